Context: an optimization exercise on an open-source flow, tuned for small area and a short achievable clock period. The choices shown serve that exercise and are no tape-out recipe. Where RTL was checked, it was by simulation tests only, not by an equivalence proof against the original. Runs are listed by start time; runs that overlapped did not see each other's results, and the first one shown may already differ from the original design. The series may have gaps, and a smaller design here may also do less where the tests do not look. Function not checked in run 1: the RTL went through the layout flow alone.

$ cat flow/run.sh
#!/bin/bash
# synth_recipe.tcl (not shown) runs the flow's synth.tcl, then flattens the netlist and writes it again
# the make line also repeats each setting of config.mk as NAME=value (left out here)
make -C /OpenROAD-flow-scripts/flow DESIGN_CONFIG=/design/flow/config.mk WORK_HOME=/design/flow/orfs CLKGATE_MAP_FILE= SYNTH_SCRIPT=/design/flow/synth_recipe.tcl finish
$ cat flow/config.mk
export PLATFORM = sky130hd
export DESIGN_NAME = cu_top
export DESIGN_NICKNAME = cu_top
export VERILOG_FILES = /design/flow/design.v
export SDC_FILE = /design/flow/constraint.sdc
export NUM_CORES = 4
export LEC_CHECK = 0
export CAP_MARGIN = 20
export CORE_MARGIN = 2
export CORE_UTILIZATION = 35
export PLACE_DENSITY = 0.55
export SLEW_MARGIN = 20
$ cat flow/constraint.sdc
create_clock -name core_clock -period 28.0 [get_ports {clk}]
set_input_delay 5.6000 -clock core_clock [delete_from_list [all_inputs] [get_ports {clk}]]
set_output_delay 5.6000 -clock core_clock [all_outputs]
set_load 0.01 [all_outputs]
$ cat flow/design.v
module cu_top 	#(parameter RF_DATASIZE=16, ADDRESS_WIDTH=4, SIGNAL_WIDTH=3)
		(
			input wire clk, reset, stall,
			input wire  ps_cu_trunc, ps_cu_float, 
			input wire ps_mul_en,ps_mul_otreg,
			input wire[3:0] ps_mul_dtsts,
			input wire[1:0] ps_mul_cls, ps_mul_sc,
			output wire mul_ps_mv, mul_ps_mn, mul_ps_mu, mul_ps_mi,
			input wire[(SIGNAL_WIDTH-1):0]ps_xb_w_cuEn,
			input wire ps_xb_w_bcEn,
			input wire[(ADDRESS_WIDTH-1):0] ps_xb_raddx, ps_xb_raddy, ps_xb_wadd,
			input wire [RF_DATASIZE-1:0] bc_dt,
			output wire [RF_DATASIZE-1:0] xb_dtx,	
			input wire ps_shf_en,
			input wire [1:0] ps_shf_cls,
			output wire shf_ps_sv, shf_ps_sz,
			input wire ps_alu_en,
			input wire [1:0]ps_alu_hc, ps_alu_sc2,
			input wire [2:0]ps_alu_sc1,
			input wire ps_alu_sat, ps_alu_ci, 
			output wire alu_ps_az, alu_ps_an, alu_ps_ac, alu_ps_av, alu_ps_au, alu_ps_as, alu_ps_ai,
			output wire alu_ps_compd
		);
	wire [RF_DATASIZE-1:0] xb_dty;
	wire xb_rf_w_En;
	wire [RF_DATASIZE-1:0] xb_rf_dt, alu_xb_dt, shf_xb_dt, mul_xb_dt, rf_xb_dtx, rf_xb_dty;
	crossbar #(.DATA_WIDTH(RF_DATASIZE), .ADDRESS_WIDTH(ADDRESS_WIDTH), .SIGNAL_WIDTH(SIGNAL_WIDTH)) xb_obj
		(	clk, stall,
			ps_xb_w_cuEn, ps_xb_w_bcEn,
			ps_xb_wadd, ps_xb_raddx, ps_xb_raddy,
			bc_dt, alu_xb_dt, shf_xb_dt, mul_xb_dt, rf_xb_dtx, rf_xb_dty,
			xb_dtx, xb_dty, 
			xb_rf_w_En, 
			xb_rf_dt
		);
	regfile #(.DATA_WIDTH(RF_DATASIZE), .ADDRESS_WIDTH(ADDRESS_WIDTH), .SIGNAL_WIDTH(SIGNAL_WIDTH)) rf_obj
			( 
				clk, xb_rf_w_En, 
				ps_xb_wadd,  ps_xb_raddx,  ps_xb_raddy,
				xb_rf_dt,
				rf_xb_dtx, rf_xb_dty
			);		
	multiplier #(.RF_DATASIZE(RF_DATASIZE)) mul_obj 
			(
				xb_dtx, xb_dty, mul_xb_dt,
				ps_mul_en, ps_cu_float, ps_mul_otreg, ps_cu_trunc,
				ps_mul_dtsts,
				ps_mul_cls, ps_mul_sc,
				clk, reset,
				mul_ps_mv, mul_ps_mn, mul_ps_mu, mul_ps_mi
			);	
	shifter #(.DATASIZE(RF_DATASIZE)) shf_obj
			(
				clk, reset,
				ps_shf_en, ps_shf_cls, 
				xb_dtx, xb_dty, 
				shf_xb_dt, shf_ps_sv, shf_ps_sz
			);
	alu #(.RF_DATASIZE(RF_DATASIZE)) alu_obj
			(
				clk, reset,
				xb_dtx, xb_dty, 
				alu_xb_dt,
				ps_alu_en, ps_cu_float, ps_alu_sat, ps_alu_ci, ps_cu_trunc,
				ps_alu_hc, ps_alu_sc2,
				ps_alu_sc1,
				alu_ps_az, alu_ps_an, alu_ps_ac, alu_ps_av, alu_ps_au, alu_ps_as, alu_ps_ai,
				alu_ps_compd
			);
endmodule
module regfile #(parameter DATA_WIDTH=16, ADDRESS_WIDTH=4, SIGNAL_WIDTH=3)
			( 
			input wire clk_rf,  xb_rf_w_En, 
			input wire [(ADDRESS_WIDTH-1):0]ps_xb_wadd,  ps_xb_raddx,  ps_xb_raddy,
			input wire[(DATA_WIDTH-1):0] xb_rf_dt,  
			output reg[(DATA_WIDTH-1):0] rf_xb_dtx,  rf_xb_dty
			);
reg[(DATA_WIDTH-1):0]regfile[(2**ADDRESS_WIDTH-1):0];
always@(posedge clk_rf)
begin
	if(xb_rf_w_En)
	begin
		case(ps_xb_wadd)
	4'h0:regfile[0]<=xb_rf_dt;
	4'h1:regfile[1]<=xb_rf_dt;
	4'h2:regfile[2]<=xb_rf_dt;
	4'h3:regfile[3]<=xb_rf_dt;
	4'h4:regfile[4]<=xb_rf_dt;
	4'h5:regfile[5]<=xb_rf_dt;
	4'h6:regfile[6]<=xb_rf_dt;
	4'h7:regfile[7]<=xb_rf_dt;
	4'h8:regfile[8]<=xb_rf_dt;
	4'h9:regfile[9]<=xb_rf_dt;
	4'ha:regfile[10]<=xb_rf_dt;
	4'hb:regfile[11]<=xb_rf_dt;
	4'hc:regfile[12]<=xb_rf_dt;
	4'hd:regfile[13]<=xb_rf_dt;
	4'he:regfile[14]<=xb_rf_dt;
	4'hf:regfile[15]<=xb_rf_dt;
		endcase
	end
end
always@(*)
begin
	rf_xb_dtx<=regfile[ps_xb_raddx];
	rf_xb_dty<=regfile[ps_xb_raddy];
end
endmodule 
module crossbar #(parameter DATA_WIDTH=16, ADDRESS_WIDTH=4, SIGNAL_WIDTH=3)
		(input  wire clk_dcd, ps_xb_stall,
		input wire[(SIGNAL_WIDTH-1):0] ps_xb_w_cuEn,
		input wire ps_xb_w_bcEn,
		input wire[(ADDRESS_WIDTH-1):0] ps_xb_wadd,  ps_xb_raddx,  ps_xb_raddy,
		input wire [(DATA_WIDTH-1):0] bc_dt, alu_xb_dt, shf_xb_dt, mul_xb_dt, rf_xb_dtx, rf_xb_dty,
		output reg [(DATA_WIDTH-1):0] xb_dtx, xb_dty, 
		output reg xb_rf_w_En, 
		output reg [(DATA_WIDTH-1):0]xb_rf_dt
		);
	wire x,y;
	reg[(ADDRESS_WIDTH-1):0] ps_xb_wadd_p;
	reg ps_xb_stall_p;
always @(posedge clk_dcd) begin
	ps_xb_stall_p<=ps_xb_stall;
	ps_xb_wadd_p<=ps_xb_wadd;
end
	wire cuEn=ps_xb_w_cuEn[0]|ps_xb_w_cuEn[1]|ps_xb_w_cuEn[2];
	assign x=((ps_xb_raddx==ps_xb_wadd)&ps_xb_stall_p&ps_xb_stall)|((ps_xb_raddx==ps_xb_wadd_p)&(~ps_xb_stall_p)&ps_xb_stall);
	assign y=((ps_xb_raddy==ps_xb_wadd)&ps_xb_stall_p&ps_xb_stall)|((ps_xb_raddy==ps_xb_wadd_p)&(~ps_xb_stall_p)&ps_xb_stall);
always@(*)
begin
	if(cuEn|ps_xb_w_bcEn)
	 xb_rf_w_En<=1;
		else
			xb_rf_w_En<=0;
end
always@(*)
begin
  case ({ps_xb_w_cuEn[2],ps_xb_w_cuEn[1],ps_xb_w_cuEn[0],ps_xb_w_bcEn})
  {1'b0,1'b0,1'b0,1'b1}:xb_rf_dt=bc_dt;
  {1'b0,1'b0,1'b1,1'b0}:xb_rf_dt=alu_xb_dt;
  {1'b0,1'b1,1'b0,1'b0}:xb_rf_dt=mul_xb_dt;
  {1'b1,1'b0,1'b0,1'b0}:xb_rf_dt=shf_xb_dt;
  default: xb_rf_dt=alu_xb_dt;
  endcase
end
always@(*)
begin
	begin
		case(x)
			0:xb_dtx<=rf_xb_dtx;
			1:begin
				case(xb_rf_w_En)
					0:xb_dtx<=rf_xb_dtx;
					1:xb_dtx<=xb_rf_dt;
					default:xb_dtx<=0;
				endcase
			end
			default:xb_dtx<=0;
		endcase
	end
	begin
		case(y)
			0:xb_dty<=rf_xb_dty;
			1:begin
				case(xb_rf_w_En)
					0:xb_dty<=rf_xb_dty;
					1:xb_dty<=xb_rf_dt;
					default:xb_dty<=0;
				endcase
			end
			default:xb_dty<=0;
		endcase
	end
end
endmodule 
module alu   
            #(parameter RF_DATASIZE = 16)  
            (
                input wire clk, reset,
                input wire [RF_DATASIZE-1:0] xb_dtx, xb_dty,
                output reg  [RF_DATASIZE-1:0] alu_xb_dt,
                input wire ps_alu_en, ps_alu_float, ps_alu_sat, ps_alu_ci, ps_alu_trunc,
                input wire [1:0] ps_alu_hc, ps_alu_sc2,
                input wire [2:0] ps_alu_sc1,
                output reg alu_ps_az, alu_ps_an, alu_ps_ac, alu_ps_av, alu_ps_au, alu_ps_as, alu_ps_ai,
                output wire alu_ps_compd
            );
    reg alu_en, alu_float, alu_sat, alu_trunc;
    reg [1:0]alu_hc, alu_sc2;
    reg [2:0]alu_sc1;
    wire satEn;
    always@(posedge clk or negedge reset)
    begin
        if(~reset)
        begin
                alu_en  <= 1'b0;
                alu_sat <= 1'b0;
        end
        else
        begin
            alu_en  <= ps_alu_en;
            alu_sat <= satEn; 
        end
    end
    assign satEn = alu_en ? ps_alu_sat : alu_sat;
    always@(posedge clk or negedge reset)
    begin
        if(~reset)
        begin
            alu_float <= 1'b0;
            alu_trunc <= 1'b0;
            alu_hc    <= 2'b00;
            alu_sc1   <= 3'b000;
            alu_sc2   <= 2'b00;
        end
        else 
            if(ps_alu_en)
                    begin
                        alu_float <= ps_alu_float;
                        alu_trunc <= ps_alu_trunc;
                        alu_hc    <= ps_alu_hc;
                        alu_sc1   <= ps_alu_sc1;
                        alu_sc2   <= ps_alu_sc2;
                    end 
    end
    reg [RF_DATASIZE-1:0] x, y;
    always@(posedge clk or negedge reset)
    begin
        if(~reset)
        begin
            x  <= 16'h0001;
            y  <= 16'h0000;
        end
        else
        begin
            x <= ps_alu_en ? xb_dtx : x;
            y <= ps_alu_en ? (~ps_alu_sc2[1] ? xb_dty : 16'h0000) : y; 
        end
    end
    wire invld_x, invld_y;       
    wire infs;                   
    assign invld_x = (&x[RF_DATASIZE-2:RF_DATASIZE-6]) & (|x[RF_DATASIZE-7:0]) & alu_float;
    assign invld_y = (&y[RF_DATASIZE-2:RF_DATASIZE-6]) & (|y[RF_DATASIZE-7:0]) & alu_float;
    assign infs = (&x[RF_DATASIZE-2:RF_DATASIZE-6]) & ~(|x[RF_DATASIZE-7:0]) & (&y[RF_DATASIZE-2:RF_DATASIZE-6]) & ~(|y[RF_DATASIZE-7:0]) & alu_float;
    reg sx, sy, s;
    reg [4:0] ex, ey;
    reg [15:0] e;
    reg [10:0] mx, my;
    reg [9:0] m;
    reg [4:0] diff;
    reg [4:0] tru_diff;
    reg [RF_DATASIZE-1:0] Fz;
    reg  [RF_DATASIZE-1:0] a, b;
    reg  c;
    wire signed [RF_DATASIZE-1:0] sum, cout;
    reg  [RF_DATASIZE-1:0] norm_ip;
    reg  [RF_DATASIZE-1:0] temp_x, temp_y;
    reg signed [25:0] temp_dt_2, temp_dt_3;
    reg signed [15:0] temp_dt_1, temp_dt; 
    always@(*)
    begin
        sx = 0; sy = 0; mx = 0; my = 0; tru_diff = 0;
        temp_x = 0; temp_y = 0; temp_dt_1 = 0; temp_dt_2 = 0; temp_dt_3 = 0;
        if(alu_hc == 2'b00)      
        begin
            if(alu_float & ~alu_sc1[0])      
            begin
                temp_dt = 0;
                sx = x[RF_DATASIZE-1];
                sy = y[RF_DATASIZE-1];
                ex = x[RF_DATASIZE-2:RF_DATASIZE-6];
                ey = y[RF_DATASIZE-2:RF_DATASIZE-6];
                diff = ex + ~ey + 1;
                tru_diff = (diff^{5{diff[4]}}) + diff[4];
                mx = {1'b1,x[RF_DATASIZE - 7:0]} >> (tru_diff & {5{diff[4]}});
                my = {1'b1,y[RF_DATASIZE - 7:0]} >> (tru_diff & {5{~diff[4]}});
                temp_x = (ex == 5'b0_0000) ? {x[15],15'b000_0000_0000_0000} : (({{5{1'b0}},mx} ^ {16{sx}}) + sx);
                temp_y = (ey == 5'b0_0000) ? {y[15],15'b000_0000_0000_0000} : (({{5{1'b0}},my} ^ {16{sy}}) + sy);
                norm_ip = sum;
            end
            else if(alu_float)
            begin
                ey = 0;
                case(alu_sc1[2:1])
                    2'b00:           
                    begin
                        sx = 0;
                        diff = 0;
                        norm_ip = 0;
                        tru_diff = 0;
                        temp_dt = 0;
                        ex = x[RF_DATASIZE-2:RF_DATASIZE-6];
                        temp_x = {{11{1'b0}},ex};
                        temp_y = alu_sc2[1] ? 16'b1111_1111_1111_0001 : y;
                    end
                    2'b01:           
                    begin
                        diff = 0;
                        norm_ip = 0;
                        sx = x[RF_DATASIZE-1];
                        ex = x[RF_DATASIZE-2:RF_DATASIZE-6];
                        temp_x = {{11{1'b0}},ex};
                        temp_y = y;
                        temp_dt_3 = {15'b000_0000_0000_0000,((|ex) ? 1'b1 : 1'b0),x[RF_DATASIZE - 7:0]};
                        if(sum < 15)
                        begin
                            temp_dt_2 = temp_dt_3 & 0;
                        end
                        else
                        begin
                            temp_dt_2 = temp_dt_3 << sum;
                        end
                        temp_dt_1 = temp_dt_2[25:10];
                        temp_dt = alu_ps_au ? 16'h0000 : (temp_dt_1 ^ {16{sx}}) + sx;
                    end
                    2'b10:           
                    begin
                        diff = 0;
                        norm_ip = 0;
                        sx = x[RF_DATASIZE-1];
                        ex = x[RF_DATASIZE-2:RF_DATASIZE-6];
                        temp_x = {{11{1'b0}},ex};
                        temp_y = y;
                        temp_dt_3 = {15'b000_0000_0000_0000,((|ex) ? 1'b1 : 1'b0),x[RF_DATASIZE - 7:0]};
                        if(sum < 15)
                        begin
                            temp_dt_2 = temp_dt_3 & 0;
                        end
                        else
                        begin
                            temp_dt_2 = temp_dt_3 << sum;
                        end
                        if(~alu_trunc)
                        begin
                            if(~temp_dt_2[9] & (~alu_trunc))	
                                temp_dt_1 = temp_dt_2[25:10];
                            else
                            begin
                                if(temp_dt_2[8:0] == 9'b0_0000_0000)
                                    temp_dt_1 = (temp_dt_2[25:10] + temp_dt_2[10]);
                                else
                                    temp_dt_1 = (temp_dt_2[25:10] + 1);
                            end
                        end
                        else
                            temp_dt_1 = temp_dt_2[25:10];
                        temp_dt = alu_ps_au ? (sx ? (alu_trunc ? 16'hffff : 16'h0000) : 16'h0000) : ((temp_dt_1 ^ {16{sx}}) + sx);
                    end
                    2'b11:           
                    begin
                        sx = 0;
                        ex = 0;
                        diff = 0;
                        temp_x = 1;
                        temp_y = 0;
                        tru_diff = 0;
                        temp_dt = 0;
                        norm_ip = x;
                    end
                    default:
                    begin
                        sx = 0;
                        ex = 0;
                        temp_x = 1;
                        temp_y = 0;
                    end
                endcase
            end
            else             
            begin
                ex = 0;
                ey = 0;
                diff = 0;
                norm_ip = 0;
                tru_diff = 0;
                temp_dt = 0;
                temp_x = x;
                temp_y = y;
            end
            c = (~alu_float) & alu_sc1[0] & ps_alu_ci;
            a = (alu_sc2[1] & alu_sc1[1] & ~alu_sc1[0]) ? (~temp_x): temp_x;
            b = alu_sc2[1] ? (((^alu_sc1[2:1]) & (~alu_float)) ? (16'hffff + (ps_alu_ci & alu_sc1[0])) : ((temp_y & {16{alu_sc2[0]}}) + ({15'b000_0000_0000_0000, (~alu_sc1[0])}) + c)) : (alu_sc2[0] ? (~temp_y + 1 - alu_sc1[0] + c) : (temp_y + c));
        end
        else
        begin
            ex = 0;
            ey = 0;
            diff = 0;
            norm_ip = 0;
            a = 1;
            b = 0;
            c = 0;
            tru_diff = 0;
            temp_dt = 0;
        end
    end
    reg [RF_DATASIZE-1:0] num_x, num_y;
    reg temp_max;    
    reg max;         
    reg [RF_DATASIZE-1:0] norm_x, norm_y;
    always@(*)
    begin
        num_x = 0; norm_x = 0; norm_y = 0;
        if(alu_hc == 2'b10)          
        begin
            norm_x = ((x[14:10] == 5'b0_0000) & alu_float) ? {x[15],15'b000_0000_0000_0000} : x;
            norm_y = ((y[14:10] == 5'b0_0000) & alu_float) ? {y[15],15'b000_0000_0000_0000} : y;
            num_x = alu_float ? norm_x[14:0] : ((x ^ {16{x[15]}}) + x[15]);
            num_y = alu_float ? norm_y[14:0] : ((y ^ {16{y[15]}}) + y[15]);
            if(num_x[15] ^ num_y[15])
                temp_max = num_y[15];
            else if(num_x[14] ^ num_y[14])
                temp_max = num_y[14];
            else if(num_x[13] ^ num_y[13])
                temp_max = num_y[13];
            else if(num_x[12] ^ num_y[12])
                temp_max = num_y[12];
            else if(num_x[11] ^ num_y[11])
                temp_max = num_y[11];
            else if(num_x[10] ^ num_y[10])
                temp_max = num_y[10];
            else if(num_x[9] ^ num_y[9])
                temp_max = num_y[9];
            else if(num_x[8] ^ num_y[8])
                temp_max = num_y[8];
            else if(num_x[7] ^ num_y[7])
                temp_max = num_y[7];
            else if(num_x[6] ^ num_y[6])
                temp_max = num_y[6];
            else if(num_x[5] ^ num_y[5])
                temp_max = num_y[5];
            else if(num_x[4] ^ num_y[4])
                temp_max = num_y[4];
            else if(num_x[3] ^ num_y[3])
                temp_max = num_y[3];
            else if(num_x[2] ^ num_y[2])
                temp_max = num_y[2];
            else if(num_x[1] ^ num_y[1])
                temp_max = num_y[1];
            else if(num_x[0] ^ num_y[0])
                temp_max = num_y[0];
            else
                temp_max = 1'b0;
            if(x[15] ^ y[15])
                max = x[15];
            else
                max = temp_max ^ x[15];
        end
        else
        begin
            num_y = 0;
            temp_max = 0;
            max = 0;
        end
    end
    always@(*)
    begin
        case(alu_hc)
            2'b00:       
            begin
                if(alu_float & ~alu_sc1[0])
                begin
                    if(~alu_sc2[0])          
                        alu_ps_ai = (invld_x | invld_y) | (infs & (x[15] ^ y[15]));
                    else if(alu_sc2[0] & alu_sc1[1])
                        alu_ps_ai = (invld_x | invld_y);
                    else
                        alu_ps_ai = (invld_x | invld_y) | (infs & ~(x[15] ^ y[15]));
                    alu_ps_av = (alu_sc1[1] & alu_sc2[0]) ? 1'b0 : (e[5] ^ (&e[4:0])) & (~alu_ps_ai);       
                    alu_ps_au = (alu_sc1[1] & alu_sc2[0]) ? 1'b0 : e[15] | ~(|e[14:0]) & (~alu_ps_ai);      
                    alu_xb_dt = (invld_x | invld_y) ? 16'hffff : ((~alu_sc2[1] & alu_sc1[2]) ? {1'b0,Fz[14:0]} : Fz);
                end
                else if(alu_float)
                begin
                    case(alu_sc1[2:1])
                        2'b00:       
                        begin
                            alu_ps_ai = invld_x;
                            alu_ps_av = (alu_sc2[1] ? ((&ex | ~(|ex)) & ~invld_x) : (~y[15] & ((|sum[15:5]) | (&sum[4:0])))) & (~alu_ps_ai);       
                            alu_ps_au = (sum[15] | ~(|sum[14:0])) & ~(alu_sc2[1]) & (~alu_ps_ai);              
                            if(alu_sc2[1])
                            begin
                                if(invld_x)
                                    alu_xb_dt = 16'hffff;
                                else if(alu_ps_av)
                                    alu_xb_dt = satEn ? ({16{&ex}} & 16'h7fff | {16{~(|ex)}} & 16'h8000) : ({16{&ex}} & 16'h7c00 | {16{~(|ex)}} & 16'hfc00);
                                else
                                    alu_xb_dt = sum;
                            end
                            else
                            begin
                                alu_xb_dt = alu_ps_av ? (alu_trunc ? {x[15],15'b11110_11_1111_1111} : {x[15],15'b11111_00_0000_0000}) : (alu_ps_au ? {x[15],15'b000_0000_0000_0000} : {x[RF_DATASIZE-1], sum[4:0],x[9:0]});
                            end
                        end
                        2'b01:       
                        begin
                            alu_ps_av = (((sum > 29) | &ex) ? 1'b1 : 1'b0) & (~invld_x);
                            alu_ps_au = (|temp_dt_3[10:0]) & (sum < 15) & (~invld_x);
                            alu_ps_ai = invld_x | (~satEn & alu_ps_av);
                            if(invld_x)
                                alu_xb_dt = 16'hffff;
                            else if(satEn)
                                alu_xb_dt = alu_ps_av ? (sx ? 16'h8000 : 16'h7fff) : temp_dt;
                            else
                                alu_xb_dt = alu_ps_av ? 16'hffff : temp_dt;
                        end
                        2'b10:       
                        begin
                            alu_ps_av = (((sum > 29) | &ex) ? 1'b1 : 1'b0) & (~invld_x);
                            alu_ps_au = (|temp_dt_3[10:0]) & (sum < 15) & (~invld_x);
                            alu_ps_ai = invld_x | (~satEn & alu_ps_av);
                            if(invld_x)
                                alu_xb_dt = 16'hffff;
                            else if(satEn)
                                alu_xb_dt = alu_ps_av ? (sx ? 16'h8000 : 16'h7fff) : temp_dt;
                            else
                                alu_xb_dt = alu_ps_av ? 16'hffff : temp_dt;
                        end
                        2'b11:       
                        begin
                            alu_ps_ai = 1'b0;        
                            alu_ps_av = (~y[15] & ((|e[15:5]) | (&e[4:0]))) & (~alu_ps_ai);       
                            alu_ps_au = (e[15] | ~(|e[14:0])) & (~alu_ps_ai);                     
                            alu_xb_dt = ~(|x) ? 16'h0000 : Fz;
                        end  
                    endcase
                end
                else
                begin
                    alu_ps_au = 1'b0;        
                    alu_ps_av = ((alu_sc1 == 3'b010) ? 1'b0 : (cout[RF_DATASIZE-1] ^ cout[RF_DATASIZE-2]));        
                    alu_ps_ai = 1'b0;        
                    alu_xb_dt = (satEn & alu_ps_av) ? (sum[15] ? 16'h7fff : 16'h8000) : ((~alu_sc2[1] & alu_sc1[1] & ~alu_sc2[0]) ? (sum >>> 1) : sum);
                end
            end       
            2'b10:       
            begin
                alu_ps_av = 1'b0;        
                alu_ps_au = 1'b0;        
                alu_ps_ai = invld_x | invld_y;     
                case(alu_sc1[1:0])
                    2'b00:       
                        alu_xb_dt = alu_ps_ai ? 16'b1111_1111_1111_1111 : (max ? norm_x : norm_y);
                    2'b10:       
                        alu_xb_dt = alu_ps_ai ? 16'b1111_1111_1111_1111 : (max ? norm_y : norm_x);
                    2'b01:       
                        alu_xb_dt = alu_ps_ai ? 16'b1111_1111_1111_1111 : (temp_max ? x : (alu_float ? ((x[15]) ? {1'b1,num_y} : {1'b0,num_y}) : ((x[15]) ? ({1'b0,num_y} ^ {16{1'b1}} + 1'b1): {1'b0,num_y})));
                    2'b11:       
                        alu_xb_dt = alu_ps_ai ? 16'b1111_1111_1111_1111 : ((x == y) ? 0 : (max ? 16'hffff : 16'h0001));
                    default:
                        alu_xb_dt = 16'h1;
                endcase
            end
            2'b01:       
            begin
                alu_ps_av = 1'b0;        
                alu_ps_au = 1'b0;        
                alu_ps_ai = 1'b0;        
                case(alu_sc1)
                    3'b000:      
                        alu_xb_dt = x & y;
                    3'b001:      
                        alu_xb_dt = x | y;
                    3'b010:      
                        alu_xb_dt = x ^ y;
                    3'b100:      
                        alu_xb_dt = &x;
                    3'b101:      
                        alu_xb_dt = |x;
                    3'b111:      
                        alu_xb_dt = ~x;
                    default: 
                        alu_xb_dt = 16'h1;
                endcase
            end
            2'b11:       
            begin
                case(alu_sc1)
                    3'b000:      
                    begin
                        alu_ps_av = 1'b0;        
                        alu_ps_au = 1'b0;        
                        if((x[RF_DATASIZE-2:RF_DATASIZE-6] == 5'b0_0000))
                        begin
                            alu_xb_dt = {~x[RF_DATASIZE-1],15'b000_0000_0000_0000};
                            alu_ps_ai = 1'b0;        
                        end
                        else if(invld_x)
                        begin
                            alu_xb_dt = 16'b1111_1111_1111_1111;
                            alu_ps_ai = 1'b1;        
                        end
                        else
                        begin
                            alu_xb_dt = {~x[RF_DATASIZE-1], x[RF_DATASIZE-2:0]};
                            alu_ps_ai = 1'b0;        
                        end
                    end
                    3'b001:      
                    begin
                        alu_ps_av = 1'b0;        
                        alu_ps_au = 1'b0;        
                        if((x[RF_DATASIZE-2:RF_DATASIZE-6] == 5'b0_0000) & alu_float)
                        begin
                            alu_xb_dt = {x[RF_DATASIZE-1],15'b000_0000_0000_0000};
                            alu_ps_ai = 1'b0;        
                        end
                        else if(invld_x)
                        begin
                            alu_xb_dt = 16'b1111_1111_1111_1111;
                            alu_ps_ai = 1'b1;        
                        end
                        else
                        begin
                            alu_xb_dt = x;
                            alu_ps_ai = 1'b0;        
                        end
                    end
                    3'b010:      
                    begin
                        alu_ps_av = 1'b0;        
                        alu_ps_au = 1'b0;        
                        if(x[RF_DATASIZE-2:RF_DATASIZE-6] == 5'b00000)
                        begin
                            alu_xb_dt = {x[RF_DATASIZE-1],15'b000_0000_0000_0000};
                            alu_ps_ai = 1'b0;        
                        end
                        else
                            if(x[RF_DATASIZE-2:RF_DATASIZE-6] == 5'b11111)
                            begin
                                alu_xb_dt = 16'b1111_1111_1111_1111;
                                alu_ps_ai = 1'b1;        
                            end
                            else
                            begin
                                alu_xb_dt = {1'b1, x[RF_DATASIZE-7:0], 5'b0_0000};
                                alu_ps_ai = 1'b1;        
                            end
                    end
                    3'b011:      
                    begin
                        alu_ps_au = 1'b0;        
                        alu_ps_ai = invld_x;     
                        alu_ps_av = (alu_float ? 1'b0 : ((x == 16'b1000_0000_0000_0000) ? 1'b1 : 1'b0)) & (~alu_ps_ai);        
                        alu_xb_dt = alu_float ? {1'b0, x[RF_DATASIZE-2:0]} : ((satEn & alu_ps_av) ? 16'h7fff : (({16{x[RF_DATASIZE-1]}} ^ x) + x[RF_DATASIZE-1]));
                    end
                    3'b100:      
                    begin
                        alu_ps_av = 1'b0;        
                        alu_ps_au = 1'b0;        
                        alu_ps_ai = invld_x | invld_y;
                        if(x[RF_DATASIZE-2:RF_DATASIZE-6] == 5'b0_0000)
                            alu_xb_dt = {y[RF_DATASIZE-1],15'b000_0000_0000_0000};
                        else
                            if(invld_x | invld_y)
                                alu_xb_dt = 16'b1111_1111_1111_1111;
                            else
                                alu_xb_dt = {y[RF_DATASIZE-1], x[RF_DATASIZE-2:0]};
                    end
                    default:
                    begin
                        alu_ps_av = 0;
                        alu_ps_au = 0;
                        alu_ps_ai = 0;
                        alu_xb_dt = 16'h1;
                    end
                endcase
            end
            default:
            begin
                alu_xb_dt = 16'h1;
            end
        endcase
    end
    reg [RF_DATASIZE-1:0] tru_norm_ip;
    reg [4:0] zeroes;
    reg [7:0] zval8;
    reg [3:0] zval4;
    reg signed [4:0] shft_amnt;
    reg signed [15:0] exp_diff;
    reg [15:0] norm_out;
    always@(*)
    begin
        zval8 = 0; zval4 = 0;
        tru_norm_ip = (norm_ip ^ {16{norm_ip[RF_DATASIZE-1]}}) + norm_ip[RF_DATASIZE-1];
        if(tru_norm_ip == 16'h0000) 	
            zeroes = 5'b10000;		 
        else
        begin
            zeroes[4] = 1'b0;
            zeroes[3] = (tru_norm_ip[15:8] == 8'h00);	
            zval8     = (zeroes[3] ? tru_norm_ip[7:0] : tru_norm_ip[15:8]);
            zeroes[2] = (zval8[7:4] == 4'h0);
            zval4     = (zeroes[2] ? zval8[3:0] : zval8[7:4]);
            zeroes[1] = (zval4[3:2] == 2'b00);
            zeroes[0] = zeroes[1] ? ~zval4[1] : ~zval4[3];
        end
        shft_amnt = 5'b0_0101 - zeroes;      
        exp_diff  = shft_amnt - {16{({alu_en,alu_float,alu_hc,alu_sc2,alu_sc1[1:0]} == 8'b11_00_00_10)}};      
        norm_out = tru_norm_ip << zeroes;
    end
    reg [9:0] rnd_out;
    always@(*)
    begin
		if(~alu_trunc)
		begin
			if(~norm_out[4])	
				rnd_out = norm_out[14:5];
			else
			begin
				if(norm_out[3:0] == 4'b0000)
					rnd_out = (norm_out[14:5] + norm_out[5]);
				else
					rnd_out = (norm_out[14:5] + 1);
			end
		end
		else
			rnd_out = norm_out[14:5];
	end
    always@(*)
    begin
        s = norm_ip[RF_DATASIZE-1];
        e = alu_sc1[0] ? (30 - zeroes + ({16{alu_sc2[1]}} & y)) : (((ex & {5{~diff[4]}}) | (ey & {5{diff[4]}})) + exp_diff);
        m = rnd_out;
        Fz = alu_ps_av ? (alu_trunc ? {s,15'b11110_11_1111_1111} : {s,15'b11111_00_0000_0000}) : (alu_ps_au ? {s,15'b000_0000_0000_0000} : {s, e[4:0], m});
    end
    always@(*)
    begin 
        alu_ps_az = ((alu_float & ~(alu_sc1[0] & ~alu_sc2[0] & (^alu_sc1[2:1]))) ? (alu_xb_dt[14:0] == 15'h0): (alu_xb_dt == 16'h0000)) & (~alu_ps_ai);          
        alu_ps_an = (({alu_hc,alu_sc1} == 5'b11_010) ? 1'b0 : alu_xb_dt[RF_DATASIZE-1]) & (~alu_ps_ai);
        alu_ps_ac = (cout[RF_DATASIZE-1] & ~(|alu_hc) & (~alu_float) & ~({alu_hc,alu_sc2,alu_sc1} == 7'b00_01_011)) & (~alu_ps_ai);
        alu_ps_as = (({alu_hc,alu_sc1[1]} == 3'b11_1) ? x[15] : 1'b0) & (~alu_ps_ai);
    end
        assign alu_ps_compd = alu_en & ({alu_hc,alu_sc1,alu_sc2} == 7'b10_011_01);
    genvar i;
    generate
        full_adder f (a[0], b[0], 1'b0, sum[0], cout[0]);
        for(i=1; i<RF_DATASIZE; i=i+1)
        begin
            full_adder f (a[i], b[i], cout[i-1], sum[i], cout[i]);
        end
    endgenerate
endmodule
module full_adder
    (
        input wire a,b,c,
        output wire sum,cout
    );
    assign sum  = a^b^c;
    assign cout = (a&b) | (b&c) | (a&c);
endmodule
module multiplier
			#(parameter RF_DATASIZE=16)
			(	
				input wire[RF_DATASIZE-1:0] xb_dtx, xb_dty, 
				output wire[RF_DATASIZE-1:0] mul_xb_dt,
				input wire ps_mul_en, ps_mul_float, ps_mul_otreg, ps_mul_trunc,
				input wire[3:0] ps_mul_dtsts,
				input wire[1:0] ps_mul_cls, ps_mul_sc,
				input wire clk, reset,
				output wire mul_ps_mv, mul_ps_mn, mul_ps_mu, mul_ps_mi
			);
		reg mul_en, mul_float, mul_otreg, mul_trunc;
		reg mul_rndPrdt, mul_IbF, mul_rxUbS, mul_ryUbS;		 
		reg[1:0] mul_cls, mul_sc;
		always@(posedge clk or negedge reset)
		begin 
			if(~reset)
			begin
				mul_en <= 1'b0;
			end
			else
				mul_en <= ps_mul_en;
		end	
		always@(posedge clk or negedge reset)
		begin
		    if(~reset)
		    begin
				mul_float <= 1'b0;
		        mul_otreg <= 1'b0;
				mul_trunc <= 1'b0;
				mul_ryUbS <= 1'b0;
				mul_rxUbS <= 1'b0;
				mul_IbF <= 1'b0;
				mul_rndPrdt <= 1'b0;
				mul_cls <= 2'b00;
				mul_sc <= 2'b00;
			end
			else if(ps_mul_en)
			begin
				mul_float <= ps_mul_float;
				mul_otreg <= ps_mul_otreg;
				mul_trunc <= ps_mul_trunc;
				mul_ryUbS <= ps_mul_dtsts[3];
				mul_rxUbS <= ps_mul_dtsts[2];
				mul_IbF <= ps_mul_dtsts[1];
				mul_rndPrdt <= ps_mul_dtsts[0];
				mul_cls <= ps_mul_cls;
				mul_sc <= ps_mul_sc;
			end
		end
		wire mul_mrUbS;
		assign mul_mrUbS=mul_rxUbS;	 
		reg[RF_DATASIZE-1:0] Rx16_latched, Ry16_latched;
		reg sx, sy;
		reg [4:0] ex, ey;
		reg [10:0] mx, my;
		wire mul_mi;
		wire den_zero;
		assign mul_mi = &xb_dtx[14:10] | &xb_dty[14:10];
		assign den_zero = ~(|xb_dtx[14:10] & |xb_dty[14:10]);
		always@(posedge clk or negedge reset)
		begin
			if(~reset)
			begin
				Ry16_latched <= 16'h0;
				sy <= 1'b0;
				ey <= 5'b0;
				my <= 11'b0;
			end
			else
				if( ps_mul_en & ps_mul_cls!=2'b00 &(~ps_mul_float))
					Ry16_latched <= xb_dty;
			else if (ps_mul_float & ~mul_mi & ~den_zero)
			begin
				sy <= xb_dty[15];
				ey <= xb_dty[14:10];
				my <= {1'b1, xb_dty[9:0]};
			end
		end
		always@(posedge clk or negedge reset)
		begin
		    if(~reset)
		    begin
		        Rx16_latched <= 16'h0;
				sx <= 1'b0;
				ex <= 5'b0;
				mx <= 11'b0;
			end
			else if( ps_mul_en & ~(ps_mul_cls==2'b00 & (~ps_mul_otreg|(&ps_mul_sc))) & (~ps_mul_float))
				Rx16_latched <= xb_dtx;
			else if (ps_mul_float & ~mul_mi & ~den_zero)
			begin
				sx <= xb_dtx[15];
				ex <= xb_dtx[14:10];
				mx <= {1'b1, xb_dtx[9:0]};
			end
		end
		wire[RF_DATASIZE:0] U_Rx, S_Rx, U_Ry, S_Ry;	 
		assign U_Rx={1'b0,Rx16_latched};
		assign S_Rx={Rx16_latched,1'b0};		 
		assign U_Ry={1'b0,Ry16_latched};
		assign S_Ry={Ry16_latched,1'b0};
		wire signed[RF_DATASIZE:0] S_x,S_y;		 
		assign S_x = mul_float ? {6'b0,mx} : mul_rxUbS ? S_Rx : U_Rx;
		assign S_y = mul_float ? {6'b0,my} : mul_ryUbS ? S_Ry : U_Ry;
		wire signed[2*RF_DATASIZE+1:0] S_p;		 
		assign S_p = S_x * S_y;
		wire s;
		wire [5:0]e;
		assign s = sx^sy;
		assign e = ex + ey - 15 + (1 & S_p[21]);
		wire s1,s0;	 
		assign s1 = ~mul_rxUbS | ~mul_ryUbS;
		assign s0 = (mul_rxUbS & (~mul_ryUbS |  mul_IbF)) | (~mul_rxUbS & mul_ryUbS);
		reg[2*RF_DATASIZE-1:0] mul32_product_data;	 
		reg[(RF_DATASIZE*5/2)-1:0] mul40_out_data;	 
		always@(*)
		begin
			case( {s1,s0} )
				2'b00:	mul32_product_data=S_p[2*RF_DATASIZE+1:2];		 
				2'b01:	mul32_product_data=S_p[2*RF_DATASIZE+1:2]<<1;		 
				2'b10:	mul32_product_data= mul_float ? ( S_p[21] ? S_p[2*RF_DATASIZE-1:0] : (S_p[2*RF_DATASIZE-1:0] << 1)) : S_p[2*RF_DATASIZE-1:0];		 
				2'b11:	mul32_product_data=S_p[2*RF_DATASIZE:1];		 
			endcase
		end
		reg [(RF_DATASIZE*5/2)-1:0] mr40_data;
		wire [(RF_DATASIZE*5/2)-1:0] mr_in_data;
		reg [RF_DATASIZE-1:0] mr_slice;	 
		wire[(RF_DATASIZE*5/2)-1:0] sat_out;
		wire satEn;
		assign satEn = (mul_cls==2'b00) & (mul_sc==2'b11);
		mul_sat sat1(satEn, mr40_data, mul_mrUbS, mul_IbF, sat_out);	
		defparam sat1.SIZE=RF_DATASIZE;
		wire[RF_DATASIZE*5/2-1:0] rnd40_out;
		mul_rnd rnd1(mul40_out_data, mul_rndPrdt, mul_trunc , mul_float, rnd40_out);
		defparam rnd1.SIZE=RF_DATASIZE;
		always@(*)
		begin
			casex(mul_cls)
				2'b00:	 
					case(mul_sc)			 
						2'b00:			 
							begin	
								mul40_out_data = { mr40_data[RF_DATASIZE*5/2-1:RF_DATASIZE], Rx16_latched };
								mr_slice = mr40_data[RF_DATASIZE-1:0];	
							end
						2'b01:			 
							begin
								mul40_out_data = { {RF_DATASIZE/2{Rx16_latched[RF_DATASIZE-1]}}, Rx16_latched, mr40_data[RF_DATASIZE-1:0] };
								mr_slice = mr40_data[RF_DATASIZE*2-1:RF_DATASIZE];
							end
						2'b10:					
							begin		 
								mul40_out_data = { Rx16_latched[RF_DATASIZE/2-1:0], mr40_data[RF_DATASIZE*2-1:0] };
								mr_slice = {{RF_DATASIZE/2{mr40_data[RF_DATASIZE*5/2-1]}}, mr40_data[RF_DATASIZE*5/2-1 : RF_DATASIZE*2]};
							end				
						2'b11:	
						    begin
						          mul40_out_data = sat_out;	 
					              mr_slice = {RF_DATASIZE{1'h0}};
					        end
					endcase
				2'b01:	 
				    begin
                        mul40_out_data = mul_float ? {3'b0, mul32_product_data, 5'b0} : { { RF_DATASIZE/2 { S_x[RF_DATASIZE]^S_y[RF_DATASIZE] } }, mul32_product_data };
						mr_slice = {RF_DATASIZE{1'h0}};
                    end
				2'b1X:	 
					begin
                        mul40_out_data = mr40_data + mul_cls[0] + ( { { RF_DATASIZE/2 { S_x[RF_DATASIZE]^S_y[RF_DATASIZE] } }, mul32_product_data } ^ { RF_DATASIZE*5/2 {mul_cls[0]} } ) ;	 
                        mr_slice = {RF_DATASIZE{1'h0}};
                    end
			endcase
		end
		assign mr_in_data = (mul_otreg & mul_en) ? rnd40_out : mr40_data;
		always@(posedge clk or negedge reset)
		begin
			if(~reset)
				mr40_data<=40'h0;		 
			else
				mr40_data<=mr_in_data;
		end
		wire [RF_DATASIZE-1:0] mul_out;
		reg mul_mi_l, den_zero_l;	 
		always@(posedge clk or negedge reset)
		begin
			if(~reset)
			begin
				mul_mi_l <= 1'b0;
				den_zero_l <= 1'b0;
			end
			else if(ps_mul_en)
			begin
				mul_mi_l <= mul_mi;
				den_zero_l <= den_zero;
			end
		end
		assign mul_out = mul_float ? (mul_mi_l ? 16'hffff : den_zero_l ? 16'h0000 : {s,e[4:0],rnd40_out[25:16]}) : mul_IbF ? rnd40_out[(2*RF_DATASIZE-1):RF_DATASIZE] : rnd40_out[RF_DATASIZE-1:0];
		assign mul_xb_dt = (mul_cls==2'b00 & mul_sc!=2'b11) ? mr_slice : mul_out;
		wire mul_mn;
		reg mul_mv;
		wire mul_mu;
		always@(*)
		begin
			case( {mul_rxUbS|mul_ryUbS , mul_IbF} )		
					2'b00:	 
						mul_mv = mul_float ? (&e[4:0]) | (e[5] & ~e[4]) : ~(rnd40_out[(RF_DATASIZE*5/2)-1:RF_DATASIZE]=={24{1'h0}}); 
					2'b01:	 
						mul_mv = ~(rnd40_out[(RF_DATASIZE*5/2)-1:RF_DATASIZE*2]==8'h00);
					2'b10:	 
						mul_mv = ~(rnd40_out[(RF_DATASIZE*5/2)-1:RF_DATASIZE-1]=={25{1'h1}} | mul40_out_data[(RF_DATASIZE*5/2)-1:RF_DATASIZE-1]=={25{1'h0}});	
					2'b11:	 
						mul_mv = ~(rnd40_out[(RF_DATASIZE*5/2)-1:RF_DATASIZE*2-1]=={9{1'h1}} | mul40_out_data[(RF_DATASIZE*5/2)-1:RF_DATASIZE*2-1]=={9{1'h0}});
			endcase
		end
		assign mul_mn = mul_float ? s : (mul_rxUbS|mul_ryUbS) & rnd40_out[(RF_DATASIZE*5/2)-1];
		assign mul_mu = mul_float ? (~|e) | (e[5] & e[4]) : 1'b0;
		assign mul_ps_mv = mul_mi ? 1'b0 : mul_mv & ~(mul_cls==2'b00 & mul_sc!=2'b11);
		assign mul_ps_mn = mul_mi ? 1'b0 : mul_mn & ~(mul_cls==2'b00 & mul_sc!=2'b11);
		assign mul_ps_mu = mul_mi ? 1'b0 : mul_mu;
		assign mul_ps_mi = mul_mi & ps_mul_en;
endmodule
module mul_rnd	
		#(parameter SIZE=16)
		(
			input wire[SIZE*5/2-1:0] data_in,		 
			input wire ps_mul_rndPrdt, mul_trunc,mul_float,
			output reg[SIZE*5/2-1:0] out		 
		);
	always@(*)
	begin
		if(ps_mul_rndPrdt | (~mul_trunc&mul_float))		 
		begin
			if(~data_in[SIZE-1])	
				out = { data_in[SIZE*5/2-1:SIZE], {SIZE{1'b0}} };
			else
			begin
				if(data_in[SIZE-2:0]=={(SIZE-1){1'b0}})
					out = { (data_in[SIZE*5/2-1:SIZE]+data_in[SIZE]), {SIZE{1'b0}} };
				else
					out = { (data_in[SIZE*5/2-1:SIZE]+1), {SIZE{1'b0}} };
			end
		end
		else if (mul_trunc)
		begin
			out = { data_in[SIZE*5/2-1:SIZE], {SIZE{1'b0}} };
		end
		else
			out=data_in;
	end
endmodule
module mul_sat	
		#(parameter SIZE=16)
		(
		input wire mul_satEn,	
		input wire[(SIZE*5/2)-1:0] data_in, 	 
		input wire UbS, IbF, 		
		output reg[(SIZE*5/2)-1:0] out		 
		);
	always@(*)
	begin
		if(mul_satEn)	 
		begin
			case( {UbS,IbF} )		 
				2'b00:	 
					out = (data_in[(SIZE*5/2)-1:SIZE]=={ (SIZE*5/2 - SIZE){1'h0} }) ? data_in : 40'h00_0000_FFFF;		 
				2'b01:	 
					out = (data_in[(SIZE*5/2)-1:SIZE*2]=={(SIZE/2){1'h0}}) ? data_in : 40'h00_FFFF_FFFF;		 
				2'b10:	 
					if(data_in[(SIZE*5/2)-1:SIZE-1]=={ (SIZE*5/2 - SIZE + 1){1'h1}} | data_in[(SIZE*5/2)-1:SIZE-1]=={ (SIZE*5/2 - SIZE + 1){1'h0}})				 
						out=data_in;
					else
						out = data_in[(SIZE*5/2)-1] ? 40'hFF_FFFF_8000 : 40'h00_0000_7FFF;
				2'b11:	 
					if(data_in[(SIZE*5/2)-1:SIZE*2-1]=={ (SIZE*5/2 - 2*SIZE +1){1'h1}} | data_in[(SIZE*5/2)-1:SIZE*2-1]=={ (SIZE*5/2 - 2*SIZE + 1){1'h0}})			 
						out=data_in;
					else
						out = data_in[(SIZE*5/2)-1] ? 40'hFF_8000_0000 : 40'h00_7FFF_FFFF;			 
			endcase
		end
		else
			out=data_in;
	end
endmodule 
module shifter #(parameter DATASIZE = 16)(clk_exe, reset, ps_shf_en, ps_shf_cls, xb_dtx, xb_dty, shf_xb_dt, shf_ps_sv, shf_ps_sz);
input wire reset, clk_exe;
input wire ps_shf_en;
input wire [1:0]ps_shf_cls;
input wire [DATASIZE-1:0]xb_dtx;
input wire [DATASIZE-1:0]xb_dty;
output reg [DATASIZE-1:0]shf_xb_dt;
output reg shf_ps_sv, shf_ps_sz;
reg [DATASIZE-1:0]ip1, ip2; 
reg [1:0]shf_cls;
reg shf_en;
wire [DATASIZE-1:0]ip2_2c;
wire [DATASIZE-1:0]rot;
wire [DATASIZE-1:0]rot_inv;
assign ip2_2c = (ip2^{DATASIZE{ip2[DATASIZE-1]}})+ip2[DATASIZE-1];
assign rot = ip2_2c%16'd16;
assign rot_inv = 16'd16-rot;
reg [7:0]zval8, oval8;
reg [4:0]zval4, oval4;
reg [4:0]leftz, lefto;
reg [DATASIZE-1:0]rot1, rot2;
always@*
begin
	zval8=0; zval4=0; oval8=0; oval4=0; leftz=0; lefto=0; rot1=0; rot2=0;
	case(shf_cls)
		2'b00:	begin
			if(ip2[DATASIZE-1])				 
			begin
				shf_xb_dt=$signed(ip1)>>>ip2_2c;
				shf_ps_sv=1'b0;	 
			end
			else	
			begin		
				shf_xb_dt=ip1<<<ip2;
			if(ip1[DATASIZE-1]!=shf_xb_dt[DATASIZE-1])
				shf_ps_sv=1'b1;
			else 
				shf_ps_sv=1'b0;
			end
			if(shf_xb_dt==16'h0000)
				shf_ps_sz=1'b1;
			else 
				shf_ps_sz=1'b0;
			end
		2'b01:	begin
			if(ip2[DATASIZE-1])			 
			begin
				rot1=rot;
				rot2=rot_inv;
			end
			else
			begin
				rot1=rot_inv;
				rot2=rot;
			end
			shf_xb_dt = (ip1>>rot1) | (ip1<<rot2);
			if(shf_xb_dt==16'h0000)
				shf_ps_sz=1'b1;
			else 
				shf_ps_sz=1'b0;
			shf_ps_sv=1'b0;
			end	
	2'b10:	begin
				if(ip1 == 16'h0000) 	leftz=5'b10000;		 
				else
				begin
					leftz[4]=1'b0;
					leftz[3] = (ip1[15:8] == 8'h00);	
					zval8      = (leftz[3] ? ip1[7:0] : ip1[15:8]);
					leftz[2] = (zval8[7:4] == 4'h0);
					zval4      = (leftz[2] ? zval8[3:0] : zval8[7:4]);
					leftz[1] = (zval4[3:2] ==2'b00);
					leftz[0] = leftz[1] ? ~zval4[1] : ~zval4[3];
				end
				shf_xb_dt=leftz;	
				if(ip1[DATASIZE-1])
					shf_ps_sz=1'b1;
				else 
					shf_ps_sz=1'b0;
				if(shf_xb_dt==16'h0010)
					shf_ps_sv=1'b1;
				else 
					shf_ps_sv=1'b0;
		end
	2'b11:	begin
				if(ip1 == 16'hffff) 	lefto=5'b10000;		 
				else
				begin
					lefto[4]=1'b0;
					lefto[3] = (ip1[15:8] == 8'hff);
					oval8    = (lefto[3] ? ip1[7:0] : ip1[15:8]);
					lefto[2] = (oval8[7:4] == 4'hf);
					oval4   = (lefto[2] ? oval8[3:0] : oval8[7:4]);
					lefto[1] = (oval4[3:2] == 2'b11);
					lefto[0] = lefto[1] ? oval4[1] : oval4[3];
				end
				shf_xb_dt=lefto;
				if(!ip1[DATASIZE-1])
					shf_ps_sz=1'b1;
				else 
					shf_ps_sz=1'b0;
				if(shf_xb_dt==16'h0010)
					shf_ps_sv=1'b1;
				else 
					shf_ps_sv=1'b0;
		end
	endcase
end
always@(posedge clk_exe or negedge reset)
begin
	if(~reset)
	begin
		shf_en<=1'b0;
		shf_cls<=2'b0;
		ip1<=16'h1;
		ip2<=16'h1;
	end
	else
	begin
		shf_en<=ps_shf_en;
		if(ps_shf_en) 
		begin
			shf_cls<=ps_shf_cls;
			ip1<=xb_dtx;
			if(!ps_shf_cls[1])	ip2<=xb_dty;
		end
	end
end
endmodule
==> results of run 1 <==
path summary, 6_finish.rpt:
kind                       cells past startpoint                  startpoint                                 to  slack [ps]
max reg2reg                                   88   alu_obj.x[12]$_DFFE_PN0P_          mul_obj.ex[1]$_DFFE_PN0P_        6390
max                                           67                   ps_alu_ci                          mul_ps_mv         650
min reg2reg                                    1  mul_obj.my[10]$_DFFE_PN0P_         mul_obj.my[10]$_DFFE_PN0P_         470
min                                            1  mul_obj.my[10]$_DFFE_PN0P_         mul_obj.my[10]$_DFFE_PN0P_         470
min in group asynchronous                      1                       reset  mul_obj.mr40_data[16]$_DFFE_PN0P_        5010
max in group asynchronous                      3                       reset      mul_obj.mul_float$_DFFE_PN0P_       20720
critical path, delay by kind of cell:
family | cells | cell delay, ps
adder cells (fa/ha/maj) | 20 | 7080
XOR/XNOR | 1 | 150
AO/OA/AOI/OAI | 21 | 4520
AND/OR/NAND/NOR | 12 | 2480
buffers and inverters | 13 | 1900
per-stage QoR:
| step | hold WS [ps] | cell area, µm² | TNS (ps) | utilization [%] |
|---|---|---|---|---|
| 6_report | 474 | 68800 | 0 | 40.1 |
| 5_1_grt | 503 | 68800 | 0 | 40.0 |
| 4_1_cts | 478 | 68400 | -582 | 39.8 |
| 3_5_place_dp | 459 | 66300 | -15900 | 38.6 |
| 3_3_place_gp | 454 | 66300 | -13580 | 38.6 |
| 2_1_floorplan | 440 | 60600 | 0 | - |
final cells by class:
cell class / instances / area share, %
well taps: 2310 / 4.20
repair buffers: 591 / 6.86
flip-flops and latches: 458 / 18.5
diodes: 5 / 0.0182
clock inverters: 37 / 0.640
inverters: 529 / 2.89
multi-input cells: 6109 / 64.9
clock buffers: 60 / 2.01
cells in the final DEF (no fill, tap or decap), drive strengths merged, types with 61 or more instances in the layout:
master         netlist  final
nor2               736    736
nand2b              65     65
a22oi              216    216
inv                518    521
nor3               168    168
a211oi             104    104
o211ai              71     71
buf                 83    504
mux2i              237    237
o21ai              509    509
o21a                61     61
xor2                97     97
edfxtp             256    256
nand3              187    187
fa                 323    323
o22ai              120    120
nand2              759    759
a31oi               86     86
dfrtp              194    194
a221oi              80     80
a21o                91     91
xnor2              241    241
ha                 255    255
a21oi              542    542
nor4                73     73
clkdlybuf4s50        0     78
mux2                68     68
nand4              105    105
cells by family (layout without fill, tap and decap cells):
family	Yosys count	in the layout	synth area share (%)
and+or+nand+nor	2449	2449	18.9
DFF	458	458	21.0
xor gates and xnor gates	338	338	4.90
AOI/OAI and AO/OA	2403	2403	26.6
buffers and inverters	1047	1217	6.57
muxes	325	325	5.93
adders and majority gates	582	582	16.0
other	2	17	0.0124
flip-flops by register name, summed over array words and instances, names as in the netlist, 11 cells and up:
signal,cells
rf_obj.regfile,256
mul_obj.mr40_data,40
alu_obj.x,16
alu_obj.y,16
mul_obj.Rx16_latched,16
mul_obj.Ry16_latched,16
shf_obj.ip1,16
shf_obj.ip2,16
mul_obj.mx,11
mul_obj.my,11
repair_timing:
action,4_1_cts,5_1_grt
endpoints found under the setup margin,21,22
pin swaps,19,40
cloned,0,1
resized for setup,57,67
setup buffers,5,10
metal layers:
metal	vias up	track usage [%]	part of all wire, %
met4	6	18.5	7.1
li1	28100	-	-
met2	3673	50.1	44
met3	871	5.92	9.0
met5	-	0	0.011
met1	31600	42.1	40
==> results by group, run 1 <==
Clocking
  • Cts bufs inserted: between 50 and 60
  • Worst-case clock buffer depth: 3
  • Clk sinks: 458
  • Root Driver: clkbuf_16
  • CTS tree: built
  • Cts hold-fix bufs: 0
  • # H-tree levels: 2
  • Clk slew on worst S/H paths: 80 ps
  • Worst skew pair latency: 700 ps

Yosys
  • Number of synthesized register bits: 458
  • Share of Yosys cell area claimed by the top area cell type: about 13%
  • Top cells by count, synth: nand2_1 (759), nor2_1 (735), a21oi_1 (537), inv_1 (512), o21ai_0 (468)
  • Synthesized cell area: 0.0605 mm²
  • Top post-synthesis cells by area: edfxtp_1 (13%), fa_1 (11%), dfrtp_1 (8.0%), ha_1 (5.3%), nand2_1 (4.7%)
  • Post-synthesis sequential area ratio: 21.0%
  • Synth area leader: edfxtp_1
  • Mean area per synthesized cell: 7.96 µm²
  • Post-Syn Instances: between 7k and 8k
  • Synthesis Warnings: 8
  • Top-count cell post-synth: nand2_1
  • Most used DFF post-synth: edfxtp_1
  • Fraction of registers with async set/reset: 43.0%
  • Post-synth EDFFs: 256
  • Synth cell types: 114

Layout
  • Fin nets: 8379
  • Multi-input logic area: 0.0446 mm²
  • FF+latch area: 0.0127 mm²
  • Finished Layout Cells: between 10k and 15k
  • Filler cells: 17.6k
  • Layout cells sized above 1: 12.1%
  • Area growth, synth to finish: 13.6%

GRT
  • Total Routing Usage GR: 32.3%
  • Overflow left after global routing: 0
  • First-pass GRT wire length: roughly 430000 µm
  • Number of global-route vias before repair: 61.4k
  • Initial antenna violation count: 9
  • Largest net degree at the start of global routing: 90

Routing
  • Post-route ant nets: 0
  • First DRT Iteration DRCs: 8080
  • Router iterations before antenna repair: 7
  • Final wirelength: 294000 µm
  • Wirelength per Cell: 29.1 µm
  • Avg Vias per Cell: 6.36
  • Vias post-DR: around 64k
  • # DRC: 0

Floorplanning
  • Site row count: 152
  • Die area: between 0.15 and 0.2 mm²
  • Initial Util: a little over a third
  • Ports: 90
  • Die Height: about 420 µm
  • Core Area: 0.172 mm²
  • Die width: 420 µm

Timing
  • Min Tclk post-route: 27350 ps
  • RSZ-0062 raised after global routing: no
  • Setup Viol. Count Final: 0
  • Clock skew: 96.9 ps
  • Max Fclk: 36.6 MHz
  • Setup ws final: 648 ps
  • Worst slew pin tran: 1220 ps
  • Slew headroom: between 10% and 20%
  • Final period util: 97.7%
  • Hold Fails Final Rpt: 0
  • Fin. max-slew vios: 0

Critical path
  • Top cell by count, worst path: fa_2
  • Crit Path Max Fanout: 7
  • Crit-path max cell delay: ~550 ps
  • CP Class: input port to primary output
  • Slowest-stage cell, CP: fa_1
  • CP startpoint kind: input port
  • Crit path DAT: 21750 ps
  • CP required: 22400 ps
  • Setup crit end kind: primary output

Run
  • Number of max-cap violations: 0

Place
  • Global placement routability congestion: 1.02
  • PortBufs: 89
  • Hpwl dp: 221000 µm
  • Pre-CTS setup slack: -1260 ps
  • Dpl cells: 9980

Hold path
  • Hold crit path type: register to register

Status
  • Status: no timing/DRC/antenna violations
Power of run 1 is left out: the tool's default activity adds up to more than one toggle a clock period on the data nets, which glitch-free logic cannot reach.
==> run 2: changes to the inputs <==
--- a/flow/design.v
+++ b/flow/design.v
@@ -751,9 +751,9 @@
 endmodule
 module multiplier
 			#(parameter RF_DATASIZE=16)
-			(	
-				input wire[RF_DATASIZE-1:0] xb_dtx, xb_dty, 
-				output wire[RF_DATASIZE-1:0] mul_xb_dt,
+			(
+				input wire[15:0] xb_dtx, xb_dty,
+				output wire[15:0] mul_xb_dt,
 				input wire ps_mul_en, ps_mul_float, ps_mul_otreg, ps_mul_trunc,
 				input wire[3:0] ps_mul_dtsts,
 				input wire[1:0] ps_mul_cls, ps_mul_sc,
@@ -761,17 +761,15 @@
 				output wire mul_ps_mv, mul_ps_mn, mul_ps_mu, mul_ps_mi
 			);
 		reg mul_en, mul_float, mul_otreg, mul_trunc;
-		reg mul_rndPrdt, mul_IbF, mul_rxUbS, mul_ryUbS;		 
+		reg mul_rndPrdt, mul_IbF, mul_rxUbS, mul_ryUbS;
 		reg[1:0] mul_cls, mul_sc;
 		always@(posedge clk or negedge reset)
-		begin 
+		begin
 			if(~reset)
-			begin
 				mul_en <= 1'b0;
-			end
 			else
 				mul_en <= ps_mul_en;
-		end	
+		end
 		always@(posedge clk or negedge reset)
 		begin
 		    if(~reset)
@@ -799,16 +797,13 @@
 				mul_sc <= ps_mul_sc;
 			end
 		end
-		wire mul_mrUbS;
-		assign mul_mrUbS=mul_rxUbS;	 
-		reg[RF_DATASIZE-1:0] Rx16_latched, Ry16_latched;
+		reg[15:0] Rx16_latched, Ry16_latched;
 		reg sx, sy;
 		reg [4:0] ex, ey;
 		reg [10:0] mx, my;
-		wire mul_mi;
-		wire den_zero;
-		assign mul_mi = &xb_dtx[14:10] | &xb_dty[14:10];
-		assign den_zero = ~(|xb_dtx[14:10] & |xb_dty[14:10]);
+		wire mul_mi = &xb_dtx[14:10] | &xb_dty[14:10];
+		wire den_zero = ~(|xb_dtx[14:10] & |xb_dty[14:10]);
+		wire fl_ld = ps_mul_float & ~mul_mi & ~den_zero;
 		always@(posedge clk or negedge reset)
 		begin
 			if(~reset)
@@ -818,10 +813,9 @@
 				ey <= 5'b0;
 				my <= 11'b0;
 			end
-			else
-				if( ps_mul_en & ps_mul_cls!=2'b00 &(~ps_mul_float))
-					Ry16_latched <= xb_dty;
-			else if (ps_mul_float & ~mul_mi & ~den_zero)
+			else if( ps_mul_en & ps_mul_cls!=2'b00 &(~ps_mul_float))
+				Ry16_latched <= xb_dty;
+			else if (fl_ld)
 			begin
 				sy <= xb_dty[15];
 				ey <= xb_dty[14:10];
@@ -839,100 +833,88 @@
 			end
 			else if( ps_mul_en & ~(ps_mul_cls==2'b00 & (~ps_mul_otreg|(&ps_mul_sc))) & (~ps_mul_float))
 				Rx16_latched <= xb_dtx;
-			else if (ps_mul_float & ~mul_mi & ~den_zero)
+			else if (fl_ld)
 			begin
 				sx <= xb_dtx[15];
 				ex <= xb_dtx[14:10];
 				mx <= {1'b1, xb_dtx[9:0]};
 			end
 		end
-		wire[RF_DATASIZE:0] U_Rx, S_Rx, U_Ry, S_Ry;	 
-		assign U_Rx={1'b0,Rx16_latched};
-		assign S_Rx={Rx16_latched,1'b0};		 
-		assign U_Ry={1'b0,Ry16_latched};
-		assign S_Ry={Ry16_latched,1'b0};
-		wire signed[RF_DATASIZE:0] S_x,S_y;		 
-		assign S_x = mul_float ? {6'b0,mx} : mul_rxUbS ? S_Rx : U_Rx;
-		assign S_y = mul_float ? {6'b0,my} : mul_ryUbS ? S_Ry : U_Ry;
-		wire signed[2*RF_DATASIZE+1:0] S_p;		 
-		assign S_p = S_x * S_y;
-		wire s;
-		wire [5:0]e;
-		assign s = sx^sy;
-		assign e = ex + ey - 15 + (1 & S_p[21]);
-		wire s1,s0;	 
-		assign s1 = ~mul_rxUbS | ~mul_ryUbS;
-		assign s0 = (mul_rxUbS & (~mul_ryUbS |  mul_IbF)) | (~mul_rxUbS & mul_ryUbS);
-		reg[2*RF_DATASIZE-1:0] mul32_product_data;	 
-		reg[(RF_DATASIZE*5/2)-1:0] mul40_out_data;	 
-		always@(*)
-		begin
-			case( {s1,s0} )
-				2'b00:	mul32_product_data=S_p[2*RF_DATASIZE+1:2];		 
-				2'b01:	mul32_product_data=S_p[2*RF_DATASIZE+1:2]<<1;		 
-				2'b10:	mul32_product_data= mul_float ? ( S_p[21] ? S_p[2*RF_DATASIZE-1:0] : (S_p[2*RF_DATASIZE-1:0] << 1)) : S_p[2*RF_DATASIZE-1:0];		 
-				2'b11:	mul32_product_data=S_p[2*RF_DATASIZE:1];		 
+		wire xs = mul_rxUbS & Rx16_latched[15];
+		wire ys = mul_ryUbS & Ry16_latched[15];
+		wire signed [16:0] X17 = mul_float ? {6'b0, mx} : {xs, Rx16_latched};
+		wire signed [16:0] Y17 = mul_float ? {6'b0, my} : {ys, Ry16_latched};
+		wire signed [31:0] P = X17 * Y17;
+		wire SS = mul_rxUbS & mul_ryUbS;
+		wire UU = ~mul_rxUbS & ~mul_ryUbS;
+		reg [31:0] prod32;
+		always @* begin
+			if (mul_float) begin
+				if (SS)
+					prod32 = mul_IbF ? {11'b0, P[21:2], 1'b0} : {12'b0, P[21:2]};
+				else if (UU)
+					prod32 = P[21] ? {10'b0, P[21:0]} : {9'b0, P[21:0], 1'b0};
+				else
+					prod32 = {11'b0, P[21:1]};
+			end
+			else
+				prod32 = (SS & mul_IbF) ? {P[30:0], 1'b0} : P;
+		end
+		wire sg = ~mul_float & (xs ^ ys);
+		wire [39:0] pext = {{8{sg}}, prod32};
+		reg [39:0] mr40_data;
+		reg [39:0] sat_out;
+		always @* begin
+			case ({mul_rxUbS, mul_IbF})
+				2'b00: sat_out = (mr40_data[39:16] == 24'h0) ? mr40_data : 40'h00_0000_FFFF;
+				2'b01: sat_out = (mr40_data[39:32] == 8'h0) ? mr40_data : 40'h00_FFFF_FFFF;
+				2'b10: sat_out = (&mr40_data[39:15] | ~|mr40_data[39:15]) ? mr40_data :
+				                 (mr40_data[39] ? 40'hFF_FFFF_8000 : 40'h00_0000_7FFF);
+				2'b11: sat_out = (&mr40_data[39:31] | ~|mr40_data[39:31]) ? mr40_data :
+				                 (mr40_data[39] ? 40'hFF_8000_0000 : 40'h00_7FFF_FFFF);
 			endcase
 		end
-		reg [(RF_DATASIZE*5/2)-1:0] mr40_data;
-		wire [(RF_DATASIZE*5/2)-1:0] mr_in_data;
-		reg [RF_DATASIZE-1:0] mr_slice;	 
-		wire[(RF_DATASIZE*5/2)-1:0] sat_out;
-		wire satEn;
-		assign satEn = (mul_cls==2'b00) & (mul_sc==2'b11);
-		mul_sat sat1(satEn, mr40_data, mul_mrUbS, mul_IbF, sat_out);	
-		defparam sat1.SIZE=RF_DATASIZE;
-		wire[RF_DATASIZE*5/2-1:0] rnd40_out;
-		mul_rnd rnd1(mul40_out_data, mul_rndPrdt, mul_trunc , mul_float, rnd40_out);
-		defparam rnd1.SIZE=RF_DATASIZE;
-		always@(*)
-		begin
-			casex(mul_cls)
-				2'b00:	 
-					case(mul_sc)			 
-						2'b00:			 
-							begin	
-								mul40_out_data = { mr40_data[RF_DATASIZE*5/2-1:RF_DATASIZE], Rx16_latched };
-								mr_slice = mr40_data[RF_DATASIZE-1:0];	
-							end
-						2'b01:			 
-							begin
-								mul40_out_data = { {RF_DATASIZE/2{Rx16_latched[RF_DATASIZE-1]}}, Rx16_latched, mr40_data[RF_DATASIZE-1:0] };
-								mr_slice = mr40_data[RF_DATASIZE*2-1:RF_DATASIZE];
-							end
-						2'b10:					
-							begin		 
-								mul40_out_data = { Rx16_latched[RF_DATASIZE/2-1:0], mr40_data[RF_DATASIZE*2-1:0] };
-								mr_slice = {{RF_DATASIZE/2{mr40_data[RF_DATASIZE*5/2-1]}}, mr40_data[RF_DATASIZE*5/2-1 : RF_DATASIZE*2]};
-							end				
-						2'b11:	
-						    begin
-						          mul40_out_data = sat_out;	 
-					              mr_slice = {RF_DATASIZE{1'h0}};
-					        end
+		wire [39:0] acc = mr40_data + (pext ^ {40{mul_cls[0]}}) + mul_cls[0];
+		reg [39:0] mul40_out_data;
+		reg [15:0] mr_slice;
+		always @* begin
+			mr_slice = 16'h0;
+			case (mul_cls)
+				2'b00:
+					case (mul_sc)
+						2'b00: begin
+							mul40_out_data = {mr40_data[39:16], Rx16_latched};
+							mr_slice = mr40_data[15:0];
+						end
+						2'b01: begin
+							mul40_out_data = {{8{Rx16_latched[15]}}, Rx16_latched, mr40_data[15:0]};
+							mr_slice = mr40_data[31:16];
+						end
+						2'b10: begin
+							mul40_out_data = {Rx16_latched[7:0], mr40_data[31:0]};
+							mr_slice = {{8{mr40_data[39]}}, mr40_data[39:32]};
+						end
+						default:
+							mul40_out_data = sat_out;
 					endcase
-				2'b01:	 
-				    begin
-                        mul40_out_data = mul_float ? {3'b0, mul32_product_data, 5'b0} : { { RF_DATASIZE/2 { S_x[RF_DATASIZE]^S_y[RF_DATASIZE] } }, mul32_product_data };
-						mr_slice = {RF_DATASIZE{1'h0}};
-                    end
-				2'b1X:	 
-					begin
-                        mul40_out_data = mr40_data + mul_cls[0] + ( { { RF_DATASIZE/2 { S_x[RF_DATASIZE]^S_y[RF_DATASIZE] } }, mul32_product_data } ^ { RF_DATASIZE*5/2 {mul_cls[0]} } ) ;	 
-                        mr_slice = {RF_DATASIZE{1'h0}};
-                    end
+				2'b01:
+					mul40_out_data = mul_float ? {3'b0, prod32, 5'b0} : pext;
+				default:
+					mul40_out_data = acc;
 			endcase
 		end
-		assign mr_in_data = (mul_otreg & mul_en) ? rnd40_out : mr40_data;
+		wire rnd = mul_rndPrdt | (~mul_trunc & mul_float);
+		wire inc = mul40_out_data[15] & (mul40_out_data[16] | (|mul40_out_data[14:0]));
+		wire [23:0] hi = mul40_out_data[39:16];
+		wire [39:0] rnd40_out = rnd ? {hi + {23'b0, inc}, 16'b0} : mul_trunc ? {hi, 16'b0} : mul40_out_data;
 		always@(posedge clk or negedge reset)
 		begin
 			if(~reset)
-				mr40_data<=40'h0;		 
-			else
-				mr40_data<=mr_in_data;
+				mr40_data<=40'h0;
+			else if (mul_otreg & mul_en)
+				mr40_data<=rnd40_out;
 		end
-		wire [RF_DATASIZE-1:0] mul_out;
-		reg mul_mi_l, den_zero_l;	 
+		reg mul_mi_l, den_zero_l;
 		always@(posedge clk or negedge reset)
 		begin
 			if(~reset)
@@ -946,198 +928,80 @@
 				den_zero_l <= den_zero;
 			end
 		end
-		assign mul_out = mul_float ? (mul_mi_l ? 16'hffff : den_zero_l ? 16'h0000 : {s,e[4:0],rnd40_out[25:16]}) : mul_IbF ? rnd40_out[(2*RF_DATASIZE-1):RF_DATASIZE] : rnd40_out[RF_DATASIZE-1:0];
-		assign mul_xb_dt = (mul_cls==2'b00 & mul_sc!=2'b11) ? mr_slice : mul_out;
-		wire mul_mn;
+		wire s = sx ^ sy;
+		wire [5:0] e = {1'b0, ex} + {1'b0, ey} + 6'd49 + {5'b0, P[21]};
+		wire [15:0] mul_out = mul_float ? (mul_mi_l ? 16'hffff : den_zero_l ? 16'h0000 : {s, e[4:0], rnd40_out[25:16]}) :
+		                      mul_IbF ? rnd40_out[31:16] : rnd40_out[15:0];
+		wire mr_xfer = (mul_cls==2'b00) & (mul_sc!=2'b11);
+		assign mul_xb_dt = mr_xfer ? mr_slice : mul_out;
 		reg mul_mv;
-		wire mul_mu;
-		always@(*)
-		begin
-			case( {mul_rxUbS|mul_ryUbS , mul_IbF} )		
-					2'b00:	 
-						mul_mv = mul_float ? (&e[4:0]) | (e[5] & ~e[4]) : ~(rnd40_out[(RF_DATASIZE*5/2)-1:RF_DATASIZE]=={24{1'h0}}); 
-					2'b01:	 
-						mul_mv = ~(rnd40_out[(RF_DATASIZE*5/2)-1:RF_DATASIZE*2]==8'h00);
-					2'b10:	 
-						mul_mv = ~(rnd40_out[(RF_DATASIZE*5/2)-1:RF_DATASIZE-1]=={25{1'h1}} | mul40_out_data[(RF_DATASIZE*5/2)-1:RF_DATASIZE-1]=={25{1'h0}});	
-					2'b11:	 
-						mul_mv = ~(rnd40_out[(RF_DATASIZE*5/2)-1:RF_DATASIZE*2-1]=={9{1'h1}} | mul40_out_data[(RF_DATASIZE*5/2)-1:RF_DATASIZE*2-1]=={9{1'h0}});
+		always @* begin
+			case ({mul_rxUbS|mul_ryUbS, mul_IbF})
+				2'b00: mul_mv = mul_float ? ((&e[4:0]) | (e[5] & ~e[4])) : (|rnd40_out[39:16]);
+				2'b01: mul_mv = |rnd40_out[39:32];
+				2'b10: mul_mv = ~(&rnd40_out[39:15] | ~|mul40_out_data[39:15]);
+				2'b11: mul_mv = ~(&rnd40_out[39:31] | ~|mul40_out_data[39:31]);
 			endcase
 		end
-		assign mul_mn = mul_float ? s : (mul_rxUbS|mul_ryUbS) & rnd40_out[(RF_DATASIZE*5/2)-1];
-		assign mul_mu = mul_float ? (~|e) | (e[5] & e[4]) : 1'b0;
-		assign mul_ps_mv = mul_mi ? 1'b0 : mul_mv & ~(mul_cls==2'b00 & mul_sc!=2'b11);
-		assign mul_ps_mn = mul_mi ? 1'b0 : mul_mn & ~(mul_cls==2'b00 & mul_sc!=2'b11);
-		assign mul_ps_mu = mul_mi ? 1'b0 : mul_mu;
+		wire mul_mn = mul_float ? s : (mul_rxUbS|mul_ryUbS) & rnd40_out[39];
+		wire mul_mu = mul_float & ((~|e) | (e[5] & e[4]));
+		assign mul_ps_mv = ~mul_mi & mul_mv & ~mr_xfer;
+		assign mul_ps_mn = ~mul_mi & mul_mn & ~mr_xfer;
+		assign mul_ps_mu = ~mul_mi & mul_mu;
 		assign mul_ps_mi = mul_mi & ps_mul_en;
 endmodule
-module mul_rnd	
-		#(parameter SIZE=16)
-		(
-			input wire[SIZE*5/2-1:0] data_in,		 
-			input wire ps_mul_rndPrdt, mul_trunc,mul_float,
-			output reg[SIZE*5/2-1:0] out		 
-		);
-	always@(*)
-	begin
-		if(ps_mul_rndPrdt | (~mul_trunc&mul_float))		 
-		begin
-			if(~data_in[SIZE-1])	
-				out = { data_in[SIZE*5/2-1:SIZE], {SIZE{1'b0}} };
-			else
-			begin
-				if(data_in[SIZE-2:0]=={(SIZE-1){1'b0}})
-					out = { (data_in[SIZE*5/2-1:SIZE]+data_in[SIZE]), {SIZE{1'b0}} };
-				else
-					out = { (data_in[SIZE*5/2-1:SIZE]+1), {SIZE{1'b0}} };
-			end
-		end
-		else if (mul_trunc)
-		begin
-			out = { data_in[SIZE*5/2-1:SIZE], {SIZE{1'b0}} };
-		end
-		else
-			out=data_in;
-	end
-endmodule
-module mul_sat	
-		#(parameter SIZE=16)
-		(
-		input wire mul_satEn,	
-		input wire[(SIZE*5/2)-1:0] data_in, 	 
-		input wire UbS, IbF, 		
-		output reg[(SIZE*5/2)-1:0] out		 
-		);
-	always@(*)
-	begin
-		if(mul_satEn)	 
-		begin
-			case( {UbS,IbF} )		 
-				2'b00:	 
-					out = (data_in[(SIZE*5/2)-1:SIZE]=={ (SIZE*5/2 - SIZE){1'h0} }) ? data_in : 40'h00_0000_FFFF;		 
-				2'b01:	 
-					out = (data_in[(SIZE*5/2)-1:SIZE*2]=={(SIZE/2){1'h0}}) ? data_in : 40'h00_FFFF_FFFF;		 
-				2'b10:	 
-					if(data_in[(SIZE*5/2)-1:SIZE-1]=={ (SIZE*5/2 - SIZE + 1){1'h1}} | data_in[(SIZE*5/2)-1:SIZE-1]=={ (SIZE*5/2 - SIZE + 1){1'h0}})				 
-						out=data_in;
-					else
-						out = data_in[(SIZE*5/2)-1] ? 40'hFF_FFFF_8000 : 40'h00_0000_7FFF;
-				2'b11:	 
-					if(data_in[(SIZE*5/2)-1:SIZE*2-1]=={ (SIZE*5/2 - 2*SIZE +1){1'h1}} | data_in[(SIZE*5/2)-1:SIZE*2-1]=={ (SIZE*5/2 - 2*SIZE + 1){1'h0}})			 
-						out=data_in;
-					else
-						out = data_in[(SIZE*5/2)-1] ? 40'hFF_8000_0000 : 40'h00_7FFF_FFFF;			 
-			endcase
-		end
-		else
-			out=data_in;
-	end
-endmodule 
 module shifter #(parameter DATASIZE = 16)(clk_exe, reset, ps_shf_en, ps_shf_cls, xb_dtx, xb_dty, shf_xb_dt, shf_ps_sv, shf_ps_sz);
 input wire reset, clk_exe;
 input wire ps_shf_en;
 input wire [1:0]ps_shf_cls;
-input wire [DATASIZE-1:0]xb_dtx;
-input wire [DATASIZE-1:0]xb_dty;
-output reg [DATASIZE-1:0]shf_xb_dt;
+input wire [15:0]xb_dtx;
+input wire [15:0]xb_dty;
+output reg [15:0]shf_xb_dt;
 output reg shf_ps_sv, shf_ps_sz;
-reg [DATASIZE-1:0]ip1, ip2; 
+reg [15:0]ip1, ip2;
 reg [1:0]shf_cls;
-reg shf_en;
-wire [DATASIZE-1:0]ip2_2c;
-wire [DATASIZE-1:0]rot;
-wire [DATASIZE-1:0]rot_inv;
-assign ip2_2c = (ip2^{DATASIZE{ip2[DATASIZE-1]}})+ip2[DATASIZE-1];
-assign rot = ip2_2c%16'd16;
-assign rot_inv = 16'd16-rot;
-reg [7:0]zval8, oval8;
-reg [4:0]zval4, oval4;
-reg [4:0]leftz, lefto;
-reg [DATASIZE-1:0]rot1, rot2;
-always@*
-begin
-	zval8=0; zval4=0; oval8=0; oval4=0; leftz=0; lefto=0; rot1=0; rot2=0;
-	case(shf_cls)
-		2'b00:	begin
-			if(ip2[DATASIZE-1])				 
-			begin
-				shf_xb_dt=$signed(ip1)>>>ip2_2c;
-				shf_ps_sv=1'b0;	 
-			end
-			else	
-			begin		
-				shf_xb_dt=ip1<<<ip2;
-			if(ip1[DATASIZE-1]!=shf_xb_dt[DATASIZE-1])
-				shf_ps_sv=1'b1;
-			else 
-				shf_ps_sv=1'b0;
-			end
-			if(shf_xb_dt==16'h0000)
-				shf_ps_sz=1'b1;
-			else 
-				shf_ps_sz=1'b0;
-			end
-		2'b01:	begin
-			if(ip2[DATASIZE-1])			 
-			begin
-				rot1=rot;
-				rot2=rot_inv;
-			end
-			else
-			begin
-				rot1=rot_inv;
-				rot2=rot;
-			end
-			shf_xb_dt = (ip1>>rot1) | (ip1<<rot2);
-			if(shf_xb_dt==16'h0000)
-				shf_ps_sz=1'b1;
-			else 
-				shf_ps_sz=1'b0;
-			shf_ps_sv=1'b0;
-			end	
-	2'b10:	begin
-				if(ip1 == 16'h0000) 	leftz=5'b10000;		 
-				else
-				begin
-					leftz[4]=1'b0;
-					leftz[3] = (ip1[15:8] == 8'h00);	
-					zval8      = (leftz[3] ? ip1[7:0] : ip1[15:8]);
-					leftz[2] = (zval8[7:4] == 4'h0);
-					zval4      = (leftz[2] ? zval8[3:0] : zval8[7:4]);
-					leftz[1] = (zval4[3:2] ==2'b00);
-					leftz[0] = leftz[1] ? ~zval4[1] : ~zval4[3];
-				end
-				shf_xb_dt=leftz;	
-				if(ip1[DATASIZE-1])
-					shf_ps_sz=1'b1;
-				else 
-					shf_ps_sz=1'b0;
-				if(shf_xb_dt==16'h0010)
-					shf_ps_sv=1'b1;
-				else 
-					shf_ps_sv=1'b0;
-		end
-	2'b11:	begin
-				if(ip1 == 16'hffff) 	lefto=5'b10000;		 
-				else
-				begin
-					lefto[4]=1'b0;
-					lefto[3] = (ip1[15:8] == 8'hff);
-					oval8    = (lefto[3] ? ip1[7:0] : ip1[15:8]);
-					lefto[2] = (oval8[7:4] == 4'hf);
-					oval4   = (lefto[2] ? oval8[3:0] : oval8[7:4]);
-					lefto[1] = (oval4[3:2] == 2'b11);
-					lefto[0] = lefto[1] ? oval4[1] : oval4[3];
-				end
-				shf_xb_dt=lefto;
-				if(!ip1[DATASIZE-1])
-					shf_ps_sz=1'b1;
-				else 
-					shf_ps_sz=1'b0;
-				if(shf_xb_dt==16'h0010)
-					shf_ps_sv=1'b1;
-				else 
-					shf_ps_sv=1'b0;
+wire [3:0] k = ip2[3:0];
+wire [15:0] r1 = k[0] ? {ip1[14:0], ip1[15]}    : ip1;
+wire [15:0] r2 = k[1] ? {r1[13:0], r1[15:14]}   : r1;
+wire [15:0] r3 = k[2] ? {r2[11:0], r2[15:12]}   : r2;
+wire [15:0] rot = k[3] ? {r3[7:0], r3[15:8]}    : r3;
+reg [15:0] ge;	 
+integer j;
+always @* begin
+	for (j = 0; j < 16; j = j + 1)
+		ge[j] = (j >= k);
+end
+wire neg = ip2[15];
+wire big_l = |ip2[14:4];
+wire big_r = ~(&ip2[14:4]) | (k == 4'd0);
+wire sgn = ip1[15];
+wire [15:0] shl = big_l ? 16'h0000 : (rot & ge);
+wire [15:0] sar = big_r ? {16{sgn}} : ((rot & ~ge) | ({16{sgn}} & ge));
+wire [15:0] ashf = neg ? sar : shl;
+wire [15:0] lz_in = ip1 ^ {16{shf_cls[0]}};
+reg [4:0] lzc;
+integer t;
+always @* begin
+	lzc = 5'd16;
+	for (t = 0; t < 16; t = t + 1)
+		if (lz_in[t]) lzc = 5'd15 - t;
+end
+always @* begin
+	case (shf_cls)
+		2'b00: begin
+			shf_xb_dt = ashf;
+			shf_ps_sv = ~neg & (sgn ^ ashf[15]);
+			shf_ps_sz = ~|ashf;
+		end
+		2'b01: begin
+			shf_xb_dt = rot;
+			shf_ps_sv = 1'b0;
+			shf_ps_sz = ~|ip1;
+		end
+		default: begin
+			shf_xb_dt = {11'd0, lzc};
+			shf_ps_sv = lzc[4];
+			shf_ps_sz = lz_in[15];
 		end
 	endcase
 end
@@ -1145,15 +1009,13 @@
 begin
 	if(~reset)
 	begin
-		shf_en<=1'b0;
 		shf_cls<=2'b0;
 		ip1<=16'h1;
 		ip2<=16'h1;
 	end
 	else
 	begin
-		shf_en<=ps_shf_en;
-		if(ps_shf_en) 
+		if(ps_shf_en)
 		begin
 			shf_cls<=ps_shf_cls;
 			ip1<=xb_dtx;
==> results by group, run 2 <==
Status
  • Status: no timing/DRC/antenna violations (unchanged)

GRT
  • Total Routing Usage GR: 32.3% (about the same)
  • Initial antenna violation count: 12 (was 9)
  • Number of global-route vias before repair: 58.6k (was 61.4k)
  • Largest net degree at the start of global routing: 82 (was 90)
  • First-pass GRT wire length: 410000 µm (was 425000 µm)
  • Overflow left after global routing: 0 (unchanged)

Floorplanning
  • Core Area: 0.167 mm² (was 0.172 mm²)
  • Site row count: 150 (was 152)
  • Die area: 0.171 mm² (was 0.176 mm²)
  • Die Height: 414 µm (was 420 µm)
  • Initial Util: 35.2% (was 35.3%)
  • Ports: 90 (unchanged)
  • Die width: 414 µm (was 420 µm)

Timing
  • Clock skew: 65.7 ps (was 96.9 ps)
  • Final period util: 97.9% (was 97.7%)
  • Hold Fails Final Rpt: 0 (unchanged)
  • Setup Viol. Count Final: 0 (unchanged)
  • Max Fclk: 36.5 MHz (was 36.6 MHz)
  • Setup TNS Final: 0 ps (unchanged)
  • Worst slew pin tran: 1270 ps (was 1220 ps)
  • Slew headroom: 14.3% (was 18.1%)
  • Min Tclk post-route: 27420 ps (was 27350 ps)
  • Fin. max-slew vios: 0 (unchanged)
  • RSZ-0062 raised after global routing: no (unchanged)

Clocking
  • # H-tree levels: 2 (unchanged)
  • Cts bufs inserted: 51 (was 52)
  • CTS tree: built (unchanged)
  • Clk slew on worst S/H paths: 70 ps (was 80 ps)
  • Root Driver: clkbuf_16 (unchanged)
  • Worst skew pair latency: 690 ps (was 700 ps)
  • Worst-case clock buffer depth: 3 (unchanged)
  • Clk sinks: 458 (unchanged)

Routing
  • Router iterations before antenna repair: 6 (was 7)
  • First DRT Iteration DRCs: 8181 (was 8080)
  • Post-route ant nets: 0 (unchanged)
  • Wirelength per Cell: 29.6 µm (was 29.1 µm)
  • Final wirelength: 285000 µm (was 294000 µm)
  • Vias post-DR: 62.0k (was 64.2k)
  • # DRC: 0 (unchanged)
  • Avg Vias per Cell: 6.43 (was 6.36)

Critical path
  • Crit-path max cell delay: 570 ps (was 550 ps)
  • CP startpoint kind: input port (unchanged)
  • CP required: 22400 ps (about the same)
  • Crit Path Max Fanout: 6 (was 7)
  • Crit path DAT: 21820 ps (was 21750 ps)
  • CP top delay family: adder cells (unchanged)
  • Setup crit end kind: primary output (unchanged)
  • Slowest-stage cell, CP: or4_4 (was fa_1)
  • Worst Path Buf+Inv: 18 (was 13)
  • Top cell by count, worst path: fa_2 (unchanged)
  • CP Class: input port to primary output (unchanged)

Layout
  • Top reg by flops: rf_obj.regfile (unchanged)
  • Area growth, synth to finish: 13.4% (was 13.6%)
  • Finished Layout Cells: 9641 (was 10.1k)
  • Top Registers: rf_obj.regfile x256, mul_obj.mr40_data x40 (unchanged)
  • Max FFs per register: 256 (unchanged)
  • Util after Layout: 39.9% (was 40.1%)
  • Commonest non-fill, non-tap cell in the layout: nand2_1 (unchanged)
  • Layout cells sized above 1: 13.0% (was 12.1%)
  • Fin nets: 8004 (was 8379)
  • Most frequent cells in the layout: nand2_1 (711), nor2_1 (553), buf_4 (484) (was nand2_1 (758), nor2_1 (716), a21oi_1 (522))

Yosys
  • Mean area per synthesized cell: 8.12 µm² (was 7.96 µm²)
  • Number of synthesized register bits: 458 (unchanged)
  • Synth area leader: edfxtp_1 (unchanged)
  • Top cells by count, synth: nand2_1 (713), nor2_1 (567), a21oi_1 (481), inv_1 (471), o21ai_0 (432) (was nand2_1 (759), nor2_1 (735), a21oi_1 (537), inv_1 (512), o21ai_0 (468))
  • Synth cell types: 125 (was 114)
  • Post-synth EDFFs: 256 (unchanged)
  • Most used DFF post-synth: edfxtp_1 (unchanged)
  • Fraction of registers with async set/reset: 43.0% (unchanged)
  • Share of Yosys cell area claimed by the top area cell type: 13.1% (was 12.7%)
  • Post-Syn Instances: 7231 (was 7604)
  • Top post-synthesis cells by area: edfxtp_1 (13%), fa_1 (10%), dfrtp_1 (8.3%), ha_1 (5.3%), nand2_1 (4.6%) (was edfxtp_1 (13%), fa_1 (11%), dfrtp_1 (8.0%), ha_1 (5.3%), nand2_1 (4.7%))
  • Synthesis Warnings: 6 (was 8)
  • Post-synthesis sequential area ratio: 21.7% (was 21.0%)
  • Synthesized cell area: 0.0587 mm² (was 0.0605 mm²)
  • Top-count cell post-synth: nand2_1 (unchanged)

Place
  • Hpwl dp: 211000 µm (was 221000 µm)
  • PortBufs: 89 (unchanged)
  • Dpl cells: 9521 (was 9980)
  • Global placement routability congestion: 1.05 (was 1.02)

Hold path
  • Hold crit path type: register to register (unchanged)

Run
  • Number of max-cap violations: 0 (unchanged)
## run 2: cell types whose count changed after synthesis, moves of 38 or more
| cell | before | now |
|---|---|---|
| o211ai_1 | 71 | 109 |
| a21oi_1 | 537 | 481 |
| nand2_1 | 759 | 713 |
| and2_1 | 52 | 139 |
| mux2i_1 | 237 | 148 |
| nor2_1 | 735 | 567 |
| inv_1 | 512 | 471 |
## run 2: cell families after synthesis
group | synth area share (%)
flip-flops | 21.7
adder cells (fa/ha/maj) | 15.9
AND/OR/NAND/NOR | 20.4
XOR/XNOR | 4.57
multiplexers | 5.38
AO/OA/AOI/OAI | 25.8
other | 0.0128
buffers and inverters | 6.36
## run 2: path summary, 6_finish.rpt
| kind | slack, ps | from | depth (start not counted) | endpoint |
|---|---|---|---|---|
| setup / recovery | 580 | ps_alu_ci | 69 | xb_dtx[7] |
| hold / removal | 480 | mul_obj.my[10]$_DFFE_PN0P_ | 1 | mul_obj.my[10]$_DFFE_PN0P_ |
| setup reg to reg | 6230 | alu_obj.y[11]$_DFFE_PN0P_ | 86 | mul_obj.my[0]$_DFFE_PN0P_ |
| hold reg to reg | 480 | mul_obj.my[10]$_DFFE_PN0P_ | 1 | mul_obj.my[10]$_DFFE_PN0P_ |
| max in group asynchronous | 21570 | reset | 2 | alu_obj.alu_float$_DFFE_PN0P_ |
| min in group asynchronous | 4890 | reset | 1 | mul_obj.mr40_data[39]$_DFFE_PN0P_ |
## run 2: per-stage QoR
| stage | worst slack, ps | cell area [µm²] | hold WS (ps) |
|---|---|---|---|
| global route | 27.6 | 66600 | 515 |
| floorplan | 39.0 | 58800 | 428 |
| global placement | -872 | 64300 | 451 |
| finish | 580 | 66600 | 482 |
| CTS | 20.6 | 66400 | 483 |
| detailed placement | -1050 | 64300 | 461 |
## run 2: area by class of cell
cell class / instances / area (µm²)
Inverter: 487 / 1830
Tap cell: 2204 / 2760
Fill cell: 17000 / 100000
Antenna cell: 7 / 17.5
Sequential cell: 458 / 12700
Clock inverter: 37 / 477
Clock buffer: 59 / 1340
Timing Repair Buffer: 578 / 4580
Multi-Input combinational cell: 5811 / 42900
## run 2: worst reg2reg max path, delay by kind of cell (launching register included)
family	cells	cell delay, ps
AO/OA/AOI/OAI	20	4620
XOR/XNOR	5	670
adder cells (fa/ha/maj)	23	8430
buffers and inverters	19	3060
flip-flops	1	380
multiplexers	3	1040
AND/OR/NAND/NOR	16	3390
## run 2: repair_timing
item | CTS | global route
setup endpoints to repair | 21 | 22
buffers inserted | 7 | 10
hold endpoints to repair | 0 | 0
resized for setup | 67 | 38
hold buffers | 0 | 0
pin swaps | 14 | 26
## run 2: metal layers
metal,GRT usage (%),wire length [µm],vias to the layer above
met5,0,31,-
met1,42.5,114000,30500
met4,17.8,18500,6
li1,-,-,26900
met2,49.4,124000,3687
met3,6.61,29000,840
Power of run 2 is left out for the same reason.
==> run 3: changes to the inputs <==
==> flow/design.v (replaced) <==
module cu_top 	#(parameter RF_DATASIZE=16, ADDRESS_WIDTH=4, SIGNAL_WIDTH=3)
		(
			input wire clk, reset, stall,
			input wire  ps_cu_trunc, ps_cu_float, 
			input wire ps_mul_en,ps_mul_otreg,
			input wire[3:0] ps_mul_dtsts,
			input wire[1:0] ps_mul_cls, ps_mul_sc,
			output wire mul_ps_mv, mul_ps_mn, mul_ps_mu, mul_ps_mi,
			input wire[(SIGNAL_WIDTH-1):0]ps_xb_w_cuEn,
			input wire ps_xb_w_bcEn,
			input wire[(ADDRESS_WIDTH-1):0] ps_xb_raddx, ps_xb_raddy, ps_xb_wadd,
			input wire [RF_DATASIZE-1:0] bc_dt,
			output wire [RF_DATASIZE-1:0] xb_dtx,	
			input wire ps_shf_en,
			input wire [1:0] ps_shf_cls,
			output wire shf_ps_sv, shf_ps_sz,
			input wire ps_alu_en,
			input wire [1:0]ps_alu_hc, ps_alu_sc2,
			input wire [2:0]ps_alu_sc1,
			input wire ps_alu_sat, ps_alu_ci, 
			output wire alu_ps_az, alu_ps_an, alu_ps_ac, alu_ps_av, alu_ps_au, alu_ps_as, alu_ps_ai,
			output wire alu_ps_compd
		);
	wire [RF_DATASIZE-1:0] xb_dty;
	wire xb_rf_w_En;
	wire [RF_DATASIZE-1:0] xb_rf_dt, alu_xb_dt, shf_xb_dt, mul_xb_dt, rf_xb_dtx, rf_xb_dty;
	crossbar #(.DATA_WIDTH(RF_DATASIZE), .ADDRESS_WIDTH(ADDRESS_WIDTH), .SIGNAL_WIDTH(SIGNAL_WIDTH)) xb_obj
		(	clk, stall,
			ps_xb_w_cuEn, ps_xb_w_bcEn,
			ps_xb_wadd, ps_xb_raddx, ps_xb_raddy,
			bc_dt, alu_xb_dt, shf_xb_dt, mul_xb_dt, rf_xb_dtx, rf_xb_dty,
			xb_dtx, xb_dty, 
			xb_rf_w_En, 
			xb_rf_dt
		);
	regfile #(.DATA_WIDTH(RF_DATASIZE), .ADDRESS_WIDTH(ADDRESS_WIDTH), .SIGNAL_WIDTH(SIGNAL_WIDTH)) rf_obj
			( 
				clk, xb_rf_w_En, 
				ps_xb_wadd,  ps_xb_raddx,  ps_xb_raddy,
				xb_rf_dt,
				rf_xb_dtx, rf_xb_dty
			);		
	multiplier #(.RF_DATASIZE(RF_DATASIZE)) mul_obj 
			(
				xb_dtx, xb_dty, mul_xb_dt,
				ps_mul_en, ps_cu_float, ps_mul_otreg, ps_cu_trunc,
				ps_mul_dtsts,
				ps_mul_cls, ps_mul_sc,
				clk, reset,
				mul_ps_mv, mul_ps_mn, mul_ps_mu, mul_ps_mi
			);	
	shifter #(.DATASIZE(RF_DATASIZE)) shf_obj
			(
				clk, reset,
				ps_shf_en, ps_shf_cls, 
				xb_dtx, xb_dty, 
				shf_xb_dt, shf_ps_sv, shf_ps_sz
			);
	alu #(.RF_DATASIZE(RF_DATASIZE)) alu_obj
			(
				clk, reset,
				xb_dtx, xb_dty, 
				alu_xb_dt,
				ps_alu_en, ps_cu_float, ps_alu_sat, ps_alu_ci, ps_cu_trunc,
				ps_alu_hc, ps_alu_sc2,
				ps_alu_sc1,
				alu_ps_az, alu_ps_an, alu_ps_ac, alu_ps_av, alu_ps_au, alu_ps_as, alu_ps_ai,
				alu_ps_compd
			);
endmodule
module regfile #(parameter DATA_WIDTH=16, ADDRESS_WIDTH=4, SIGNAL_WIDTH=3)
			( 
			input wire clk_rf,  xb_rf_w_En, 
			input wire [(ADDRESS_WIDTH-1):0]ps_xb_wadd,  ps_xb_raddx,  ps_xb_raddy,
			input wire[(DATA_WIDTH-1):0] xb_rf_dt,  
			output reg[(DATA_WIDTH-1):0] rf_xb_dtx,  rf_xb_dty
			);
reg[(DATA_WIDTH-1):0]regfile[(2**ADDRESS_WIDTH-1):0];
always@(posedge clk_rf)
begin
	if(xb_rf_w_En)
	begin
		case(ps_xb_wadd)
	4'h0:regfile[0]<=xb_rf_dt;
	4'h1:regfile[1]<=xb_rf_dt;
	4'h2:regfile[2]<=xb_rf_dt;
	4'h3:regfile[3]<=xb_rf_dt;
	4'h4:regfile[4]<=xb_rf_dt;
	4'h5:regfile[5]<=xb_rf_dt;
	4'h6:regfile[6]<=xb_rf_dt;
	4'h7:regfile[7]<=xb_rf_dt;
	4'h8:regfile[8]<=xb_rf_dt;
	4'h9:regfile[9]<=xb_rf_dt;
	4'ha:regfile[10]<=xb_rf_dt;
	4'hb:regfile[11]<=xb_rf_dt;
	4'hc:regfile[12]<=xb_rf_dt;
	4'hd:regfile[13]<=xb_rf_dt;
	4'he:regfile[14]<=xb_rf_dt;
	4'hf:regfile[15]<=xb_rf_dt;
		endcase
	end
end
always@(*)
begin
	rf_xb_dtx<=regfile[ps_xb_raddx];
	rf_xb_dty<=regfile[ps_xb_raddy];
end
endmodule 
module crossbar #(parameter DATA_WIDTH=16, ADDRESS_WIDTH=4, SIGNAL_WIDTH=3)
		(input  wire clk_dcd, ps_xb_stall,
		input wire[(SIGNAL_WIDTH-1):0] ps_xb_w_cuEn,
		input wire ps_xb_w_bcEn,
		input wire[(ADDRESS_WIDTH-1):0] ps_xb_wadd,  ps_xb_raddx,  ps_xb_raddy,
		input wire [(DATA_WIDTH-1):0] bc_dt, alu_xb_dt, shf_xb_dt, mul_xb_dt, rf_xb_dtx, rf_xb_dty,
		output reg [(DATA_WIDTH-1):0] xb_dtx, xb_dty, 
		output reg xb_rf_w_En, 
		output reg [(DATA_WIDTH-1):0]xb_rf_dt
		);
	wire x,y;
	reg[(ADDRESS_WIDTH-1):0] ps_xb_wadd_p;
	reg ps_xb_stall_p;
always @(posedge clk_dcd) begin
	ps_xb_stall_p<=ps_xb_stall;
	ps_xb_wadd_p<=ps_xb_wadd;
end
	wire cuEn=ps_xb_w_cuEn[0]|ps_xb_w_cuEn[1]|ps_xb_w_cuEn[2];
	assign x=((ps_xb_raddx==ps_xb_wadd)&ps_xb_stall_p&ps_xb_stall)|((ps_xb_raddx==ps_xb_wadd_p)&(~ps_xb_stall_p)&ps_xb_stall);
	assign y=((ps_xb_raddy==ps_xb_wadd)&ps_xb_stall_p&ps_xb_stall)|((ps_xb_raddy==ps_xb_wadd_p)&(~ps_xb_stall_p)&ps_xb_stall);
always@(*)
begin
	if(cuEn|ps_xb_w_bcEn)
	 xb_rf_w_En<=1;
		else
			xb_rf_w_En<=0;
end
always@(*)
begin
  case ({ps_xb_w_cuEn[2],ps_xb_w_cuEn[1],ps_xb_w_cuEn[0],ps_xb_w_bcEn})
  {1'b0,1'b0,1'b0,1'b1}:xb_rf_dt=bc_dt;
  {1'b0,1'b0,1'b1,1'b0}:xb_rf_dt=alu_xb_dt;
  {1'b0,1'b1,1'b0,1'b0}:xb_rf_dt=mul_xb_dt;
  {1'b1,1'b0,1'b0,1'b0}:xb_rf_dt=shf_xb_dt;
  default: xb_rf_dt=alu_xb_dt;
  endcase
end
always@(*)
begin
	begin
		case(x)
			0:xb_dtx<=rf_xb_dtx;
			1:begin
				case(xb_rf_w_En)
					0:xb_dtx<=rf_xb_dtx;
					1:xb_dtx<=xb_rf_dt;
					default:xb_dtx<=0;
				endcase
			end
			default:xb_dtx<=0;
		endcase
	end
	begin
		case(y)
			0:xb_dty<=rf_xb_dty;
			1:begin
				case(xb_rf_w_En)
					0:xb_dty<=rf_xb_dty;
					1:xb_dty<=xb_rf_dt;
					default:xb_dty<=0;
				endcase
			end
			default:xb_dty<=0;
		endcase
	end
end
endmodule 
module alu
            #(parameter RF_DATASIZE = 16)
            (
                input wire clk, reset,
                input wire [15:0] xb_dtx, xb_dty,
                output reg  [15:0] alu_xb_dt,
                input wire ps_alu_en, ps_alu_float, ps_alu_sat, ps_alu_ci, ps_alu_trunc,
                input wire [1:0] ps_alu_hc, ps_alu_sc2,
                input wire [2:0] ps_alu_sc1,
                output reg alu_ps_az, alu_ps_an, alu_ps_ac, alu_ps_av, alu_ps_au, alu_ps_as, alu_ps_ai,
                output wire alu_ps_compd
            );
    reg alu_en, alu_float, alu_sat, alu_trunc;
    reg [1:0] alu_hc, alu_sc2;
    reg [2:0] alu_sc1;
    wire satEn;
    always@(posedge clk or negedge reset)
    begin
        if(~reset)
        begin
            alu_en  <= 1'b0;
            alu_sat <= 1'b0;
        end
        else
        begin
            alu_en  <= ps_alu_en;
            alu_sat <= satEn;
        end
    end
    assign satEn = alu_en ? ps_alu_sat : alu_sat;
    always@(posedge clk or negedge reset)
    begin
        if(~reset)
        begin
            alu_float <= 1'b0;
            alu_trunc <= 1'b0;
            alu_hc    <= 2'b00;
            alu_sc1   <= 3'b000;
            alu_sc2   <= 2'b00;
        end
        else if(ps_alu_en)
        begin
            alu_float <= ps_alu_float;
            alu_trunc <= ps_alu_trunc;
            alu_hc    <= ps_alu_hc;
            alu_sc1   <= ps_alu_sc1;
            alu_sc2   <= ps_alu_sc2;
        end
    end
    reg [15:0] x, y;
    wire [15:0] x_n = ps_alu_en ? xb_dtx : x;
    wire [15:0] y_n = ps_alu_en ? (~ps_alu_sc2[1] ? xb_dty : 16'h0000) : y;
    wire [2:0] sc1_n = ps_alu_en ? ps_alu_sc1 : alu_sc1;
    wire [1:0] sc2_n = ps_alu_en ? ps_alu_sc2 : alu_sc2;
    always@(posedge clk or negedge reset)
    begin
        if(~reset)
        begin
            x  <= 16'h0001;
            y  <= 16'h0000;
        end
        else
        begin
            x <= x_n;
            y <= y_n;
        end
    end
    wire ns_n;
    wire [15:0] tn_n;
    alu_fadd fa (.x(x_n), .y(y_n), .sc1(sc1_n), .sc2(sc2_n), .ns(ns_n), .tn(tn_n));
    reg ns;
    reg [15:0] tn;
    always@(posedge clk or negedge reset)
    begin
        if(~reset)
        begin
            ns <= 1'b0;
            tn <= 16'h0000;
        end
        else
        begin
            ns <= ns_n;
            tn <= tn_n;
        end
    end
    wire F = alu_float;
    wire T = alu_trunc;
    wire [1:0] hc = alu_hc;
    wire [1:0] sc2 = alu_sc2;
    wire [2:0] sc1 = alu_sc1;
    wire sx = x[15];
    wire sy = y[15];
    wire [4:0] ex = x[14:10];
    wire [4:0] ey = y[14:10];
    wire xz = (ex == 5'd0);
    wire yz = (ey == 5'd0);
    wire x_all1 = &ex;
    wire invld_x = x_all1 & (|x[9:0]) & F;
    wire invld_y = (&ey) & (|y[9:0]) & F;
    wire inv = invld_x | invld_y;
    wire infs = x_all1 & ~(|x[9:0]) & (&ey) & ~(|y[9:0]) & F;
    wire [4:0] diff = ex - ey;
    wire d4 = diff[4];
    wire [15:0] absx = (x ^ {16{sx}}) + sx;
    reg [4:0] zeroes;
    integer k;
    always @* begin
        zeroes = 5'd16;
        for (k = 0; k < 16; k = k + 1)
            if (tn[k]) zeroes = 5'd15 - k;
    end
    wire [15:0] nout = tn << zeroes;
    wire [9:0] m = T ? nout[14:5] : (nout[14:5] + (nout[4] & (nout[5] | (|nout[3:0]))));
    wire [4:0] shft_amnt = 5'b0_0101 - zeroes;
    wire by2 = alu_en & F & (hc == 2'b00) & (sc2 == 2'b00) & (sc1[1:0] == 2'b10);
    wire [15:0] exp_diff = {11'b0, shft_amnt} + {15'b0, by2};
    wire [4:0] emax = d4 ? ey : ex;
    wire [15:0] e = sc1[0] ? (16'd30 - {11'b0, zeroes} + ({16{sc2[1]}} & y)) : ({11'b0, emax} + exp_diff);
    wire ai_A = ~sc2[0] ? (inv | (infs & (sx ^ sy))) : sc1[1] ? inv : (inv | (infs & ~(sx ^ sy)));
    wire avau_off = sc1[1] & sc2[0];
    wire av_A = ~avau_off & (e[5] ^ (&e[4:0])) & ~ai_A;
    wire au_A = ~avau_off & (e[15] | (~(|e[14:0]) & ~ai_A));
    wire av_FL = ~sy & ((|e[15:5]) | (&e[4:0]));
    wire au_FL = e[15] | ~(|e[14:0]);
    wire av_f = sc1[0] ? av_FL : av_A;
    wire au_f = sc1[0] ? au_FL : au_A;
    wire [15:0] Fz = av_f ? (T ? {ns, 15'h7bff} : {ns, 15'h7c00}) : (au_f ? {ns, 15'b0} : {ns, e[4:0], m});
    wire [15:0] dt_A = inv ? 16'hffff : ((~sc2[1] & sc1[2]) ? {1'b0, Fz[14:0]} : Fz);
    wire [15:0] dt_FL = ~(|x) ? 16'h0000 : Fz;
    wire [15:0] yb = (sc2 == 2'b01) ? ~y : (sc2 == 2'b10) ? 16'h0000 :
                     ((sc2 == 2'b11) & (sc1[2:1] == 2'b00)) ? 16'hfff1 : y;
    wire [15:0] sum_e = {11'b0, ex} + yb;
    wire av_SL = (sc2[1] ? ((x_all1 | xz) & ~invld_x) : (~sy & ((|sum_e[15:5]) | (&sum_e[4:0])))) & ~invld_x;
    wire au_SL = (sum_e[15] | ~(|sum_e[14:0])) & ~sc2[1] & ~invld_x;
    wire [15:0] sl_sat = ({16{x_all1}} & 16'h7fff) | ({16{xz}} & 16'h8000);
    wire [15:0] sl_nsat = ({16{x_all1}} & 16'h7c00) | ({16{xz}} & 16'hfc00);
    wire [15:0] dt_SCB = av_SL ? (T ? {sx, 15'h7bff} : {sx, 15'h7c00}) : (au_SL ? {sx, 15'b0} : {sx, sum_e[4:0], x[9:0]});
    wire [10:0] tv = {~xz, x[9:0]};
    wire slt15 = $signed(sum_e) < 16'sd15;
    wire sgt29 = $signed(sum_e) > 16'sd29;
    wire [25:0] td2 = slt15 ? 26'd0 : ({15'b0, tv} << sum_e);
    wire [15:0] td1 = td2[25:10];
    wire av_TF = (sgt29 | x_all1) & ~invld_x;
    wire au_TF = (|tv) & slt15 & ~invld_x;
    wire [15:0] td_neg = (td1 ^ {16{sx}}) + sx;
    wire [15:0] temp_dt = au_TF ? ((sc1[2] & sx & T) ? 16'hffff : 16'h0000) : td_neg;
    wire [15:0] a_c = (sc2[1] & sc1[1] & ~sc1[0]) ? ~x : x;
    wire [15:0] B0 = sc2[1] ? ((^sc1[2:1]) ? 16'hffff : ((y & {16{sc2[0]}}) + {15'b0, ~sc1[0]})) :
                              (sc2[0] ? (~y + 16'd1 - {15'b0, sc1[0]}) : y);
    wire [16:0] s0 = {1'b0, a_c} + {1'b0, B0};
    wire [16:0] s1 = {1'b0, a_c} + {1'b0, B0} + 17'd1;
    wire b0_all1 = &B0;
    wire c15_0 = s0[16];
    wire c14_0 = s0[15] ^ a_c[15] ^ B0[15];
    wire c15_1 = s1[16] & ~b0_all1;
    wire c14_1 = s1[15] ^ a_c[15] ^ (B0[15] ^ (&B0[14:0]));
    wire shr = ~sc2[1] & sc1[1] & ~sc2[0];
    wire av_off_C = (sc1 == 3'b010);
    wire [15:0] norm_x = (xz & F) ? {sx, 15'b0} : x;
    wire [15:0] norm_y = (yz & F) ? {sy, 15'b0} : y;
    wire [15:0] num_x = F ? {1'b0, norm_x[14:0]} : absx;
    wire [15:0] num_y = F ? {1'b0, norm_y[14:0]} : ((y ^ {16{sy}}) + sy);
    wire temp_max = num_y > num_x;
    wire max = (sx ^ sy) ? sx : (temp_max ^ sx);
    reg [15:0] dt_CMP;
    always @* begin
        case (sc1[1:0])
            2'b00: dt_CMP = max ? norm_x : norm_y;
            2'b10: dt_CMP = max ? norm_y : norm_x;
            2'b01: dt_CMP = temp_max ? x : num_y;
            default: dt_CMP = (x == y) ? 16'h0000 : (max ? 16'hffff : 16'h0001);
        endcase
        if (inv) dt_CMP = 16'hffff;
    end
    reg [15:0] dt_LOG;
    always @* begin
        case (sc1)
            3'b000: dt_LOG = x & y;
            3'b001: dt_LOG = x | y;
            3'b010: dt_LOG = x ^ y;
            3'b100: dt_LOG = {15'b0, &x};
            3'b101: dt_LOG = {15'b0, |x};
            3'b111: dt_LOG = ~x;
            default: dt_LOG = 16'h0001;
        endcase
    end
    reg [15:0] dt_R;
    reg ai_R;
    always @* begin
        ai_R = 1'b0;
        case (sc1)
            3'b000: begin
                if (xz) dt_R = {~sx, 15'b0};
                else if (invld_x) begin dt_R = 16'hffff; ai_R = 1'b1; end
                else dt_R = {~sx, x[14:0]};
            end
            3'b001: begin
                if (xz & F) dt_R = {sx, 15'b0};
                else if (invld_x) begin dt_R = 16'hffff; ai_R = 1'b1; end
                else dt_R = x;
            end
            3'b010: begin
                if (xz) dt_R = {sx, 15'b0};
                else begin
                    ai_R = 1'b1;
                    dt_R = x_all1 ? 16'hffff : {1'b1, x[9:0], 5'b0};
                end
            end
            3'b100: begin
                ai_R = inv;
                if (xz) dt_R = {sy, 15'b0};
                else if (inv) dt_R = 16'hffff;
                else dt_R = {sy, x[14:0]};
            end
            default: dt_R = 16'h0001;
        endcase
    end
    wire abs_ov = ~F & (x == 16'h8000);
    wire [15:0] abs_x = F ? {1'b0, x[14:0]} : absx;
    wire [22:0] rv [0:3];
    genvar g;
    generate
        for (g = 0; g < 4; g = g + 1) begin : ov
            wire sat = (g >= 2);
            wire ci = (g % 2 == 1);
            wire [22:0] r;
        wire c = ~F & sc1[0] & ci;
        wire [15:0] sum = c ? s1[15:0] : s0[15:0];
        wire c15 = c ? c15_1 : c15_0;
        wire c14 = c ? c14_1 : c14_0;
        reg [15:0] dt;
        reg av, au, ai, ac;
        always @* begin
            ac = 1'b0;
            case (hc)
                2'b00: begin
                    if (F & ~sc1[0]) begin
                        ai = ai_A; av = av_A; au = au_A; dt = dt_A;
                    end
                    else if (F) begin
                        case (sc1[2:1])
                            2'b00: begin
                                ai = invld_x; av = av_SL; au = au_SL;
                                if (sc2[1])
                                    dt = invld_x ? 16'hffff : av_SL ? (sat ? sl_sat : sl_nsat) : sum_e;
                                else
                                    dt = dt_SCB;
                            end
                            2'b11: begin
                                ai = 1'b0; av = av_FL; au = au_FL; dt = dt_FL;
                            end
                            default: begin
                                av = av_TF; au = au_TF;
                                ai = invld_x | (~sat & av_TF);
                                if (invld_x) dt = 16'hffff;
                                else if (sat) dt = av_TF ? (sx ? 16'h8000 : 16'h7fff) : temp_dt;
                                else dt = av_TF ? 16'hffff : temp_dt;
                            end
                        endcase
                    end
                    else begin
                        ai = 1'b0; au = 1'b0;
                        av = ~av_off_C & (c15 ^ c14);
                        ac = c15 & ~((sc2 == 2'b01) & (sc1 == 3'b011));
                        dt = (sat & av) ? (sum[15] ? 16'h7fff : 16'h8000) : (shr ? {1'b0, sum[15:1]} : sum);
                    end
                end
                2'b10: begin
                    av = 1'b0; au = 1'b0; ai = inv; dt = dt_CMP;
                end
                2'b01: begin
                    av = 1'b0; au = 1'b0; ai = 1'b0; dt = dt_LOG;
                end
                default: begin
                    if (sc1 == 3'b011) begin
                        au = 1'b0; ai = invld_x;
                        av = abs_ov;
                        dt = (sat & abs_ov) ? 16'h7fff : abs_x;
                    end
                    else begin
                        av = 1'b0; au = 1'b0; ai = ai_R; dt = dt_R;
                    end
                end
            endcase
        end
        wire az = ((F & ~(sc1[0] & ~sc2[0] & (^sc1[2:1]))) ? (dt[14:0] == 15'h0) : (dt == 16'h0)) & ~ai;
        wire an = (({hc, sc1} == 5'b11_010) ? 1'b0 : dt[15]) & ~ai;
        wire as = (((hc == 2'b11) & sc1[1]) ? x[15] : 1'b0) & ~ai;
        assign r = {dt, az, an, ac & ~ai, av, au, as, ai};
            assign rv[g] = r;
        end
    endgenerate
    wire [22:0] rsel = rv[{satEn, ps_alu_ci}];
    always @* begin
        {alu_xb_dt, alu_ps_az, alu_ps_an, alu_ps_ac, alu_ps_av, alu_ps_au, alu_ps_as, alu_ps_ai} = rsel;
    end
    assign alu_ps_compd = alu_en & ({hc, sc1, sc2} == 7'b10_011_01);
endmodule
module alu_fadd (
    input wire [15:0] x, y,
    input wire [2:0] sc1,
    input wire [1:0] sc2,
    output wire ns,
    output wire [15:0] tn
);
    wire sx = x[15];
    wire sy = y[15];
    wire [4:0] ex = x[14:10];
    wire [4:0] ey = y[14:10];
    wire xz = (ex == 5'd0);
    wire yz = (ey == 5'd0);
    wire [4:0] diff = ex - ey;
    wire [4:0] dyx = ey - ex;
    wire d4 = diff[4];
    wire [10:0] mantx = {1'b1, x[9:0]};
    wire [10:0] manty = {1'b1, y[9:0]};
    wire [10:0] mxs = d4 ? (mantx >> dyx) : mantx;
    wire [10:0] mys = d4 ? manty : (manty >> diff);
    wire [15:0] TXr = xz ? {sx, 15'b0} : ({5'b0, mxs} ^ {16{sx}});
    wire [15:0] TYr = yz ? {sy, 15'b0} : ({5'b0, mys} ^ {16{sy}});
    wire ix = ~xz & sx;
    wire iy = ~yz & sy;
    wire neg_x = sc2[1] & sc1[1];
    wire [15:0] XA = neg_x ? ~TXr : TXr;
    wire cx = neg_x ? ~ix : ix;
    wire [15:0] YB = (sc2 == 2'b01) ? ~TYr : (sc2 == 2'b10) ? 16'h0000 : TYr;
    wire cy = (sc2 == 2'b01) ? ~iy : (sc2 == 2'b10) ? 1'b0 : iy;
    wire ce = sc2[1] & ~neg_x;
    wire [1:0] K = {1'b0, cx} + {1'b0, cy} + {1'b0, ce};
    wire [15:0] K2 = 16'd2 - {14'b0, K};
    wire [15:0] fsum = XA + YB + {14'b0, K};
    wire [15:0] nfsum = ~XA + ~YB + K2;
    wire [15:0] absx = (x ^ {16{sx}}) + sx;
    assign ns = sc1[0] ? sx : fsum[15];
    assign tn = sc1[0] ? absx : (fsum[15] ? nfsum : fsum);
endmodule
module multiplier
			#(parameter RF_DATASIZE=16)
			(
				input wire[15:0] xb_dtx, xb_dty,
				output wire[15:0] mul_xb_dt,
				input wire ps_mul_en, ps_mul_float, ps_mul_otreg, ps_mul_trunc,
				input wire[3:0] ps_mul_dtsts,
				input wire[1:0] ps_mul_cls, ps_mul_sc,
				input wire clk, reset,
				output wire mul_ps_mv, mul_ps_mn, mul_ps_mu, mul_ps_mi
			);
		reg mul_en, mul_float, mul_otreg, mul_trunc;
		reg mul_rndPrdt, mul_IbF, mul_rxUbS, mul_ryUbS;
		reg[1:0] mul_cls, mul_sc;
		always@(posedge clk or negedge reset)
		begin
			if(~reset)
				mul_en <= 1'b0;
			else
				mul_en <= ps_mul_en;
		end
		always@(posedge clk or negedge reset)
		begin
		    if(~reset)
		    begin
				mul_float <= 1'b0;
		        mul_otreg <= 1'b0;
				mul_trunc <= 1'b0;
				mul_ryUbS <= 1'b0;
				mul_rxUbS <= 1'b0;
				mul_IbF <= 1'b0;
				mul_rndPrdt <= 1'b0;
				mul_cls <= 2'b00;
				mul_sc <= 2'b00;
			end
			else if(ps_mul_en)
			begin
				mul_float <= ps_mul_float;
				mul_otreg <= ps_mul_otreg;
				mul_trunc <= ps_mul_trunc;
				mul_ryUbS <= ps_mul_dtsts[3];
				mul_rxUbS <= ps_mul_dtsts[2];
				mul_IbF <= ps_mul_dtsts[1];
				mul_rndPrdt <= ps_mul_dtsts[0];
				mul_cls <= ps_mul_cls;
				mul_sc <= ps_mul_sc;
			end
		end
		reg[15:0] Rx16_latched, Ry16_latched;
		reg sx, sy;
		reg [4:0] ex, ey;
		reg [10:0] mx, my;
		wire mul_mi = &xb_dtx[14:10] | &xb_dty[14:10];
		wire den_zero = ~(|xb_dtx[14:10] & |xb_dty[14:10]);
		wire fl_ld = ps_mul_float & ~mul_mi & ~den_zero;
		wire ry_ld = ps_mul_en & (ps_mul_cls!=2'b00) & ~ps_mul_float;
		wire rx_ld = ps_mul_en & ~(ps_mul_cls==2'b00 & (~ps_mul_otreg|(&ps_mul_sc))) & ~ps_mul_float;
		wire [15:0] Rx_n = rx_ld ? xb_dtx : Rx16_latched;
		wire [15:0] Ry_n = ry_ld ? xb_dty : Ry16_latched;
		wire [10:0] mx_n = fl_ld ? {1'b1, xb_dtx[9:0]} : mx;
		wire [10:0] my_n = fl_ld ? {1'b1, xb_dty[9:0]} : my;
		always@(posedge clk or negedge reset)
		begin
			if(~reset)
			begin
				Ry16_latched <= 16'h0;
				sy <= 1'b0;
				ey <= 5'b0;
				my <= 11'b0;
			end
			else if (ry_ld)
				Ry16_latched <= xb_dty;
			else if (fl_ld)
			begin
				sy <= xb_dty[15];
				ey <= xb_dty[14:10];
				my <= {1'b1, xb_dty[9:0]};
			end
		end
		always@(posedge clk or negedge reset)
		begin
		    if(~reset)
		    begin
		        Rx16_latched <= 16'h0;
				sx <= 1'b0;
				ex <= 5'b0;
				mx <= 11'b0;
			end
			else if (rx_ld)
				Rx16_latched <= xb_dtx;
			else if (fl_ld)
			begin
				sx <= xb_dtx[15];
				ex <= xb_dtx[14:10];
				mx <= {1'b1, xb_dtx[9:0]};
			end
		end
		wire float_n = ps_mul_en ? ps_mul_float : mul_float;
		wire rxS_n = ps_mul_en ? ps_mul_dtsts[2] : mul_rxUbS;
		wire ryS_n = ps_mul_en ? ps_mul_dtsts[3] : mul_ryUbS;
		wire signed [16:0] X17_n = float_n ? {6'b0, mx_n} : {rxS_n & Rx_n[15], Rx_n};
		wire signed [16:0] Y17_n = float_n ? {6'b0, my_n} : {ryS_n & Ry_n[15], Ry_n};
		wire signed [31:0] P_n = X17_n * Y17_n;
		reg [31:0] P;
		always@(posedge clk or negedge reset)
		begin
			if(~reset)
				P <= 32'h0;
			else
				P <= P_n;
		end
		wire xs = mul_rxUbS & Rx16_latched[15];
		wire ys = mul_ryUbS & Ry16_latched[15];
		wire SS = mul_rxUbS & mul_ryUbS;
		wire UU = ~mul_rxUbS & ~mul_ryUbS;
		reg [31:0] prod32;
		always @* begin
			if (mul_float) begin
				if (SS)
					prod32 = mul_IbF ? {11'b0, P[21:2], 1'b0} : {12'b0, P[21:2]};
				else if (UU)
					prod32 = P[21] ? {10'b0, P[21:0]} : {9'b0, P[21:0], 1'b0};
				else
					prod32 = {11'b0, P[21:1]};
			end
			else
				prod32 = (SS & mul_IbF) ? {P[30:0], 1'b0} : P;
		end
		wire sg = ~mul_float & (xs ^ ys);
		wire [39:0] pext = {{8{sg}}, prod32};
		reg [39:0] mr40_data;
		reg [39:0] sat_out;
		always @* begin
			case ({mul_rxUbS, mul_IbF})
				2'b00: sat_out = (mr40_data[39:16] == 24'h0) ? mr40_data : 40'h00_0000_FFFF;
				2'b01: sat_out = (mr40_data[39:32] == 8'h0) ? mr40_data : 40'h00_FFFF_FFFF;
				2'b10: sat_out = (&mr40_data[39:15] | ~|mr40_data[39:15]) ? mr40_data :
				                 (mr40_data[39] ? 40'hFF_FFFF_8000 : 40'h00_0000_7FFF);
				2'b11: sat_out = (&mr40_data[39:31] | ~|mr40_data[39:31]) ? mr40_data :
				                 (mr40_data[39] ? 40'hFF_8000_0000 : 40'h00_7FFF_FFFF);
			endcase
		end
		wire [39:0] acc = mr40_data + (pext ^ {40{mul_cls[0]}}) + mul_cls[0];
		reg [39:0] mul40_out_data;
		reg [15:0] mr_slice;
		always @* begin
			mr_slice = 16'h0;
			case (mul_cls)
				2'b00:
					case (mul_sc)
						2'b00: begin
							mul40_out_data = {mr40_data[39:16], Rx16_latched};
							mr_slice = mr40_data[15:0];
						end
						2'b01: begin
							mul40_out_data = {{8{Rx16_latched[15]}}, Rx16_latched, mr40_data[15:0]};
							mr_slice = mr40_data[31:16];
						end
						2'b10: begin
							mul40_out_data = {Rx16_latched[7:0], mr40_data[31:0]};
							mr_slice = {{8{mr40_data[39]}}, mr40_data[39:32]};
						end
						default:
							mul40_out_data = sat_out;
					endcase
				2'b01:
					mul40_out_data = mul_float ? {3'b0, prod32, 5'b0} : pext;
				default:
					mul40_out_data = acc;
			endcase
		end
		wire rnd = mul_rndPrdt | (~mul_trunc & mul_float);
		wire inc = mul40_out_data[15] & (mul40_out_data[16] | (|mul40_out_data[14:0]));
		wire [23:0] hi = mul40_out_data[39:16];
		wire [39:0] rnd40_out = rnd ? {hi + {23'b0, inc}, 16'b0} : mul_trunc ? {hi, 16'b0} : mul40_out_data;
		always@(posedge clk or negedge reset)
		begin
			if(~reset)
				mr40_data<=40'h0;
			else if (mul_otreg & mul_en)
				mr40_data<=rnd40_out;
		end
		reg mul_mi_l, den_zero_l;
		always@(posedge clk or negedge reset)
		begin
			if(~reset)
			begin
				mul_mi_l <= 1'b0;
				den_zero_l <= 1'b0;
			end
			else if(ps_mul_en)
			begin
				mul_mi_l <= mul_mi;
				den_zero_l <= den_zero;
			end
		end
		wire s = sx ^ sy;
		wire [5:0] e = {1'b0, ex} + {1'b0, ey} + 6'd49 + {5'b0, P[21]};
		wire [15:0] mul_out = mul_float ? (mul_mi_l ? 16'hffff : den_zero_l ? 16'h0000 : {s, e[4:0], rnd40_out[25:16]}) :
		                      mul_IbF ? rnd40_out[31:16] : rnd40_out[15:0];
		wire mr_xfer = (mul_cls==2'b00) & (mul_sc!=2'b11);
		assign mul_xb_dt = mr_xfer ? mr_slice : mul_out;
		reg mul_mv;
		always @* begin
			case ({mul_rxUbS|mul_ryUbS, mul_IbF})
				2'b00: mul_mv = mul_float ? ((&e[4:0]) | (e[5] & ~e[4])) : (|rnd40_out[39:16]);
				2'b01: mul_mv = |rnd40_out[39:32];
				2'b10: mul_mv = ~(&rnd40_out[39:15] | ~|mul40_out_data[39:15]);
				2'b11: mul_mv = ~(&rnd40_out[39:31] | ~|mul40_out_data[39:31]);
			endcase
		end
		wire mul_mn = mul_float ? s : (mul_rxUbS|mul_ryUbS) & rnd40_out[39];
		wire mul_mu = mul_float & ((~|e) | (e[5] & e[4]));
		assign mul_ps_mv = ~mul_mi & mul_mv & ~mr_xfer;
		assign mul_ps_mn = ~mul_mi & mul_mn & ~mr_xfer;
		assign mul_ps_mu = ~mul_mi & mul_mu;
		assign mul_ps_mi = mul_mi & ps_mul_en;
endmodule
module shifter #(parameter DATASIZE = 16)(clk_exe, reset, ps_shf_en, ps_shf_cls, xb_dtx, xb_dty, shf_xb_dt, shf_ps_sv, shf_ps_sz);
input wire reset, clk_exe;
input wire ps_shf_en;
input wire [1:0]ps_shf_cls;
input wire [15:0]xb_dtx;
input wire [15:0]xb_dty;
output reg [15:0]shf_xb_dt;
output reg shf_ps_sv, shf_ps_sz;
reg [15:0]ip1, ip2;
reg [1:0]shf_cls;
wire [3:0] k = ip2[3:0];
wire [15:0] r1 = k[0] ? {ip1[14:0], ip1[15]}    : ip1;
wire [15:0] r2 = k[1] ? {r1[13:0], r1[15:14]}   : r1;
wire [15:0] r3 = k[2] ? {r2[11:0], r2[15:12]}   : r2;
wire [15:0] rot = k[3] ? {r3[7:0], r3[15:8]}    : r3;
reg [15:0] ge;	 
integer j;
always @* begin
	for (j = 0; j < 16; j = j + 1)
		ge[j] = (j >= k);
end
wire neg = ip2[15];
wire big_l = |ip2[14:4];
wire big_r = ~(&ip2[14:4]) | (k == 4'd0);
wire sgn = ip1[15];
wire [15:0] shl = big_l ? 16'h0000 : (rot & ge);
wire [15:0] sar = big_r ? {16{sgn}} : ((rot & ~ge) | ({16{sgn}} & ge));
wire [15:0] ashf = neg ? sar : shl;
wire [15:0] lz_in = ip1 ^ {16{shf_cls[0]}};
reg [4:0] lzc;
integer t;
always @* begin
	lzc = 5'd16;
	for (t = 0; t < 16; t = t + 1)
		if (lz_in[t]) lzc = 5'd15 - t;
end
always @* begin
	case (shf_cls)
		2'b00: begin
			shf_xb_dt = ashf;
			shf_ps_sv = ~neg & (sgn ^ ashf[15]);
			shf_ps_sz = ~|ashf;
		end
		2'b01: begin
			shf_xb_dt = rot;
			shf_ps_sv = 1'b0;
			shf_ps_sz = ~|ip1;
		end
		default: begin
			shf_xb_dt = {11'd0, lzc};
			shf_ps_sv = lzc[4];
			shf_ps_sz = lz_in[15];
		end
	endcase
end
always@(posedge clk_exe or negedge reset)
begin
	if(~reset)
	begin
		shf_cls<=2'b0;
		ip1<=16'h1;
		ip2<=16'h1;
	end
	else
	begin
		if(ps_shf_en)
		begin
			shf_cls<=ps_shf_cls;
			ip1<=xb_dtx;
			if(!ps_shf_cls[1])	ip2<=xb_dty;
		end
	end
end
endmodule
==> results by group, run 3 <==
Status
  • Status: no timing/DRC/antenna violations (unchanged)

Clocking
  • Clk slew on worst S/H paths: 60 ps (was 70 ps)
  • Worst-case clock buffer depth: 3 (unchanged)
  • # H-tree levels: 2 (unchanged)
  • # resized after CTS: 0 (was 67)
  • CTS tree: built (unchanged)
  • Cts hold-fix bufs: 0 (unchanged)
  • Root Driver: clkbuf_16 (unchanged)
  • Total setup buffers inserted after CTS: 0 (was 7)
  • Clk sinks: 507 (was 458)
  • Cts bufs inserted: 60 (was 51)
  • Worst skew pair latency: 740 ps (was 690 ps)

Floorplanning
  • Core Area: 0.183 mm² (was 0.167 mm²)
  • Site row count: 157 (was 150)
  • Initial Util: 35.3% (was 35.2%)
  • Die area: 0.188 mm² (was 0.171 mm²)
  • Ports: 90 (unchanged)
  • Die Height: 434 µm (was 414 µm)
  • Die width: 434 µm (was 414 µm)

Critical path
  • Worst Path Buf+Inv: 6 (was 18)
  • Worst reg-to-reg path cell count: 61 (was 86)
  • Slowest-stage cell, CP: clkinv_1 (was or4_4)
  • CP top delay family: compound AO/OA/AOI/OAI gates (was adder cells)
  • Critical path launch point: alu_obj.y[11]$_DFF_PN0_ (was ps_alu_ci)
  • Crit Path Max Fanout: 36 (was 6)
  • Reg-to-reg endpoint: mul_obj.P[30]$_DFF_PN0_ (was mul_obj.my[0]$_DFFE_PN0P_)
  • FF-to-FF setup slack: 9720 ps (was 6230 ps)
  • Crit-path max cell delay: 790 ps (was 570 ps)
  • CP endpoint: mul_obj.P[30]$_DFF_PN0_ (was xb_dtx[7])
  • Reg2reg start: alu_obj.y[11]$_DFF_PN0_ (was alu_obj.y[11]$_DFFE_PN0P_)
  • Cell count along the critical path: 61 (was 69)
  • CP startpoint kind: register (was input port)
  • CP Class: register to register (was input port to primary output)
  • CP required: 28650 ps (was 22400 ps)
  • Top cell by count, worst path: o21ai_0 (was fa_2)
  • Crit path DAT: 18930 ps (was 21820 ps)
  • Setup crit end kind: register (was primary output)

Hold path
  • Worst Hold Launch: mul_obj.my[10]$_DFFE_PN0N_ (was mul_obj.my[10]$_DFFE_PN0P_)
  • Worst Hold Path Cells: 1 (unchanged)
  • Hold crit path type: register to register (unchanged)

Timing
  • RSZ-0062 raised after global routing: no (unchanged)
  • Clock skew: 53.5 ps (was 65.7 ps)
  • Max Fclk: 54.7 MHz (was 36.5 MHz)
  • Min Tclk post-route: 18280 ps (was 27420 ps)
  • Final Hold Slack: 473 ps (was 482 ps)
  • Worst slew pin tran: 1330 ps (was 1270 ps)
  • Fin. max-slew vios: 0 (unchanged)
  • Setup Viol. Count Final: 0 (unchanged)
  • Setup TNS Final: 0 ps (unchanged)
  • Final period util: 65.3% (was 97.9%)
  • Slew headroom: 10.7% (was 14.3%)
  • Hold Fails Final Rpt: 0 (unchanged)

Yosys
  • Top cells by count, synth: nand2_1 (861), nor2_1 (729), inv_1 (587), a21oi_1 (505), o21ai_0 (491) (was nand2_1 (713), nor2_1 (567), a21oi_1 (481), inv_1 (471), o21ai_0 (432))
  • Synthesized cell area: 0.0647 mm² (was 0.0587 mm²)
  • Mean area per synthesized cell: 7.95 µm² (was 8.12 µm²)
  • Synthesis Warnings: 6 (unchanged)
  • Post-synthesis sequential area ratio: 21.6% (was 21.7%)
  • Number of synthesized register bits: 507 (was 458)
  • Top-count cell post-synth: nand2_1 (unchanged)
  • Top post-synthesis cells by area: edfxtp_1 (12%), fa_1 (9.5%), dfrtp_1 (9.4%), ha_1 (6.1%), nand2_1 (5.0%) (was edfxtp_1 (13%), fa_1 (10%), dfrtp_1 (8.3%), ha_1 (5.3%), nand2_1 (4.6%))
  • Synth area leader: edfxtp_1 (unchanged)
  • Synth cell types: 130 (was 125)
  • Post-Syn Instances: 8133 (was 7231)
  • Share of Yosys cell area claimed by the top area cell type: 11.9% (was 13.1%)
  • Post-synth EDFFs: 256 (unchanged)
  • Most used DFF post-synth: edfxtp_1 (unchanged)
  • Fraction of registers with async set/reset: 48.5% (was 43.0%)

Layout
  • Most frequent cells in the layout: nand2_1 (860), nor2_1 (716), inv_1 (587) (was nand2_1 (711), nor2_1 (553), buf_4 (484))
  • Max FFs per register: 256 (unchanged)
  • Area growth, synth to finish: 9.79% (was 13.4%)
  • Top reg by flops: rf_obj.regfile (unchanged)
  • Commonest non-fill, non-tap cell in the layout: nand2_1 (unchanged)
  • Fin nets: 8731 (was 8004)
  • Layout cells sized above 1: 8.14% (was 13.0%)
  • Top Registers: rf_obj.regfile x256, mul_obj.mr40_data x40, mul_obj.P x32 (was rf_obj.regfile x256, mul_obj.mr40_data x40)

Routing
  • # DRC: 0 (unchanged)
  • Final wirelength: 332000 µm (was 285000 µm)
  • Router iterations before antenna repair: 7 (was 6)
  • Wirelength per Cell: 31.4 µm (was 29.6 µm)
  • First DRT Iteration DRCs: 8969 (was 8181)
  • Vias post-DR: 68.5k (was 62.0k)
  • Post-route ant nets: 0 (unchanged)
  • Avg Vias per Cell: 6.48 (was 6.43)

Place
  • PortBufs: 89 (unchanged)
  • Global placement routability congestion: 1.08 (was 1.05)
  • Hpwl dp: 253000 µm (was 211000 µm)

GRT
  • First-pass GRT wire length: 476000 µm (was 410000 µm)
  • Initial antenna violation count: 21 (was 12)
  • Overflow left after global routing: 0 (unchanged)
  • Total Routing Usage GR: 34.5% (was 32.3%)
  • Number of global-route vias before repair: 65.9k (was 58.6k)
  • Largest net degree at the start of global routing: 162 (was 82)

Run
  • Number of max-cap violations: 0 (unchanged)
-- run 3: changes by cell type after synthesis, sizes merged, moves of 35 or more --
cell,change
o31ai,+36
o21ai,+77
ha,+67
nor2,+163
nand3,+57
nor3,+35
xnor2,+44
a21o,+40
and2,-37
inv,+127
nand2,+148
dfrtp,+49
-- run 3: area by class of cell --
cell class,instances,area [µm²]
fill,19000,112000
multi-input combinational,6525,46700
sequential,507,14000
tap,2464,3080
timing repair buffer,337,2780
inverter,618,2320
clock buffer,73,1620
clock inverter,39,455
antenna,16,40.0
-- run 3: through the flow --
stage	instance area [µm²]	cells	setup slack, ps	utilization [%]
final	71000	10600	9720	38.7
after global routing	71000	10600	8570	38.7
after CTS	70900	10600	9930	38.7
after detailed placement	68800	10400	9940	37.5
after global placement	68800	10400	10190	37.5
after floorplan	64700	8137	12580	-
-- run 3: per-layer routing --
layer  GRT usage [%]  wire (µm)
met1            42.3     125000
met2            52.6     142000
met3            7.43      32900
met4            26.6      31900
met5               0         74
-- run 3: worst min-delay path by stage --
stage                                  to  slack [ps]
5_1_grt        mul_obj.my[10]$_DFFE_PN0N_         520
4_1_cts        mul_obj.my[10]$_DFFE_PN0N_         470
3_5_place_dp   mul_obj.my[10]$_DFFE_PN0N_         460
3_3_place_gp   mul_obj.my[10]$_DFFE_PN0N_         450
2_1_floorplan  mul_obj.mx[10]$_DFFE_PN0N_         440
6_report       mul_obj.my[10]$_DFFE_PN0N_         470
-- run 3: logic make-up (layout without fill, tap and decap cells) --
family	Yosys count	in the layout	share of synthesized area, %
flip-flops	507	507	21.6
adder cells (fa/ha/maj)	622	622	15.6
AND/OR/NAND/NOR	2785	2785	20.4
multiplexers	262	262	4.62
AO/OA/AOI/OAI	2484	2484	26.2
buffers and inverters	1105	1067	6.59
other	2	22	0.0116
XOR/XNOR	366	366	5.04
Power of run 3 is not shown: the default activity estimate is doubtful for this run.
==> run 4: changes to the inputs <==
--- a/flow/design.v
+++ b/flow/design.v
@@ -240,22 +240,22 @@
             y <= y_n;
         end
     end
-    wire ns_n;
-    wire [15:0] tn_n;
-    alu_fadd fa (.x(x_n), .y(y_n), .sc1(sc1_n), .sc2(sc2_n), .ns(ns_n), .tn(tn_n));
-    reg ns;
-    reg [15:0] tn;
+    wire nsf_n;
+    wire [15:0] tnf_n;
+    alu_fadd fa (.x(x_n), .y(y_n), .sc1(sc1_n), .sc2(sc2_n), .ns(nsf_n), .tn(tnf_n));
+    reg nsf;
+    reg [15:0] tnf;
     always@(posedge clk or negedge reset)
     begin
         if(~reset)
         begin
-            ns <= 1'b0;
-            tn <= 16'h0000;
+            nsf <= 1'b0;
+            tnf <= 16'h0000;
         end
         else
         begin
-            ns <= ns_n;
-            tn <= tn_n;
+            nsf <= nsf_n;
+            tnf <= tnf_n;
         end
     end
     wire F = alu_float;
@@ -277,6 +277,8 @@
     wire [4:0] diff = ex - ey;
     wire d4 = diff[4];
     wire [15:0] absx = (x ^ {16{sx}}) + sx;
+    wire ns = sc1[0] ? sx : nsf;
+    wire [15:0] tn = sc1[0] ? absx : tnf;
     reg [4:0] zeroes;
     integer k;
     always @* begin
@@ -392,12 +394,12 @@
     end
     wire abs_ov = ~F & (x == 16'h8000);
     wire [15:0] abs_x = F ? {1'b0, x[14:0]} : absx;
-    wire [22:0] rv [0:3];
+    wire [22:0] rv [0:0];
     genvar g;
     generate
-        for (g = 0; g < 4; g = g + 1) begin : ov
-            wire sat = (g >= 2);
-            wire ci = (g % 2 == 1);
+        for (g = 0; g < 1; g = g + 1) begin : ov
+            wire sat = 1'b0;
+            wire ci = 1'b0;
             wire [22:0] r;
         wire c = ~F & sc1[0] & ci;
         wire [15:0] sum = c ? s1[15:0] : s0[15:0];
@@ -465,7 +467,41 @@
             assign rv[g] = r;
         end
     endgenerate
-    wire [22:0] rsel = rv[{satEn, ps_alu_ci}];
+    reg [15:0] dt_s;
+    reg av_s, au_s, ai_s;
+    always @* begin
+        if (hc == 2'b11) begin
+            dt_s = abs_ov ? 16'h7fff : abs_x; av_s = abs_ov; au_s = 1'b0; ai_s = invld_x;
+        end
+        else if (sc1[2:1] == 2'b00) begin
+            dt_s = sc2[1] ? (invld_x ? 16'hffff : av_SL ? sl_sat : sum_e) : dt_SCB;
+            av_s = av_SL; au_s = au_SL; ai_s = invld_x;
+        end
+        else begin
+            dt_s = invld_x ? 16'hffff : (av_TF ? (sx ? 16'h8000 : 16'h7fff) : temp_dt);
+            av_s = av_TF; au_s = au_TF; ai_s = invld_x;
+        end
+    end
+    wire az_s = ((F & ~(sc1[0] & ~sc2[0] & (^sc1[2:1]))) ? (dt_s[14:0] == 15'h0) : (dt_s == 16'h0)) & ~ai_s;
+    wire an_s = dt_s[15] & ~ai_s;
+    wire as_s = ((hc == 2'b11) & sc1[1]) & sx & ~ai_s;
+    wire [22:0] r_s = {dt_s, az_s, an_s, 1'b0, av_s, au_s, as_s, ai_s};
+    wire sat_op = ((hc == 2'b00) & F & sc1[0] & ((sc1[2:1] == 2'b00) ? sc2[1] : (sc1[2:1] != 2'b11))) |
+                  ((hc == 2'b11) & (sc1 == 3'b011) & ~F);
+    wire av_c0 = ~av_off_C & (c15_0 ^ c14_0);
+    wire av_c1 = ~av_off_C & (c15_1 ^ c14_1);
+    wire ac_mask = ~((sc2 == 2'b01) & (sc1 == 3'b011));
+    wire [15:0] n_c0 = shr ? {1'b0, s0[15:1]} : s0[15:0];
+    wire [15:0] n_c1 = shr ? {1'b0, s1[15:1]} : s1[15:0];
+    wire [22:0] r_fx0 = {n_c0, n_c0 == 16'h0, n_c0[15], c15_0 & ac_mask, av_c0, 3'b000};
+    wire [22:0] r_fx1 = {n_c1, n_c1 == 16'h0, n_c1[15], c15_1 & ac_mask, av_c1, 3'b000};
+    wire [22:0] r_fs0 = {(s0[15] ? 16'h7fff : 16'h8000), 1'b0, ~s0[15], c15_0 & ac_mask, av_c0, 3'b000};
+    wire [22:0] r_fs1 = {(s1[15] ? 16'h7fff : 16'h8000), 1'b0, ~s1[15], c15_1 & ac_mask, av_c1, 3'b000};
+    wire [22:0] r_f0 = (satEn & av_c0) ? r_fs0 : r_fx0;
+    wire [22:0] r_f1 = (satEn & av_c1) ? r_fs1 : r_fx1;
+    wire is_fix = (hc == 2'b00) & ~F;
+    wire [22:0] rsel = is_fix ? ((ps_alu_ci & sc1[0]) ? r_f1 : r_f0) :
+                       ((satEn & sat_op) ? r_s : rv[0]);
     always @* begin
         {alu_xb_dt, alu_ps_az, alu_ps_an, alu_ps_ac, alu_ps_av, alu_ps_au, alu_ps_as, alu_ps_ai} = rsel;
     end
@@ -505,9 +541,8 @@
     wire [15:0] K2 = 16'd2 - {14'b0, K};
     wire [15:0] fsum = XA + YB + {14'b0, K};
     wire [15:0] nfsum = ~XA + ~YB + K2;
-    wire [15:0] absx = (x ^ {16{sx}}) + sx;
-    assign ns = sc1[0] ? sx : fsum[15];
-    assign tn = sc1[0] ? absx : (fsum[15] ? nfsum : fsum);
+    assign ns = fsum[15];
+    assign tn = fsum[15] ? nfsum : fsum;
 endmodule
 module multiplier
 			#(parameter RF_DATASIZE=16)
--- a/flow/config.mk
+++ b/flow/config.mk
@@ -7,6 +7,6 @@
 export LEC_CHECK = 0
 export CAP_MARGIN = 20
 export CORE_MARGIN = 2
-export CORE_UTILIZATION = 35
-export PLACE_DENSITY = 0.55
+export CORE_UTILIZATION = 55
+export PLACE_DENSITY = 0.7
 export SLEW_MARGIN = 20
==> results by group, run 4 <==
GRT
  • Total Routing Usage GR: 52.2% (was 34.5%)
  • Overflow left after global routing: 0 (unchanged)
  • Number of global-route vias before repair: 65.2k (was 65.9k)
  • Largest net degree at the start of global routing: 74 (was 162)
  • First-pass GRT wire length: 451000 µm (was 476000 µm)
  • Initial antenna violation count: 23 (was 21)

Routing
  • Met3 Wirelength: 45100 µm (was 32900 µm)
  • Post-route ant nets: 0 (unchanged)
  • Avg Vias per Cell: 7.35 (was 6.48)
  • First DRT Iteration DRCs: 10.9k (was 8969)
  • Met2 Routed Length: 128000 µm (was 142000 µm)
  • Final wirelength: 313000 µm (was 332000 µm)
  • Router iterations before antenna repair: 8 (was 7)
  • Wirelength per Cell: 33.5 µm (was 31.4 µm)
  • Highest Signal Layer: met5 (unchanged)
  • Met1 wire length: 105000 µm (was 125000 µm)
  • # DRC: 0 (unchanged)
  • Vias post-DR: 68.5k (about the same)

Yosys
  • Share of Yosys cell area claimed by the top area cell type: 12.2% (was 11.9%)
  • Top cells by count, synth: nor2_1 (758), nand2_1 (749), inv_1 (607), o21ai_0 (511), a21oi_1 (492) (was nand2_1 (861), nor2_1 (729), inv_1 (587), a21oi_1 (505), o21ai_0 (491))
  • Post-synthesis sequential area ratio: 22.1% (was 21.6%)
  • Synth area leader: edfxtp_1 (unchanged)
  • Post-synth EDFFs: 256 (unchanged)
  • Post-Syn Instances: 7810 (was 8133)
  • Most used DFF post-synth: edfxtp_1 (unchanged)
  • Number of synthesized register bits: 507 (unchanged)
  • Synthesis Warnings: 6 (unchanged)
  • Mean area per synthesized cell: 8.09 µm² (was 7.95 µm²)
  • Synth cell types: 148 (was 130)
  • Synthesized cell area: 0.0632 mm² (was 0.0647 mm²)
  • Top-count cell post-synth: nor2_1 (was nand2_1)
  • Fraction of registers with async set/reset: 48.5% (unchanged)
  • Top post-synthesis cells by area: edfxtp_1 (12%), fa_1 (9.7%), dfrtp_1 (9.6%), ha_1 (6.1%), nor2_1 (4.5%) (was edfxtp_1 (12%), fa_1 (9.5%), dfrtp_1 (9.4%), ha_1 (6.1%), nand2_1 (5.0%))

Clocking
  • # H-tree levels: 2 (unchanged)
  • Worst skew pair latency: 730 ps (was 740 ps)
  • Worst-case clock buffer depth: 3 (unchanged)
  • Clk sinks: 507 (unchanged)
  • Total setup buffers inserted after CTS: 0 (unchanged)
  • Cts hold-fix bufs: 0 (unchanged)
  • Cts bufs inserted: 59 (was 60)
  • Clk slew on worst S/H paths: 70 ps (was 60 ps)
  • CTS tree: built (unchanged)
  • # resized after CTS: 0 (unchanged)
  • Root Driver: clkbuf_16 (unchanged)

Place
  • Global placement routability congestion: 1.16 (was 1.08)
  • Hpwl dp: 236000 µm (was 253000 µm)
  • PortBufs: 89 (unchanged)
  • Pre-CTS setup slack: 9160 ps (was 9940 ps)

Run
  • Number of max-cap violations: 0 (unchanged)

Critical path
  • Top cell by count, worst path: ha_1 (was o21ai_0)
  • CP required: 28600 ps (was 28650 ps)
  • Slowest-stage cell, CP: a21oi_1 (was clkinv_1)
  • Crit-path max cell delay: 840 ps (was 790 ps)
  • CP Class: register to register (unchanged)
  • Crit path DAT: 20120 ps (was 18930 ps)
  • Setup crit end kind: register (unchanged)
  • Crit Path Max Fanout: 43 (was 36)
  • CP startpoint kind: register (unchanged)

Timing
  • Hold Fails Final Rpt: 0 (unchanged)
  • Max Fclk: 51.2 MHz (was 54.7 MHz)
  • Final Hold Slack: 476 ps (was 473 ps)
  • Final period util: 69.7% (was 65.3%)
  • RSZ-0062 raised after global routing: no (unchanged)
  • Fin. max-slew vios: 0 (unchanged)
  • Setup TNS Final: 0 ps (unchanged)
  • Setup ws final: 8480 ps (was 9720 ps)
  • Min Tclk post-route: 19520 ps (was 18280 ps)
  • Slew headroom: 8.86% (was 10.7%)
  • Worst slew pin tran: 1350 ps (was 1330 ps)
  • Clock skew: 44.8 ps (was 53.5 ps)
  • Setup Viol. Count Final: 0 (unchanged)

Floorplanning
  • Core Area: 0.114 mm² (was 0.183 mm²)
  • Initial Util: 55.3% (was 35.3%)
  • Die width: 343 µm (was 434 µm)
  • Site row count: 124 (was 157)
  • Ports: 90 (unchanged)
  • Die Height: 343 µm (was 434 µm)
  • Die area: 0.118 mm² (was 0.188 mm²)

Layout
  • Top Registers: rf_obj.regfile x256, mul_obj.mr40_data x40, mul_obj.P x32 (unchanged)
  • Layout cells sized above 1: 8.59% (was 8.14%)
  • Filler cells: 10.1k (was 19.0k)
  • Top reg by flops: rf_obj.regfile (unchanged)
  • Fin nets: 8421 (was 8731)
  • Most frequent cells in the layout: nand2_1 (748), nor2_1 (745), inv_1 (607) (was nand2_1 (860), nor2_1 (716), inv_1 (587))
  • Commonest non-fill, non-tap cell in the layout: nand2_1 (unchanged)
  • Area growth, synth to finish: 8.15% (was 9.79%)
  • Max FFs per register: 256 (unchanged)

Status
  • Status: no timing/DRC/antenna violations (unchanged)

Hold path
  • Hold crit path type: register to register (unchanged)
==> run 4: cell count changes after synthesis, sizes merged, moves of 26 or more <==
| cell | previous run | this run |
|---|---|---|
| nor2 | 731 | 760 |
| nand2 | 862 | 751 |
| and2 | 103 | 59 |
| a21o | 101 | 73 |
| nor4 | 91 | 65 |
| nand3 | 253 | 193 |
==> run 4: path summary, 6_finish.rpt <==
kind / from / to / slack, ps / depth (start not counted)
setup reg to reg: alu_obj.x[0]$_DFF_PN1_ / mul_obj.P[30]$_DFF_PN0_ / 8480 / 65
min in group asynchronous: reset / alu_obj.tnf[12]$_DFF_PN0_ / 4840 / 1
max in group asynchronous: reset / mul_obj.P[21]$_DFF_PN0_ / 20660 / 3
hold / removal: mul_obj.my[10]$_DFFE_PN0N_ / mul_obj.my[10]$_DFFE_PN0N_ / 480 / 1
setup / recovery: alu_obj.x[0]$_DFF_PN1_ / mul_obj.P[30]$_DFF_PN0_ / 8480 / 65
hold reg to reg: mul_obj.my[10]$_DFFE_PN0N_ / mul_obj.my[10]$_DFFE_PN0N_ / 480 / 1
==> run 4: kinds of logic (layout without fill, tap and decap cells) <==
family,after synthesis,after routing,synth area share [%]
simple gates,2578,2578,19.5
compound gates,2404,2404,26.0
buf+inv,1080,1065,6.63
fa+ha+maj,613,613,15.8
flops,507,507,22.1
xor+xnor,356,356,5.06
mux,270,270,4.96
other cells,2,25,0.0119
==> run 4: critical path: cells and delay by family (launching register included) <==
kind | cells | cell delay [ps]
adders and majority gates | 12 | 4390
DFF | 1 | 810
AOI/OAI and AO/OA | 26 | 6680
buffers and inverters | 6 | 1290
muxes | 3 | 1470
and+or+nand+nor | 15 | 4040
xor gates and xnor gates | 3 | 670
==> run 4: area by class of cell <==
class,instances,area (µm²),area share [%]
multi-input cells,6227,45300,66.3
well taps,1512,1890,2.77
flip-flops and latches,507,14000,20.4
repair buffers,321,2660,3.89
inverters,632,2370,3.47
clock buffers,69,1620,2.37
diodes,19,47.5,0.0696
clock inverters,43,495,0.725
==> run 4: per-layer routing <==
layer | vias up | track usage (%)
met5 | - | 1.68
met3 | 1788 | 19.8
li1 | 28400 | -
met4 | 26 | 43.5
met2 | 5872 | 75.9
met1 | 32500 | 60.8
==> run 4: metrics by stage <==
| step | area [µm²] | std cells | util [%] |
|---|---|---|---|
| 4_1_cts | 68200 | 9309 | 59.8 |
| 6_report | 68300 | 9330 | 59.9 |
| 5_1_grt | 68300 | 9311 | 59.8 |
| 3_5_place_dp | 66100 | 9197 | 57.9 |
| 2_1_floorplan | 63200 | 7814 | - |
| 3_3_place_gp | 66100 | 9197 | 57.9 |
Power of run 4 is not shown: the default activity estimate is doubtful for this run.
==> run 5: changes to the inputs <==
--- a/flow/design.v
+++ b/flow/design.v
@@ -243,6 +243,18 @@
     wire nsf_n;
     wire [15:0] tnf_n;
     alu_fadd fa (.x(x_n), .y(y_n), .sc1(sc1_n), .sc2(sc2_n), .ns(nsf_n), .tn(tnf_n));
+    wire F_n = ps_alu_en ? ps_alu_float : alu_float;
+    wire [15:0] absx_n = (x_n ^ {16{x_n[15]}}) + x_n[15];
+    wire [15:0] cnx_n = F_n ? {1'b0, ((x_n[14:10] == 5'd0) ? 15'b0 : x_n[14:0])} : absx_n;
+    wire [15:0] cny_n = F_n ? {1'b0, ((y_n[14:10] == 5'd0) ? 15'b0 : y_n[14:0])} : ((y_n ^ {16{y_n[15]}}) + y_n[15]);
+    reg temp_max;
+    always@(posedge clk or negedge reset)
+    begin
+        if(~reset)
+            temp_max <= 1'b0;
+        else
+            temp_max <= cny_n > cnx_n;
+    end
     reg nsf;
     reg [15:0] tnf;
     always@(posedge clk or negedge reset)
@@ -254,8 +266,8 @@
         end
         else
         begin
-            nsf <= nsf_n;
-            tnf <= tnf_n;
+            nsf <= sc1_n[0] ? x_n[15] : nsf_n;
+            tnf <= sc1_n[0] ? absx_n : tnf_n;
         end
     end
     wire F = alu_float;
@@ -277,8 +289,8 @@
     wire [4:0] diff = ex - ey;
     wire d4 = diff[4];
     wire [15:0] absx = (x ^ {16{sx}}) + sx;
-    wire ns = sc1[0] ? sx : nsf;
-    wire [15:0] tn = sc1[0] ? absx : tnf;
+    wire ns = nsf;
+    wire [15:0] tn = tnf;
     reg [4:0] zeroes;
     integer k;
     always @* begin
@@ -322,22 +334,21 @@
     wire [15:0] td_neg = (td1 ^ {16{sx}}) + sx;
     wire [15:0] temp_dt = au_TF ? ((sc1[2] & sx & T) ? 16'hffff : 16'h0000) : td_neg;
     wire [15:0] a_c = (sc2[1] & sc1[1] & ~sc1[0]) ? ~x : x;
-    wire [15:0] B0 = sc2[1] ? ((^sc1[2:1]) ? 16'hffff : ((y & {16{sc2[0]}}) + {15'b0, ~sc1[0]})) :
-                              (sc2[0] ? (~y + 16'd1 - {15'b0, sc1[0]}) : y);
-    wire [16:0] s0 = {1'b0, a_c} + {1'b0, B0};
-    wire [16:0] s1 = {1'b0, a_c} + {1'b0, B0} + 17'd1;
-    wire b0_all1 = &B0;
-    wire c15_0 = s0[16];
-    wire c14_0 = s0[15] ^ a_c[15] ^ B0[15];
-    wire c15_1 = s1[16] & ~b0_all1;
-    wire c14_1 = s1[15] ^ a_c[15] ^ (B0[15] ^ (&B0[14:0]));
+    wire [15:0] Braw = sc2[1] ? ((^sc1[2:1]) ? 16'hffff : (y & {16{sc2[0]}})) : (sc2[0] ? ~y : y);
+    wire k1 = sc2[1] ? (~(^sc1[2:1]) & ~sc1[0]) : (sc2[0] & ~sc1[0]);
+    wire [16:0] s0 = {1'b0, a_c} + {1'b0, Braw} + {16'b0, k1};
+    wire [16:0] s1 = {1'b0, a_c} + {1'b0, Braw} + 17'd1;
+    wire braw_all1 = &Braw;
+    wire b0_15 = Braw[15] ^ (k1 & (&Braw[14:0]));
+    wire c15_0 = s0[16] & ~(k1 & braw_all1);
+    wire c14_0 = s0[15] ^ a_c[15] ^ b0_15;
+    wire c15_1 = s1[16] & ~braw_all1;
+    wire c14_1 = s1[15] ^ a_c[15] ^ (Braw[15] ^ (&Braw[14:0]));
     wire shr = ~sc2[1] & sc1[1] & ~sc2[0];
     wire av_off_C = (sc1 == 3'b010);
     wire [15:0] norm_x = (xz & F) ? {sx, 15'b0} : x;
     wire [15:0] norm_y = (yz & F) ? {sy, 15'b0} : y;
-    wire [15:0] num_x = F ? {1'b0, norm_x[14:0]} : absx;
     wire [15:0] num_y = F ? {1'b0, norm_y[14:0]} : ((y ^ {16{sy}}) + sy);
-    wire temp_max = num_y > num_x;
     wire max = (sx ^ sy) ? sx : (temp_max ^ sx);
     reg [15:0] dt_CMP;
     always @* begin
@@ -539,8 +550,13 @@
     wire ce = sc2[1] & ~neg_x;
     wire [1:0] K = {1'b0, cx} + {1'b0, cy} + {1'b0, ce};
     wire [15:0] K2 = 16'd2 - {14'b0, K};
-    wire [15:0] fsum = XA + YB + {14'b0, K};
-    wire [15:0] nfsum = ~XA + ~YB + K2;
+    wire [15:0] Kv = {14'b0, K};
+    wire [15:0] fs_s = XA ^ YB ^ Kv;
+    wire [15:0] fs_c = (XA & YB) | (XA & Kv) | (YB & Kv);
+    wire [15:0] fsum = fs_s + {fs_c[14:0], 1'b0};
+    wire [15:0] nf_s = ~XA ^ ~YB ^ K2;
+    wire [15:0] nf_c = (~XA & ~YB) | (~XA & K2) | (~YB & K2);
+    wire [15:0] nfsum = nf_s + {nf_c[14:0], 1'b0};
     assign ns = fsum[15];
     assign tn = fsum[15] ? nfsum : fsum;
 endmodule
@@ -646,7 +662,8 @@
 		wire ryS_n = ps_mul_en ? ps_mul_dtsts[3] : mul_ryUbS;
 		wire signed [16:0] X17_n = float_n ? {6'b0, mx_n} : {rxS_n & Rx_n[15], Rx_n};
 		wire signed [16:0] Y17_n = float_n ? {6'b0, my_n} : {ryS_n & Ry_n[15], Ry_n};
-		wire signed [31:0] P_n = X17_n * Y17_n;
+		wire [31:0] P_n;
+		mul17 mp (.a(X17_n), .b(Y17_n), .p(P_n));
 		reg [31:0] P;
 		always@(posedge clk or negedge reset)
 		begin
@@ -762,6 +779,1547 @@
 		assign mul_ps_mu = ~mul_mi & mul_mu;
 		assign mul_ps_mi = mul_mi & ps_mul_en;
 endmodule
+module mul17 (input wire [16:0] a, input wire [16:0] b, output wire [31:0] p);
+    wire pp1;
+    assign pp1 = (a[0] & b[0]);
+    wire pp2;
+    assign pp2 = (a[0] & b[1]);
+    wire pp3;
+    assign pp3 = (a[1] & b[0]);
+    wire pp4;
+    assign pp4 = (a[0] & b[2]);
+    wire pp5;
+    assign pp5 = (a[1] & b[1]);
+    wire pp6;
+    assign pp6 = (a[2] & b[0]);
+    wire pp7;
+    assign pp7 = (a[0] & b[3]);
+    wire pp8;
+    assign pp8 = (a[1] & b[2]);
+    wire pp9;
+    assign pp9 = (a[2] & b[1]);
+    wire pp10;
+    assign pp10 = (a[3] & b[0]);
+    wire pp11;
+    assign pp11 = (a[0] & b[4]);
+    wire pp12;
+    assign pp12 = (a[1] & b[3]);
+    wire pp13;
+    assign pp13 = (a[2] & b[2]);
+    wire pp14;
+    assign pp14 = (a[3] & b[1]);
+    wire pp15;
+    assign pp15 = (a[4] & b[0]);
+    wire pp16;
+    assign pp16 = (a[0] & b[5]);
+    wire pp17;
+    assign pp17 = (a[1] & b[4]);
+    wire pp18;
+    assign pp18 = (a[2] & b[3]);
+    wire pp19;
+    assign pp19 = (a[3] & b[2]);
+    wire pp20;
+    assign pp20 = (a[4] & b[1]);
+    wire pp21;
+    assign pp21 = (a[5] & b[0]);
+    wire pp22;
+    assign pp22 = (a[0] & b[6]);
+    wire pp23;
+    assign pp23 = (a[1] & b[5]);
+    wire pp24;
+    assign pp24 = (a[2] & b[4]);
+    wire pp25;
+    assign pp25 = (a[3] & b[3]);
+    wire pp26;
+    assign pp26 = (a[4] & b[2]);
+    wire pp27;
+    assign pp27 = (a[5] & b[1]);
+    wire pp28;
+    assign pp28 = (a[6] & b[0]);
+    wire pp29;
+    assign pp29 = (a[0] & b[7]);
+    wire pp30;
+    assign pp30 = (a[1] & b[6]);
+    wire pp31;
+    assign pp31 = (a[2] & b[5]);
+    wire pp32;
+    assign pp32 = (a[3] & b[4]);
+    wire pp33;
+    assign pp33 = (a[4] & b[3]);
+    wire pp34;
+    assign pp34 = (a[5] & b[2]);
+    wire pp35;
+    assign pp35 = (a[6] & b[1]);
+    wire pp36;
+    assign pp36 = (a[7] & b[0]);
+    wire pp37;
+    assign pp37 = (a[0] & b[8]);
+    wire pp38;
+    assign pp38 = (a[1] & b[7]);
+    wire pp39;
+    assign pp39 = (a[2] & b[6]);
+    wire pp40;
+    assign pp40 = (a[3] & b[5]);
+    wire pp41;
+    assign pp41 = (a[4] & b[4]);
+    wire pp42;
+    assign pp42 = (a[5] & b[3]);
+    wire pp43;
+    assign pp43 = (a[6] & b[2]);
+    wire pp44;
+    assign pp44 = (a[7] & b[1]);
+    wire pp45;
+    assign pp45 = (a[8] & b[0]);
+    wire pp46;
+    assign pp46 = (a[0] & b[9]);
+    wire pp47;
+    assign pp47 = (a[1] & b[8]);
+    wire pp48;
+    assign pp48 = (a[2] & b[7]);
+    wire pp49;
+    assign pp49 = (a[3] & b[6]);
+    wire pp50;
+    assign pp50 = (a[4] & b[5]);
+    wire pp51;
+    assign pp51 = (a[5] & b[4]);
+    wire pp52;
+    assign pp52 = (a[6] & b[3]);
+    wire pp53;
+    assign pp53 = (a[7] & b[2]);
+    wire pp54;
+    assign pp54 = (a[8] & b[1]);
+    wire pp55;
+    assign pp55 = (a[9] & b[0]);
+    wire pp56;
+    assign pp56 = (a[0] & b[10]);
+    wire pp57;
+    assign pp57 = (a[1] & b[9]);
+    wire pp58;
+    assign pp58 = (a[2] & b[8]);
+    wire pp59;
+    assign pp59 = (a[3] & b[7]);
+    wire pp60;
+    assign pp60 = (a[4] & b[6]);
+    wire pp61;
+    assign pp61 = (a[5] & b[5]);
+    wire pp62;
+    assign pp62 = (a[6] & b[4]);
+    wire pp63;
+    assign pp63 = (a[7] & b[3]);
+    wire pp64;
+    assign pp64 = (a[8] & b[2]);
+    wire pp65;
+    assign pp65 = (a[9] & b[1]);
+    wire pp66;
+    assign pp66 = (a[10] & b[0]);
+    wire pp67;
+    assign pp67 = (a[0] & b[11]);
+    wire pp68;
+    assign pp68 = (a[1] & b[10]);
+    wire pp69;
+    assign pp69 = (a[2] & b[9]);
+    wire pp70;
+    assign pp70 = (a[3] & b[8]);
+    wire pp71;
+    assign pp71 = (a[4] & b[7]);
+    wire pp72;
+    assign pp72 = (a[5] & b[6]);
+    wire pp73;
+    assign pp73 = (a[6] & b[5]);
+    wire pp74;
+    assign pp74 = (a[7] & b[4]);
+    wire pp75;
+    assign pp75 = (a[8] & b[3]);
+    wire pp76;
+    assign pp76 = (a[9] & b[2]);
+    wire pp77;
+    assign pp77 = (a[10] & b[1]);
+    wire pp78;
+    assign pp78 = (a[11] & b[0]);
+    wire pp79;
+    assign pp79 = (a[0] & b[12]);
+    wire pp80;
+    assign pp80 = (a[1] & b[11]);
+    wire pp81;
+    assign pp81 = (a[2] & b[10]);
+    wire pp82;
+    assign pp82 = (a[3] & b[9]);
+    wire pp83;
+    assign pp83 = (a[4] & b[8]);
+    wire pp84;
+    assign pp84 = (a[5] & b[7]);
+    wire pp85;
+    assign pp85 = (a[6] & b[6]);
+    wire pp86;
+    assign pp86 = (a[7] & b[5]);
+    wire pp87;
+    assign pp87 = (a[8] & b[4]);
+    wire pp88;
+    assign pp88 = (a[9] & b[3]);
+    wire pp89;
+    assign pp89 = (a[10] & b[2]);
+    wire pp90;
+    assign pp90 = (a[11] & b[1]);
+    wire pp91;
+    assign pp91 = (a[12] & b[0]);
+    wire pp92;
+    assign pp92 = (a[0] & b[13]);
+    wire pp93;
+    assign pp93 = (a[1] & b[12]);
+    wire pp94;
+    assign pp94 = (a[2] & b[11]);
+    wire pp95;
+    assign pp95 = (a[3] & b[10]);
+    wire pp96;
+    assign pp96 = (a[4] & b[9]);
+    wire pp97;
+    assign pp97 = (a[5] & b[8]);
+    wire pp98;
+    assign pp98 = (a[6] & b[7]);
+    wire pp99;
+    assign pp99 = (a[7] & b[6]);
+    wire pp100;
+    assign pp100 = (a[8] & b[5]);
+    wire pp101;
+    assign pp101 = (a[9] & b[4]);
+    wire pp102;
+    assign pp102 = (a[10] & b[3]);
+    wire pp103;
+    assign pp103 = (a[11] & b[2]);
+    wire pp104;
+    assign pp104 = (a[12] & b[1]);
+    wire pp105;
+    assign pp105 = (a[13] & b[0]);
+    wire pp106;
+    assign pp106 = (a[0] & b[14]);
+    wire pp107;
+    assign pp107 = (a[1] & b[13]);
+    wire pp108;
+    assign pp108 = (a[2] & b[12]);
+    wire pp109;
+    assign pp109 = (a[3] & b[11]);
+    wire pp110;
+    assign pp110 = (a[4] & b[10]);
+    wire pp111;
+    assign pp111 = (a[5] & b[9]);
+    wire pp112;
+    assign pp112 = (a[6] & b[8]);
+    wire pp113;
+    assign pp113 = (a[7] & b[7]);
+    wire pp114;
+    assign pp114 = (a[8] & b[6]);
+    wire pp115;
+    assign pp115 = (a[9] & b[5]);
+    wire pp116;
+    assign pp116 = (a[10] & b[4]);
+    wire pp117;
+    assign pp117 = (a[11] & b[3]);
+    wire pp118;
+    assign pp118 = (a[12] & b[2]);
+    wire pp119;
+    assign pp119 = (a[13] & b[1]);
+    wire pp120;
+    assign pp120 = (a[14] & b[0]);
+    wire pp121;
+    assign pp121 = (a[0] & b[15]);
+    wire pp122;
+    assign pp122 = (a[1] & b[14]);
+    wire pp123;
+    assign pp123 = (a[2] & b[13]);
+    wire pp124;
+    assign pp124 = (a[3] & b[12]);
+    wire pp125;
+    assign pp125 = (a[4] & b[11]);
+    wire pp126;
+    assign pp126 = (a[5] & b[10]);
+    wire pp127;
+    assign pp127 = (a[6] & b[9]);
+    wire pp128;
+    assign pp128 = (a[7] & b[8]);
+    wire pp129;
+    assign pp129 = (a[8] & b[7]);
+    wire pp130;
+    assign pp130 = (a[9] & b[6]);
+    wire pp131;
+    assign pp131 = (a[10] & b[5]);
+    wire pp132;
+    assign pp132 = (a[11] & b[4]);
+    wire pp133;
+    assign pp133 = (a[12] & b[3]);
+    wire pp134;
+    assign pp134 = (a[13] & b[2]);
+    wire pp135;
+    assign pp135 = (a[14] & b[1]);
+    wire pp136;
+    assign pp136 = (a[15] & b[0]);
+    wire pp137;
+    assign pp137 = ~(a[0] & b[16]);
+    wire pp138;
+    assign pp138 = (a[1] & b[15]);
+    wire pp139;
+    assign pp139 = (a[2] & b[14]);
+    wire pp140;
+    assign pp140 = (a[3] & b[13]);
+    wire pp141;
+    assign pp141 = (a[4] & b[12]);
+    wire pp142;
+    assign pp142 = (a[5] & b[11]);
+    wire pp143;
+    assign pp143 = (a[6] & b[10]);
+    wire pp144;
+    assign pp144 = (a[7] & b[9]);
+    wire pp145;
+    assign pp145 = (a[8] & b[8]);
+    wire pp146;
+    assign pp146 = (a[9] & b[7]);
+    wire pp147;
+    assign pp147 = (a[10] & b[6]);
+    wire pp148;
+    assign pp148 = (a[11] & b[5]);
+    wire pp149;
+    assign pp149 = (a[12] & b[4]);
+    wire pp150;
+    assign pp150 = (a[13] & b[3]);
+    wire pp151;
+    assign pp151 = (a[14] & b[2]);
+    wire pp152;
+    assign pp152 = (a[15] & b[1]);
+    wire pp153;
+    assign pp153 = ~(a[16] & b[0]);
+    wire pp154;
+    assign pp154 = ~(a[1] & b[16]);
+    wire pp155;
+    assign pp155 = (a[2] & b[15]);
+    wire pp156;
+    assign pp156 = (a[3] & b[14]);
+    wire pp157;
+    assign pp157 = (a[4] & b[13]);
+    wire pp158;
+    assign pp158 = (a[5] & b[12]);
+    wire pp159;
+    assign pp159 = (a[6] & b[11]);
+    wire pp160;
+    assign pp160 = (a[7] & b[10]);
+    wire pp161;
+    assign pp161 = (a[8] & b[9]);
+    wire pp162;
+    assign pp162 = (a[9] & b[8]);
+    wire pp163;
+    assign pp163 = (a[10] & b[7]);
+    wire pp164;
+    assign pp164 = (a[11] & b[6]);
+    wire pp165;
+    assign pp165 = (a[12] & b[5]);
+    wire pp166;
+    assign pp166 = (a[13] & b[4]);
+    wire pp167;
+    assign pp167 = (a[14] & b[3]);
+    wire pp168;
+    assign pp168 = (a[15] & b[2]);
+    wire pp169;
+    assign pp169 = ~(a[16] & b[1]);
+    wire pp170;
+    assign pp170 = ~(a[2] & b[16]);
+    wire pp171;
+    assign pp171 = (a[3] & b[15]);
+    wire pp172;
+    assign pp172 = (a[4] & b[14]);
+    wire pp173;
+    assign pp173 = (a[5] & b[13]);
+    wire pp174;
+    assign pp174 = (a[6] & b[12]);
+    wire pp175;
+    assign pp175 = (a[7] & b[11]);
+    wire pp176;
+    assign pp176 = (a[8] & b[10]);
+    wire pp177;
+    assign pp177 = (a[9] & b[9]);
+    wire pp178;
+    assign pp178 = (a[10] & b[8]);
+    wire pp179;
+    assign pp179 = (a[11] & b[7]);
+    wire pp180;
+    assign pp180 = (a[12] & b[6]);
+    wire pp181;
+    assign pp181 = (a[13] & b[5]);
+    wire pp182;
+    assign pp182 = (a[14] & b[4]);
+    wire pp183;
+    assign pp183 = (a[15] & b[3]);
+    wire pp184;
+    assign pp184 = ~(a[16] & b[2]);
+    wire pp185;
+    assign pp185 = ~(a[3] & b[16]);
+    wire pp186;
+    assign pp186 = (a[4] & b[15]);
+    wire pp187;
+    assign pp187 = (a[5] & b[14]);
+    wire pp188;
+    assign pp188 = (a[6] & b[13]);
+    wire pp189;
+    assign pp189 = (a[7] & b[12]);
+    wire pp190;
+    assign pp190 = (a[8] & b[11]);
+    wire pp191;
+    assign pp191 = (a[9] & b[10]);
+    wire pp192;
+    assign pp192 = (a[10] & b[9]);
+    wire pp193;
+    assign pp193 = (a[11] & b[8]);
+    wire pp194;
+    assign pp194 = (a[12] & b[7]);
+    wire pp195;
+    assign pp195 = (a[13] & b[6]);
+    wire pp196;
+    assign pp196 = (a[14] & b[5]);
+    wire pp197;
+    assign pp197 = (a[15] & b[4]);
+    wire pp198;
+    assign pp198 = ~(a[16] & b[3]);
+    wire pp199;
+    assign pp199 = ~(a[4] & b[16]);
+    wire pp200;
+    assign pp200 = (a[5] & b[15]);
+    wire pp201;
+    assign pp201 = (a[6] & b[14]);
+    wire pp202;
+    assign pp202 = (a[7] & b[13]);
+    wire pp203;
+    assign pp203 = (a[8] & b[12]);
+    wire pp204;
+    assign pp204 = (a[9] & b[11]);
+    wire pp205;
+    assign pp205 = (a[10] & b[10]);
+    wire pp206;
+    assign pp206 = (a[11] & b[9]);
+    wire pp207;
+    assign pp207 = (a[12] & b[8]);
+    wire pp208;
+    assign pp208 = (a[13] & b[7]);
+    wire pp209;
+    assign pp209 = (a[14] & b[6]);
+    wire pp210;
+    assign pp210 = (a[15] & b[5]);
+    wire pp211;
+    assign pp211 = ~(a[16] & b[4]);
+    wire pp212;
+    assign pp212 = ~(a[5] & b[16]);
+    wire pp213;
+    assign pp213 = (a[6] & b[15]);
+    wire pp214;
+    assign pp214 = (a[7] & b[14]);
+    wire pp215;
+    assign pp215 = (a[8] & b[13]);
+    wire pp216;
+    assign pp216 = (a[9] & b[12]);
+    wire pp217;
+    assign pp217 = (a[10] & b[11]);
+    wire pp218;
+    assign pp218 = (a[11] & b[10]);
+    wire pp219;
+    assign pp219 = (a[12] & b[9]);
+    wire pp220;
+    assign pp220 = (a[13] & b[8]);
+    wire pp221;
+    assign pp221 = (a[14] & b[7]);
+    wire pp222;
+    assign pp222 = (a[15] & b[6]);
+    wire pp223;
+    assign pp223 = ~(a[16] & b[5]);
+    wire pp224;
+    assign pp224 = ~(a[6] & b[16]);
+    wire pp225;
+    assign pp225 = (a[7] & b[15]);
+    wire pp226;
+    assign pp226 = (a[8] & b[14]);
+    wire pp227;
+    assign pp227 = (a[9] & b[13]);
+    wire pp228;
+    assign pp228 = (a[10] & b[12]);
+    wire pp229;
+    assign pp229 = (a[11] & b[11]);
+    wire pp230;
+    assign pp230 = (a[12] & b[10]);
+    wire pp231;
+    assign pp231 = (a[13] & b[9]);
+    wire pp232;
+    assign pp232 = (a[14] & b[8]);
+    wire pp233;
+    assign pp233 = (a[15] & b[7]);
+    wire pp234;
+    assign pp234 = ~(a[16] & b[6]);
+    wire pp235;
+    assign pp235 = ~(a[7] & b[16]);
+    wire pp236;
+    assign pp236 = (a[8] & b[15]);
+    wire pp237;
+    assign pp237 = (a[9] & b[14]);
+    wire pp238;
+    assign pp238 = (a[10] & b[13]);
+    wire pp239;
+    assign pp239 = (a[11] & b[12]);
+    wire pp240;
+    assign pp240 = (a[12] & b[11]);
+    wire pp241;
+    assign pp241 = (a[13] & b[10]);
+    wire pp242;
+    assign pp242 = (a[14] & b[9]);
+    wire pp243;
+    assign pp243 = (a[15] & b[8]);
+    wire pp244;
+    assign pp244 = ~(a[16] & b[7]);
+    wire pp245;
+    assign pp245 = ~(a[8] & b[16]);
+    wire pp246;
+    assign pp246 = (a[9] & b[15]);
+    wire pp247;
+    assign pp247 = (a[10] & b[14]);
+    wire pp248;
+    assign pp248 = (a[11] & b[13]);
+    wire pp249;
+    assign pp249 = (a[12] & b[12]);
+    wire pp250;
+    assign pp250 = (a[13] & b[11]);
+    wire pp251;
+    assign pp251 = (a[14] & b[10]);
+    wire pp252;
+    assign pp252 = (a[15] & b[9]);
+    wire pp253;
+    assign pp253 = ~(a[16] & b[8]);
+    wire pp254;
+    assign pp254 = ~(a[9] & b[16]);
+    wire pp255;
+    assign pp255 = (a[10] & b[15]);
+    wire pp256;
+    assign pp256 = (a[11] & b[14]);
+    wire pp257;
+    assign pp257 = (a[12] & b[13]);
+    wire pp258;
+    assign pp258 = (a[13] & b[12]);
+    wire pp259;
+    assign pp259 = (a[14] & b[11]);
+    wire pp260;
+    assign pp260 = (a[15] & b[10]);
+    wire pp261;
+    assign pp261 = ~(a[16] & b[9]);
+    wire pp262;
+    assign pp262 = ~(a[10] & b[16]);
+    wire pp263;
+    assign pp263 = (a[11] & b[15]);
+    wire pp264;
+    assign pp264 = (a[12] & b[14]);
+    wire pp265;
+    assign pp265 = (a[13] & b[13]);
+    wire pp266;
+    assign pp266 = (a[14] & b[12]);
+    wire pp267;
+    assign pp267 = (a[15] & b[11]);
+    wire pp268;
+    assign pp268 = ~(a[16] & b[10]);
+    wire pp269;
+    assign pp269 = ~(a[11] & b[16]);
+    wire pp270;
+    assign pp270 = (a[12] & b[15]);
+    wire pp271;
+    assign pp271 = (a[13] & b[14]);
+    wire pp272;
+    assign pp272 = (a[14] & b[13]);
+    wire pp273;
+    assign pp273 = (a[15] & b[12]);
+    wire pp274;
+    assign pp274 = ~(a[16] & b[11]);
+    wire pp275;
+    assign pp275 = ~(a[12] & b[16]);
+    wire pp276;
+    assign pp276 = (a[13] & b[15]);
+    wire pp277;
+    assign pp277 = (a[14] & b[14]);
+    wire pp278;
+    assign pp278 = (a[15] & b[13]);
+    wire pp279;
+    assign pp279 = ~(a[16] & b[12]);
+    wire pp280;
+    assign pp280 = ~(a[13] & b[16]);
+    wire pp281;
+    assign pp281 = (a[14] & b[15]);
+    wire pp282;
+    assign pp282 = (a[15] & b[14]);
+    wire pp283;
+    assign pp283 = ~(a[16] & b[13]);
+    wire pp284;
+    assign pp284 = ~(a[14] & b[16]);
+    wire pp285;
+    assign pp285 = (a[15] & b[15]);
+    wire pp286;
+    assign pp286 = ~(a[16] & b[14]);
+    wire pp287;
+    assign pp287 = ~(a[15] & b[16]);
+    wire pp288;
+    assign pp288 = ~(a[16] & b[15]);
+    wire s289;
+    wire c290;
+    assign s289 = pp92 ^ pp93;
+    assign c290 = pp92 & pp93;
+    wire s291;
+    wire c292;
+    assign s291 = pp106 ^ pp107 ^ pp108;
+    assign c292 = (pp106 & pp107) | (pp108 & (pp106 ^ pp107));
+    wire s293;
+    wire c294;
+    assign s293 = pp109 ^ pp110;
+    assign c294 = pp109 & pp110;
+    wire s295;
+    wire c296;
+    assign s295 = pp121 ^ pp122 ^ pp123;
+    assign c296 = (pp121 & pp122) | (pp123 & (pp121 ^ pp122));
+    wire s297;
+    wire c298;
+    assign s297 = pp124 ^ pp125 ^ pp126;
+    assign c298 = (pp124 & pp125) | (pp126 & (pp124 ^ pp125));
+    wire s299;
+    wire c300;
+    assign s299 = pp127 ^ pp128;
+    assign c300 = pp127 & pp128;
+    wire s301;
+    wire c302;
+    assign s301 = pp137 ^ pp138 ^ pp139;
+    assign c302 = (pp137 & pp138) | (pp139 & (pp137 ^ pp138));
+    wire s303;
+    wire c304;
+    assign s303 = pp140 ^ pp141 ^ pp142;
+    assign c304 = (pp140 & pp141) | (pp142 & (pp140 ^ pp141));
+    wire s305;
+    wire c306;
+    assign s305 = pp143 ^ pp144 ^ pp145;
+    assign c306 = (pp143 & pp144) | (pp145 & (pp143 ^ pp144));
+    wire s307;
+    wire c308;
+    assign s307 = pp146 ^ pp147;
+    assign c308 = pp146 & pp147;
+    wire s309;
+    wire c310;
+    assign s309 = pp154 ^ pp155 ^ pp156;
+    assign c310 = (pp154 & pp155) | (pp156 & (pp154 ^ pp155));
+    wire s311;
+    wire c312;
+    assign s311 = pp157 ^ pp158 ^ pp159;
+    assign c312 = (pp157 & pp158) | (pp159 & (pp157 ^ pp158));
+    wire s313;
+    wire c314;
+    assign s313 = pp160 ^ pp161 ^ pp162;
+    assign c314 = (pp160 & pp161) | (pp162 & (pp160 ^ pp161));
+    wire s315;
+    wire c316;
+    assign s315 = pp163 ^ pp164 ^ pp165;
+    assign c316 = (pp163 & pp164) | (pp165 & (pp163 ^ pp164));
+    wire s317;
+    wire c318;
+    assign s317 = pp170 ^ pp171 ^ pp172;
+    assign c318 = (pp170 & pp171) | (pp172 & (pp170 ^ pp171));
+    wire s319;
+    wire c320;
+    assign s319 = pp173 ^ pp174 ^ pp175;
+    assign c320 = (pp173 & pp174) | (pp175 & (pp173 ^ pp174));
+    wire s321;
+    wire c322;
+    assign s321 = pp176 ^ pp177 ^ pp178;
+    assign c322 = (pp176 & pp177) | (pp178 & (pp176 ^ pp177));
+    wire s323;
+    wire c324;
+    assign s323 = pp185 ^ pp186 ^ pp187;
+    assign c324 = (pp185 & pp186) | (pp187 & (pp185 ^ pp186));
+    wire s325;
+    wire c326;
+    assign s325 = pp188 ^ pp189 ^ pp190;
+    assign c326 = (pp188 & pp189) | (pp190 & (pp188 ^ pp189));
+    wire s327;
+    wire c328;
+    assign s327 = pp199 ^ pp200 ^ pp201;
+    assign c328 = (pp199 & pp200) | (pp201 & (pp199 ^ pp200));
+    wire s329;
+    wire c330;
+    assign s329 = pp46 ^ pp47;
+    assign c330 = pp46 & pp47;
+    wire s331;
+    wire c332;
+    assign s331 = pp56 ^ pp57 ^ pp58;
+    assign c332 = (pp56 & pp57) | (pp58 & (pp56 ^ pp57));
+    wire s333;
+    wire c334;
+    assign s333 = pp59 ^ pp60;
+    assign c334 = pp59 & pp60;
+    wire s335;
+    wire c336;
+    assign s335 = pp67 ^ pp68 ^ pp69;
+    assign c336 = (pp67 & pp68) | (pp69 & (pp67 ^ pp68));
+    wire s337;
+    wire c338;
+    assign s337 = pp70 ^ pp71 ^ pp72;
+    assign c338 = (pp70 & pp71) | (pp72 & (pp70 ^ pp71));
+    wire s339;
+    wire c340;
+    assign s339 = pp73 ^ pp74;
+    assign c340 = pp73 & pp74;
+    wire s341;
+    wire c342;
+    assign s341 = pp79 ^ pp80 ^ pp81;
+    assign c342 = (pp79 & pp80) | (pp81 & (pp79 ^ pp80));
+    wire s343;
+    wire c344;
+    assign s343 = pp82 ^ pp83 ^ pp84;
+    assign c344 = (pp82 & pp83) | (pp84 & (pp82 ^ pp83));
+    wire s345;
+    wire c346;
+    assign s345 = pp85 ^ pp86 ^ pp87;
+    assign c346 = (pp85 & pp86) | (pp87 & (pp85 ^ pp86));
+    wire s347;
+    wire c348;
+    assign s347 = pp88 ^ pp89;
+    assign c348 = pp88 & pp89;
+    wire s349;
+    wire c350;
+    assign s349 = pp94 ^ pp95 ^ pp96;
+    assign c350 = (pp94 & pp95) | (pp96 & (pp94 ^ pp95));
+    wire s351;
+    wire c352;
+    assign s351 = pp97 ^ pp98 ^ pp99;
+    assign c352 = (pp97 & pp98) | (pp99 & (pp97 ^ pp98));
+    wire s353;
+    wire c354;
+    assign s353 = pp100 ^ pp101 ^ pp102;
+    assign c354 = (pp100 & pp101) | (pp102 & (pp100 ^ pp101));
+    wire s355;
+    wire c356;
+    assign s355 = pp103 ^ pp104 ^ pp105;
+    assign c356 = (pp103 & pp104) | (pp105 & (pp103 ^ pp104));
+    wire s357;
+    wire c358;
+    assign s357 = pp111 ^ pp112 ^ pp113;
+    assign c358 = (pp111 & pp112) | (pp113 & (pp111 ^ pp112));
+    wire s359;
+    wire c360;
+    assign s359 = pp114 ^ pp115 ^ pp116;
+    assign c360 = (pp114 & pp115) | (pp116 & (pp114 ^ pp115));
+    wire s361;
+    wire c362;
+    assign s361 = pp117 ^ pp118 ^ pp119;
+    assign c362 = (pp117 & pp118) | (pp119 & (pp117 ^ pp118));
+    wire s363;
+    wire c364;
+    assign s363 = pp120 ^ s291 ^ s293;
+    assign c364 = (pp120 & s291) | (s293 & (pp120 ^ s291));
+    wire s365;
+    wire c366;
+    assign s365 = pp129 ^ pp130 ^ pp131;
+    assign c366 = (pp129 & pp130) | (pp131 & (pp129 ^ pp130));
+    wire s367;
+    wire c368;
+    assign s367 = pp132 ^ pp133 ^ pp134;
+    assign c368 = (pp132 & pp133) | (pp134 & (pp132 ^ pp133));
+    wire s369;
+    wire c370;
+    assign s369 = pp135 ^ pp136 ^ s295;
+    assign c370 = (pp135 & pp136) | (s295 & (pp135 ^ pp136));
+    wire s371;
+    wire c372;
+    assign s371 = s297 ^ s299 ^ c292;
+    assign c372 = (s297 & s299) | (c292 & (s297 ^ s299));
+    wire s373;
+    wire c374;
+    assign s373 = pp148 ^ pp149 ^ pp150;
+    assign c374 = (pp148 & pp149) | (pp150 & (pp148 ^ pp149));
+    wire s375;
+    wire c376;
+    assign s375 = pp151 ^ pp152 ^ pp153;
+    assign c376 = (pp151 & pp152) | (pp153 & (pp151 ^ pp152));
+    wire s377;
+    wire c378;
+    assign s377 = s301 ^ s303 ^ s305;
+    assign c378 = (s301 & s303) | (s305 & (s301 ^ s303));
+    wire s379;
+    wire c380;
+    assign s379 = s307 ^ c296 ^ c298;
+    assign c380 = (s307 & c296) | (c298 & (s307 ^ c296));
+    wire s381;
+    wire c382;
+    assign s381 = pp166 ^ pp167 ^ pp168;
+    assign c382 = (pp166 & pp167) | (pp168 & (pp166 ^ pp167));
+    wire s383;
+    wire c384;
+    assign s383 = pp169 ^ 1'b1 ^ s309;
+    assign c384 = (pp169 & 1'b1) | (s309 & (pp169 ^ 1'b1));
+    wire s385;
+    wire c386;
+    assign s385 = s311 ^ s313 ^ s315;
+    assign c386 = (s311 & s313) | (s315 & (s311 ^ s313));
+    wire s387;
+    wire c388;
+    assign s387 = c302 ^ c304 ^ c306;
+    assign c388 = (c302 & c304) | (c306 & (c302 ^ c304));
+    wire s389;
+    wire c390;
+    assign s389 = pp179 ^ pp180 ^ pp181;
+    assign c390 = (pp179 & pp180) | (pp181 & (pp179 ^ pp180));
+    wire s391;
+    wire c392;
+    assign s391 = pp182 ^ pp183 ^ pp184;
+    assign c392 = (pp182 & pp183) | (pp184 & (pp182 ^ pp183));
+    wire s393;
+    wire c394;
+    assign s393 = s317 ^ s319 ^ s321;
+    assign c394 = (s317 & s319) | (s321 & (s317 ^ s319));
+    wire s395;
+    wire c396;
+    assign s395 = c310 ^ c312 ^ c314;
+    assign c396 = (c310 & c312) | (c314 & (c310 ^ c312));
+    wire s397;
+    wire c398;
+    assign s397 = pp191 ^ pp192 ^ pp193;
+    assign c398 = (pp191 & pp192) | (pp193 & (pp191 ^ pp192));
+    wire s399;
+    wire c400;
+    assign s399 = pp194 ^ pp195 ^ pp196;
+    assign c400 = (pp194 & pp195) | (pp196 & (pp194 ^ pp195));
+    wire s401;
+    wire c402;
+    assign s401 = pp197 ^ pp198 ^ s323;
+    assign c402 = (pp197 & pp198) | (s323 & (pp197 ^ pp198));
+    wire s403;
+    wire c404;
+    assign s403 = s325 ^ c318 ^ c320;
+    assign c404 = (s325 & c318) | (c320 & (s325 ^ c318));
+    wire s405;
+    wire c406;
+    assign s405 = pp202 ^ pp203 ^ pp204;
+    assign c406 = (pp202 & pp203) | (pp204 & (pp202 ^ pp203));
+    wire s407;
+    wire c408;
+    assign s407 = pp205 ^ pp206 ^ pp207;
+    assign c408 = (pp205 & pp206) | (pp207 & (pp205 ^ pp206));
+    wire s409;
+    wire c410;
+    assign s409 = pp208 ^ pp209 ^ pp210;
+    assign c410 = (pp208 & pp209) | (pp210 & (pp208 ^ pp209));
+    wire s411;
+    wire c412;
+    assign s411 = pp211 ^ s327 ^ c324;
+    assign c412 = (pp211 & s327) | (c324 & (pp211 ^ s327));
+    wire s413;
+    wire c414;
+    assign s413 = pp212 ^ pp213 ^ pp214;
+    assign c414 = (pp212 & pp213) | (pp214 & (pp212 ^ pp213));
+    wire s415;
+    wire c416;
+    assign s415 = pp215 ^ pp216 ^ pp217;
+    assign c416 = (pp215 & pp216) | (pp217 & (pp215 ^ pp216));
+    wire s417;
+    wire c418;
+    assign s417 = pp218 ^ pp219 ^ pp220;
+    assign c418 = (pp218 & pp219) | (pp220 & (pp218 ^ pp219));
+    wire s419;
+    wire c420;
+    assign s419 = pp221 ^ pp222 ^ pp223;
+    assign c420 = (pp221 & pp222) | (pp223 & (pp221 ^ pp222));
+    wire s421;
+    wire c422;
+    assign s421 = pp224 ^ pp225 ^ pp226;
+    assign c422 = (pp224 & pp225) | (pp226 & (pp224 ^ pp225));
+    wire s423;
+    wire c424;
+    assign s423 = pp227 ^ pp228 ^ pp229;
+    assign c424 = (pp227 & pp228) | (pp229 & (pp227 ^ pp228));
+    wire s425;
+    wire c426;
+    assign s425 = pp230 ^ pp231 ^ pp232;
+    assign c426 = (pp230 & pp231) | (pp232 & (pp230 ^ pp231));
+    wire s427;
+    wire c428;
+    assign s427 = pp235 ^ pp236 ^ pp237;
+    assign c428 = (pp235 & pp236) | (pp237 & (pp235 ^ pp236));
+    wire s429;
+    wire c430;
+    assign s429 = pp238 ^ pp239 ^ pp240;
+    assign c430 = (pp238 & pp239) | (pp240 & (pp238 ^ pp239));
+    wire s431;
+    wire c432;
+    assign s431 = pp245 ^ pp246 ^ pp247;
+    assign c432 = (pp245 & pp246) | (pp247 & (pp245 ^ pp246));
+    wire s433;
+    wire c434;
+    assign s433 = pp22 ^ pp23;
+    assign c434 = pp22 & pp23;
+    wire s435;
+    wire c436;
+    assign s435 = pp29 ^ pp30 ^ pp31;
+    assign c436 = (pp29 & pp30) | (pp31 & (pp29 ^ pp30));
+    wire s437;
+    wire c438;
+    assign s437 = pp32 ^ pp33;
+    assign c438 = pp32 & pp33;
+    wire s439;
+    wire c440;
+    assign s439 = pp37 ^ pp38 ^ pp39;
+    assign c440 = (pp37 & pp38) | (pp39 & (pp37 ^ pp38));
+    wire s441;
+    wire c442;
+    assign s441 = pp40 ^ pp41 ^ pp42;
+    assign c442 = (pp40 & pp41) | (pp42 & (pp40 ^ pp41));
+    wire s443;
+    wire c444;
+    assign s443 = pp43 ^ pp44;
+    assign c444 = pp43 & pp44;
+    wire s445;
+    wire c446;
+    assign s445 = pp48 ^ pp49 ^ pp50;
+    assign c446 = (pp48 & pp49) | (pp50 & (pp48 ^ pp49));
+    wire s447;
+    wire c448;
+    assign s447 = pp51 ^ pp52 ^ pp53;
+    assign c448 = (pp51 & pp52) | (pp53 & (pp51 ^ pp52));
+    wire s449;
+    wire c450;
+    assign s449 = pp54 ^ pp55 ^ s329;
+    assign c450 = (pp54 & pp55) | (s329 & (pp54 ^ pp55));
+    wire s451;
+    wire c452;
+    assign s451 = pp61 ^ pp62 ^ pp63;
+    assign c452 = (pp61 & pp62) | (pp63 & (pp61 ^ pp62));
+    wire s453;
+    wire c454;
+    assign s453 = pp64 ^ pp65 ^ pp66;
+    assign c454 = (pp64 & pp65) | (pp66 & (pp64 ^ pp65));
+    wire s455;
+    wire c456;
+    assign s455 = s331 ^ s333 ^ c330;
+    assign c456 = (s331 & s333) | (c330 & (s331 ^ s333));
+    wire s457;
+    wire c458;
+    assign s457 = pp75 ^ pp76 ^ pp77;
+    assign c458 = (pp75 & pp76) | (pp77 & (pp75 ^ pp76));
+    wire s459;
+    wire c460;
+    assign s459 = pp78 ^ s335 ^ s337;
+    assign c460 = (pp78 & s335) | (s337 & (pp78 ^ s335));
+    wire s461;
+    wire c462;
+    assign s461 = s339 ^ c332 ^ c334;
+    assign c462 = (s339 & c332) | (c334 & (s339 ^ c332));
+    wire s463;
+    wire c464;
+    assign s463 = pp90 ^ pp91 ^ s341;
+    assign c464 = (pp90 & pp91) | (s341 & (pp90 ^ pp91));
+    wire s465;
+    wire c466;
+    assign s465 = s343 ^ s345 ^ s347;
+    assign c466 = (s343 & s345) | (s347 & (s343 ^ s345));
+    wire s467;
+    wire c468;
+    assign s467 = c336 ^ c338 ^ c340;
+    assign c468 = (c336 & c338) | (c340 & (c336 ^ c338));
+    wire s469;
+    wire c470;
+    assign s469 = s289 ^ s349 ^ s351;
+    assign c470 = (s289 & s349) | (s351 & (s289 ^ s349));
+    wire s471;
+    wire c472;
+    assign s471 = s353 ^ s355 ^ c342;
+    assign c472 = (s353 & s355) | (c342 & (s353 ^ s355));
+    wire s473;
+    wire c474;
+    assign s473 = c344 ^ c346 ^ c348;
+    assign c474 = (c344 & c346) | (c348 & (c344 ^ c346));
+    wire s475;
+    wire c476;
+    assign s475 = c290 ^ s357 ^ s359;
+    assign c476 = (c290 & s357) | (s359 & (c290 ^ s357));
+    wire s477;
+    wire c478;
+    assign s477 = s361 ^ s363 ^ c350;
+    assign c478 = (s361 & s363) | (c350 & (s361 ^ s363));
+    wire s479;
+    wire c480;
+    assign s479 = c352 ^ c354 ^ c356;
+    assign c480 = (c352 & c354) | (c356 & (c352 ^ c354));
+    wire s481;
+    wire c482;
+    assign s481 = c294 ^ s365 ^ s367;
+    assign c482 = (c294 & s365) | (s367 & (c294 ^ s365));
+    wire s483;
+    wire c484;
+    assign s483 = s369 ^ s371 ^ c358;
+    assign c484 = (s369 & s371) | (c358 & (s369 ^ s371));
+    wire s485;
+    wire c486;
+    assign s485 = c360 ^ c362 ^ c364;
+    assign c486 = (c360 & c362) | (c364 & (c360 ^ c362));
+    wire s487;
+    wire c488;
+    assign s487 = c300 ^ s373 ^ s375;
+    assign c488 = (c300 & s373) | (s375 & (c300 ^ s373));
+    wire s489;
+    wire c490;
+    assign s489 = s377 ^ s379 ^ c366;
+    assign c490 = (s377 & s379) | (c366 & (s377 ^ s379));
+    wire s491;
+    wire c492;
+    assign s491 = c368 ^ c370 ^ c372;
+    assign c492 = (c368 & c370) | (c372 & (c368 ^ c370));
+    wire s493;
+    wire c494;
+    assign s493 = c308 ^ s381 ^ s383;
+    assign c494 = (c308 & s381) | (s383 & (c308 ^ s381));
+    wire s495;
+    wire c496;
+    assign s495 = s385 ^ s387 ^ c374;
+    assign c496 = (s385 & s387) | (c374 & (s385 ^ s387));
+    wire s497;
+    wire c498;
+    assign s497 = c376 ^ c378 ^ c380;
+    assign c498 = (c376 & c378) | (c380 & (c376 ^ c378));
+    wire s499;
+    wire c500;
+    assign s499 = c316 ^ s389 ^ s391;
+    assign c500 = (c316 & s389) | (s391 & (c316 ^ s389));
+    wire s501;
+    wire c502;
+    assign s501 = s393 ^ s395 ^ c382;
+    assign c502 = (s393 & s395) | (c382 & (s393 ^ s395));
+    wire s503;
+    wire c504;
+    assign s503 = c384 ^ c386 ^ c388;
+    assign c504 = (c384 & c386) | (c388 & (c384 ^ c386));
+    wire s505;
+    wire c506;
+    assign s505 = c322 ^ s397 ^ s399;
+    assign c506 = (c322 & s397) | (s399 & (c322 ^ s397));
+    wire s507;
+    wire c508;
+    assign s507 = s401 ^ s403 ^ c390;
+    assign c508 = (s401 & s403) | (c390 & (s401 ^ s403));
+    wire s509;
+    wire c510;
+    assign s509 = c392 ^ c394 ^ c396;
+    assign c510 = (c392 & c394) | (c396 & (c392 ^ c394));
+    wire s511;
+    wire c512;
+    assign s511 = c326 ^ s405 ^ s407;
+    assign c512 = (c326 & s405) | (s407 & (c326 ^ s405));
+    wire s513;
+    wire c514;
+    assign s513 = s409 ^ s411 ^ c398;
+    assign c514 = (s409 & s411) | (c398 & (s409 ^ s411));
+    wire s515;
+    wire c516;
+    assign s515 = c400 ^ c402 ^ c404;
+    assign c516 = (c400 & c402) | (c404 & (c400 ^ c402));
+    wire s517;
+    wire c518;
+    assign s517 = c328 ^ s413 ^ s415;
+    assign c518 = (c328 & s413) | (s415 & (c328 ^ s413));
+    wire s519;
+    wire c520;
+    assign s519 = s417 ^ s419 ^ c406;
+    assign c520 = (s417 & s419) | (c406 & (s417 ^ s419));
+    wire s521;
+    wire c522;
+    assign s521 = c408 ^ c410 ^ c412;
+    assign c522 = (c408 & c410) | (c412 & (c408 ^ c410));
+    wire s523;
+    wire c524;
+    assign s523 = pp233 ^ pp234 ^ s421;
+    assign c524 = (pp233 & pp234) | (s421 & (pp233 ^ pp234));
+    wire s525;
+    wire c526;
+    assign s525 = s423 ^ s425 ^ c414;
+    assign c526 = (s423 & s425) | (c414 & (s423 ^ s425));
+    wire s527;
+    wire c528;
+    assign s527 = c416 ^ c418 ^ c420;
+    assign c528 = (c416 & c418) | (c420 & (c416 ^ c418));
+    wire s529;
+    wire c530;
+    assign s529 = pp241 ^ pp242 ^ pp243;
+    assign c530 = (pp241 & pp242) | (pp243 & (pp241 ^ pp242));
+    wire s531;
+    wire c532;
+    assign s531 = pp244 ^ s427 ^ s429;
+    assign c532 = (pp244 & s427) | (s429 & (pp244 ^ s427));
+    wire s533;
+    wire c534;
+    assign s533 = c422 ^ c424 ^ c426;
+    assign c534 = (c422 & c424) | (c426 & (c422 ^ c424));
+    wire s535;
+    wire c536;
+    assign s535 = pp248 ^ pp249 ^ pp250;
+    assign c536 = (pp248 & pp249) | (pp250 & (pp248 ^ pp249));
+    wire s537;
+    wire c538;
+    assign s537 = pp251 ^ pp252 ^ pp253;
+    assign c538 = (pp251 & pp252) | (pp253 & (pp251 ^ pp252));
+    wire s539;
+    wire c540;
+    assign s539 = s431 ^ c428 ^ c430;
+    assign c540 = (s431 & c428) | (c430 & (s431 ^ c428));
+    wire s541;
+    wire c542;
+    assign s541 = pp254 ^ pp255 ^ pp256;
+    assign c542 = (pp254 & pp255) | (pp256 & (pp254 ^ pp255));
+    wire s543;
+    wire c544;
+    assign s543 = pp257 ^ pp258 ^ pp259;
+    assign c544 = (pp257 & pp258) | (pp259 & (pp257 ^ pp258));
+    wire s545;
+    wire c546;
+    assign s545 = pp260 ^ pp261 ^ c432;
+    assign c546 = (pp260 & pp261) | (c432 & (pp260 ^ pp261));
+    wire s547;
+    wire c548;
+    assign s547 = pp262 ^ pp263 ^ pp264;
+    assign c548 = (pp262 & pp263) | (pp264 & (pp262 ^ pp263));
+    wire s549;
+    wire c550;
+    assign s549 = pp265 ^ pp266 ^ pp267;
+    assign c550 = (pp265 & pp266) | (pp267 & (pp265 ^ pp266));
+    wire s551;
+    wire c552;
+    assign s551 = pp269 ^ pp270 ^ pp271;
+    assign c552 = (pp269 & pp270) | (pp271 & (pp269 ^ pp270));
+    wire s553;
+    wire c554;
+    assign s553 = pp11 ^ pp12;
+    assign c554 = pp11 & pp12;
+    wire s555;
+    wire c556;
+    assign s555 = pp16 ^ pp17 ^ pp18;
+    assign c556 = (pp16 & pp17) | (pp18 & (pp16 ^ pp17));
+    wire s557;
+    wire c558;
+    assign s557 = pp19 ^ pp20;
+    assign c558 = pp19 & pp20;
+    wire s559;
+    wire c560;
+    assign s559 = pp24 ^ pp25 ^ pp26;
+    assign c560 = (pp24 & pp25) | (pp26 & (pp24 ^ pp25));
+    wire s561;
+    wire c562;
+    assign s561 = pp27 ^ pp28 ^ s433;
+    assign c562 = (pp27 & pp28) | (s433 & (pp27 ^ pp28));
+    wire s563;
+    wire c564;
+    assign s563 = pp34 ^ pp35 ^ pp36;
+    assign c564 = (pp34 & pp35) | (pp36 & (pp34 ^ pp35));
+    wire s565;
+    wire c566;
+    assign s565 = s435 ^ s437 ^ c434;
+    assign c566 = (s435 & s437) | (c434 & (s435 ^ s437));
+    wire s567;
+    wire c568;
+    assign s567 = pp45 ^ s439 ^ s441;
+    assign c568 = (pp45 & s439) | (s441 & (pp45 ^ s439));
+    wire s569;
+    wire c570;
+    assign s569 = s443 ^ c436 ^ c438;
+    assign c570 = (s443 & c436) | (c438 & (s443 ^ c436));
+    wire s571;
+    wire c572;
+    assign s571 = s445 ^ s447 ^ s449;
+    assign c572 = (s445 & s447) | (s449 & (s445 ^ s447));
+    wire s573;
+    wire c574;
+    assign s573 = c440 ^ c442 ^ c444;
+    assign c574 = (c440 & c442) | (c444 & (c440 ^ c442));
+    wire s575;
+    wire c576;
+    assign s575 = s451 ^ s453 ^ s455;
+    assign c576 = (s451 & s453) | (s455 & (s451 ^ s453));
+    wire s577;
+    wire c578;
+    assign s577 = c446 ^ c448 ^ c450;
+    assign c578 = (c446 & c448) | (c450 & (c446 ^ c448));
+    wire s579;
+    wire c580;
+    assign s579 = s457 ^ s459 ^ s461;
+    assign c580 = (s457 & s459) | (s461 & (s457 ^ s459));
+    wire s581;
+    wire c582;
+    assign s581 = c452 ^ c454 ^ c456;
+    assign c582 = (c452 & c454) | (c456 & (c452 ^ c454));
+    wire s583;
+    wire c584;
+    assign s583 = s463 ^ s465 ^ s467;
+    assign c584 = (s463 & s465) | (s467 & (s463 ^ s465));
+    wire s585;
+    wire c586;
+    assign s585 = c458 ^ c460 ^ c462;
+    assign c586 = (c458 & c460) | (c462 & (c458 ^ c460));
+    wire s587;
+    wire c588;
+    assign s587 = s469 ^ s471 ^ s473;
+    assign c588 = (s469 & s471) | (s473 & (s469 ^ s471));
+    wire s589;
+    wire c590;
+    assign s589 = c464 ^ c466 ^ c468;
+    assign c590 = (c464 & c466) | (c468 & (c464 ^ c466));
+    wire s591;
+    wire c592;
+    assign s591 = s475 ^ s477 ^ s479;
+    assign c592 = (s475 & s477) | (s479 & (s475 ^ s477));
+    wire s593;
+    wire c594;
+    assign s593 = c470 ^ c472 ^ c474;
+    assign c594 = (c470 & c472) | (c474 & (c470 ^ c472));
+    wire s595;
+    wire c596;
+    assign s595 = s481 ^ s483 ^ s485;
+    assign c596 = (s481 & s483) | (s485 & (s481 ^ s483));
+    wire s597;
+    wire c598;
+    assign s597 = c476 ^ c478 ^ c480;
+    assign c598 = (c476 & c478) | (c480 & (c476 ^ c478));
+    wire s599;
+    wire c600;
+    assign s599 = s487 ^ s489 ^ s491;
+    assign c600 = (s487 & s489) | (s491 & (s487 ^ s489));
+    wire s601;
+    wire c602;
+    assign s601 = c482 ^ c484 ^ c486;
+    assign c602 = (c482 & c484) | (c486 & (c482 ^ c484));
+    wire s603;
+    wire c604;
+    assign s603 = s493 ^ s495 ^ s497;
+    assign c604 = (s493 & s495) | (s497 & (s493 ^ s495));
+    wire s605;
+    wire c606;
+    assign s605 = c488 ^ c490 ^ c492;
+    assign c606 = (c488 & c490) | (c492 & (c488 ^ c490));
+    wire s607;
+    wire c608;
+    assign s607 = s499 ^ s501 ^ s503;
+    assign c608 = (s499 & s501) | (s503 & (s499 ^ s501));
+    wire s609;
+    wire c610;
+    assign s609 = c494 ^ c496 ^ c498;
+    assign c610 = (c494 & c496) | (c498 & (c494 ^ c496));
+    wire s611;
+    wire c612;
+    assign s611 = s505 ^ s507 ^ s509;
+    assign c612 = (s505 & s507) | (s509 & (s505 ^ s507));
+    wire s613;
+    wire c614;
+    assign s613 = c500 ^ c502 ^ c504;
+    assign c614 = (c500 & c502) | (c504 & (c500 ^ c502));
+    wire s615;
+    wire c616;
+    assign s615 = s511 ^ s513 ^ s515;
+    assign c616 = (s511 & s513) | (s515 & (s511 ^ s513));
+    wire s617;
+    wire c618;
+    assign s617 = c506 ^ c508 ^ c510;
+    assign c618 = (c506 & c508) | (c510 & (c506 ^ c508));
+    wire s619;
+    wire c620;
+    assign s619 = s517 ^ s519 ^ s521;
+    assign c620 = (s517 & s519) | (s521 & (s517 ^ s519));
+    wire s621;
+    wire c622;
+    assign s621 = c512 ^ c514 ^ c516;
+    assign c622 = (c512 & c514) | (c516 & (c512 ^ c514));
+    wire s623;
+    wire c624;
+    assign s623 = s523 ^ s525 ^ s527;
+    assign c624 = (s523 & s525) | (s527 & (s523 ^ s525));
+    wire s625;
+    wire c626;
+    assign s625 = c518 ^ c520 ^ c522;
+    assign c626 = (c518 & c520) | (c522 & (c518 ^ c520));
+    wire s627;
+    wire c628;
+    assign s627 = s529 ^ s531 ^ s533;
+    assign c628 = (s529 & s531) | (s533 & (s529 ^ s531));
+    wire s629;
+    wire c630;
+    assign s629 = c524 ^ c526 ^ c528;
+    assign c630 = (c524 & c526) | (c528 & (c524 ^ c526));
+    wire s631;
+    wire c632;
+    assign s631 = s535 ^ s537 ^ s539;
+    assign c632 = (s535 & s537) | (s539 & (s535 ^ s537));
+    wire s633;
+    wire c634;
+    assign s633 = c530 ^ c532 ^ c534;
+    assign c634 = (c530 & c532) | (c534 & (c530 ^ c532));
+    wire s635;
+    wire c636;
+    assign s635 = s541 ^ s543 ^ s545;
+    assign c636 = (s541 & s543) | (s545 & (s541 ^ s543));
+    wire s637;
+    wire c638;
+    assign s637 = c536 ^ c538 ^ c540;
+    assign c638 = (c536 & c538) | (c540 & (c536 ^ c538));
+    wire s639;
+    wire c640;
+    assign s639 = pp268 ^ s547 ^ s549;
+    assign c640 = (pp268 & s547) | (s549 & (pp268 ^ s547));
+    wire s641;
+    wire c642;
+    assign s641 = c542 ^ c544 ^ c546;
+    assign c642 = (c542 & c544) | (c546 & (c542 ^ c544));
+    wire s643;
+    wire c644;
+    assign s643 = pp272 ^ pp273 ^ pp274;
+    assign c644 = (pp272 & pp273) | (pp274 & (pp272 ^ pp273));
+    wire s645;
+    wire c646;
+    assign s645 = s551 ^ c548 ^ c550;
+    assign c646 = (s551 & c548) | (c550 & (s551 ^ c548));
+    wire s647;
+    wire c648;
+    assign s647 = pp275 ^ pp276 ^ pp277;
+    assign c648 = (pp275 & pp276) | (pp277 & (pp275 ^ pp276));
+    wire s649;
+    wire c650;
+    assign s649 = pp278 ^ pp279 ^ c552;
+    assign c650 = (pp278 & pp279) | (c552 & (pp278 ^ pp279));
+    wire s651;
+    wire c652;
+    assign s651 = pp280 ^ pp281 ^ pp282;
+    assign c652 = (pp280 & pp281) | (pp282 & (pp280 ^ pp281));
+    wire s653;
+    wire c654;
+    assign s653 = pp7 ^ pp8;
+    assign c654 = pp7 & pp8;
+    wire s655;
+    wire c656;
+    assign s655 = pp13 ^ pp14 ^ pp15;
+    assign c656 = (pp13 & pp14) | (pp15 & (pp13 ^ pp14));
+    wire s657;
+    wire c658;
+    assign s657 = pp21 ^ s555 ^ s557;
+    assign c658 = (pp21 & s555) | (s557 & (pp21 ^ s555));
+    wire s659;
+    wire c660;
+    assign s659 = s559 ^ s561 ^ c556;
+    assign c660 = (s559 & s561) | (c556 & (s559 ^ s561));
+    wire s661;
+    wire c662;
+    assign s661 = s563 ^ s565 ^ c560;
+    assign c662 = (s563 & s565) | (c560 & (s563 ^ s565));
+    wire s663;
+    wire c664;
+    assign s663 = s567 ^ s569 ^ c564;
+    assign c664 = (s567 & s569) | (c564 & (s567 ^ s569));
+    wire s665;
+    wire c666;
+    assign s665 = s571 ^ s573 ^ c568;
+    assign c666 = (s571 & s573) | (c568 & (s571 ^ s573));
+    wire s667;
+    wire c668;
+    assign s667 = s575 ^ s577 ^ c572;
+    assign c668 = (s575 & s577) | (c572 & (s575 ^ s577));
+    wire s669;
+    wire c670;
+    assign s669 = s579 ^ s581 ^ c576;
+    assign c670 = (s579 & s581) | (c576 & (s579 ^ s581));
+    wire s671;
+    wire c672;
+    assign s671 = s583 ^ s585 ^ c580;
+    assign c672 = (s583 & s585) | (c580 & (s583 ^ s585));
+    wire s673;
+    wire c674;
+    assign s673 = s587 ^ s589 ^ c584;
+    assign c674 = (s587 & s589) | (c584 & (s587 ^ s589));
+    wire s675;
+    wire c676;
+    assign s675 = s591 ^ s593 ^ c588;
+    assign c676 = (s591 & s593) | (c588 & (s591 ^ s593));
+    wire s677;
+    wire c678;
+    assign s677 = s595 ^ s597 ^ c592;
+    assign c678 = (s595 & s597) | (c592 & (s595 ^ s597));
+    wire s679;
+    wire c680;
+    assign s679 = s599 ^ s601 ^ c596;
+    assign c680 = (s599 & s601) | (c596 & (s599 ^ s601));
+    wire s681;
+    wire c682;
+    assign s681 = s603 ^ s605 ^ c600;
+    assign c682 = (s603 & s605) | (c600 & (s603 ^ s605));
+    wire s683;
+    wire c684;
+    assign s683 = s607 ^ s609 ^ c604;
+    assign c684 = (s607 & s609) | (c604 & (s607 ^ s609));
+    wire s685;
+    wire c686;
+    assign s685 = s611 ^ s613 ^ c608;
+    assign c686 = (s611 & s613) | (c608 & (s611 ^ s613));
+    wire s687;
+    wire c688;
+    assign s687 = s615 ^ s617 ^ c612;
+    assign c688 = (s615 & s617) | (c612 & (s615 ^ s617));
+    wire s689;
+    wire c690;
+    assign s689 = s619 ^ s621 ^ c616;
+    assign c690 = (s619 & s621) | (c616 & (s619 ^ s621));
+    wire s691;
+    wire c692;
+    assign s691 = s623 ^ s625 ^ c620;
+    assign c692 = (s623 & s625) | (c620 & (s623 ^ s625));
+    wire s693;
+    wire c694;
+    assign s693 = s627 ^ s629 ^ c624;
+    assign c694 = (s627 & s629) | (c624 & (s627 ^ s629));
+    wire s695;
+    wire c696;
+    assign s695 = s631 ^ s633 ^ c628;
+    assign c696 = (s631 & s633) | (c628 & (s631 ^ s633));
+    wire s697;
+    wire c698;
+    assign s697 = s635 ^ s637 ^ c632;
+    assign c698 = (s635 & s637) | (c632 & (s635 ^ s637));
+    wire s699;
+    wire c700;
+    assign s699 = s639 ^ s641 ^ c636;
+    assign c700 = (s639 & s641) | (c636 & (s639 ^ s641));
+    wire s701;
+    wire c702;
+    assign s701 = s643 ^ s645 ^ c640;
+    assign c702 = (s643 & s645) | (c640 & (s643 ^ s645));
+    wire s703;
+    wire c704;
+    assign s703 = s647 ^ s649 ^ c644;
+    assign c704 = (s647 & s649) | (c644 & (s647 ^ s649));
+    wire s705;
+    wire c706;
+    assign s705 = pp283 ^ s651 ^ c648;
+    assign c706 = (pp283 & s651) | (c648 & (pp283 ^ s651));
+    wire s707;
+    wire c708;
+    assign s707 = pp284 ^ pp285 ^ pp286;
+    assign c708 = (pp284 & pp285) | (pp286 & (pp284 ^ pp285));
+    wire s709;
+    wire c710;
+    assign s709 = pp4 ^ pp5;
+    assign c710 = pp4 & pp5;
+    wire s711;
+    wire c712;
+    assign s711 = pp9 ^ pp10 ^ s653;
+    assign c712 = (pp9 & pp10) | (s653 & (pp9 ^ pp10));
+    wire s713;
+    wire c714;
+    assign s713 = s553 ^ s655 ^ c654;
+    assign c714 = (s553 & s655) | (c654 & (s553 ^ s655));
+    wire s715;
+    wire c716;
+    assign s715 = c554 ^ s657 ^ c656;
+    assign c716 = (c554 & s657) | (c656 & (c554 ^ s657));
+    wire s717;
+    wire c718;
+    assign s717 = c558 ^ s659 ^ c658;
+    assign c718 = (c558 & s659) | (c658 & (c558 ^ s659));
+    wire s719;
+    wire c720;
+    assign s719 = c562 ^ s661 ^ c660;
+    assign c720 = (c562 & s661) | (c660 & (c562 ^ s661));
+    wire s721;
+    wire c722;
+    assign s721 = c566 ^ s663 ^ c662;
+    assign c722 = (c566 & s663) | (c662 & (c566 ^ s663));
+    wire s723;
+    wire c724;
+    assign s723 = c570 ^ s665 ^ c664;
+    assign c724 = (c570 & s665) | (c664 & (c570 ^ s665));
+    wire s725;
+    wire c726;
+    assign s725 = c574 ^ s667 ^ c666;
+    assign c726 = (c574 & s667) | (c666 & (c574 ^ s667));
+    wire s727;
+    wire c728;
+    assign s727 = c578 ^ s669 ^ c668;
+    assign c728 = (c578 & s669) | (c668 & (c578 ^ s669));
+    wire s729;
+    wire c730;
+    assign s729 = c582 ^ s671 ^ c670;
+    assign c730 = (c582 & s671) | (c670 & (c582 ^ s671));
+    wire s731;
+    wire c732;
+    assign s731 = c586 ^ s673 ^ c672;
+    assign c732 = (c586 & s673) | (c672 & (c586 ^ s673));
+    wire s733;
+    wire c734;
+    assign s733 = c590 ^ s675 ^ c674;
+    assign c734 = (c590 & s675) | (c674 & (c590 ^ s675));
+    wire s735;
+    wire c736;
+    assign s735 = c594 ^ s677 ^ c676;
+    assign c736 = (c594 & s677) | (c676 & (c594 ^ s677));
+    wire s737;
+    wire c738;
+    assign s737 = c598 ^ s679 ^ c678;
+    assign c738 = (c598 & s679) | (c678 & (c598 ^ s679));
+    wire s739;
+    wire c740;
+    assign s739 = c602 ^ s681 ^ c680;
+    assign c740 = (c602 & s681) | (c680 & (c602 ^ s681));
+    wire s741;
+    wire c742;
+    assign s741 = c606 ^ s683 ^ c682;
+    assign c742 = (c606 & s683) | (c682 & (c606 ^ s683));
+    wire s743;
+    wire c744;
+    assign s743 = c610 ^ s685 ^ c684;
+    assign c744 = (c610 & s685) | (c684 & (c610 ^ s685));
+    wire s745;
+    wire c746;
+    assign s745 = c614 ^ s687 ^ c686;
+    assign c746 = (c614 & s687) | (c686 & (c614 ^ s687));
+    wire s747;
+    wire c748;
+    assign s747 = c618 ^ s689 ^ c688;
+    assign c748 = (c618 & s689) | (c688 & (c618 ^ s689));
+    wire s749;
+    wire c750;
+    assign s749 = c622 ^ s691 ^ c690;
+    assign c750 = (c622 & s691) | (c690 & (c622 ^ s691));
+    wire s751;
+    wire c752;
+    assign s751 = c626 ^ s693 ^ c692;
+    assign c752 = (c626 & s693) | (c692 & (c626 ^ s693));
+    wire s753;
+    wire c754;
+    assign s753 = c630 ^ s695 ^ c694;
+    assign c754 = (c630 & s695) | (c694 & (c630 ^ s695));
+    wire s755;
+    wire c756;
+    assign s755 = c634 ^ s697 ^ c696;
+    assign c756 = (c634 & s697) | (c696 & (c634 ^ s697));
+    wire s757;
+    wire c758;
+    assign s757 = c638 ^ s699 ^ c698;
+    assign c758 = (c638 & s699) | (c698 & (c638 ^ s699));
+    wire s759;
+    wire c760;
+    assign s759 = c642 ^ s701 ^ c700;
+    assign c760 = (c642 & s701) | (c700 & (c642 ^ s701));
+    wire s761;
+    wire c762;
+    assign s761 = c646 ^ s703 ^ c702;
+    assign c762 = (c646 & s703) | (c702 & (c646 ^ s703));
+    wire s763;
+    wire c764;
+    assign s763 = c650 ^ s705 ^ c704;
+    assign c764 = (c650 & s705) | (c704 & (c650 ^ s705));
+    wire s765;
+    wire c766;
+    assign s765 = c652 ^ s707 ^ c706;
+    assign c766 = (c652 & s707) | (c706 & (c652 ^ s707));
+    wire s767;
+    wire c768;
+    assign s767 = pp287 ^ pp288 ^ c708;
+    assign c768 = (pp287 & pp288) | (c708 & (pp287 ^ pp288));
+    wire [31:0] ra = {s767, s765, s763, s761, s759, s757, s755, s753, s751, s749, s747, s745, s743, s741, s739, s737, s735, s733, s731, s729, s727, s725, s723, s721, s719, s717, s715, s713, s711, pp6, pp2, pp1};
+    wire [31:0] rb = {c766, c764, c762, c760, c758, c756, c754, c752, c750, c748, c746, c744, c742, c740, c738, c736, c734, c732, c730, c728, c726, c724, c722, c720, c718, c716, c714, c712, c710, s709, pp3, 1'b0};
+    assign p = ra + rb;
+endmodule
 module shifter #(parameter DATASIZE = 16)(clk_exe, reset, ps_shf_en, ps_shf_cls, xb_dtx, xb_dty, shf_xb_dt, shf_ps_sv, shf_ps_sz);
 input wire reset, clk_exe;
 input wire ps_shf_en;
--- a/flow/config.mk
+++ b/flow/config.mk
@@ -7,6 +7,6 @@
 export LEC_CHECK = 0
 export CAP_MARGIN = 20
 export CORE_MARGIN = 2
-export CORE_UTILIZATION = 55
-export PLACE_DENSITY = 0.7
+export CORE_UTILIZATION = 35
+export PLACE_DENSITY = 0.55
 export SLEW_MARGIN = 20
==> results by group, run 5 <==
Layout
  • FF+latch area: 0.0140 mm² (about the same)
  • Max FFs per register: 256 (unchanged)
  • Layout cells sized above 1: 8.64% (was 8.59%)
  • Top reg by flops: rf_obj.regfile (unchanged)
  • Filler cells: 17.9k (was 10.1k)
  • Most frequent cells in the layout: nor2_1 (769), nand2_1 (762), inv_1 (483) (was nand2_1 (748), nor2_1 (745), inv_1 (607))
  • Fin nets: 8112 (was 8421)
  • Top Registers: rf_obj.regfile x256, mul_obj.mr40_data x40, mul_obj.P x32 (unchanged)
  • Area growth, synth to finish: 9.86% (was 8.15%)
  • Final Instance Area: 0.0669 mm² (was 0.0683 mm²)
  • Commonest non-fill, non-tap cell in the layout: nor2_1 (was nand2_1)
  • Multi-input logic area: 0.0434 mm² (was 0.0453 mm²)

Place
  • Dpl cell area: 0.0649 mm² (was 0.0661 mm²)
  • PortBufs: 89 (unchanged)
  • Global placement routability congestion: 1.03 (was 1.16)
  • Hpwl dp: 229000 µm (was 236000 µm)

Critical path
  • CP required: 28570 ps (was 28600 ps)
  • Slowest-stage cell, CP: a21oi_1 (unchanged)
  • Crit Path Max Fanout: 24 (was 43)
  • CP startpoint kind: register (unchanged)
  • CP Class: register to register (unchanged)
  • Setup crit end kind: register (unchanged)
  • Top cell by count, worst path: fa_1 (was ha_1)
  • Crit path DAT: 18750 ps (was 20120 ps)
  • Crit-path max cell delay: 930 ps (was 840 ps)

Routing
  • Avg Vias per Cell: 6.43 (was 7.35)
  • Met1 wire length: 117000 µm (was 105000 µm)
  • Final wirelength: 302000 µm (was 313000 µm)
  • Router iterations before antenna repair: 9 (was 8)
  • Highest Signal Layer: met4 (was met5)
  • Met2 Routed Length: 134000 µm (was 128000 µm)
  • Vias post-DR: 63.7k (was 68.5k)
  • First DRT Iteration DRCs: 8469 (was 10.9k)
  • Wirelength per Cell: 30.5 µm (was 33.5 µm)
  • Post-route ant nets: 0 (unchanged)
  • Met3 Wirelength: 26600 µm (was 45100 µm)
  • # DRC: 0 (unchanged)

GRT
  • Total Routing Usage GR: 32.7% (was 52.2%)
  • Overflow left after global routing: 0 (unchanged)
  • Largest net degree at the start of global routing: 73 (was 74)
  • Initial antenna violation count: 5 (was 23)
  • First-pass GRT wire length: 434000 µm (was 451000 µm)
  • Number of global-route vias before repair: 60.7k (was 65.2k)

Clocking
  • Cts bufs inserted: 57 (was 59)
  • Worst-case clock buffer depth: 3 (unchanged)
  • Cts hold-fix bufs: 0 (unchanged)
  • Total setup buffers inserted after CTS: 0 (unchanged)
  • Clk slew on worst S/H paths: 70 ps (about the same)
  • # H-tree levels: 2 (unchanged)
  • Root Driver: clkbuf_16 (unchanged)
  • CTS tree: built (unchanged)
  • Clk sinks: 508 (was 507)
  • Worst skew pair latency: 740 ps (was 730 ps)
  • # resized after CTS: 0 (unchanged)

Timing
  • Min Tclk post-route: 18180 ps (was 19520 ps)
  • Slew headroom: 19.3% (was 8.86%)
  • Clock skew: 87.5 ps (was 44.8 ps)
  • Fin. max-slew vios: 0 (unchanged)
  • Final Hold Slack: 462 ps (was 476 ps)
  • Hold Fails Final Rpt: 0 (unchanged)
  • Final period util: 64.9% (was 69.7%)
  • Setup Viol. Count Final: 0 (unchanged)
  • Max Fclk: 55.0 MHz (was 51.2 MHz)
  • RSZ-0062 raised after global routing: no (unchanged)
  • Worst slew pin tran: 1210 ps (was 1350 ps)
  • Setup TNS Final: 0 ps (unchanged)

Yosys
  • Synth area leader: edfxtp_1 (unchanged)
  • Mean area per synthesized cell: 7.99 µm² (was 8.09 µm²)
  • Share of Yosys cell area claimed by the top area cell type: 12.6% (was 12.2%)
  • Number of synthesized register bits: 508 (was 507)
  • Synth cell types: 130 (was 148)
  • Top-count cell post-synth: nor2_1 (unchanged)
  • Synthesis Warnings: 6 (unchanged)
  • Synthesized cell area: 0.0609 mm² (was 0.0632 mm²)
  • Post-synthesis sequential area ratio: 22.9% (was 22.1%)
  • Most used DFF post-synth: edfxtp_1 (unchanged)
  • Post-Syn Instances: 7626 (was 7810)
  • Top cells by count, synth: nor2_1 (783), nand2_1 (763), inv_1 (483), a21oi_1 (476), o21ai_0 (476) (was nor2_1 (758), nand2_1 (749), inv_1 (607), o21ai_0 (511), a21oi_1 (492))
  • Post-synth EDFFs: 256 (unchanged)
  • Top post-synthesis cells by area: edfxtp_1 (13%), dfrtp_1 (10%), fa_1 (8.1%), ha_1 (5.5%), nor2_1 (4.8%) (was edfxtp_1 (12%), fa_1 (9.7%), dfrtp_1 (9.6%), ha_1 (6.1%), nor2_1 (4.5%))
  • Fraction of registers with async set/reset: 48.6% (was 48.5%)

Floorplanning
  • Die area: 0.177 mm² (was 0.118 mm²)
  • Initial Util: 35.1% (was 55.3%)
  • Die width: 421 µm (was 343 µm)
  • Die Height: 421 µm (was 343 µm)
  • Site row count: 153 (was 124)
  • Core Area: 0.173 mm² (was 0.114 mm²)
  • Ports: 90 (unchanged)

Hold path
  • Hold crit path type: register to register (unchanged)

Run
  • Number of max-cap violations: 0 (unchanged)

Status
  • Status: no timing/DRC/antenna violations (unchanged)
-- run 5: area by class of cell --
type / instances / share of cell area, %
inverter: 502 / 2.82
antenna: 2 / 0.00748
clock buffer: 67 / 2.23
multi-input combinational: 6135 / 64.9
tap: 2325 / 4.35
clock inverter: 40 / 0.759
sequential: 508 / 20.9
timing repair buffer: 331 / 4.04
-- run 5: path summary, 6_finish.rpt --
kind,from,end,slack [ps],depth (start not counted)
worst max-delay path,alu_obj.alu_sc1[2]$_DFFE_PN0P_,mul_obj.P[31]$_DFF_PN0_,9820,50
worst min-delay path,mul_obj.mx[10]$_DFFE_PN0N_,mul_obj.mx[10]$_DFFE_PN0N_,460,1
worst max register to register,alu_obj.alu_sc1[2]$_DFFE_PN0P_,mul_obj.P[31]$_DFF_PN0_,9820,50
worst min register to register,mul_obj.mx[10]$_DFFE_PN0N_,mul_obj.mx[10]$_DFFE_PN0N_,460,1
max in group asynchronous,reset,mul_obj.mul_cls[0]$_DFFE_PN0P_,21500,2
min in group asynchronous,reset,mul_obj.P[23]$_DFF_PN0_,4810,1
-- run 5: per-layer routing --
| metal | global-route usage [%] | vias up |
|---|---|---|
| met4 | 21.2 | 0 |
| li1 | - | 27800 |
| met1 | 41.1 | 31200 |
| met3 | 5.94 | 931 |
| met2 | 51.4 | 3768 |
| met5 | 0 | - |
-- run 5: critical path: cells and delay by family, from the launching register on --
kind / cells / cell delay [ps]
XOR/XNOR: 3 / 1320
AO/OA/AOI/OAI: 20 / 6010
flip-flops: 1 / 820
buffers and inverters: 5 / 1100
multiplexers: 2 / 650
AND/OR/NAND/NOR: 12 / 4480
adder cells (fa/ha/maj): 8 / 3610
-- run 5: kinds of logic after synthesis --
logic type / after synthesis / synth area share (%)
and+or+nand+nor: 2657 / 20.7
AOI/OAI and AO/OA: 2347 / 26.3
muxes: 242 / 4.66
adders and majority gates: 517 / 13.7
xor gates and xnor gates: 365 / 5.37
buffers and inverters: 988 / 6.33
other: 2 / 0.0123
DFF: 508 / 22.9
-- run 5: stage by stage --
stage | util [%] | worst slack, ps | std cells
after floorplan | - | 12460 | 7631
after global placement | 37.4 | 9530 | 9800
after detailed placement | 37.4 | 9400 | 9800
after CTS | 38.6 | 10030 | 9907
after global routing | 38.6 | 8880 | 9909
final | 38.6 | 9820 | 9910
Power of run 5 is not shown: the default activity estimate is doubtful for this run.
==> run 6: changes to the inputs <==
==> flow/design.v (replaced) <==
module cu_top 	#(parameter RF_DATASIZE=16, ADDRESS_WIDTH=4, SIGNAL_WIDTH=3)
		(
			input wire clk, reset, stall,
			input wire  ps_cu_trunc, ps_cu_float, 
			input wire ps_mul_en,ps_mul_otreg,
			input wire[3:0] ps_mul_dtsts,
			input wire[1:0] ps_mul_cls, ps_mul_sc,
			output wire mul_ps_mv, mul_ps_mn, mul_ps_mu, mul_ps_mi,
			input wire[(SIGNAL_WIDTH-1):0]ps_xb_w_cuEn,
			input wire ps_xb_w_bcEn,
			input wire[(ADDRESS_WIDTH-1):0] ps_xb_raddx, ps_xb_raddy, ps_xb_wadd,
			input wire [RF_DATASIZE-1:0] bc_dt,
			output wire [RF_DATASIZE-1:0] xb_dtx,	
			input wire ps_shf_en,
			input wire [1:0] ps_shf_cls,
			output wire shf_ps_sv, shf_ps_sz,
			input wire ps_alu_en,
			input wire [1:0]ps_alu_hc, ps_alu_sc2,
			input wire [2:0]ps_alu_sc1,
			input wire ps_alu_sat, ps_alu_ci, 
			output wire alu_ps_az, alu_ps_an, alu_ps_ac, alu_ps_av, alu_ps_au, alu_ps_as, alu_ps_ai,
			output wire alu_ps_compd
		);
	wire [RF_DATASIZE-1:0] xb_dty;
	wire xb_rf_w_En;
	wire [RF_DATASIZE-1:0] xb_rf_dt, alu_xb_dt, shf_xb_dt, mul_xb_dt, rf_xb_dtx, rf_xb_dty;
	crossbar #(.DATA_WIDTH(RF_DATASIZE), .ADDRESS_WIDTH(ADDRESS_WIDTH), .SIGNAL_WIDTH(SIGNAL_WIDTH)) xb_obj
		(	clk, stall,
			ps_xb_w_cuEn, ps_xb_w_bcEn,
			ps_xb_wadd, ps_xb_raddx, ps_xb_raddy,
			bc_dt, alu_xb_dt, shf_xb_dt, mul_xb_dt, rf_xb_dtx, rf_xb_dty,
			xb_dtx, xb_dty, 
			xb_rf_w_En, 
			xb_rf_dt
		);
	regfile #(.DATA_WIDTH(RF_DATASIZE), .ADDRESS_WIDTH(ADDRESS_WIDTH), .SIGNAL_WIDTH(SIGNAL_WIDTH)) rf_obj
			( 
				clk, xb_rf_w_En, 
				ps_xb_wadd,  ps_xb_raddx,  ps_xb_raddy,
				xb_rf_dt,
				rf_xb_dtx, rf_xb_dty
			);		
	multiplier #(.RF_DATASIZE(RF_DATASIZE)) mul_obj 
			(
				xb_dtx, xb_dty, mul_xb_dt,
				ps_mul_en, ps_cu_float, ps_mul_otreg, ps_cu_trunc,
				ps_mul_dtsts,
				ps_mul_cls, ps_mul_sc,
				clk, reset,
				mul_ps_mv, mul_ps_mn, mul_ps_mu, mul_ps_mi
			);	
	shifter #(.DATASIZE(RF_DATASIZE)) shf_obj
			(
				clk, reset,
				ps_shf_en, ps_shf_cls, 
				xb_dtx, xb_dty, 
				shf_xb_dt, shf_ps_sv, shf_ps_sz
			);
	alu #(.RF_DATASIZE(RF_DATASIZE)) alu_obj
			(
				clk, reset,
				xb_dtx, xb_dty, 
				alu_xb_dt,
				ps_alu_en, ps_cu_float, ps_alu_sat, ps_alu_ci, ps_cu_trunc,
				ps_alu_hc, ps_alu_sc2,
				ps_alu_sc1,
				alu_ps_az, alu_ps_an, alu_ps_ac, alu_ps_av, alu_ps_au, alu_ps_as, alu_ps_ai,
				alu_ps_compd
			);
endmodule
module regfile #(parameter DATA_WIDTH=16, ADDRESS_WIDTH=4, SIGNAL_WIDTH=3)
			( 
			input wire clk_rf,  xb_rf_w_En, 
			input wire [(ADDRESS_WIDTH-1):0]ps_xb_wadd,  ps_xb_raddx,  ps_xb_raddy,
			input wire[(DATA_WIDTH-1):0] xb_rf_dt,  
			output reg[(DATA_WIDTH-1):0] rf_xb_dtx,  rf_xb_dty
			);
reg[(DATA_WIDTH-1):0]regfile[(2**ADDRESS_WIDTH-1):0];
always@(posedge clk_rf)
begin
	if(xb_rf_w_En)
	begin
		case(ps_xb_wadd)
	4'h0:regfile[0]<=xb_rf_dt;
	4'h1:regfile[1]<=xb_rf_dt;
	4'h2:regfile[2]<=xb_rf_dt;
	4'h3:regfile[3]<=xb_rf_dt;
	4'h4:regfile[4]<=xb_rf_dt;
	4'h5:regfile[5]<=xb_rf_dt;
	4'h6:regfile[6]<=xb_rf_dt;
	4'h7:regfile[7]<=xb_rf_dt;
	4'h8:regfile[8]<=xb_rf_dt;
	4'h9:regfile[9]<=xb_rf_dt;
	4'ha:regfile[10]<=xb_rf_dt;
	4'hb:regfile[11]<=xb_rf_dt;
	4'hc:regfile[12]<=xb_rf_dt;
	4'hd:regfile[13]<=xb_rf_dt;
	4'he:regfile[14]<=xb_rf_dt;
	4'hf:regfile[15]<=xb_rf_dt;
		endcase
	end
end
always@(*)
begin
	rf_xb_dtx<=regfile[ps_xb_raddx];
	rf_xb_dty<=regfile[ps_xb_raddy];
end
endmodule 
module crossbar #(parameter DATA_WIDTH=16, ADDRESS_WIDTH=4, SIGNAL_WIDTH=3)
		(input  wire clk_dcd, ps_xb_stall,
		input wire[(SIGNAL_WIDTH-1):0] ps_xb_w_cuEn,
		input wire ps_xb_w_bcEn,
		input wire[(ADDRESS_WIDTH-1):0] ps_xb_wadd,  ps_xb_raddx,  ps_xb_raddy,
		input wire [(DATA_WIDTH-1):0] bc_dt, alu_xb_dt, shf_xb_dt, mul_xb_dt, rf_xb_dtx, rf_xb_dty,
		output reg [(DATA_WIDTH-1):0] xb_dtx, xb_dty, 
		output reg xb_rf_w_En, 
		output reg [(DATA_WIDTH-1):0]xb_rf_dt
		);
	wire x,y;
	reg[(ADDRESS_WIDTH-1):0] ps_xb_wadd_p;
	reg ps_xb_stall_p;
always @(posedge clk_dcd) begin
	ps_xb_stall_p<=ps_xb_stall;
	ps_xb_wadd_p<=ps_xb_wadd;
end
	wire cuEn=ps_xb_w_cuEn[0]|ps_xb_w_cuEn[1]|ps_xb_w_cuEn[2];
	assign x=((ps_xb_raddx==ps_xb_wadd)&ps_xb_stall_p&ps_xb_stall)|((ps_xb_raddx==ps_xb_wadd_p)&(~ps_xb_stall_p)&ps_xb_stall);
	assign y=((ps_xb_raddy==ps_xb_wadd)&ps_xb_stall_p&ps_xb_stall)|((ps_xb_raddy==ps_xb_wadd_p)&(~ps_xb_stall_p)&ps_xb_stall);
always@(*)
begin
	if(cuEn|ps_xb_w_bcEn)
	 xb_rf_w_En<=1;
		else
			xb_rf_w_En<=0;
end
always@(*)
begin
  case ({ps_xb_w_cuEn[2],ps_xb_w_cuEn[1],ps_xb_w_cuEn[0],ps_xb_w_bcEn})
  {1'b0,1'b0,1'b0,1'b1}:xb_rf_dt=bc_dt;
  {1'b0,1'b0,1'b1,1'b0}:xb_rf_dt=alu_xb_dt;
  {1'b0,1'b1,1'b0,1'b0}:xb_rf_dt=mul_xb_dt;
  {1'b1,1'b0,1'b0,1'b0}:xb_rf_dt=shf_xb_dt;
  default: xb_rf_dt=alu_xb_dt;
  endcase
end
always@(*)
begin
	begin
		case(x)
			0:xb_dtx<=rf_xb_dtx;
			1:begin
				case(xb_rf_w_En)
					0:xb_dtx<=rf_xb_dtx;
					1:xb_dtx<=xb_rf_dt;
					default:xb_dtx<=0;
				endcase
			end
			default:xb_dtx<=0;
		endcase
	end
	begin
		case(y)
			0:xb_dty<=rf_xb_dty;
			1:begin
				case(xb_rf_w_En)
					0:xb_dty<=rf_xb_dty;
					1:xb_dty<=xb_rf_dt;
					default:xb_dty<=0;
				endcase
			end
			default:xb_dty<=0;
		endcase
	end
end
endmodule 
module alu
            #(parameter RF_DATASIZE = 16)
            (
                input wire clk, reset,
                input wire [15:0] xb_dtx, xb_dty,
                output reg  [15:0] alu_xb_dt,
                input wire ps_alu_en, ps_alu_float, ps_alu_sat, ps_alu_ci, ps_alu_trunc,
                input wire [1:0] ps_alu_hc, ps_alu_sc2,
                input wire [2:0] ps_alu_sc1,
                output reg alu_ps_az, alu_ps_an, alu_ps_ac, alu_ps_av, alu_ps_au, alu_ps_as, alu_ps_ai,
                output wire alu_ps_compd
            );
    reg alu_en, alu_float, alu_sat, alu_trunc;
    reg [1:0] alu_hc, alu_sc2;
    reg [2:0] alu_sc1;
    wire satEn;
    always@(posedge clk or negedge reset)
    begin
        if(~reset)
        begin
            alu_en  <= 1'b0;
            alu_sat <= 1'b0;
        end
        else
        begin
            alu_en  <= ps_alu_en;
            alu_sat <= satEn;
        end
    end
    assign satEn = alu_en ? ps_alu_sat : alu_sat;
    always@(posedge clk or negedge reset)
    begin
        if(~reset)
        begin
            alu_float <= 1'b0;
            alu_trunc <= 1'b0;
            alu_hc    <= 2'b00;
            alu_sc1   <= 3'b000;
            alu_sc2   <= 2'b00;
        end
        else if(ps_alu_en)
        begin
            alu_float <= ps_alu_float;
            alu_trunc <= ps_alu_trunc;
            alu_hc    <= ps_alu_hc;
            alu_sc1   <= ps_alu_sc1;
            alu_sc2   <= ps_alu_sc2;
        end
    end
    reg [15:0] x, y;
    wire [15:0] x_n = ps_alu_en ? xb_dtx : x;
    wire [15:0] y_n = ps_alu_en ? (~ps_alu_sc2[1] ? xb_dty : 16'h0000) : y;
    wire [2:0] sc1_n = ps_alu_en ? ps_alu_sc1 : alu_sc1;
    wire [1:0] sc2_n = ps_alu_en ? ps_alu_sc2 : alu_sc2;
    always@(posedge clk or negedge reset)
    begin
        if(~reset)
        begin
            x  <= 16'h0001;
            y  <= 16'h0000;
        end
        else
        begin
            x <= x_n;
            y <= y_n;
        end
    end
    wire nsf_n;
    wire [15:0] tnf_n;
    alu_fadd fa (.x(x_n), .y(y_n), .sc1(sc1_n), .sc2(sc2_n), .ns(nsf_n), .tn(tnf_n));
    wire F_n = ps_alu_en ? ps_alu_float : alu_float;
    wire [15:0] absx_n = (x_n ^ {16{x_n[15]}}) + x_n[15];
    wire [15:0] cnx_n = F_n ? {1'b0, ((x_n[14:10] == 5'd0) ? 15'b0 : x_n[14:0])} : absx_n;
    wire [15:0] cny_n = F_n ? {1'b0, ((y_n[14:10] == 5'd0) ? 15'b0 : y_n[14:0])} : ((y_n ^ {16{y_n[15]}}) + y_n[15]);
    reg temp_max;
    always@(posedge clk or negedge reset)
    begin
        if(~reset)
            temp_max <= 1'b0;
        else
            temp_max <= cny_n > cnx_n;
    end
    reg nsf;
    reg [15:0] tnf;
    always@(posedge clk or negedge reset)
    begin
        if(~reset)
        begin
            nsf <= 1'b0;
            tnf <= 16'h0000;
        end
        else
        begin
            nsf <= sc1_n[0] ? x_n[15] : nsf_n;
            tnf <= sc1_n[0] ? absx_n : tnf_n;
        end
    end
    wire F = alu_float;
    wire T = alu_trunc;
    wire [1:0] hc = alu_hc;
    wire [1:0] sc2 = alu_sc2;
    wire [2:0] sc1 = alu_sc1;
    wire sx = x[15];
    wire sy = y[15];
    wire [4:0] ex = x[14:10];
    wire [4:0] ey = y[14:10];
    wire xz = (ex == 5'd0);
    wire yz = (ey == 5'd0);
    wire x_all1 = &ex;
    wire invld_x = x_all1 & (|x[9:0]) & F;
    wire invld_y = (&ey) & (|y[9:0]) & F;
    wire inv = invld_x | invld_y;
    wire infs = x_all1 & ~(|x[9:0]) & (&ey) & ~(|y[9:0]) & F;
    wire [4:0] diff = ex - ey;
    wire d4 = diff[4];
    wire [15:0] absx = (x ^ {16{sx}}) + sx;
    wire ns = nsf;
    wire [15:0] tn = tnf;
    reg [4:0] zeroes;
    integer k;
    always @* begin
        zeroes = 5'd16;
        for (k = 0; k < 16; k = k + 1)
            if (tn[k]) zeroes = 5'd15 - k;
    end
    wire [15:0] nout = tn << zeroes;
    wire [9:0] m = T ? nout[14:5] : (nout[14:5] + (nout[4] & (nout[5] | (|nout[3:0]))));
    wire [4:0] shft_amnt = 5'b0_0101 - zeroes;
    wire by2 = alu_en & F & (hc == 2'b00) & (sc2 == 2'b00) & (sc1[1:0] == 2'b10);
    wire [15:0] exp_diff = {11'b0, shft_amnt} + {15'b0, by2};
    wire [4:0] emax = d4 ? ey : ex;
    wire [15:0] e = sc1[0] ? (16'd30 - {11'b0, zeroes} + ({16{sc2[1]}} & y)) : ({11'b0, emax} + exp_diff);
    wire ai_A = ~sc2[0] ? (inv | (infs & (sx ^ sy))) : sc1[1] ? inv : (inv | (infs & ~(sx ^ sy)));
    wire avau_off = sc1[1] & sc2[0];
    wire av_A = ~avau_off & (e[5] ^ (&e[4:0])) & ~ai_A;
    wire au_A = ~avau_off & (e[15] | (~(|e[14:0]) & ~ai_A));
    wire av_FL = ~sy & ((|e[15:5]) | (&e[4:0]));
    wire au_FL = e[15] | ~(|e[14:0]);
    wire av_f = sc1[0] ? av_FL : av_A;
    wire au_f = sc1[0] ? au_FL : au_A;
    wire [15:0] Fz = av_f ? (T ? {ns, 15'h7bff} : {ns, 15'h7c00}) : (au_f ? {ns, 15'b0} : {ns, e[4:0], m});
    wire [15:0] dt_A = inv ? 16'hffff : ((~sc2[1] & sc1[2]) ? {1'b0, Fz[14:0]} : Fz);
    wire [15:0] dt_FL = ~(|x) ? 16'h0000 : Fz;
    wire [15:0] yb = (sc2 == 2'b01) ? ~y : (sc2 == 2'b10) ? 16'h0000 :
                     ((sc2 == 2'b11) & (sc1[2:1] == 2'b00)) ? 16'hfff1 : y;
    wire [15:0] sum_e = {11'b0, ex} + yb;
    wire av_SL = (sc2[1] ? ((x_all1 | xz) & ~invld_x) : (~sy & ((|sum_e[15:5]) | (&sum_e[4:0])))) & ~invld_x;
    wire au_SL = (sum_e[15] | ~(|sum_e[14:0])) & ~sc2[1] & ~invld_x;
    wire [15:0] sl_sat = ({16{x_all1}} & 16'h7fff) | ({16{xz}} & 16'h8000);
    wire [15:0] sl_nsat = ({16{x_all1}} & 16'h7c00) | ({16{xz}} & 16'hfc00);
    wire [15:0] dt_SCB = av_SL ? (T ? {sx, 15'h7bff} : {sx, 15'h7c00}) : (au_SL ? {sx, 15'b0} : {sx, sum_e[4:0], x[9:0]});
    wire [10:0] tv = {~xz, x[9:0]};
    wire slt15 = $signed(sum_e) < 16'sd15;
    wire sgt29 = $signed(sum_e) > 16'sd29;
    wire [25:0] td2 = slt15 ? 26'd0 : ({15'b0, tv} << sum_e);
    wire [15:0] td1 = td2[25:10];
    wire av_TF = (sgt29 | x_all1) & ~invld_x;
    wire au_TF = (|tv) & slt15 & ~invld_x;
    wire [15:0] td_neg = (td1 ^ {16{sx}}) + sx;
    wire [15:0] temp_dt = au_TF ? ((sc1[2] & sx & T) ? 16'hffff : 16'h0000) : td_neg;
    wire [15:0] a_c = (sc2[1] & sc1[1] & ~sc1[0]) ? ~x : x;
    wire [15:0] Braw = sc2[1] ? ((^sc1[2:1]) ? 16'hffff : (y & {16{sc2[0]}})) : (sc2[0] ? ~y : y);
    wire k1 = sc2[1] ? (~(^sc1[2:1]) & ~sc1[0]) : (sc2[0] & ~sc1[0]);
    wire [16:0] s0, s1;
    cu_add #(.W(16)) add_s0 (.a(a_c), .b(Braw), .ci(k1), .s(s0[15:0]), .co(s0[16]));
    cu_add #(.W(16)) add_s1 (.a(a_c), .b(Braw), .ci(1'b1), .s(s1[15:0]), .co(s1[16]));
    wire braw_all1 = &Braw;
    wire b0_15 = Braw[15] ^ (k1 & (&Braw[14:0]));
    wire c15_0 = s0[16] & ~(k1 & braw_all1);
    wire c14_0 = s0[15] ^ a_c[15] ^ b0_15;
    wire c15_1 = s1[16] & ~braw_all1;
    wire c14_1 = s1[15] ^ a_c[15] ^ (Braw[15] ^ (&Braw[14:0]));
    wire shr = ~sc2[1] & sc1[1] & ~sc2[0];
    wire av_off_C = (sc1 == 3'b010);
    wire [15:0] norm_x = (xz & F) ? {sx, 15'b0} : x;
    wire [15:0] norm_y = (yz & F) ? {sy, 15'b0} : y;
    wire [15:0] num_y = F ? {1'b0, norm_y[14:0]} : ((y ^ {16{sy}}) + sy);
    wire max = (sx ^ sy) ? sx : (temp_max ^ sx);
    reg [15:0] dt_CMP;
    always @* begin
        case (sc1[1:0])
            2'b00: dt_CMP = max ? norm_x : norm_y;
            2'b10: dt_CMP = max ? norm_y : norm_x;
            2'b01: dt_CMP = temp_max ? x : num_y;
            default: dt_CMP = (x == y) ? 16'h0000 : (max ? 16'hffff : 16'h0001);
        endcase
        if (inv) dt_CMP = 16'hffff;
    end
    reg [15:0] dt_LOG;
    always @* begin
        case (sc1)
            3'b000: dt_LOG = x & y;
            3'b001: dt_LOG = x | y;
            3'b010: dt_LOG = x ^ y;
            3'b100: dt_LOG = {15'b0, &x};
            3'b101: dt_LOG = {15'b0, |x};
            3'b111: dt_LOG = ~x;
            default: dt_LOG = 16'h0001;
        endcase
    end
    reg [15:0] dt_R;
    reg ai_R;
    always @* begin
        ai_R = 1'b0;
        case (sc1)
            3'b000: begin
                if (xz) dt_R = {~sx, 15'b0};
                else if (invld_x) begin dt_R = 16'hffff; ai_R = 1'b1; end
                else dt_R = {~sx, x[14:0]};
            end
            3'b001: begin
                if (xz & F) dt_R = {sx, 15'b0};
                else if (invld_x) begin dt_R = 16'hffff; ai_R = 1'b1; end
                else dt_R = x;
            end
            3'b010: begin
                if (xz) dt_R = {sx, 15'b0};
                else begin
                    ai_R = 1'b1;
                    dt_R = x_all1 ? 16'hffff : {1'b1, x[9:0], 5'b0};
                end
            end
            3'b100: begin
                ai_R = inv;
                if (xz) dt_R = {sy, 15'b0};
                else if (inv) dt_R = 16'hffff;
                else dt_R = {sy, x[14:0]};
            end
            default: dt_R = 16'h0001;
        endcase
    end
    wire abs_ov = ~F & (x == 16'h8000);
    wire [15:0] abs_x = F ? {1'b0, x[14:0]} : absx;
    wire [22:0] rv [0:0];
    genvar g;
    generate
        for (g = 0; g < 1; g = g + 1) begin : ov
            wire sat = 1'b0;
            wire ci = 1'b0;
            wire [22:0] r;
        wire c = ~F & sc1[0] & ci;
        wire [15:0] sum = c ? s1[15:0] : s0[15:0];
        wire c15 = c ? c15_1 : c15_0;
        wire c14 = c ? c14_1 : c14_0;
        reg [15:0] dt;
        reg av, au, ai, ac;
        always @* begin
            ac = 1'b0;
            case (hc)
                2'b00: begin
                    if (F & ~sc1[0]) begin
                        ai = ai_A; av = av_A; au = au_A; dt = dt_A;
                    end
                    else if (F) begin
                        case (sc1[2:1])
                            2'b00: begin
                                ai = invld_x; av = av_SL; au = au_SL;
                                if (sc2[1])
                                    dt = invld_x ? 16'hffff : av_SL ? (sat ? sl_sat : sl_nsat) : sum_e;
                                else
                                    dt = dt_SCB;
                            end
                            2'b11: begin
                                ai = 1'b0; av = av_FL; au = au_FL; dt = dt_FL;
                            end
                            default: begin
                                av = av_TF; au = au_TF;
                                ai = invld_x | (~sat & av_TF);
                                if (invld_x) dt = 16'hffff;
                                else if (sat) dt = av_TF ? (sx ? 16'h8000 : 16'h7fff) : temp_dt;
                                else dt = av_TF ? 16'hffff : temp_dt;
                            end
                        endcase
                    end
                    else begin
                        ai = 1'b0; au = 1'b0;
                        av = ~av_off_C & (c15 ^ c14);
                        ac = c15 & ~((sc2 == 2'b01) & (sc1 == 3'b011));
                        dt = (sat & av) ? (sum[15] ? 16'h7fff : 16'h8000) : (shr ? {1'b0, sum[15:1]} : sum);
                    end
                end
                2'b10: begin
                    av = 1'b0; au = 1'b0; ai = inv; dt = dt_CMP;
                end
                2'b01: begin
                    av = 1'b0; au = 1'b0; ai = 1'b0; dt = dt_LOG;
                end
                default: begin
                    if (sc1 == 3'b011) begin
                        au = 1'b0; ai = invld_x;
                        av = abs_ov;
                        dt = (sat & abs_ov) ? 16'h7fff : abs_x;
                    end
                    else begin
                        av = 1'b0; au = 1'b0; ai = ai_R; dt = dt_R;
                    end
                end
            endcase
        end
        wire az = ((F & ~(sc1[0] & ~sc2[0] & (^sc1[2:1]))) ? (dt[14:0] == 15'h0) : (dt == 16'h0)) & ~ai;
        wire an = (({hc, sc1} == 5'b11_010) ? 1'b0 : dt[15]) & ~ai;
        wire as = (((hc == 2'b11) & sc1[1]) ? x[15] : 1'b0) & ~ai;
        assign r = {dt, az, an, ac & ~ai, av, au, as, ai};
            assign rv[g] = r;
        end
    endgenerate
    reg [15:0] dt_s;
    reg av_s, au_s, ai_s;
    always @* begin
        if (hc == 2'b11) begin
            dt_s = abs_ov ? 16'h7fff : abs_x; av_s = abs_ov; au_s = 1'b0; ai_s = invld_x;
        end
        else if (sc1[2:1] == 2'b00) begin
            dt_s = sc2[1] ? (invld_x ? 16'hffff : av_SL ? sl_sat : sum_e) : dt_SCB;
            av_s = av_SL; au_s = au_SL; ai_s = invld_x;
        end
        else begin
            dt_s = invld_x ? 16'hffff : (av_TF ? (sx ? 16'h8000 : 16'h7fff) : temp_dt);
            av_s = av_TF; au_s = au_TF; ai_s = invld_x;
        end
    end
    wire az_s = ((F & ~(sc1[0] & ~sc2[0] & (^sc1[2:1]))) ? (dt_s[14:0] == 15'h0) : (dt_s == 16'h0)) & ~ai_s;
    wire an_s = dt_s[15] & ~ai_s;
    wire as_s = ((hc == 2'b11) & sc1[1]) & sx & ~ai_s;
    wire [22:0] r_s = {dt_s, az_s, an_s, 1'b0, av_s, au_s, as_s, ai_s};
    wire sat_op = ((hc == 2'b00) & F & sc1[0] & ((sc1[2:1] == 2'b00) ? sc2[1] : (sc1[2:1] != 2'b11))) |
                  ((hc == 2'b11) & (sc1 == 3'b011) & ~F);
    wire av_c0 = ~av_off_C & (c15_0 ^ c14_0);
    wire av_c1 = ~av_off_C & (c15_1 ^ c14_1);
    wire ac_mask = ~((sc2 == 2'b01) & (sc1 == 3'b011));
    wire [15:0] n_c0 = shr ? {1'b0, s0[15:1]} : s0[15:0];
    wire [15:0] n_c1 = shr ? {1'b0, s1[15:1]} : s1[15:0];
    wire [22:0] r_fx0 = {n_c0, n_c0 == 16'h0, n_c0[15], c15_0 & ac_mask, av_c0, 3'b000};
    wire [22:0] r_fx1 = {n_c1, n_c1 == 16'h0, n_c1[15], c15_1 & ac_mask, av_c1, 3'b000};
    wire [22:0] r_fs0 = {(s0[15] ? 16'h7fff : 16'h8000), 1'b0, ~s0[15], c15_0 & ac_mask, av_c0, 3'b000};
    wire [22:0] r_fs1 = {(s1[15] ? 16'h7fff : 16'h8000), 1'b0, ~s1[15], c15_1 & ac_mask, av_c1, 3'b000};
    wire [22:0] r_f0 = (satEn & av_c0) ? r_fs0 : r_fx0;
    wire [22:0] r_f1 = (satEn & av_c1) ? r_fs1 : r_fx1;
    wire is_fix = (hc == 2'b00) & ~F;
    wire [22:0] rsel = is_fix ? ((ps_alu_ci & sc1[0]) ? r_f1 : r_f0) :
                       ((satEn & sat_op) ? r_s : rv[0]);
    always @* begin
        {alu_xb_dt, alu_ps_az, alu_ps_an, alu_ps_ac, alu_ps_av, alu_ps_au, alu_ps_as, alu_ps_ai} = rsel;
    end
    assign alu_ps_compd = alu_en & ({hc, sc1, sc2} == 7'b10_011_01);
endmodule
module alu_fadd (
    input wire [15:0] x, y,
    input wire [2:0] sc1,
    input wire [1:0] sc2,
    output wire ns,
    output wire [15:0] tn
);
    wire sx = x[15];
    wire sy = y[15];
    wire [4:0] ex = x[14:10];
    wire [4:0] ey = y[14:10];
    wire xz = (ex == 5'd0);
    wire yz = (ey == 5'd0);
    wire [4:0] diff = ex - ey;
    wire [4:0] dyx = ey - ex;
    wire d4 = diff[4];
    wire [10:0] mantx = {1'b1, x[9:0]};
    wire [10:0] manty = {1'b1, y[9:0]};
    wire [10:0] mxs = d4 ? (mantx >> dyx) : mantx;
    wire [10:0] mys = d4 ? manty : (manty >> diff);
    wire [15:0] TXr = xz ? {sx, 15'b0} : ({5'b0, mxs} ^ {16{sx}});
    wire [15:0] TYr = yz ? {sy, 15'b0} : ({5'b0, mys} ^ {16{sy}});
    wire ix = ~xz & sx;
    wire iy = ~yz & sy;
    wire neg_x = sc2[1] & sc1[1];
    wire [15:0] XA = neg_x ? ~TXr : TXr;
    wire cx = neg_x ? ~ix : ix;
    wire [15:0] YB = (sc2 == 2'b01) ? ~TYr : (sc2 == 2'b10) ? 16'h0000 : TYr;
    wire cy = (sc2 == 2'b01) ? ~iy : (sc2 == 2'b10) ? 1'b0 : iy;
    wire ce = sc2[1] & ~neg_x;
    wire [1:0] K = {1'b0, cx} + {1'b0, cy} + {1'b0, ce};
    wire [15:0] K2 = 16'd2 - {14'b0, K};
    wire [15:0] Kv = {14'b0, K};
    wire [15:0] fs_s = XA ^ YB ^ Kv;
    wire [15:0] fs_c = (XA & YB) | (XA & Kv) | (YB & Kv);
    wire [15:0] fsum;
    wire fsum_co;
    cu_add #(.W(16)) add_f (.a(fs_s), .b({fs_c[14:0], 1'b0}), .ci(1'b0), .s(fsum), .co(fsum_co));
    wire [15:0] nf_s = ~XA ^ ~YB ^ K2;
    wire [15:0] nf_c = (~XA & ~YB) | (~XA & K2) | (~YB & K2);
    wire [15:0] nfsum;
    wire nfsum_co;
    cu_add #(.W(16)) add_nf (.a(nf_s), .b({nf_c[14:0], 1'b0}), .ci(1'b0), .s(nfsum), .co(nfsum_co));
    assign ns = fsum[15];
    assign tn = fsum[15] ? nfsum : fsum;
endmodule
module multiplier
			#(parameter RF_DATASIZE=16)
			(
				input wire[15:0] xb_dtx, xb_dty,
				output wire[15:0] mul_xb_dt,
				input wire ps_mul_en, ps_mul_float, ps_mul_otreg, ps_mul_trunc,
				input wire[3:0] ps_mul_dtsts,
				input wire[1:0] ps_mul_cls, ps_mul_sc,
				input wire clk, reset,
				output wire mul_ps_mv, mul_ps_mn, mul_ps_mu, mul_ps_mi
			);
		reg mul_en, mul_float, mul_otreg, mul_trunc;
		reg mul_rndPrdt, mul_IbF, mul_rxUbS, mul_ryUbS;
		reg[1:0] mul_cls, mul_sc;
		always@(posedge clk or negedge reset)
		begin
			if(~reset)
				mul_en <= 1'b0;
			else
				mul_en <= ps_mul_en;
		end
		always@(posedge clk or negedge reset)
		begin
		    if(~reset)
		    begin
				mul_float <= 1'b0;
		        mul_otreg <= 1'b0;
				mul_trunc <= 1'b0;
				mul_ryUbS <= 1'b0;
				mul_rxUbS <= 1'b0;
				mul_IbF <= 1'b0;
				mul_rndPrdt <= 1'b0;
				mul_cls <= 2'b00;
				mul_sc <= 2'b00;
			end
			else if(ps_mul_en)
			begin
				mul_float <= ps_mul_float;
				mul_otreg <= ps_mul_otreg;
				mul_trunc <= ps_mul_trunc;
				mul_ryUbS <= ps_mul_dtsts[3];
				mul_rxUbS <= ps_mul_dtsts[2];
				mul_IbF <= ps_mul_dtsts[1];
				mul_rndPrdt <= ps_mul_dtsts[0];
				mul_cls <= ps_mul_cls;
				mul_sc <= ps_mul_sc;
			end
		end
		reg[15:0] Rx16_latched, Ry16_latched;
		reg sx, sy;
		reg [4:0] ex, ey;
		reg [10:0] mx, my;
		wire mul_mi = &xb_dtx[14:10] | &xb_dty[14:10];
		wire den_zero = ~(|xb_dtx[14:10] & |xb_dty[14:10]);
		wire fl_ld = ps_mul_float & ~mul_mi & ~den_zero;
		wire ry_ld = ps_mul_en & (ps_mul_cls!=2'b00) & ~ps_mul_float;
		wire rx_ld = ps_mul_en & ~(ps_mul_cls==2'b00 & (~ps_mul_otreg|(&ps_mul_sc))) & ~ps_mul_float;
		wire [15:0] Rx_n = rx_ld ? xb_dtx : Rx16_latched;
		wire [15:0] Ry_n = ry_ld ? xb_dty : Ry16_latched;
		wire [10:0] mx_n = fl_ld ? {1'b1, xb_dtx[9:0]} : mx;
		wire [10:0] my_n = fl_ld ? {1'b1, xb_dty[9:0]} : my;
		always@(posedge clk or negedge reset)
		begin
			if(~reset)
			begin
				Ry16_latched <= 16'h0;
				sy <= 1'b0;
				ey <= 5'b0;
				my <= 11'b0;
			end
			else if (ry_ld)
				Ry16_latched <= xb_dty;
			else if (fl_ld)
			begin
				sy <= xb_dty[15];
				ey <= xb_dty[14:10];
				my <= {1'b1, xb_dty[9:0]};
			end
		end
		always@(posedge clk or negedge reset)
		begin
		    if(~reset)
		    begin
		        Rx16_latched <= 16'h0;
				sx <= 1'b0;
				ex <= 5'b0;
				mx <= 11'b0;
			end
			else if (rx_ld)
				Rx16_latched <= xb_dtx;
			else if (fl_ld)
			begin
				sx <= xb_dtx[15];
				ex <= xb_dtx[14:10];
				mx <= {1'b1, xb_dtx[9:0]};
			end
		end
		wire float_n = ps_mul_en ? ps_mul_float : mul_float;
		wire rxS_n = ps_mul_en ? ps_mul_dtsts[2] : mul_rxUbS;
		wire ryS_n = ps_mul_en ? ps_mul_dtsts[3] : mul_ryUbS;
		wire signed [16:0] X17_n = float_n ? {6'b0, mx_n} : {rxS_n & Rx_n[15], Rx_n};
		wire signed [16:0] Y17_n = float_n ? {6'b0, my_n} : {ryS_n & Ry_n[15], Ry_n};
		wire [31:0] P_n;
		mul17 mp (.a(X17_n), .b(Y17_n), .p(P_n));
		reg [31:0] P;
		always@(posedge clk or negedge reset)
		begin
			if(~reset)
				P <= 32'h0;
			else
				P <= P_n;
		end
		wire xs = mul_rxUbS & Rx16_latched[15];
		wire ys = mul_ryUbS & Ry16_latched[15];
		wire SS = mul_rxUbS & mul_ryUbS;
		wire UU = ~mul_rxUbS & ~mul_ryUbS;
		reg [31:0] prod32;
		always @* begin
			if (mul_float) begin
				if (SS)
					prod32 = mul_IbF ? {11'b0, P[21:2], 1'b0} : {12'b0, P[21:2]};
				else if (UU)
					prod32 = P[21] ? {10'b0, P[21:0]} : {9'b0, P[21:0], 1'b0};
				else
					prod32 = {11'b0, P[21:1]};
			end
			else
				prod32 = (SS & mul_IbF) ? {P[30:0], 1'b0} : P;
		end
		wire sg = ~mul_float & (xs ^ ys);
		wire [39:0] pext = {{8{sg}}, prod32};
		reg [39:0] mr40_data;
		reg [39:0] sat_out;
		always @* begin
			case ({mul_rxUbS, mul_IbF})
				2'b00: sat_out = (mr40_data[39:16] == 24'h0) ? mr40_data : 40'h00_0000_FFFF;
				2'b01: sat_out = (mr40_data[39:32] == 8'h0) ? mr40_data : 40'h00_FFFF_FFFF;
				2'b10: sat_out = (&mr40_data[39:15] | ~|mr40_data[39:15]) ? mr40_data :
				                 (mr40_data[39] ? 40'hFF_FFFF_8000 : 40'h00_0000_7FFF);
				2'b11: sat_out = (&mr40_data[39:31] | ~|mr40_data[39:31]) ? mr40_data :
				                 (mr40_data[39] ? 40'hFF_8000_0000 : 40'h00_7FFF_FFFF);
			endcase
		end
		wire [39:0] acc;
		wire acc_co;
		cu_add #(.W(40)) acc_add (.a(mr40_data), .b(pext ^ {40{mul_cls[0]}}), .ci(mul_cls[0]), .s(acc), .co(acc_co));
		reg [39:0] mul40_out_data;
		reg [15:0] mr_slice;
		always @* begin
			mr_slice = 16'h0;
			case (mul_cls)
				2'b00:
					case (mul_sc)
						2'b00: begin
							mul40_out_data = {mr40_data[39:16], Rx16_latched};
							mr_slice = mr40_data[15:0];
						end
						2'b01: begin
							mul40_out_data = {{8{Rx16_latched[15]}}, Rx16_latched, mr40_data[15:0]};
							mr_slice = mr40_data[31:16];
						end
						2'b10: begin
							mul40_out_data = {Rx16_latched[7:0], mr40_data[31:0]};
							mr_slice = {{8{mr40_data[39]}}, mr40_data[39:32]};
						end
						default:
							mul40_out_data = sat_out;
					endcase
				2'b01:
					mul40_out_data = mul_float ? {3'b0, prod32, 5'b0} : pext;
				default:
					mul40_out_data = acc;
			endcase
		end
		wire rnd = mul_rndPrdt | (~mul_trunc & mul_float);
		wire inc = mul40_out_data[15] & (mul40_out_data[16] | (|mul40_out_data[14:0]));
		wire [23:0] hi = mul40_out_data[39:16];
		wire [23:0] hi_inc;
		wire hi_co;
		cu_add #(.W(24)) rnd_add (.a(hi), .b(24'h0), .ci(inc), .s(hi_inc), .co(hi_co));
		wire [39:0] rnd40_out = rnd ? {hi_inc, 16'b0} : mul_trunc ? {hi, 16'b0} : mul40_out_data;
		always@(posedge clk or negedge reset)
		begin
			if(~reset)
				mr40_data<=40'h0;
			else if (mul_otreg & mul_en)
				mr40_data<=rnd40_out;
		end
		reg mul_mi_l, den_zero_l;
		always@(posedge clk or negedge reset)
		begin
			if(~reset)
			begin
				mul_mi_l <= 1'b0;
				den_zero_l <= 1'b0;
			end
			else if(ps_mul_en)
			begin
				mul_mi_l <= mul_mi;
				den_zero_l <= den_zero;
			end
		end
		wire s = sx ^ sy;
		wire [5:0] e = {1'b0, ex} + {1'b0, ey} + 6'd49 + {5'b0, P[21]};
		wire [15:0] mul_out = mul_float ? (mul_mi_l ? 16'hffff : den_zero_l ? 16'h0000 : {s, e[4:0], rnd40_out[25:16]}) :
		                      mul_IbF ? rnd40_out[31:16] : rnd40_out[15:0];
		wire mr_xfer = (mul_cls==2'b00) & (mul_sc!=2'b11);
		assign mul_xb_dt = mr_xfer ? mr_slice : mul_out;
		reg mul_mv;
		always @* begin
			case ({mul_rxUbS|mul_ryUbS, mul_IbF})
				2'b00: mul_mv = mul_float ? ((&e[4:0]) | (e[5] & ~e[4])) : (|rnd40_out[39:16]);
				2'b01: mul_mv = |rnd40_out[39:32];
				2'b10: mul_mv = ~(&rnd40_out[39:15] | ~|mul40_out_data[39:15]);
				2'b11: mul_mv = ~(&rnd40_out[39:31] | ~|mul40_out_data[39:31]);
			endcase
		end
		wire mul_mn = mul_float ? s : (mul_rxUbS|mul_ryUbS) & rnd40_out[39];
		wire mul_mu = mul_float & ((~|e) | (e[5] & e[4]));
		assign mul_ps_mv = ~mul_mi & mul_mv & ~mr_xfer;
		assign mul_ps_mn = ~mul_mi & mul_mn & ~mr_xfer;
		assign mul_ps_mu = ~mul_mi & mul_mu;
		assign mul_ps_mi = mul_mi & ps_mul_en;
endmodule
module mul17 (input wire [16:0] a, input wire [16:0] b, output wire [31:0] p);
    wire neg0 = b[1];
    wire one0 = b[0] ^ 1'b0;
    wire two0 = (b[1] & ~b[0] & ~1'b0) | (~b[1] & b[0] & 1'b0);
    wire neg1 = b[3];
    wire one1 = b[2] ^ b[1];
    wire two1 = (b[3] & ~b[2] & ~b[1]) | (~b[3] & b[2] & b[1]);
    wire neg2 = b[5];
    wire one2 = b[4] ^ b[3];
    wire two2 = (b[5] & ~b[4] & ~b[3]) | (~b[5] & b[4] & b[3]);
    wire neg3 = b[7];
    wire one3 = b[6] ^ b[5];
    wire two3 = (b[7] & ~b[6] & ~b[5]) | (~b[7] & b[6] & b[5]);
    wire neg4 = b[9];
    wire one4 = b[8] ^ b[7];
    wire two4 = (b[9] & ~b[8] & ~b[7]) | (~b[9] & b[8] & b[7]);
    wire neg5 = b[11];
    wire one5 = b[10] ^ b[9];
    wire two5 = (b[11] & ~b[10] & ~b[9]) | (~b[11] & b[10] & b[9]);
    wire neg6 = b[13];
    wire one6 = b[12] ^ b[11];
    wire two6 = (b[13] & ~b[12] & ~b[11]) | (~b[13] & b[12] & b[11]);
    wire neg7 = b[15];
    wire one7 = b[14] ^ b[13];
    wire two7 = (b[15] & ~b[14] & ~b[13]) | (~b[15] & b[14] & b[13]);
    wire neg8 = b[16];
    wire one8 = b[16] ^ b[15];
    wire two8 = (b[16] & ~b[16] & ~b[15]) | (~b[16] & b[16] & b[15]);
    wire pp1;
    assign pp1 = (((one0 & a[0]) | (two0 & 1'b0)) ^ neg0);
    wire pp2;
    assign pp2 = neg0;
    wire pp3;
    assign pp3 = (((one0 & a[1]) | (two0 & a[0])) ^ neg0);
    wire pp4;
    assign pp4 = (((one0 & a[2]) | (two0 & a[1])) ^ neg0);
    wire pp5;
    assign pp5 = (((one1 & a[0]) | (two1 & 1'b0)) ^ neg1);
    wire pp6;
    assign pp6 = neg1;
    wire pp7;
    assign pp7 = (((one0 & a[3]) | (two0 & a[2])) ^ neg0);
    wire pp8;
    assign pp8 = (((one1 & a[1]) | (two1 & a[0])) ^ neg1);
    wire pp9;
    assign pp9 = (((one0 & a[4]) | (two0 & a[3])) ^ neg0);
    wire pp10;
    assign pp10 = (((one1 & a[2]) | (two1 & a[1])) ^ neg1);
    wire pp11;
    assign pp11 = (((one2 & a[0]) | (two2 & 1'b0)) ^ neg2);
    wire pp12;
    assign pp12 = neg2;
    wire pp13;
    assign pp13 = (((one0 & a[5]) | (two0 & a[4])) ^ neg0);
    wire pp14;
    assign pp14 = (((one1 & a[3]) | (two1 & a[2])) ^ neg1);
    wire pp15;
    assign pp15 = (((one2 & a[1]) | (two2 & a[0])) ^ neg2);
    wire pp16;
    assign pp16 = (((one0 & a[6]) | (two0 & a[5])) ^ neg0);
    wire pp17;
    assign pp17 = (((one1 & a[4]) | (two1 & a[3])) ^ neg1);
    wire pp18;
    assign pp18 = (((one2 & a[2]) | (two2 & a[1])) ^ neg2);
    wire pp19;
    assign pp19 = (((one3 & a[0]) | (two3 & 1'b0)) ^ neg3);
    wire pp20;
    assign pp20 = neg3;
    wire pp21;
    assign pp21 = (((one0 & a[7]) | (two0 & a[6])) ^ neg0);
    wire pp22;
    assign pp22 = (((one1 & a[5]) | (two1 & a[4])) ^ neg1);
    wire pp23;
    assign pp23 = (((one2 & a[3]) | (two2 & a[2])) ^ neg2);
    wire pp24;
    assign pp24 = (((one3 & a[1]) | (two3 & a[0])) ^ neg3);
    wire pp25;
    assign pp25 = (((one0 & a[8]) | (two0 & a[7])) ^ neg0);
    wire pp26;
    assign pp26 = (((one1 & a[6]) | (two1 & a[5])) ^ neg1);
    wire pp27;
    assign pp27 = (((one2 & a[4]) | (two2 & a[3])) ^ neg2);
    wire pp28;
    assign pp28 = (((one3 & a[2]) | (two3 & a[1])) ^ neg3);
    wire pp29;
    assign pp29 = (((one4 & a[0]) | (two4 & 1'b0)) ^ neg4);
    wire pp30;
    assign pp30 = neg4;
    wire pp31;
    assign pp31 = (((one0 & a[9]) | (two0 & a[8])) ^ neg0);
    wire pp32;
    assign pp32 = (((one1 & a[7]) | (two1 & a[6])) ^ neg1);
    wire pp33;
    assign pp33 = (((one2 & a[5]) | (two2 & a[4])) ^ neg2);
    wire pp34;
    assign pp34 = (((one3 & a[3]) | (two3 & a[2])) ^ neg3);
    wire pp35;
    assign pp35 = (((one4 & a[1]) | (two4 & a[0])) ^ neg4);
    wire pp36;
    assign pp36 = (((one0 & a[10]) | (two0 & a[9])) ^ neg0);
    wire pp37;
    assign pp37 = (((one1 & a[8]) | (two1 & a[7])) ^ neg1);
    wire pp38;
    assign pp38 = (((one2 & a[6]) | (two2 & a[5])) ^ neg2);
    wire pp39;
    assign pp39 = (((one3 & a[4]) | (two3 & a[3])) ^ neg3);
    wire pp40;
    assign pp40 = (((one4 & a[2]) | (two4 & a[1])) ^ neg4);
    wire pp41;
    assign pp41 = (((one5 & a[0]) | (two5 & 1'b0)) ^ neg5);
    wire pp42;
    assign pp42 = neg5;
    wire pp43;
    assign pp43 = (((one0 & a[11]) | (two0 & a[10])) ^ neg0);
    wire pp44;
    assign pp44 = (((one1 & a[9]) | (two1 & a[8])) ^ neg1);
    wire pp45;
    assign pp45 = (((one2 & a[7]) | (two2 & a[6])) ^ neg2);
    wire pp46;
    assign pp46 = (((one3 & a[5]) | (two3 & a[4])) ^ neg3);
    wire pp47;
    assign pp47 = (((one4 & a[3]) | (two4 & a[2])) ^ neg4);
    wire pp48;
    assign pp48 = (((one5 & a[1]) | (two5 & a[0])) ^ neg5);
    wire pp49;
    assign pp49 = (((one0 & a[12]) | (two0 & a[11])) ^ neg0);
    wire pp50;
    assign pp50 = (((one1 & a[10]) | (two1 & a[9])) ^ neg1);
    wire pp51;
    assign pp51 = (((one2 & a[8]) | (two2 & a[7])) ^ neg2);
    wire pp52;
    assign pp52 = (((one3 & a[6]) | (two3 & a[5])) ^ neg3);
    wire pp53;
    assign pp53 = (((one4 & a[4]) | (two4 & a[3])) ^ neg4);
    wire pp54;
    assign pp54 = (((one5 & a[2]) | (two5 & a[1])) ^ neg5);
    wire pp55;
    assign pp55 = (((one6 & a[0]) | (two6 & 1'b0)) ^ neg6);
    wire pp56;
    assign pp56 = neg6;
    wire pp57;
    assign pp57 = (((one0 & a[13]) | (two0 & a[12])) ^ neg0);
    wire pp58;
    assign pp58 = (((one1 & a[11]) | (two1 & a[10])) ^ neg1);
    wire pp59;
    assign pp59 = (((one2 & a[9]) | (two2 & a[8])) ^ neg2);
    wire pp60;
    assign pp60 = (((one3 & a[7]) | (two3 & a[6])) ^ neg3);
    wire pp61;
    assign pp61 = (((one4 & a[5]) | (two4 & a[4])) ^ neg4);
    wire pp62;
    assign pp62 = (((one5 & a[3]) | (two5 & a[2])) ^ neg5);
    wire pp63;
    assign pp63 = (((one6 & a[1]) | (two6 & a[0])) ^ neg6);
    wire pp64;
    assign pp64 = (((one0 & a[14]) | (two0 & a[13])) ^ neg0);
    wire pp65;
    assign pp65 = (((one1 & a[12]) | (two1 & a[11])) ^ neg1);
    wire pp66;
    assign pp66 = (((one2 & a[10]) | (two2 & a[9])) ^ neg2);
    wire pp67;
    assign pp67 = (((one3 & a[8]) | (two3 & a[7])) ^ neg3);
    wire pp68;
    assign pp68 = (((one4 & a[6]) | (two4 & a[5])) ^ neg4);
    wire pp69;
    assign pp69 = (((one5 & a[4]) | (two5 & a[3])) ^ neg5);
    wire pp70;
    assign pp70 = (((one6 & a[2]) | (two6 & a[1])) ^ neg6);
    wire pp71;
    assign pp71 = (((one7 & a[0]) | (two7 & 1'b0)) ^ neg7);
    wire pp72;
    assign pp72 = neg7;
    wire pp73;
    assign pp73 = (((one0 & a[15]) | (two0 & a[14])) ^ neg0);
    wire pp74;
    assign pp74 = (((one1 & a[13]) | (two1 & a[12])) ^ neg1);
    wire pp75;
    assign pp75 = (((one2 & a[11]) | (two2 & a[10])) ^ neg2);
    wire pp76;
    assign pp76 = (((one3 & a[9]) | (two3 & a[8])) ^ neg3);
    wire pp77;
    assign pp77 = (((one4 & a[7]) | (two4 & a[6])) ^ neg4);
    wire pp78;
    assign pp78 = (((one5 & a[5]) | (two5 & a[4])) ^ neg5);
    wire pp79;
    assign pp79 = (((one6 & a[3]) | (two6 & a[2])) ^ neg6);
    wire pp80;
    assign pp80 = (((one7 & a[1]) | (two7 & a[0])) ^ neg7);
    wire pp81;
    assign pp81 = (((one0 & a[16]) | (two0 & a[15])) ^ neg0);
    wire pp82;
    assign pp82 = (((one1 & a[14]) | (two1 & a[13])) ^ neg1);
    wire pp83;
    assign pp83 = (((one2 & a[12]) | (two2 & a[11])) ^ neg2);
    wire pp84;
    assign pp84 = (((one3 & a[10]) | (two3 & a[9])) ^ neg3);
    wire pp85;
    assign pp85 = (((one4 & a[8]) | (two4 & a[7])) ^ neg4);
    wire pp86;
    assign pp86 = (((one5 & a[6]) | (two5 & a[5])) ^ neg5);
    wire pp87;
    assign pp87 = (((one6 & a[4]) | (two6 & a[3])) ^ neg6);
    wire pp88;
    assign pp88 = (((one7 & a[2]) | (two7 & a[1])) ^ neg7);
    wire pp89;
    assign pp89 = (((one8 & a[0]) | (two8 & 1'b0)) ^ neg8);
    wire pp90;
    assign pp90 = neg8;
    wire pp91;
    assign pp91 = ~(((one0 & a[16]) | (two0 & a[16])) ^ neg0);
    wire pp92;
    assign pp92 = (((one1 & a[15]) | (two1 & a[14])) ^ neg1);
    wire pp93;
    assign pp93 = (((one2 & a[13]) | (two2 & a[12])) ^ neg2);
    wire pp94;
    assign pp94 = (((one3 & a[11]) | (two3 & a[10])) ^ neg3);
    wire pp95;
    assign pp95 = (((one4 & a[9]) | (two4 & a[8])) ^ neg4);
    wire pp96;
    assign pp96 = (((one5 & a[7]) | (two5 & a[6])) ^ neg5);
    wire pp97;
    assign pp97 = (((one6 & a[5]) | (two6 & a[4])) ^ neg6);
    wire pp98;
    assign pp98 = (((one7 & a[3]) | (two7 & a[2])) ^ neg7);
    wire pp99;
    assign pp99 = (((one8 & a[1]) | (two8 & a[0])) ^ neg8);
    wire pp100;
    assign pp100 = (((one1 & a[16]) | (two1 & a[15])) ^ neg1);
    wire pp101;
    assign pp101 = (((one2 & a[14]) | (two2 & a[13])) ^ neg2);
    wire pp102;
    assign pp102 = (((one3 & a[12]) | (two3 & a[11])) ^ neg3);
    wire pp103;
    assign pp103 = (((one4 & a[10]) | (two4 & a[9])) ^ neg4);
    wire pp104;
    assign pp104 = (((one5 & a[8]) | (two5 & a[7])) ^ neg5);
    wire pp105;
    assign pp105 = (((one6 & a[6]) | (two6 & a[5])) ^ neg6);
    wire pp106;
    assign pp106 = (((one7 & a[4]) | (two7 & a[3])) ^ neg7);
    wire pp107;
    assign pp107 = (((one8 & a[2]) | (two8 & a[1])) ^ neg8);
    wire pp108;
    assign pp108 = ~(((one1 & a[16]) | (two1 & a[16])) ^ neg1);
    wire pp109;
    assign pp109 = (((one2 & a[15]) | (two2 & a[14])) ^ neg2);
    wire pp110;
    assign pp110 = (((one3 & a[13]) | (two3 & a[12])) ^ neg3);
    wire pp111;
    assign pp111 = (((one4 & a[11]) | (two4 & a[10])) ^ neg4);
    wire pp112;
    assign pp112 = (((one5 & a[9]) | (two5 & a[8])) ^ neg5);
    wire pp113;
    assign pp113 = (((one6 & a[7]) | (two6 & a[6])) ^ neg6);
    wire pp114;
    assign pp114 = (((one7 & a[5]) | (two7 & a[4])) ^ neg7);
    wire pp115;
    assign pp115 = (((one8 & a[3]) | (two8 & a[2])) ^ neg8);
    wire pp116;
    assign pp116 = (((one2 & a[16]) | (two2 & a[15])) ^ neg2);
    wire pp117;
    assign pp117 = (((one3 & a[14]) | (two3 & a[13])) ^ neg3);
    wire pp118;
    assign pp118 = (((one4 & a[12]) | (two4 & a[11])) ^ neg4);
    wire pp119;
    assign pp119 = (((one5 & a[10]) | (two5 & a[9])) ^ neg5);
    wire pp120;
    assign pp120 = (((one6 & a[8]) | (two6 & a[7])) ^ neg6);
    wire pp121;
    assign pp121 = (((one7 & a[6]) | (two7 & a[5])) ^ neg7);
    wire pp122;
    assign pp122 = (((one8 & a[4]) | (two8 & a[3])) ^ neg8);
    wire pp123;
    assign pp123 = ~(((one2 & a[16]) | (two2 & a[16])) ^ neg2);
    wire pp124;
    assign pp124 = (((one3 & a[15]) | (two3 & a[14])) ^ neg3);
    wire pp125;
    assign pp125 = (((one4 & a[13]) | (two4 & a[12])) ^ neg4);
    wire pp126;
    assign pp126 = (((one5 & a[11]) | (two5 & a[10])) ^ neg5);
    wire pp127;
    assign pp127 = (((one6 & a[9]) | (two6 & a[8])) ^ neg6);
    wire pp128;
    assign pp128 = (((one7 & a[7]) | (two7 & a[6])) ^ neg7);
    wire pp129;
    assign pp129 = (((one8 & a[5]) | (two8 & a[4])) ^ neg8);
    wire pp130;
    assign pp130 = (((one3 & a[16]) | (two3 & a[15])) ^ neg3);
    wire pp131;
    assign pp131 = (((one4 & a[14]) | (two4 & a[13])) ^ neg4);
    wire pp132;
    assign pp132 = (((one5 & a[12]) | (two5 & a[11])) ^ neg5);
    wire pp133;
    assign pp133 = (((one6 & a[10]) | (two6 & a[9])) ^ neg6);
    wire pp134;
    assign pp134 = (((one7 & a[8]) | (two7 & a[7])) ^ neg7);
    wire pp135;
    assign pp135 = (((one8 & a[6]) | (two8 & a[5])) ^ neg8);
    wire pp136;
    assign pp136 = ~(((one3 & a[16]) | (two3 & a[16])) ^ neg3);
    wire pp137;
    assign pp137 = (((one4 & a[15]) | (two4 & a[14])) ^ neg4);
    wire pp138;
    assign pp138 = (((one5 & a[13]) | (two5 & a[12])) ^ neg5);
    wire pp139;
    assign pp139 = (((one6 & a[11]) | (two6 & a[10])) ^ neg6);
    wire pp140;
    assign pp140 = (((one7 & a[9]) | (two7 & a[8])) ^ neg7);
    wire pp141;
    assign pp141 = (((one8 & a[7]) | (two8 & a[6])) ^ neg8);
    wire pp142;
    assign pp142 = (((one4 & a[16]) | (two4 & a[15])) ^ neg4);
    wire pp143;
    assign pp143 = (((one5 & a[14]) | (two5 & a[13])) ^ neg5);
    wire pp144;
    assign pp144 = (((one6 & a[12]) | (two6 & a[11])) ^ neg6);
    wire pp145;
    assign pp145 = (((one7 & a[10]) | (two7 & a[9])) ^ neg7);
    wire pp146;
    assign pp146 = (((one8 & a[8]) | (two8 & a[7])) ^ neg8);
    wire pp147;
    assign pp147 = ~(((one4 & a[16]) | (two4 & a[16])) ^ neg4);
    wire pp148;
    assign pp148 = (((one5 & a[15]) | (two5 & a[14])) ^ neg5);
    wire pp149;
    assign pp149 = (((one6 & a[13]) | (two6 & a[12])) ^ neg6);
    wire pp150;
    assign pp150 = (((one7 & a[11]) | (two7 & a[10])) ^ neg7);
    wire pp151;
    assign pp151 = (((one8 & a[9]) | (two8 & a[8])) ^ neg8);
    wire pp152;
    assign pp152 = (((one5 & a[16]) | (two5 & a[15])) ^ neg5);
    wire pp153;
    assign pp153 = (((one6 & a[14]) | (two6 & a[13])) ^ neg6);
    wire pp154;
    assign pp154 = (((one7 & a[12]) | (two7 & a[11])) ^ neg7);
    wire pp155;
    assign pp155 = (((one8 & a[10]) | (two8 & a[9])) ^ neg8);
    wire pp156;
    assign pp156 = ~(((one5 & a[16]) | (two5 & a[16])) ^ neg5);
    wire pp157;
    assign pp157 = (((one6 & a[15]) | (two6 & a[14])) ^ neg6);
    wire pp158;
    assign pp158 = (((one7 & a[13]) | (two7 & a[12])) ^ neg7);
    wire pp159;
    assign pp159 = (((one8 & a[11]) | (two8 & a[10])) ^ neg8);
    wire pp160;
    assign pp160 = (((one6 & a[16]) | (two6 & a[15])) ^ neg6);
    wire pp161;
    assign pp161 = (((one7 & a[14]) | (two7 & a[13])) ^ neg7);
    wire pp162;
    assign pp162 = (((one8 & a[12]) | (two8 & a[11])) ^ neg8);
    wire pp163;
    assign pp163 = ~(((one6 & a[16]) | (two6 & a[16])) ^ neg6);
    wire pp164;
    assign pp164 = (((one7 & a[15]) | (two7 & a[14])) ^ neg7);
    wire pp165;
    assign pp165 = (((one8 & a[13]) | (two8 & a[12])) ^ neg8);
    wire pp166;
    assign pp166 = (((one7 & a[16]) | (two7 & a[15])) ^ neg7);
    wire pp167;
    assign pp167 = (((one8 & a[14]) | (two8 & a[13])) ^ neg8);
    wire pp168;
    assign pp168 = ~(((one7 & a[16]) | (two7 & a[16])) ^ neg7);
    wire pp169;
    assign pp169 = (((one8 & a[15]) | (two8 & a[14])) ^ neg8);
    wire s170;
    wire c171;
    assign s170 = pp81 ^ pp82;
    assign c171 = pp81 & pp82;
    wire s172;
    wire c173;
    assign s172 = pp91 ^ pp92 ^ pp93;
    assign c173 = (pp91 & pp92) | (pp93 & (pp91 ^ pp92));
    wire s174;
    wire c175;
    assign s174 = pp100 ^ pp101;
    assign c175 = pp100 & pp101;
    wire s176;
    wire c177;
    assign s176 = pp36 ^ pp37;
    assign c177 = pp36 & pp37;
    wire s178;
    wire c179;
    assign s178 = pp43 ^ pp44;
    assign c179 = pp43 & pp44;
    wire s180;
    wire c181;
    assign s180 = pp49 ^ pp50 ^ pp51;
    assign c181 = (pp49 & pp50) | (pp51 & (pp49 ^ pp50));
    wire s182;
    wire c183;
    assign s182 = pp52 ^ pp53;
    assign c183 = pp52 & pp53;
    wire s184;
    wire c185;
    assign s184 = pp57 ^ pp58 ^ pp59;
    assign c185 = (pp57 & pp58) | (pp59 & (pp57 ^ pp58));
    wire s186;
    wire c187;
    assign s186 = pp60 ^ pp61;
    assign c187 = pp60 & pp61;
    wire s188;
    wire c189;
    assign s188 = pp64 ^ pp65 ^ pp66;
    assign c189 = (pp64 & pp65) | (pp66 & (pp64 ^ pp65));
    wire s190;
    wire c191;
    assign s190 = pp67 ^ pp68 ^ pp69;
    assign c191 = (pp67 & pp68) | (pp69 & (pp67 ^ pp68));
    wire s192;
    wire c193;
    assign s192 = pp70 ^ pp71;
    assign c193 = pp70 & pp71;
    wire s194;
    wire c195;
    assign s194 = pp73 ^ pp74 ^ pp75;
    assign c195 = (pp73 & pp74) | (pp75 & (pp73 ^ pp74));
    wire s196;
    wire c197;
    assign s196 = pp76 ^ pp77 ^ pp78;
    assign c197 = (pp76 & pp77) | (pp78 & (pp76 ^ pp77));
    wire s198;
    wire c199;
    assign s198 = pp79 ^ pp80;
    assign c199 = pp79 & pp80;
    wire s200;
    wire c201;
    assign s200 = pp83 ^ pp84 ^ pp85;
    assign c201 = (pp83 & pp84) | (pp85 & (pp83 ^ pp84));
    wire s202;
    wire c203;
    assign s202 = pp86 ^ pp87 ^ pp88;
    assign c203 = (pp86 & pp87) | (pp88 & (pp86 ^ pp87));
    wire s204;
    wire c205;
    assign s204 = pp89 ^ pp90 ^ s170;
    assign c205 = (pp89 & pp90) | (s170 & (pp89 ^ pp90));
    wire s206;
    wire c207;
    assign s206 = pp94 ^ pp95 ^ pp96;
    assign c207 = (pp94 & pp95) | (pp96 & (pp94 ^ pp95));
    wire s208;
    wire c209;
    assign s208 = pp97 ^ pp98 ^ pp99;
    assign c209 = (pp97 & pp98) | (pp99 & (pp97 ^ pp98));
    wire s210;
    wire c211;
    assign s210 = 1'b1 ^ s172 ^ c171;
    assign c211 = (1'b1 & s172) | (c171 & (1'b1 ^ s172));
    wire s212;
    wire c213;
    assign s212 = pp102 ^ pp103 ^ pp104;
    assign c213 = (pp102 & pp103) | (pp104 & (pp102 ^ pp103));
    wire s214;
    wire c215;
    assign s214 = pp105 ^ pp106 ^ pp107;
    assign c215 = (pp105 & pp106) | (pp107 & (pp105 ^ pp106));
    wire s216;
    wire c217;
    assign s216 = 1'b1 ^ s174 ^ c173;
    assign c217 = (1'b1 & s174) | (c173 & (1'b1 ^ s174));
    wire s218;
    wire c219;
    assign s218 = pp108 ^ pp109 ^ pp110;
    assign c219 = (pp108 & pp109) | (pp110 & (pp108 ^ pp109));
    wire s220;
    wire c221;
    assign s220 = pp111 ^ pp112 ^ pp113;
    assign c221 = (pp111 & pp112) | (pp113 & (pp111 ^ pp112));
    wire s222;
    wire c223;
    assign s222 = pp114 ^ pp115 ^ c175;
    assign c223 = (pp114 & pp115) | (c175 & (pp114 ^ pp115));
    wire s224;
    wire c225;
    assign s224 = pp116 ^ pp117 ^ pp118;
    assign c225 = (pp116 & pp117) | (pp118 & (pp116 ^ pp117));
    wire s226;
    wire c227;
    assign s226 = pp119 ^ pp120 ^ pp121;
    assign c227 = (pp119 & pp120) | (pp121 & (pp119 ^ pp120));
    wire s228;
    wire c229;
    assign s228 = pp122 ^ 1'b1;
    assign c229 = pp122 & 1'b1;
    wire s230;
    wire c231;
    assign s230 = pp123 ^ pp124 ^ pp125;
    assign c231 = (pp123 & pp124) | (pp125 & (pp123 ^ pp124));
    wire s232;
    wire c233;
    assign s232 = pp126 ^ pp127 ^ pp128;
    assign c233 = (pp126 & pp127) | (pp128 & (pp126 ^ pp127));
    wire s234;
    wire c235;
    assign s234 = pp130 ^ pp131 ^ pp132;
    assign c235 = (pp130 & pp131) | (pp132 & (pp130 ^ pp131));
    wire s236;
    wire c237;
    assign s236 = pp133 ^ pp134;
    assign c237 = pp133 & pp134;
    wire s238;
    wire c239;
    assign s238 = pp136 ^ pp137 ^ pp138;
    assign c239 = (pp136 & pp137) | (pp138 & (pp136 ^ pp137));
    wire s240;
    wire c241;
    assign s240 = pp142 ^ pp143;
    assign c241 = pp142 & pp143;
    wire s242;
    wire c243;
    assign s242 = pp16 ^ pp17;
    assign c243 = pp16 & pp17;
    wire s244;
    wire c245;
    assign s244 = pp21 ^ pp22;
    assign c245 = pp21 & pp22;
    wire s246;
    wire c247;
    assign s246 = pp25 ^ pp26 ^ pp27;
    assign c247 = (pp25 & pp26) | (pp27 & (pp25 ^ pp26));
    wire s248;
    wire c249;
    assign s248 = pp28 ^ pp29;
    assign c249 = pp28 & pp29;
    wire s250;
    wire c251;
    assign s250 = pp31 ^ pp32 ^ pp33;
    assign c251 = (pp31 & pp32) | (pp33 & (pp31 ^ pp32));
    wire s252;
    wire c253;
    assign s252 = pp34 ^ pp35;
    assign c253 = pp34 & pp35;
    wire s254;
    wire c255;
    assign s254 = pp38 ^ pp39 ^ pp40;
    assign c255 = (pp38 & pp39) | (pp40 & (pp38 ^ pp39));
    wire s256;
    wire c257;
    assign s256 = pp41 ^ pp42 ^ s176;
    assign c257 = (pp41 & pp42) | (s176 & (pp41 ^ pp42));
    wire s258;
    wire c259;
    assign s258 = pp45 ^ pp46 ^ pp47;
    assign c259 = (pp45 & pp46) | (pp47 & (pp45 ^ pp46));
    wire s260;
    wire c261;
    assign s260 = pp48 ^ s178 ^ c177;
    assign c261 = (pp48 & s178) | (c177 & (pp48 ^ s178));
    wire s262;
    wire c263;
    assign s262 = pp54 ^ pp55 ^ pp56;
    assign c263 = (pp54 & pp55) | (pp56 & (pp54 ^ pp55));
    wire s264;
    wire c265;
    assign s264 = s180 ^ s182 ^ c179;
    assign c265 = (s180 & s182) | (c179 & (s180 ^ s182));
    wire s266;
    wire c267;
    assign s266 = pp62 ^ pp63 ^ s184;
    assign c267 = (pp62 & pp63) | (s184 & (pp62 ^ pp63));
    wire s268;
    wire c269;
    assign s268 = s186 ^ c181 ^ c183;
    assign c269 = (s186 & c181) | (c183 & (s186 ^ c181));
    wire s270;
    wire c271;
    assign s270 = pp72 ^ s188 ^ s190;
    assign c271 = (pp72 & s188) | (s190 & (pp72 ^ s188));
    wire s272;
    wire c273;
    assign s272 = s192 ^ c185 ^ c187;
    assign c273 = (s192 & c185) | (c187 & (s192 ^ c185));
    wire s274;
    wire c275;
    assign s274 = s194 ^ s196 ^ s198;
    assign c275 = (s194 & s196) | (s198 & (s194 ^ s196));
    wire s276;
    wire c277;
    assign s276 = c189 ^ c191 ^ c193;
    assign c277 = (c189 & c191) | (c193 & (c189 ^ c191));
    wire s278;
    wire c279;
    assign s278 = s200 ^ s202 ^ s204;
    assign c279 = (s200 & s202) | (s204 & (s200 ^ s202));
    wire s280;
    wire c281;
    assign s280 = c195 ^ c197 ^ c199;
    assign c281 = (c195 & c197) | (c199 & (c195 ^ c197));
    wire s282;
    wire c283;
    assign s282 = s206 ^ s208 ^ s210;
    assign c283 = (s206 & s208) | (s210 & (s206 ^ s208));
    wire s284;
    wire c285;
    assign s284 = c201 ^ c203 ^ c205;
    assign c285 = (c201 & c203) | (c205 & (c201 ^ c203));
    wire s286;
    wire c287;
    assign s286 = s212 ^ s214 ^ s216;
    assign c287 = (s212 & s214) | (s216 & (s212 ^ s214));
    wire s288;
    wire c289;
    assign s288 = c207 ^ c209 ^ c211;
    assign c289 = (c207 & c209) | (c211 & (c207 ^ c209));
    wire s290;
    wire c291;
    assign s290 = s218 ^ s220 ^ s222;
    assign c291 = (s218 & s220) | (s222 & (s218 ^ s220));
    wire s292;
    wire c293;
    assign s292 = c213 ^ c215 ^ c217;
    assign c293 = (c213 & c215) | (c217 & (c213 ^ c215));
    wire s294;
    wire c295;
    assign s294 = s224 ^ s226 ^ s228;
    assign c295 = (s224 & s226) | (s228 & (s224 ^ s226));
    wire s296;
    wire c297;
    assign s296 = c219 ^ c221 ^ c223;
    assign c297 = (c219 & c221) | (c223 & (c219 ^ c221));
    wire s298;
    wire c299;
    assign s298 = pp129 ^ s230 ^ s232;
    assign c299 = (pp129 & s230) | (s232 & (pp129 ^ s230));
    wire s300;
    wire c301;
    assign s300 = c225 ^ c227 ^ c229;
    assign c301 = (c225 & c227) | (c229 & (c225 ^ c227));
    wire s302;
    wire c303;
    assign s302 = pp135 ^ 1'b1 ^ s234;
    assign c303 = (pp135 & 1'b1) | (s234 & (pp135 ^ 1'b1));
    wire s304;
    wire c305;
    assign s304 = s236 ^ c231 ^ c233;
    assign c305 = (s236 & c231) | (c233 & (s236 ^ c231));
    wire s306;
    wire c307;
    assign s306 = pp139 ^ pp140 ^ pp141;
    assign c307 = (pp139 & pp140) | (pp141 & (pp139 ^ pp140));
    wire s308;
    wire c309;
    assign s308 = s238 ^ c235 ^ c237;
    assign c309 = (s238 & c235) | (c237 & (s238 ^ c235));
    wire s310;
    wire c311;
    assign s310 = pp144 ^ pp145 ^ pp146;
    assign c311 = (pp144 & pp145) | (pp146 & (pp144 ^ pp145));
    wire s312;
    wire c313;
    assign s312 = 1'b1 ^ s240 ^ c239;
    assign c313 = (1'b1 & s240) | (c239 & (1'b1 ^ s240));
    wire s314;
    wire c315;
    assign s314 = pp147 ^ pp148 ^ pp149;
    assign c315 = (pp147 & pp148) | (pp149 & (pp147 ^ pp148));
    wire s316;
    wire c317;
    assign s316 = pp150 ^ pp151 ^ c241;
    assign c317 = (pp150 & pp151) | (c241 & (pp150 ^ pp151));
    wire s318;
    wire c319;
    assign s318 = pp152 ^ pp153 ^ pp154;
    assign c319 = (pp152 & pp153) | (pp154 & (pp152 ^ pp153));
    wire s320;
    wire c321;
    assign s320 = pp155 ^ 1'b1;
    assign c321 = pp155 & 1'b1;
    wire s322;
    wire c323;
    assign s322 = pp156 ^ pp157 ^ pp158;
    assign c323 = (pp156 & pp157) | (pp158 & (pp156 ^ pp157));
    wire s324;
    wire c325;
    assign s324 = pp160 ^ pp161;
    assign c325 = pp160 & pp161;
    wire s326;
    wire c327;
    assign s326 = pp9 ^ pp10;
    assign c327 = pp9 & pp10;
    wire s328;
    wire c329;
    assign s328 = pp13 ^ pp14;
    assign c329 = pp13 & pp14;
    wire s330;
    wire c331;
    assign s330 = pp18 ^ pp19 ^ pp20;
    assign c331 = (pp18 & pp19) | (pp20 & (pp18 ^ pp19));
    wire s332;
    wire c333;
    assign s332 = pp23 ^ pp24 ^ s244;
    assign c333 = (pp23 & pp24) | (s244 & (pp23 ^ pp24));
    wire s334;
    wire c335;
    assign s334 = pp30 ^ s246 ^ s248;
    assign c335 = (pp30 & s246) | (s248 & (pp30 ^ s246));
    wire s336;
    wire c337;
    assign s336 = s250 ^ s252 ^ c247;
    assign c337 = (s250 & s252) | (c247 & (s250 ^ s252));
    wire s338;
    wire c339;
    assign s338 = s254 ^ s256 ^ c251;
    assign c339 = (s254 & s256) | (c251 & (s254 ^ s256));
    wire s340;
    wire c341;
    assign s340 = s258 ^ s260 ^ c255;
    assign c341 = (s258 & s260) | (c255 & (s258 ^ s260));
    wire s342;
    wire c343;
    assign s342 = s262 ^ s264 ^ c259;
    assign c343 = (s262 & s264) | (c259 & (s262 ^ s264));
    wire s344;
    wire c345;
    assign s344 = s266 ^ s268 ^ c263;
    assign c345 = (s266 & s268) | (c263 & (s266 ^ s268));
    wire s346;
    wire c347;
    assign s346 = s270 ^ s272 ^ c267;
    assign c347 = (s270 & s272) | (c267 & (s270 ^ s272));
    wire s348;
    wire c349;
    assign s348 = s274 ^ s276 ^ c271;
    assign c349 = (s274 & s276) | (c271 & (s274 ^ s276));
    wire s350;
    wire c351;
    assign s350 = s278 ^ s280 ^ c275;
    assign c351 = (s278 & s280) | (c275 & (s278 ^ s280));
    wire s352;
    wire c353;
    assign s352 = s282 ^ s284 ^ c279;
    assign c353 = (s282 & s284) | (c279 & (s282 ^ s284));
    wire s354;
    wire c355;
    assign s354 = s286 ^ s288 ^ c283;
    assign c355 = (s286 & s288) | (c283 & (s286 ^ s288));
    wire s356;
    wire c357;
    assign s356 = s290 ^ s292 ^ c287;
    assign c357 = (s290 & s292) | (c287 & (s290 ^ s292));
    wire s358;
    wire c359;
    assign s358 = s294 ^ s296 ^ c291;
    assign c359 = (s294 & s296) | (c291 & (s294 ^ s296));
    wire s360;
    wire c361;
    assign s360 = s298 ^ s300 ^ c295;
    assign c361 = (s298 & s300) | (c295 & (s298 ^ s300));
    wire s362;
    wire c363;
    assign s362 = s302 ^ s304 ^ c299;
    assign c363 = (s302 & s304) | (c299 & (s302 ^ s304));
    wire s364;
    wire c365;
    assign s364 = s306 ^ s308 ^ c303;
    assign c365 = (s306 & s308) | (c303 & (s306 ^ s308));
    wire s366;
    wire c367;
    assign s366 = s310 ^ s312 ^ c307;
    assign c367 = (s310 & s312) | (c307 & (s310 ^ s312));
    wire s368;
    wire c369;
    assign s368 = s314 ^ s316 ^ c311;
    assign c369 = (s314 & s316) | (c311 & (s314 ^ s316));
    wire s370;
    wire c371;
    assign s370 = s318 ^ s320 ^ c315;
    assign c371 = (s318 & s320) | (c315 & (s318 ^ s320));
    wire s372;
    wire c373;
    assign s372 = pp159 ^ s322 ^ c319;
    assign c373 = (pp159 & s322) | (c319 & (pp159 ^ s322));
    wire s374;
    wire c375;
    assign s374 = pp162 ^ 1'b1 ^ s324;
    assign c375 = (pp162 & 1'b1) | (s324 & (pp162 ^ 1'b1));
    wire s376;
    wire c377;
    assign s376 = pp163 ^ pp164 ^ pp165;
    assign c377 = (pp163 & pp164) | (pp165 & (pp163 ^ pp164));
    wire s378;
    wire c379;
    assign s378 = pp166 ^ pp167;
    assign c379 = pp166 & pp167;
    wire s380;
    wire c381;
    assign s380 = pp4 ^ pp5;
    assign c381 = pp4 & pp5;
    wire s382;
    wire c383;
    assign s382 = pp7 ^ pp8;
    assign c383 = pp7 & pp8;
    wire s384;
    wire c385;
    assign s384 = pp11 ^ pp12 ^ s326;
    assign c385 = (pp11 & pp12) | (s326 & (pp11 ^ pp12));
    wire s386;
    wire c387;
    assign s386 = pp15 ^ s328 ^ c327;
    assign c387 = (pp15 & s328) | (c327 & (pp15 ^ s328));
    wire s388;
    wire c389;
    assign s388 = s242 ^ s330 ^ c329;
    assign c389 = (s242 & s330) | (c329 & (s242 ^ s330));
    wire s390;
    wire c391;
    assign s390 = c243 ^ s332 ^ c331;
    assign c391 = (c243 & s332) | (c331 & (c243 ^ s332));
    wire s392;
    wire c393;
    assign s392 = c245 ^ s334 ^ c333;
    assign c393 = (c245 & s334) | (c333 & (c245 ^ s334));
    wire s394;
    wire c395;
    assign s394 = c249 ^ s336 ^ c335;
    assign c395 = (c249 & s336) | (c335 & (c249 ^ s336));
    wire s396;
    wire c397;
    assign s396 = c253 ^ s338 ^ c337;
    assign c397 = (c253 & s338) | (c337 & (c253 ^ s338));
    wire s398;
    wire c399;
    assign s398 = c257 ^ s340 ^ c339;
    assign c399 = (c257 & s340) | (c339 & (c257 ^ s340));
    wire s400;
    wire c401;
    assign s400 = c261 ^ s342 ^ c341;
    assign c401 = (c261 & s342) | (c341 & (c261 ^ s342));
    wire s402;
    wire c403;
    assign s402 = c265 ^ s344 ^ c343;
    assign c403 = (c265 & s344) | (c343 & (c265 ^ s344));
    wire s404;
    wire c405;
    assign s404 = c269 ^ s346 ^ c345;
    assign c405 = (c269 & s346) | (c345 & (c269 ^ s346));
    wire s406;
    wire c407;
    assign s406 = c273 ^ s348 ^ c347;
    assign c407 = (c273 & s348) | (c347 & (c273 ^ s348));
    wire s408;
    wire c409;
    assign s408 = c277 ^ s350 ^ c349;
    assign c409 = (c277 & s350) | (c349 & (c277 ^ s350));
    wire s410;
    wire c411;
    assign s410 = c281 ^ s352 ^ c351;
    assign c411 = (c281 & s352) | (c351 & (c281 ^ s352));
    wire s412;
    wire c413;
    assign s412 = c285 ^ s354 ^ c353;
    assign c413 = (c285 & s354) | (c353 & (c285 ^ s354));
    wire s414;
    wire c415;
    assign s414 = c289 ^ s356 ^ c355;
    assign c415 = (c289 & s356) | (c355 & (c289 ^ s356));
    wire s416;
    wire c417;
    assign s416 = c293 ^ s358 ^ c357;
    assign c417 = (c293 & s358) | (c357 & (c293 ^ s358));
    wire s418;
    wire c419;
    assign s418 = c297 ^ s360 ^ c359;
    assign c419 = (c297 & s360) | (c359 & (c297 ^ s360));
    wire s420;
    wire c421;
    assign s420 = c301 ^ s362 ^ c361;
    assign c421 = (c301 & s362) | (c361 & (c301 ^ s362));
    wire s422;
    wire c423;
    assign s422 = c305 ^ s364 ^ c363;
    assign c423 = (c305 & s364) | (c363 & (c305 ^ s364));
    wire s424;
    wire c425;
    assign s424 = c309 ^ s366 ^ c365;
    assign c425 = (c309 & s366) | (c365 & (c309 ^ s366));
    wire s426;
    wire c427;
    assign s426 = c313 ^ s368 ^ c367;
    assign c427 = (c313 & s368) | (c367 & (c313 ^ s368));
    wire s428;
    wire c429;
    assign s428 = c317 ^ s370 ^ c369;
    assign c429 = (c317 & s370) | (c369 & (c317 ^ s370));
    wire s430;
    wire c431;
    assign s430 = c321 ^ s372 ^ c371;
    assign c431 = (c321 & s372) | (c371 & (c321 ^ s372));
    wire s432;
    wire c433;
    assign s432 = c323 ^ s374 ^ c373;
    assign c433 = (c323 & s374) | (c373 & (c323 ^ s374));
    wire s434;
    wire c435;
    assign s434 = c325 ^ s376 ^ c375;
    assign c435 = (c325 & s376) | (c375 & (c325 ^ s376));
    wire s436;
    wire c437;
    assign s436 = 1'b1 ^ s378 ^ c377;
    assign c437 = (1'b1 & s378) | (c377 & (1'b1 ^ s378));
    wire s438;
    wire c439;
    assign s438 = pp168 ^ pp169 ^ c379;
    assign c439 = (pp168 & pp169) | (c379 & (pp168 ^ pp169));
    wire [31:0] ra = {s438, s436, s434, s432, s430, s428, s426, s424, s422, s420, s418, s416, s414, s412, s410, s408, s406, s404, s402, s400, s398, s396, s394, s392, s390, s388, s386, s384, s382, pp6, pp3, pp1};
    wire [31:0] rb = {c437, c435, c433, c431, c429, c427, c425, c423, c421, c419, c417, c415, c413, c411, c409, c407, c405, c403, c401, c399, c397, c395, c393, c391, c389, c387, c385, c383, c381, s380, 1'b0, pp2};
    wire pco;
    cu_add #(.W(32)) fin (.a(ra), .b(rb), .ci(1'b0), .s(p), .co(pco));
endmodule
module cu_add #(parameter W = 16)
		(
			input wire [W-1:0] a, b,
			input wire ci,
			output wire [W-1:0] s,
			output wire co
		);
	assign {co, s} = a + b + {{W{1'b0}}, ci};
endmodule
module shifter #(parameter DATASIZE = 16)(clk_exe, reset, ps_shf_en, ps_shf_cls, xb_dtx, xb_dty, shf_xb_dt, shf_ps_sv, shf_ps_sz);
input wire reset, clk_exe;
input wire ps_shf_en;
input wire [1:0]ps_shf_cls;
input wire [15:0]xb_dtx;
input wire [15:0]xb_dty;
output reg [15:0]shf_xb_dt;
output reg shf_ps_sv, shf_ps_sz;
reg [15:0]ip1, ip2;
reg [1:0]shf_cls;
wire [3:0] k = ip2[3:0];
wire [15:0] r1 = k[0] ? {ip1[14:0], ip1[15]}    : ip1;
wire [15:0] r2 = k[1] ? {r1[13:0], r1[15:14]}   : r1;
wire [15:0] r3 = k[2] ? {r2[11:0], r2[15:12]}   : r2;
wire [15:0] rot = k[3] ? {r3[7:0], r3[15:8]}    : r3;
reg [15:0] ge;	 
integer j;
always @* begin
	for (j = 0; j < 16; j = j + 1)
		ge[j] = (j >= k);
end
wire neg = ip2[15];
wire big_l = |ip2[14:4];
wire big_r = ~(&ip2[14:4]) | (k == 4'd0);
wire sgn = ip1[15];
wire [15:0] shl = big_l ? 16'h0000 : (rot & ge);
wire [15:0] sar = big_r ? {16{sgn}} : ((rot & ~ge) | ({16{sgn}} & ge));
wire [15:0] ashf = neg ? sar : shl;
wire [15:0] lz_in = ip1 ^ {16{shf_cls[0]}};
reg [4:0] lzc;
integer t;
always @* begin
	lzc = 5'd16;
	for (t = 0; t < 16; t = t + 1)
		if (lz_in[t]) lzc = 5'd15 - t;
end
always @* begin
	case (shf_cls)
		2'b00: begin
			shf_xb_dt = ashf;
			shf_ps_sv = ~neg & (sgn ^ ashf[15]);
			shf_ps_sz = ~|ashf;
		end
		2'b01: begin
			shf_xb_dt = rot;
			shf_ps_sv = 1'b0;
			shf_ps_sz = ~|ip1;
		end
		default: begin
			shf_xb_dt = {11'd0, lzc};
			shf_ps_sv = lzc[4];
			shf_ps_sz = lz_in[15];
		end
	endcase
end
always@(posedge clk_exe or negedge reset)
begin
	if(~reset)
	begin
		shf_cls<=2'b0;
		ip1<=16'h1;
		ip2<=16'h1;
	end
	else
	begin
		if(ps_shf_en)
		begin
			shf_cls<=ps_shf_cls;
			ip1<=xb_dtx;
			if(!ps_shf_cls[1])	ip2<=xb_dty;
		end
	end
end
endmodule
==> results by group, run 6 <==
Hold path
  • Worst Hold Endpoint: mul_obj.my[10]$_DFFE_PN0N_ (was mul_obj.mx[10]$_DFFE_PN0N_)
  • Worst Hold Path Cells: 1 (unchanged)
  • Worst Hold Launch: mul_obj.my[10]$_DFFE_PN0N_ (was mul_obj.mx[10]$_DFFE_PN0N_)
  • Hold crit path type: register to register (unchanged)

Layout
  • Commonest non-fill, non-tap cell in the layout: nand2_1 (was nor2_1)
  • Area growth, synth to finish: 9.97% (was 9.86%)
  • Filler cells: 17.7k (was 17.9k)
  • Top Registers: rf_obj.regfile x256, mul_obj.mr40_data x40, mul_obj.P x32 (unchanged)
  • Layout cells sized above 1: 8.65% (was 8.64%)
  • Most frequent cells in the layout: nand2_1 (723), nor2_1 (714), a21oi_1 (680) (was nor2_1 (769), nand2_1 (762), inv_1 (483))
  • Max FFs per register: 256 (unchanged)
  • Fin nets: 8189 (was 8112)
  • Top reg by flops: rf_obj.regfile (unchanged)

Yosys
  • Synthesis Warnings: 6 (unchanged)
  • Synth area leader: edfxtp_1 (unchanged)
  • Post-Syn Instances: 7862 (was 7626)
  • Synthesized cell area: 0.0605 mm² (was 0.0609 mm²)
  • Fraction of registers with async set/reset: 48.6% (unchanged)
  • Synth cell types: 114 (was 130)
  • Top post-synthesis cells by area: edfxtp_1 (13%), dfrtp_1 (10%), ha_1 (5.8%), a21oi_1 (5.7%), o21ai_0 (5.4%) (was edfxtp_1 (13%), dfrtp_1 (10%), fa_1 (8.1%), ha_1 (5.5%), nor2_1 (4.8%))
  • Top cells by count, synth: nor2_1 (728), nand2_1 (724), a21oi_1 (683), o21ai_0 (647), clkbuf_1 (472) (was nor2_1 (783), nand2_1 (763), inv_1 (483), a21oi_1 (476), o21ai_0 (476))
  • Post-synthesis sequential area ratio: 23.1% (was 22.9%)
  • Top-count cell post-synth: nor2_1 (unchanged)
  • Post-synth EDFFs: 256 (unchanged)
  • Number of synthesized register bits: 508 (unchanged)
  • Most used DFF post-synth: edfxtp_1 (unchanged)
  • Share of Yosys cell area claimed by the top area cell type: 12.7% (was 12.6%)
  • Mean area per synthesized cell: 7.69 µm² (was 7.99 µm²)

Floorplanning
  • Core Area: 0.172 mm² (was 0.173 mm²)
  • Initial Util: 35.2% (was 35.1%)
  • Ports: 90 (unchanged)
  • Die width: 420 µm (was 421 µm)
  • Die Height: 420 µm (was 421 µm)
  • Site row count: 152 (was 153)
  • Die area: 0.176 mm² (was 0.177 mm²)

Timing
  • RSZ-0062 raised after global routing: no (unchanged)
  • Final period util: 62.3% (was 64.9%)
  • Setup TNS Final: 0 ps (unchanged)
  • Min Tclk post-route: 17460 ps (was 18180 ps)
  • Max Fclk: 57.3 MHz (was 55.0 MHz)
  • Setup Viol. Count Final: 0 (unchanged)
  • Worst slew pin tran: 1180 ps (was 1210 ps)
  • Fin. max-slew vios: 0 (unchanged)
  • Hold Fails Final Rpt: 0 (unchanged)
  • Slew headroom: 20.7% (was 19.3%)
  • Clock skew: 74.4 ps (was 87.5 ps)

Place
  • Hpwl dp: 227000 µm (was 229000 µm)
  • Global placement routability congestion: 1.05 (was 1.03)
  • PortBufs: 89 (unchanged)

Clocking
  • Clk slew on worst S/H paths: 60 ps (was 70 ps)
  • Cts bufs inserted: 60 (was 57)
  • # resized after CTS: 0 (unchanged)
  • Worst-case clock buffer depth: 3 (unchanged)
  • # H-tree levels: 2 (unchanged)
  • Worst skew pair latency: 730 ps (was 740 ps)
  • Root Driver: clkbuf_16 (unchanged)
  • CTS tree: built (unchanged)
  • Total setup buffers inserted after CTS: 0 (unchanged)
  • Clk sinks: 508 (unchanged)
  • Cts hold-fix bufs: 0 (unchanged)

Critical path
  • CP required: 28540 ps (was 28570 ps)
  • CP startpoint kind: register (unchanged)
  • Crit-path max cell delay: 940 ps (was 930 ps)
  • CP Class: register to register (unchanged)
  • Crit path DAT: 18000 ps (was 18750 ps)
  • FF-to-FF setup slack: 10540 ps (was 9820 ps)
  • Reg2reg start: mul_obj.mul_rxUbS$_DFF_PN0_ (was alu_obj.alu_sc1[2]$_DFFE_PN0P_)
  • Top cell by count, worst path: a21oi_1 (was fa_1)
  • Reg-to-reg endpoint: mul_obj.P[30]$_DFF_PN0_ (was mul_obj.P[31]$_DFF_PN0_)
  • Crit Path Max Fanout: 67 (was 24)
  • Worst reg-to-reg path cell count: 53 (was 50)
  • Slowest-stage cell, CP: a211oi_1 (was a21oi_1)
  • Setup crit end kind: register (unchanged)

Routing
  • # DRC: 0 (unchanged)
  • Avg Vias per Cell: 6.57 (was 6.43)
  • First DRT Iteration DRCs: 9835 (was 8469)
  • Post-route ant nets: 0 (unchanged)
  • Final wirelength: 305000 µm (was 302000 µm)
  • Wirelength per Cell: 30.2 µm (was 30.5 µm)
  • Vias post-DR: 66.3k (was 63.7k)
  • Router iterations before antenna repair: 7 (was 9)

GRT
  • Largest net degree at the start of global routing: 69 (was 73)
  • Total Routing Usage GR: 33.4% (was 32.7%)
  • Number of global-route vias before repair: 60.6k (was 60.7k)
  • First-pass GRT wire length: 437000 µm (was 434000 µm)
  • Overflow left after global routing: 0 (unchanged)
  • Initial antenna violation count: 17 (was 5)

Run
  • Number of max-cap violations: 0 (unchanged)

Status
  • Status: no timing/DRC/antenna violations (unchanged)
## run 6: changes by cell type after synthesis, moves of 41 or more
cell,previous run,this run
clkbuf_1,369,472
o221ai_1,36,99
fa_1,248,126
a22oi_1,197,244
a21oi_1,476,683
o22ai_1,74,155
nor2_1,783,728
o21ai_0,476,647
inv_1,483,398
nand3_1,228,187
## run 6: how the worst max path moves through the flow
stage | startpoint | end | slack (ps) | depth (start not counted)
after floorplan | ps_xb_w_cuEn[0] | mul_obj.P[30]$_DFF_PN0_ | 13120 | 47
after global placement | ps_xb_w_cuEn[0] | mul_obj.P[30]$_DFF_PN0_ | 10610 | 41
after detailed placement | ps_xb_w_cuEn[0] | mul_obj.P[30]$_DFF_PN0_ | 10460 | 41
after CTS | mul_obj.mul_rxUbS$_DFF_PN0_ | mul_obj.P[30]$_DFF_PN0_ | 10920 | 56
after global routing | mul_obj.mul_rxUbS$_DFF_PN0_ | mul_obj.P[30]$_DFF_PN0_ | 9610 | 56
final | mul_obj.mul_rxUbS$_DFF_PN0_ | mul_obj.P[30]$_DFF_PN0_ | 10540 | 53
## run 6: per-stage QoR
step	area (µm²)	std cells	worst slack (ps)	utilization [%]	hold slack, ps
floorplan	60500	7867	13120	-	436
global placement	64500	9970	10610	37.5	453
detailed placement	64500	9970	10460	37.5	453
CTS	66500	10100	10920	38.7	467
global route	66500	10100	9610	38.7	478
finish	66500	10100	10540	38.7	470
## run 6: critical path: cells and delay by family, from the launching register on
kind | cells | cell delay, ps
xor+xnor | 1 | 200
compound gates | 24 | 6300
buf+inv | 6 | 1750
flops | 1 | 390
fa+ha+maj | 6 | 2560
simple gates | 16 | 6030
## run 6: cell type report
type                            count  area (µm²)  share of cell area (%)
Antenna cell                        5        12.5                  0.0188
Clock buffer                       74        1590                    2.40
Clock inverter                     38         410                   0.617
Inverter                          415        1560                    2.34
Multi-Input combinational cell   6367       43100                    64.7
Sequential cell                   508       14000                    21.0
Tap cell                         2310        2890                    4.35
Timing Repair Buffer              371        3010                    4.52
## run 6: per-layer routing
layer	vias up	track usage (%)	wire length, µm
met3	734	6.48	32600
met1	32200	46.6	128000
met5	-	0	98
met2	4316	49.9	129000
met4	16	14.2	15800
li1	29000	-	-
## run 6: kinds of logic (layout without fill, tap and decap cells)
family	Yosys count	count (layout)	synth area share [%]
AO/OA/AOI/OAI	2854	2854	30.9
adder cells (fa/ha/maj)	407	407	9.98
other	2	12	0.0124
flip-flops	508	508	23.1
multiplexers	247	247	4.75
XOR/XNOR	419	419	6.09
buffers and inverters	992	898	6.25
AND/OR/NAND/NOR	2433	2433	18.9
Power of run 6 is not shown: the default activity estimate is doubtful for this run.
==> run 7: changes to the inputs <==
==> flow/design.v: back to that of run 5 <==
--- a/flow/config.mk
+++ b/flow/config.mk
@@ -5,8 +5,8 @@
 export SDC_FILE = /design/flow/constraint.sdc
 export NUM_CORES = 4
 export LEC_CHECK = 0
-export CAP_MARGIN = 20
+export CAP_MARGIN = 60
 export CORE_MARGIN = 2
 export CORE_UTILIZATION = 35
 export PLACE_DENSITY = 0.55
-export SLEW_MARGIN = 20
+export SLEW_MARGIN = 60
==> results by group, run 7 <==
Status
  • Status: no timing/DRC/antenna violations (unchanged)

Layout
  • Top reg by flops: rf_obj.regfile (unchanged)
  • Final Instance Area: 0.0689 mm² (was 0.0665 mm²)
  • Area growth, synth to finish: 13.1% (was 9.97%)
  • Layout cells sized above 1: 12.2% (was 8.65%)
  • Most frequent cells in the layout: nand2_1 (758), nor2_1 (744), inv_1 (473) (was nand2_1 (723), nor2_1 (714), a21oi_1 (680))
  • Fin nets: 8153 (was 8189)
  • Multi-input logic area: 0.0448 mm² (was 0.0431 mm²)
  • Filler cells: 17.7k (about the same)
  • Max FFs per register: 256 (unchanged)
  • Top Registers: rf_obj.regfile x256, mul_obj.mr40_data x40, mul_obj.P x32 (unchanged)
  • Commonest non-fill, non-tap cell in the layout: nand2_1 (unchanged)
  • Util after Layout: 39.7% (was 38.7%)
  • FF+latch area: 0.0140 mm² (about the same)

GRT
  • Initial antenna violation count: 9 (was 17)
  • Number of global-route vias before repair: 61.5k (was 60.6k)
  • Overflow left after global routing: 0 (unchanged)
  • Total Routing Usage GR: 33.0% (was 33.4%)
  • First-pass GRT wire length: 439000 µm (was 437000 µm)
  • Largest net degree at the start of global routing: 65 (was 69)

Routing
  • First DRT Iteration DRCs: 8201 (was 9835)
  • Post-route ant nets: 0 (unchanged)
  • Avg Vias per Cell: 6.42 (was 6.57)
  • Router iterations before antenna repair: 7 (unchanged)
  • # DRC: 0 (unchanged)
  • Wirelength per Cell: 30.5 µm (was 30.2 µm)
  • Vias post-DR: 64.0k (was 66.3k)
  • Final wirelength: 303000 µm (was 305000 µm)

Timing
  • Setup TNS Final: 0 ps (unchanged)
  • Final period util: 60.1% (was 62.3%)
  • Slew headroom: 55.2% (was 20.7%)
  • Worst slew pin tran: 665 ps (was 1180 ps)
  • Clock skew: 58.1 ps (was 74.4 ps)
  • RSZ-0062 raised after global routing: no (unchanged)
  • Final Hold Slack: 469 ps (was 470 ps)
  • Min Tclk post-route: 16840 ps (was 17460 ps)
  • Hold Fails Final Rpt: 0 (unchanged)
  • Fin. max-slew vios: 0 (unchanged)
  • Max Fclk: 59.4 MHz (was 57.3 MHz)
  • Setup Viol. Count Final: 0 (unchanged)

Critical path
  • CP top delay family: compound AO/OA/AOI/OAI gates (unchanged)
  • CP startpoint kind: input port (was register)
  • Setup crit end kind: register (unchanged)
  • Crit-path max cell delay: 550 ps (was 940 ps)
  • Top cell by count, worst path: fa_1 (was a21oi_1)
  • Crit path DAT: 17410 ps (was 18000 ps)
  • Worst Path Buf+Inv: 5 (was 6)
  • Crit Path Max Fanout: 24 (was 67)
  • CP required: 28570 ps (was 28540 ps)
  • CP Class: input port to register (was register to register)
  • Slowest-stage cell, CP: a32oi_1 (was a211oi_1)

Floorplanning
  • Die Height: 421 µm (was 420 µm)
  • Initial Util: 35.1% (was 35.2%)
  • Die area: 0.177 mm² (was 0.176 mm²)
  • Core Area: 0.173 mm² (was 0.172 mm²)
  • Ports: 90 (unchanged)
  • Site row count: 153 (was 152)
  • Die width: 421 µm (was 420 µm)

Yosys
  • Top post-synthesis cells by area: edfxtp_1 (13%), dfrtp_1 (10%), fa_1 (8.1%), ha_1 (5.5%), nor2_1 (4.8%) (was edfxtp_1 (13%), dfrtp_1 (10%), ha_1 (5.8%), a21oi_1 (5.7%), o21ai_0 (5.4%))
  • Synthesis Warnings: 6 (unchanged)
  • Mean area per synthesized cell: 7.99 µm² (was 7.69 µm²)
  • Most used DFF post-synth: edfxtp_1 (unchanged)
  • Top-count cell post-synth: nor2_1 (unchanged)
  • Synthesized cell area: 0.0609 mm² (was 0.0605 mm²)
  • Number of synthesized register bits: 508 (unchanged)
  • Post-synthesis sequential area ratio: 22.9% (was 23.1%)
  • Share of Yosys cell area claimed by the top area cell type: 12.6% (was 12.7%)
  • Synth area leader: edfxtp_1 (unchanged)
  • Post-synth EDFFs: 256 (unchanged)
  • Post-Syn Instances: 7626 (was 7862)
  • Top cells by count, synth: nor2_1 (783), nand2_1 (763), inv_1 (483), a21oi_1 (476), o21ai_0 (476) (was nor2_1 (728), nand2_1 (724), a21oi_1 (683), o21ai_0 (647), clkbuf_1 (472))
  • Fraction of registers with async set/reset: 48.6% (unchanged)
  • Synth cell types: 130 (was 114)

Run
  • Number of max-cap violations: 0 (unchanged)

Clocking
  • CTS tree: built (unchanged)
  • Cts hold-fix bufs: 0 (unchanged)
  • # resized after CTS: 0 (unchanged)
  • Worst skew pair latency: 730 ps (about the same)
  • Clk sinks: 508 (unchanged)
  • Root Driver: clkbuf_16 (unchanged)
  • Clk slew on worst S/H paths: 60 ps (about the same)
  • # H-tree levels: 2 (unchanged)
  • Cts bufs inserted: 59 (was 60)
  • Total setup buffers inserted after CTS: 0 (unchanged)
  • Worst-case clock buffer depth: 3 (unchanged)

Place
  • Global placement routability congestion: 1.03 (was 1.05)
  • Hpwl dp: 231000 µm (was 227000 µm)
  • Dpl cell area: 0.0663 mm² (was 0.0645 mm²)
  • PortBufs: 89 (unchanged)

Hold path
  • Hold crit path type: register to register (unchanged)
## run 7: changes by cell type in the layout (fill, tap and decap cells not counted), sizes merged, moves of 20 or more
cell / before / now
a21oi: 686 / 483
or2: 49 / 76
o221ai: 99 / 36
a2111oi: 9 / 29
o22ai: 155 / 74
fa: 126 / 248
a22oi: 244 / 197
nand2: 724 / 764
xnor2: 308 / 269
nor2: 728 / 784
inv: 410 / 494
nand3: 187 / 229
o21ai: 664 / 501
## run 7: path summary, 6_finish.rpt
kind / slack, ps / startpoint / endpoint / cells past startpoint
min in group asynchronous: 4800 / reset / mul_obj.P[23]$_DFF_PN0_ / 2
worst max register to register: 11240 / alu_obj.alu_sc1[2]$_DFFE_PN0P_ / mul_obj.P[31]$_DFF_PN0_ / 53
worst max-delay path: 11160 / ps_alu_sat / mul_obj.P[31]$_DFF_PN0_ / 41
max in group asynchronous: 22000 / reset / mul_obj.mul_sc[0]$_DFFE_PN0P_ / 5
worst min-delay path: 470 / mul_obj.mx[10]$_DFFE_PN0N_ / mul_obj.mx[10]$_DFFE_PN0N_ / 1
worst min register to register: 470 / mul_obj.mx[10]$_DFFE_PN0N_ / mul_obj.mx[10]$_DFFE_PN0N_ / 1
## run 7: cells by family (layout without fill, tap and decap cells)
family	count (synthesis)	in the layout	synth area share, %
and+or+nand+nor	2657	2657	20.7
AOI/OAI and AO/OA	2347	2347	26.3
buffers and inverters	988	984	6.33
adders and majority gates	517	517	13.7
DFF	508	508	22.9
xor gates and xnor gates	365	365	5.37
muxes	242	242	4.66
other	2	10	0.0123
## run 7: stage by stage
stage	cells	setup WS (ps)
2_1_floorplan	7631	12460
6_report	9955	11160
3_3_place_gp	9800	9530
3_5_place_dp	9837	10320
5_1_grt	9953	10370
4_1_cts	9949	11030
## run 7: area by class of cell
class                           count  share of cell area (%)
Sequential cell                   508                    20.3
Clock buffer                       63                    2.18
Antenna cell                        3                  0.0109
Inverter                          502                    2.74
Clock inverter                     49                   0.908
Tap cell                         2325                    4.22
Timing Repair Buffer              370                    4.56
Multi-Input combinational cell   6135                    65.1
## run 7: metal layers
metal | global-route usage (%) | up-vias | wire length, µm
met5 | 0 | - | 78
met4 | 21.6 | 12 | 24200
met3 | 5.66 | 928 | 26700
met2 | 51.4 | 3849 | 134000
met1 | 41.9 | 31300 | 118000
li1 | - | 27900 | -
Power of run 7 is not shown: the default activity estimate is doubtful for this run.
==> run 8: changes to the inputs <==
==> flow/design.v: back to that of run 6 <==
==> results by group, run 8 <==
Status
  • Status: no timing/DRC/antenna violations (unchanged)

GRT
  • Initial antenna violation count: 13 (was 9)
  • First-pass GRT wire length: 438000 µm (was 439000 µm)
  • Number of global-route vias before repair: 61.1k (was 61.5k)
  • Met3 Use GR: 6.47% (was 5.66%)
  • Overflow left after global routing: 0 (unchanged)
  • Global routing usage on met2: 49.9% (was 51.4%)
  • Largest net degree at the start of global routing: 69 (was 65)
  • Total Routing Usage GR: 33.3% (was 33.0%)
  • Most used routing layer: met2 (unchanged)
  • Met1 usage: 46.5% (was 41.9%)

Clocking
  • Worst-case clock buffer depth: 3 (unchanged)
  • # H-tree levels: 2 (unchanged)
  • Cts hold-fix bufs: 0 (unchanged)
  • Clk sinks: 508 (unchanged)
  • # resized after CTS: 0 (unchanged)
  • Total setup buffers inserted after CTS: 0 (unchanged)
  • Cts bufs inserted: 60 (was 59)
  • Root Driver: clkbuf_16 (unchanged)
  • CTS tree: built (unchanged)
  • Worst skew pair latency: 740 ps (was 730 ps)
  • Clk slew on worst S/H paths: 60 ps (about the same)

Routing
  • Vias post-DR: 66.7k (was 64.0k)
  • First DRT Iteration DRCs: 10.0k (was 8201)
  • Final wirelength: 305000 µm (was 303000 µm)
  • Router iterations before antenna repair: 9 (was 7)
  • Wirelength per Cell: 30.2 µm (was 30.5 µm)
  • Post-route ant nets: 0 (unchanged)
  • # DRC: 0 (unchanged)
  • Avg Vias per Cell: 6.58 (was 6.42)

Yosys
  • Top post-synthesis cells by area: edfxtp_1 (13%), dfrtp_1 (10%), ha_1 (5.8%), a21oi_1 (5.7%), o21ai_0 (5.4%) (was edfxtp_1 (13%), dfrtp_1 (10%), fa_1 (8.1%), ha_1 (5.5%), nor2_1 (4.8%))
  • Top-count cell post-synth: nor2_1 (unchanged)
  • Fraction of registers with async set/reset: 48.6% (unchanged)
  • Mean area per synthesized cell: 7.69 µm² (was 7.99 µm²)
  • Top cells by count, synth: nor2_1 (728), nand2_1 (724), a21oi_1 (683), o21ai_0 (647), clkbuf_1 (472) (was nor2_1 (783), nand2_1 (763), inv_1 (483), a21oi_1 (476), o21ai_0 (476))
  • Post-synth EDFFs: 256 (unchanged)
  • Post-synthesis sequential area ratio: 23.1% (was 22.9%)
  • Synth area leader: edfxtp_1 (unchanged)
  • Share of Yosys cell area claimed by the top area cell type: 12.7% (was 12.6%)
  • Number of synthesized register bits: 508 (unchanged)
  • Synthesis Warnings: 6 (unchanged)
  • Synth cell types: 114 (was 130)
  • Synthesized cell area: 0.0605 mm² (was 0.0609 mm²)
  • Post-Syn Instances: 7862 (was 7626)
  • Most used DFF post-synth: edfxtp_1 (unchanged)

Floorplanning
  • Initial Util: 35.2% (was 35.1%)
  • Ports: 90 (unchanged)
  • Core Area: 0.172 mm² (was 0.173 mm²)
  • Die Height: 420 µm (was 421 µm)
  • Die width: 420 µm (was 421 µm)
  • Site row count: 152 (was 153)
  • Die area: 0.176 mm² (was 0.177 mm²)

Place
  • Global placement routability congestion: 1.05 (was 1.03)
  • PortBufs: 89 (unchanged)
  • Hpwl dp: 228000 µm (was 231000 µm)

Timing
  • Min Tclk post-route: 16700 ps (was 16840 ps)
  • Slew headroom: 48.4% (was 55.2%)
  • Final period util: 59.6% (was 60.1%)
  • Setup TNS Final: 0 ps (unchanged)
  • Clock skew: 97.2 ps (was 58.1 ps)
  • Worst slew pin tran: 766 ps (was 665 ps)
  • Fin. max-slew vios: 0 (unchanged)
  • Hold Fails Final Rpt: 0 (unchanged)
  • Max Fclk: 59.9 MHz (was 59.4 MHz)
  • RSZ-0062 raised after global routing: no (unchanged)
  • Setup Viol. Count Final: 0 (unchanged)

Layout
  • Top reg by flops: rf_obj.regfile (unchanged)
  • Filler cells: 17.6k (was 17.7k)
  • Max FFs per register: 256 (unchanged)
  • Commonest non-fill, non-tap cell in the layout: nand2_1 (unchanged)
  • Layout cells sized above 1: 11.7% (was 12.2%)
  • Most frequent cells in the layout: nand2_1 (714), nor2_1 (694), a21oi_1 (657) (was nand2_1 (758), nor2_1 (744), inv_1 (473))
  • Fin nets: 8228 (was 8153)
  • Area growth, synth to finish: 12.7% (was 13.1%)
  • Top Registers: rf_obj.regfile x256, mul_obj.mr40_data x40, mul_obj.P x32 (unchanged)

Critical path
  • CP required: 22400 ps (was 28570 ps)
  • Crit-path max cell delay: 650 ps (was 550 ps)
  • Crit Path Max Fanout: 19 (was 24)
  • Setup crit end kind: primary output (was register)
  • Cell count along the critical path: 15 (was 41)
  • Worst Path Buf+Inv: 3 (was 5)
  • Slowest-stage cell, CP: clkdlybuf4s50_1 (was a32oi_1)
  • Crit path DAT: 11100 ps (was 17410 ps)
  • FF-to-FF setup slack: 11680 ps (was 11240 ps)
  • Worst reg-to-reg path cell count: 52 (was 53)
  • CP top delay family: simple AND/OR/NAND/NOR gates (was compound AO/OA/AOI/OAI gates)
  • Crit-path cells: clkdlybuf4s50_1, mux2_2, nand2_1, or4_1, and2_1, a311oi_1, o31ai_1, o21ai_1, clkinv_1, a32oi_1, nor4b_2, nor2_1, nand2_1, nor3_2, clkdlybuf4s50_1
  • CP startpoint kind: input port (unchanged)
  • Reg2reg start: alu_obj.alu_sc1[1]$_DFF_PN0_ (was alu_obj.alu_sc1[2]$_DFFE_PN0P_)
  • CP Class: input port to primary output (was input port to register)
  • Reg-to-reg endpoint: mul_obj.P[30]$_DFF_PN0_ (was mul_obj.P[31]$_DFF_PN0_)

Hold path
  • Worst Hold Endpoint: mul_obj.Ry16_latched[8]$_DFF_PN0_ (was mul_obj.mx[10]$_DFFE_PN0N_)
  • Worst Hold Path Cells: 2 (was 1)
  • Worst Hold Launch: mul_obj.Ry16_latched[8]$_DFF_PN0_ (was mul_obj.mx[10]$_DFFE_PN0N_)
  • Hold crit path type: register to register (unchanged)

Run
  • Number of max-cap violations: 0 (unchanged)
==> run 8: cell count changes in the layout (fill, tap and decap cells not counted), sizes merged, moves of 56 or more <==
cell,before,now
o22ai,74,155
nor2,784,728
a21oi,483,686
o221ai,36,99
o21ai,501,664
fa,248,126
inv,494,410
==> run 8: how the worst max path moves through the flow <==
stage / slack (ps) / start / to
after floorplan: 13120 / ps_xb_w_cuEn[0] / mul_obj.P[30]$_DFF_PN0_
after global placement: 10610 / ps_xb_w_cuEn[0] / mul_obj.P[30]$_DFF_PN0_
after detailed placement: 11150 / ps_xb_w_cuEn[0] / mul_obj.P[30]$_DFF_PN0_
after CTS: 11550 / ps_xb_w_cuEn[0] / mul_ps_mi
after global routing: 10700 / alu_obj.alu_sc1[1]$_DFF_PN0_ / mul_obj.P[30]$_DFF_PN0_
final: 11300 / ps_alu_sat / mul_ps_mv
==> run 8: metrics by stage <==
stage / setup WS, ps / area (µm²) / util, % / std cells / hold slack (ps)
after floorplan: 13120 / 60500 / - / 7867 / 436
after global placement: 10610 / 64500 / 37.5 / 9970 / 453
after detailed placement: 11150 / 65700 / 38.2 / 10000 / 453
after CTS: 11550 / 67800 / 39.5 / 10100 / 469
after global routing: 10700 / 68200 / 39.7 / 10100 / 494
final: 11300 / 68200 / 39.7 / 10100 / 476
==> run 8: per-layer routing <==
metal | part of all wire, % | vias up | wire (µm)
met3 | 11 | 781 | 32700
met5 | 0.014 | - | 44
met1 | 42 | 32400 | 127000
li1 | - | 29100 | -
met4 | 5.1 | 8 | 15600
met2 | 42 | 4401 | 130000
==> run 8: kinds of logic after synthesis <==
group                    count (synthesis)  share of synthesized area [%]
buffers and inverters                  992                           6.25
adder cells (fa/ha/maj)                407                           9.98
multiplexers                           247                           4.75
XOR/XNOR                               419                           6.09
other                                    2                         0.0124
flip-flops                             508                           23.1
AND/OR/NAND/NOR                       2433                           18.9
AO/OA/AOI/OAI                         2854                           30.9
==> run 8: tightest hold or removal path, cell delays in order, from the launching register on <==
cell and delay, ps:
dfrtp_1 320, mux2i_1 70, inv_1 50
==> run 8: layout make-up <==
| type | instances | area [µm²] | area share, % |
|---|---|---|---|
| Inverter | 415 | 1560 | 2.29 |
| Timing Repair Buffer | 410 | 3350 | 4.91 |
| Clock buffer | 74 | 1600 | 2.35 |
| Sequential cell | 508 | 14000 | 20.5 |
| Antenna cell | 4 | 10.0 | 0.0147 |
| Clock inverter | 40 | 507 | 0.743 |
| Tap cell | 2310 | 2890 | 4.24 |
| Multi-Input combinational cell | 6367 | 44300 | 64.9 |
Power of run 8 is not shown: the default activity estimate is doubtful for this run.

==> separate check: timing with driven ports <==
How much do the figures lean on ideal ports? The routed layouts below were timed once more, with nothing changed but the port constraints. Step 1 (the two cells are an assumption about what drives the block):
set clk [get_ports {clk}]
set_driving_cell -lib_cell sky130_fd_sc_hd__clkbuf_16 $clk
set_driving_cell -lib_cell sky130_fd_sc_hd__buf_2 [delete_from_list [all_inputs] $clk]
Step 2 times the ports against the registers' clock, not the clock port: input delays grow and output delays shrink by t, the midpoint of the rising clock arrivals with the driver on. Slacks: ideal ports / drivers / drivers and shift; pairs: ideal ports / drivers.
run | shift t [ns] | setup slack, ns | hold slack, ns | latest minus earliest clock arrival (ns) | worst register clock-pin slew, ns
run 1 | 0.726 | 0.648 / 0.621 / 0.621 | 0.474 / 0.474 / 0.474 | 0.097 / 0.097 | 0.08 / 0.08
run 2 | 0.744 | 0.580 / 0.558 / 0.558 | 0.482 / 0.482 / 0.482 | 0.065 / 0.065 | 0.08 / 0.08
run 3 | 0.798 | 9.723 / 9.723 / 9.637 | 0.473 / 0.473 / 0.473 | 0.054 / 0.054 | 0.08 / 0.08
run 4 | 0.800 | 8.482 / 8.482 / 8.482 | 0.476 / 0.476 / 0.476 | 0.045 / 0.045 | 0.07 / 0.07
run 5 | 0.779 | 9.825 / 9.825 / 9.650 | 0.462 / 0.462 / 0.462 | 0.088 / 0.087 | 0.08 / 0.08
run 6 | 0.781 | 10.545 / 10.545 / 10.178 | 0.470 / 0.470 / 0.470 | 0.075 / 0.076 | 0.07 / 0.07
run 7 | 0.785 | 11.158 / 11.218 / 10.433 | 0.469 / 0.469 / 0.469 | 0.058 / 0.058 | 0.08 / 0.08
run 8 | 0.779 | 11.299 / 11.274 / 10.836 | 0.476 / 0.476 / 0.476 | 0.097 / 0.097 | 0.07 / 0.07
After both steps setup and hold are still met in every run listed. For run 7, which loses most, drivers alone change the setup slack by +0.060 ns; drivers and shift together by -0.725 ns.
